This design comes from an exercise in tuning for small area on the open sky130 flow, not from production work.
At most, simulation tests tie the RTL to the original design; equivalence was not proved.
The runs stand in the order in which they began. Some may have run side by side, so a run need not build on the results above it, and the first need not be the original design.
Not every run is shown, and edits may drop behaviour that the tests do not exercise.
For run 2, only the layout was checked, not whether the RTL still works.
Power is estimated from default activity; no workload was simulated.

**design/flow/config.mk**
```make
export PLATFORM = sky130hd
export DESIGN_NAME = ocx_dlx_rxdf
export DESIGN_NICKNAME = ocx_dlx_rxdf
export VERILOG_FILES = /design/flow/design.v
export SDC_FILE = /design/flow/constraint.sdc
export NUM_CORES = 8
export LEC_CHECK = 0
export CAP_MARGIN = 20
export CORE_MARGIN = 2
export CORE_UTILIZATION = 40
export SLEW_MARGIN = 20
```
**design/flow/constraint.sdc**
```tcl
create_clock -name core_clock -period 10.0 [get_ports {opt_gckn}]
set_input_delay 2.0000 -clock core_clock [delete_from_list [all_inputs] [get_ports {opt_gckn}]]
set_output_delay 2.0000 -clock core_clock [all_outputs]
set_load 0.01 [all_outputs]
```
**design/flow/design.v**
```verilog
module ocx_dlx_crc (
    init                      
  , checkbits_in              
  , data                      
  , checkbits0_out             
  , checkbits1_out
);
input           init;
input  [35:0]   checkbits_in;
input  [511:0]  data;
output [35:0]   checkbits0_out;
output [35:0]   checkbits1_out;
wire [35:0]  checkbits,temp_checkbits0, temp_checkbits1;
assign  checkbits = init ? 36'b0 : checkbits_in;
assign temp_checkbits0[35] = checkbits[1] ^ checkbits[3] ^ checkbits[4] ^ checkbits[5] ^ checkbits[7] ^ checkbits[8] ^ checkbits[10] ^ checkbits[11] ^ checkbits[12] ^ checkbits[14] ^ checkbits[15] ^ checkbits[17] ^ checkbits[19] ^ checkbits[22] ^ checkbits[25] ^ checkbits[26] ^ checkbits[27] ^ checkbits[28] ^ checkbits[29] ^ checkbits[30] ^ checkbits[31] ^ checkbits[32] ^ data[2] ^ data[3] ^ data[5] ^ data[8] ^ data[10] ^ data[12] ^ data[13] ^ data[15] ^ data[17] ^ data[18] ^ data[19] ^ data[21] ^ data[22] ^ data[23] ^ data[25] ^ data[31] ^ data[33] ^ data[35] ^ data[37] ^ data[38] ^ data[41] ^ data[43] ^ data[46] ^ data[49] ^ data[50] ^ data[52] ^ data[55] ^ data[57] ^ data[59] ^ data[61] ^ data[62] ^ data[63] ^ data[64] ^ data[66] ^ data[68] ^ data[69] ^ data[77] ^ data[81] ^ data[85] ^ data[86] ^ data[93] ^ data[95] ^ data[97] ^ data[98] ^ data[99] ^ data[100] ^ data[102] ^ data[103] ^ data[104] ^ data[105] ^ data[107] ^ data[108] ^ data[111] ^ data[112] ^ data[119] ^ data[120] ^ data[122] ^ data[123] ^ data[124] ^ data[127] ^ data[130] ^ data[132] ^ data[134] ^ data[135] ^ data[136] ^ data[137] ^ data[138] ^ data[139] ^ data[141] ^ data[142] ^ data[143] ^ data[146] ^ data[148] ^ data[151] ^ data[153] ^ data[154] ^ data[155] ^ data[156] ^ data[157] ^ data[158] ^ data[166] ^ data[167] ^ data[168] ^ data[170] ^ data[171] ^ data[172] ^ data[176] ^ data[177] ^ data[178] ^ data[182] ^ data[183] ^ data[188] ^ data[192] ^ data[194] ^ data[195] ^ data[196] ^ data[197] ^ data[199] ^ data[204] ^ data[207] ^ data[210] ^ data[211] ^ data[218] ^ data[219] ^ data[220] ^ data[222] ^ data[223] ^ data[225] ^ data[226] ^ data[232] ^ data[233] ^ data[235] ^ data[239] ^ data[241] ^ data[242] ^ data[244] ^ data[245] ^ data[246] ^ data[247] ^ data[251] ^ data[252] ^ data[253] ;
assign temp_checkbits0[34] = checkbits[0] ^ checkbits[2] ^ checkbits[3] ^ checkbits[4] ^ checkbits[6] ^ checkbits[7] ^ checkbits[9] ^ checkbits[10] ^ checkbits[11] ^ checkbits[13] ^ checkbits[14] ^ checkbits[16] ^ checkbits[18] ^ checkbits[21] ^ checkbits[24] ^ checkbits[25] ^ checkbits[26] ^ checkbits[27] ^ checkbits[28] ^ checkbits[29] ^ checkbits[30] ^ checkbits[31] ^ data[3] ^ data[4] ^ data[6] ^ data[9] ^ data[11] ^ data[13] ^ data[14] ^ data[16] ^ data[18] ^ data[19] ^ data[20] ^ data[22] ^ data[23] ^ data[24] ^ data[26] ^ data[32] ^ data[34] ^ data[36] ^ data[38] ^ data[39] ^ data[42] ^ data[44] ^ data[47] ^ data[50] ^ data[51] ^ data[53] ^ data[56] ^ data[58] ^ data[60] ^ data[62] ^ data[63] ^ data[64] ^ data[65] ^ data[67] ^ data[69] ^ data[70] ^ data[78] ^ data[82] ^ data[86] ^ data[87] ^ data[94] ^ data[96] ^ data[98] ^ data[99] ^ data[100] ^ data[101] ^ data[103] ^ data[104] ^ data[105] ^ data[106] ^ data[108] ^ data[109] ^ data[112] ^ data[113] ^ data[120] ^ data[121] ^ data[123] ^ data[124] ^ data[125] ^ data[128] ^ data[131] ^ data[133] ^ data[135] ^ data[136] ^ data[137] ^ data[138] ^ data[139] ^ data[140] ^ data[142] ^ data[143] ^ data[144] ^ data[147] ^ data[149] ^ data[152] ^ data[154] ^ data[155] ^ data[156] ^ data[157] ^ data[158] ^ data[159] ^ data[167] ^ data[168] ^ data[169] ^ data[171] ^ data[172] ^ data[173] ^ data[177] ^ data[178] ^ data[179] ^ data[183] ^ data[184] ^ data[189] ^ data[193] ^ data[195] ^ data[196] ^ data[197] ^ data[198] ^ data[200] ^ data[205] ^ data[208] ^ data[211] ^ data[212] ^ data[219] ^ data[220] ^ data[221] ^ data[223] ^ data[224] ^ data[226] ^ data[227] ^ data[233] ^ data[234] ^ data[236] ^ data[240] ^ data[242] ^ data[243] ^ data[245] ^ data[246] ^ data[247] ^ data[248] ^ data[252] ^ data[253] ^ data[254] ;
assign temp_checkbits0[33] = checkbits[2] ^ checkbits[4] ^ checkbits[6] ^ checkbits[7] ^ checkbits[9] ^ checkbits[11] ^ checkbits[13] ^ checkbits[14] ^ checkbits[19] ^ checkbits[20] ^ checkbits[22] ^ checkbits[23] ^ checkbits[24] ^ checkbits[31] ^ checkbits[32] ^ data[0] ^ data[2] ^ data[3] ^ data[4] ^ data[7] ^ data[8] ^ data[13] ^ data[14] ^ data[18] ^ data[20] ^ data[22] ^ data[24] ^ data[27] ^ data[31] ^ data[38] ^ data[39] ^ data[40] ^ data[41] ^ data[45] ^ data[46] ^ data[48] ^ data[49] ^ data[50] ^ data[51] ^ data[54] ^ data[55] ^ data[62] ^ data[65] ^ data[69] ^ data[70] ^ data[71] ^ data[77] ^ data[79] ^ data[81] ^ data[83] ^ data[85] ^ data[86] ^ data[87] ^ data[88] ^ data[93] ^ data[98] ^ data[101] ^ data[103] ^ data[106] ^ data[108] ^ data[109] ^ data[110] ^ data[111] ^ data[112] ^ data[113] ^ data[114] ^ data[119] ^ data[120] ^ data[121] ^ data[123] ^ data[125] ^ data[126] ^ data[127] ^ data[129] ^ data[130] ^ data[135] ^ data[140] ^ data[142] ^ data[144] ^ data[145] ^ data[146] ^ data[150] ^ data[151] ^ data[154] ^ data[159] ^ data[160] ^ data[166] ^ data[167] ^ data[169] ^ data[171] ^ data[173] ^ data[174] ^ data[176] ^ data[177] ^ data[179] ^ data[180] ^ data[182] ^ data[183] ^ data[184] ^ data[185] ^ data[188] ^ data[190] ^ data[192] ^ data[195] ^ data[198] ^ data[201] ^ data[204] ^ data[206] ^ data[207] ^ data[209] ^ data[210] ^ data[211] ^ data[212] ^ data[213] ^ data[218] ^ data[219] ^ data[221] ^ data[223] ^ data[224] ^ data[226] ^ data[227] ^ data[228] ^ data[232] ^ data[233] ^ data[234] ^ data[237] ^ data[239] ^ data[242] ^ data[243] ^ data[245] ^ data[248] ^ data[249] ^ data[251] ^ data[252] ^ data[254] ^ data[255] ;
assign temp_checkbits0[32] = checkbits[1] ^ checkbits[3] ^ checkbits[5] ^ checkbits[6] ^ checkbits[8] ^ checkbits[10] ^ checkbits[12] ^ checkbits[13] ^ checkbits[18] ^ checkbits[19] ^ checkbits[21] ^ checkbits[22] ^ checkbits[23] ^ checkbits[30] ^ checkbits[31] ^ checkbits[35] ^ data[1] ^ data[3] ^ data[4] ^ data[5] ^ data[8] ^ data[9] ^ data[14] ^ data[15] ^ data[19] ^ data[21] ^ data[23] ^ data[25] ^ data[28] ^ data[32] ^ data[39] ^ data[40] ^ data[41] ^ data[42] ^ data[46] ^ data[47] ^ data[49] ^ data[50] ^ data[51] ^ data[52] ^ data[55] ^ data[56] ^ data[63] ^ data[66] ^ data[70] ^ data[71] ^ data[72] ^ data[78] ^ data[80] ^ data[82] ^ data[84] ^ data[86] ^ data[87] ^ data[88] ^ data[89] ^ data[94] ^ data[99] ^ data[102] ^ data[104] ^ data[107] ^ data[109] ^ data[110] ^ data[111] ^ data[112] ^ data[113] ^ data[114] ^ data[115] ^ data[120] ^ data[121] ^ data[122] ^ data[124] ^ data[126] ^ data[127] ^ data[128] ^ data[130] ^ data[131] ^ data[136] ^ data[141] ^ data[143] ^ data[145] ^ data[146] ^ data[147] ^ data[151] ^ data[152] ^ data[155] ^ data[160] ^ data[161] ^ data[167] ^ data[168] ^ data[170] ^ data[172] ^ data[174] ^ data[175] ^ data[177] ^ data[178] ^ data[180] ^ data[181] ^ data[183] ^ data[184] ^ data[185] ^ data[186] ^ data[189] ^ data[191] ^ data[193] ^ data[196] ^ data[199] ^ data[202] ^ data[205] ^ data[207] ^ data[208] ^ data[210] ^ data[211] ^ data[212] ^ data[213] ^ data[214] ^ data[219] ^ data[220] ^ data[222] ^ data[224] ^ data[225] ^ data[227] ^ data[228] ^ data[229] ^ data[233] ^ data[234] ^ data[235] ^ data[238] ^ data[240] ^ data[243] ^ data[244] ^ data[246] ^ data[249] ^ data[250] ^ data[252] ^ data[253] ^ data[255] ;
assign temp_checkbits0[31] = checkbits[0] ^ checkbits[2] ^ checkbits[4] ^ checkbits[5] ^ checkbits[7] ^ checkbits[9] ^ checkbits[11] ^ checkbits[12] ^ checkbits[17] ^ checkbits[18] ^ checkbits[20] ^ checkbits[21] ^ checkbits[22] ^ checkbits[29] ^ checkbits[30] ^ checkbits[34] ^ checkbits[35] ^ data[2] ^ data[4] ^ data[5] ^ data[6] ^ data[9] ^ data[10] ^ data[15] ^ data[16] ^ data[20] ^ data[22] ^ data[24] ^ data[26] ^ data[29] ^ data[33] ^ data[40] ^ data[41] ^ data[42] ^ data[43] ^ data[47] ^ data[48] ^ data[50] ^ data[51] ^ data[52] ^ data[53] ^ data[56] ^ data[57] ^ data[64] ^ data[67] ^ data[71] ^ data[72] ^ data[73] ^ data[79] ^ data[81] ^ data[83] ^ data[85] ^ data[87] ^ data[88] ^ data[89] ^ data[90] ^ data[95] ^ data[100] ^ data[103] ^ data[105] ^ data[108] ^ data[110] ^ data[111] ^ data[112] ^ data[113] ^ data[114] ^ data[115] ^ data[116] ^ data[121] ^ data[122] ^ data[123] ^ data[125] ^ data[127] ^ data[128] ^ data[129] ^ data[131] ^ data[132] ^ data[137] ^ data[142] ^ data[144] ^ data[146] ^ data[147] ^ data[148] ^ data[152] ^ data[153] ^ data[156] ^ data[161] ^ data[162] ^ data[168] ^ data[169] ^ data[171] ^ data[173] ^ data[175] ^ data[176] ^ data[178] ^ data[179] ^ data[181] ^ data[182] ^ data[184] ^ data[185] ^ data[186] ^ data[187] ^ data[190] ^ data[192] ^ data[194] ^ data[197] ^ data[200] ^ data[203] ^ data[206] ^ data[208] ^ data[209] ^ data[211] ^ data[212] ^ data[213] ^ data[214] ^ data[215] ^ data[220] ^ data[221] ^ data[223] ^ data[225] ^ data[226] ^ data[228] ^ data[229] ^ data[230] ^ data[234] ^ data[235] ^ data[236] ^ data[239] ^ data[241] ^ data[244] ^ data[245] ^ data[247] ^ data[250] ^ data[251] ^ data[253] ^ data[254] ;
assign temp_checkbits0[30] = checkbits[5] ^ checkbits[6] ^ checkbits[7] ^ checkbits[12] ^ checkbits[14] ^ checkbits[15] ^ checkbits[16] ^ checkbits[20] ^ checkbits[21] ^ checkbits[22] ^ checkbits[25] ^ checkbits[26] ^ checkbits[27] ^ checkbits[30] ^ checkbits[31] ^ checkbits[32] ^ checkbits[33] ^ checkbits[34] ^ data[0] ^ data[2] ^ data[6] ^ data[7] ^ data[8] ^ data[11] ^ data[12] ^ data[13] ^ data[15] ^ data[16] ^ data[18] ^ data[19] ^ data[22] ^ data[27] ^ data[30] ^ data[31] ^ data[33] ^ data[34] ^ data[35] ^ data[37] ^ data[38] ^ data[42] ^ data[44] ^ data[46] ^ data[48] ^ data[50] ^ data[51] ^ data[53] ^ data[54] ^ data[55] ^ data[58] ^ data[59] ^ data[61] ^ data[62] ^ data[63] ^ data[64] ^ data[65] ^ data[66] ^ data[69] ^ data[72] ^ data[73] ^ data[74] ^ data[77] ^ data[80] ^ data[81] ^ data[82] ^ data[84] ^ data[85] ^ data[88] ^ data[89] ^ data[90] ^ data[91] ^ data[93] ^ data[95] ^ data[96] ^ data[97] ^ data[98] ^ data[99] ^ data[100] ^ data[101] ^ data[102] ^ data[103] ^ data[105] ^ data[106] ^ data[107] ^ data[108] ^ data[109] ^ data[113] ^ data[114] ^ data[115] ^ data[116] ^ data[117] ^ data[119] ^ data[120] ^ data[126] ^ data[127] ^ data[128] ^ data[129] ^ data[133] ^ data[134] ^ data[135] ^ data[136] ^ data[137] ^ data[139] ^ data[141] ^ data[142] ^ data[145] ^ data[146] ^ data[147] ^ data[149] ^ data[151] ^ data[155] ^ data[156] ^ data[158] ^ data[162] ^ data[163] ^ data[166] ^ data[167] ^ data[168] ^ data[169] ^ data[171] ^ data[174] ^ data[178] ^ data[179] ^ data[180] ^ data[185] ^ data[186] ^ data[187] ^ data[191] ^ data[192] ^ data[193] ^ data[194] ^ data[196] ^ data[197] ^ data[198] ^ data[199] ^ data[201] ^ data[209] ^ data[211] ^ data[212] ^ data[213] ^ data[214] ^ data[215] ^ data[216] ^ data[218] ^ data[219] ^ data[220] ^ data[221] ^ data[223] ^ data[224] ^ data[225] ^ data[227] ^ data[229] ^ data[230] ^ data[231] ^ data[232] ^ data[233] ^ data[236] ^ data[237] ^ data[239] ^ data[240] ^ data[241] ^ data[244] ^ data[247] ^ data[248] ^ data[253] ^ data[254] ^ data[255] ;
assign temp_checkbits0[29] = checkbits[1] ^ checkbits[3] ^ checkbits[6] ^ checkbits[7] ^ checkbits[8] ^ checkbits[10] ^ checkbits[12] ^ checkbits[13] ^ checkbits[17] ^ checkbits[20] ^ checkbits[21] ^ checkbits[22] ^ checkbits[24] ^ checkbits[27] ^ checkbits[28] ^ checkbits[33] ^ data[1] ^ data[2] ^ data[5] ^ data[7] ^ data[9] ^ data[10] ^ data[14] ^ data[15] ^ data[16] ^ data[18] ^ data[20] ^ data[21] ^ data[22] ^ data[25] ^ data[28] ^ data[32] ^ data[33] ^ data[34] ^ data[36] ^ data[37] ^ data[39] ^ data[41] ^ data[45] ^ data[46] ^ data[47] ^ data[50] ^ data[51] ^ data[54] ^ data[56] ^ data[57] ^ data[60] ^ data[61] ^ data[65] ^ data[67] ^ data[68] ^ data[69] ^ data[70] ^ data[73] ^ data[74] ^ data[75] ^ data[77] ^ data[78] ^ data[82] ^ data[83] ^ data[89] ^ data[90] ^ data[91] ^ data[92] ^ data[93] ^ data[94] ^ data[95] ^ data[96] ^ data[101] ^ data[105] ^ data[106] ^ data[109] ^ data[110] ^ data[111] ^ data[112] ^ data[114] ^ data[115] ^ data[116] ^ data[117] ^ data[118] ^ data[119] ^ data[121] ^ data[122] ^ data[123] ^ data[124] ^ data[128] ^ data[129] ^ data[132] ^ data[139] ^ data[140] ^ data[141] ^ data[147] ^ data[150] ^ data[151] ^ data[152] ^ data[153] ^ data[154] ^ data[155] ^ data[158] ^ data[159] ^ data[163] ^ data[164] ^ data[166] ^ data[169] ^ data[171] ^ data[175] ^ data[176] ^ data[177] ^ data[178] ^ data[179] ^ data[180] ^ data[181] ^ data[182] ^ data[183] ^ data[186] ^ data[187] ^ data[193] ^ data[196] ^ data[198] ^ data[200] ^ data[202] ^ data[204] ^ data[207] ^ data[211] ^ data[212] ^ data[213] ^ data[214] ^ data[215] ^ data[216] ^ data[217] ^ data[218] ^ data[221] ^ data[223] ^ data[224] ^ data[228] ^ data[230] ^ data[231] ^ data[234] ^ data[235] ^ data[237] ^ data[238] ^ data[239] ^ data[240] ^ data[244] ^ data[246] ^ data[247] ^ data[248] ^ data[249] ^ data[251] ^ data[252] ^ data[253] ^ data[254] ^ data[255] ;
assign temp_checkbits0[28] = checkbits[0] ^ checkbits[2] ^ checkbits[5] ^ checkbits[6] ^ checkbits[7] ^ checkbits[9] ^ checkbits[11] ^ checkbits[12] ^ checkbits[16] ^ checkbits[19] ^ checkbits[20] ^ checkbits[21] ^ checkbits[23] ^ checkbits[26] ^ checkbits[27] ^ checkbits[32] ^ checkbits[35] ^ data[2] ^ data[3] ^ data[6] ^ data[8] ^ data[10] ^ data[11] ^ data[15] ^ data[16] ^ data[17] ^ data[19] ^ data[21] ^ data[22] ^ data[23] ^ data[26] ^ data[29] ^ data[33] ^ data[34] ^ data[35] ^ data[37] ^ data[38] ^ data[40] ^ data[42] ^ data[46] ^ data[47] ^ data[48] ^ data[51] ^ data[52] ^ data[55] ^ data[57] ^ data[58] ^ data[61] ^ data[62] ^ data[66] ^ data[68] ^ data[69] ^ data[70] ^ data[71] ^ data[74] ^ data[75] ^ data[76] ^ data[78] ^ data[79] ^ data[83] ^ data[84] ^ data[90] ^ data[91] ^ data[92] ^ data[93] ^ data[94] ^ data[95] ^ data[96] ^ data[97] ^ data[102] ^ data[106] ^ data[107] ^ data[110] ^ data[111] ^ data[112] ^ data[113] ^ data[115] ^ data[116] ^ data[117] ^ data[118] ^ data[119] ^ data[120] ^ data[122] ^ data[123] ^ data[124] ^ data[125] ^ data[129] ^ data[130] ^ data[133] ^ data[140] ^ data[141] ^ data[142] ^ data[148] ^ data[151] ^ data[152] ^ data[153] ^ data[154] ^ data[155] ^ data[156] ^ data[159] ^ data[160] ^ data[164] ^ data[165] ^ data[167] ^ data[170] ^ data[172] ^ data[176] ^ data[177] ^ data[178] ^ data[179] ^ data[180] ^ data[181] ^ data[182] ^ data[183] ^ data[184] ^ data[187] ^ data[188] ^ data[194] ^ data[197] ^ data[199] ^ data[201] ^ data[203] ^ data[205] ^ data[208] ^ data[212] ^ data[213] ^ data[214] ^ data[215] ^ data[216] ^ data[217] ^ data[218] ^ data[219] ^ data[222] ^ data[224] ^ data[225] ^ data[229] ^ data[231] ^ data[232] ^ data[235] ^ data[236] ^ data[238] ^ data[239] ^ data[240] ^ data[241] ^ data[245] ^ data[247] ^ data[248] ^ data[249] ^ data[250] ^ data[252] ^ data[253] ^ data[254] ^ data[255] ;
assign temp_checkbits0[27] = checkbits[1] ^ checkbits[4] ^ checkbits[5] ^ checkbits[6] ^ checkbits[8] ^ checkbits[10] ^ checkbits[11] ^ checkbits[15] ^ checkbits[18] ^ checkbits[19] ^ checkbits[20] ^ checkbits[22] ^ checkbits[25] ^ checkbits[26] ^ checkbits[31] ^ checkbits[34] ^ data[0] ^ data[3] ^ data[4] ^ data[7] ^ data[9] ^ data[11] ^ data[12] ^ data[16] ^ data[17] ^ data[18] ^ data[20] ^ data[22] ^ data[23] ^ data[24] ^ data[27] ^ data[30] ^ data[34] ^ data[35] ^ data[36] ^ data[38] ^ data[39] ^ data[41] ^ data[43] ^ data[47] ^ data[48] ^ data[49] ^ data[52] ^ data[53] ^ data[56] ^ data[58] ^ data[59] ^ data[62] ^ data[63] ^ data[67] ^ data[69] ^ data[70] ^ data[71] ^ data[72] ^ data[75] ^ data[76] ^ data[77] ^ data[79] ^ data[80] ^ data[84] ^ data[85] ^ data[91] ^ data[92] ^ data[93] ^ data[94] ^ data[95] ^ data[96] ^ data[97] ^ data[98] ^ data[103] ^ data[107] ^ data[108] ^ data[111] ^ data[112] ^ data[113] ^ data[114] ^ data[116] ^ data[117] ^ data[118] ^ data[119] ^ data[120] ^ data[121] ^ data[123] ^ data[124] ^ data[125] ^ data[126] ^ data[130] ^ data[131] ^ data[134] ^ data[141] ^ data[142] ^ data[143] ^ data[149] ^ data[152] ^ data[153] ^ data[154] ^ data[155] ^ data[156] ^ data[157] ^ data[160] ^ data[161] ^ data[165] ^ data[166] ^ data[168] ^ data[171] ^ data[173] ^ data[177] ^ data[178] ^ data[179] ^ data[180] ^ data[181] ^ data[182] ^ data[183] ^ data[184] ^ data[185] ^ data[188] ^ data[189] ^ data[195] ^ data[198] ^ data[200] ^ data[202] ^ data[204] ^ data[206] ^ data[209] ^ data[213] ^ data[214] ^ data[215] ^ data[216] ^ data[217] ^ data[218] ^ data[219] ^ data[220] ^ data[223] ^ data[225] ^ data[226] ^ data[230] ^ data[232] ^ data[233] ^ data[236] ^ data[237] ^ data[239] ^ data[240] ^ data[241] ^ data[242] ^ data[246] ^ data[248] ^ data[249] ^ data[250] ^ data[251] ^ data[253] ^ data[254] ^ data[255] ;
assign temp_checkbits0[26] = checkbits[0] ^ checkbits[1] ^ checkbits[8] ^ checkbits[9] ^ checkbits[11] ^ checkbits[12] ^ checkbits[15] ^ checkbits[18] ^ checkbits[21] ^ checkbits[22] ^ checkbits[24] ^ checkbits[26] ^ checkbits[27] ^ checkbits[28] ^ checkbits[29] ^ checkbits[31] ^ checkbits[32] ^ checkbits[33] ^ checkbits[35] ^ data[1] ^ data[2] ^ data[3] ^ data[4] ^ data[15] ^ data[22] ^ data[24] ^ data[28] ^ data[33] ^ data[36] ^ data[38] ^ data[39] ^ data[40] ^ data[41] ^ data[42] ^ data[43] ^ data[44] ^ data[46] ^ data[48] ^ data[52] ^ data[53] ^ data[54] ^ data[55] ^ data[60] ^ data[61] ^ data[62] ^ data[66] ^ data[69] ^ data[70] ^ data[71] ^ data[72] ^ data[73] ^ data[76] ^ data[78] ^ data[80] ^ data[92] ^ data[94] ^ data[96] ^ data[100] ^ data[102] ^ data[103] ^ data[105] ^ data[107] ^ data[109] ^ data[111] ^ data[113] ^ data[114] ^ data[115] ^ data[117] ^ data[118] ^ data[121] ^ data[123] ^ data[125] ^ data[126] ^ data[130] ^ data[131] ^ data[134] ^ data[136] ^ data[137] ^ data[138] ^ data[139] ^ data[141] ^ data[144] ^ data[146] ^ data[148] ^ data[150] ^ data[151] ^ data[161] ^ data[162] ^ data[168] ^ data[169] ^ data[170] ^ data[171] ^ data[174] ^ data[176] ^ data[177] ^ data[179] ^ data[180] ^ data[181] ^ data[184] ^ data[185] ^ data[186] ^ data[188] ^ data[189] ^ data[190] ^ data[192] ^ data[194] ^ data[195] ^ data[197] ^ data[201] ^ data[203] ^ data[204] ^ data[205] ^ data[211] ^ data[214] ^ data[215] ^ data[216] ^ data[217] ^ data[221] ^ data[222] ^ data[223] ^ data[224] ^ data[225] ^ data[227] ^ data[231] ^ data[232] ^ data[234] ^ data[235] ^ data[237] ^ data[238] ^ data[239] ^ data[240] ^ data[243] ^ data[244] ^ data[245] ^ data[246] ^ data[249] ^ data[250] ^ data[253] ^ data[254] ^ data[255] ;
assign temp_checkbits0[25] = checkbits[0] ^ checkbits[7] ^ checkbits[8] ^ checkbits[10] ^ checkbits[11] ^ checkbits[14] ^ checkbits[17] ^ checkbits[20] ^ checkbits[21] ^ checkbits[23] ^ checkbits[25] ^ checkbits[26] ^ checkbits[27] ^ checkbits[28] ^ checkbits[30] ^ checkbits[31] ^ checkbits[32] ^ checkbits[34] ^ data[0] ^ data[2] ^ data[3] ^ data[4] ^ data[5] ^ data[16] ^ data[23] ^ data[25] ^ data[29] ^ data[34] ^ data[37] ^ data[39] ^ data[40] ^ data[41] ^ data[42] ^ data[43] ^ data[44] ^ data[45] ^ data[47] ^ data[49] ^ data[53] ^ data[54] ^ data[55] ^ data[56] ^ data[61] ^ data[62] ^ data[63] ^ data[67] ^ data[70] ^ data[71] ^ data[72] ^ data[73] ^ data[74] ^ data[77] ^ data[79] ^ data[81] ^ data[93] ^ data[95] ^ data[97] ^ data[101] ^ data[103] ^ data[104] ^ data[106] ^ data[108] ^ data[110] ^ data[112] ^ data[114] ^ data[115] ^ data[116] ^ data[118] ^ data[119] ^ data[122] ^ data[124] ^ data[126] ^ data[127] ^ data[131] ^ data[132] ^ data[135] ^ data[137] ^ data[138] ^ data[139] ^ data[140] ^ data[142] ^ data[145] ^ data[147] ^ data[149] ^ data[151] ^ data[152] ^ data[162] ^ data[163] ^ data[169] ^ data[170] ^ data[171] ^ data[172] ^ data[175] ^ data[177] ^ data[178] ^ data[180] ^ data[181] ^ data[182] ^ data[185] ^ data[186] ^ data[187] ^ data[189] ^ data[190] ^ data[191] ^ data[193] ^ data[195] ^ data[196] ^ data[198] ^ data[202] ^ data[204] ^ data[205] ^ data[206] ^ data[212] ^ data[215] ^ data[216] ^ data[217] ^ data[218] ^ data[222] ^ data[223] ^ data[224] ^ data[225] ^ data[226] ^ data[228] ^ data[232] ^ data[233] ^ data[235] ^ data[236] ^ data[238] ^ data[239] ^ data[240] ^ data[241] ^ data[244] ^ data[245] ^ data[246] ^ data[247] ^ data[250] ^ data[251] ^ data[254] ^ data[255] ;
assign temp_checkbits0[24] = checkbits[6] ^ checkbits[7] ^ checkbits[9] ^ checkbits[10] ^ checkbits[13] ^ checkbits[16] ^ checkbits[19] ^ checkbits[20] ^ checkbits[22] ^ checkbits[24] ^ checkbits[25] ^ checkbits[26] ^ checkbits[27] ^ checkbits[29] ^ checkbits[30] ^ checkbits[31] ^ checkbits[33] ^ checkbits[35] ^ data[0] ^ data[1] ^ data[3] ^ data[4] ^ data[5] ^ data[6] ^ data[17] ^ data[24] ^ data[26] ^ data[30] ^ data[35] ^ data[38] ^ data[40] ^ data[41] ^ data[42] ^ data[43] ^ data[44] ^ data[45] ^ data[46] ^ data[48] ^ data[50] ^ data[54] ^ data[55] ^ data[56] ^ data[57] ^ data[62] ^ data[63] ^ data[64] ^ data[68] ^ data[71] ^ data[72] ^ data[73] ^ data[74] ^ data[75] ^ data[78] ^ data[80] ^ data[82] ^ data[94] ^ data[96] ^ data[98] ^ data[102] ^ data[104] ^ data[105] ^ data[107] ^ data[109] ^ data[111] ^ data[113] ^ data[115] ^ data[116] ^ data[117] ^ data[119] ^ data[120] ^ data[123] ^ data[125] ^ data[127] ^ data[128] ^ data[132] ^ data[133] ^ data[136] ^ data[138] ^ data[139] ^ data[140] ^ data[141] ^ data[143] ^ data[146] ^ data[148] ^ data[150] ^ data[152] ^ data[153] ^ data[163] ^ data[164] ^ data[170] ^ data[171] ^ data[172] ^ data[173] ^ data[176] ^ data[178] ^ data[179] ^ data[181] ^ data[182] ^ data[183] ^ data[186] ^ data[187] ^ data[188] ^ data[190] ^ data[191] ^ data[192] ^ data[194] ^ data[196] ^ data[197] ^ data[199] ^ data[203] ^ data[205] ^ data[206] ^ data[207] ^ data[213] ^ data[216] ^ data[217] ^ data[218] ^ data[219] ^ data[223] ^ data[224] ^ data[225] ^ data[226] ^ data[227] ^ data[229] ^ data[233] ^ data[234] ^ data[236] ^ data[237] ^ data[239] ^ data[240] ^ data[241] ^ data[242] ^ data[245] ^ data[246] ^ data[247] ^ data[248] ^ data[251] ^ data[252] ^ data[255] ;
assign temp_checkbits0[23] = checkbits[1] ^ checkbits[3] ^ checkbits[4] ^ checkbits[6] ^ checkbits[7] ^ checkbits[9] ^ checkbits[10] ^ checkbits[11] ^ checkbits[14] ^ checkbits[17] ^ checkbits[18] ^ checkbits[21] ^ checkbits[22] ^ checkbits[23] ^ checkbits[24] ^ checkbits[27] ^ checkbits[31] ^ checkbits[34] ^ checkbits[35] ^ data[1] ^ data[3] ^ data[4] ^ data[6] ^ data[7] ^ data[8] ^ data[10] ^ data[12] ^ data[13] ^ data[15] ^ data[17] ^ data[19] ^ data[21] ^ data[22] ^ data[23] ^ data[27] ^ data[33] ^ data[35] ^ data[36] ^ data[37] ^ data[38] ^ data[39] ^ data[42] ^ data[44] ^ data[45] ^ data[47] ^ data[50] ^ data[51] ^ data[52] ^ data[56] ^ data[58] ^ data[59] ^ data[61] ^ data[62] ^ data[65] ^ data[66] ^ data[68] ^ data[72] ^ data[73] ^ data[74] ^ data[75] ^ data[76] ^ data[77] ^ data[79] ^ data[83] ^ data[85] ^ data[86] ^ data[93] ^ data[98] ^ data[100] ^ data[102] ^ data[104] ^ data[106] ^ data[107] ^ data[110] ^ data[111] ^ data[114] ^ data[116] ^ data[117] ^ data[118] ^ data[119] ^ data[121] ^ data[122] ^ data[123] ^ data[126] ^ data[127] ^ data[128] ^ data[129] ^ data[130] ^ data[132] ^ data[133] ^ data[135] ^ data[136] ^ data[138] ^ data[140] ^ data[143] ^ data[144] ^ data[146] ^ data[147] ^ data[148] ^ data[149] ^ data[155] ^ data[156] ^ data[157] ^ data[158] ^ data[164] ^ data[165] ^ data[166] ^ data[167] ^ data[168] ^ data[170] ^ data[173] ^ data[174] ^ data[176] ^ data[178] ^ data[179] ^ data[180] ^ data[184] ^ data[187] ^ data[189] ^ data[191] ^ data[193] ^ data[194] ^ data[196] ^ data[198] ^ data[199] ^ data[200] ^ data[206] ^ data[208] ^ data[210] ^ data[211] ^ data[214] ^ data[217] ^ data[222] ^ data[223] ^ data[224] ^ data[227] ^ data[228] ^ data[230] ^ data[232] ^ data[233] ^ data[234] ^ data[237] ^ data[238] ^ data[239] ^ data[240] ^ data[243] ^ data[244] ^ data[245] ^ data[248] ^ data[249] ^ data[251] ;
assign temp_checkbits0[22] = checkbits[0] ^ checkbits[2] ^ checkbits[3] ^ checkbits[5] ^ checkbits[6] ^ checkbits[8] ^ checkbits[9] ^ checkbits[10] ^ checkbits[13] ^ checkbits[16] ^ checkbits[17] ^ checkbits[20] ^ checkbits[21] ^ checkbits[22] ^ checkbits[23] ^ checkbits[26] ^ checkbits[30] ^ checkbits[33] ^ checkbits[34] ^ data[2] ^ data[4] ^ data[5] ^ data[7] ^ data[8] ^ data[9] ^ data[11] ^ data[13] ^ data[14] ^ data[16] ^ data[18] ^ data[20] ^ data[22] ^ data[23] ^ data[24] ^ data[28] ^ data[34] ^ data[36] ^ data[37] ^ data[38] ^ data[39] ^ data[40] ^ data[43] ^ data[45] ^ data[46] ^ data[48] ^ data[51] ^ data[52] ^ data[53] ^ data[57] ^ data[59] ^ data[60] ^ data[62] ^ data[63] ^ data[66] ^ data[67] ^ data[69] ^ data[73] ^ data[74] ^ data[75] ^ data[76] ^ data[77] ^ data[78] ^ data[80] ^ data[84] ^ data[86] ^ data[87] ^ data[94] ^ data[99] ^ data[101] ^ data[103] ^ data[105] ^ data[107] ^ data[108] ^ data[111] ^ data[112] ^ data[115] ^ data[117] ^ data[118] ^ data[119] ^ data[120] ^ data[122] ^ data[123] ^ data[124] ^ data[127] ^ data[128] ^ data[129] ^ data[130] ^ data[131] ^ data[133] ^ data[134] ^ data[136] ^ data[137] ^ data[139] ^ data[141] ^ data[144] ^ data[145] ^ data[147] ^ data[148] ^ data[149] ^ data[150] ^ data[156] ^ data[157] ^ data[158] ^ data[159] ^ data[165] ^ data[166] ^ data[167] ^ data[168] ^ data[169] ^ data[171] ^ data[174] ^ data[175] ^ data[177] ^ data[179] ^ data[180] ^ data[181] ^ data[185] ^ data[188] ^ data[190] ^ data[192] ^ data[194] ^ data[195] ^ data[197] ^ data[199] ^ data[200] ^ data[201] ^ data[207] ^ data[209] ^ data[211] ^ data[212] ^ data[215] ^ data[218] ^ data[223] ^ data[224] ^ data[225] ^ data[228] ^ data[229] ^ data[231] ^ data[233] ^ data[234] ^ data[235] ^ data[238] ^ data[239] ^ data[240] ^ data[241] ^ data[244] ^ data[245] ^ data[246] ^ data[249] ^ data[250] ^ data[252] ;
assign temp_checkbits0[21] = checkbits[1] ^ checkbits[2] ^ checkbits[4] ^ checkbits[5] ^ checkbits[7] ^ checkbits[8] ^ checkbits[9] ^ checkbits[12] ^ checkbits[15] ^ checkbits[16] ^ checkbits[19] ^ checkbits[20] ^ checkbits[21] ^ checkbits[22] ^ checkbits[25] ^ checkbits[29] ^ checkbits[32] ^ checkbits[33] ^ data[0] ^ data[3] ^ data[5] ^ data[6] ^ data[8] ^ data[9] ^ data[10] ^ data[12] ^ data[14] ^ data[15] ^ data[17] ^ data[19] ^ data[21] ^ data[23] ^ data[24] ^ data[25] ^ data[29] ^ data[35] ^ data[37] ^ data[38] ^ data[39] ^ data[40] ^ data[41] ^ data[44] ^ data[46] ^ data[47] ^ data[49] ^ data[52] ^ data[53] ^ data[54] ^ data[58] ^ data[60] ^ data[61] ^ data[63] ^ data[64] ^ data[67] ^ data[68] ^ data[70] ^ data[74] ^ data[75] ^ data[76] ^ data[77] ^ data[78] ^ data[79] ^ data[81] ^ data[85] ^ data[87] ^ data[88] ^ data[95] ^ data[100] ^ data[102] ^ data[104] ^ data[106] ^ data[108] ^ data[109] ^ data[112] ^ data[113] ^ data[116] ^ data[118] ^ data[119] ^ data[120] ^ data[121] ^ data[123] ^ data[124] ^ data[125] ^ data[128] ^ data[129] ^ data[130] ^ data[131] ^ data[132] ^ data[134] ^ data[135] ^ data[137] ^ data[138] ^ data[140] ^ data[142] ^ data[145] ^ data[146] ^ data[148] ^ data[149] ^ data[150] ^ data[151] ^ data[157] ^ data[158] ^ data[159] ^ data[160] ^ data[166] ^ data[167] ^ data[168] ^ data[169] ^ data[170] ^ data[172] ^ data[175] ^ data[176] ^ data[178] ^ data[180] ^ data[181] ^ data[182] ^ data[186] ^ data[189] ^ data[191] ^ data[193] ^ data[195] ^ data[196] ^ data[198] ^ data[200] ^ data[201] ^ data[202] ^ data[208] ^ data[210] ^ data[212] ^ data[213] ^ data[216] ^ data[219] ^ data[224] ^ data[225] ^ data[226] ^ data[229] ^ data[230] ^ data[232] ^ data[234] ^ data[235] ^ data[236] ^ data[239] ^ data[240] ^ data[241] ^ data[242] ^ data[245] ^ data[246] ^ data[247] ^ data[250] ^ data[251] ^ data[253] ;
assign temp_checkbits0[20] = checkbits[0] ^ checkbits[1] ^ checkbits[3] ^ checkbits[4] ^ checkbits[6] ^ checkbits[7] ^ checkbits[8] ^ checkbits[11] ^ checkbits[14] ^ checkbits[15] ^ checkbits[18] ^ checkbits[19] ^ checkbits[20] ^ checkbits[21] ^ checkbits[24] ^ checkbits[28] ^ checkbits[31] ^ checkbits[32] ^ data[1] ^ data[4] ^ data[6] ^ data[7] ^ data[9] ^ data[10] ^ data[11] ^ data[13] ^ data[15] ^ data[16] ^ data[18] ^ data[20] ^ data[22] ^ data[24] ^ data[25] ^ data[26] ^ data[30] ^ data[36] ^ data[38] ^ data[39] ^ data[40] ^ data[41] ^ data[42] ^ data[45] ^ data[47] ^ data[48] ^ data[50] ^ data[53] ^ data[54] ^ data[55] ^ data[59] ^ data[61] ^ data[62] ^ data[64] ^ data[65] ^ data[68] ^ data[69] ^ data[71] ^ data[75] ^ data[76] ^ data[77] ^ data[78] ^ data[79] ^ data[80] ^ data[82] ^ data[86] ^ data[88] ^ data[89] ^ data[96] ^ data[101] ^ data[103] ^ data[105] ^ data[107] ^ data[109] ^ data[110] ^ data[113] ^ data[114] ^ data[117] ^ data[119] ^ data[120] ^ data[121] ^ data[122] ^ data[124] ^ data[125] ^ data[126] ^ data[129] ^ data[130] ^ data[131] ^ data[132] ^ data[133] ^ data[135] ^ data[136] ^ data[138] ^ data[139] ^ data[141] ^ data[143] ^ data[146] ^ data[147] ^ data[149] ^ data[150] ^ data[151] ^ data[152] ^ data[158] ^ data[159] ^ data[160] ^ data[161] ^ data[167] ^ data[168] ^ data[169] ^ data[170] ^ data[171] ^ data[173] ^ data[176] ^ data[177] ^ data[179] ^ data[181] ^ data[182] ^ data[183] ^ data[187] ^ data[190] ^ data[192] ^ data[194] ^ data[196] ^ data[197] ^ data[199] ^ data[201] ^ data[202] ^ data[203] ^ data[209] ^ data[211] ^ data[213] ^ data[214] ^ data[217] ^ data[220] ^ data[225] ^ data[226] ^ data[227] ^ data[230] ^ data[231] ^ data[233] ^ data[235] ^ data[236] ^ data[237] ^ data[240] ^ data[241] ^ data[242] ^ data[243] ^ data[246] ^ data[247] ^ data[248] ^ data[251] ^ data[252] ^ data[254] ;
assign temp_checkbits0[19] = checkbits[0] ^ checkbits[2] ^ checkbits[3] ^ checkbits[5] ^ checkbits[6] ^ checkbits[7] ^ checkbits[10] ^ checkbits[13] ^ checkbits[14] ^ checkbits[17] ^ checkbits[18] ^ checkbits[19] ^ checkbits[20] ^ checkbits[23] ^ checkbits[27] ^ checkbits[30] ^ checkbits[31] ^ data[0] ^ data[2] ^ data[5] ^ data[7] ^ data[8] ^ data[10] ^ data[11] ^ data[12] ^ data[14] ^ data[16] ^ data[17] ^ data[19] ^ data[21] ^ data[23] ^ data[25] ^ data[26] ^ data[27] ^ data[31] ^ data[37] ^ data[39] ^ data[40] ^ data[41] ^ data[42] ^ data[43] ^ data[46] ^ data[48] ^ data[49] ^ data[51] ^ data[54] ^ data[55] ^ data[56] ^ data[60] ^ data[62] ^ data[63] ^ data[65] ^ data[66] ^ data[69] ^ data[70] ^ data[72] ^ data[76] ^ data[77] ^ data[78] ^ data[79] ^ data[80] ^ data[81] ^ data[83] ^ data[87] ^ data[89] ^ data[90] ^ data[97] ^ data[102] ^ data[104] ^ data[106] ^ data[108] ^ data[110] ^ data[111] ^ data[114] ^ data[115] ^ data[118] ^ data[120] ^ data[121] ^ data[122] ^ data[123] ^ data[125] ^ data[126] ^ data[127] ^ data[130] ^ data[131] ^ data[132] ^ data[133] ^ data[134] ^ data[136] ^ data[137] ^ data[139] ^ data[140] ^ data[142] ^ data[144] ^ data[147] ^ data[148] ^ data[150] ^ data[151] ^ data[152] ^ data[153] ^ data[159] ^ data[160] ^ data[161] ^ data[162] ^ data[168] ^ data[169] ^ data[170] ^ data[171] ^ data[172] ^ data[174] ^ data[177] ^ data[178] ^ data[180] ^ data[182] ^ data[183] ^ data[184] ^ data[188] ^ data[191] ^ data[193] ^ data[195] ^ data[197] ^ data[198] ^ data[200] ^ data[202] ^ data[203] ^ data[204] ^ data[210] ^ data[212] ^ data[214] ^ data[215] ^ data[218] ^ data[221] ^ data[226] ^ data[227] ^ data[228] ^ data[231] ^ data[232] ^ data[234] ^ data[236] ^ data[237] ^ data[238] ^ data[241] ^ data[242] ^ data[243] ^ data[244] ^ data[247] ^ data[248] ^ data[249] ^ data[252] ^ data[253] ^ data[255] ;
assign temp_checkbits0[18] = checkbits[2] ^ checkbits[3] ^ checkbits[6] ^ checkbits[7] ^ checkbits[8] ^ checkbits[9] ^ checkbits[10] ^ checkbits[11] ^ checkbits[13] ^ checkbits[14] ^ checkbits[15] ^ checkbits[16] ^ checkbits[18] ^ checkbits[25] ^ checkbits[27] ^ checkbits[28] ^ checkbits[31] ^ checkbits[32] ^ data[0] ^ data[1] ^ data[2] ^ data[5] ^ data[6] ^ data[9] ^ data[10] ^ data[11] ^ data[19] ^ data[20] ^ data[21] ^ data[23] ^ data[24] ^ data[25] ^ data[26] ^ data[27] ^ data[28] ^ data[31] ^ data[32] ^ data[33] ^ data[35] ^ data[37] ^ data[40] ^ data[42] ^ data[44] ^ data[46] ^ data[47] ^ data[56] ^ data[59] ^ data[62] ^ data[67] ^ data[68] ^ data[69] ^ data[70] ^ data[71] ^ data[73] ^ data[78] ^ data[79] ^ data[80] ^ data[82] ^ data[84] ^ data[85] ^ data[86] ^ data[88] ^ data[90] ^ data[91] ^ data[93] ^ data[95] ^ data[97] ^ data[99] ^ data[100] ^ data[102] ^ data[104] ^ data[108] ^ data[109] ^ data[115] ^ data[116] ^ data[120] ^ data[121] ^ data[126] ^ data[128] ^ data[130] ^ data[131] ^ data[133] ^ data[136] ^ data[139] ^ data[140] ^ data[142] ^ data[145] ^ data[146] ^ data[149] ^ data[152] ^ data[155] ^ data[156] ^ data[157] ^ data[158] ^ data[160] ^ data[161] ^ data[162] ^ data[163] ^ data[166] ^ data[167] ^ data[168] ^ data[169] ^ data[173] ^ data[175] ^ data[176] ^ data[177] ^ data[179] ^ data[181] ^ data[182] ^ data[184] ^ data[185] ^ data[188] ^ data[189] ^ data[195] ^ data[197] ^ data[198] ^ data[201] ^ data[203] ^ data[205] ^ data[207] ^ data[210] ^ data[213] ^ data[215] ^ data[216] ^ data[218] ^ data[220] ^ data[223] ^ data[225] ^ data[226] ^ data[227] ^ data[228] ^ data[229] ^ data[237] ^ data[238] ^ data[241] ^ data[243] ^ data[246] ^ data[247] ^ data[248] ^ data[249] ^ data[250] ^ data[251] ^ data[252] ^ data[254] ;
assign temp_checkbits0[17] = checkbits[2] ^ checkbits[3] ^ checkbits[4] ^ checkbits[6] ^ checkbits[9] ^ checkbits[11] ^ checkbits[13] ^ checkbits[19] ^ checkbits[22] ^ checkbits[24] ^ checkbits[25] ^ checkbits[28] ^ checkbits[29] ^ checkbits[32] ^ data[1] ^ data[5] ^ data[6] ^ data[7] ^ data[8] ^ data[11] ^ data[13] ^ data[15] ^ data[17] ^ data[18] ^ data[19] ^ data[20] ^ data[23] ^ data[24] ^ data[26] ^ data[27] ^ data[28] ^ data[29] ^ data[31] ^ data[32] ^ data[34] ^ data[35] ^ data[36] ^ data[37] ^ data[45] ^ data[46] ^ data[47] ^ data[48] ^ data[49] ^ data[50] ^ data[52] ^ data[55] ^ data[59] ^ data[60] ^ data[61] ^ data[62] ^ data[64] ^ data[66] ^ data[70] ^ data[71] ^ data[72] ^ data[74] ^ data[77] ^ data[79] ^ data[80] ^ data[83] ^ data[87] ^ data[89] ^ data[91] ^ data[92] ^ data[93] ^ data[94] ^ data[95] ^ data[96] ^ data[97] ^ data[99] ^ data[101] ^ data[102] ^ data[104] ^ data[107] ^ data[108] ^ data[109] ^ data[110] ^ data[111] ^ data[112] ^ data[116] ^ data[117] ^ data[119] ^ data[120] ^ data[121] ^ data[123] ^ data[124] ^ data[129] ^ data[130] ^ data[131] ^ data[135] ^ data[136] ^ data[138] ^ data[139] ^ data[140] ^ data[142] ^ data[147] ^ data[148] ^ data[150] ^ data[151] ^ data[154] ^ data[155] ^ data[159] ^ data[161] ^ data[162] ^ data[163] ^ data[164] ^ data[166] ^ data[169] ^ data[171] ^ data[172] ^ data[174] ^ data[180] ^ data[185] ^ data[186] ^ data[188] ^ data[189] ^ data[190] ^ data[192] ^ data[194] ^ data[195] ^ data[197] ^ data[198] ^ data[202] ^ data[206] ^ data[207] ^ data[208] ^ data[210] ^ data[214] ^ data[216] ^ data[217] ^ data[218] ^ data[220] ^ data[221] ^ data[222] ^ data[223] ^ data[224] ^ data[225] ^ data[227] ^ data[228] ^ data[229] ^ data[230] ^ data[232] ^ data[233] ^ data[235] ^ data[238] ^ data[241] ^ data[245] ^ data[246] ^ data[248] ^ data[249] ^ data[250] ^ data[255] ;
assign temp_checkbits0[16] = checkbits[2] ^ checkbits[4] ^ checkbits[7] ^ checkbits[11] ^ checkbits[14] ^ checkbits[15] ^ checkbits[17] ^ checkbits[18] ^ checkbits[19] ^ checkbits[21] ^ checkbits[22] ^ checkbits[23] ^ checkbits[24] ^ checkbits[25] ^ checkbits[26] ^ checkbits[29] ^ checkbits[30] ^ checkbits[32] ^ checkbits[35] ^ data[3] ^ data[5] ^ data[6] ^ data[7] ^ data[9] ^ data[10] ^ data[13] ^ data[14] ^ data[15] ^ data[16] ^ data[17] ^ data[20] ^ data[22] ^ data[23] ^ data[24] ^ data[27] ^ data[28] ^ data[29] ^ data[30] ^ data[31] ^ data[32] ^ data[36] ^ data[41] ^ data[43] ^ data[47] ^ data[48] ^ data[51] ^ data[52] ^ data[53] ^ data[55] ^ data[56] ^ data[57] ^ data[59] ^ data[60] ^ data[64] ^ data[65] ^ data[66] ^ data[67] ^ data[68] ^ data[69] ^ data[71] ^ data[72] ^ data[73] ^ data[75] ^ data[77] ^ data[78] ^ data[80] ^ data[84] ^ data[85] ^ data[86] ^ data[88] ^ data[90] ^ data[92] ^ data[94] ^ data[96] ^ data[99] ^ data[104] ^ data[107] ^ data[109] ^ data[110] ^ data[113] ^ data[117] ^ data[118] ^ data[119] ^ data[121] ^ data[123] ^ data[125] ^ data[127] ^ data[131] ^ data[134] ^ data[135] ^ data[138] ^ data[140] ^ data[142] ^ data[146] ^ data[149] ^ data[152] ^ data[153] ^ data[154] ^ data[157] ^ data[158] ^ data[160] ^ data[162] ^ data[163] ^ data[164] ^ data[165] ^ data[166] ^ data[168] ^ data[171] ^ data[173] ^ data[175] ^ data[176] ^ data[177] ^ data[178] ^ data[181] ^ data[182] ^ data[183] ^ data[186] ^ data[187] ^ data[188] ^ data[189] ^ data[190] ^ data[191] ^ data[192] ^ data[193] ^ data[194] ^ data[197] ^ data[198] ^ data[203] ^ data[204] ^ data[208] ^ data[209] ^ data[210] ^ data[215] ^ data[217] ^ data[220] ^ data[221] ^ data[224] ^ data[228] ^ data[229] ^ data[230] ^ data[231] ^ data[232] ^ data[234] ^ data[235] ^ data[236] ^ data[241] ^ data[244] ^ data[245] ^ data[249] ^ data[250] ^ data[252] ^ data[253] ;
assign temp_checkbits0[15] = checkbits[1] ^ checkbits[3] ^ checkbits[6] ^ checkbits[10] ^ checkbits[13] ^ checkbits[14] ^ checkbits[16] ^ checkbits[17] ^ checkbits[18] ^ checkbits[20] ^ checkbits[21] ^ checkbits[22] ^ checkbits[23] ^ checkbits[24] ^ checkbits[25] ^ checkbits[28] ^ checkbits[29] ^ checkbits[31] ^ checkbits[34] ^ data[4] ^ data[6] ^ data[7] ^ data[8] ^ data[10] ^ data[11] ^ data[14] ^ data[15] ^ data[16] ^ data[17] ^ data[18] ^ data[21] ^ data[23] ^ data[24] ^ data[25] ^ data[28] ^ data[29] ^ data[30] ^ data[31] ^ data[32] ^ data[33] ^ data[37] ^ data[42] ^ data[44] ^ data[48] ^ data[49] ^ data[52] ^ data[53] ^ data[54] ^ data[56] ^ data[57] ^ data[58] ^ data[60] ^ data[61] ^ data[65] ^ data[66] ^ data[67] ^ data[68] ^ data[69] ^ data[70] ^ data[72] ^ data[73] ^ data[74] ^ data[76] ^ data[78] ^ data[79] ^ data[81] ^ data[85] ^ data[86] ^ data[87] ^ data[89] ^ data[91] ^ data[93] ^ data[95] ^ data[97] ^ data[100] ^ data[105] ^ data[108] ^ data[110] ^ data[111] ^ data[114] ^ data[118] ^ data[119] ^ data[120] ^ data[122] ^ data[124] ^ data[126] ^ data[128] ^ data[132] ^ data[135] ^ data[136] ^ data[139] ^ data[141] ^ data[143] ^ data[147] ^ data[150] ^ data[153] ^ data[154] ^ data[155] ^ data[158] ^ data[159] ^ data[161] ^ data[163] ^ data[164] ^ data[165] ^ data[166] ^ data[167] ^ data[169] ^ data[172] ^ data[174] ^ data[176] ^ data[177] ^ data[178] ^ data[179] ^ data[182] ^ data[183] ^ data[184] ^ data[187] ^ data[188] ^ data[189] ^ data[190] ^ data[191] ^ data[192] ^ data[193] ^ data[194] ^ data[195] ^ data[198] ^ data[199] ^ data[204] ^ data[205] ^ data[209] ^ data[210] ^ data[211] ^ data[216] ^ data[218] ^ data[221] ^ data[222] ^ data[225] ^ data[229] ^ data[230] ^ data[231] ^ data[232] ^ data[233] ^ data[235] ^ data[236] ^ data[237] ^ data[242] ^ data[245] ^ data[246] ^ data[250] ^ data[251] ^ data[253] ^ data[254] ;
assign temp_checkbits0[14] = checkbits[0] ^ checkbits[1] ^ checkbits[2] ^ checkbits[3] ^ checkbits[4] ^ checkbits[7] ^ checkbits[8] ^ checkbits[9] ^ checkbits[10] ^ checkbits[11] ^ checkbits[13] ^ checkbits[14] ^ checkbits[16] ^ checkbits[20] ^ checkbits[21] ^ checkbits[23] ^ checkbits[24] ^ checkbits[25] ^ checkbits[26] ^ checkbits[29] ^ checkbits[31] ^ checkbits[32] ^ checkbits[33] ^ checkbits[35] ^ data[2] ^ data[3] ^ data[7] ^ data[9] ^ data[10] ^ data[11] ^ data[13] ^ data[16] ^ data[21] ^ data[23] ^ data[24] ^ data[26] ^ data[29] ^ data[30] ^ data[32] ^ data[34] ^ data[35] ^ data[37] ^ data[41] ^ data[45] ^ data[46] ^ data[52] ^ data[53] ^ data[54] ^ data[58] ^ data[63] ^ data[64] ^ data[67] ^ data[70] ^ data[71] ^ data[73] ^ data[74] ^ data[75] ^ data[79] ^ data[80] ^ data[81] ^ data[82] ^ data[85] ^ data[87] ^ data[88] ^ data[90] ^ data[92] ^ data[93] ^ data[94] ^ data[95] ^ data[96] ^ data[97] ^ data[99] ^ data[100] ^ data[101] ^ data[102] ^ data[103] ^ data[104] ^ data[105] ^ data[106] ^ data[107] ^ data[108] ^ data[109] ^ data[115] ^ data[121] ^ data[122] ^ data[124] ^ data[125] ^ data[129] ^ data[130] ^ data[132] ^ data[133] ^ data[134] ^ data[135] ^ data[138] ^ data[139] ^ data[140] ^ data[141] ^ data[143] ^ data[144] ^ data[146] ^ data[153] ^ data[157] ^ data[158] ^ data[159] ^ data[160] ^ data[162] ^ data[164] ^ data[165] ^ data[171] ^ data[172] ^ data[173] ^ data[175] ^ data[176] ^ data[179] ^ data[180] ^ data[182] ^ data[184] ^ data[185] ^ data[189] ^ data[190] ^ data[191] ^ data[193] ^ data[197] ^ data[200] ^ data[204] ^ data[205] ^ data[206] ^ data[207] ^ data[212] ^ data[217] ^ data[218] ^ data[220] ^ data[225] ^ data[230] ^ data[231] ^ data[234] ^ data[235] ^ data[236] ^ data[237] ^ data[238] ^ data[239] ^ data[241] ^ data[242] ^ data[243] ^ data[244] ^ data[245] ^ data[253] ^ data[254] ^ data[255] ;
assign temp_checkbits0[13] = checkbits[0] ^ checkbits[2] ^ checkbits[4] ^ checkbits[5] ^ checkbits[6] ^ checkbits[9] ^ checkbits[11] ^ checkbits[13] ^ checkbits[14] ^ checkbits[17] ^ checkbits[20] ^ checkbits[23] ^ checkbits[24] ^ checkbits[26] ^ checkbits[27] ^ checkbits[29] ^ checkbits[34] ^ data[0] ^ data[2] ^ data[4] ^ data[5] ^ data[11] ^ data[13] ^ data[14] ^ data[15] ^ data[18] ^ data[19] ^ data[21] ^ data[23] ^ data[24] ^ data[27] ^ data[30] ^ data[36] ^ data[37] ^ data[41] ^ data[42] ^ data[43] ^ data[47] ^ data[49] ^ data[50] ^ data[52] ^ data[53] ^ data[54] ^ data[57] ^ data[61] ^ data[62] ^ data[63] ^ data[65] ^ data[66] ^ data[69] ^ data[71] ^ data[72] ^ data[74] ^ data[75] ^ data[76] ^ data[77] ^ data[80] ^ data[82] ^ data[83] ^ data[85] ^ data[88] ^ data[89] ^ data[91] ^ data[94] ^ data[96] ^ data[99] ^ data[101] ^ data[106] ^ data[109] ^ data[110] ^ data[111] ^ data[112] ^ data[116] ^ data[119] ^ data[120] ^ data[124] ^ data[125] ^ data[126] ^ data[127] ^ data[131] ^ data[132] ^ data[133] ^ data[137] ^ data[138] ^ data[140] ^ data[143] ^ data[144] ^ data[145] ^ data[146] ^ data[147] ^ data[148] ^ data[151] ^ data[153] ^ data[155] ^ data[156] ^ data[157] ^ data[159] ^ data[160] ^ data[161] ^ data[163] ^ data[165] ^ data[167] ^ data[168] ^ data[170] ^ data[171] ^ data[173] ^ data[174] ^ data[178] ^ data[180] ^ data[181] ^ data[182] ^ data[185] ^ data[186] ^ data[188] ^ data[190] ^ data[191] ^ data[195] ^ data[196] ^ data[197] ^ data[198] ^ data[199] ^ data[201] ^ data[204] ^ data[205] ^ data[206] ^ data[208] ^ data[210] ^ data[211] ^ data[213] ^ data[220] ^ data[221] ^ data[222] ^ data[223] ^ data[225] ^ data[231] ^ data[233] ^ data[236] ^ data[237] ^ data[238] ^ data[240] ^ data[241] ^ data[243] ^ data[247] ^ data[251] ^ data[252] ^ data[253] ^ data[254] ^ data[255] ;
assign temp_checkbits0[12] = checkbits[1] ^ checkbits[3] ^ checkbits[4] ^ checkbits[5] ^ checkbits[8] ^ checkbits[10] ^ checkbits[12] ^ checkbits[13] ^ checkbits[16] ^ checkbits[19] ^ checkbits[22] ^ checkbits[23] ^ checkbits[25] ^ checkbits[26] ^ checkbits[28] ^ checkbits[33] ^ data[0] ^ data[1] ^ data[3] ^ data[5] ^ data[6] ^ data[12] ^ data[14] ^ data[15] ^ data[16] ^ data[19] ^ data[20] ^ data[22] ^ data[24] ^ data[25] ^ data[28] ^ data[31] ^ data[37] ^ data[38] ^ data[42] ^ data[43] ^ data[44] ^ data[48] ^ data[50] ^ data[51] ^ data[53] ^ data[54] ^ data[55] ^ data[58] ^ data[62] ^ data[63] ^ data[64] ^ data[66] ^ data[67] ^ data[70] ^ data[72] ^ data[73] ^ data[75] ^ data[76] ^ data[77] ^ data[78] ^ data[81] ^ data[83] ^ data[84] ^ data[86] ^ data[89] ^ data[90] ^ data[92] ^ data[95] ^ data[97] ^ data[100] ^ data[102] ^ data[107] ^ data[110] ^ data[111] ^ data[112] ^ data[113] ^ data[117] ^ data[120] ^ data[121] ^ data[125] ^ data[126] ^ data[127] ^ data[128] ^ data[132] ^ data[133] ^ data[134] ^ data[138] ^ data[139] ^ data[141] ^ data[144] ^ data[145] ^ data[146] ^ data[147] ^ data[148] ^ data[149] ^ data[152] ^ data[154] ^ data[156] ^ data[157] ^ data[158] ^ data[160] ^ data[161] ^ data[162] ^ data[164] ^ data[166] ^ data[168] ^ data[169] ^ data[171] ^ data[172] ^ data[174] ^ data[175] ^ data[179] ^ data[181] ^ data[182] ^ data[183] ^ data[186] ^ data[187] ^ data[189] ^ data[191] ^ data[192] ^ data[196] ^ data[197] ^ data[198] ^ data[199] ^ data[200] ^ data[202] ^ data[205] ^ data[206] ^ data[207] ^ data[209] ^ data[211] ^ data[212] ^ data[214] ^ data[221] ^ data[222] ^ data[223] ^ data[224] ^ data[226] ^ data[232] ^ data[234] ^ data[237] ^ data[238] ^ data[239] ^ data[241] ^ data[242] ^ data[244] ^ data[248] ^ data[252] ^ data[253] ^ data[254] ^ data[255] ;
assign temp_checkbits0[11] = checkbits[0] ^ checkbits[1] ^ checkbits[2] ^ checkbits[5] ^ checkbits[8] ^ checkbits[9] ^ checkbits[10] ^ checkbits[14] ^ checkbits[17] ^ checkbits[18] ^ checkbits[19] ^ checkbits[21] ^ checkbits[24] ^ checkbits[26] ^ checkbits[28] ^ checkbits[29] ^ checkbits[30] ^ checkbits[31] ^ data[1] ^ data[3] ^ data[4] ^ data[5] ^ data[6] ^ data[7] ^ data[8] ^ data[10] ^ data[12] ^ data[16] ^ data[18] ^ data[19] ^ data[20] ^ data[22] ^ data[26] ^ data[29] ^ data[31] ^ data[32] ^ data[33] ^ data[35] ^ data[37] ^ data[39] ^ data[41] ^ data[44] ^ data[45] ^ data[46] ^ data[50] ^ data[51] ^ data[54] ^ data[56] ^ data[57] ^ data[61] ^ data[62] ^ data[65] ^ data[66] ^ data[67] ^ data[69] ^ data[71] ^ data[73] ^ data[74] ^ data[76] ^ data[78] ^ data[79] ^ data[81] ^ data[82] ^ data[84] ^ data[86] ^ data[87] ^ data[90] ^ data[91] ^ data[95] ^ data[96] ^ data[97] ^ data[99] ^ data[100] ^ data[101] ^ data[102] ^ data[104] ^ data[105] ^ data[107] ^ data[113] ^ data[114] ^ data[118] ^ data[119] ^ data[120] ^ data[121] ^ data[123] ^ data[124] ^ data[126] ^ data[128] ^ data[129] ^ data[130] ^ data[132] ^ data[133] ^ data[136] ^ data[137] ^ data[138] ^ data[140] ^ data[141] ^ data[143] ^ data[145] ^ data[147] ^ data[149] ^ data[150] ^ data[151] ^ data[154] ^ data[156] ^ data[159] ^ data[161] ^ data[162] ^ data[163] ^ data[165] ^ data[166] ^ data[168] ^ data[169] ^ data[171] ^ data[173] ^ data[175] ^ data[177] ^ data[178] ^ data[180] ^ data[184] ^ data[187] ^ data[190] ^ data[193] ^ data[194] ^ data[195] ^ data[196] ^ data[198] ^ data[200] ^ data[201] ^ data[203] ^ data[204] ^ data[206] ^ data[208] ^ data[211] ^ data[212] ^ data[213] ^ data[215] ^ data[218] ^ data[219] ^ data[220] ^ data[224] ^ data[226] ^ data[227] ^ data[232] ^ data[238] ^ data[240] ^ data[241] ^ data[243] ^ data[244] ^ data[246] ^ data[247] ^ data[249] ^ data[251] ^ data[252] ^ data[254] ^ data[255] ;
assign temp_checkbits0[10] = checkbits[0] ^ checkbits[1] ^ checkbits[4] ^ checkbits[7] ^ checkbits[8] ^ checkbits[9] ^ checkbits[13] ^ checkbits[16] ^ checkbits[17] ^ checkbits[18] ^ checkbits[20] ^ checkbits[23] ^ checkbits[25] ^ checkbits[27] ^ checkbits[28] ^ checkbits[29] ^ checkbits[30] ^ checkbits[35] ^ data[0] ^ data[2] ^ data[4] ^ data[5] ^ data[6] ^ data[7] ^ data[8] ^ data[9] ^ data[11] ^ data[13] ^ data[17] ^ data[19] ^ data[20] ^ data[21] ^ data[23] ^ data[27] ^ data[30] ^ data[32] ^ data[33] ^ data[34] ^ data[36] ^ data[38] ^ data[40] ^ data[42] ^ data[45] ^ data[46] ^ data[47] ^ data[51] ^ data[52] ^ data[55] ^ data[57] ^ data[58] ^ data[62] ^ data[63] ^ data[66] ^ data[67] ^ data[68] ^ data[70] ^ data[72] ^ data[74] ^ data[75] ^ data[77] ^ data[79] ^ data[80] ^ data[82] ^ data[83] ^ data[85] ^ data[87] ^ data[88] ^ data[91] ^ data[92] ^ data[96] ^ data[97] ^ data[98] ^ data[100] ^ data[101] ^ data[102] ^ data[103] ^ data[105] ^ data[106] ^ data[108] ^ data[114] ^ data[115] ^ data[119] ^ data[120] ^ data[121] ^ data[122] ^ data[124] ^ data[125] ^ data[127] ^ data[129] ^ data[130] ^ data[131] ^ data[133] ^ data[134] ^ data[137] ^ data[138] ^ data[139] ^ data[141] ^ data[142] ^ data[144] ^ data[146] ^ data[148] ^ data[150] ^ data[151] ^ data[152] ^ data[155] ^ data[157] ^ data[160] ^ data[162] ^ data[163] ^ data[164] ^ data[166] ^ data[167] ^ data[169] ^ data[170] ^ data[172] ^ data[174] ^ data[176] ^ data[178] ^ data[179] ^ data[181] ^ data[185] ^ data[188] ^ data[191] ^ data[194] ^ data[195] ^ data[196] ^ data[197] ^ data[199] ^ data[201] ^ data[202] ^ data[204] ^ data[205] ^ data[207] ^ data[209] ^ data[212] ^ data[213] ^ data[214] ^ data[216] ^ data[219] ^ data[220] ^ data[221] ^ data[225] ^ data[227] ^ data[228] ^ data[233] ^ data[239] ^ data[241] ^ data[242] ^ data[244] ^ data[245] ^ data[247] ^ data[248] ^ data[250] ^ data[252] ^ data[253] ^ data[255] ;
assign temp_checkbits0[9] = checkbits[0] ^ checkbits[3] ^ checkbits[6] ^ checkbits[7] ^ checkbits[8] ^ checkbits[12] ^ checkbits[15] ^ checkbits[16] ^ checkbits[17] ^ checkbits[19] ^ checkbits[22] ^ checkbits[24] ^ checkbits[26] ^ checkbits[27] ^ checkbits[28] ^ checkbits[29] ^ checkbits[34] ^ data[0] ^ data[1] ^ data[3] ^ data[5] ^ data[6] ^ data[7] ^ data[8] ^ data[9] ^ data[10] ^ data[12] ^ data[14] ^ data[18] ^ data[20] ^ data[21] ^ data[22] ^ data[24] ^ data[28] ^ data[31] ^ data[33] ^ data[34] ^ data[35] ^ data[37] ^ data[39] ^ data[41] ^ data[43] ^ data[46] ^ data[47] ^ data[48] ^ data[52] ^ data[53] ^ data[56] ^ data[58] ^ data[59] ^ data[63] ^ data[64] ^ data[67] ^ data[68] ^ data[69] ^ data[71] ^ data[73] ^ data[75] ^ data[76] ^ data[78] ^ data[80] ^ data[81] ^ data[83] ^ data[84] ^ data[86] ^ data[88] ^ data[89] ^ data[92] ^ data[93] ^ data[97] ^ data[98] ^ data[99] ^ data[101] ^ data[102] ^ data[103] ^ data[104] ^ data[106] ^ data[107] ^ data[109] ^ data[115] ^ data[116] ^ data[120] ^ data[121] ^ data[122] ^ data[123] ^ data[125] ^ data[126] ^ data[128] ^ data[130] ^ data[131] ^ data[132] ^ data[134] ^ data[135] ^ data[138] ^ data[139] ^ data[140] ^ data[142] ^ data[143] ^ data[145] ^ data[147] ^ data[149] ^ data[151] ^ data[152] ^ data[153] ^ data[156] ^ data[158] ^ data[161] ^ data[163] ^ data[164] ^ data[165] ^ data[167] ^ data[168] ^ data[170] ^ data[171] ^ data[173] ^ data[175] ^ data[177] ^ data[179] ^ data[180] ^ data[182] ^ data[186] ^ data[189] ^ data[192] ^ data[195] ^ data[196] ^ data[197] ^ data[198] ^ data[200] ^ data[202] ^ data[203] ^ data[205] ^ data[206] ^ data[208] ^ data[210] ^ data[213] ^ data[214] ^ data[215] ^ data[217] ^ data[220] ^ data[221] ^ data[222] ^ data[226] ^ data[228] ^ data[229] ^ data[234] ^ data[240] ^ data[242] ^ data[243] ^ data[245] ^ data[246] ^ data[248] ^ data[249] ^ data[251] ^ data[253] ^ data[254] ;
assign temp_checkbits0[8] = checkbits[2] ^ checkbits[5] ^ checkbits[6] ^ checkbits[7] ^ checkbits[11] ^ checkbits[14] ^ checkbits[15] ^ checkbits[16] ^ checkbits[18] ^ checkbits[21] ^ checkbits[23] ^ checkbits[25] ^ checkbits[26] ^ checkbits[27] ^ checkbits[28] ^ checkbits[33] ^ data[0] ^ data[1] ^ data[2] ^ data[4] ^ data[6] ^ data[7] ^ data[8] ^ data[9] ^ data[10] ^ data[11] ^ data[13] ^ data[15] ^ data[19] ^ data[21] ^ data[22] ^ data[23] ^ data[25] ^ data[29] ^ data[32] ^ data[34] ^ data[35] ^ data[36] ^ data[38] ^ data[40] ^ data[42] ^ data[44] ^ data[47] ^ data[48] ^ data[49] ^ data[53] ^ data[54] ^ data[57] ^ data[59] ^ data[60] ^ data[64] ^ data[65] ^ data[68] ^ data[69] ^ data[70] ^ data[72] ^ data[74] ^ data[76] ^ data[77] ^ data[79] ^ data[81] ^ data[82] ^ data[84] ^ data[85] ^ data[87] ^ data[89] ^ data[90] ^ data[93] ^ data[94] ^ data[98] ^ data[99] ^ data[100] ^ data[102] ^ data[103] ^ data[104] ^ data[105] ^ data[107] ^ data[108] ^ data[110] ^ data[116] ^ data[117] ^ data[121] ^ data[122] ^ data[123] ^ data[124] ^ data[126] ^ data[127] ^ data[129] ^ data[131] ^ data[132] ^ data[133] ^ data[135] ^ data[136] ^ data[139] ^ data[140] ^ data[141] ^ data[143] ^ data[144] ^ data[146] ^ data[148] ^ data[150] ^ data[152] ^ data[153] ^ data[154] ^ data[157] ^ data[159] ^ data[162] ^ data[164] ^ data[165] ^ data[166] ^ data[168] ^ data[169] ^ data[171] ^ data[172] ^ data[174] ^ data[176] ^ data[178] ^ data[180] ^ data[181] ^ data[183] ^ data[187] ^ data[190] ^ data[193] ^ data[196] ^ data[197] ^ data[198] ^ data[199] ^ data[201] ^ data[203] ^ data[204] ^ data[206] ^ data[207] ^ data[209] ^ data[211] ^ data[214] ^ data[215] ^ data[216] ^ data[218] ^ data[221] ^ data[222] ^ data[223] ^ data[227] ^ data[229] ^ data[230] ^ data[235] ^ data[241] ^ data[243] ^ data[244] ^ data[246] ^ data[247] ^ data[249] ^ data[250] ^ data[252] ^ data[254] ^ data[255] ;
assign temp_checkbits0[7] = checkbits[1] ^ checkbits[4] ^ checkbits[5] ^ checkbits[6] ^ checkbits[10] ^ checkbits[13] ^ checkbits[14] ^ checkbits[15] ^ checkbits[17] ^ checkbits[20] ^ checkbits[22] ^ checkbits[24] ^ checkbits[25] ^ checkbits[26] ^ checkbits[27] ^ checkbits[32] ^ data[1] ^ data[2] ^ data[3] ^ data[5] ^ data[7] ^ data[8] ^ data[9] ^ data[10] ^ data[11] ^ data[12] ^ data[14] ^ data[16] ^ data[20] ^ data[22] ^ data[23] ^ data[24] ^ data[26] ^ data[30] ^ data[33] ^ data[35] ^ data[36] ^ data[37] ^ data[39] ^ data[41] ^ data[43] ^ data[45] ^ data[48] ^ data[49] ^ data[50] ^ data[54] ^ data[55] ^ data[58] ^ data[60] ^ data[61] ^ data[65] ^ data[66] ^ data[69] ^ data[70] ^ data[71] ^ data[73] ^ data[75] ^ data[77] ^ data[78] ^ data[80] ^ data[82] ^ data[83] ^ data[85] ^ data[86] ^ data[88] ^ data[90] ^ data[91] ^ data[94] ^ data[95] ^ data[99] ^ data[100] ^ data[101] ^ data[103] ^ data[104] ^ data[105] ^ data[106] ^ data[108] ^ data[109] ^ data[111] ^ data[117] ^ data[118] ^ data[122] ^ data[123] ^ data[124] ^ data[125] ^ data[127] ^ data[128] ^ data[130] ^ data[132] ^ data[133] ^ data[134] ^ data[136] ^ data[137] ^ data[140] ^ data[141] ^ data[142] ^ data[144] ^ data[145] ^ data[147] ^ data[149] ^ data[151] ^ data[153] ^ data[154] ^ data[155] ^ data[158] ^ data[160] ^ data[163] ^ data[165] ^ data[166] ^ data[167] ^ data[169] ^ data[170] ^ data[172] ^ data[173] ^ data[175] ^ data[177] ^ data[179] ^ data[181] ^ data[182] ^ data[184] ^ data[188] ^ data[191] ^ data[194] ^ data[197] ^ data[198] ^ data[199] ^ data[200] ^ data[202] ^ data[204] ^ data[205] ^ data[207] ^ data[208] ^ data[210] ^ data[212] ^ data[215] ^ data[216] ^ data[217] ^ data[219] ^ data[222] ^ data[223] ^ data[224] ^ data[228] ^ data[230] ^ data[231] ^ data[236] ^ data[242] ^ data[244] ^ data[245] ^ data[247] ^ data[248] ^ data[250] ^ data[251] ^ data[253] ^ data[255] ;
assign temp_checkbits0[6] = checkbits[0] ^ checkbits[3] ^ checkbits[4] ^ checkbits[5] ^ checkbits[9] ^ checkbits[12] ^ checkbits[13] ^ checkbits[14] ^ checkbits[16] ^ checkbits[19] ^ checkbits[21] ^ checkbits[23] ^ checkbits[24] ^ checkbits[25] ^ checkbits[26] ^ checkbits[31] ^ checkbits[35] ^ data[2] ^ data[3] ^ data[4] ^ data[6] ^ data[8] ^ data[9] ^ data[10] ^ data[11] ^ data[12] ^ data[13] ^ data[15] ^ data[17] ^ data[21] ^ data[23] ^ data[24] ^ data[25] ^ data[27] ^ data[31] ^ data[34] ^ data[36] ^ data[37] ^ data[38] ^ data[40] ^ data[42] ^ data[44] ^ data[46] ^ data[49] ^ data[50] ^ data[51] ^ data[55] ^ data[56] ^ data[59] ^ data[61] ^ data[62] ^ data[66] ^ data[67] ^ data[70] ^ data[71] ^ data[72] ^ data[74] ^ data[76] ^ data[78] ^ data[79] ^ data[81] ^ data[83] ^ data[84] ^ data[86] ^ data[87] ^ data[89] ^ data[91] ^ data[92] ^ data[95] ^ data[96] ^ data[100] ^ data[101] ^ data[102] ^ data[104] ^ data[105] ^ data[106] ^ data[107] ^ data[109] ^ data[110] ^ data[112] ^ data[118] ^ data[119] ^ data[123] ^ data[124] ^ data[125] ^ data[126] ^ data[128] ^ data[129] ^ data[131] ^ data[133] ^ data[134] ^ data[135] ^ data[137] ^ data[138] ^ data[141] ^ data[142] ^ data[143] ^ data[145] ^ data[146] ^ data[148] ^ data[150] ^ data[152] ^ data[154] ^ data[155] ^ data[156] ^ data[159] ^ data[161] ^ data[164] ^ data[166] ^ data[167] ^ data[168] ^ data[170] ^ data[171] ^ data[173] ^ data[174] ^ data[176] ^ data[178] ^ data[180] ^ data[182] ^ data[183] ^ data[185] ^ data[189] ^ data[192] ^ data[195] ^ data[198] ^ data[199] ^ data[200] ^ data[201] ^ data[203] ^ data[205] ^ data[206] ^ data[208] ^ data[209] ^ data[211] ^ data[213] ^ data[216] ^ data[217] ^ data[218] ^ data[220] ^ data[223] ^ data[224] ^ data[225] ^ data[229] ^ data[231] ^ data[232] ^ data[237] ^ data[243] ^ data[245] ^ data[246] ^ data[248] ^ data[249] ^ data[251] ^ data[252] ^ data[254] ;
assign temp_checkbits0[5] = checkbits[2] ^ checkbits[3] ^ checkbits[4] ^ checkbits[8] ^ checkbits[11] ^ checkbits[12] ^ checkbits[13] ^ checkbits[15] ^ checkbits[18] ^ checkbits[20] ^ checkbits[22] ^ checkbits[23] ^ checkbits[24] ^ checkbits[25] ^ checkbits[30] ^ checkbits[34] ^ checkbits[35] ^ data[0] ^ data[3] ^ data[4] ^ data[5] ^ data[7] ^ data[9] ^ data[10] ^ data[11] ^ data[12] ^ data[13] ^ data[14] ^ data[16] ^ data[18] ^ data[22] ^ data[24] ^ data[25] ^ data[26] ^ data[28] ^ data[32] ^ data[35] ^ data[37] ^ data[38] ^ data[39] ^ data[41] ^ data[43] ^ data[45] ^ data[47] ^ data[50] ^ data[51] ^ data[52] ^ data[56] ^ data[57] ^ data[60] ^ data[62] ^ data[63] ^ data[67] ^ data[68] ^ data[71] ^ data[72] ^ data[73] ^ data[75] ^ data[77] ^ data[79] ^ data[80] ^ data[82] ^ data[84] ^ data[85] ^ data[87] ^ data[88] ^ data[90] ^ data[92] ^ data[93] ^ data[96] ^ data[97] ^ data[101] ^ data[102] ^ data[103] ^ data[105] ^ data[106] ^ data[107] ^ data[108] ^ data[110] ^ data[111] ^ data[113] ^ data[119] ^ data[120] ^ data[124] ^ data[125] ^ data[126] ^ data[127] ^ data[129] ^ data[130] ^ data[132] ^ data[134] ^ data[135] ^ data[136] ^ data[138] ^ data[139] ^ data[142] ^ data[143] ^ data[144] ^ data[146] ^ data[147] ^ data[149] ^ data[151] ^ data[153] ^ data[155] ^ data[156] ^ data[157] ^ data[160] ^ data[162] ^ data[165] ^ data[167] ^ data[168] ^ data[169] ^ data[171] ^ data[172] ^ data[174] ^ data[175] ^ data[177] ^ data[179] ^ data[181] ^ data[183] ^ data[184] ^ data[186] ^ data[190] ^ data[193] ^ data[196] ^ data[199] ^ data[200] ^ data[201] ^ data[202] ^ data[204] ^ data[206] ^ data[207] ^ data[209] ^ data[210] ^ data[212] ^ data[214] ^ data[217] ^ data[218] ^ data[219] ^ data[221] ^ data[224] ^ data[225] ^ data[226] ^ data[230] ^ data[232] ^ data[233] ^ data[238] ^ data[244] ^ data[246] ^ data[247] ^ data[249] ^ data[250] ^ data[252] ^ data[253] ^ data[255] ;
assign temp_checkbits0[4] = checkbits[2] ^ checkbits[4] ^ checkbits[5] ^ checkbits[8] ^ checkbits[15] ^ checkbits[21] ^ checkbits[23] ^ checkbits[24] ^ checkbits[25] ^ checkbits[26] ^ checkbits[27] ^ checkbits[28] ^ checkbits[30] ^ checkbits[31] ^ checkbits[32] ^ checkbits[33] ^ checkbits[34] ^ checkbits[35] ^ data[1] ^ data[2] ^ data[3] ^ data[4] ^ data[6] ^ data[11] ^ data[14] ^ data[18] ^ data[21] ^ data[22] ^ data[26] ^ data[27] ^ data[29] ^ data[31] ^ data[35] ^ data[36] ^ data[37] ^ data[39] ^ data[40] ^ data[41] ^ data[42] ^ data[43] ^ data[44] ^ data[48] ^ data[49] ^ data[50] ^ data[51] ^ data[53] ^ data[55] ^ data[58] ^ data[59] ^ data[62] ^ data[66] ^ data[72] ^ data[73] ^ data[74] ^ data[76] ^ data[77] ^ data[78] ^ data[80] ^ data[83] ^ data[88] ^ data[89] ^ data[91] ^ data[94] ^ data[95] ^ data[99] ^ data[100] ^ data[105] ^ data[106] ^ data[109] ^ data[114] ^ data[119] ^ data[121] ^ data[122] ^ data[123] ^ data[124] ^ data[125] ^ data[126] ^ data[128] ^ data[131] ^ data[132] ^ data[133] ^ data[134] ^ data[138] ^ data[140] ^ data[141] ^ data[142] ^ data[144] ^ data[145] ^ data[146] ^ data[147] ^ data[150] ^ data[151] ^ data[152] ^ data[153] ^ data[155] ^ data[161] ^ data[163] ^ data[167] ^ data[169] ^ data[171] ^ data[173] ^ data[175] ^ data[177] ^ data[180] ^ data[183] ^ data[184] ^ data[185] ^ data[187] ^ data[188] ^ data[191] ^ data[192] ^ data[195] ^ data[196] ^ data[199] ^ data[200] ^ data[201] ^ data[202] ^ data[203] ^ data[204] ^ data[205] ^ data[208] ^ data[213] ^ data[215] ^ data[223] ^ data[227] ^ data[231] ^ data[232] ^ data[234] ^ data[235] ^ data[241] ^ data[242] ^ data[244] ^ data[246] ^ data[248] ^ data[250] ^ data[252] ^ data[254] ;
assign temp_checkbits0[3] = checkbits[1] ^ checkbits[3] ^ checkbits[4] ^ checkbits[7] ^ checkbits[14] ^ checkbits[20] ^ checkbits[22] ^ checkbits[23] ^ checkbits[24] ^ checkbits[25] ^ checkbits[26] ^ checkbits[27] ^ checkbits[29] ^ checkbits[30] ^ checkbits[31] ^ checkbits[32] ^ checkbits[33] ^ checkbits[34] ^ data[2] ^ data[3] ^ data[4] ^ data[5] ^ data[7] ^ data[12] ^ data[15] ^ data[19] ^ data[22] ^ data[23] ^ data[27] ^ data[28] ^ data[30] ^ data[32] ^ data[36] ^ data[37] ^ data[38] ^ data[40] ^ data[41] ^ data[42] ^ data[43] ^ data[44] ^ data[45] ^ data[49] ^ data[50] ^ data[51] ^ data[52] ^ data[54] ^ data[56] ^ data[59] ^ data[60] ^ data[63] ^ data[67] ^ data[73] ^ data[74] ^ data[75] ^ data[77] ^ data[78] ^ data[79] ^ data[81] ^ data[84] ^ data[89] ^ data[90] ^ data[92] ^ data[95] ^ data[96] ^ data[100] ^ data[101] ^ data[106] ^ data[107] ^ data[110] ^ data[115] ^ data[120] ^ data[122] ^ data[123] ^ data[124] ^ data[125] ^ data[126] ^ data[127] ^ data[129] ^ data[132] ^ data[133] ^ data[134] ^ data[135] ^ data[139] ^ data[141] ^ data[142] ^ data[143] ^ data[145] ^ data[146] ^ data[147] ^ data[148] ^ data[151] ^ data[152] ^ data[153] ^ data[154] ^ data[156] ^ data[162] ^ data[164] ^ data[168] ^ data[170] ^ data[172] ^ data[174] ^ data[176] ^ data[178] ^ data[181] ^ data[184] ^ data[185] ^ data[186] ^ data[188] ^ data[189] ^ data[192] ^ data[193] ^ data[196] ^ data[197] ^ data[200] ^ data[201] ^ data[202] ^ data[203] ^ data[204] ^ data[205] ^ data[206] ^ data[209] ^ data[214] ^ data[216] ^ data[224] ^ data[228] ^ data[232] ^ data[233] ^ data[235] ^ data[236] ^ data[242] ^ data[243] ^ data[245] ^ data[247] ^ data[249] ^ data[251] ^ data[253] ^ data[255] ;
assign temp_checkbits0[2] = checkbits[0] ^ checkbits[2] ^ checkbits[3] ^ checkbits[6] ^ checkbits[13] ^ checkbits[19] ^ checkbits[21] ^ checkbits[22] ^ checkbits[23] ^ checkbits[24] ^ checkbits[25] ^ checkbits[26] ^ checkbits[28] ^ checkbits[29] ^ checkbits[30] ^ checkbits[31] ^ checkbits[32] ^ checkbits[33] ^ checkbits[35] ^ data[3] ^ data[4] ^ data[5] ^ data[6] ^ data[8] ^ data[13] ^ data[16] ^ data[20] ^ data[23] ^ data[24] ^ data[28] ^ data[29] ^ data[31] ^ data[33] ^ data[37] ^ data[38] ^ data[39] ^ data[41] ^ data[42] ^ data[43] ^ data[44] ^ data[45] ^ data[46] ^ data[50] ^ data[51] ^ data[52] ^ data[53] ^ data[55] ^ data[57] ^ data[60] ^ data[61] ^ data[64] ^ data[68] ^ data[74] ^ data[75] ^ data[76] ^ data[78] ^ data[79] ^ data[80] ^ data[82] ^ data[85] ^ data[90] ^ data[91] ^ data[93] ^ data[96] ^ data[97] ^ data[101] ^ data[102] ^ data[107] ^ data[108] ^ data[111] ^ data[116] ^ data[121] ^ data[123] ^ data[124] ^ data[125] ^ data[126] ^ data[127] ^ data[128] ^ data[130] ^ data[133] ^ data[134] ^ data[135] ^ data[136] ^ data[140] ^ data[142] ^ data[143] ^ data[144] ^ data[146] ^ data[147] ^ data[148] ^ data[149] ^ data[152] ^ data[153] ^ data[154] ^ data[155] ^ data[157] ^ data[163] ^ data[165] ^ data[169] ^ data[171] ^ data[173] ^ data[175] ^ data[177] ^ data[179] ^ data[182] ^ data[185] ^ data[186] ^ data[187] ^ data[189] ^ data[190] ^ data[193] ^ data[194] ^ data[197] ^ data[198] ^ data[201] ^ data[202] ^ data[203] ^ data[204] ^ data[205] ^ data[206] ^ data[207] ^ data[210] ^ data[215] ^ data[217] ^ data[225] ^ data[229] ^ data[233] ^ data[234] ^ data[236] ^ data[237] ^ data[243] ^ data[244] ^ data[246] ^ data[248] ^ data[250] ^ data[252] ^ data[254] ;
assign temp_checkbits0[1] = checkbits[2] ^ checkbits[3] ^ checkbits[4] ^ checkbits[7] ^ checkbits[8] ^ checkbits[10] ^ checkbits[11] ^ checkbits[14] ^ checkbits[15] ^ checkbits[17] ^ checkbits[18] ^ checkbits[19] ^ checkbits[20] ^ checkbits[21] ^ checkbits[23] ^ checkbits[24] ^ checkbits[26] ^ checkbits[34] ^ data[0] ^ data[2] ^ data[3] ^ data[4] ^ data[6] ^ data[7] ^ data[8] ^ data[9] ^ data[10] ^ data[12] ^ data[13] ^ data[14] ^ data[15] ^ data[18] ^ data[19] ^ data[22] ^ data[23] ^ data[24] ^ data[29] ^ data[30] ^ data[31] ^ data[32] ^ data[33] ^ data[34] ^ data[35] ^ data[37] ^ data[39] ^ data[40] ^ data[41] ^ data[42] ^ data[44] ^ data[45] ^ data[47] ^ data[49] ^ data[50] ^ data[51] ^ data[53] ^ data[54] ^ data[55] ^ data[56] ^ data[57] ^ data[58] ^ data[59] ^ data[63] ^ data[64] ^ data[65] ^ data[66] ^ data[68] ^ data[75] ^ data[76] ^ data[79] ^ data[80] ^ data[83] ^ data[85] ^ data[91] ^ data[92] ^ data[93] ^ data[94] ^ data[95] ^ data[99] ^ data[100] ^ data[104] ^ data[105] ^ data[107] ^ data[109] ^ data[111] ^ data[117] ^ data[119] ^ data[120] ^ data[123] ^ data[125] ^ data[126] ^ data[128] ^ data[129] ^ data[130] ^ data[131] ^ data[132] ^ data[138] ^ data[139] ^ data[142] ^ data[144] ^ data[145] ^ data[146] ^ data[147] ^ data[149] ^ data[150] ^ data[151] ^ data[157] ^ data[164] ^ data[167] ^ data[168] ^ data[171] ^ data[174] ^ data[177] ^ data[180] ^ data[182] ^ data[186] ^ data[187] ^ data[190] ^ data[191] ^ data[192] ^ data[196] ^ data[197] ^ data[198] ^ data[202] ^ data[203] ^ data[205] ^ data[206] ^ data[208] ^ data[210] ^ data[216] ^ data[219] ^ data[220] ^ data[222] ^ data[223] ^ data[225] ^ data[230] ^ data[232] ^ data[233] ^ data[234] ^ data[237] ^ data[238] ^ data[239] ^ data[241] ^ data[242] ^ data[246] ^ data[249] ^ data[252] ^ data[255] ;
assign temp_checkbits0[0] = checkbits[2] ^ checkbits[4] ^ checkbits[5] ^ checkbits[6] ^ checkbits[8] ^ checkbits[9] ^ checkbits[11] ^ checkbits[12] ^ checkbits[13] ^ checkbits[15] ^ checkbits[16] ^ checkbits[18] ^ checkbits[20] ^ checkbits[23] ^ checkbits[26] ^ checkbits[27] ^ checkbits[28] ^ checkbits[29] ^ checkbits[30] ^ checkbits[31] ^ checkbits[32] ^ checkbits[33] ^ data[1] ^ data[2] ^ data[4] ^ data[7] ^ data[9] ^ data[11] ^ data[12] ^ data[14] ^ data[16] ^ data[17] ^ data[18] ^ data[20] ^ data[21] ^ data[22] ^ data[24] ^ data[30] ^ data[32] ^ data[34] ^ data[36] ^ data[37] ^ data[40] ^ data[42] ^ data[45] ^ data[48] ^ data[49] ^ data[51] ^ data[54] ^ data[56] ^ data[58] ^ data[60] ^ data[61] ^ data[62] ^ data[63] ^ data[65] ^ data[67] ^ data[68] ^ data[76] ^ data[80] ^ data[84] ^ data[85] ^ data[92] ^ data[94] ^ data[96] ^ data[97] ^ data[98] ^ data[99] ^ data[101] ^ data[102] ^ data[103] ^ data[104] ^ data[106] ^ data[107] ^ data[110] ^ data[111] ^ data[118] ^ data[119] ^ data[121] ^ data[122] ^ data[123] ^ data[126] ^ data[129] ^ data[131] ^ data[133] ^ data[134] ^ data[135] ^ data[136] ^ data[137] ^ data[138] ^ data[140] ^ data[141] ^ data[142] ^ data[145] ^ data[147] ^ data[150] ^ data[152] ^ data[153] ^ data[154] ^ data[155] ^ data[156] ^ data[157] ^ data[165] ^ data[166] ^ data[167] ^ data[169] ^ data[170] ^ data[171] ^ data[175] ^ data[176] ^ data[177] ^ data[181] ^ data[182] ^ data[187] ^ data[191] ^ data[193] ^ data[194] ^ data[195] ^ data[196] ^ data[198] ^ data[203] ^ data[206] ^ data[209] ^ data[210] ^ data[217] ^ data[218] ^ data[219] ^ data[221] ^ data[222] ^ data[224] ^ data[225] ^ data[231] ^ data[232] ^ data[234] ^ data[238] ^ data[240] ^ data[241] ^ data[243] ^ data[244] ^ data[245] ^ data[246] ^ data[250] ^ data[251] ^ data[252] ;
assign temp_checkbits1[35] =   data[257] ^ data[258] ^ data[259] ^ data[262] ^ data[263] ^ data[265] ^ data[267] ^ data[268] ^ data[272] ^ data[273] ^ data[274] ^ data[276] ^ data[277] ^ data[278] ^ data[282] ^ data[285] ^ data[287] ^ data[288] ^ data[291] ^ data[293] ^ data[294] ^ data[298] ^ data[299] ^ data[300] ^ data[302] ^ data[303] ^ data[304] ^ data[305] ^ data[306] ^ data[308] ^ data[310] ^ data[311] ^ data[312] ^ data[315] ^ data[320] ^ data[321] ^ data[323] ^ data[324] ^ data[326] ^ data[327] ^ data[329] ^ data[330] ^ data[335] ^ data[338] ^ data[342] ^ data[346] ^ data[349] ^ data[351] ^ data[355] ^ data[356] ^ data[357] ^ data[358] ^ data[364] ^ data[369] ^ data[372] ^ data[373] ^ data[374] ^ data[376] ^ data[378] ^ data[379] ^ data[380] ^ data[381] ^ data[382] ^ data[383] ^ data[385] ^ data[386] ^ data[387] ^ data[389] ^ data[390] ^ data[391] ^ data[392] ^ data[393] ^ data[394] ^ data[395] ^ data[396] ^ data[398] ^ data[399] ^ data[405] ^ data[410] ^ data[411] ^ data[412] ^ data[414] ^ data[418] ^ data[420] ^ data[423] ^ data[424] ^ data[426] ^ data[433] ^ data[435] ^ data[436] ^ data[442] ^ data[444] ^ data[446] ^ data[447] ^ data[450] ^ data[452] ^ data[453] ^ data[454] ^ data[455] ^ data[460] ^ data[461] ^ data[462] ^ data[466] ^ data[468] ^ data[471] ^ data[472] ^ data[474] ^ data[476];
assign temp_checkbits1[34] =   data[258] ^ data[259] ^ data[260] ^ data[263] ^ data[264] ^ data[266] ^ data[268] ^ data[269] ^ data[273] ^ data[274] ^ data[275] ^ data[277] ^ data[278] ^ data[279] ^ data[283] ^ data[286] ^ data[288] ^ data[289] ^ data[292] ^ data[294] ^ data[295] ^ data[299] ^ data[300] ^ data[301] ^ data[303] ^ data[304] ^ data[305] ^ data[306] ^ data[307] ^ data[309] ^ data[311] ^ data[312] ^ data[313] ^ data[316] ^ data[321] ^ data[322] ^ data[324] ^ data[325] ^ data[327] ^ data[328] ^ data[330] ^ data[331] ^ data[336] ^ data[339] ^ data[343] ^ data[347] ^ data[350] ^ data[352] ^ data[356] ^ data[357] ^ data[358] ^ data[359] ^ data[365] ^ data[370] ^ data[373] ^ data[374] ^ data[375] ^ data[377] ^ data[379] ^ data[380] ^ data[381] ^ data[382] ^ data[383] ^ data[384] ^ data[386] ^ data[387] ^ data[388] ^ data[390] ^ data[391] ^ data[392] ^ data[393] ^ data[394] ^ data[395] ^ data[396] ^ data[397] ^ data[399] ^ data[400] ^ data[406] ^ data[411] ^ data[412] ^ data[413] ^ data[415] ^ data[419] ^ data[421] ^ data[424] ^ data[425] ^ data[427] ^ data[434] ^ data[436] ^ data[437] ^ data[443] ^ data[445] ^ data[447] ^ data[448] ^ data[451] ^ data[453] ^ data[454] ^ data[455] ^ data[456] ^ data[461] ^ data[462] ^ data[463] ^ data[467] ^ data[469] ^ data[472] ^ data[473] ^ data[475] ^ data[477];
assign temp_checkbits1[33] =   data[257] ^ data[258] ^ data[260] ^ data[261] ^ data[262] ^ data[263] ^ data[264] ^ data[268] ^ data[269] ^ data[270] ^ data[272] ^ data[273] ^ data[275] ^ data[277] ^ data[279] ^ data[280] ^ data[282] ^ data[284] ^ data[285] ^ data[288] ^ data[289] ^ data[290] ^ data[291] ^ data[294] ^ data[295] ^ data[296] ^ data[298] ^ data[299] ^ data[301] ^ data[303] ^ data[307] ^ data[311] ^ data[313] ^ data[314] ^ data[315] ^ data[317] ^ data[320] ^ data[321] ^ data[322] ^ data[324] ^ data[325] ^ data[327] ^ data[328] ^ data[330] ^ data[331] ^ data[332] ^ data[335] ^ data[337] ^ data[338] ^ data[340] ^ data[342] ^ data[344] ^ data[346] ^ data[348] ^ data[349] ^ data[353] ^ data[355] ^ data[356] ^ data[359] ^ data[360] ^ data[364] ^ data[366] ^ data[369] ^ data[371] ^ data[372] ^ data[373] ^ data[375] ^ data[379] ^ data[384] ^ data[386] ^ data[388] ^ data[390] ^ data[397] ^ data[399] ^ data[400] ^ data[401] ^ data[405] ^ data[407] ^ data[410] ^ data[411] ^ data[413] ^ data[416] ^ data[418] ^ data[422] ^ data[423] ^ data[424] ^ data[425] ^ data[428] ^ data[433] ^ data[436] ^ data[437] ^ data[438] ^ data[442] ^ data[447] ^ data[448] ^ data[449] ^ data[450] ^ data[453] ^ data[456] ^ data[457] ^ data[460] ^ data[461] ^ data[463] ^ data[464] ^ data[466] ^ data[470] ^ data[471] ^ data[472] ^ data[473] ^ data[478];
assign temp_checkbits1[32] =   data[256] ^ data[258] ^ data[259] ^ data[261] ^ data[262] ^ data[263] ^ data[264] ^ data[265] ^ data[269] ^ data[270] ^ data[271] ^ data[273] ^ data[274] ^ data[276] ^ data[278] ^ data[280] ^ data[281] ^ data[283] ^ data[285] ^ data[286] ^ data[289] ^ data[290] ^ data[291] ^ data[292] ^ data[295] ^ data[296] ^ data[297] ^ data[299] ^ data[300] ^ data[302] ^ data[304] ^ data[308] ^ data[312] ^ data[314] ^ data[315] ^ data[316] ^ data[318] ^ data[321] ^ data[322] ^ data[323] ^ data[325] ^ data[326] ^ data[328] ^ data[329] ^ data[331] ^ data[332] ^ data[333] ^ data[336] ^ data[338] ^ data[339] ^ data[341] ^ data[343] ^ data[345] ^ data[347] ^ data[349] ^ data[350] ^ data[354] ^ data[356] ^ data[357] ^ data[360] ^ data[361] ^ data[365] ^ data[367] ^ data[370] ^ data[372] ^ data[373] ^ data[374] ^ data[376] ^ data[380] ^ data[385] ^ data[387] ^ data[389] ^ data[391] ^ data[398] ^ data[400] ^ data[401] ^ data[402] ^ data[406] ^ data[408] ^ data[411] ^ data[412] ^ data[414] ^ data[417] ^ data[419] ^ data[423] ^ data[424] ^ data[425] ^ data[426] ^ data[429] ^ data[434] ^ data[437] ^ data[438] ^ data[439] ^ data[443] ^ data[448] ^ data[449] ^ data[450] ^ data[451] ^ data[454] ^ data[457] ^ data[458] ^ data[461] ^ data[462] ^ data[464] ^ data[465] ^ data[467] ^ data[471] ^ data[472] ^ data[473] ^ data[474] ^ data[479];
assign temp_checkbits1[31] =   data[256] ^ data[257] ^ data[259] ^ data[260] ^ data[262] ^ data[263] ^ data[264] ^ data[265] ^ data[266] ^ data[270] ^ data[271] ^ data[272] ^ data[274] ^ data[275] ^ data[277] ^ data[279] ^ data[281] ^ data[282] ^ data[284] ^ data[286] ^ data[287] ^ data[290] ^ data[291] ^ data[292] ^ data[293] ^ data[296] ^ data[297] ^ data[298] ^ data[300] ^ data[301] ^ data[303] ^ data[305] ^ data[309] ^ data[313] ^ data[315] ^ data[316] ^ data[317] ^ data[319] ^ data[322] ^ data[323] ^ data[324] ^ data[326] ^ data[327] ^ data[329] ^ data[330] ^ data[332] ^ data[333] ^ data[334] ^ data[337] ^ data[339] ^ data[340] ^ data[342] ^ data[344] ^ data[346] ^ data[348] ^ data[350] ^ data[351] ^ data[355] ^ data[357] ^ data[358] ^ data[361] ^ data[362] ^ data[366] ^ data[368] ^ data[371] ^ data[373] ^ data[374] ^ data[375] ^ data[377] ^ data[381] ^ data[386] ^ data[388] ^ data[390] ^ data[392] ^ data[399] ^ data[401] ^ data[402] ^ data[403] ^ data[407] ^ data[409] ^ data[412] ^ data[413] ^ data[415] ^ data[418] ^ data[420] ^ data[424] ^ data[425] ^ data[426] ^ data[427] ^ data[430] ^ data[435] ^ data[438] ^ data[439] ^ data[440] ^ data[444] ^ data[449] ^ data[450] ^ data[451] ^ data[452] ^ data[455] ^ data[458] ^ data[459] ^ data[462] ^ data[463] ^ data[465] ^ data[466] ^ data[468] ^ data[472] ^ data[473] ^ data[474] ^ data[475] ^ data[480];
assign temp_checkbits1[30] =   data[259] ^ data[260] ^ data[261] ^ data[262] ^ data[264] ^ data[266] ^ data[268] ^ data[271] ^ data[274] ^ data[275] ^ data[277] ^ data[280] ^ data[283] ^ data[292] ^ data[297] ^ data[300] ^ data[301] ^ data[303] ^ data[305] ^ data[308] ^ data[311] ^ data[312] ^ data[314] ^ data[315] ^ data[316] ^ data[317] ^ data[318] ^ data[321] ^ data[325] ^ data[326] ^ data[328] ^ data[329] ^ data[331] ^ data[333] ^ data[334] ^ data[340] ^ data[341] ^ data[342] ^ data[343] ^ data[345] ^ data[346] ^ data[347] ^ data[352] ^ data[355] ^ data[357] ^ data[359] ^ data[362] ^ data[363] ^ data[364] ^ data[367] ^ data[373] ^ data[375] ^ data[379] ^ data[380] ^ data[381] ^ data[383] ^ data[385] ^ data[386] ^ data[390] ^ data[392] ^ data[394] ^ data[395] ^ data[396] ^ data[398] ^ data[399] ^ data[400] ^ data[402] ^ data[403] ^ data[404] ^ data[405] ^ data[408] ^ data[411] ^ data[412] ^ data[413] ^ data[416] ^ data[418] ^ data[419] ^ data[420] ^ data[421] ^ data[423] ^ data[424] ^ data[425] ^ data[427] ^ data[428] ^ data[431] ^ data[433] ^ data[435] ^ data[439] ^ data[440] ^ data[441] ^ data[442] ^ data[444] ^ data[445] ^ data[446] ^ data[447] ^ data[451] ^ data[454] ^ data[455] ^ data[456] ^ data[459] ^ data[461] ^ data[462] ^ data[463] ^ data[464] ^ data[467] ^ data[468] ^ data[469] ^ data[471] ^ data[472] ^ data[473] ^ data[475] ^ data[481];
assign temp_checkbits1[29] =   data[256] ^ data[257] ^ data[258] ^ data[259] ^ data[260] ^ data[261] ^ data[268] ^ data[269] ^ data[273] ^ data[274] ^ data[275] ^ data[277] ^ data[281] ^ data[282] ^ data[284] ^ data[285] ^ data[287] ^ data[288] ^ data[291] ^ data[294] ^ data[299] ^ data[300] ^ data[301] ^ data[303] ^ data[305] ^ data[308] ^ data[309] ^ data[310] ^ data[311] ^ data[313] ^ data[316] ^ data[317] ^ data[318] ^ data[319] ^ data[320] ^ data[321] ^ data[322] ^ data[323] ^ data[324] ^ data[332] ^ data[334] ^ data[338] ^ data[341] ^ data[343] ^ data[344] ^ data[347] ^ data[348] ^ data[349] ^ data[351] ^ data[353] ^ data[355] ^ data[357] ^ data[360] ^ data[363] ^ data[365] ^ data[368] ^ data[369] ^ data[372] ^ data[373] ^ data[378] ^ data[379] ^ data[383] ^ data[384] ^ data[385] ^ data[389] ^ data[390] ^ data[392] ^ data[394] ^ data[397] ^ data[398] ^ data[400] ^ data[401] ^ data[403] ^ data[404] ^ data[406] ^ data[409] ^ data[410] ^ data[411] ^ data[413] ^ data[417] ^ data[418] ^ data[419] ^ data[421] ^ data[422] ^ data[423] ^ data[425] ^ data[428] ^ data[429] ^ data[432] ^ data[433] ^ data[434] ^ data[435] ^ data[440] ^ data[441] ^ data[443] ^ data[444] ^ data[445] ^ data[448] ^ data[450] ^ data[453] ^ data[454] ^ data[456] ^ data[457] ^ data[461] ^ data[463] ^ data[464] ^ data[465] ^ data[466] ^ data[469] ^ data[470] ^ data[471] ^ data[473] ^ data[482];
assign temp_checkbits1[28] =   data[256] ^ data[257] ^ data[258] ^ data[259] ^ data[260] ^ data[261] ^ data[262] ^ data[269] ^ data[270] ^ data[274] ^ data[275] ^ data[276] ^ data[278] ^ data[282] ^ data[283] ^ data[285] ^ data[286] ^ data[288] ^ data[289] ^ data[292] ^ data[295] ^ data[300] ^ data[301] ^ data[302] ^ data[304] ^ data[306] ^ data[309] ^ data[310] ^ data[311] ^ data[312] ^ data[314] ^ data[317] ^ data[318] ^ data[319] ^ data[320] ^ data[321] ^ data[322] ^ data[323] ^ data[324] ^ data[325] ^ data[333] ^ data[335] ^ data[339] ^ data[342] ^ data[344] ^ data[345] ^ data[348] ^ data[349] ^ data[350] ^ data[352] ^ data[354] ^ data[356] ^ data[358] ^ data[361] ^ data[364] ^ data[366] ^ data[369] ^ data[370] ^ data[373] ^ data[374] ^ data[379] ^ data[380] ^ data[384] ^ data[385] ^ data[386] ^ data[390] ^ data[391] ^ data[393] ^ data[395] ^ data[398] ^ data[399] ^ data[401] ^ data[402] ^ data[404] ^ data[405] ^ data[407] ^ data[410] ^ data[411] ^ data[412] ^ data[414] ^ data[418] ^ data[419] ^ data[420] ^ data[422] ^ data[423] ^ data[424] ^ data[426] ^ data[429] ^ data[430] ^ data[433] ^ data[434] ^ data[435] ^ data[436] ^ data[441] ^ data[442] ^ data[444] ^ data[445] ^ data[446] ^ data[449] ^ data[451] ^ data[454] ^ data[455] ^ data[457] ^ data[458] ^ data[462] ^ data[464] ^ data[465] ^ data[466] ^ data[467] ^ data[470] ^ data[471] ^ data[472] ^ data[474] ^ data[483];
assign temp_checkbits1[27] =   data[256] ^ data[257] ^ data[258] ^ data[259] ^ data[260] ^ data[261] ^ data[262] ^ data[263] ^ data[270] ^ data[271] ^ data[275] ^ data[276] ^ data[277] ^ data[279] ^ data[283] ^ data[284] ^ data[286] ^ data[287] ^ data[289] ^ data[290] ^ data[293] ^ data[296] ^ data[301] ^ data[302] ^ data[303] ^ data[305] ^ data[307] ^ data[310] ^ data[311] ^ data[312] ^ data[313] ^ data[315] ^ data[318] ^ data[319] ^ data[320] ^ data[321] ^ data[322] ^ data[323] ^ data[324] ^ data[325] ^ data[326] ^ data[334] ^ data[336] ^ data[340] ^ data[343] ^ data[345] ^ data[346] ^ data[349] ^ data[350] ^ data[351] ^ data[353] ^ data[355] ^ data[357] ^ data[359] ^ data[362] ^ data[365] ^ data[367] ^ data[370] ^ data[371] ^ data[374] ^ data[375] ^ data[380] ^ data[381] ^ data[385] ^ data[386] ^ data[387] ^ data[391] ^ data[392] ^ data[394] ^ data[396] ^ data[399] ^ data[400] ^ data[402] ^ data[403] ^ data[405] ^ data[406] ^ data[408] ^ data[411] ^ data[412] ^ data[413] ^ data[415] ^ data[419] ^ data[420] ^ data[421] ^ data[423] ^ data[424] ^ data[425] ^ data[427] ^ data[430] ^ data[431] ^ data[434] ^ data[435] ^ data[436] ^ data[437] ^ data[442] ^ data[443] ^ data[445] ^ data[446] ^ data[447] ^ data[450] ^ data[452] ^ data[455] ^ data[456] ^ data[458] ^ data[459] ^ data[463] ^ data[465] ^ data[466] ^ data[467] ^ data[468] ^ data[471] ^ data[472] ^ data[473] ^ data[475] ^ data[484];
assign temp_checkbits1[26] =   data[256] ^ data[260] ^ data[261] ^ data[264] ^ data[265] ^ data[267] ^ data[268] ^ data[271] ^ data[273] ^ data[274] ^ data[280] ^ data[282] ^ data[284] ^ data[290] ^ data[293] ^ data[297] ^ data[298] ^ data[299] ^ data[300] ^ data[305] ^ data[310] ^ data[313] ^ data[314] ^ data[315] ^ data[316] ^ data[319] ^ data[322] ^ data[325] ^ data[329] ^ data[330] ^ data[337] ^ data[338] ^ data[341] ^ data[342] ^ data[344] ^ data[347] ^ data[349] ^ data[350] ^ data[352] ^ data[354] ^ data[355] ^ data[357] ^ data[360] ^ data[363] ^ data[364] ^ data[366] ^ data[368] ^ data[369] ^ data[371] ^ data[373] ^ data[374] ^ data[375] ^ data[378] ^ data[379] ^ data[380] ^ data[383] ^ data[385] ^ data[388] ^ data[389] ^ data[390] ^ data[391] ^ data[394] ^ data[396] ^ data[397] ^ data[398] ^ data[399] ^ data[400] ^ data[401] ^ data[403] ^ data[404] ^ data[405] ^ data[406] ^ data[407] ^ data[409] ^ data[410] ^ data[411] ^ data[413] ^ data[416] ^ data[418] ^ data[421] ^ data[422] ^ data[423] ^ data[425] ^ data[428] ^ data[431] ^ data[432] ^ data[433] ^ data[437] ^ data[438] ^ data[442] ^ data[443] ^ data[448] ^ data[450] ^ data[451] ^ data[452] ^ data[454] ^ data[455] ^ data[456] ^ data[457] ^ data[459] ^ data[461] ^ data[462] ^ data[464] ^ data[467] ^ data[469] ^ data[471] ^ data[473] ^ data[485];
assign temp_checkbits1[25] =   data[256] ^ data[257] ^ data[261] ^ data[262] ^ data[265] ^ data[266] ^ data[268] ^ data[269] ^ data[272] ^ data[274] ^ data[275] ^ data[281] ^ data[283] ^ data[285] ^ data[291] ^ data[294] ^ data[298] ^ data[299] ^ data[300] ^ data[301] ^ data[306] ^ data[311] ^ data[314] ^ data[315] ^ data[316] ^ data[317] ^ data[320] ^ data[323] ^ data[326] ^ data[330] ^ data[331] ^ data[338] ^ data[339] ^ data[342] ^ data[343] ^ data[345] ^ data[348] ^ data[350] ^ data[351] ^ data[353] ^ data[355] ^ data[356] ^ data[358] ^ data[361] ^ data[364] ^ data[365] ^ data[367] ^ data[369] ^ data[370] ^ data[372] ^ data[374] ^ data[375] ^ data[376] ^ data[379] ^ data[380] ^ data[381] ^ data[384] ^ data[386] ^ data[389] ^ data[390] ^ data[391] ^ data[392] ^ data[395] ^ data[397] ^ data[398] ^ data[399] ^ data[400] ^ data[401] ^ data[402] ^ data[404] ^ data[405] ^ data[406] ^ data[407] ^ data[408] ^ data[410] ^ data[411] ^ data[412] ^ data[414] ^ data[417] ^ data[419] ^ data[422] ^ data[423] ^ data[424] ^ data[426] ^ data[429] ^ data[432] ^ data[433] ^ data[434] ^ data[438] ^ data[439] ^ data[443] ^ data[444] ^ data[449] ^ data[451] ^ data[452] ^ data[453] ^ data[455] ^ data[456] ^ data[457] ^ data[458] ^ data[460] ^ data[462] ^ data[463] ^ data[465] ^ data[468] ^ data[470] ^ data[472] ^ data[474] ^ data[486];
assign temp_checkbits1[24] =   data[256] ^ data[257] ^ data[258] ^ data[262] ^ data[263] ^ data[266] ^ data[267] ^ data[269] ^ data[270] ^ data[273] ^ data[275] ^ data[276] ^ data[282] ^ data[284] ^ data[286] ^ data[292] ^ data[295] ^ data[299] ^ data[300] ^ data[301] ^ data[302] ^ data[307] ^ data[312] ^ data[315] ^ data[316] ^ data[317] ^ data[318] ^ data[321] ^ data[324] ^ data[327] ^ data[331] ^ data[332] ^ data[339] ^ data[340] ^ data[343] ^ data[344] ^ data[346] ^ data[349] ^ data[351] ^ data[352] ^ data[354] ^ data[356] ^ data[357] ^ data[359] ^ data[362] ^ data[365] ^ data[366] ^ data[368] ^ data[370] ^ data[371] ^ data[373] ^ data[375] ^ data[376] ^ data[377] ^ data[380] ^ data[381] ^ data[382] ^ data[385] ^ data[387] ^ data[390] ^ data[391] ^ data[392] ^ data[393] ^ data[396] ^ data[398] ^ data[399] ^ data[400] ^ data[401] ^ data[402] ^ data[403] ^ data[405] ^ data[406] ^ data[407] ^ data[408] ^ data[409] ^ data[411] ^ data[412] ^ data[413] ^ data[415] ^ data[418] ^ data[420] ^ data[423] ^ data[424] ^ data[425] ^ data[427] ^ data[430] ^ data[433] ^ data[434] ^ data[435] ^ data[439] ^ data[440] ^ data[444] ^ data[445] ^ data[450] ^ data[452] ^ data[453] ^ data[454] ^ data[456] ^ data[457] ^ data[458] ^ data[459] ^ data[461] ^ data[463] ^ data[464] ^ data[466] ^ data[469] ^ data[471] ^ data[473] ^ data[475] ^ data[487];
assign temp_checkbits1[23] =   data[256] ^ data[262] ^ data[264] ^ data[265] ^ data[270] ^ data[271] ^ data[272] ^ data[273] ^ data[278] ^ data[282] ^ data[283] ^ data[288] ^ data[291] ^ data[294] ^ data[296] ^ data[298] ^ data[299] ^ data[301] ^ data[304] ^ data[305] ^ data[306] ^ data[310] ^ data[311] ^ data[312] ^ data[313] ^ data[315] ^ data[316] ^ data[317] ^ data[318] ^ data[319] ^ data[320] ^ data[321] ^ data[322] ^ data[323] ^ data[324] ^ data[325] ^ data[326] ^ data[327] ^ data[328] ^ data[329] ^ data[330] ^ data[332] ^ data[333] ^ data[335] ^ data[338] ^ data[340] ^ data[341] ^ data[342] ^ data[344] ^ data[345] ^ data[346] ^ data[347] ^ data[349] ^ data[350] ^ data[351] ^ data[352] ^ data[353] ^ data[356] ^ data[360] ^ data[363] ^ data[364] ^ data[366] ^ data[367] ^ data[371] ^ data[373] ^ data[377] ^ data[379] ^ data[380] ^ data[385] ^ data[387] ^ data[388] ^ data[389] ^ data[390] ^ data[395] ^ data[396] ^ data[397] ^ data[398] ^ data[400] ^ data[401] ^ data[402] ^ data[403] ^ data[404] ^ data[405] ^ data[406] ^ data[407] ^ data[408] ^ data[409] ^ data[411] ^ data[413] ^ data[416] ^ data[418] ^ data[419] ^ data[420] ^ data[421] ^ data[423] ^ data[425] ^ data[428] ^ data[431] ^ data[433] ^ data[434] ^ data[440] ^ data[441] ^ data[442] ^ data[444] ^ data[445] ^ data[447] ^ data[450] ^ data[451] ^ data[452] ^ data[457] ^ data[458] ^ data[459] ^ data[461] ^ data[464] ^ data[465] ^ data[466] ^ data[467] ^ data[468] ^ data[470] ^ data[471] ^ data[488];
assign temp_checkbits1[22] =   data[257] ^ data[263] ^ data[265] ^ data[266] ^ data[271] ^ data[272] ^ data[273] ^ data[274] ^ data[279] ^ data[283] ^ data[284] ^ data[289] ^ data[292] ^ data[295] ^ data[297] ^ data[299] ^ data[300] ^ data[302] ^ data[305] ^ data[306] ^ data[307] ^ data[311] ^ data[312] ^ data[313] ^ data[314] ^ data[316] ^ data[317] ^ data[318] ^ data[319] ^ data[320] ^ data[321] ^ data[322] ^ data[323] ^ data[324] ^ data[325] ^ data[326] ^ data[327] ^ data[328] ^ data[329] ^ data[330] ^ data[331] ^ data[333] ^ data[334] ^ data[336] ^ data[339] ^ data[341] ^ data[342] ^ data[343] ^ data[345] ^ data[346] ^ data[347] ^ data[348] ^ data[350] ^ data[351] ^ data[352] ^ data[353] ^ data[354] ^ data[357] ^ data[361] ^ data[364] ^ data[365] ^ data[367] ^ data[368] ^ data[372] ^ data[374] ^ data[378] ^ data[380] ^ data[381] ^ data[386] ^ data[388] ^ data[389] ^ data[390] ^ data[391] ^ data[396] ^ data[397] ^ data[398] ^ data[399] ^ data[401] ^ data[402] ^ data[403] ^ data[404] ^ data[405] ^ data[406] ^ data[407] ^ data[408] ^ data[409] ^ data[410] ^ data[412] ^ data[414] ^ data[417] ^ data[419] ^ data[420] ^ data[421] ^ data[422] ^ data[424] ^ data[426] ^ data[429] ^ data[432] ^ data[434] ^ data[435] ^ data[441] ^ data[442] ^ data[443] ^ data[445] ^ data[446] ^ data[448] ^ data[451] ^ data[452] ^ data[453] ^ data[458] ^ data[459] ^ data[460] ^ data[462] ^ data[465] ^ data[466] ^ data[467] ^ data[468] ^ data[469] ^ data[471] ^ data[472] ^ data[489];
assign temp_checkbits1[21] =   data[258] ^ data[264] ^ data[266] ^ data[267] ^ data[272] ^ data[273] ^ data[274] ^ data[275] ^ data[280] ^ data[284] ^ data[285] ^ data[290] ^ data[293] ^ data[296] ^ data[298] ^ data[300] ^ data[301] ^ data[303] ^ data[306] ^ data[307] ^ data[308] ^ data[312] ^ data[313] ^ data[314] ^ data[315] ^ data[317] ^ data[318] ^ data[319] ^ data[320] ^ data[321] ^ data[322] ^ data[323] ^ data[324] ^ data[325] ^ data[326] ^ data[327] ^ data[328] ^ data[329] ^ data[330] ^ data[331] ^ data[332] ^ data[334] ^ data[335] ^ data[337] ^ data[340] ^ data[342] ^ data[343] ^ data[344] ^ data[346] ^ data[347] ^ data[348] ^ data[349] ^ data[351] ^ data[352] ^ data[353] ^ data[354] ^ data[355] ^ data[358] ^ data[362] ^ data[365] ^ data[366] ^ data[368] ^ data[369] ^ data[373] ^ data[375] ^ data[379] ^ data[381] ^ data[382] ^ data[387] ^ data[389] ^ data[390] ^ data[391] ^ data[392] ^ data[397] ^ data[398] ^ data[399] ^ data[400] ^ data[402] ^ data[403] ^ data[404] ^ data[405] ^ data[406] ^ data[407] ^ data[408] ^ data[409] ^ data[410] ^ data[411] ^ data[413] ^ data[415] ^ data[418] ^ data[420] ^ data[421] ^ data[422] ^ data[423] ^ data[425] ^ data[427] ^ data[430] ^ data[433] ^ data[435] ^ data[436] ^ data[442] ^ data[443] ^ data[444] ^ data[446] ^ data[447] ^ data[449] ^ data[452] ^ data[453] ^ data[454] ^ data[459] ^ data[460] ^ data[461] ^ data[463] ^ data[466] ^ data[467] ^ data[468] ^ data[469] ^ data[470] ^ data[472] ^ data[473] ^ data[490];
assign temp_checkbits1[20] =   data[259] ^ data[265] ^ data[267] ^ data[268] ^ data[273] ^ data[274] ^ data[275] ^ data[276] ^ data[281] ^ data[285] ^ data[286] ^ data[291] ^ data[294] ^ data[297] ^ data[299] ^ data[301] ^ data[302] ^ data[304] ^ data[307] ^ data[308] ^ data[309] ^ data[313] ^ data[314] ^ data[315] ^ data[316] ^ data[318] ^ data[319] ^ data[320] ^ data[321] ^ data[322] ^ data[323] ^ data[324] ^ data[325] ^ data[326] ^ data[327] ^ data[328] ^ data[329] ^ data[330] ^ data[331] ^ data[332] ^ data[333] ^ data[335] ^ data[336] ^ data[338] ^ data[341] ^ data[343] ^ data[344] ^ data[345] ^ data[347] ^ data[348] ^ data[349] ^ data[350] ^ data[352] ^ data[353] ^ data[354] ^ data[355] ^ data[356] ^ data[359] ^ data[363] ^ data[366] ^ data[367] ^ data[369] ^ data[370] ^ data[374] ^ data[376] ^ data[380] ^ data[382] ^ data[383] ^ data[388] ^ data[390] ^ data[391] ^ data[392] ^ data[393] ^ data[398] ^ data[399] ^ data[400] ^ data[401] ^ data[403] ^ data[404] ^ data[405] ^ data[406] ^ data[407] ^ data[408] ^ data[409] ^ data[410] ^ data[411] ^ data[412] ^ data[414] ^ data[416] ^ data[419] ^ data[421] ^ data[422] ^ data[423] ^ data[424] ^ data[426] ^ data[428] ^ data[431] ^ data[434] ^ data[436] ^ data[437] ^ data[443] ^ data[444] ^ data[445] ^ data[447] ^ data[448] ^ data[450] ^ data[453] ^ data[454] ^ data[455] ^ data[460] ^ data[461] ^ data[462] ^ data[464] ^ data[467] ^ data[468] ^ data[469] ^ data[470] ^ data[471] ^ data[473] ^ data[474] ^ data[491];
assign temp_checkbits1[19] =   data[260] ^ data[266] ^ data[268] ^ data[269] ^ data[274] ^ data[275] ^ data[276] ^ data[277] ^ data[282] ^ data[286] ^ data[287] ^ data[292] ^ data[295] ^ data[298] ^ data[300] ^ data[302] ^ data[303] ^ data[305] ^ data[308] ^ data[309] ^ data[310] ^ data[314] ^ data[315] ^ data[316] ^ data[317] ^ data[319] ^ data[320] ^ data[321] ^ data[322] ^ data[323] ^ data[324] ^ data[325] ^ data[326] ^ data[327] ^ data[328] ^ data[329] ^ data[330] ^ data[331] ^ data[332] ^ data[333] ^ data[334] ^ data[336] ^ data[337] ^ data[339] ^ data[342] ^ data[344] ^ data[345] ^ data[346] ^ data[348] ^ data[349] ^ data[350] ^ data[351] ^ data[353] ^ data[354] ^ data[355] ^ data[356] ^ data[357] ^ data[360] ^ data[364] ^ data[367] ^ data[368] ^ data[370] ^ data[371] ^ data[375] ^ data[377] ^ data[381] ^ data[383] ^ data[384] ^ data[389] ^ data[391] ^ data[392] ^ data[393] ^ data[394] ^ data[399] ^ data[400] ^ data[401] ^ data[402] ^ data[404] ^ data[405] ^ data[406] ^ data[407] ^ data[408] ^ data[409] ^ data[410] ^ data[411] ^ data[412] ^ data[413] ^ data[415] ^ data[417] ^ data[420] ^ data[422] ^ data[423] ^ data[424] ^ data[425] ^ data[427] ^ data[429] ^ data[432] ^ data[435] ^ data[437] ^ data[438] ^ data[444] ^ data[445] ^ data[446] ^ data[448] ^ data[449] ^ data[451] ^ data[454] ^ data[455] ^ data[456] ^ data[461] ^ data[462] ^ data[463] ^ data[465] ^ data[468] ^ data[469] ^ data[470] ^ data[471] ^ data[472] ^ data[474] ^ data[475] ^ data[492];
assign temp_checkbits1[18] =   data[256] ^ data[257] ^ data[258] ^ data[259] ^ data[261] ^ data[262] ^ data[263] ^ data[265] ^ data[268] ^ data[269] ^ data[270] ^ data[272] ^ data[273] ^ data[274] ^ data[275] ^ data[282] ^ data[283] ^ data[285] ^ data[291] ^ data[294] ^ data[296] ^ data[298] ^ data[300] ^ data[301] ^ data[302] ^ data[305] ^ data[308] ^ data[309] ^ data[312] ^ data[316] ^ data[317] ^ data[318] ^ data[322] ^ data[325] ^ data[328] ^ data[331] ^ data[332] ^ data[333] ^ data[334] ^ data[337] ^ data[340] ^ data[342] ^ data[343] ^ data[345] ^ data[347] ^ data[350] ^ data[352] ^ data[354] ^ data[361] ^ data[364] ^ data[365] ^ data[368] ^ data[371] ^ data[373] ^ data[374] ^ data[379] ^ data[380] ^ data[381] ^ data[383] ^ data[384] ^ data[386] ^ data[387] ^ data[389] ^ data[391] ^ data[396] ^ data[398] ^ data[399] ^ data[400] ^ data[401] ^ data[402] ^ data[403] ^ data[406] ^ data[407] ^ data[408] ^ data[409] ^ data[413] ^ data[416] ^ data[420] ^ data[421] ^ data[425] ^ data[428] ^ data[430] ^ data[435] ^ data[438] ^ data[439] ^ data[442] ^ data[444] ^ data[445] ^ data[449] ^ data[453] ^ data[454] ^ data[456] ^ data[457] ^ data[460] ^ data[461] ^ data[463] ^ data[464] ^ data[468] ^ data[469] ^ data[470] ^ data[473] ^ data[474] ^ data[475] ^ data[493];
assign temp_checkbits1[17] =   data[260] ^ data[264] ^ data[265] ^ data[266] ^ data[267] ^ data[268] ^ data[269] ^ data[270] ^ data[271] ^ data[272] ^ data[275] ^ data[277] ^ data[278] ^ data[282] ^ data[283] ^ data[284] ^ data[285] ^ data[286] ^ data[287] ^ data[288] ^ data[291] ^ data[292] ^ data[293] ^ data[294] ^ data[295] ^ data[297] ^ data[298] ^ data[300] ^ data[301] ^ data[304] ^ data[305] ^ data[308] ^ data[309] ^ data[311] ^ data[312] ^ data[313] ^ data[315] ^ data[317] ^ data[318] ^ data[319] ^ data[320] ^ data[321] ^ data[324] ^ data[327] ^ data[330] ^ data[332] ^ data[333] ^ data[334] ^ data[341] ^ data[342] ^ data[343] ^ data[344] ^ data[348] ^ data[349] ^ data[353] ^ data[356] ^ data[357] ^ data[358] ^ data[362] ^ data[364] ^ data[365] ^ data[366] ^ data[373] ^ data[375] ^ data[376] ^ data[378] ^ data[379] ^ data[383] ^ data[384] ^ data[386] ^ data[388] ^ data[389] ^ data[391] ^ data[393] ^ data[394] ^ data[395] ^ data[396] ^ data[397] ^ data[398] ^ data[400] ^ data[401] ^ data[402] ^ data[403] ^ data[404] ^ data[405] ^ data[407] ^ data[408] ^ data[409] ^ data[411] ^ data[412] ^ data[417] ^ data[418] ^ data[420] ^ data[421] ^ data[422] ^ data[423] ^ data[424] ^ data[429] ^ data[431] ^ data[433] ^ data[435] ^ data[439] ^ data[440] ^ data[442] ^ data[443] ^ data[444] ^ data[445] ^ data[447] ^ data[452] ^ data[453] ^ data[457] ^ data[458] ^ data[460] ^ data[464] ^ data[465] ^ data[466] ^ data[468] ^ data[469] ^ data[470] ^ data[472] ^ data[475] ^ data[494];
assign temp_checkbits1[16] =   data[256] ^ data[257] ^ data[258] ^ data[259] ^ data[261] ^ data[262] ^ data[263] ^ data[266] ^ data[269] ^ data[270] ^ data[271] ^ data[274] ^ data[277] ^ data[279] ^ data[282] ^ data[283] ^ data[284] ^ data[286] ^ data[289] ^ data[291] ^ data[292] ^ data[295] ^ data[296] ^ data[300] ^ data[301] ^ data[303] ^ data[304] ^ data[308] ^ data[309] ^ data[311] ^ data[313] ^ data[314] ^ data[315] ^ data[316] ^ data[318] ^ data[319] ^ data[322] ^ data[323] ^ data[324] ^ data[325] ^ data[326] ^ data[327] ^ data[328] ^ data[329] ^ data[330] ^ data[331] ^ data[333] ^ data[334] ^ data[338] ^ data[343] ^ data[344] ^ data[345] ^ data[346] ^ data[350] ^ data[351] ^ data[354] ^ data[355] ^ data[356] ^ data[359] ^ data[363] ^ data[364] ^ data[365] ^ data[366] ^ data[367] ^ data[369] ^ data[372] ^ data[373] ^ data[377] ^ data[378] ^ data[381] ^ data[382] ^ data[383] ^ data[384] ^ data[386] ^ data[391] ^ data[393] ^ data[397] ^ data[401] ^ data[402] ^ data[403] ^ data[404] ^ data[406] ^ data[408] ^ data[409] ^ data[411] ^ data[413] ^ data[414] ^ data[419] ^ data[420] ^ data[421] ^ data[422] ^ data[425] ^ data[426] ^ data[430] ^ data[432] ^ data[433] ^ data[434] ^ data[435] ^ data[440] ^ data[441] ^ data[442] ^ data[443] ^ data[445] ^ data[447] ^ data[448] ^ data[450] ^ data[452] ^ data[455] ^ data[458] ^ data[459] ^ data[460] ^ data[462] ^ data[465] ^ data[467] ^ data[468] ^ data[469] ^ data[470] ^ data[472] ^ data[473] ^ data[474] ^ data[495];
assign temp_checkbits1[15] =   data[257] ^ data[258] ^ data[259] ^ data[260] ^ data[262] ^ data[263] ^ data[264] ^ data[267] ^ data[270] ^ data[271] ^ data[272] ^ data[275] ^ data[278] ^ data[280] ^ data[283] ^ data[284] ^ data[285] ^ data[287] ^ data[290] ^ data[292] ^ data[293] ^ data[296] ^ data[297] ^ data[301] ^ data[302] ^ data[304] ^ data[305] ^ data[309] ^ data[310] ^ data[312] ^ data[314] ^ data[315] ^ data[316] ^ data[317] ^ data[319] ^ data[320] ^ data[323] ^ data[324] ^ data[325] ^ data[326] ^ data[327] ^ data[328] ^ data[329] ^ data[330] ^ data[331] ^ data[332] ^ data[334] ^ data[335] ^ data[339] ^ data[344] ^ data[345] ^ data[346] ^ data[347] ^ data[351] ^ data[352] ^ data[355] ^ data[356] ^ data[357] ^ data[360] ^ data[364] ^ data[365] ^ data[366] ^ data[367] ^ data[368] ^ data[370] ^ data[373] ^ data[374] ^ data[378] ^ data[379] ^ data[382] ^ data[383] ^ data[384] ^ data[385] ^ data[387] ^ data[392] ^ data[394] ^ data[398] ^ data[402] ^ data[403] ^ data[404] ^ data[405] ^ data[407] ^ data[409] ^ data[410] ^ data[412] ^ data[414] ^ data[415] ^ data[420] ^ data[421] ^ data[422] ^ data[423] ^ data[426] ^ data[427] ^ data[431] ^ data[433] ^ data[434] ^ data[435] ^ data[436] ^ data[441] ^ data[442] ^ data[443] ^ data[444] ^ data[446] ^ data[448] ^ data[449] ^ data[451] ^ data[453] ^ data[456] ^ data[459] ^ data[460] ^ data[461] ^ data[463] ^ data[466] ^ data[468] ^ data[469] ^ data[470] ^ data[471] ^ data[473] ^ data[474] ^ data[475] ^ data[496];
assign temp_checkbits1[14] =   data[257] ^ data[260] ^ data[261] ^ data[262] ^ data[264] ^ data[267] ^ data[271] ^ data[274] ^ data[277] ^ data[278] ^ data[279] ^ data[281] ^ data[282] ^ data[284] ^ data[286] ^ data[287] ^ data[297] ^ data[299] ^ data[300] ^ data[304] ^ data[308] ^ data[312] ^ data[313] ^ data[316] ^ data[317] ^ data[318] ^ data[323] ^ data[325] ^ data[328] ^ data[331] ^ data[332] ^ data[333] ^ data[336] ^ data[338] ^ data[340] ^ data[342] ^ data[345] ^ data[347] ^ data[348] ^ data[349] ^ data[351] ^ data[352] ^ data[353] ^ data[355] ^ data[361] ^ data[364] ^ data[365] ^ data[366] ^ data[367] ^ data[368] ^ data[371] ^ data[372] ^ data[373] ^ data[375] ^ data[376] ^ data[378] ^ data[381] ^ data[382] ^ data[384] ^ data[387] ^ data[388] ^ data[389] ^ data[390] ^ data[391] ^ data[392] ^ data[394] ^ data[396] ^ data[398] ^ data[403] ^ data[404] ^ data[406] ^ data[408] ^ data[412] ^ data[413] ^ data[414] ^ data[415] ^ data[416] ^ data[418] ^ data[420] ^ data[421] ^ data[422] ^ data[426] ^ data[427] ^ data[428] ^ data[432] ^ data[433] ^ data[434] ^ data[437] ^ data[443] ^ data[445] ^ data[446] ^ data[449] ^ data[453] ^ data[455] ^ data[457] ^ data[464] ^ data[466] ^ data[467] ^ data[468] ^ data[469] ^ data[470] ^ data[475] ^ data[497];
assign temp_checkbits1[13] =   data[256] ^ data[257] ^ data[259] ^ data[261] ^ data[267] ^ data[273] ^ data[274] ^ data[275] ^ data[276] ^ data[277] ^ data[279] ^ data[280] ^ data[283] ^ data[291] ^ data[293] ^ data[294] ^ data[299] ^ data[301] ^ data[302] ^ data[303] ^ data[304] ^ data[306] ^ data[308] ^ data[309] ^ data[310] ^ data[311] ^ data[312] ^ data[313] ^ data[314] ^ data[315] ^ data[317] ^ data[318] ^ data[319] ^ data[320] ^ data[321] ^ data[323] ^ data[327] ^ data[330] ^ data[332] ^ data[333] ^ data[334] ^ data[335] ^ data[337] ^ data[338] ^ data[339] ^ data[341] ^ data[342] ^ data[343] ^ data[348] ^ data[350] ^ data[351] ^ data[352] ^ data[353] ^ data[354] ^ data[355] ^ data[357] ^ data[358] ^ data[362] ^ data[364] ^ data[365] ^ data[366] ^ data[367] ^ data[368] ^ data[377] ^ data[378] ^ data[380] ^ data[381] ^ data[386] ^ data[387] ^ data[388] ^ data[394] ^ data[396] ^ data[397] ^ data[398] ^ data[404] ^ data[407] ^ data[409] ^ data[410] ^ data[411] ^ data[412] ^ data[413] ^ data[415] ^ data[416] ^ data[417] ^ data[418] ^ data[419] ^ data[420] ^ data[421] ^ data[422] ^ data[424] ^ data[426] ^ data[427] ^ data[428] ^ data[429] ^ data[434] ^ data[436] ^ data[438] ^ data[442] ^ data[452] ^ data[453] ^ data[455] ^ data[456] ^ data[458] ^ data[460] ^ data[461] ^ data[462] ^ data[465] ^ data[466] ^ data[467] ^ data[469] ^ data[470] ^ data[472] ^ data[474] ^ data[498];
assign temp_checkbits1[12] =   data[256] ^ data[257] ^ data[258] ^ data[260] ^ data[262] ^ data[268] ^ data[274] ^ data[275] ^ data[276] ^ data[277] ^ data[278] ^ data[280] ^ data[281] ^ data[284] ^ data[292] ^ data[294] ^ data[295] ^ data[300] ^ data[302] ^ data[303] ^ data[304] ^ data[305] ^ data[307] ^ data[309] ^ data[310] ^ data[311] ^ data[312] ^ data[313] ^ data[314] ^ data[315] ^ data[316] ^ data[318] ^ data[319] ^ data[320] ^ data[321] ^ data[322] ^ data[324] ^ data[328] ^ data[331] ^ data[333] ^ data[334] ^ data[335] ^ data[336] ^ data[338] ^ data[339] ^ data[340] ^ data[342] ^ data[343] ^ data[344] ^ data[349] ^ data[351] ^ data[352] ^ data[353] ^ data[354] ^ data[355] ^ data[356] ^ data[358] ^ data[359] ^ data[363] ^ data[365] ^ data[366] ^ data[367] ^ data[368] ^ data[369] ^ data[378] ^ data[379] ^ data[381] ^ data[382] ^ data[387] ^ data[388] ^ data[389] ^ data[395] ^ data[397] ^ data[398] ^ data[399] ^ data[405] ^ data[408] ^ data[410] ^ data[411] ^ data[412] ^ data[413] ^ data[414] ^ data[416] ^ data[417] ^ data[418] ^ data[419] ^ data[420] ^ data[421] ^ data[422] ^ data[423] ^ data[425] ^ data[427] ^ data[428] ^ data[429] ^ data[430] ^ data[435] ^ data[437] ^ data[439] ^ data[443] ^ data[453] ^ data[454] ^ data[456] ^ data[457] ^ data[459] ^ data[461] ^ data[462] ^ data[463] ^ data[466] ^ data[467] ^ data[468] ^ data[470] ^ data[471] ^ data[473] ^ data[475] ^ data[499];
assign temp_checkbits1[11] =   data[256] ^ data[261] ^ data[262] ^ data[265] ^ data[267] ^ data[268] ^ data[269] ^ data[272] ^ data[273] ^ data[274] ^ data[275] ^ data[279] ^ data[281] ^ data[287] ^ data[288] ^ data[291] ^ data[294] ^ data[295] ^ data[296] ^ data[298] ^ data[299] ^ data[300] ^ data[301] ^ data[302] ^ data[313] ^ data[314] ^ data[316] ^ data[317] ^ data[319] ^ data[322] ^ data[324] ^ data[325] ^ data[326] ^ data[327] ^ data[330] ^ data[332] ^ data[334] ^ data[336] ^ data[337] ^ data[338] ^ data[339] ^ data[340] ^ data[341] ^ data[342] ^ data[343] ^ data[344] ^ data[345] ^ data[346] ^ data[349] ^ data[350] ^ data[351] ^ data[352] ^ data[353] ^ data[354] ^ data[358] ^ data[359] ^ data[360] ^ data[366] ^ data[367] ^ data[368] ^ data[370] ^ data[372] ^ data[373] ^ data[374] ^ data[376] ^ data[378] ^ data[381] ^ data[385] ^ data[386] ^ data[387] ^ data[388] ^ data[391] ^ data[392] ^ data[393] ^ data[394] ^ data[395] ^ data[400] ^ data[405] ^ data[406] ^ data[409] ^ data[410] ^ data[413] ^ data[415] ^ data[417] ^ data[419] ^ data[421] ^ data[422] ^ data[428] ^ data[429] ^ data[430] ^ data[431] ^ data[433] ^ data[435] ^ data[438] ^ data[440] ^ data[442] ^ data[446] ^ data[447] ^ data[450] ^ data[452] ^ data[453] ^ data[457] ^ data[458] ^ data[461] ^ data[463] ^ data[464] ^ data[466] ^ data[467] ^ data[469] ^ data[500];
assign temp_checkbits1[10] =   data[256] ^ data[257] ^ data[262] ^ data[263] ^ data[266] ^ data[268] ^ data[269] ^ data[270] ^ data[273] ^ data[274] ^ data[275] ^ data[276] ^ data[280] ^ data[282] ^ data[288] ^ data[289] ^ data[292] ^ data[295] ^ data[296] ^ data[297] ^ data[299] ^ data[300] ^ data[301] ^ data[302] ^ data[303] ^ data[314] ^ data[315] ^ data[317] ^ data[318] ^ data[320] ^ data[323] ^ data[325] ^ data[326] ^ data[327] ^ data[328] ^ data[331] ^ data[333] ^ data[335] ^ data[337] ^ data[338] ^ data[339] ^ data[340] ^ data[341] ^ data[342] ^ data[343] ^ data[344] ^ data[345] ^ data[346] ^ data[347] ^ data[350] ^ data[351] ^ data[352] ^ data[353] ^ data[354] ^ data[355] ^ data[359] ^ data[360] ^ data[361] ^ data[367] ^ data[368] ^ data[369] ^ data[371] ^ data[373] ^ data[374] ^ data[375] ^ data[377] ^ data[379] ^ data[382] ^ data[386] ^ data[387] ^ data[388] ^ data[389] ^ data[392] ^ data[393] ^ data[394] ^ data[395] ^ data[396] ^ data[401] ^ data[406] ^ data[407] ^ data[410] ^ data[411] ^ data[414] ^ data[416] ^ data[418] ^ data[420] ^ data[422] ^ data[423] ^ data[429] ^ data[430] ^ data[431] ^ data[432] ^ data[434] ^ data[436] ^ data[439] ^ data[441] ^ data[443] ^ data[447] ^ data[448] ^ data[451] ^ data[453] ^ data[454] ^ data[458] ^ data[459] ^ data[462] ^ data[464] ^ data[465] ^ data[467] ^ data[468] ^ data[470] ^ data[501];
assign temp_checkbits1[9] =   data[256] ^ data[257] ^ data[258] ^ data[263] ^ data[264] ^ data[267] ^ data[269] ^ data[270] ^ data[271] ^ data[274] ^ data[275] ^ data[276] ^ data[277] ^ data[281] ^ data[283] ^ data[289] ^ data[290] ^ data[293] ^ data[296] ^ data[297] ^ data[298] ^ data[300] ^ data[301] ^ data[302] ^ data[303] ^ data[304] ^ data[315] ^ data[316] ^ data[318] ^ data[319] ^ data[321] ^ data[324] ^ data[326] ^ data[327] ^ data[328] ^ data[329] ^ data[332] ^ data[334] ^ data[336] ^ data[338] ^ data[339] ^ data[340] ^ data[341] ^ data[342] ^ data[343] ^ data[344] ^ data[345] ^ data[346] ^ data[347] ^ data[348] ^ data[351] ^ data[352] ^ data[353] ^ data[354] ^ data[355] ^ data[356] ^ data[360] ^ data[361] ^ data[362] ^ data[368] ^ data[369] ^ data[370] ^ data[372] ^ data[374] ^ data[375] ^ data[376] ^ data[378] ^ data[380] ^ data[383] ^ data[387] ^ data[388] ^ data[389] ^ data[390] ^ data[393] ^ data[394] ^ data[395] ^ data[396] ^ data[397] ^ data[402] ^ data[407] ^ data[408] ^ data[411] ^ data[412] ^ data[415] ^ data[417] ^ data[419] ^ data[421] ^ data[423] ^ data[424] ^ data[430] ^ data[431] ^ data[432] ^ data[433] ^ data[435] ^ data[437] ^ data[440] ^ data[442] ^ data[444] ^ data[448] ^ data[449] ^ data[452] ^ data[454] ^ data[455] ^ data[459] ^ data[460] ^ data[463] ^ data[465] ^ data[466] ^ data[468] ^ data[469] ^ data[471] ^ data[502];
assign temp_checkbits1[8] =   data[257] ^ data[258] ^ data[259] ^ data[264] ^ data[265] ^ data[268] ^ data[270] ^ data[271] ^ data[272] ^ data[275] ^ data[276] ^ data[277] ^ data[278] ^ data[282] ^ data[284] ^ data[290] ^ data[291] ^ data[294] ^ data[297] ^ data[298] ^ data[299] ^ data[301] ^ data[302] ^ data[303] ^ data[304] ^ data[305] ^ data[316] ^ data[317] ^ data[319] ^ data[320] ^ data[322] ^ data[325] ^ data[327] ^ data[328] ^ data[329] ^ data[330] ^ data[333] ^ data[335] ^ data[337] ^ data[339] ^ data[340] ^ data[341] ^ data[342] ^ data[343] ^ data[344] ^ data[345] ^ data[346] ^ data[347] ^ data[348] ^ data[349] ^ data[352] ^ data[353] ^ data[354] ^ data[355] ^ data[356] ^ data[357] ^ data[361] ^ data[362] ^ data[363] ^ data[369] ^ data[370] ^ data[371] ^ data[373] ^ data[375] ^ data[376] ^ data[377] ^ data[379] ^ data[381] ^ data[384] ^ data[388] ^ data[389] ^ data[390] ^ data[391] ^ data[394] ^ data[395] ^ data[396] ^ data[397] ^ data[398] ^ data[403] ^ data[408] ^ data[409] ^ data[412] ^ data[413] ^ data[416] ^ data[418] ^ data[420] ^ data[422] ^ data[424] ^ data[425] ^ data[431] ^ data[432] ^ data[433] ^ data[434] ^ data[436] ^ data[438] ^ data[441] ^ data[443] ^ data[445] ^ data[449] ^ data[450] ^ data[453] ^ data[455] ^ data[456] ^ data[460] ^ data[461] ^ data[464] ^ data[466] ^ data[467] ^ data[469] ^ data[470] ^ data[472] ^ data[503];
assign temp_checkbits1[7] =   data[256] ^ data[258] ^ data[259] ^ data[260] ^ data[265] ^ data[266] ^ data[269] ^ data[271] ^ data[272] ^ data[273] ^ data[276] ^ data[277] ^ data[278] ^ data[279] ^ data[283] ^ data[285] ^ data[291] ^ data[292] ^ data[295] ^ data[298] ^ data[299] ^ data[300] ^ data[302] ^ data[303] ^ data[304] ^ data[305] ^ data[306] ^ data[317] ^ data[318] ^ data[320] ^ data[321] ^ data[323] ^ data[326] ^ data[328] ^ data[329] ^ data[330] ^ data[331] ^ data[334] ^ data[336] ^ data[338] ^ data[340] ^ data[341] ^ data[342] ^ data[343] ^ data[344] ^ data[345] ^ data[346] ^ data[347] ^ data[348] ^ data[349] ^ data[350] ^ data[353] ^ data[354] ^ data[355] ^ data[356] ^ data[357] ^ data[358] ^ data[362] ^ data[363] ^ data[364] ^ data[370] ^ data[371] ^ data[372] ^ data[374] ^ data[376] ^ data[377] ^ data[378] ^ data[380] ^ data[382] ^ data[385] ^ data[389] ^ data[390] ^ data[391] ^ data[392] ^ data[395] ^ data[396] ^ data[397] ^ data[398] ^ data[399] ^ data[404] ^ data[409] ^ data[410] ^ data[413] ^ data[414] ^ data[417] ^ data[419] ^ data[421] ^ data[423] ^ data[425] ^ data[426] ^ data[432] ^ data[433] ^ data[434] ^ data[435] ^ data[437] ^ data[439] ^ data[442] ^ data[444] ^ data[446] ^ data[450] ^ data[451] ^ data[454] ^ data[456] ^ data[457] ^ data[461] ^ data[462] ^ data[465] ^ data[467] ^ data[468] ^ data[470] ^ data[471] ^ data[473] ^ data[504];
assign temp_checkbits1[6] =   data[256] ^ data[257] ^ data[259] ^ data[260] ^ data[261] ^ data[266] ^ data[267] ^ data[270] ^ data[272] ^ data[273] ^ data[274] ^ data[277] ^ data[278] ^ data[279] ^ data[280] ^ data[284] ^ data[286] ^ data[292] ^ data[293] ^ data[296] ^ data[299] ^ data[300] ^ data[301] ^ data[303] ^ data[304] ^ data[305] ^ data[306] ^ data[307] ^ data[318] ^ data[319] ^ data[321] ^ data[322] ^ data[324] ^ data[327] ^ data[329] ^ data[330] ^ data[331] ^ data[332] ^ data[335] ^ data[337] ^ data[339] ^ data[341] ^ data[342] ^ data[343] ^ data[344] ^ data[345] ^ data[346] ^ data[347] ^ data[348] ^ data[349] ^ data[350] ^ data[351] ^ data[354] ^ data[355] ^ data[356] ^ data[357] ^ data[358] ^ data[359] ^ data[363] ^ data[364] ^ data[365] ^ data[371] ^ data[372] ^ data[373] ^ data[375] ^ data[377] ^ data[378] ^ data[379] ^ data[381] ^ data[383] ^ data[386] ^ data[390] ^ data[391] ^ data[392] ^ data[393] ^ data[396] ^ data[397] ^ data[398] ^ data[399] ^ data[400] ^ data[405] ^ data[410] ^ data[411] ^ data[414] ^ data[415] ^ data[418] ^ data[420] ^ data[422] ^ data[424] ^ data[426] ^ data[427] ^ data[433] ^ data[434] ^ data[435] ^ data[436] ^ data[438] ^ data[440] ^ data[443] ^ data[445] ^ data[447] ^ data[451] ^ data[452] ^ data[455] ^ data[457] ^ data[458] ^ data[462] ^ data[463] ^ data[466] ^ data[468] ^ data[469] ^ data[471] ^ data[472] ^ data[474] ^ data[505];
assign temp_checkbits1[5] =   data[257] ^ data[258] ^ data[260] ^ data[261] ^ data[262] ^ data[267] ^ data[268] ^ data[271] ^ data[273] ^ data[274] ^ data[275] ^ data[278] ^ data[279] ^ data[280] ^ data[281] ^ data[285] ^ data[287] ^ data[293] ^ data[294] ^ data[297] ^ data[300] ^ data[301] ^ data[302] ^ data[304] ^ data[305] ^ data[306] ^ data[307] ^ data[308] ^ data[319] ^ data[320] ^ data[322] ^ data[323] ^ data[325] ^ data[328] ^ data[330] ^ data[331] ^ data[332] ^ data[333] ^ data[336] ^ data[338] ^ data[340] ^ data[342] ^ data[343] ^ data[344] ^ data[345] ^ data[346] ^ data[347] ^ data[348] ^ data[349] ^ data[350] ^ data[351] ^ data[352] ^ data[355] ^ data[356] ^ data[357] ^ data[358] ^ data[359] ^ data[360] ^ data[364] ^ data[365] ^ data[366] ^ data[372] ^ data[373] ^ data[374] ^ data[376] ^ data[378] ^ data[379] ^ data[380] ^ data[382] ^ data[384] ^ data[387] ^ data[391] ^ data[392] ^ data[393] ^ data[394] ^ data[397] ^ data[398] ^ data[399] ^ data[400] ^ data[401] ^ data[406] ^ data[411] ^ data[412] ^ data[415] ^ data[416] ^ data[419] ^ data[421] ^ data[423] ^ data[425] ^ data[427] ^ data[428] ^ data[434] ^ data[435] ^ data[436] ^ data[437] ^ data[439] ^ data[441] ^ data[444] ^ data[446] ^ data[448] ^ data[452] ^ data[453] ^ data[456] ^ data[458] ^ data[459] ^ data[463] ^ data[464] ^ data[467] ^ data[469] ^ data[470] ^ data[472] ^ data[473] ^ data[475] ^ data[506];
assign temp_checkbits1[4] =   data[256] ^ data[257] ^ data[261] ^ data[265] ^ data[267] ^ data[269] ^ data[273] ^ data[275] ^ data[277] ^ data[278] ^ data[279] ^ data[280] ^ data[281] ^ data[285] ^ data[286] ^ data[287] ^ data[291] ^ data[293] ^ data[295] ^ data[299] ^ data[300] ^ data[301] ^ data[304] ^ data[307] ^ data[309] ^ data[310] ^ data[311] ^ data[312] ^ data[315] ^ data[327] ^ data[330] ^ data[331] ^ data[332] ^ data[333] ^ data[334] ^ data[335] ^ data[337] ^ data[338] ^ data[339] ^ data[341] ^ data[342] ^ data[343] ^ data[344] ^ data[345] ^ data[347] ^ data[348] ^ data[350] ^ data[352] ^ data[353] ^ data[355] ^ data[359] ^ data[360] ^ data[361] ^ data[364] ^ data[365] ^ data[366] ^ data[367] ^ data[369] ^ data[372] ^ data[375] ^ data[376] ^ data[377] ^ data[378] ^ data[382] ^ data[386] ^ data[387] ^ data[388] ^ data[389] ^ data[390] ^ data[391] ^ data[396] ^ data[400] ^ data[401] ^ data[402] ^ data[405] ^ data[407] ^ data[410] ^ data[411] ^ data[413] ^ data[414] ^ data[416] ^ data[417] ^ data[418] ^ data[422] ^ data[423] ^ data[428] ^ data[429] ^ data[433] ^ data[437] ^ data[438] ^ data[440] ^ data[444] ^ data[445] ^ data[446] ^ data[449] ^ data[450] ^ data[452] ^ data[455] ^ data[457] ^ data[459] ^ data[461] ^ data[462] ^ data[464] ^ data[465] ^ data[466] ^ data[470] ^ data[472] ^ data[473] ^ data[507];
assign temp_checkbits1[3] =   data[257] ^ data[258] ^ data[262] ^ data[266] ^ data[268] ^ data[270] ^ data[274] ^ data[276] ^ data[278] ^ data[279] ^ data[280] ^ data[281] ^ data[282] ^ data[286] ^ data[287] ^ data[288] ^ data[292] ^ data[294] ^ data[296] ^ data[300] ^ data[301] ^ data[302] ^ data[305] ^ data[308] ^ data[310] ^ data[311] ^ data[312] ^ data[313] ^ data[316] ^ data[328] ^ data[331] ^ data[332] ^ data[333] ^ data[334] ^ data[335] ^ data[336] ^ data[338] ^ data[339] ^ data[340] ^ data[342] ^ data[343] ^ data[344] ^ data[345] ^ data[346] ^ data[348] ^ data[349] ^ data[351] ^ data[353] ^ data[354] ^ data[356] ^ data[360] ^ data[361] ^ data[362] ^ data[365] ^ data[366] ^ data[367] ^ data[368] ^ data[370] ^ data[373] ^ data[376] ^ data[377] ^ data[378] ^ data[379] ^ data[383] ^ data[387] ^ data[388] ^ data[389] ^ data[390] ^ data[391] ^ data[392] ^ data[397] ^ data[401] ^ data[402] ^ data[403] ^ data[406] ^ data[408] ^ data[411] ^ data[412] ^ data[414] ^ data[415] ^ data[417] ^ data[418] ^ data[419] ^ data[423] ^ data[424] ^ data[429] ^ data[430] ^ data[434] ^ data[438] ^ data[439] ^ data[441] ^ data[445] ^ data[446] ^ data[447] ^ data[450] ^ data[451] ^ data[453] ^ data[456] ^ data[458] ^ data[460] ^ data[462] ^ data[463] ^ data[465] ^ data[466] ^ data[467] ^ data[471] ^ data[473] ^ data[474] ^ data[508];
assign temp_checkbits1[2] =   data[256] ^ data[258] ^ data[259] ^ data[263] ^ data[267] ^ data[269] ^ data[271] ^ data[275] ^ data[277] ^ data[279] ^ data[280] ^ data[281] ^ data[282] ^ data[283] ^ data[287] ^ data[288] ^ data[289] ^ data[293] ^ data[295] ^ data[297] ^ data[301] ^ data[302] ^ data[303] ^ data[306] ^ data[309] ^ data[311] ^ data[312] ^ data[313] ^ data[314] ^ data[317] ^ data[329] ^ data[332] ^ data[333] ^ data[334] ^ data[335] ^ data[336] ^ data[337] ^ data[339] ^ data[340] ^ data[341] ^ data[343] ^ data[344] ^ data[345] ^ data[346] ^ data[347] ^ data[349] ^ data[350] ^ data[352] ^ data[354] ^ data[355] ^ data[357] ^ data[361] ^ data[362] ^ data[363] ^ data[366] ^ data[367] ^ data[368] ^ data[369] ^ data[371] ^ data[374] ^ data[377] ^ data[378] ^ data[379] ^ data[380] ^ data[384] ^ data[388] ^ data[389] ^ data[390] ^ data[391] ^ data[392] ^ data[393] ^ data[398] ^ data[402] ^ data[403] ^ data[404] ^ data[407] ^ data[409] ^ data[412] ^ data[413] ^ data[415] ^ data[416] ^ data[418] ^ data[419] ^ data[420] ^ data[424] ^ data[425] ^ data[430] ^ data[431] ^ data[435] ^ data[439] ^ data[440] ^ data[442] ^ data[446] ^ data[447] ^ data[448] ^ data[451] ^ data[452] ^ data[454] ^ data[457] ^ data[459] ^ data[461] ^ data[463] ^ data[464] ^ data[466] ^ data[467] ^ data[468] ^ data[472] ^ data[474] ^ data[475] ^ data[509];
assign temp_checkbits1[1] =   data[258] ^ data[260] ^ data[262] ^ data[263] ^ data[264] ^ data[265] ^ data[267] ^ data[270] ^ data[273] ^ data[274] ^ data[277] ^ data[280] ^ data[281] ^ data[283] ^ data[284] ^ data[285] ^ data[287] ^ data[289] ^ data[290] ^ data[291] ^ data[293] ^ data[296] ^ data[299] ^ data[300] ^ data[305] ^ data[306] ^ data[307] ^ data[308] ^ data[311] ^ data[313] ^ data[314] ^ data[318] ^ data[320] ^ data[321] ^ data[323] ^ data[324] ^ data[326] ^ data[327] ^ data[329] ^ data[333] ^ data[334] ^ data[336] ^ data[337] ^ data[340] ^ data[341] ^ data[344] ^ data[345] ^ data[347] ^ data[348] ^ data[349] ^ data[350] ^ data[353] ^ data[357] ^ data[362] ^ data[363] ^ data[367] ^ data[368] ^ data[370] ^ data[373] ^ data[374] ^ data[375] ^ data[376] ^ data[382] ^ data[383] ^ data[386] ^ data[387] ^ data[395] ^ data[396] ^ data[398] ^ data[403] ^ data[404] ^ data[408] ^ data[411] ^ data[412] ^ data[413] ^ data[416] ^ data[417] ^ data[418] ^ data[419] ^ data[421] ^ data[423] ^ data[424] ^ data[425] ^ data[431] ^ data[432] ^ data[433] ^ data[435] ^ data[440] ^ data[441] ^ data[442] ^ data[443] ^ data[444] ^ data[446] ^ data[448] ^ data[449] ^ data[450] ^ data[454] ^ data[458] ^ data[461] ^ data[464] ^ data[465] ^ data[466] ^ data[467] ^ data[469] ^ data[471] ^ data[472] ^ data[473] ^ data[474] ^ data[475] ^ data[510];
assign temp_checkbits1[0] =   data[256] ^ data[257] ^ data[258] ^ data[261] ^ data[262] ^ data[264] ^ data[266] ^ data[267] ^ data[271] ^ data[272] ^ data[273] ^ data[275] ^ data[276] ^ data[277] ^ data[281] ^ data[284] ^ data[286] ^ data[287] ^ data[290] ^ data[292] ^ data[293] ^ data[297] ^ data[298] ^ data[299] ^ data[301] ^ data[302] ^ data[303] ^ data[304] ^ data[305] ^ data[307] ^ data[309] ^ data[310] ^ data[311] ^ data[314] ^ data[319] ^ data[320] ^ data[322] ^ data[323] ^ data[325] ^ data[326] ^ data[328] ^ data[329] ^ data[334] ^ data[337] ^ data[341] ^ data[345] ^ data[348] ^ data[350] ^ data[354] ^ data[355] ^ data[356] ^ data[357] ^ data[363] ^ data[368] ^ data[371] ^ data[372] ^ data[373] ^ data[375] ^ data[377] ^ data[378] ^ data[379] ^ data[380] ^ data[381] ^ data[382] ^ data[384] ^ data[385] ^ data[386] ^ data[388] ^ data[389] ^ data[390] ^ data[391] ^ data[392] ^ data[393] ^ data[394] ^ data[395] ^ data[397] ^ data[398] ^ data[404] ^ data[409] ^ data[410] ^ data[411] ^ data[413] ^ data[417] ^ data[419] ^ data[422] ^ data[423] ^ data[425] ^ data[432] ^ data[434] ^ data[435] ^ data[441] ^ data[443] ^ data[445] ^ data[446] ^ data[449] ^ data[451] ^ data[452] ^ data[453] ^ data[454] ^ data[459] ^ data[460] ^ data[461] ^ data[465] ^ data[467] ^ data[470] ^ data[471] ^ data[473] ^ data[475] ^ data[511];
assign    checkbits0_out = temp_checkbits0;
assign    checkbits1_out = temp_checkbits1;
endmodule  
module ocx_dlx_rx_lane_66 (
  ln_valid_in            
 ,ln_header_in           
 ,ln_data_in             
 ,ln_slip_out            
 ,slip_in                
 ,ln_data_out            
 ,ln_header_out          
 ,ln_valid_out           
 ,lane_inverted          
 ,found_pattern_a        
 ,found_pattern_b        
 ,found_sync_pattern     
 ,find_a                 
 ,find_b                 
 ,find_first_b           
 ,rx_clk_in              
 ,rx_reset               
);
input           ln_valid_in;             
input  [1:0]    ln_header_in;            
input  [63:0]   ln_data_in;              
output [63:0]   ln_data_out;             
output          ln_slip_out;             
input           slip_in;                 
output [1:0]    ln_header_out;           
output          ln_valid_out;            
output          lane_inverted;           
output          found_pattern_a;         
output          found_pattern_b;         
output          found_sync_pattern;      
input           find_a;                  
input           find_b;                  
input           find_first_b;            
input           rx_clk_in;               
input           rx_reset;                
reg             ln_valid_q     ;          
reg  [63:0]     ln_data_q      ;         
reg  [1:0]      ln_header_q    ;          
reg             ln_slip_q      ;          
reg             need_slip_d1_q ;          
reg             need_slip_d2_q ;          
reg             need_slip_d3_q ;          
reg             need_slip_d4_q ;          
reg             need_slip_d5_q ;          
reg             need_slip_d6_q ;          
reg             found_pattern_a_dly1_q ;
reg             found_pattern_a_dly2_q ;
reg             found_pattern_a_dly3_q ;
reg [2:0]       post_slip_cnt_q        ;
wire            ln_valid_din;
wire [63:0]     ln_data_din;
wire [1:0]      ln_header_din;
wire            ln_slip_din;
wire            need_slip_d1_din;
wire            need_slip_d2_din;
wire            need_slip_d3_din;
wire            need_slip_d4_din;
wire            need_slip_d5_din;
wire            need_slip_d6_din;
wire            found_pattern_a_dly1_din;
wire            found_pattern_a_dly2_din;
wire            found_pattern_a_dly3_din;
wire [2:0]      post_slip_cnt_din;
wire            valid_in;                
wire [1:0]      header;                  
wire            ab_slip;               
wire            need_slip;
wire [63:0]     data_beat;               
reg  [2:0]      cycle_cntr_q                   ;          
reg             found_partial_pattern_b1_q     ;          
reg             found_partial_pattern_b2_q     ;          
reg             found_partial_inv_pattern_b1_q ;          
reg             found_partial_inv_pattern_b2_q ;          
reg             found_partial_sync1_q          ;          
reg             found_partial_sync2_q          ;          
reg             lane_inverted_q                ;          
wire [2:0]      cycle_cntr_din;
wire            found_partial_pattern_b1_din;
wire            found_partial_pattern_b2_din;
wire            found_partial_inv_pattern_b1_din;
wire            found_partial_inv_pattern_b2_din;
wire            found_partial_sync1_din;
wire            found_partial_sync2_din;
wire            lane_inverted_din;
wire [3:0]      found_a;                 
wire            found_pattern_a;         
wire            found_pattern_b_internal;         
wire            found_pattern_a_int;         
wire            found_std_pattern_b;     
wire            found_inv_pattern_b;     
wire            found_sync_pattern;      
assign ln_valid_din             = ln_valid_in;
assign ln_header_din[1:0]       = {2{lane_inverted_q}}  ^ ln_header_in[1:0];
assign ln_data_din[63:0]        = {64{lane_inverted_q}} ^ ln_data_in[63:0];
assign valid_in                 = ln_valid_q;
assign ln_slip_out              = ln_slip_q;
assign data_beat[63:0] = ln_data_q[63:0];                                  
assign header[1:0]     = ln_header_q[1:0];                                 
assign post_slip_cnt_din[2:0] =  rx_reset               ? 3'b000:
                                 ln_slip_q              ? 3'b110:
                                |(post_slip_cnt_q[2:0]) ? post_slip_cnt_q[2:0] - 3'b001:
                                                          3'b000;
assign ln_slip_din              = (need_slip & ~(need_slip_d1_q | need_slip_d2_q | need_slip_d3_q | need_slip_d4_q | need_slip_d5_q | need_slip_d6_q)) & ~rx_reset;
assign need_slip = valid_in & (ab_slip | slip_in) & ~(need_slip_d1_q | need_slip_d2_q | need_slip_d3_q | need_slip_d4_q | need_slip_d5_q | need_slip_d6_q);
assign need_slip_d1_din = ((valid_in & need_slip)      | (~valid_in & need_slip_d1_q)) & ~rx_reset;
assign need_slip_d2_din = ((valid_in & need_slip_d1_q) | (~valid_in & need_slip_d2_q)) & ~rx_reset;
assign need_slip_d3_din = ((valid_in & need_slip_d2_q) | (~valid_in & need_slip_d3_q)) & ~rx_reset;
assign need_slip_d4_din = ((valid_in & need_slip_d3_q) | (~valid_in & need_slip_d4_q)) & ~rx_reset;
assign need_slip_d5_din = ((valid_in & need_slip_d4_q) | (~valid_in & need_slip_d5_q)) & ~rx_reset;
assign need_slip_d6_din = ((valid_in & need_slip_d5_q) | (~valid_in & need_slip_d6_q)) & ~rx_reset;
assign ln_valid_out     = valid_in;
assign ln_data_out      = data_beat[63:0];
assign ln_header_out    = header[1:0];
assign cycle_cntr_din[2:0] =  (~find_a & ~find_b)              ?  3'b000                   :
                              ( valid_in & (find_a | find_b) ) ? (cycle_cntr_q[2:0] + 3'b001) :                       
                                                                 (cycle_cntr_q[2:0] );                                
assign found_pattern_a_int = &(found_a[3:0]) ;        
assign found_pattern_a = found_pattern_a_int;
assign found_a[0] = ( (cycle_cntr_q[2:0] == 3'd0) & (&(  data_beat[63:57]                   )) & (&(~data_beat[55:49])) ) |        
                    ( (cycle_cntr_q[2:0] == 3'd1) & (&( {data_beat[63:59], data_beat[49:48]})) & (&(~data_beat[57:51])) ) |        
                    ( (cycle_cntr_q[2:0] == 3'd2) & (&( {data_beat[63:61], data_beat[51:48]})) & (&(~data_beat[59:53])) ) |        
                    ( (cycle_cntr_q[2:0] == 3'd3) & (&( {data_beat[63],    data_beat[53:48]})) & (&(~data_beat[61:55])) ) |        
                    ( (cycle_cntr_q[2:0] == 3'd4) & (&( ~data_beat[63:57]                   )) & (&( data_beat[55:49])) ) |        
                    ( (cycle_cntr_q[2:0] == 3'd5) & (&(~{data_beat[63:59], data_beat[49:48]})) & (&( data_beat[57:51])) ) |        
                    ( (cycle_cntr_q[2:0] == 3'd6) & (&(~{data_beat[63:61], data_beat[51:48]})) & (&( data_beat[59:53])) ) |        
                    ( (cycle_cntr_q[2:0] == 3'd7) & (&(~{data_beat[63],    data_beat[53:48]})) & (&( data_beat[61:55])) );         
assign found_a[1] = ( (cycle_cntr_q[2:0] == 3'd0) & (&(  data_beat[47:41]                   )) & (&(~data_beat[39:33])) ) |        
                    ( (cycle_cntr_q[2:0] == 3'd1) & (&( {data_beat[47:43], data_beat[33:32]})) & (&(~data_beat[41:35])) ) |        
                    ( (cycle_cntr_q[2:0] == 3'd2) & (&( {data_beat[47:45], data_beat[35:32]})) & (&(~data_beat[43:37])) ) |        
                    ( (cycle_cntr_q[2:0] == 3'd3) & (&( {data_beat[47],    data_beat[37:32]})) & (&(~data_beat[45:39])) ) |        
                    ( (cycle_cntr_q[2:0] == 3'd4) & (&( ~data_beat[47:41]                   )) & (&( data_beat[39:33])) ) |        
                    ( (cycle_cntr_q[2:0] == 3'd5) & (&(~{data_beat[47:43], data_beat[33:32]})) & (&( data_beat[41:35])) ) |        
                    ( (cycle_cntr_q[2:0] == 3'd6) & (&(~{data_beat[47:45], data_beat[35:32]})) & (&( data_beat[43:37])) ) |        
                    ( (cycle_cntr_q[2:0] == 3'd7) & (&(~{data_beat[47],    data_beat[37:32]})) & (&( data_beat[45:39])) );         
assign found_a[2] = ( (cycle_cntr_q[2:0] == 3'd0) & (&(  data_beat[31:25]                   )) & (&(~data_beat[23:17])) ) |        
                    ( (cycle_cntr_q[2:0] == 3'd1) & (&( {data_beat[31:27], data_beat[17:16]})) & (&(~data_beat[25:19])) ) |        
                    ( (cycle_cntr_q[2:0] == 3'd2) & (&( {data_beat[31:29], data_beat[19:16]})) & (&(~data_beat[27:21])) ) |        
                    ( (cycle_cntr_q[2:0] == 3'd3) & (&( {data_beat[31],    data_beat[21:16]})) & (&(~data_beat[29:23])) ) |        
                    ( (cycle_cntr_q[2:0] == 3'd4) & (&( ~data_beat[31:25]                   )) & (&( data_beat[23:17])) ) |        
                    ( (cycle_cntr_q[2:0] == 3'd5) & (&(~{data_beat[31:27], data_beat[17:16]})) & (&( data_beat[25:19])) ) |        
                    ( (cycle_cntr_q[2:0] == 3'd6) & (&(~{data_beat[31:29], data_beat[19:16]})) & (&( data_beat[27:21])) ) |        
                    ( (cycle_cntr_q[2:0] == 3'd7) & (&(~{data_beat[31],    data_beat[21:16]})) & (&( data_beat[29:23])) );         
assign found_a[3] = ( (cycle_cntr_q[2:0] == 3'd0) & (&(  data_beat[15: 9]                 ))   & (&(~data_beat[ 7:1])) ) |         
                    ( (cycle_cntr_q[2:0] == 3'd1) & (&( {data_beat[15:11], data_beat[1:0]}))   & (&(~data_beat[ 9:3])) ) |         
                    ( (cycle_cntr_q[2:0] == 3'd2) & (&( {data_beat[15:13], data_beat[3:0]}))   & (&(~data_beat[11:5])) ) |         
                    ( (cycle_cntr_q[2:0] == 3'd3) & (&( {data_beat[15],    data_beat[5:0]}))   & (&(~data_beat[13:7])) ) |         
                    ( (cycle_cntr_q[2:0] == 3'd4) & (&( ~data_beat[15: 9]                 ))   & (&( data_beat[ 7:1])) ) |         
                    ( (cycle_cntr_q[2:0] == 3'd5) & (&(~{data_beat[15:11], data_beat[1:0]}))   & (&( data_beat[ 9:3])) ) |         
                    ( (cycle_cntr_q[2:0] == 3'd6) & (&(~{data_beat[15:13], data_beat[3:0]}))   & (&( data_beat[11:5])) ) |         
                    ( (cycle_cntr_q[2:0] == 3'd7) & (&(~{data_beat[15],    data_beat[5:0]}))   & (&( data_beat[13:7])) );          
assign found_partial_pattern_b1_din = rx_reset ? 1'b0 : ( ~valid_in ) ? found_partial_pattern_b1_q :       
                                      (( (cycle_cntr_q[2:0] == 3'd0) & (&(data_beat[15:1 ]))                         ) |           
                                       ( (cycle_cntr_q[2:0] == 3'd1) & (&(data_beat[17:3 ])) & (  ~data_beat[0   ]  )) |           
                                       ( (cycle_cntr_q[2:0] == 3'd2) & (&(data_beat[19:5 ])) & (&(~data_beat[2:0 ]) )) |           
                                       ( (cycle_cntr_q[2:0] == 3'd3) & (&(data_beat[21:7 ])) & (&(~data_beat[4:0 ]) )) |           
                                       ( (cycle_cntr_q[2:0] == 3'd4) & (&(data_beat[23:9 ])) & (&(~data_beat[6:0 ]) )) |           
                                       ( (cycle_cntr_q[2:0] == 3'd5) & (&(data_beat[25:11])) & (&(~data_beat[8:0 ]) )) |           
                                       ( (cycle_cntr_q[2:0] == 3'd6) & (&(data_beat[27:13])) & (&(~data_beat[10:0]) )) |           
                                       ( (cycle_cntr_q[2:0] == 3'd7) & (&(data_beat[29:15])) & (&(~data_beat[12:0]) )));           
assign found_partial_pattern_b2_din = rx_reset ? 1'b0 : ( ~valid_in ) ? found_partial_pattern_b2_q :                               
                                      (( (cycle_cntr_q[2:0] == 3'd1) & data_beat[1] & data_beat[0] ) |           
                                       ( (cycle_cntr_q[2:0] == 3'd2) & (&(data_beat[3:0 ])) ) |                  
                                       ( (cycle_cntr_q[2:0] == 3'd3) & (&(data_beat[5:0 ])) ) |                  
                                       ( (cycle_cntr_q[2:0] == 3'd4) & (&(data_beat[7:0 ])) ) |                  
                                       ( (cycle_cntr_q[2:0] == 3'd5) & (&(data_beat[9:0 ])) ) |                  
                                       ( (cycle_cntr_q[2:0] == 3'd6) & (&(data_beat[11:0])) ) |                  
                                       ( (cycle_cntr_q[2:0] == 3'd7) & (&(data_beat[13:0])) ));                  
assign found_std_pattern_b = (((cycle_cntr_q[2:0] == 3'd0) & (&(data_beat[63:49])) & (&(~data_beat[47:33]))   ) |                                                      
                             ( (cycle_cntr_q[2:0] == 3'd0) & (&(data_beat[47:33])) & (&(~data_beat[31:17]))   ) |                                                      
                             ( (cycle_cntr_q[2:0] == 3'd0) & (&(data_beat[31:17])) & (&(~data_beat[15:1 ]))   ) |                                                      
                             ( (cycle_cntr_q[2:0] == 3'd0) & found_partial_pattern_b1_q & (&(~header[1]))   )   |                                                      
                             ( (cycle_cntr_q[2:0] == 3'd0) & found_partial_pattern_b2_q & (&( header[1])) & (&(~data_beat[63:49])) ) |                               
                             ( (cycle_cntr_q[2:0] == 3'd1) & (&(data_beat[49:35])) & (&(~data_beat[33:19])) ) |                                                        
                             ( (cycle_cntr_q[2:0] == 3'd1) & (&(data_beat[33:19])) & (&(~data_beat[17:3 ])) ) |                                                        
                             ( (cycle_cntr_q[2:0] == 3'd1) & found_partial_pattern_b1_q & (&(~header[1:0])) & (&(~data_beat[63:51]))   ) |                             
                             ( (cycle_cntr_q[2:0] == 3'd1) & (&(header[1:0]))         & (&(data_beat[63:51])) & (&(~data_beat[49:35])) ) |                             
                             ( (cycle_cntr_q[2:0] == 3'd2) & (&(data_beat[51:37])) & (&(~data_beat[35:21])) ) |                                                        
                             ( (cycle_cntr_q[2:0] == 3'd2) & (&(data_beat[35:21])) & (&(~data_beat[19:5 ])) ) |                                                        
                             ( (cycle_cntr_q[2:0] == 3'd2) & found_partial_pattern_b1_q & (&(~header[1:0])) & (&(~data_beat[63:53])) ) |                               
                             ( (cycle_cntr_q[2:0] == 3'd2) & found_partial_pattern_b2_q & (&( header[1:0])) & (&( data_beat[63:53])) & (&(~data_beat[51:37])) ) |      
                             ( (cycle_cntr_q[2:0] == 3'd3) & (&(data_beat[53:39])) & (&(~data_beat[37:23])) ) |                                                        
                             ( (cycle_cntr_q[2:0] == 3'd3) & (&(data_beat[37:23])) & (&(~data_beat[21:7 ])) ) |                                                        
                             ( (cycle_cntr_q[2:0] == 3'd3) & found_partial_pattern_b1_q & (&(~header[1:0])) & (&(~data_beat[63:55])) ) |                               
                             ( (cycle_cntr_q[2:0] == 3'd3) & found_partial_pattern_b2_q & (&( header[1:0])) & (&( data_beat[63:55])) & (&(~data_beat[53:39])) ) |      
                             ( (cycle_cntr_q[2:0] == 3'd4) & (&(data_beat[55:41])) & (&(~data_beat[39:25])) ) |                                                        
                             ( (cycle_cntr_q[2:0] == 3'd4) & (&(data_beat[39:25])) & (&(~data_beat[23:9 ])) ) |                                                        
                             ( (cycle_cntr_q[2:0] == 3'd4) & found_partial_pattern_b1_q & (&(~header[1:0])) & (&(~data_beat[63:57])) ) |                               
                             ( (cycle_cntr_q[2:0] == 3'd4) & found_partial_pattern_b2_q & (&( header[1:0])) & (&( data_beat[63:57])) & (&(~data_beat[55:41])) ) |      
                             ( (cycle_cntr_q[2:0] == 3'd5) & (&(data_beat[57:43])) & (&(~data_beat[41:27])) ) |                                                        
                             ( (cycle_cntr_q[2:0] == 3'd5) & (&(data_beat[41:27])) & (&(~data_beat[25:11])) ) |                                                        
                             ( (cycle_cntr_q[2:0] == 3'd5) & found_partial_pattern_b1_q & (&(~header[1:0])) & (&(~data_beat[63:59])) ) |                               
                             ( (cycle_cntr_q[2:0] == 3'd5) & found_partial_pattern_b2_q & (&( header[1:0])) & (&( data_beat[63:59])) & (&(~data_beat[57:43])) ) |      
                             ( (cycle_cntr_q[2:0] == 3'd6) & (&(data_beat[59:45])) & (&(~data_beat[43:29])) ) |                                                        
                             ( (cycle_cntr_q[2:0] == 3'd6) & (&(data_beat[43:29])) & (&(~data_beat[27:13])) ) |                                                        
                             ( (cycle_cntr_q[2:0] == 3'd6) & found_partial_pattern_b1_q & (&(~header[1:0])) & (&(~data_beat[63:61])) ) |                               
                             ( (cycle_cntr_q[2:0] == 3'd6) & found_partial_pattern_b2_q & (&( header[1:0])) & (&( data_beat[63:61])) & (&(~data_beat[59:45])) ) |      
                             ( (cycle_cntr_q[2:0] == 3'd7) & (&(data_beat[61:47])) & (&(~data_beat[45:31])) ) |                                                        
                             ( (cycle_cntr_q[2:0] == 3'd7) & (&(data_beat[45:31])) & (&(~data_beat[29:15])) ) |                                                        
                             ( (cycle_cntr_q[2:0] == 3'd7) & found_partial_pattern_b1_q & (&(~header[1:0])) & (~data_beat[63]) ) |                                     
                             ( (cycle_cntr_q[2:0] == 3'd7) & found_partial_pattern_b2_q & (&( header[1:0])) &  data_beat[63] & (&(~data_beat[61:47])) ));              
assign found_partial_inv_pattern_b1_din = rx_reset ? 1'b0 : ( ~valid_in ) ? found_partial_inv_pattern_b1_q :                                            
                                         (( (cycle_cntr_q[2:0] == 3'd4) & (&(~data_beat[15:1 ]))                         ) |          
                                          ( (cycle_cntr_q[2:0] == 3'd5) & (&(~data_beat[17:3 ])) & (  data_beat[0   ]  )) |           
                                          ( (cycle_cntr_q[2:0] == 3'd6) & (&(~data_beat[19:5 ])) & (&(data_beat[2:0 ]) )) |           
                                          ( (cycle_cntr_q[2:0] == 3'd7) & (&(~data_beat[21:7 ])) & (&(data_beat[4:0 ]) )) |           
                                          ( (cycle_cntr_q[2:0] == 3'd0) & (&(~data_beat[23:9 ])) & (&(data_beat[6:0 ]) )) |           
                                          ( (cycle_cntr_q[2:0] == 3'd1) & (&(~data_beat[25:11])) & (&(data_beat[8:0 ]) )) |           
                                          ( (cycle_cntr_q[2:0] == 3'd2) & (&(~data_beat[27:13])) & (&(data_beat[10:0]) )) |           
                                          ( (cycle_cntr_q[2:0] == 3'd3) & (&(~data_beat[29:15])) & (&(data_beat[12:0]) )));           
assign found_partial_inv_pattern_b2_din = rx_reset ? 1'b0 : ( ~valid_in ) ? found_partial_inv_pattern_b2_q :                           
                                         (( (cycle_cntr_q[2:0] == 3'd5) & ~data_beat[1] & ~data_beat[0] ) |          
                                          ( (cycle_cntr_q[2:0] == 3'd6) & (&(~data_beat[3:0 ])) ) |                  
                                          ( (cycle_cntr_q[2:0] == 3'd7) & (&(~data_beat[5:0 ])) ) |                  
                                          ( (cycle_cntr_q[2:0] == 3'd0) & (&(~data_beat[7:0 ])) ) |                  
                                          ( (cycle_cntr_q[2:0] == 3'd1) & (&(~data_beat[9:0 ])) ) |                  
                                          ( (cycle_cntr_q[2:0] == 3'd2) & (&(~data_beat[11:0])) ) |                  
                                          ( (cycle_cntr_q[2:0] == 3'd3) & (&(~data_beat[13:0])) ));                  
assign found_inv_pattern_b = (((cycle_cntr_q[2:0] == 3'd4) & (&(~data_beat[63:49])) & (&(data_beat[47:33]))   ) |                                                      
                             ( (cycle_cntr_q[2:0] == 3'd4) & (&(~data_beat[47:33])) & (&(data_beat[31:17]))   ) |                                                      
                             ( (cycle_cntr_q[2:0] == 3'd4) & (&(~data_beat[31:17])) & (&(data_beat[15:1 ]))   ) |                                                      
                             ( (cycle_cntr_q[2:0] == 3'd4) & found_partial_inv_pattern_b1_q & (&(header[1]))  ) |                                                     
                             ( (cycle_cntr_q[2:0] == 3'd4) & found_partial_inv_pattern_b2_q & (&( ~header[1])) & (&(data_beat[63:49])) ) |                            
                             ( (cycle_cntr_q[2:0] == 3'd5) & (&(~data_beat[49:35])) & (&(data_beat[33:19])) ) |                                                        
                             ( (cycle_cntr_q[2:0] == 3'd5) & (&(~data_beat[33:19])) & (&(data_beat[17:3 ])) ) |                                                        
                             ( (cycle_cntr_q[2:0] == 3'd5) & found_partial_inv_pattern_b1_q & (&(header[1:0])) & (&(data_beat[63:51]))   ) |                          
                             ( (cycle_cntr_q[2:0] == 3'd5) & (&(~header[1:0]))         & (&(~data_beat[63:51])) & (&(data_beat[49:35])) ) |                             
                             ( (cycle_cntr_q[2:0] == 3'd6) & (&(~data_beat[51:37])) & (&(data_beat[35:21])) ) |                                                           
                             ( (cycle_cntr_q[2:0] == 3'd6) & (&(~data_beat[35:21])) & (&(data_beat[19:5 ])) ) |                                                           
                             ( (cycle_cntr_q[2:0] == 3'd6) & found_partial_inv_pattern_b1_q & (&(header[1:0])) & (&(data_beat[63:53])) ) |                               
                             ( (cycle_cntr_q[2:0] == 3'd6) & found_partial_inv_pattern_b2_q & (&( ~header[1:0])) & (&( ~data_beat[63:53])) & (&(data_beat[51:37])) ) |     
                             ( (cycle_cntr_q[2:0] == 3'd7) & (&(~data_beat[53:39])) & (&(data_beat[37:23])) ) |                                                            
                             ( (cycle_cntr_q[2:0] == 3'd7) & (&(~data_beat[37:23])) & (&(data_beat[21:7 ])) ) |                                                           
                             ( (cycle_cntr_q[2:0] == 3'd7) & found_partial_inv_pattern_b1_q & (&(header[1:0])) & (&(data_beat[63:55])) ) |                               
                             ( (cycle_cntr_q[2:0] == 3'd7) & found_partial_inv_pattern_b2_q & (&( ~header[1:0])) & (&( ~data_beat[63:55])) & (&(data_beat[53:39])) ) |     
                             ( (cycle_cntr_q[2:0] == 3'd0) & (&(~data_beat[55:41])) & (&(data_beat[39:25])) ) |                                                             
                             ( (cycle_cntr_q[2:0] == 3'd0) & (&(~data_beat[39:25])) & (&(data_beat[23:9 ])) ) |                                                           
                             ( (cycle_cntr_q[2:0] == 3'd0) & found_partial_inv_pattern_b1_q & (&(header[1:0])) & (&(data_beat[63:57])) ) |                               
                             ( (cycle_cntr_q[2:0] == 3'd0) & found_partial_inv_pattern_b2_q & (&( ~header[1:0])) & (&( ~data_beat[63:57])) & (&(data_beat[55:41])) ) |     
                             ( (cycle_cntr_q[2:0] == 3'd1) & (&(~data_beat[57:43])) & (&(data_beat[41:27])) ) |                                                           
                             ( (cycle_cntr_q[2:0] == 3'd1) & (&(~data_beat[41:27])) & (&(data_beat[25:11])) ) |                                                           
                             ( (cycle_cntr_q[2:0] == 3'd1) & found_partial_inv_pattern_b1_q & (&(header[1:0])) & (&(data_beat[63:59])) ) |                               
                             ( (cycle_cntr_q[2:0] == 3'd1) & found_partial_inv_pattern_b2_q & (&( ~header[1:0])) & (&( ~data_beat[63:59])) & (&(data_beat[57:43])) ) |     
                             ( (cycle_cntr_q[2:0] == 3'd2) & (&(~data_beat[59:45])) & (&(data_beat[43:29])) ) |                                                           
                             ( (cycle_cntr_q[2:0] == 3'd2) & (&(~data_beat[43:29])) & (&(data_beat[27:13])) ) |                                                           
                             ( (cycle_cntr_q[2:0] == 3'd2) & found_partial_inv_pattern_b1_q & (&(header[1:0])) & (&(data_beat[63:61])) ) |                               
                             ( (cycle_cntr_q[2:0] == 3'd2) & found_partial_inv_pattern_b2_q & (&( ~header[1:0])) & (&( ~data_beat[63:61])) & (&(data_beat[59:45])) ) |     
                             ( (cycle_cntr_q[2:0] == 3'd3) & (&(~data_beat[61:47])) & (&(data_beat[45:31])) ) |                                                           
                             ( (cycle_cntr_q[2:0] == 3'd3) & (&(~data_beat[45:31])) & (&(data_beat[29:15])) ) |                                                           
                             ( (cycle_cntr_q[2:0] == 3'd3) & found_partial_inv_pattern_b1_q & (&(header[1:0])) & (data_beat[63]) ) |                                     
                             ( (cycle_cntr_q[2:0] == 3'd3) & found_partial_inv_pattern_b2_q & (&( ~header[1:0])) &  ~data_beat[63] & (&(data_beat[61:47])) ));             
assign found_pattern_b_internal = (found_std_pattern_b | found_inv_pattern_b) & ~(|(post_slip_cnt_q[2:0]));      
assign found_pattern_b          = found_pattern_b_internal;
assign found_partial_sync1_din = rx_reset ? 1'b0 : ( ~valid_in ) ? found_partial_sync1_q :                                                                                               
                                 (( (cycle_cntr_q[2:0] == 3'd0) & (&(data_beat[15: 9])) & (&(~data_beat[ 7:0])) ) |                                                    
                                  ( (cycle_cntr_q[2:0] == 3'd1) & (&(data_beat[17:11])) & (&(~data_beat[ 9:0])) ) |                                                    
                                  ( (cycle_cntr_q[2:0] == 3'd2) & (&(data_beat[19:13])) & (&(~data_beat[11:0])) ) |                                                    
                                  ( (cycle_cntr_q[2:0] == 3'd3) & (&(data_beat[21:15])) & (&(~data_beat[13:0])) ) |                                                    
                                  ( (cycle_cntr_q[2:0] == 3'd4) & (&(data_beat[23:17])) & (&(~data_beat[15:1])) ) |                                                    
                                  ( (cycle_cntr_q[2:0] == 3'd5) & (&(data_beat[25:19])) & (&(~data_beat[17:3])) & (&(data_beat[1:0])) ) |                              
                                  ( (cycle_cntr_q[2:0] == 3'd6) & (&(data_beat[27:21])) & (&(~data_beat[19:5])) & (&(data_beat[3:0])) ) |                              
                                  ( (cycle_cntr_q[2:0] == 3'd7) & (&(data_beat[29:23])) & (&(~data_beat[21:7])) & (&(data_beat[5:0])) ));                              
assign found_partial_sync2_din = rx_reset ? 1'b0 : ( ~valid_in ) ? found_partial_sync2_q :                                                                                               
                                 (( (cycle_cntr_q[2:0] == 3'd1) & (&(data_beat[ 1:0])) ) |                                                                             
                                  ( (cycle_cntr_q[2:0] == 3'd2) & (&(data_beat[ 3:0])) ) |                                                                             
                                  ( (cycle_cntr_q[2:0] == 3'd3) & (&(data_beat[ 5:0])) ) |                                                                             
                                  ( (cycle_cntr_q[2:0] == 3'd4) & (&(data_beat[ 7:1])) ) |                                                                             
                                  ( (cycle_cntr_q[2:0] == 3'd5) & (&(data_beat[ 9:3])) & (&(~data_beat[1:0])) ) |                                                      
                                  ( (cycle_cntr_q[2:0] == 3'd6) & (&(data_beat[11:5])) & (&(~data_beat[3:0])) ) |                                                      
                                  ( (cycle_cntr_q[2:0] == 3'd7) & (&(data_beat[13:7])) & (&(~data_beat[5:0])) ));                                                      
assign found_sync_pattern = ~(|(post_slip_cnt_q[2:0])) &                                                                                                                                 
                           (( (cycle_cntr_q[2:0] == 3'd0) & (&(data_beat[63:57])) & (&(~data_beat[55:41])) & (&(data_beat[39:33])) ) |                                                 
                            ( (cycle_cntr_q[2:0] == 3'd0) & (&(data_beat[47:41])) & (&(~data_beat[39:25])) & (&(data_beat[23:17])) ) |                                                 
                            ( (cycle_cntr_q[2:0] == 3'd0) & (&(data_beat[31:25])) & (&(~data_beat[23: 9])) & (&(data_beat[ 7: 1])) ) |                                                 
                            ( (cycle_cntr_q[2:0] == 3'd0) & found_partial_sync1_q & (&( header[1:0])) ) |                                                                              
                            ( (cycle_cntr_q[2:0] == 3'd0) & found_partial_sync2_q & (&(~header[1:0])) & (&(~data_beat[63:57])) & (&(data_beat[55:49])) ) |                             
                            ( (cycle_cntr_q[2:0] == 3'd1) & (&(data_beat[49:43])) & (&(~data_beat[41:27])) & (&(data_beat[25:19])) ) |                                                 
                            ( (cycle_cntr_q[2:0] == 3'd1) & (&(data_beat[33:27])) & (&(~data_beat[25:11])) & (&(data_beat[ 9: 3])) ) |                                                 
                            ( (cycle_cntr_q[2:0] == 3'd1) & found_partial_sync1_q & (&(~header[1:0])) & (&(~data_beat[63:59])) & (&( data_beat[57:51])) ) |                            
                            ( (cycle_cntr_q[2:0] == 3'd1) & (&( header[1:0])) & (&( data_beat[63:59])) & (&(~data_beat[57:43])) & (&(data_beat[41:35])) ) |    
                            ( (cycle_cntr_q[2:0] == 3'd2) & (&(data_beat[51:45])) & (&(~data_beat[43:29])) & (&(data_beat[27:21])) ) |                                                 
                            ( (cycle_cntr_q[2:0] == 3'd2) & (&(data_beat[35:29])) & (&(~data_beat[27:13])) & (&(data_beat[11: 5])) ) |                                                 
                            ( (cycle_cntr_q[2:0] == 3'd2) & found_partial_sync1_q & (&(~header[1:0])) & (&(~data_beat[63:61])) & (&( data_beat[59:53])) ) |                            
                            ( (cycle_cntr_q[2:0] == 3'd2) & found_partial_sync2_q & (&( header[1:0])) & (&( data_beat[63:61])) & (&(~data_beat[59:45])) & (&(data_beat[43:37])) ) |    
                            ( (cycle_cntr_q[2:0] == 3'd3) & (&(data_beat[53:47])) & (&(~data_beat[45:31])) & (&(data_beat[29:23])) ) |                                                 
                            ( (cycle_cntr_q[2:0] == 3'd3) & (&(data_beat[37:31])) & (&(~data_beat[29:15])) & (&(data_beat[13: 7])) ) |                                                 
                            ( (cycle_cntr_q[2:0] == 3'd3) & found_partial_sync1_q & (&(~header[1:0])) & (~data_beat[63]) & (&( data_beat[61:55])) ) |                                  
                            ( (cycle_cntr_q[2:0] == 3'd3) & found_partial_sync2_q & (&( header[1:0])) &   data_beat[63]  & (&(~data_beat[61:47])) & (&(data_beat[45:39])) ) |          
                            ( (cycle_cntr_q[2:0] == 3'd4) & (&(data_beat[55:49])) & (&(~data_beat[47:33])) & (&(data_beat[31:25])) ) |                                                 
                            ( (cycle_cntr_q[2:0] == 3'd4) & (&(data_beat[39:33])) & (&(~data_beat[31:17])) & (&(data_beat[15: 9])) ) |                                                 
                            ( (cycle_cntr_q[2:0] == 3'd4) & found_partial_sync1_q & (&(~header[1])) & (&( data_beat[63:57])) ) |                                                       
                            ( (cycle_cntr_q[2:0] == 3'd4) & found_partial_sync2_q & (&( header[1])) & (&(~data_beat[63:49])) & (&(data_beat[47:41])) ) |                               
                            ( (cycle_cntr_q[2:0] == 3'd5) & (&(data_beat[57:51])) & (&(~data_beat[49:35])) & (&(data_beat[33:27])) ) |                                                 
                            ( (cycle_cntr_q[2:0] == 3'd5) & (&(data_beat[41:35])) & (&(~data_beat[33:19])) & (&(data_beat[17:11])) ) |                                                 
                            ( (cycle_cntr_q[2:0] == 3'd5) & found_partial_sync1_q & (&( header[1:0])) & (&( data_beat[63:59])) ) |                                                     
                            ( (cycle_cntr_q[2:0] == 3'd5) & found_partial_sync2_q & (&(~header[1:0])) & (&(~data_beat[63:51])) & (&(data_beat[49:43])) ) |                             
                            ( (cycle_cntr_q[2:0] == 3'd6) & (&(data_beat[59:53])) & (&(~data_beat[51:37])) & (&(data_beat[35:29])) ) |                                                 
                            ( (cycle_cntr_q[2:0] == 3'd6) & (&(data_beat[43:37])) & (&(~data_beat[35:21])) & (&(data_beat[19:13])) ) |                                                 
                            ( (cycle_cntr_q[2:0] == 3'd6) & found_partial_sync1_q & (&( header[1:0])) & (&( data_beat[63:61])) ) |                                                     
                            ( (cycle_cntr_q[2:0] == 3'd6) & found_partial_sync2_q & (&(~header[1:0])) & (&(~data_beat[63:53])) & (&(data_beat[51:45])) ) |                             
                            ( (cycle_cntr_q[2:0] == 3'd7) & (&(data_beat[61:55]))   & (&(~data_beat[53:39])) & (&(data_beat[37:31])) ) |                                               
                            ( (cycle_cntr_q[2:0] == 3'd7) & (&(data_beat[45:39]))   & (&(~data_beat[37:23])) & (&(data_beat[21:15])) ) |                                               
                            ( (cycle_cntr_q[2:0] == 3'd7) & found_partial_sync1_q & (&( header[1:0])) & data_beat[63] ) |                                                              
                            ( (cycle_cntr_q[2:0] == 3'd7) & found_partial_sync2_q & (&(~header[1:0])) & (&(~data_beat[63:55])) & (&(data_beat[53:47])) ));                             
assign found_pattern_a_dly1_din = found_pattern_a_int;
assign found_pattern_a_dly2_din = found_pattern_a_dly1_q;
assign found_pattern_a_dly3_din = found_pattern_a_dly2_q;
assign ab_slip = ((find_a | find_b) & ~found_pattern_a_int & ~found_pattern_a_dly1_q & ~found_pattern_a_dly2_q & ~found_pattern_a_dly3_q & ~found_pattern_b_internal & ~(|(post_slip_cnt_q[2:0])));       
assign lane_inverted_din = (lane_inverted_q | (find_first_b & found_inv_pattern_b) & ~(|(post_slip_cnt_q[2:0]))) & ~rx_reset;       
assign lane_inverted = lane_inverted_q;
always @(posedge rx_clk_in) begin
  ln_valid_q              <= ln_valid_din;
  ln_data_q[63:0]         <= ln_data_din[63:0];
  ln_header_q[1:0]        <= ln_header_din[1:0];
  ln_slip_q               <= ln_slip_din;
  need_slip_d1_q          <= need_slip_d1_din;
  need_slip_d2_q          <= need_slip_d2_din;
  need_slip_d3_q          <= need_slip_d3_din;
  need_slip_d4_q          <= need_slip_d4_din;
  need_slip_d5_q          <= need_slip_d5_din;
  need_slip_d6_q          <= need_slip_d6_din;
  found_pattern_a_dly1_q  <= found_pattern_a_dly1_din;
  found_pattern_a_dly2_q  <= found_pattern_a_dly2_din;
  found_pattern_a_dly3_q  <= found_pattern_a_dly3_din;
  post_slip_cnt_q[2:0]    <= post_slip_cnt_din[2:0];
  cycle_cntr_q[2:0]               <= cycle_cntr_din[2:0];
  lane_inverted_q                 <= lane_inverted_din;
  found_partial_pattern_b1_q      <= found_partial_pattern_b1_din;         
  found_partial_pattern_b2_q      <= found_partial_pattern_b2_din;         
  found_partial_inv_pattern_b1_q  <= found_partial_inv_pattern_b1_din;
  found_partial_inv_pattern_b2_q  <= found_partial_inv_pattern_b2_din;
  found_partial_sync1_q           <= found_partial_sync1_din;
  found_partial_sync2_q           <= found_partial_sync2_din;
end
endmodule  
module ocx_dlx_rx_lane (
  valid_in               
 ,header_in              
 ,data_in                
 ,slip_out               
 ,found_pattern_a        
 ,found_pattern_b        
 ,found_sync_pattern     
 ,ctl_header             
 ,find_a                 
 ,find_b                 
 ,find_first_b           
 ,nghbr_data_in          
 ,nghbr_data_out         
 ,rx_clk_in              
 ,rx_reset               
 ,rx_data_out            
 ,rx_tx_last_byte_ts3    
 ,training_enable        
 ,phy_training           
 ,deskew_enable          
 ,deskew_all_valid       
 ,deskew_reset           
 ,deskew_valid           
 ,deskew_overflow        
 ,x4_hold_data           
 ,pattern_a              
 ,pattern_b              
 ,pattern_sync           
 ,pattern_TS1            
 ,pattern_TS2            
 ,pattern_TS3            
 ,block_lock             
 ,data_flit              
);
input           valid_in;        
input [1:0]     header_in;       
input [63:0]    data_in;         
output          slip_out;        
input           found_pattern_a;
input           found_pattern_b;
input           found_sync_pattern;
output          ctl_header;
output          find_a;
output          find_b;
output          find_first_b;
input           rx_clk_in;               
input           rx_reset;                
output [63:0]   rx_data_out;             
input  [63:0]   nghbr_data_in;           
output [63:0]   nghbr_data_out;          
output [7:0]    rx_tx_last_byte_ts3;     
input           training_enable;         
input           phy_training;            
input           deskew_enable;           
input           deskew_all_valid;        
input           deskew_reset;            
output          deskew_valid;            
output          deskew_overflow;         
input           x4_hold_data;            
output          pattern_a;       
output          pattern_b;       
output          pattern_sync;    
output          pattern_TS1;     
output          pattern_TS2;     
output          pattern_TS3;     
output          block_lock;      
output          data_flit;       
reg             count_pattern_a_q;       
reg             count_pattern_b_q;       
reg  [6:0]      a_cntr_q;                
reg  [6:0]      b_cntr_q;                
reg  [3:0]      pattern_b_cntr_q;        
reg             pattern_a_q    ;             
reg             pattern_b_q    ;             
reg             pattern_sync_q ;          
wire            count_pattern_a_din;
wire            count_pattern_b_din;
wire [6:0]      a_cntr_din;
wire [6:0]      b_cntr_din;
wire [3:0]      pattern_b_cntr_din;
wire            pattern_a_din;
wire            pattern_b_din;
wire            pattern_sync_din;
wire            count_pattern_a;         
wire            count_pattern_b;         
wire            rcv_pattern_b;           
wire            phy_training_done;       
wire            reset;                   
reg             phy_training_d1_q;       
reg             find_ts_q;               
reg  [3:0]      ts1_cntr_q;              
reg  [3:0]      ts2_cntr_q;              
reg  [3:0]      ts3_cntr_q;              
reg             pattern_TS1_q;           
reg             pattern_TS2_q;           
reg             pattern_TS3_q;           
wire            phy_training_d1_din;
wire            find_ts_din;
wire [3:0]      ts1_cntr_din;
wire [3:0]      ts2_cntr_din;
wire [3:0]      ts3_cntr_din;
wire            pattern_TS1_din;
wire            pattern_TS2_din;
wire            pattern_TS3_din;
wire            find_ts;                 
wire [1:0]      ts_type;                 
wire            found_data_flit;         
reg             find_header_q;           
reg             block_locked_q;          
reg  [6:0]      header_cntr_q;           
wire            find_header_din;
wire            block_locked_din;
wire [6:0]      header_cntr_din;
wire            find_header;             
wire            found_header;            
wire            block_locked;            
reg  [0:22]     lfsr_q;                  
reg             lfsr_locked_q ;           
reg             lfsr_running_q;          
reg  [0:2]      lfsr_cntr_q;             
reg  [1:0]      ts_type_d1_q;            
reg  [1:0]      ts_type_d1c_q;            
reg             bad_ts_d1_q;             
reg             bad_ts_d2_q;             
wire [0:22]     lfsr_din;
wire            lfsr_locked_din;
wire            lfsr_running_din;
wire [0:2]      lfsr_cntr_din;
wire [1:0]      ts_type_d1_din;
wire [1:0]      ts_type_d1c_din;
wire            bad_ts_d1_din;
wire            bad_ts_d2_din;
wire [0:47]     init_data_in;
wire [0:47]     raw_sequence1x;          
wire [0:47]     raw_sequence2x;
wire [0:47]     raw_sequence1;           
wire [0:47]     raw_sequence2;
wire [0:22]     initial_lfsr1;
wire [0:22]     initial_lfsr2;
wire [0:22]     final_lfsr1;
wire [0:22]     final_lfsr2;
wire [23:47]    prbs_pattern1;
wire [23:47]    prbs_pattern2;
wire [0:4]      match_pat1;
wire [0:4]      match_pat2;
wire            match_pattern1;
wire            match_pattern2;
wire [0:63]     descramble;              
wire [0:63]     descrambled_data_raw;    
wire [0:63] 	descrambled_data;        
wire [63:0]     pre_deskew_data;         
wire [63:0]     deskewed_data;           
wire            lfsr_advance;
wire		lfsr_init_check;
wire            load_pattern1;
wire            load_pattern2;
wire            lfsr_lock;
wire            lfsr_unlock;             
wire            data_aligned;            
wire            is_any_TS;               
wire            is_same_TS;              
wire            bad_ts;                  
reg  [63:0]     deskew_buffer0_q;        
reg  [63:0]     deskew_buffer1_q;
reg  [63:0]     deskew_buffer2_q;
reg  [63:0]     deskew_buffer3_q;
reg  [2:0]      deskew_write_ptr_q;      
reg  [2:0]      deskew_read_ptr_q ;       
reg             data_flit0_q   ;            
reg             data_flit1_q   ;
reg             data_flit2_q   ;
reg             data_flit3_q   ;
reg             deskew_found_q ;          
reg             deskew_locked_q;         
reg             valid_q        ;
wire            valid_din;
wire [63:0]     deskew_buffer0_din;
wire [63:0]     deskew_buffer1_din;
wire [63:0]     deskew_buffer2_din;
wire [63:0]     deskew_buffer3_din;
wire [2:0]      deskew_write_ptr_din;
wire [2:0]      deskew_read_ptr_din;
wire            data_flit0_din;
wire            data_flit1_din;
wire            data_flit2_din;
wire            data_flit3_din;
wire            deskew_found_din;
wire            deskew_locked_din;
wire            is_deskew_din;               
reg             is_deskew_q;
wire            found_pattern_a_din;
reg             found_pattern_a_q;
wire [7:0]      rx_tx_last_byte_ts3_din;
reg  [7:0]      rx_tx_last_byte_ts3_q;
wire            found_pattern_b_din;
reg             found_pattern_b_q;
wire            deskew_found;            
wire            deskew_write;            
wire            deskew_read;             
wire [2:0]      deskew_diff;             
wire            deskew_lock;             
wire            slip;
wire            found_header_din;
reg              found_header_q;
function [63:0] reverse64 (input [63:0] forward);
  integer i;
  for (i=0; i<=63; i=i+1)
    reverse64[63-i] = forward[i];
endfunction
function [22:0] reverse23 (input [22:0] forward);
  integer i;
  for (i=0; i<=22; i=i+1)
    reverse23[22-i] = forward[i];
endfunction
function [15:0] reverse16 (input [15:0] forward);
  integer i;
  for (i=0; i<=15; i=i+1)
    reverse16[15-i] = forward[i];
endfunction
function [7:0] reverse8 (input [7:0] forward);
  integer i;
  for (i=0; i<=7; i=i+1)
    reverse8[7-i] = forward[i];
endfunction
function [0:22] advance64;       
input [0:22] lfsr;
begin 
advance64[22] =    lfsr[2]  ^ lfsr[4]  ^ lfsr[6]  ^ lfsr[13] ^ lfsr[15] ^ lfsr[18] ^
                   lfsr[19] ^ lfsr[20] ^ lfsr[22];
advance64[21] =    lfsr[1]  ^ lfsr[3]  ^ lfsr[5]  ^ lfsr[12] ^ lfsr[14] ^ lfsr[17] ^
                   lfsr[18] ^ lfsr[19] ^ lfsr[21];
advance64[20] =    lfsr[0]  ^ lfsr[2]  ^ lfsr[4]  ^ lfsr[11] ^ lfsr[13] ^ lfsr[16] ^
                   lfsr[17] ^ lfsr[18] ^ lfsr[20];
advance64[19] =    lfsr[3]  ^ lfsr[6]  ^ lfsr[10] ^ lfsr[12] ^ lfsr[14] ^ lfsr[15] ^
                   lfsr[16] ^ lfsr[19] ^ lfsr[20] ^ lfsr[22];
advance64[18] =    lfsr[2]  ^ lfsr[5]  ^ lfsr[9]  ^ lfsr[11] ^ lfsr[13] ^ lfsr[14] ^
                   lfsr[15] ^ lfsr[18] ^ lfsr[19] ^ lfsr[21];
advance64[17] =    lfsr[1]  ^ lfsr[4]  ^ lfsr[8]  ^ lfsr[10] ^ lfsr[12] ^ lfsr[13] ^
                   lfsr[14] ^ lfsr[17] ^ lfsr[18] ^ lfsr[20];
advance64[16] =    lfsr[0]  ^ lfsr[3]  ^ lfsr[7]  ^ lfsr[9]  ^ lfsr[11] ^ lfsr[12] ^
                   lfsr[13] ^ lfsr[16] ^ lfsr[17] ^ lfsr[19];
advance64[15] =    lfsr[1]  ^ lfsr[2]  ^ lfsr[8]  ^ lfsr[10] ^ lfsr[11] ^ lfsr[12] ^
                   lfsr[14] ^ lfsr[15] ^ lfsr[16] ^ lfsr[17] ^ lfsr[18] ^ lfsr[20] ^ lfsr[22];
advance64[14] =    lfsr[0]  ^ lfsr[1]  ^ lfsr[7]  ^ lfsr[9]  ^ lfsr[10] ^ lfsr[11] ^
                   lfsr[13] ^ lfsr[14] ^ lfsr[15] ^ lfsr[16] ^ lfsr[17] ^ lfsr[19] ^ lfsr[21];
advance64[13] =    lfsr[0]  ^ lfsr[1]  ^ lfsr[8]  ^ lfsr[9]  ^ lfsr[10] ^ lfsr[12] ^
                   lfsr[13] ^ lfsr[15] ^ lfsr[16] ^ lfsr[17] ^ lfsr[18] ^ lfsr[22];
advance64[12] =    lfsr[0]  ^ lfsr[1]  ^ lfsr[6]  ^ lfsr[7]  ^ lfsr[8]  ^ lfsr[9]  ^
                   lfsr[11] ^ lfsr[12] ^ lfsr[15] ^ lfsr[16] ^ lfsr[20] ^ lfsr[21] ^ lfsr[22];
advance64[11] =    lfsr[0]  ^ lfsr[1]  ^ lfsr[5]  ^ lfsr[7]  ^ lfsr[8]  ^ lfsr[10] ^
                   lfsr[11] ^ lfsr[15] ^ lfsr[17] ^ lfsr[19] ^ lfsr[21] ^ lfsr[22];
advance64[10] =    lfsr[0]  ^ lfsr[1]  ^ lfsr[4]  ^ lfsr[7]  ^ lfsr[9]  ^ lfsr[10] ^
                   lfsr[16] ^ lfsr[17] ^ lfsr[18] ^ lfsr[21] ^ lfsr[22];
advance64[9]  =    lfsr[0]  ^ lfsr[1]  ^ lfsr[3]  ^ lfsr[8]  ^ lfsr[9]  ^ lfsr[14] ^
                   lfsr[15] ^ lfsr[16] ^ lfsr[21] ^ lfsr[22];
advance64[8]  =    lfsr[0]  ^ lfsr[1]  ^ lfsr[2]  ^ lfsr[6]  ^ lfsr[7]  ^ lfsr[8]  ^
                   lfsr[13] ^ lfsr[15] ^ lfsr[17] ^ lfsr[21] ^ lfsr[22];
advance64[7]  =    lfsr[0]  ^ lfsr[5]  ^ lfsr[7]  ^ lfsr[12] ^ lfsr[16] ^ lfsr[17] ^
                   lfsr[21] ^ lfsr[22];
advance64[6]  =    lfsr[1]  ^ lfsr[4]  ^ lfsr[11] ^ lfsr[14] ^ lfsr[15] ^ lfsr[16] ^
                   lfsr[17] ^ lfsr[21] ^ lfsr[22];
advance64[5]  =    lfsr[0]  ^ lfsr[3]  ^ lfsr[10] ^ lfsr[13] ^ lfsr[14] ^ lfsr[15] ^
                   lfsr[16] ^ lfsr[20] ^ lfsr[21];
advance64[4]  =    lfsr[1]  ^ lfsr[2]  ^ lfsr[6]  ^ lfsr[9]  ^ lfsr[12] ^ lfsr[13] ^
                   lfsr[15] ^ lfsr[17] ^ lfsr[19] ^ lfsr[22];
advance64[3]  =    lfsr[0]  ^ lfsr[1]  ^ lfsr[5]  ^ lfsr[8]  ^ lfsr[11] ^ lfsr[12] ^
                   lfsr[14] ^ lfsr[16] ^ lfsr[18] ^ lfsr[21];
advance64[2]  =    lfsr[0]  ^ lfsr[1]  ^ lfsr[4]  ^ lfsr[6]  ^ lfsr[7]  ^ lfsr[10] ^
                   lfsr[11] ^ lfsr[13] ^ lfsr[14] ^ lfsr[15] ^ lfsr[22];
advance64[1]  =    lfsr[0]  ^ lfsr[1]  ^ lfsr[3]  ^ lfsr[5]  ^ lfsr[9]  ^ lfsr[10] ^
                   lfsr[12] ^ lfsr[13] ^ lfsr[17] ^ lfsr[20] ^ lfsr[21] ^ lfsr[22];
advance64[0]  =    lfsr[0]  ^ lfsr[1]  ^ lfsr[2]  ^ lfsr[4]  ^ lfsr[6]  ^ lfsr[8]  ^
                   lfsr[9]  ^ lfsr[11] ^ lfsr[12] ^ lfsr[14] ^ lfsr[16] ^ lfsr[17] ^
                   lfsr[19] ^ lfsr[21] ^ lfsr[22];
end 
endfunction
function [0:63] next64;          
input [0:22] lfsr_q;
begin
  next64[0]    = lfsr_q[22];
  next64[1]    = lfsr_q[21];
  next64[2]    = lfsr_q[20];
  next64[3]    = lfsr_q[19];
  next64[4]    = lfsr_q[18];
  next64[5]    = lfsr_q[17];
  next64[6]    = lfsr_q[16];
  next64[7]    = lfsr_q[15];
  next64[8]    = lfsr_q[14];
  next64[9]    = lfsr_q[13];
  next64[10]   = lfsr_q[12];
  next64[11]   = lfsr_q[11];
  next64[12]   = lfsr_q[10];
  next64[13]   = lfsr_q[9];
  next64[14]   = lfsr_q[8];
  next64[15]   = lfsr_q[7];
  next64[16]   = lfsr_q[6];
  next64[17]   = lfsr_q[5];
  next64[18]   = lfsr_q[4];
  next64[19]   = lfsr_q[3];
  next64[20]   = lfsr_q[2];
  next64[21]   = lfsr_q[1];
  next64[22]   = lfsr_q[0];
  next64[23]   = lfsr_q[1]  ^ lfsr_q[6]  ^ lfsr_q[14] ^ lfsr_q[17] ^ lfsr_q[20] ^ lfsr_q[22];
  next64[24]   = lfsr_q[0]  ^ lfsr_q[5]  ^ lfsr_q[13] ^ lfsr_q[16] ^ lfsr_q[19] ^ lfsr_q[21];
  next64[25]   = lfsr_q[1]  ^ lfsr_q[4]  ^ lfsr_q[6]  ^ lfsr_q[12] ^ lfsr_q[14] ^ lfsr_q[15] ^ lfsr_q[17] ^ lfsr_q[18] ^ lfsr_q[22];
  next64[26]   = lfsr_q[0]  ^ lfsr_q[3]  ^ lfsr_q[5]  ^ lfsr_q[11] ^ lfsr_q[13] ^ lfsr_q[14] ^ lfsr_q[16] ^ lfsr_q[17] ^ lfsr_q[21];
  next64[27]   = lfsr_q[1]  ^ lfsr_q[2]  ^ lfsr_q[4]  ^ lfsr_q[6]  ^ lfsr_q[10] ^ lfsr_q[12] ^ lfsr_q[13] ^ lfsr_q[14] ^ lfsr_q[15] ^ lfsr_q[16] ^ lfsr_q[17] ^ lfsr_q[22];
  next64[28]   = lfsr_q[0]  ^ lfsr_q[1]  ^ lfsr_q[3]  ^ lfsr_q[5]  ^ lfsr_q[9]  ^ lfsr_q[11] ^ lfsr_q[12] ^ lfsr_q[13] ^ lfsr_q[14] ^ lfsr_q[15] ^ lfsr_q[16] ^ lfsr_q[21];
  next64[29]   = lfsr_q[0]  ^ lfsr_q[1]  ^ lfsr_q[2]  ^ lfsr_q[4]  ^ lfsr_q[6]  ^ lfsr_q[8]  ^ lfsr_q[10] ^ lfsr_q[11] ^ lfsr_q[12] ^ lfsr_q[13] ^ lfsr_q[15] ^ lfsr_q[17] ^ lfsr_q[22];
  next64[30]   = lfsr_q[0]  ^ lfsr_q[3]  ^ lfsr_q[5]  ^ lfsr_q[6]  ^ lfsr_q[7]  ^ lfsr_q[9]  ^ lfsr_q[10] ^ lfsr_q[11] ^ lfsr_q[12] ^ lfsr_q[16] ^ lfsr_q[17] ^ lfsr_q[20] ^ lfsr_q[21] ^ lfsr_q[22];
  next64[31]   = lfsr_q[1]  ^ lfsr_q[2]  ^ lfsr_q[4]  ^ lfsr_q[5]  ^ lfsr_q[8]  ^ lfsr_q[9]  ^ lfsr_q[10] ^ lfsr_q[11] ^ lfsr_q[14] ^ lfsr_q[15] ^ lfsr_q[16] ^ lfsr_q[17] ^ lfsr_q[19] ^ lfsr_q[21] ^ lfsr_q[22];
  next64[32]   = lfsr_q[0]  ^ lfsr_q[1]  ^ lfsr_q[3]  ^ lfsr_q[4]  ^ lfsr_q[7]  ^ lfsr_q[8]  ^ lfsr_q[9]  ^ lfsr_q[10] ^ lfsr_q[13] ^ lfsr_q[14] ^ lfsr_q[15] ^ lfsr_q[16] ^ lfsr_q[18] ^ lfsr_q[20] ^ lfsr_q[21];
  next64[33]   = lfsr_q[0]  ^ lfsr_q[1]  ^ lfsr_q[2]  ^ lfsr_q[3]  ^ lfsr_q[7]  ^ lfsr_q[8]  ^ lfsr_q[9]  ^ lfsr_q[12] ^ lfsr_q[13] ^ lfsr_q[15] ^ lfsr_q[19] ^ lfsr_q[22];
  next64[34]   = lfsr_q[0]  ^ lfsr_q[2]  ^ lfsr_q[7]  ^ lfsr_q[8]  ^ lfsr_q[11] ^ lfsr_q[12] ^ lfsr_q[17] ^ lfsr_q[18] ^ lfsr_q[20] ^ lfsr_q[21] ^ lfsr_q[22];
  next64[35]   = lfsr_q[7]  ^ lfsr_q[10] ^ lfsr_q[11] ^ lfsr_q[14] ^ lfsr_q[16] ^ lfsr_q[19] ^ lfsr_q[21] ^ lfsr_q[22];
  next64[36]   = lfsr_q[6]  ^ lfsr_q[9]  ^ lfsr_q[10] ^ lfsr_q[13] ^ lfsr_q[15] ^ lfsr_q[18] ^ lfsr_q[20] ^ lfsr_q[21];
  next64[37]   = lfsr_q[5]  ^ lfsr_q[8]  ^ lfsr_q[9]  ^ lfsr_q[12] ^ lfsr_q[14] ^ lfsr_q[17] ^ lfsr_q[19] ^ lfsr_q[20];
  next64[38]   = lfsr_q[4]  ^ lfsr_q[7]  ^ lfsr_q[8]  ^ lfsr_q[11] ^ lfsr_q[13] ^ lfsr_q[16] ^ lfsr_q[18] ^ lfsr_q[19];
  next64[39]   = lfsr_q[3]  ^ lfsr_q[6]  ^ lfsr_q[7]  ^ lfsr_q[10] ^ lfsr_q[12] ^ lfsr_q[15] ^ lfsr_q[17] ^ lfsr_q[18];
  next64[40]   = lfsr_q[2]  ^ lfsr_q[5]  ^ lfsr_q[6]  ^ lfsr_q[9]  ^ lfsr_q[11] ^ lfsr_q[14] ^ lfsr_q[16] ^ lfsr_q[17];
  next64[41]   = lfsr_q[1]  ^ lfsr_q[4]  ^ lfsr_q[5]  ^ lfsr_q[8]  ^ lfsr_q[10] ^ lfsr_q[13] ^ lfsr_q[15] ^ lfsr_q[16];
  next64[42]   = lfsr_q[0]  ^ lfsr_q[3]  ^ lfsr_q[4]  ^ lfsr_q[7]  ^ lfsr_q[9]  ^ lfsr_q[12] ^ lfsr_q[14] ^ lfsr_q[15];
  next64[43]   = lfsr_q[1]  ^ lfsr_q[2]  ^ lfsr_q[3]  ^ lfsr_q[8]  ^ lfsr_q[11] ^ lfsr_q[13] ^ lfsr_q[17] ^ lfsr_q[20] ^ lfsr_q[22];
  next64[44]   = lfsr_q[0]  ^ lfsr_q[1]  ^ lfsr_q[2]  ^ lfsr_q[7]  ^ lfsr_q[10] ^ lfsr_q[12] ^ lfsr_q[16] ^ lfsr_q[19] ^ lfsr_q[21];
  next64[45]   = lfsr_q[0]  ^ lfsr_q[9]  ^ lfsr_q[11] ^ lfsr_q[14] ^ lfsr_q[15] ^ lfsr_q[17] ^ lfsr_q[18] ^ lfsr_q[22];
  next64[46]   = lfsr_q[1]  ^ lfsr_q[6]  ^ lfsr_q[8]  ^ lfsr_q[10] ^ lfsr_q[13] ^ lfsr_q[16] ^ lfsr_q[20] ^ lfsr_q[21] ^ lfsr_q[22];
  next64[47]   = lfsr_q[0]  ^ lfsr_q[5]  ^ lfsr_q[7]  ^ lfsr_q[9]  ^ lfsr_q[12] ^ lfsr_q[15] ^ lfsr_q[19] ^ lfsr_q[20] ^ lfsr_q[21];
  next64[48]   = lfsr_q[1]  ^ lfsr_q[4]  ^ lfsr_q[8]  ^ lfsr_q[11] ^ lfsr_q[17] ^ lfsr_q[18] ^ lfsr_q[19] ^ lfsr_q[22];
  next64[49]   = lfsr_q[0]  ^ lfsr_q[3]  ^ lfsr_q[7]  ^ lfsr_q[10] ^ lfsr_q[16] ^ lfsr_q[17] ^ lfsr_q[18] ^ lfsr_q[21];
  next64[50]   = lfsr_q[1]  ^ lfsr_q[2]  ^ lfsr_q[9]  ^ lfsr_q[14] ^ lfsr_q[15] ^ lfsr_q[16] ^ lfsr_q[22];
  next64[51]   = lfsr_q[0]  ^ lfsr_q[1]  ^ lfsr_q[8]  ^ lfsr_q[13] ^ lfsr_q[14] ^ lfsr_q[15] ^ lfsr_q[21];
  next64[52]   = lfsr_q[0]  ^ lfsr_q[1]  ^ lfsr_q[6]  ^ lfsr_q[7]  ^ lfsr_q[12] ^ lfsr_q[13] ^ lfsr_q[17] ^ lfsr_q[22];
  next64[53]   = lfsr_q[0]  ^ lfsr_q[1]  ^ lfsr_q[5]  ^ lfsr_q[11] ^ lfsr_q[12] ^ lfsr_q[14] ^ lfsr_q[16] ^ lfsr_q[17] ^ lfsr_q[20] ^ lfsr_q[21] ^ lfsr_q[22];
  next64[54]   = lfsr_q[0]  ^ lfsr_q[1]  ^ lfsr_q[4]  ^ lfsr_q[6]  ^ lfsr_q[10] ^ lfsr_q[11] ^ lfsr_q[13] ^ lfsr_q[14] ^ lfsr_q[15] ^ lfsr_q[16] ^ lfsr_q[17] ^ lfsr_q[19] ^ lfsr_q[21] ^ lfsr_q[22];
  next64[55]   = lfsr_q[0]  ^ lfsr_q[1]  ^ lfsr_q[3]  ^ lfsr_q[5]  ^ lfsr_q[6]  ^ lfsr_q[9]  ^ lfsr_q[10] ^ lfsr_q[12] ^ lfsr_q[13] ^ lfsr_q[15] ^ lfsr_q[16] ^ lfsr_q[17] ^ lfsr_q[18] ^ lfsr_q[21] ^ lfsr_q[22];
  next64[56]   = lfsr_q[0]  ^ lfsr_q[1]  ^ lfsr_q[2]  ^ lfsr_q[4]  ^ lfsr_q[5]  ^ lfsr_q[6]  ^ lfsr_q[8]  ^ lfsr_q[9]  ^ lfsr_q[11] ^ lfsr_q[12] ^ lfsr_q[15] ^ lfsr_q[16] ^ lfsr_q[21] ^ lfsr_q[22];
  next64[57]   = lfsr_q[0]  ^ lfsr_q[3]  ^ lfsr_q[4]  ^ lfsr_q[5]  ^ lfsr_q[6]  ^ lfsr_q[7]  ^ lfsr_q[8]  ^ lfsr_q[10] ^ lfsr_q[11] ^ lfsr_q[15] ^ lfsr_q[17] ^ lfsr_q[21] ^ lfsr_q[22];
  next64[58]   = lfsr_q[1]  ^ lfsr_q[2]  ^ lfsr_q[3]  ^ lfsr_q[4]  ^ lfsr_q[5]  ^ lfsr_q[7]  ^ lfsr_q[9]  ^ lfsr_q[10] ^ lfsr_q[16] ^ lfsr_q[17] ^ lfsr_q[21] ^ lfsr_q[22];
  next64[59]   = lfsr_q[0]  ^ lfsr_q[1]  ^ lfsr_q[2]  ^ lfsr_q[3]  ^ lfsr_q[4]  ^ lfsr_q[6]  ^ lfsr_q[8]  ^ lfsr_q[9]  ^ lfsr_q[15] ^ lfsr_q[16] ^ lfsr_q[20] ^ lfsr_q[21];
  next64[60]   = lfsr_q[0]  ^ lfsr_q[2]  ^ lfsr_q[3]  ^ lfsr_q[5]  ^ lfsr_q[6]  ^ lfsr_q[7]  ^ lfsr_q[8]  ^ lfsr_q[15] ^ lfsr_q[17] ^ lfsr_q[19] ^ lfsr_q[22];
  next64[61]   = lfsr_q[2]  ^ lfsr_q[4]  ^ lfsr_q[5]  ^ lfsr_q[7]  ^ lfsr_q[16] ^ lfsr_q[17] ^ lfsr_q[18] ^ lfsr_q[20] ^ lfsr_q[21] ^ lfsr_q[22];
  next64[62]   = lfsr_q[1]  ^ lfsr_q[3]  ^ lfsr_q[4]  ^ lfsr_q[6]  ^ lfsr_q[15] ^ lfsr_q[16] ^ lfsr_q[17] ^ lfsr_q[19] ^ lfsr_q[20] ^ lfsr_q[21];
  next64[63]   = lfsr_q[0]  ^ lfsr_q[2]  ^ lfsr_q[3]  ^ lfsr_q[5]  ^ lfsr_q[14] ^ lfsr_q[15] ^ lfsr_q[16] ^ lfsr_q[18] ^ lfsr_q[19] ^ lfsr_q[20];
end
endfunction
assign valid_din = valid_in;
assign reset = rx_reset;
assign phy_training_d1_din = phy_training;
assign phy_training_done = (~phy_training & phy_training_d1_q);                  
assign count_pattern_a = phy_training & ~reset;     
assign found_pattern_a_din = found_pattern_a;   
assign found_pattern_b_din = found_pattern_b & a_cntr_q[6];   
assign count_pattern_b = ( (count_pattern_a_q & found_pattern_b_q) | count_pattern_b_q ) & phy_training & ~reset;       
assign find_ts =  training_enable;                                     
assign count_pattern_a_din = count_pattern_a;
assign count_pattern_b_din = count_pattern_b;
assign find_ts_din = find_ts;
assign find_a = count_pattern_a & ~count_pattern_b;      
assign find_b = count_pattern_b & ~find_ts;              
assign find_first_b = a_cntr_q[6] & ~count_pattern_b & ~find_ts;          
assign a_cntr_din[6:0] = ( (count_pattern_a_din & ~count_pattern_a_q) | reset )                 ? 7'b0000000 :                      
                         ( valid_q & count_pattern_a &  found_pattern_a_q & ~a_cntr_q[6] )     ? (a_cntr_q[6:0] + 7'b0000001) :    
                         ( valid_q & count_pattern_a & ~found_pattern_a_q & |(a_cntr_q[6:0]) ) ? (a_cntr_q[6:0] - 7'b0000001) :    
                                                                                                   a_cntr_q[6:0];                   
assign b_cntr_din[6:0] = reset                                                                                             ? 7'b0000001 :                     
                         (valid_in & count_pattern_b &  rcv_pattern_b & ~(b_cntr_q[3] & b_cntr_q[2]))                      ? (b_cntr_q[6:0] + 7'b0000001) :   
                         (valid_in & count_pattern_b & (pattern_b_cntr_q[3:0] == 4'b0000) & (b_cntr_q[6:0]) != 7'b0000000) ? (b_cntr_q[6:0] - 7'b0000001) :   
                                                                                                                              b_cntr_q[6:0];                  
assign rcv_pattern_b = count_pattern_b & ( found_pattern_b_q & (pattern_b_cntr_q[3:0] != 4'b0000) );                                     
assign pattern_b_cntr_din[3:0] = reset                                                    ? 4'b0000 :                            
                                 ( valid_q & count_pattern_b & found_pattern_b_q )        ? 4'b1000 :                            
                                 ( valid_q & count_pattern_b )                            ? (pattern_b_cntr_q[3:0] - 4'b0001) :  
                                                                                              pattern_b_cntr_q[3:0];             
assign pattern_a_din = ( (count_pattern_a & a_cntr_q[4]) | found_pattern_b_q | (pattern_a_q & |(a_cntr_q[6:0])) ) & ~reset & phy_training;      
assign pattern_b_din = ( (count_pattern_b & b_cntr_q[3]) | (pattern_b_q & |(b_cntr_q[6:0])) ) & ~reset & phy_training;                        
assign pattern_sync_din = ( (count_pattern_b_q & found_sync_pattern & b_cntr_q[3]) | pattern_sync_q ) & ~reset & phy_training;                              
assign pattern_a        = pattern_a_q;
assign pattern_b        = pattern_b_q;
assign pattern_sync     = pattern_sync_q;
assign ts1_cntr_din[3:0] = ( reset | ~training_enable )                                              ? 4'b0000 :                       
                           ( valid_in & find_ts &   ~ts_type_d1c_q[1] & ts_type_d1c_q[0]  & ~ts1_cntr_q[3] )     ? (ts1_cntr_q[3:0] + 4'b0001) :   
                           ( valid_in & find_ts & ~(~ts_type_d1c_q[1] & ts_type_d1c_q[0]) & |(ts1_cntr_q[3:0]) ) ? (ts1_cntr_q[3:0] - 4'b0001) :   
                                                                                                        ts1_cntr_q[3:0];               
assign ts2_cntr_din[3:0] = ( reset | ~training_enable )                                       ? 4'b0000 :                      
                           ( valid_in & find_ts & ts_type_d1c_q[1] & ~ts_type_d1c_q[0] & ~ts2_cntr_q[3] ) ? (ts2_cntr_q[3:0] + 4'b0001) :  
                                                                                                 ts2_cntr_q[3:0];              
assign ts3_cntr_din[3:0] = ( reset | ~training_enable )                                       ? 4'b0000 :                      
                           ( valid_in & find_ts & ((ts_type_d1c_q[1] &  ts_type_d1c_q[0]) | (found_data_flit & ts2_cntr_q[3])) & ~ts3_cntr_q[3] ) ? (ts3_cntr_q[3:0] + 4'b0001) :  
                                                                                                 ts3_cntr_q[3:0];              
assign pattern_TS1_din          = |(ts1_cntr_q[3:0]) & training_enable;        
assign pattern_TS2_din          = ts2_cntr_din[3] & training_enable;           
assign pattern_TS3_din          = ts3_cntr_din[3] & training_enable;           
assign block_locked_din         = (block_locked | block_locked_q) & ~reset;              
assign pattern_TS1      = pattern_TS1_q;
assign pattern_TS2      = pattern_TS2_q;
assign pattern_TS3      = pattern_TS3_q;
assign block_lock       = block_locked_q;
assign ts_type[1:0] = (descrambled_data[0:63] == 64'h4B4A4A4A4A4A4A4A) ? 2'b01 :         
                      (descrambled_data[0:47] == 48'h4B4545454545)     ? 2'b10 :         
                      (descrambled_data[0:47] == 48'h4B4141414141)     ? 2'b11 :         
                      2'b00;                                                             
assign rx_tx_last_byte_ts3_din[7:0] = ts_type[1] ? descrambled_data[56:63] : 8'h00;
assign rx_tx_last_byte_ts3[7:0]     = rx_tx_last_byte_ts3_q[7:0];
assign is_any_TS = valid_in & (ts_type[1] | ts_type[0]);                                                 
assign is_same_TS = (ts_type[1:0] == ts_type_d1_q[1:0]);                                                 
assign ts_type_d1_din[1:0] = ({2{valid_in}} & ts_type[1:0]) | ({2{~valid_in}} & ts_type_d1_q[1:0]);      
assign ts_type_d1c_din[1:0] = ts_type[1:0];   
assign is_deskew_din = data_aligned & (descrambled_data[0:39] == 40'h4B1E1E1E1E);            
assign bad_ts = valid_in & ~is_any_TS & ~is_deskew_q;                                      
assign bad_ts_d1_din = (~valid_in & bad_ts_d1_q) | (valid_in & bad_ts);                  
assign bad_ts_d2_din = (~valid_in & bad_ts_d2_q) | (valid_in & bad_ts_d1_q);                  
assign header_cntr_din[6:0] = ( reset )                        ? 7'b0000000 :                             
                              ( ~valid_in )                    ? ( header_cntr_q[6:0] ) :                 
                              ( find_header_q & found_header ) ? (header_cntr_q[6:0] + 7'b0000001) :      
                                                                 7'b0000000;                              
assign find_header     = ~reset & ( (phy_training_done | find_header_q) & ~block_locked );    
assign find_header_din = find_header;
assign found_header_din = ~valid_in ? found_header_q:
                                      found_header;
assign ctl_header      = found_header_q;
assign found_header    = header_in[1] & ~header_in[0];              
assign slip            = valid_in & find_header & ~found_header;        
assign slip_out        = slip;          
assign block_locked    = find_header_q & header_cntr_q[6];          
assign deskew_found_din = deskew_found;
assign deskew_found = deskew_enable & (is_deskew_q | deskew_found_q) & ~deskew_reset;      
assign deskew_valid = ( ~deskew_locked_q & deskew_found ) |                              
                      (  deskew_locked_q & ~( ((deskew_diff[2:0] == 3'b001) & ~valid_in) |    
                                              &(~deskew_diff[2:0]) ) );                  
assign deskew_locked_din = (deskew_locked_q | deskew_lock) & ~reset & ~deskew_reset;     
assign deskew_lock = deskew_enable & deskew_found;                       
assign deskew_write = valid_in & (deskew_locked_q | deskew_found);       
assign deskew_read = deskew_all_valid;                                   
assign deskew_write_ptr_din[2:0] = ( deskew_reset | reset ) ? 3'b000 :                     
                                   ( deskew_write )         ? (deskew_write_ptr_q[2:0] + 3'b001) :    
                                                              deskew_write_ptr_q[2:0];                              
assign deskew_read_ptr_din[2:0] = ( deskew_reset | reset ) ? 3'b000 :                      
                                  ( deskew_read )          ? (deskew_read_ptr_q[2:0] + 3'b001) :       
                                                              deskew_read_ptr_q[2:0];                                
assign deskew_diff = deskew_write_ptr_q[2:0] - deskew_read_ptr_q[2:0];
assign deskew_overflow = ( deskew_diff[2] & (~deskew_read | deskew_diff[1] | deskew_diff[0]) );          
assign pre_deskew_data[63:0] = (~header_in[1] & header_in[0]) ? {descrambled_data[56:63], descrambled_data[48:55], descrambled_data[40:47], descrambled_data[32:39],
                                                                 descrambled_data[24:31], descrambled_data[16:23], descrambled_data[ 8:15], descrambled_data[ 0: 7]} :    
                               descrambled_data[0:63];
assign deskew_buffer0_din[63:0] =  x4_hold_data & deskew_all_valid                    ? nghbr_data_in[63:0]:
                                   x4_hold_data                                       ? deskew_buffer0_q[63:0]:
                                  (deskew_write & (deskew_write_ptr_q[1:0] == 2'b00)) ? pre_deskew_data[63:0] :
                                                                                        deskew_buffer0_q[63:0];      
assign deskew_buffer1_din[63:0] =  x4_hold_data & deskew_all_valid                    ? nghbr_data_in[63:0]:
                                   x4_hold_data                                       ? deskew_buffer1_q[63:0]:
                                  (deskew_write & (deskew_write_ptr_q[1:0] == 2'b01)) ? pre_deskew_data[63:0] :
                                                                                        deskew_buffer1_q[63:0];      
assign deskew_buffer2_din[63:0] =  x4_hold_data & deskew_all_valid                    ? nghbr_data_in[63:0]:
                                   x4_hold_data                                       ? deskew_buffer2_q[63:0]:
                                  (deskew_write & (deskew_write_ptr_q[1:0] == 2'b10)) ? pre_deskew_data[63:0] :
                                                                                        deskew_buffer2_q[63:0];      
assign deskew_buffer3_din[63:0] =  x4_hold_data & deskew_all_valid                    ? nghbr_data_in[63:0]:
                                   x4_hold_data                                       ? deskew_buffer3_q[63:0]:
                                  (deskew_write & (deskew_write_ptr_q[1:0] == 2'b11)) ? pre_deskew_data[63:0] :
                                                                                        deskew_buffer3_q[63:0];      
assign nghbr_data_out[63:0] = deskewed_data[63:0];
assign deskewed_data[63:0] = 
                             ( {64{deskew_read_ptr_q[1:0] == 2'b00}} & (deskew_buffer0_q[63:0]) ) |      
                             ( {64{deskew_read_ptr_q[1:0] == 2'b01}} & (deskew_buffer1_q[63:0]) ) |
                             ( {64{deskew_read_ptr_q[1:0] == 2'b10}} & (deskew_buffer2_q[63:0]) ) |
                             ( {64{deskew_read_ptr_q[1:0] == 2'b11}} & (deskew_buffer3_q[63:0]) );
assign rx_data_out[63:0] =  deskewed_data[63:0];          
assign found_data_flit = ~header_in[1] & header_in[0];   
assign data_flit0_din = reset                                                 ? 1'b0:
                        ( deskew_write & (deskew_write_ptr_q[1:0] == 2'b00) ) ? found_data_flit:
                                                                                data_flit0_q;
assign data_flit1_din = reset                                                 ? 1'b0:
                        ( deskew_write & (deskew_write_ptr_q[1:0] == 2'b01) ) ? found_data_flit :
                                                                                data_flit1_q;
assign data_flit2_din = reset                                                 ? 1'b0:
                        ( deskew_write & (deskew_write_ptr_q[1:0] == 2'b10) ) ? found_data_flit :
                                                                                data_flit2_q;
assign data_flit3_din = reset                                                 ? 1'b0:
                        ( deskew_write & (deskew_write_ptr_q[1:0] == 2'b11) ) ? found_data_flit :
                                                                                data_flit3_q;
assign data_flit = 
                  ((deskew_read_ptr_q[1:0] == 2'b00) &  deskew_read & data_flit0_q) |   
                  ((deskew_read_ptr_q[1:0] == 2'b01) & ~deskew_read & data_flit0_q) |   
                  ((deskew_read_ptr_q[1:0] == 2'b01) &  deskew_read & data_flit1_q) |
                  ((deskew_read_ptr_q[1:0] == 2'b10) & ~deskew_read & data_flit1_q) |
                  ((deskew_read_ptr_q[1:0] == 2'b10) &  deskew_read & data_flit2_q) |
                  ((deskew_read_ptr_q[1:0] == 2'b11) & ~deskew_read & data_flit2_q) |
                  ((deskew_read_ptr_q[1:0] == 2'b11) &  deskew_read & data_flit3_q) |
                  ((deskew_read_ptr_q[1:0] == 2'b00) & ~deskew_read & data_flit3_q);
assign data_aligned = valid_in & (block_locked_q | (find_ts & found_header));
assign lfsr_din[0:22] = ~valid_in     ? lfsr_q[0:22]:                 
                        load_pattern1 ? final_lfsr1[0:22]:            
                        load_pattern2 ? final_lfsr2[0:22]:            
                        lfsr_advance  ? advance64(lfsr_q[0:22]):      
                        ~lfsr_unlock  ? lfsr_q[0:22]:                 
                                        23'b0;  
assign lfsr_cntr_din[0:2] = ( ~valid_in )                                                               ? lfsr_cntr_q[0:2] :               
                            ( data_aligned & lfsr_running_q & ~lfsr_locked_q & is_any_TS & is_same_TS ) ? (lfsr_cntr_q[0:2] + 3'b001) :    
                                                                                                           3'b000;                        
assign descramble[0:63] = next64(lfsr_q[0:22]);                          
assign descrambled_data_raw[0:63] = data_in[63:0] ^ descramble[0:63];    
assign descrambled_data[0:63] = { reverse8(descrambled_data_raw[ 0: 7]), reverse8(descrambled_data_raw[ 8:15]), reverse8(descrambled_data_raw[16:23]), reverse8(descrambled_data_raw[24:31]),   
                                  reverse8(descrambled_data_raw[32:39]), reverse8(descrambled_data_raw[40:47]), reverse8(descrambled_data_raw[48:55]), reverse8(descrambled_data_raw[56:63]) };
assign init_data_in[0:47] = { reverse8(data_in[63:56]), reverse8(data_in[55:48]), reverse8(data_in[47:40]), reverse8(data_in[39:32]),   
                                  reverse8(data_in[31:24]), reverse8(data_in[23:16])};
assign lfsr_running_din = (valid_in & (load_pattern1 | load_pattern2 | lfsr_running_q) & ~lfsr_unlock) | (~valid_in & lfsr_running_q);       
assign lfsr_advance = data_aligned & lfsr_running_q;                                             
assign lfsr_locked_din  = (lfsr_lock | lfsr_locked_q) & ~lfsr_unlock;                            
assign lfsr_lock = lfsr_running_q & (&(lfsr_cntr_din[0:2]));       
assign lfsr_unlock = ( lfsr_running_q & ~lfsr_locked_q & bad_ts_d2_q & bad_ts_d1_q )                  
                     | slip | reset;                                                         
assign lfsr_init_check = ~lfsr_running_q & data_aligned;         
assign load_pattern1 = match_pattern1 & lfsr_init_check;         
assign load_pattern2 = match_pattern2 & lfsr_init_check;         
assign raw_sequence1x[0:47] = init_data_in[0:47] ^ 48'h4B4A4A4A4A4A;
assign raw_sequence2x[0:47] = init_data_in[0:47] ^ 48'h4B4545454545;
assign raw_sequence1[0:47] = { reverse8(raw_sequence1x[ 0: 7]), reverse8(raw_sequence1x[ 8:15]), reverse8(raw_sequence1x[16:23]),        
                               reverse8(raw_sequence1x[24:31]), reverse8(raw_sequence1x[32:39]), reverse8(raw_sequence1x[40:47]) };
assign raw_sequence2[0:47] = { reverse8(raw_sequence2x[ 0: 7]), reverse8(raw_sequence2x[ 8:15]), reverse8(raw_sequence2x[16:23]),
                               reverse8(raw_sequence2x[24:31]), reverse8(raw_sequence2x[32:39]), reverse8(raw_sequence2x[40:47]) };
assign initial_lfsr1[0:22] = reverse23(raw_sequence1[0:22]);
assign final_lfsr1[0:22] = advance64(initial_lfsr1[0:22]);
assign prbs_pattern1[23]   = initial_lfsr1[1]  ^ initial_lfsr1[6]  ^ initial_lfsr1[14] ^ initial_lfsr1[17] ^ initial_lfsr1[20] ^ initial_lfsr1[22];
assign prbs_pattern1[24]   = initial_lfsr1[0]  ^ initial_lfsr1[5]  ^ initial_lfsr1[13] ^ initial_lfsr1[16] ^ initial_lfsr1[19] ^ initial_lfsr1[21];
assign prbs_pattern1[25]   = initial_lfsr1[1]  ^ initial_lfsr1[4]  ^ initial_lfsr1[6]  ^ initial_lfsr1[12] ^ initial_lfsr1[14] ^ initial_lfsr1[15] ^ initial_lfsr1[17] ^ initial_lfsr1[18] ^ initial_lfsr1[22];
assign prbs_pattern1[26]   = initial_lfsr1[0]  ^ initial_lfsr1[3]  ^ initial_lfsr1[5]  ^ initial_lfsr1[11] ^ initial_lfsr1[13] ^ initial_lfsr1[14] ^ initial_lfsr1[16] ^ initial_lfsr1[17] ^ initial_lfsr1[21];
assign prbs_pattern1[27]   = initial_lfsr1[1]  ^ initial_lfsr1[2]  ^ initial_lfsr1[4]  ^ initial_lfsr1[6]  ^ initial_lfsr1[10] ^ initial_lfsr1[12] ^ initial_lfsr1[13] ^ initial_lfsr1[14] ^ initial_lfsr1[15] ^ initial_lfsr1[16] ^ initial_lfsr1[17] ^ initial_lfsr1[22];
assign prbs_pattern1[28]   = initial_lfsr1[0]  ^ initial_lfsr1[1]  ^ initial_lfsr1[3]  ^ initial_lfsr1[5]  ^ initial_lfsr1[9]  ^ initial_lfsr1[11] ^ initial_lfsr1[12] ^ initial_lfsr1[13] ^ initial_lfsr1[14] ^ initial_lfsr1[15] ^ initial_lfsr1[16] ^ initial_lfsr1[21];
assign prbs_pattern1[29]   = initial_lfsr1[0]  ^ initial_lfsr1[1]  ^ initial_lfsr1[2]  ^ initial_lfsr1[4]  ^ initial_lfsr1[6]  ^ initial_lfsr1[8]  ^ initial_lfsr1[10] ^ initial_lfsr1[11] ^ initial_lfsr1[12] ^ initial_lfsr1[13] ^ initial_lfsr1[15] ^ initial_lfsr1[17] ^ initial_lfsr1[22];
assign prbs_pattern1[30]   = initial_lfsr1[0]  ^ initial_lfsr1[3]  ^ initial_lfsr1[5]  ^ initial_lfsr1[6]  ^ initial_lfsr1[7]  ^ initial_lfsr1[9]  ^ initial_lfsr1[10] ^ initial_lfsr1[11] ^ initial_lfsr1[12] ^ initial_lfsr1[16] ^ initial_lfsr1[17] ^ initial_lfsr1[20] ^ initial_lfsr1[21] ^ initial_lfsr1[22];
assign prbs_pattern1[31]   = initial_lfsr1[1]  ^ initial_lfsr1[2]  ^ initial_lfsr1[4]  ^ initial_lfsr1[5]  ^ initial_lfsr1[8]  ^ initial_lfsr1[9]  ^ initial_lfsr1[10] ^ initial_lfsr1[11] ^ initial_lfsr1[14] ^ initial_lfsr1[15] ^ initial_lfsr1[16] ^ initial_lfsr1[17] ^ initial_lfsr1[19] ^ initial_lfsr1[21] ^ initial_lfsr1[22];
assign prbs_pattern1[32]   = initial_lfsr1[0]  ^ initial_lfsr1[1]  ^ initial_lfsr1[3]  ^ initial_lfsr1[4]  ^ initial_lfsr1[7]  ^ initial_lfsr1[8]  ^ initial_lfsr1[9]  ^ initial_lfsr1[10] ^ initial_lfsr1[13] ^ initial_lfsr1[14] ^ initial_lfsr1[15] ^ initial_lfsr1[16] ^ initial_lfsr1[18] ^ initial_lfsr1[20] ^ initial_lfsr1[21];
assign prbs_pattern1[33]   = initial_lfsr1[0]  ^ initial_lfsr1[1]  ^ initial_lfsr1[2]  ^ initial_lfsr1[3]  ^ initial_lfsr1[7]  ^ initial_lfsr1[8]  ^ initial_lfsr1[9]  ^ initial_lfsr1[12] ^ initial_lfsr1[13] ^ initial_lfsr1[15] ^ initial_lfsr1[19] ^ initial_lfsr1[22];
assign prbs_pattern1[34]   = initial_lfsr1[0]  ^ initial_lfsr1[2]  ^ initial_lfsr1[7]  ^ initial_lfsr1[8]  ^ initial_lfsr1[11] ^ initial_lfsr1[12] ^ initial_lfsr1[17] ^ initial_lfsr1[18] ^ initial_lfsr1[20] ^ initial_lfsr1[21] ^ initial_lfsr1[22];
assign prbs_pattern1[35]   = initial_lfsr1[7]  ^ initial_lfsr1[10] ^ initial_lfsr1[11] ^ initial_lfsr1[14] ^ initial_lfsr1[16] ^ initial_lfsr1[19] ^ initial_lfsr1[21] ^ initial_lfsr1[22];
assign prbs_pattern1[36]   = initial_lfsr1[6]  ^ initial_lfsr1[9]  ^ initial_lfsr1[10] ^ initial_lfsr1[13] ^ initial_lfsr1[15] ^ initial_lfsr1[18] ^ initial_lfsr1[20] ^ initial_lfsr1[21];
assign prbs_pattern1[37]   = initial_lfsr1[5]  ^ initial_lfsr1[8]  ^ initial_lfsr1[9]  ^ initial_lfsr1[12] ^ initial_lfsr1[14] ^ initial_lfsr1[17] ^ initial_lfsr1[19] ^ initial_lfsr1[20];
assign prbs_pattern1[38]   = initial_lfsr1[4]  ^ initial_lfsr1[7]  ^ initial_lfsr1[8]  ^ initial_lfsr1[11] ^ initial_lfsr1[13] ^ initial_lfsr1[16] ^ initial_lfsr1[18] ^ initial_lfsr1[19];
assign prbs_pattern1[39]   = initial_lfsr1[3]  ^ initial_lfsr1[6]  ^ initial_lfsr1[7]  ^ initial_lfsr1[10] ^ initial_lfsr1[12] ^ initial_lfsr1[15] ^ initial_lfsr1[17] ^ initial_lfsr1[18];
assign prbs_pattern1[40]   = initial_lfsr1[2]  ^ initial_lfsr1[5]  ^ initial_lfsr1[6]  ^ initial_lfsr1[9]  ^ initial_lfsr1[11] ^ initial_lfsr1[14] ^ initial_lfsr1[16] ^ initial_lfsr1[17];
assign prbs_pattern1[41]   = initial_lfsr1[1]  ^ initial_lfsr1[4]  ^ initial_lfsr1[5]  ^ initial_lfsr1[8]  ^ initial_lfsr1[10] ^ initial_lfsr1[13] ^ initial_lfsr1[15] ^ initial_lfsr1[16];
assign prbs_pattern1[42]   = initial_lfsr1[0]  ^ initial_lfsr1[3]  ^ initial_lfsr1[4]  ^ initial_lfsr1[7]  ^ initial_lfsr1[9]  ^ initial_lfsr1[12] ^ initial_lfsr1[14] ^ initial_lfsr1[15];
assign prbs_pattern1[43]   = initial_lfsr1[1]  ^ initial_lfsr1[2]  ^ initial_lfsr1[3]  ^ initial_lfsr1[8]  ^ initial_lfsr1[11] ^ initial_lfsr1[13] ^ initial_lfsr1[17] ^ initial_lfsr1[20] ^ initial_lfsr1[22];
assign prbs_pattern1[44]   = initial_lfsr1[0]  ^ initial_lfsr1[1]  ^ initial_lfsr1[2]  ^ initial_lfsr1[7]  ^ initial_lfsr1[10] ^ initial_lfsr1[12] ^ initial_lfsr1[16] ^ initial_lfsr1[19] ^ initial_lfsr1[21];
assign prbs_pattern1[45]   = initial_lfsr1[0]  ^ initial_lfsr1[9]  ^ initial_lfsr1[11] ^ initial_lfsr1[14] ^ initial_lfsr1[15] ^ initial_lfsr1[17] ^ initial_lfsr1[18] ^ initial_lfsr1[22];
assign prbs_pattern1[46]   = initial_lfsr1[1]  ^ initial_lfsr1[6]  ^ initial_lfsr1[8]  ^ initial_lfsr1[10] ^ initial_lfsr1[13] ^ initial_lfsr1[16] ^ initial_lfsr1[20] ^ initial_lfsr1[21] ^ initial_lfsr1[22];
assign prbs_pattern1[47]   = initial_lfsr1[0]  ^ initial_lfsr1[5]  ^ initial_lfsr1[7]  ^ initial_lfsr1[9]  ^ initial_lfsr1[12] ^ initial_lfsr1[15] ^ initial_lfsr1[19] ^ initial_lfsr1[20] ^ initial_lfsr1[21];
assign match_pat1[0] = 1'b1;
assign match_pat1[1] = 1'b1;
assign match_pat1[2] = 1'b1;
assign match_pat1[3] = 1'b1;
assign match_pat1[4] = (prbs_pattern1[35:42] == raw_sequence1[35:42]);
assign match_pattern1 = match_pat1[0] & match_pat1[1] & match_pat1[2] & match_pat1[3] & match_pat1[4];
assign initial_lfsr2[0:22] = reverse23(raw_sequence2[0:22]);
assign final_lfsr2[0:22] = advance64(initial_lfsr2[0:22]);
assign prbs_pattern2[23]   = initial_lfsr2[1]  ^ initial_lfsr2[6]  ^ initial_lfsr2[14] ^ initial_lfsr2[17] ^ initial_lfsr2[20] ^ initial_lfsr2[22];
assign prbs_pattern2[24]   = initial_lfsr2[0]  ^ initial_lfsr2[5]  ^ initial_lfsr2[13] ^ initial_lfsr2[16] ^ initial_lfsr2[19] ^ initial_lfsr2[21];
assign prbs_pattern2[25]   = initial_lfsr2[1]  ^ initial_lfsr2[4]  ^ initial_lfsr2[6]  ^ initial_lfsr2[12] ^ initial_lfsr2[14] ^ initial_lfsr2[15] ^ initial_lfsr2[17] ^ initial_lfsr2[18] ^ initial_lfsr2[22];
assign prbs_pattern2[26]   = initial_lfsr2[0]  ^ initial_lfsr2[3]  ^ initial_lfsr2[5]  ^ initial_lfsr2[11] ^ initial_lfsr2[13] ^ initial_lfsr2[14] ^ initial_lfsr2[16] ^ initial_lfsr2[17] ^ initial_lfsr2[21];
assign prbs_pattern2[27]   = initial_lfsr2[1]  ^ initial_lfsr2[2]  ^ initial_lfsr2[4]  ^ initial_lfsr2[6]  ^ initial_lfsr2[10] ^ initial_lfsr2[12] ^ initial_lfsr2[13] ^ initial_lfsr2[14] ^ initial_lfsr2[15] ^ initial_lfsr2[16] ^ initial_lfsr2[17] ^ initial_lfsr2[22];
assign prbs_pattern2[28]   = initial_lfsr2[0]  ^ initial_lfsr2[1]  ^ initial_lfsr2[3]  ^ initial_lfsr2[5]  ^ initial_lfsr2[9]  ^ initial_lfsr2[11] ^ initial_lfsr2[12] ^ initial_lfsr2[13] ^ initial_lfsr2[14] ^ initial_lfsr2[15] ^ initial_lfsr2[16] ^ initial_lfsr2[21];
assign prbs_pattern2[29]   = initial_lfsr2[0]  ^ initial_lfsr2[1]  ^ initial_lfsr2[2]  ^ initial_lfsr2[4]  ^ initial_lfsr2[6]  ^ initial_lfsr2[8]  ^ initial_lfsr2[10] ^ initial_lfsr2[11] ^ initial_lfsr2[12] ^ initial_lfsr2[13] ^ initial_lfsr2[15] ^ initial_lfsr2[17] ^ initial_lfsr2[22];
assign prbs_pattern2[30]   = initial_lfsr2[0]  ^ initial_lfsr2[3]  ^ initial_lfsr2[5]  ^ initial_lfsr2[6]  ^ initial_lfsr2[7]  ^ initial_lfsr2[9]  ^ initial_lfsr2[10] ^ initial_lfsr2[11] ^ initial_lfsr2[12] ^ initial_lfsr2[16] ^ initial_lfsr2[17] ^ initial_lfsr2[20] ^ initial_lfsr2[21] ^ initial_lfsr2[22];
assign prbs_pattern2[31]   = initial_lfsr2[1]  ^ initial_lfsr2[2]  ^ initial_lfsr2[4]  ^ initial_lfsr2[5]  ^ initial_lfsr2[8]  ^ initial_lfsr2[9]  ^ initial_lfsr2[10] ^ initial_lfsr2[11] ^ initial_lfsr2[14] ^ initial_lfsr2[15] ^ initial_lfsr2[16] ^ initial_lfsr2[17] ^ initial_lfsr2[19] ^ initial_lfsr2[21] ^ initial_lfsr2[22];
assign prbs_pattern2[32]   = initial_lfsr2[0]  ^ initial_lfsr2[1]  ^ initial_lfsr2[3]  ^ initial_lfsr2[4]  ^ initial_lfsr2[7]  ^ initial_lfsr2[8]  ^ initial_lfsr2[9]  ^ initial_lfsr2[10] ^ initial_lfsr2[13] ^ initial_lfsr2[14] ^ initial_lfsr2[15] ^ initial_lfsr2[16] ^ initial_lfsr2[18] ^ initial_lfsr2[20] ^ initial_lfsr2[21];
assign prbs_pattern2[33]   = initial_lfsr2[0]  ^ initial_lfsr2[1]  ^ initial_lfsr2[2]  ^ initial_lfsr2[3]  ^ initial_lfsr2[7]  ^ initial_lfsr2[8]  ^ initial_lfsr2[9]  ^ initial_lfsr2[12] ^ initial_lfsr2[13] ^ initial_lfsr2[15] ^ initial_lfsr2[19] ^ initial_lfsr2[22];
assign prbs_pattern2[34]   = initial_lfsr2[0]  ^ initial_lfsr2[2]  ^ initial_lfsr2[7]  ^ initial_lfsr2[8]  ^ initial_lfsr2[11] ^ initial_lfsr2[12] ^ initial_lfsr2[17] ^ initial_lfsr2[18] ^ initial_lfsr2[20] ^ initial_lfsr2[21] ^ initial_lfsr2[22];
assign prbs_pattern2[35]   = initial_lfsr2[7]  ^ initial_lfsr2[10] ^ initial_lfsr2[11] ^ initial_lfsr2[14] ^ initial_lfsr2[16] ^ initial_lfsr2[19] ^ initial_lfsr2[21] ^ initial_lfsr2[22];
assign prbs_pattern2[36]   = initial_lfsr2[6]  ^ initial_lfsr2[9]  ^ initial_lfsr2[10] ^ initial_lfsr2[13] ^ initial_lfsr2[15] ^ initial_lfsr2[18] ^ initial_lfsr2[20] ^ initial_lfsr2[21];
assign prbs_pattern2[37]   = initial_lfsr2[5]  ^ initial_lfsr2[8]  ^ initial_lfsr2[9]  ^ initial_lfsr2[12] ^ initial_lfsr2[14] ^ initial_lfsr2[17] ^ initial_lfsr2[19] ^ initial_lfsr2[20];
assign prbs_pattern2[38]   = initial_lfsr2[4]  ^ initial_lfsr2[7]  ^ initial_lfsr2[8]  ^ initial_lfsr2[11] ^ initial_lfsr2[13] ^ initial_lfsr2[16] ^ initial_lfsr2[18] ^ initial_lfsr2[19];
assign prbs_pattern2[39]   = initial_lfsr2[3]  ^ initial_lfsr2[6]  ^ initial_lfsr2[7]  ^ initial_lfsr2[10] ^ initial_lfsr2[12] ^ initial_lfsr2[15] ^ initial_lfsr2[17] ^ initial_lfsr2[18];
assign prbs_pattern2[40]   = initial_lfsr2[2]  ^ initial_lfsr2[5]  ^ initial_lfsr2[6]  ^ initial_lfsr2[9]  ^ initial_lfsr2[11] ^ initial_lfsr2[14] ^ initial_lfsr2[16] ^ initial_lfsr2[17];
assign prbs_pattern2[41]   = initial_lfsr2[1]  ^ initial_lfsr2[4]  ^ initial_lfsr2[5]  ^ initial_lfsr2[8]  ^ initial_lfsr2[10] ^ initial_lfsr2[13] ^ initial_lfsr2[15] ^ initial_lfsr2[16];
assign prbs_pattern2[42]   = initial_lfsr2[0]  ^ initial_lfsr2[3]  ^ initial_lfsr2[4]  ^ initial_lfsr2[7]  ^ initial_lfsr2[9]  ^ initial_lfsr2[12] ^ initial_lfsr2[14] ^ initial_lfsr2[15];
assign prbs_pattern2[43]   = initial_lfsr2[1]  ^ initial_lfsr2[2]  ^ initial_lfsr2[3]  ^ initial_lfsr2[8]  ^ initial_lfsr2[11] ^ initial_lfsr2[13] ^ initial_lfsr2[17] ^ initial_lfsr2[20] ^ initial_lfsr2[22];
assign prbs_pattern2[44]   = initial_lfsr2[0]  ^ initial_lfsr2[1]  ^ initial_lfsr2[2]  ^ initial_lfsr2[7]  ^ initial_lfsr2[10] ^ initial_lfsr2[12] ^ initial_lfsr2[16] ^ initial_lfsr2[19] ^ initial_lfsr2[21];
assign prbs_pattern2[45]   = initial_lfsr2[0]  ^ initial_lfsr2[9]  ^ initial_lfsr2[11] ^ initial_lfsr2[14] ^ initial_lfsr2[15] ^ initial_lfsr2[17] ^ initial_lfsr2[18] ^ initial_lfsr2[22];
assign prbs_pattern2[46]   = initial_lfsr2[1]  ^ initial_lfsr2[6]  ^ initial_lfsr2[8]  ^ initial_lfsr2[10] ^ initial_lfsr2[13] ^ initial_lfsr2[16] ^ initial_lfsr2[20] ^ initial_lfsr2[21] ^ initial_lfsr2[22];
assign prbs_pattern2[47]   = initial_lfsr2[0]  ^ initial_lfsr2[5]  ^ initial_lfsr2[7]  ^ initial_lfsr2[9]  ^ initial_lfsr2[12] ^ initial_lfsr2[15] ^ initial_lfsr2[19] ^ initial_lfsr2[20] ^ initial_lfsr2[21];
assign match_pat2[0] = 1'b1;
assign match_pat2[1] = 1'b1;
assign match_pat2[2] = 1'b1;
assign match_pat2[3] = 1'b1;
assign match_pat2[4] = (prbs_pattern2[35:42] == raw_sequence2[35:42]);
assign match_pattern2 = match_pat2[0] & match_pat2[1] & match_pat2[2] & match_pat2[3] & match_pat2[4];
always @(posedge rx_clk_in) begin
count_pattern_a_q       <= count_pattern_a_din;
count_pattern_b_q       <= count_pattern_b_din;
find_ts_q               <= find_ts_din;
phy_training_d1_q       <= phy_training_d1_din;
lfsr_q[0:22]            <= lfsr_din[0:22];
lfsr_locked_q           <= lfsr_locked_din;
lfsr_running_q          <= lfsr_running_din;
lfsr_cntr_q[0:2]        <= lfsr_cntr_din[0:2];
deskew_buffer0_q[63:0]  <= deskew_buffer0_din[63:0];
deskew_buffer1_q[63:0]  <= deskew_buffer1_din[63:0];
deskew_buffer2_q[63:0]  <= deskew_buffer2_din[63:0];
deskew_buffer3_q[63:0]  <= deskew_buffer3_din[63:0];
deskew_write_ptr_q[2:0] <= deskew_write_ptr_din[2:0];
deskew_read_ptr_q[2:0]  <= deskew_read_ptr_din[2:0];
data_flit0_q            <= data_flit0_din;
data_flit1_q            <= data_flit1_din;
data_flit2_q            <= data_flit2_din;
data_flit3_q            <= data_flit3_din;
deskew_found_q          <= deskew_found_din;
deskew_locked_q         <= deskew_locked_din;
find_header_q           <= find_header_din;
header_cntr_q[6:0]      <= header_cntr_din[6:0];
ts_type_d1_q[1:0]       <= ts_type_d1_din[1:0];
ts_type_d1c_q[1:0]      <= ts_type_d1c_din[1:0];
bad_ts_d1_q             <= bad_ts_d1_din;
bad_ts_d2_q             <= bad_ts_d2_din;
pattern_a_q             <= pattern_a_din;
pattern_b_q             <= pattern_b_din;
a_cntr_q[6:0]           <= a_cntr_din[6:0];
b_cntr_q[6:0]           <= b_cntr_din[6:0];
pattern_b_cntr_q[3:0]   <= pattern_b_cntr_din[3:0];
pattern_sync_q          <= pattern_sync_din;
pattern_TS1_q           <= pattern_TS1_din;
pattern_TS2_q           <= pattern_TS2_din;
pattern_TS3_q           <= pattern_TS3_din;
ts1_cntr_q[3:0]         <= ts1_cntr_din[3:0];
ts2_cntr_q[3:0]         <= ts2_cntr_din[3:0];
ts3_cntr_q[3:0]         <= ts3_cntr_din[3:0];
block_locked_q          <= block_locked_din;
is_deskew_q             <= is_deskew_din; 
found_pattern_a_q       <= found_pattern_a_din;
found_pattern_b_q       <= found_pattern_b_din;
rx_tx_last_byte_ts3_q   <= rx_tx_last_byte_ts3_din;
valid_q                 <= valid_din;
found_header_q          <= found_header_din;
end
endmodule  
module ocx_dlx_rx_main (
  reset                          
 ,training_enable                
 ,train_ts2                      
 ,train_ts67                     
 ,ln0_data                       
 ,ln1_data                       
 ,ln2_data                       
 ,ln3_data                       
 ,ln4_data                       
 ,ln5_data                       
 ,ln6_data                       
 ,ln7_data                       
 ,data_flit                      
 ,disabled_lanes                 
 ,ctl_header                     
 ,deskew_valid                   
 ,deskew_overflow                
 ,deskew_all_valid_l0            
 ,deskew_all_valid_l1            
 ,deskew_all_valid_l2            
 ,deskew_all_valid_l3            
 ,deskew_all_valid_l4            
 ,deskew_all_valid_l5            
 ,deskew_all_valid_l6            
 ,deskew_all_valid_l7            
 ,deskew_reset                   
 ,flit_out                       
 ,valid_out                      
 ,tlx_crc_error                  
 ,tx_crc_error                   
 ,rx_TS1                         
 ,rx_tx_retrain                  
 ,x4_rx_good_evens               
 ,x4_rx_good_odds                
 ,nack_out                       
 ,ack_ptr_vld_out                
 ,ack_ptr_out                    
 ,ack_rtn_out                    
 ,ack_inc_out                    
 ,deskew_done_out                
 ,lane_swap_out                  
 ,linkup_out                     
 ,tl_linkup_out                  
 ,dlx_config_info                
 ,cfg_transmit_order             
 ,rx_clk_in                      
);
input           reset;                   
input           training_enable;         
input           train_ts2;               
input           train_ts67;              
input [63:0]    ln0_data;                
input [63:0]    ln1_data;
input [63:0]    ln2_data;
input [63:0]    ln3_data;
input [63:0]    ln4_data;
input [63:0]    ln5_data;
input [63:0]    ln6_data;
input [63:0]    ln7_data;
input [7:0]     data_flit;               
input [7:0]     disabled_lanes;          
input [7:0]     ctl_header;              
input [7:0]     deskew_valid;            
input [7:0]     deskew_overflow;         
output          deskew_all_valid_l0;        
output          deskew_all_valid_l1;        
output          deskew_all_valid_l2;        
output          deskew_all_valid_l3;        
output          deskew_all_valid_l4;        
output          deskew_all_valid_l5;        
output          deskew_all_valid_l6;        
output          deskew_all_valid_l7;        
output          deskew_reset;            
output [511:0]  flit_out;                
output          valid_out;               
output          tlx_crc_error;           
output          tx_crc_error;            
input  [7:0]    rx_TS1;                  
output          rx_tx_retrain;           
output          x4_rx_good_evens;        
output          x4_rx_good_odds;         
output          nack_out;                
output          ack_ptr_vld_out;         
output [6:0]    ack_ptr_out;             
output [4:0]    ack_rtn_out;             
output [3:0]    ack_inc_out;             
output          deskew_done_out;         
output          lane_swap_out;           
output          linkup_out;              
output          tl_linkup_out;           
output [31:0]   dlx_config_info;   
input           cfg_transmit_order;
input           rx_clk_in;               
reg  [511:0]    flit_q ;                  
reg  [35:0]     crc_bits0_q;             
reg  [35:0]     crc_bits1_q;             
reg             crc_init_q;              
reg  [3:0]      run_length_q;            
reg             flit_vld_q;              
reg             tlx_crc_error_q;         
reg             tx_crc_error_q;          
reg             replay_pending_q;        
reg             replay_ip_q;             
reg  [6:0]      rx_ack_ptr_q;            
reg  [6:0]      rx_curr_ptr_q;           
reg             nack_q;                  
reg             tx_ack_ptr_vld_q;        
reg  [6:0]      tx_ack_ptr_q;            
reg  [4:0]      tx_ack_rtn_q;            
reg  [3:0]      ack_cnt_q;               
reg  [3:0]      tx_ack_inc_q;            
reg             deskew_reset_q;          
reg  [63:0]     ln0_data_d1_q; 
reg  [63:0]     ln1_data_d1_q;
reg  [4:0]      ln2_data_d1_q;
reg  [4:0]      ln3_data_d1_q;
reg             deskew_all_valid_d1_q; 
reg             deskew_all_valid_q;      
reg             deskew_all_valid_l0_q;      
reg             deskew_all_valid_l1_q;      
reg             deskew_all_valid_l2_q;      
reg             deskew_all_valid_l3_q;      
reg             deskew_all_valid_l4_q;      
reg             deskew_all_valid_l5_q;      
reg             deskew_all_valid_l6_q;      
reg             deskew_all_valid_l7_q;      
reg  [7:0]      replay_deskew_cntr_q ;    
reg  [23:5]     prev_deskew_q;           
reg             deskew_done_q;           
reg             lane_swap_q;             
reg             linkup_q;                
reg             tl_linkup_q;                
reg             link_is_tl_q;                
reg             link_is_tl_d1_q;             
reg             link_is_tl_d2_q;             
reg             link_is_tl_d3_q;             
wire [511:0]    flit_din;
wire [511:0]    flit_to_tl_din;
reg  [511:0]    flit_to_tl_q;
wire [35:0]     crc_bits, crc_bits0_din, crc_bits1_din;
wire [35:0]     crc_bits0_out, crc_bits1_out;
wire            crc_init_din;
wire [3:0]      run_length_din;
wire            flit_vld_din;
wire            tlx_crc_error_din;
wire            tx_crc_error_din;
wire            replay_pending_din;
wire            replay_ip_din;
wire [31:0]     dlx_config_din;
reg  [31:0]     dlx_config_q;
wire [7:0]      dlx_link_error_din;
reg  [7:0]      dlx_link_error_q;
wire [7:0]      disabled_lanes_din;
reg  [7:0]      disabled_lanes_q;
wire            good_evens_only_din;
reg             good_evens_only_q;
wire            good_odds_only_din;
reg             good_odds_only_q;
wire            x4_not_x8_rx_mode_din;
reg             x4_not_x8_rx_mode_q;
wire            flit_cycle_odd_din;
reg             flit_cycle_odd_q;
wire            is_crc_data_flit_din;
reg             is_crc_data_flit_q;
wire [6:0]      rx_ack_ptr_din;
wire [6:0]      rx_curr_ptr_din;
wire            nack_din;
wire            tx_ack_ptr_vld_din;
wire [6:0]      tx_ack_ptr_din;
wire [4:0]      tx_ack_rtn_din;
wire [3:0]      ack_cnt_din;
wire [3:0]      tx_ack_inc_din;
wire            deskew_reset_din;
wire [63:0]     ln0_data_d1_din; 
wire [63:0]     ln1_data_d1_din;
wire [4:0]      ln2_data_d1_din;
wire [4:0]      ln3_data_d1_din;
wire            deskew_all_valid_d1_din; 
wire            deskew_all_valid_din;
wire            deskew_all_valid_l0_din;
wire            deskew_all_valid_l1_din;
wire            deskew_all_valid_l2_din;
wire            deskew_all_valid_l3_din;
wire            deskew_all_valid_l4_din;
wire            deskew_all_valid_l5_din;
wire            deskew_all_valid_l6_din;
wire            deskew_all_valid_l7_din;
wire [7:0]      replay_deskew_cntr_din;
wire [23:5]     prev_deskew_din;
wire            deskew_done_din;
wire            lane_swap_din;
wire            linkup_din;
wire            tl_linkup_din;
wire            link_is_tl_din;
wire            link_is_tl_d1_din;
wire            link_is_tl_d2_din;
wire            link_is_tl_d3_din;
wire            retrain_din;
reg             retrain_q;
wire            retrain_d1_din;
reg             retrain_d1_q;
wire            retrain_d2_din;
reg             retrain_d2_q;
wire            retrain_d3_din;
reg             retrain_d3_q;
wire [511:0]    flit;                    
wire            master_valid;            
wire            master_valid_din;
reg             master_valid_q;
wire            master_valid_dly_din;
reg             master_valid_dly_q;
wire [3:0]      num_good_flits_rcvd;     
wire            replay_pending;          
wire            replay_ip;               
wire            crc_nonzero;             
wire            nack_dly_din;
reg             nack_dly_q;
wire            crc_error;
wire            is_data_flit;            
wire            is_ctrl_flit;            
wire            is_dl2dl_flit;           
wire            is_replay_flit;          
wire            is_idle_flit;
wire            are_deskew;              
wire            matching_deskew;         
wire            good_odds;
wire            good_evens;
wire            valid_crc_din;
wire            is_crc_data_flit;
wire  [3:0]     sum_ctl_headers;
wire  [15:0]    crc_error_cntr_din;
wire            start_cycle;
reg [15:0] crc_error_cntr_q; 
assign flit[511:0] =  {ln7_data[63:0] , ln6_data[63:0] , ln5_data[63:0] , ln4_data[63:0] , ln3_data[63:0] , ln2_data[63:0] , ln1_data[63:0] , ln0_data[63:0] } ;
assign deskew_all_valid_d1_din = deskew_all_valid_q;
assign ln0_data_d1_din[63:0]   = ln0_data[63:0];
assign ln1_data_d1_din[63:0]   = ln1_data[63:0];
assign ln2_data_d1_din[4:0]    = ln2_data[4:0];
assign ln3_data_d1_din[4:0]    = ln3_data[4:0];
assign flit_din[511:0] = flit[511:0];
assign flit_to_tl_din[511:0] = is_data_flit ? flit_q[511:0]:
                                              {46'b0, flit_q[465:0]};
assign flit_out[511:0] = flit_to_tl_q[511:0];
assign start_cycle =  (({data_flit[7], data_flit[5], data_flit[3], data_flit[1]} == 4'b1000) |                
                       ({data_flit[7], data_flit[5], data_flit[3], data_flit[1]} == 4'b0100) |
                       ({data_flit[7], data_flit[5], data_flit[3], data_flit[1]} == 4'b0010) |
                       ({data_flit[7], data_flit[5], data_flit[3], data_flit[1]} == 4'b0001) |
                       ({data_flit[7], data_flit[5], data_flit[3], data_flit[1]} == 4'b0000) |
                       ({data_flit[6], data_flit[4], data_flit[2], data_flit[0]} == 4'b1000) |
                       ({data_flit[6], data_flit[4], data_flit[2], data_flit[0]} == 4'b0100) |
                       ({data_flit[6], data_flit[4], data_flit[2], data_flit[0]} == 4'b0010) |
                       ({data_flit[6], data_flit[4], data_flit[2], data_flit[0]} == 4'b0001) |
                       ({data_flit[6], data_flit[4], data_flit[2], data_flit[0]} == 4'b0000)) &                
                     ~(({data_flit[7], data_flit[5], data_flit[3], data_flit[1]} == 4'b1110) |
                       ({data_flit[7], data_flit[5], data_flit[3], data_flit[1]} == 4'b0111) |
                       ({data_flit[7], data_flit[5], data_flit[3], data_flit[1]} == 4'b1011) |
                       ({data_flit[7], data_flit[5], data_flit[3], data_flit[1]} == 4'b1101) |
                       ({data_flit[7], data_flit[5], data_flit[3], data_flit[1]} == 4'b1111) |
                       ({data_flit[6], data_flit[4], data_flit[2], data_flit[0]} == 4'b1110) |
                       ({data_flit[6], data_flit[4], data_flit[2], data_flit[0]} == 4'b0111) |
                       ({data_flit[6], data_flit[4], data_flit[2], data_flit[0]} == 4'b1011) |
                       ({data_flit[6], data_flit[4], data_flit[2], data_flit[0]} == 4'b1101) |
                       ({data_flit[6], data_flit[4], data_flit[2], data_flit[0]} == 4'b1111));
assign flit_cycle_odd_din = start_cycle                     ? 1'b0:                         
                             master_valid                   ? ~flit_cycle_odd_q:
                                                               flit_cycle_odd_q;
assign x4_rx_good_evens =  good_evens_only_q ; 
assign x4_rx_good_odds  =  good_odds_only_q ; 
assign valid_crc_din = (flit_cycle_odd_q & master_valid) | ~x4_not_x8_rx_mode_q;
ocx_dlx_crc crc_mod (
  .init                 (crc_init_q)
 ,.checkbits_in         (crc_bits)
 ,.data                 (flit[511:0])
 ,.checkbits0_out        (crc_bits0_out[35:0])
 ,.checkbits1_out        (crc_bits1_out[35:0])
);
assign crc_bits = crc_bits0_q ^ crc_bits1_q;
assign crc_bits0_din[35:0] =                                                                    reset ? 36'h000000000:
                             master_valid & valid_crc_din & (flit_cycle_odd_q | ~x4_not_x8_rx_mode_q) ? crc_bits0_out[35:0]:
                                                                                                        crc_bits0_q[35:0];        
assign crc_bits1_din[35:0] =                                                                    reset ? 36'h000000000:
                             master_valid & valid_crc_din & (flit_cycle_odd_q | ~x4_not_x8_rx_mode_q) ? crc_bits1_out[35:0]:
                                                                                                        crc_bits1_q[35:0];        
assign is_crc_data_flit   = ~x4_not_x8_rx_mode_q ?                     (run_length_din[3:0] != 4'b0000):                                                  
                                                   flit_cycle_odd_q  & (run_length_q[3:0]   != 4'b0000);                                           
assign is_crc_data_flit_din = master_valid ? is_crc_data_flit:
                                             is_crc_data_flit_q;
assign crc_init_din = (master_valid & ~is_crc_data_flit & ~(is_crc_data_flit_q & x4_not_x8_rx_mode_q)) | reset | ~link_is_tl_d3_q;         
assign crc_nonzero = (|crc_bits) & linkup_q;
assign crc_error          =  ~x4_not_x8_rx_mode_q ?                      master_valid_q & ~is_crc_data_flit_q & crc_nonzero:      
                                                    ~flit_cycle_odd_q & (master_valid_q & ~is_crc_data_flit_q & crc_nonzero);     
assign replay_pending     = ~is_replay_flit & (crc_error | replay_pending_q) & ~reset;                       
assign replay_ip          = is_replay_flit | (replay_ip_q & (rx_curr_ptr_q[6:0] != rx_ack_ptr_q[6:0]));      
assign replay_pending_din = replay_pending;
assign replay_ip_din      = replay_ip;
assign flit_vld_din       = (is_data_flit | is_ctrl_flit) & ~(replay_pending | replay_ip) & linkup_q ;       
assign crc_error_cntr_din[15:0] = reset     ? 16'h0000 :
                                  crc_error ? crc_error_cntr_q[15:0] + 16'h0001 :
                                              crc_error_cntr_q[15:0];
assign tlx_crc_error_din  = is_replay_flit | crc_error;                                          
assign tx_crc_error_din   = crc_error | (replay_pending_q & (&(replay_deskew_cntr_q[7:0])));     
assign valid_out        = flit_vld_q;
assign tlx_crc_error    = tlx_crc_error_q;
assign tx_crc_error     = tx_crc_error_q;
assign nack_din            = (is_replay_flit & flit_q[468]);            
assign tx_ack_ptr_vld_din  = is_replay_flit;                             
assign tx_ack_ptr_din[6:0] = {7{is_replay_flit}} & flit_q[422:416];      
assign tx_ack_rtn_din[4:0] = ((is_ctrl_flit | is_dl2dl_flit) & ~replay_pending_q & train_ts67)  ? flit_q[475:471]:
                                                                                                  5'b0;            
assign ack_cnt_din[3:0] = (~reset & is_data_flit)                  ? (ack_cnt_q[3:0] + 4'b0001) :   
                          (x4_not_x8_rx_mode_q & flit_cycle_odd_q) ? ack_cnt_q[3:0]:                
                          (~reset & ~master_valid_q)               ? ack_cnt_q[3:0] :               
                                                                     4'b0;                                                  
assign num_good_flits_rcvd[3:0] = (~reset & is_ctrl_flit & linkup_q) ? (ack_cnt_q[3:0] + 4'b0001) :                     
                                                                        4'b0;                                            
assign tx_ack_inc_din[3:0] = ( ~(replay_pending | replay_ip) & master_valid_q ) ? num_good_flits_rcvd[3:0] :
                                                                                4'b0;                        
assign rx_ack_ptr_din[6:0] = {7{~reset}} & (rx_ack_ptr_q[6:0] + {3'b0, tx_ack_inc_din[3:0]});               
assign rx_curr_ptr_din[6:0] = reset            ? 7'b0 :                                                     
                              (is_replay_flit) ? flit_q[438:432] :                                          
                                                 (rx_curr_ptr_q[6:0] + {3'b0, num_good_flits_rcvd[3:0]});   
assign nack_out   =  master_valid_dly_q ? nack_q:       
                                          nack_dly_q;
assign nack_dly_din = reset              ? 1'b0:
                      master_valid_dly_q ? nack_q:
                                           nack_dly_q; 
assign ack_ptr_vld_out          = tx_ack_ptr_vld_q & train_ts67;
assign ack_ptr_out[6:0]         = tx_ack_ptr_q[6:0];
assign ack_rtn_out[4:0]         = tx_ack_rtn_q[4:0];
assign ack_inc_out[3:0]         = tx_ack_inc_q[3:0];
assign deskew_reset_din = |(deskew_overflow[7:0] & ~disabled_lanes_q[7:0]) | reset;               
assign deskew_all_valid_l0_din = &(deskew_valid[7:0] | disabled_lanes_q[7:0]) & ~deskew_reset_din;  
assign deskew_all_valid_l1_din = &(deskew_valid[7:0] | disabled_lanes_q[7:0]) & ~deskew_reset_din;  
assign deskew_all_valid_l2_din = &(deskew_valid[7:0] | disabled_lanes_q[7:0]) & ~deskew_reset_din;  
assign deskew_all_valid_l3_din = &(deskew_valid[7:0] | disabled_lanes_q[7:0]) & ~deskew_reset_din;  
assign deskew_all_valid_l4_din = &(deskew_valid[7:0] | disabled_lanes_q[7:0]) & ~deskew_reset_din;  
assign deskew_all_valid_l5_din = &(deskew_valid[7:0] | disabled_lanes_q[7:0]) & ~deskew_reset_din;  
assign deskew_all_valid_l6_din = &(deskew_valid[7:0] | disabled_lanes_q[7:0]) & ~deskew_reset_din;  
assign deskew_all_valid_l7_din = &(deskew_valid[7:0] | disabled_lanes_q[7:0]) & ~deskew_reset_din;  
assign deskew_all_valid_din = &(deskew_valid[7:0] | disabled_lanes_q[7:0]) & ~deskew_reset_din;  
assign are_deskew = good_evens ? deskew_all_valid_d1_q & (ln0_data_d1_q[63:24] == 40'h4B1E1E1E1E):            
                                 deskew_all_valid_d1_q & (ln1_data_d1_q[63:24] == 40'h4B1E1E1E1E);
assign matching_deskew = good_evens ? are_deskew & (ln0_data_d1_q[23:5] == prev_deskew_q[23:5]):           
                                      are_deskew & (ln1_data_d1_q[23:5] == prev_deskew_q[23:5]);
assign prev_deskew_din[23:5] = (good_evens & are_deskew) ? ln0_data_d1_q[23:5] :        
                                              are_deskew ? ln1_data_d1_q[23:5] :
                                                           (prev_deskew_q[23:5] & {19{~reset}});
assign replay_deskew_cntr_din[7:0] = (reset | (replay_pending_din & ~replay_pending_q))       ? 8'b0 :                                        
                                     ((training_enable & matching_deskew) | (replay_pending)) ? (replay_deskew_cntr_q[7:0] + 8'b00000001) :   
                                                                                                 replay_deskew_cntr_q[7:0];                   
assign deskew_done_din = ((deskew_all_valid_q & (&(replay_deskew_cntr_q[2:0]))) | deskew_done_q) & ~reset;    
assign lane_swap_din = ~reset & ( lane_swap_q | (matching_deskew &                                                       
                                ((good_evens & (ln0_data_d1_q[4:0] == 5'b00111)  & (ln2_data_d1_q[4:0] == 5'b00101)) | (good_odds & (ln1_data_d1_q[4:0] == 5'b00110) & (ln3_data_d1_q[4:0] == 5'b00100))) ));
assign linkup_din     = ~(reset | (retrain_q & retrain_d1_q & retrain_d2_q)) & (linkup_q | ((&(data_flit[7:0] | disabled_lanes_q[7:0])) & train_ts67));                         
assign tl_linkup_din  = ~reset & (tl_linkup_q | ( (&(data_flit[7:0] | disabled_lanes_q[7:0]))  & train_ts67) );                                   
assign link_is_tl_din    = ~reset & ~train_ts2 & (link_is_tl_q | (train_ts67 & ~start_cycle));        
assign link_is_tl_d1_din = reset ? 1'b0 : deskew_all_valid_q ? link_is_tl_q    : link_is_tl_d1_q;
assign link_is_tl_d2_din = reset ? 1'b0 : deskew_all_valid_q ? link_is_tl_d1_q : link_is_tl_d2_q;
assign link_is_tl_d3_din = reset ? 1'b0 : deskew_all_valid_q ? link_is_tl_d2_q : link_is_tl_d3_q;
assign sum_ctl_headers[3:0] = {3'b000, (ctl_header[7] & ~disabled_lanes_q[7])} +
                              {3'b000, (ctl_header[6] & ~disabled_lanes_q[6])} +
                              {3'b000, (ctl_header[5] & ~disabled_lanes_q[5])} +
                              {3'b000, (ctl_header[4] & ~disabled_lanes_q[4])} +
                              {3'b000, (ctl_header[3] & ~disabled_lanes_q[3])} +
                              {3'b000, (ctl_header[2] & ~disabled_lanes_q[2])} +
                              {3'b000, (ctl_header[1] & ~disabled_lanes_q[1])} +
                              {3'b000, (ctl_header[0] & ~disabled_lanes_q[0])};
assign retrain_din    = (link_is_tl_q     & (|sum_ctl_headers[3:1]) & ~training_enable) | (train_ts67 & ~link_is_tl_q & (|(ctl_header[7:0] & rx_TS1[7:0] & ~disabled_lanes_q[7:0])));
assign retrain_d1_din = retrain_q;   
assign retrain_d2_din = retrain_d1_q;
assign retrain_d3_din = retrain_d2_q;
assign rx_tx_retrain = retrain_q & retrain_d1_q & retrain_d2_q;
assign disabled_lanes_din = disabled_lanes;
assign good_odds                   = ~(disabled_lanes_q[7] | disabled_lanes_q[5] | disabled_lanes_q[3] | disabled_lanes_q[1]); 
assign good_evens                  = ~(disabled_lanes_q[6] | disabled_lanes_q[4] | disabled_lanes_q[2] | disabled_lanes_q[0]); 
assign good_odds_only_din          = reset ? 1'b0 :
                                             good_odds & ~good_evens;
assign good_evens_only_din         = reset ? 1'b0 :
                                             good_evens & ~good_odds;
assign x4_not_x8_rx_mode_din       = good_odds_only_q || good_evens_only_q;
assign deskew_all_valid_l0 = deskew_all_valid_l0_q;
assign deskew_all_valid_l1 = deskew_all_valid_l1_q;
assign deskew_all_valid_l2 = deskew_all_valid_l2_q;
assign deskew_all_valid_l3 = deskew_all_valid_l3_q;
assign deskew_all_valid_l4 = deskew_all_valid_l4_q;
assign deskew_all_valid_l5 = deskew_all_valid_l5_q;
assign deskew_all_valid_l6 = deskew_all_valid_l6_q;
assign deskew_all_valid_l7 = deskew_all_valid_l7_q;
assign deskew_reset        = deskew_reset_q;
assign deskew_done_out     = deskew_done_q;
assign lane_swap_out       = lane_swap_q;
assign linkup_out          = linkup_q;
assign tl_linkup_out       = tl_linkup_q;
assign master_valid         = deskew_all_valid_q & link_is_tl_d3_q & ~reset;
assign master_valid_din     = master_valid;
assign master_valid_dly_din = master_valid_q;
assign is_data_flit   = ~x4_not_x8_rx_mode_q ?                     master_valid_q & linkup_q & (run_length_q[3:0] != 4'b0000):                                                  
                                               ~flit_cycle_odd_q & master_valid_q & linkup_q & (run_length_q[3:0] != 4'b0000);                                           
assign is_ctrl_flit   = ~x4_not_x8_rx_mode_q ?                     master_valid_q & linkup_q & ~crc_error & (run_length_q[3:0] == 4'b0000) & (flit_q[451:448] <= 4'b1000):      
                                               ~flit_cycle_odd_q & master_valid_q & linkup_q & ~crc_error & (run_length_q[3:0] == 4'b0000) & (flit_q[451:448] <= 4'b1000);  
assign is_dl2dl_flit  = ~x4_not_x8_rx_mode_q ?                     master_valid_q & linkup_q & ~crc_error & (run_length_q[3:0] == 4'b0000) & (flit_q[451:448] > 4'b1000):       
                                               ~flit_cycle_odd_q & master_valid_q & linkup_q & ~crc_error & (run_length_q[3:0] == 4'b0000) & (flit_q[451:448] > 4'b1000);   
assign is_replay_flit = ~x4_not_x8_rx_mode_q ?                     master_valid_q & linkup_q & ~crc_error & (run_length_q[3:0] == 4'b0000) & (flit_q[451:448] == 4'hA):         
                                               ~flit_cycle_odd_q & master_valid_q & linkup_q & ~crc_error & (run_length_q[3:0] == 4'b0000) & (flit_q[451:448] == 4'hA);  
assign is_idle_flit   = ~x4_not_x8_rx_mode_q ?                     master_valid_q & linkup_q & ~crc_error & (run_length_q[3:0] == 4'b0000) & (flit_q[451:448] == 4'hF):         
                                               ~flit_cycle_odd_q & master_valid_q & linkup_q & ~crc_error & (run_length_q[3:0] == 4'b0000) & (flit_q[451:448] == 4'hF);  
assign run_length_din[3:0] = ~train_ts67                                  ? 4'b0000:                         
                             is_data_flit                                 ? (run_length_q[3:0] - 4'b0001):   
                             is_ctrl_flit & ~flit_q[467]                  ? flit_q[451:448]:                 
                             is_replay_flit & ~flit_q[467]                ? flit_q[455:452]:                 
                             is_idle_flit & ~(flit_q[455:452] == 4'b0000) ? flit_q[455:452]:                 
                             ~master_valid_q & ~reset                     ? run_length_q[3:0]:               
                             flit_cycle_odd_q                             ? run_length_q[3:0]:               
                                                                            4'b0000;                         
assign dlx_link_error_din[7:0] = reset          ? 8'b0:
                                 is_replay_flit ? flit_q[463:456]:
                                                  dlx_link_error_q[7:0];
assign dlx_config_din[31:0] = reset          ? 32'b0:
                              is_replay_flit ? flit_q[415:384]:
                                               dlx_config_q[31:0];
assign dlx_config_info[31:0] = dlx_config_q[31:0];
always @(posedge rx_clk_in) begin
flit_q[511:0]              <= flit_din[511:0];
flit_to_tl_q[511:0]        <= flit_to_tl_din[511:0];
flit_cycle_odd_q           <= flit_cycle_odd_din;
crc_bits0_q[35:0]          <= crc_bits0_din[35:0];
crc_bits1_q[35:0]          <= crc_bits1_din[35:0];
crc_init_q                 <= crc_init_din;
replay_pending_q           <= replay_pending_din;
replay_ip_q                <= replay_ip_din;
flit_vld_q                 <= flit_vld_din;
tlx_crc_error_q            <= tlx_crc_error_din;
tx_crc_error_q             <= tx_crc_error_din;
deskew_reset_q             <= deskew_reset_din;
deskew_all_valid_d1_q      <= deskew_all_valid_d1_din;
ln0_data_d1_q[63:0]        <= ln0_data_d1_din[63:0];
ln1_data_d1_q[63:0]        <= ln1_data_d1_din[63:0];
ln2_data_d1_q[4:0]         <= ln2_data_d1_din[4:0];
ln3_data_d1_q[4:0]         <= ln3_data_d1_din[4:0];
deskew_all_valid_q         <= deskew_all_valid_din;
deskew_all_valid_l0_q      <= deskew_all_valid_l0_din;
deskew_all_valid_l1_q      <= deskew_all_valid_l1_din;
deskew_all_valid_l2_q      <= deskew_all_valid_l2_din;
deskew_all_valid_l3_q      <= deskew_all_valid_l3_din;
deskew_all_valid_l4_q      <= deskew_all_valid_l4_din;
deskew_all_valid_l5_q      <= deskew_all_valid_l5_din;
deskew_all_valid_l6_q      <= deskew_all_valid_l6_din;
deskew_all_valid_l7_q      <= deskew_all_valid_l7_din;
prev_deskew_q[23:5]        <= prev_deskew_din[23:5];
replay_deskew_cntr_q[7:0]  <= replay_deskew_cntr_din[7:0];
deskew_done_q              <= deskew_done_din;
lane_swap_q                <= lane_swap_din;
linkup_q                   <= linkup_din;
tl_linkup_q                <= tl_linkup_din;
link_is_tl_q               <= link_is_tl_din;
link_is_tl_d1_q            <= link_is_tl_d1_din;
link_is_tl_d2_q            <= link_is_tl_d2_din;
link_is_tl_d3_q            <= link_is_tl_d3_din;
retrain_q                  <= retrain_din;
retrain_d1_q               <= retrain_d1_din;
retrain_d2_q               <= retrain_d2_din;
retrain_d3_q               <= retrain_d3_din;
disabled_lanes_q           <= disabled_lanes_din;
good_evens_only_q          <= good_evens_only_din;
good_odds_only_q           <= good_odds_only_din;
x4_not_x8_rx_mode_q        <= x4_not_x8_rx_mode_din;
nack_q                     <= nack_din;
tx_ack_ptr_vld_q           <= tx_ack_ptr_vld_din;
tx_ack_ptr_q[6:0]          <= tx_ack_ptr_din[6:0];
tx_ack_rtn_q[4:0]          <= tx_ack_rtn_din[4:0];
ack_cnt_q[3:0]             <= ack_cnt_din[3:0];
tx_ack_inc_q[3:0]          <= tx_ack_inc_din[3:0];
rx_ack_ptr_q[6:0]          <= rx_ack_ptr_din[6:0];
rx_curr_ptr_q[6:0]         <= rx_curr_ptr_din[6:0];
run_length_q[3:0]          <= run_length_din[3:0];
dlx_config_q[31:0]         <= dlx_config_din[31:0];
dlx_link_error_q[7:0]      <= dlx_link_error_din[7:0];
is_crc_data_flit_q         <= is_crc_data_flit_din;
master_valid_q             <= master_valid_din;
master_valid_dly_q         <= master_valid_dly_din;
nack_dly_q                 <= nack_dly_din;
crc_error_cntr_q[15:0]     <= crc_error_cntr_din[15:0];
end
endmodule  
module ocx_dlx_rxdf (
  ln0_rx_valid                    
 ,ln0_rx_data                     
 ,ln0_rx_header                   
 ,ln0_rx_slip                     
 ,ln1_rx_valid                    
 ,ln1_rx_data                     
 ,ln1_rx_header                   
 ,ln1_rx_slip                     
 ,ln2_rx_valid                    
 ,ln2_rx_data                     
 ,ln2_rx_header                   
 ,ln2_rx_slip                     
 ,ln3_rx_valid                    
 ,ln3_rx_data                     
 ,ln3_rx_header                   
 ,ln3_rx_slip                     
 ,ln4_rx_valid                    
 ,ln4_rx_data                     
 ,ln4_rx_header                   
 ,ln4_rx_slip                     
 ,ln5_rx_valid                    
 ,ln5_rx_data                     
 ,ln5_rx_header                   
 ,ln5_rx_slip                     
 ,ln6_rx_valid                    
 ,ln6_rx_data                     
 ,ln6_rx_header                   
 ,ln6_rx_slip                     
 ,ln7_rx_valid                    
 ,ln7_rx_data                     
 ,ln7_rx_header                   
 ,ln7_rx_slip                     
 ,dlx_tlx_flit_valid              
 ,dlx_tlx_flit                    
 ,dlx_tlx_flit_crc_err            
 ,dlx_tlx_link_up                 
 ,dlx_config_info                 
 ,tx_rx_reset                     
 ,train_ts2                       
 ,train_ts67                      
 ,rx_tx_retrain                   
 ,rx_tx_crc_error                 
 ,rx_tx_nack                      
 ,rx_tx_tx_ack_rtn                
 ,rx_tx_rx_ack_inc                
 ,rx_tx_tx_ack_ptr_vld            
 ,rx_tx_tx_ack_ptr                
 ,ln0_rx_tx_last_byte_ts3         
 ,ln1_rx_tx_last_byte_ts3         
 ,ln2_rx_tx_last_byte_ts3         
 ,ln3_rx_tx_last_byte_ts3         
 ,cfg_transmit_order             
 ,rx_tx_tx_lane_swap              
 ,rx_tx_deskew_done               
 ,tx_rx_training                  
 ,tx_rx_phy_training              
 ,tx_rx_disabled_rx_lanes            
 ,rx_tx_pattern_a                 
 ,rx_tx_pattern_b                 
 ,rx_tx_lane_inverted             
 ,rx_tx_sync                      
 ,rx_tx_TS1                       
 ,rx_tx_TS2                       
 ,rx_tx_TS3                       
 ,rx_tx_block_lock                
 ,rx_tx_linkup                    
 ,opt_gckn                        
);
input             ln0_rx_valid;                  
input  [63:0]     ln0_rx_data;
input  [1:0]      ln0_rx_header;
output            ln0_rx_slip;                   
output [7:0]      ln0_rx_tx_last_byte_ts3;
input             ln1_rx_valid;
input  [63:0]     ln1_rx_data;
input  [1:0]      ln1_rx_header;
output            ln1_rx_slip;
output [7:0]      ln1_rx_tx_last_byte_ts3;
input             ln2_rx_valid;
input  [63:0]     ln2_rx_data;
input  [1:0]      ln2_rx_header;
output            ln2_rx_slip;
output [7:0]      ln2_rx_tx_last_byte_ts3;
input             ln3_rx_valid;
input  [63:0]     ln3_rx_data;
input  [1:0]      ln3_rx_header;
output            ln3_rx_slip;
output [7:0]      ln3_rx_tx_last_byte_ts3;
input             ln4_rx_valid;
input  [63:0]     ln4_rx_data;
input  [1:0]      ln4_rx_header;
output            ln4_rx_slip;
input             ln5_rx_valid;
input  [63:0]     ln5_rx_data;
input  [1:0]      ln5_rx_header;
output            ln5_rx_slip;
input             ln6_rx_valid;
input  [63:0]     ln6_rx_data;
input  [1:0]      ln6_rx_header;
output            ln6_rx_slip;
input             ln7_rx_valid;
input  [63:0]     ln7_rx_data;
input  [1:0]      ln7_rx_header;
output            ln7_rx_slip;
output            dlx_tlx_flit_valid;            
output [511:0]    dlx_tlx_flit;                  
output            dlx_tlx_flit_crc_err;          
output            dlx_tlx_link_up;               
output [31:0]     dlx_config_info;
input             tx_rx_reset;                   
input             train_ts2;                     
input             train_ts67;                    
output            rx_tx_retrain;                 
output            rx_tx_crc_error;               
output            rx_tx_nack;                    
output [4:0]      rx_tx_tx_ack_rtn;              
output [3:0]      rx_tx_rx_ack_inc;              
output            rx_tx_tx_ack_ptr_vld;          
output [6:0]      rx_tx_tx_ack_ptr;              
input             tx_rx_training;                
input             tx_rx_phy_training;            
input  [7:0]      tx_rx_disabled_rx_lanes;          
input             cfg_transmit_order;
output [7:0]      rx_tx_pattern_a;               
output [7:0]      rx_tx_pattern_b;               
output [7:0]      rx_tx_lane_inverted;           
output [7:0]      rx_tx_sync;                    
output [7:0]      rx_tx_TS1;                     
output [7:0]      rx_tx_TS2;                     
output [7:0]      rx_tx_TS3;                     
output [7:0]      rx_tx_block_lock;              
output            rx_tx_deskew_done;             
output            rx_tx_tx_lane_swap;            
output            rx_tx_linkup;                  
input             opt_gckn;                      
reg     training_q     ;
reg     phy_training_q ;
reg     reset_q        ;
wire    training_din;
wire    phy_training_din;
wire    reset_din;
wire    any_training;
wire    phy_training;
wire    reset;
wire    deskew_enable;
wire [7:0]  block_lock_int;
wire    training_enable;
wire    x4_rx_good_evens;
wire    x4_rx_good_odds;
always @(posedge opt_gckn) begin
training_q              <= training_din;
phy_training_q          <= phy_training_din;
reset_q                 <= reset_din;
end
assign training_din             = tx_rx_training;        
assign phy_training_din         = tx_rx_phy_training;
assign reset_din                = tx_rx_reset;
assign any_training     = training_q | phy_training_q; 
assign training_enable  = training_q;                    
assign phy_training     = phy_training_q;
assign reset            = reset_q;
assign deskew_enable         = &(block_lock_int[7:0] | tx_rx_disabled_rx_lanes[7:0]);      
assign rx_tx_block_lock[7:0] =  block_lock_int[7:0];
wire [63:0]     ln0_data;
wire [63:0]     ln1_data;
wire [63:0]     ln2_data;
wire [63:0]     ln3_data;
wire [63:0]     ln4_data;
wire [63:0]     ln5_data;
wire [63:0]     ln6_data;
wire [63:0]     ln7_data;
wire [7:0]      data_flit;
wire [7:0]      deskew_valid;
wire [7:0]      deskew_overflow;
wire            deskew_all_valid_l0;
wire            deskew_all_valid_l1;
wire            deskew_all_valid_l2;
wire            deskew_all_valid_l3;
wire            deskew_all_valid_l4;
wire            deskew_all_valid_l5;
wire            deskew_all_valid_l6;
wire            deskew_all_valid_l7;
wire            deskew_reset;
wire [63:0]     nghbr_data_0to1;
wire [63:0]     nghbr_data_1to0;
wire [63:0]     nghbr_data_2to3;
wire [63:0]     nghbr_data_3to2;
wire [63:0]     nghbr_data_4to5;
wire [63:0]     nghbr_data_5to4;
wire [63:0]     nghbr_data_6to7;
wire [63:0]     nghbr_data_7to6;
wire [7:0]      unused4;
wire [7:0]      unused5;
wire [7:0]      unused6;
wire [7:0]      unused7;
wire [7:0]      ctl_header;
wire linkup;
wire tl_linkup;
assign rx_tx_linkup = linkup;
assign dlx_tlx_link_up = tl_linkup;
ocx_dlx_rx_main main (
    .reset              ( reset )
   ,.training_enable    ( any_training )
   ,.train_ts2          ( train_ts2 )
   ,.train_ts67         ( train_ts67 )
   ,.rx_tx_retrain      ( rx_tx_retrain )
   ,.ln0_data           ( ln0_data )
   ,.ln1_data           ( ln1_data )
   ,.ln2_data           ( ln2_data )
   ,.ln3_data           ( ln3_data )
   ,.ln4_data           ( ln4_data )
   ,.ln5_data           ( ln5_data )
   ,.ln6_data           ( ln6_data )
   ,.ln7_data           ( ln7_data )
   ,.ctl_header         ( ctl_header[7:0] )
   ,.data_flit          ( data_flit[7:0] )
   ,.disabled_lanes     ( tx_rx_disabled_rx_lanes )
   ,.cfg_transmit_order ( cfg_transmit_order )
   ,.deskew_valid       ( deskew_valid[7:0] )
   ,.deskew_overflow    ( deskew_overflow[7:0] )
   ,.deskew_all_valid_l0   ( deskew_all_valid_l0 )
   ,.deskew_all_valid_l1   ( deskew_all_valid_l1 )
   ,.deskew_all_valid_l2   ( deskew_all_valid_l2 )
   ,.deskew_all_valid_l3   ( deskew_all_valid_l3 )
   ,.deskew_all_valid_l4   ( deskew_all_valid_l4 )
   ,.deskew_all_valid_l5   ( deskew_all_valid_l5 )
   ,.deskew_all_valid_l6   ( deskew_all_valid_l6 )
   ,.deskew_all_valid_l7   ( deskew_all_valid_l7 )
   ,.deskew_reset       ( deskew_reset )
   ,.flit_out           ( dlx_tlx_flit[511:0] )
   ,.valid_out          ( dlx_tlx_flit_valid )
   ,.tlx_crc_error      ( dlx_tlx_flit_crc_err )
   ,.tx_crc_error       ( rx_tx_crc_error )
   ,.rx_TS1             ( rx_tx_TS1[7:0])
   ,.x4_rx_good_evens   ( x4_rx_good_evens)
   ,.x4_rx_good_odds    ( x4_rx_good_odds)
   ,.nack_out           ( rx_tx_nack )
   ,.ack_ptr_vld_out    ( rx_tx_tx_ack_ptr_vld )
   ,.ack_ptr_out        ( rx_tx_tx_ack_ptr[6:0] )
   ,.ack_rtn_out        ( rx_tx_tx_ack_rtn )
   ,.ack_inc_out        ( rx_tx_rx_ack_inc )
   ,.deskew_done_out    ( rx_tx_deskew_done )
   ,.lane_swap_out      ( rx_tx_tx_lane_swap )
   ,.linkup_out         ( linkup )
   ,.tl_linkup_out      ( tl_linkup )
   ,.dlx_config_info    ( dlx_config_info )
   ,.rx_clk_in          ( opt_gckn )
);
wire [7:0] found_a;
wire [7:0] found_b;
wire [7:0] found_sync;
wire [7:0] find_a;
wire [7:0] find_b;
wire [7:0] find_first_b;
wire [7:0] valid_ln;
wire [7:0] slip_ln;
wire [63:0] data_ln0;
wire [1:0] header_ln0;
ocx_dlx_rx_lane lane0 (
    .valid_in           ( valid_ln[0] )
   ,.data_in            ( data_ln0[63:0] )
   ,.header_in          ( header_ln0[1:0] )
   ,.slip_out           ( slip_ln[0] )
   ,.found_pattern_a    ( found_a[0] )
   ,.found_pattern_b    ( found_b[0] )
   ,.found_sync_pattern ( found_sync[0] )
   ,.ctl_header         ( ctl_header[0] )
   ,.find_a             ( find_a[0] )
   ,.find_b             ( find_b[0] )
   ,.find_first_b       ( find_first_b[0] )
   ,.nghbr_data_in      ( nghbr_data_1to0[63:0] )
   ,.nghbr_data_out     ( nghbr_data_0to1[63:0] )
   ,.rx_clk_in           ( opt_gckn )
   ,.rx_reset            ( reset )
   ,.rx_data_out         ( ln0_data[63:0] )
   ,.rx_tx_last_byte_ts3 ( ln0_rx_tx_last_byte_ts3[7:0] )
   ,.data_flit           ( data_flit[0] )
   ,.training_enable    ( training_enable )
   ,.phy_training       ( phy_training )
   ,.deskew_enable      ( deskew_enable )
   ,.deskew_all_valid   ( deskew_all_valid_l0 )
   ,.deskew_reset       ( deskew_reset )
   ,.deskew_valid       ( deskew_valid[0] )
   ,.deskew_overflow    ( deskew_overflow[0] )
   ,.x4_hold_data       ( x4_rx_good_odds)
   ,.pattern_a          ( rx_tx_pattern_a[0] )
   ,.pattern_b          ( rx_tx_pattern_b[0] )
   ,.pattern_sync       ( rx_tx_sync[0] )
   ,.pattern_TS1        ( rx_tx_TS1[0] )
   ,.pattern_TS2        ( rx_tx_TS2[0] )
   ,.pattern_TS3        ( rx_tx_TS3[0] )
   ,.block_lock         ( block_lock_int[0] )
);
ocx_dlx_rx_lane_66 phy0 (
    .slip_in            ( slip_ln[0] )
   ,.ln_data_out        ( data_ln0[63:0] )
   ,.ln_header_out      ( header_ln0[1:0] )
   ,.ln_valid_out       ( valid_ln[0] )
   ,.found_pattern_a    ( found_a[0] )
   ,.found_pattern_b    ( found_b[0] )
   ,.found_sync_pattern ( found_sync[0] )
   ,.find_a             ( find_a[0] )
   ,.find_b             ( find_b[0] )
   ,.find_first_b       ( find_first_b[0] )
   ,.lane_inverted      ( rx_tx_lane_inverted[0] )
   ,.ln_valid_in        ( ln0_rx_valid )
   ,.ln_data_in         ( ln0_rx_data[63:0] )
   ,.ln_header_in       ( ln0_rx_header[1:0] )
   ,.ln_slip_out        ( ln0_rx_slip )
   ,.rx_clk_in          ( opt_gckn )
   ,.rx_reset           ( reset )
);
wire [63:0] data_ln1;
wire [1:0] header_ln1;
ocx_dlx_rx_lane lane1 (
    .valid_in           ( valid_ln[1] )
   ,.data_in            ( data_ln1[63:0] )
   ,.header_in          ( header_ln1[1:0] )
   ,.slip_out           ( slip_ln[1] )
   ,.found_pattern_a    ( found_a[1] )
   ,.found_pattern_b    ( found_b[1] )
   ,.found_sync_pattern ( found_sync[1] )
   ,.ctl_header         ( ctl_header[1] )
   ,.find_a             ( find_a[1] )
   ,.find_b             ( find_b[1] )
   ,.find_first_b       ( find_first_b[1] )
   ,.nghbr_data_in      ( nghbr_data_0to1[63:0] )
   ,.nghbr_data_out     ( nghbr_data_1to0[63:0] )
   ,.rx_clk_in           ( opt_gckn )
   ,.rx_reset            ( reset )
   ,.rx_data_out         ( ln1_data[63:0] )
   ,.rx_tx_last_byte_ts3 ( ln1_rx_tx_last_byte_ts3[7:0] )
   ,.data_flit           ( data_flit[1] )
   ,.training_enable    ( training_enable )
   ,.phy_training       ( phy_training )
   ,.deskew_enable      ( deskew_enable )
   ,.deskew_all_valid   ( deskew_all_valid_l1 )
   ,.deskew_reset       ( deskew_reset )
   ,.deskew_valid       ( deskew_valid[1] )
   ,.deskew_overflow    ( deskew_overflow[1] )
   ,.x4_hold_data       ( x4_rx_good_evens)
   ,.pattern_a          ( rx_tx_pattern_a[1] )
   ,.pattern_b          ( rx_tx_pattern_b[1] )
   ,.pattern_sync       ( rx_tx_sync[1] )
   ,.pattern_TS1        ( rx_tx_TS1[1] )
   ,.pattern_TS2        ( rx_tx_TS2[1] )
   ,.pattern_TS3        ( rx_tx_TS3[1] )
   ,.block_lock         ( block_lock_int[1] )
);
ocx_dlx_rx_lane_66 phy1 (
    .slip_in            ( slip_ln[1] )
   ,.ln_data_out        ( data_ln1[63:0] )
   ,.ln_header_out      ( header_ln1[1:0] )
   ,.ln_valid_out       ( valid_ln[1] )
   ,.found_pattern_a    ( found_a[1] )
   ,.found_pattern_b    ( found_b[1] )
   ,.found_sync_pattern ( found_sync[1] )
   ,.find_a             ( find_a[1] )
   ,.find_b             ( find_b[1] )
   ,.find_first_b       ( find_first_b[1] )
   ,.lane_inverted      ( rx_tx_lane_inverted[1] )
   ,.ln_valid_in        ( ln1_rx_valid )
   ,.ln_data_in         ( ln1_rx_data[63:0] )
   ,.ln_header_in       ( ln1_rx_header[1:0] )
   ,.ln_slip_out        ( ln1_rx_slip )
   ,.rx_clk_in          ( opt_gckn )
   ,.rx_reset           ( reset )
); 
wire [63:0] data_ln2;
wire [1:0] header_ln2;
ocx_dlx_rx_lane lane2 (
    .valid_in           ( valid_ln[2] )
   ,.data_in            ( data_ln2[63:0] )
   ,.header_in          ( header_ln2[1:0] )
   ,.slip_out           ( slip_ln[2] )
   ,.found_pattern_a    ( found_a[2] )
   ,.found_pattern_b    ( found_b[2] )
   ,.found_sync_pattern ( found_sync[2] )
   ,.ctl_header         ( ctl_header[2] )
   ,.find_a             ( find_a[2] )
   ,.find_b             ( find_b[2] )
   ,.find_first_b       ( find_first_b[2] )
   ,.nghbr_data_in      ( nghbr_data_3to2[63:0] )
   ,.nghbr_data_out     ( nghbr_data_2to3[63:0] )
   ,.rx_clk_in           ( opt_gckn )
   ,.rx_reset            ( reset )
   ,.rx_data_out         ( ln2_data[63:0] )
   ,.rx_tx_last_byte_ts3 ( ln2_rx_tx_last_byte_ts3[7:0] )
   ,.data_flit           ( data_flit[2] )
   ,.training_enable    ( training_enable )
   ,.phy_training       ( phy_training )
   ,.deskew_enable      ( deskew_enable )
   ,.deskew_all_valid   ( deskew_all_valid_l2 )
   ,.deskew_reset       ( deskew_reset )
   ,.deskew_valid       ( deskew_valid[2] )
   ,.deskew_overflow    ( deskew_overflow[2] )
   ,.x4_hold_data       ( x4_rx_good_odds)
   ,.pattern_a          ( rx_tx_pattern_a[2] )
   ,.pattern_b          ( rx_tx_pattern_b[2] )
   ,.pattern_sync       ( rx_tx_sync[2] )
   ,.pattern_TS1        ( rx_tx_TS1[2] )
   ,.pattern_TS2        ( rx_tx_TS2[2] )
   ,.pattern_TS3        ( rx_tx_TS3[2] )
   ,.block_lock         ( block_lock_int[2] )
);
ocx_dlx_rx_lane_66 phy2 (
    .slip_in            ( slip_ln[2] )
   ,.ln_data_out        ( data_ln2[63:0] )
   ,.ln_header_out      ( header_ln2[1:0] )
   ,.ln_valid_out       ( valid_ln[2] )
   ,.found_pattern_a    ( found_a[2] )
   ,.found_pattern_b    ( found_b[2] )
   ,.found_sync_pattern ( found_sync[2] )
   ,.find_a             ( find_a[2] )
   ,.find_b             ( find_b[2] )
   ,.find_first_b       ( find_first_b[2] )
   ,.lane_inverted      ( rx_tx_lane_inverted[2] )
   ,.ln_valid_in        ( ln2_rx_valid )
   ,.ln_data_in         ( ln2_rx_data[63:0] )
   ,.ln_header_in       ( ln2_rx_header[1:0] )
   ,.ln_slip_out        ( ln2_rx_slip )
   ,.rx_clk_in          ( opt_gckn )
   ,.rx_reset           ( reset )
); 
wire [63:0] data_ln3;
wire [1:0] header_ln3;
ocx_dlx_rx_lane lane3 (
    .valid_in           ( valid_ln[3] )
   ,.data_in            ( data_ln3[63:0] )
   ,.header_in          ( header_ln3[1:0] )
   ,.slip_out           ( slip_ln[3] )
   ,.found_pattern_a    ( found_a[3] )
   ,.found_pattern_b    ( found_b[3] )
   ,.found_sync_pattern ( found_sync[3] )
   ,.ctl_header         ( ctl_header[3] )
   ,.find_a             ( find_a[3] )
   ,.find_b             ( find_b[3] )
   ,.find_first_b       ( find_first_b[3] )
   ,.nghbr_data_in      ( nghbr_data_2to3[63:0] )
   ,.nghbr_data_out     ( nghbr_data_3to2[63:0] )
   ,.rx_clk_in          ( opt_gckn )
   ,.rx_reset           ( reset )
   ,.rx_data_out        ( ln3_data[63:0] )
   ,.rx_tx_last_byte_ts3 ( ln3_rx_tx_last_byte_ts3[7:0]  )
   ,.data_flit          ( data_flit[3] )
   ,.training_enable    ( training_enable )
   ,.phy_training       ( phy_training )
   ,.deskew_enable      ( deskew_enable )
   ,.deskew_all_valid   ( deskew_all_valid_l3 )
   ,.deskew_reset       ( deskew_reset )
   ,.deskew_valid       ( deskew_valid[3] )
   ,.deskew_overflow    ( deskew_overflow[3] )
   ,.x4_hold_data       ( x4_rx_good_evens)
   ,.pattern_a          ( rx_tx_pattern_a[3] )
   ,.pattern_b          ( rx_tx_pattern_b[3] )
   ,.pattern_sync       ( rx_tx_sync[3] )
   ,.pattern_TS1        ( rx_tx_TS1[3] )
   ,.pattern_TS2        ( rx_tx_TS2[3] )
   ,.pattern_TS3        ( rx_tx_TS3[3] )
   ,.block_lock         ( block_lock_int[3] )
);
ocx_dlx_rx_lane_66 phy3 (
    .slip_in            ( slip_ln[3] )
   ,.ln_data_out        ( data_ln3[63:0] )
   ,.ln_header_out      ( header_ln3[1:0] )
   ,.ln_valid_out       ( valid_ln[3] )
   ,.found_pattern_a    ( found_a[3] )
   ,.found_pattern_b    ( found_b[3] )
   ,.found_sync_pattern ( found_sync[3] )
   ,.find_a             ( find_a[3] )
   ,.find_b             ( find_b[3] )
   ,.find_first_b       ( find_first_b[3] )
   ,.lane_inverted      ( rx_tx_lane_inverted[3] )
   ,.ln_valid_in        ( ln3_rx_valid )
   ,.ln_data_in         ( ln3_rx_data[63:0] )
   ,.ln_header_in       ( ln3_rx_header[1:0] )
   ,.ln_slip_out        ( ln3_rx_slip )
   ,.rx_clk_in          ( opt_gckn )
   ,.rx_reset           ( reset )
); 
wire [63:0] data_ln4;
wire [1:0] header_ln4;
ocx_dlx_rx_lane lane4 (
    .valid_in           ( valid_ln[4] )
   ,.data_in            ( data_ln4[63:0] )
   ,.header_in          ( header_ln4[1:0] )
   ,.slip_out           ( slip_ln[4] )
   ,.found_pattern_a    ( found_a[4] )
   ,.found_pattern_b    ( found_b[4] )
   ,.found_sync_pattern ( found_sync[4] )
   ,.ctl_header         ( ctl_header[4] )
   ,.find_a             ( find_a[4] )
   ,.find_b             ( find_b[4] )
   ,.find_first_b       ( find_first_b[4] )
   ,.nghbr_data_in      ( nghbr_data_5to4[63:0] )
   ,.nghbr_data_out     ( nghbr_data_4to5[63:0] )
   ,.rx_clk_in          ( opt_gckn )
   ,.rx_reset           ( reset )
   ,.rx_data_out        ( ln4_data[63:0] )
   ,.rx_tx_last_byte_ts3 ( unused4[7:0] )
   ,.data_flit          ( data_flit[4] )
   ,.training_enable    ( training_enable )
   ,.phy_training       ( phy_training )
   ,.deskew_enable      ( deskew_enable )
   ,.deskew_all_valid   ( deskew_all_valid_l4 )
   ,.deskew_reset       ( deskew_reset )
   ,.deskew_valid       ( deskew_valid[4] )
   ,.deskew_overflow    ( deskew_overflow[4] )
   ,.x4_hold_data       ( x4_rx_good_odds)
   ,.pattern_a          ( rx_tx_pattern_a[4] )
   ,.pattern_b          ( rx_tx_pattern_b[4] )
   ,.pattern_sync       ( rx_tx_sync[4] )
   ,.pattern_TS1        ( rx_tx_TS1[4] )
   ,.pattern_TS2        ( rx_tx_TS2[4] )
   ,.pattern_TS3        ( rx_tx_TS3[4] )
   ,.block_lock         ( block_lock_int[4] )
);
ocx_dlx_rx_lane_66 phy4 (
    .slip_in            ( slip_ln[4] )
   ,.ln_data_out        ( data_ln4[63:0] )
   ,.ln_header_out      ( header_ln4[1:0] )
   ,.ln_valid_out       ( valid_ln[4] )
   ,.found_pattern_a    ( found_a[4] )
   ,.found_pattern_b    ( found_b[4] )
   ,.found_sync_pattern ( found_sync[4] )
   ,.find_a             ( find_a[4] )
   ,.find_b             ( find_b[4] )
   ,.find_first_b       ( find_first_b[4] )
   ,.lane_inverted      ( rx_tx_lane_inverted[4] )
   ,.ln_valid_in        ( ln4_rx_valid )
   ,.ln_data_in         ( ln4_rx_data[63:0] )
   ,.ln_header_in       ( ln4_rx_header[1:0] )
   ,.ln_slip_out        ( ln4_rx_slip )
   ,.rx_clk_in          ( opt_gckn )
   ,.rx_reset           ( reset )
); 
wire [63:0] data_ln5;
wire [1:0] header_ln5;
ocx_dlx_rx_lane lane5 (
    .valid_in           ( valid_ln[5] )
   ,.data_in            ( data_ln5[63:0] )
   ,.header_in          ( header_ln5[1:0] )
   ,.slip_out           ( slip_ln[5] )
   ,.found_pattern_a    ( found_a[5] )
   ,.found_pattern_b    ( found_b[5] )
   ,.found_sync_pattern ( found_sync[5] )
   ,.ctl_header         ( ctl_header[5] )
   ,.find_a             ( find_a[5] )
   ,.find_b             ( find_b[5] )
   ,.find_first_b       ( find_first_b[5] )
   ,.nghbr_data_in      ( nghbr_data_4to5[63:0] )
   ,.nghbr_data_out     ( nghbr_data_5to4[63:0] )
   ,.rx_clk_in          ( opt_gckn )
   ,.rx_reset           ( reset )
   ,.rx_data_out        ( ln5_data[63:0] )
   ,.rx_tx_last_byte_ts3 ( unused5[7:0]  )
   ,.data_flit          ( data_flit[5] )
   ,.training_enable    ( training_enable )
   ,.phy_training       ( phy_training )
   ,.deskew_enable      ( deskew_enable )
   ,.deskew_all_valid   ( deskew_all_valid_l5 )
   ,.deskew_reset       ( deskew_reset )
   ,.deskew_valid       ( deskew_valid[5] )
   ,.deskew_overflow    ( deskew_overflow[5] )
   ,.x4_hold_data       ( x4_rx_good_evens)
   ,.pattern_a          ( rx_tx_pattern_a[5] )
   ,.pattern_b          ( rx_tx_pattern_b[5] )
   ,.pattern_sync       ( rx_tx_sync[5] )
   ,.pattern_TS1        ( rx_tx_TS1[5] )
   ,.pattern_TS2        ( rx_tx_TS2[5] )
   ,.pattern_TS3        ( rx_tx_TS3[5] )
   ,.block_lock         ( block_lock_int[5] )
);
ocx_dlx_rx_lane_66 phy5 (
    .slip_in            ( slip_ln[5] )
   ,.ln_data_out        ( data_ln5[63:0] )
   ,.ln_header_out      ( header_ln5[1:0] )
   ,.ln_valid_out       ( valid_ln[5] )
   ,.found_pattern_a    ( found_a[5] )
   ,.found_pattern_b    ( found_b[5] )
   ,.found_sync_pattern ( found_sync[5] )
   ,.find_a             ( find_a[5] )
   ,.find_b             ( find_b[5] )
   ,.find_first_b       ( find_first_b[5] )
   ,.lane_inverted      ( rx_tx_lane_inverted[5] )
   ,.ln_valid_in        ( ln5_rx_valid )
   ,.ln_data_in         ( ln5_rx_data[63:0] )
   ,.ln_header_in       ( ln5_rx_header[1:0] )
   ,.ln_slip_out        ( ln5_rx_slip )
   ,.rx_clk_in          ( opt_gckn )
   ,.rx_reset           ( reset )
); 
wire [63:0] data_ln6;
wire [1:0] header_ln6;
ocx_dlx_rx_lane lane6 (
    .valid_in           ( valid_ln[6] )
   ,.data_in            ( data_ln6[63:0] )
   ,.header_in          ( header_ln6[1:0] )
   ,.slip_out           ( slip_ln[6] )
   ,.found_pattern_a    ( found_a[6] )
   ,.found_pattern_b    ( found_b[6] )
   ,.found_sync_pattern ( found_sync[6] )
   ,.ctl_header         ( ctl_header[6] )
   ,.find_a             ( find_a[6] )
   ,.find_b             ( find_b[6] )
   ,.find_first_b       ( find_first_b[6] )
   ,.nghbr_data_in      ( nghbr_data_7to6[63:0] )
   ,.nghbr_data_out     ( nghbr_data_6to7[63:0] )
   ,.rx_clk_in          ( opt_gckn )
   ,.rx_reset           ( reset )
   ,.rx_data_out        ( ln6_data[63:0] )
   ,.rx_tx_last_byte_ts3 ( unused6[7:0] )
   ,.data_flit          ( data_flit[6] )
   ,.training_enable    ( training_enable )
   ,.phy_training       ( phy_training )
   ,.deskew_enable      ( deskew_enable )
   ,.deskew_all_valid   ( deskew_all_valid_l6 )
   ,.deskew_reset       ( deskew_reset )
   ,.deskew_valid       ( deskew_valid[6] )
   ,.deskew_overflow    ( deskew_overflow[6] )
   ,.x4_hold_data       ( x4_rx_good_odds)
   ,.pattern_a          ( rx_tx_pattern_a[6] )
   ,.pattern_b          ( rx_tx_pattern_b[6] )
   ,.pattern_sync       ( rx_tx_sync[6] )
   ,.pattern_TS1        ( rx_tx_TS1[6] )
   ,.pattern_TS2        ( rx_tx_TS2[6] )
   ,.pattern_TS3        ( rx_tx_TS3[6] )
   ,.block_lock         ( block_lock_int[6] )
);
ocx_dlx_rx_lane_66 phy6 (
    .slip_in            ( slip_ln[6] )
   ,.ln_data_out        ( data_ln6[63:0] )
   ,.ln_header_out      ( header_ln6[1:0] )
   ,.ln_valid_out       ( valid_ln[6] )
   ,.found_pattern_a    ( found_a[6] )
   ,.found_pattern_b    ( found_b[6] )
   ,.found_sync_pattern ( found_sync[6] )
   ,.find_a             ( find_a[6] )
   ,.find_b             ( find_b[6] )
   ,.find_first_b       ( find_first_b[6] )
   ,.lane_inverted      ( rx_tx_lane_inverted[6] )
   ,.ln_valid_in        ( ln6_rx_valid )
   ,.ln_data_in         ( ln6_rx_data[63:0] )
   ,.ln_header_in       ( ln6_rx_header[1:0] )
   ,.ln_slip_out        ( ln6_rx_slip )
   ,.rx_clk_in          ( opt_gckn )
   ,.rx_reset           ( reset )
); 
wire [63:0] data_ln7;
wire [1:0] header_ln7;
ocx_dlx_rx_lane lane7 (
    .valid_in           ( valid_ln[7] )
   ,.data_in            ( data_ln7[63:0] )
   ,.header_in          ( header_ln7[1:0] )
   ,.slip_out           ( slip_ln[7] )
   ,.found_pattern_a    ( found_a[7] )
   ,.found_pattern_b    ( found_b[7] )
   ,.found_sync_pattern ( found_sync[7] )
   ,.ctl_header         ( ctl_header[7] )
   ,.find_a             ( find_a[7] )
   ,.find_b             ( find_b[7] )
   ,.find_first_b       ( find_first_b[7] )
   ,.nghbr_data_in      ( nghbr_data_6to7[63:0] )
   ,.nghbr_data_out     ( nghbr_data_7to6[63:0] )
   ,.rx_clk_in          ( opt_gckn )
   ,.rx_reset           ( reset )
   ,.rx_data_out        ( ln7_data[63:0] )
   ,.rx_tx_last_byte_ts3 ( unused7[7:0]  )
   ,.data_flit          ( data_flit[7] )
   ,.training_enable    ( training_enable )
   ,.phy_training       ( phy_training )
   ,.deskew_enable      ( deskew_enable )
   ,.deskew_all_valid   ( deskew_all_valid_l7 )
   ,.deskew_reset       ( deskew_reset )
   ,.deskew_valid       ( deskew_valid[7] )
   ,.deskew_overflow    ( deskew_overflow[7] )
   ,.x4_hold_data       ( x4_rx_good_evens)
   ,.pattern_a          ( rx_tx_pattern_a[7] )
   ,.pattern_b          ( rx_tx_pattern_b[7] )
   ,.pattern_sync       ( rx_tx_sync[7] )
   ,.pattern_TS1        ( rx_tx_TS1[7] )
   ,.pattern_TS2        ( rx_tx_TS2[7] )
   ,.pattern_TS3        ( rx_tx_TS3[7] )
   ,.block_lock         ( block_lock_int[7] )
);
ocx_dlx_rx_lane_66 phy7 (
    .slip_in            ( slip_ln[7] )
   ,.ln_data_out        ( data_ln7[63:0] )
   ,.ln_header_out      ( header_ln7[1:0] )
   ,.ln_valid_out       ( valid_ln[7] )
   ,.found_pattern_a    ( found_a[7] )
   ,.found_pattern_b    ( found_b[7] )
   ,.found_sync_pattern ( found_sync[7] )
   ,.find_a             ( find_a[7] )
   ,.find_b             ( find_b[7] )
   ,.find_first_b       ( find_first_b[7] )
   ,.lane_inverted      ( rx_tx_lane_inverted[7] )
   ,.ln_valid_in        ( ln7_rx_valid )
   ,.ln_data_in         ( ln7_rx_data[63:0] )
   ,.ln_header_in       ( ln7_rx_header[1:0] )
   ,.ln_slip_out        ( ln7_rx_slip )
   ,.rx_clk_in          ( opt_gckn )
   ,.rx_reset           ( reset )
);
endmodule  
```
**design/flow/run.sh**
```bash
#!/bin/bash
# synth_recipe.tcl (not shown) runs the flow's synth.tcl, then flattens the netlist and writes it again
# the make line also repeats each setting of config.mk as NAME=value (left out here)
make -C /OpenROAD-flow-scripts/flow DESIGN_CONFIG=/design/flow/config.mk WORK_HOME=/design/flow/orfs CLKGATE_MAP_FILE= SYNTH_SCRIPT=/design/flow/synth_recipe.tcl finish
```
==> out/results.ini, run 1 <==
[synth]
synth_commonest_cells=xnor2_1 (6,187), xor2_1 (2,553), dfxtp_1 (2,527), edfxtp_1 (2,277), nand2_1 (2,133)
netlist_instances=27600
ys.warnings.count=4
ys_ff_latch=4804
synth-seq-area-share_pct=42.3
yosysTopAreaCell=edfxtp_1
synth_area_leaders=edfxtp_1 (24%), xnor2_1 (19%), dfxtp_1 (18%)
synth_edf_count=2277
synth_fp_nets=28500
synth_area_per_cell_um2=10.2
synth_top_area_share_pct=24.3
syn_area_um2=281000
synth-async-reset-ratio_pct=0
synth_flop_cell=dfxtp_1
synth.distinct_cells=95
synth_most_common_cell=xnor2_1

[hold_path]
holdPathEnd=main.flit_to_tl_q[304]
min_path_cells=0
hp-start=main.flit_q[304]
hp-class=reg2reg

[floorplanning]
ios=1225
die-area_um2=710000
std_cell_rows=308
initial_core_util_pct=40.1
die_h_um=843
core_um2=702000
die_w_um=843

[timing]
rsz0062_at_grt=false
maxSlewViolCount=0
fin_crit_sh_pct=69.6
hold_viol=0
setup_viol=0
relSlewSlack_pct=6.73
timing.final.ws_setup_ps=3040
fin_worst_skew_ps=88.2
worst_slew_pin_slew_ps=1390
fin_hold_ws_ps=312
fmax_mhz=144
period_minus_slack_ps=6960
tns_ps=0

[drt]
vias=235000
vias_per_cell=6.08
dr.first_iter.drc_count=35600
drc=0
totalWireLength_mm=1570
drtPass1Iterations=9
post_drt_wl_per_cell_um=40.5
ant_nets=0

[clock_tree]
cts_hold_buf=0
clkTransAtPathRegs_ps=60
cts_tree=done
cts_buffers=529
cts.sinks=4804
cts_max_level=6
clock_latency_ps=1190
clock_path_buffers=4
post-cts-setup-buffer-count=0
ctsResizeCount=0
root_buffer=clkbuf_16

[critical_path]
r2r-end=main.crc_bits0_q[9]
path_max_fanout=25
r2r-start=lane3.deskew_read_ptr_q[1]
cpMaxStageDelayCell=xnor2_1
crit_chain=ha_2, buf_4, a22oi_1, nand2_1, xor2_1, xnor2_1, xnor2_1, xnor2_1, xnor2_1, xnor2_1, xnor2_1, a211oi_1
path_buf_inv=1
path_common_cell=xnor2_1
end_kind=register
r2r_slack_ps=3040
slowest_delay_ps=1030
path_class=reg2reg
path_delay_family=XOR/XNOR gates
rr_worst_depth=12
crit_required_ps=10970
worst_setup_path_start_kind=register
worstPathArrival_ps=7920

[grt]
antenna_found_initial=191
grtUsageTotal_pct=42.2
grt_overflow=0
grt_pass1_wl_mm=2040
grt_max_degree=149
grt_pass1_vias=219000

[outcome]
status=complete, no violations

[power]
vdd_drop_max_mv=0.187
power.density_nw_per_um2=160
p_leak_nw=115

[placement]
portBuffers=1223
dp_hpwl_mm=1180
dp.cells=37600
dp_slack_ps=3060
placed_area_um2=308000
place_congestion=1.10

[layout]
drive_above_1_share_pct=8.42
layoutNonFillerInstCount=38700
nNetsFinal=29700
area.growth.synth_to_final_pct=16.2
nFillCells=65900
multi_input_area_um2=157000
seq_area_um2=119000
stdcell_area_um2=327000
reg_top3=main.flit_q x512, main.flit_to_tl_q x512

[run]
cap_violations=0

==> logic make-up after synthesis <==
family          share of synthesized area [%]
flops                                    42.3
mux                                     0.793
fa+ha+maj                                1.62
compound gates                           9.08
simple gates                             12.4
buf+inv                                  2.62
xor+xnor                                 31.2
==> final cells by class <==
type / instances / area share (%)
tap: 9300 / 3.56
sequential: 4804 / 36.4
multi-input combinational: 21000 / 47.9
antenna: 102 / 0.0781
clock inverter: 243 / 0.931
inverter: 252 / 0.291
clock buffer: 723 / 4.58
timing repair buffer: 2306 / 6.26
==> per-stage QoR <==
stage	util (%)	total power, W
final	46.6	0.0522
after global routing	46.5	0.0535
after CTS	46.5	0.0521
after detailed placement	43.9	0.0320
after global placement	43.9	0.0319
after floorplan	-	0.0284
==> how the worst max path moves through the flow <==
stage                                           from                         end  slack, ps  depth (start not counted)
final                     lane3.deskew_read_ptr_q[1]         main.crc_bits0_q[9]       3040                         12
after global routing      lane3.deskew_read_ptr_q[1]         main.crc_bits0_q[9]       3360                         12
after CTS                 lane2.deskew_read_ptr_q[1]        main.crc_bits0_q[25]       3600                         14
after detailed placement  tx_rx_disabled_rx_lanes[0]  lane5.deskew_buffer3_q[29]       3060                         14
after global placement    tx_rx_disabled_rx_lanes[0]  lane5.deskew_buffer0_q[62]       3110                         14
after floorplan           tx_rx_disabled_rx_lanes[5]   lane3.deskew_buffer0_q[0]       5040                          9
==> cell usage in the layout (no fill, tap or decap), drive strengths merged, types with 569 or more instances in the layout <==
cell type and count:
edfxtp 2277, xor2 2558, o21ai 756, xnor2 6198
nand3 569, clkbuf 723, dfxtp 2527, nand2 2133
clkdlybuf4s50 1223, buf 1083, a21oi 941, a22oi 1041
nor2 2002
==> layer usage <==
metal / track usage (%) / vias up / part of all wire (%) / routed length (um)
met4: 30.3 / 89 / 8.9 / 139000
met3: 9.94 / 3946 / 10 / 162000
met1: 53.5 / 117000 / 38 / 598000
met5: 0 / - / 0.048 / 757
met2: 63.3 / 16300 / 43 / 669000
li1: - / 98300 / - / -
==> where the power goes <==
part	leakage [nW]	internal (W)	switching, W
Clock	8.76	0.0116	0.00868
Sequential	41.6	0.0215	0.000658
Combinational	64.5	0.00365	0.00612
==> worst register-to-register path, cell delays in order (launching register included) <==
cell and delay, ps:
dfxtp_1 430, ha_2 550, buf_4 450, a22oi_1 190, nand2_1 780, xor2_1 1020
xnor2_1 390, xnor2_1 1030, xnor2_1 190, xnor2_1 1000, xnor2_1 210, xnor2_1 380
a211oi_1 130
--- run 2: outline of the changes from run 1 ---
design/flow/design.v: 2250 -> 3875 lines; modules unchanged: 2
  ocx_dlx_crc: edited, 89 -> 1583 lines, shown in part
  ocx_dlx_rx_lane: edited, 635 -> 772 lines, not shown
  ocx_dlx_rx_main: edited, 485 -> 479 lines
==> module ocx_dlx_crc, changes in run 2, first 19 of 1667 lines <==
@@ -1,89 +1,1583 @@
 module ocx_dlx_crc (
-    init                      
-  , checkbits_in              
-  , data                      
-  , checkbits0_out             
-  , checkbits1_out
+    init
+  , checkbits_in
+  , data
+  , checkbits_out
 );
 input           init;
 input  [35:0]   checkbits_in;
 input  [511:0]  data;
-output [35:0]   checkbits0_out;
-output [35:0]   checkbits1_out;
-wire [35:0]  checkbits,temp_checkbits0, temp_checkbits1;
-assign  checkbits = init ? 36'b0 : checkbits_in;
==> module ocx_dlx_rx_main, changes in run 2 <==
@@ -94,6 +94,5 @@
 input           rx_clk_in;               
 reg  [511:0]    flit_q ;                  
-reg  [35:0]     crc_bits0_q;             
-reg  [35:0]     crc_bits1_q;             
+reg  [35:0]     crc_bits_q;              
 reg             crc_init_q;              
 reg  [3:0]      run_length_q;            
@@ -139,6 +138,6 @@
 wire [511:0]    flit_to_tl_din;
 reg  [511:0]    flit_to_tl_q;
-wire [35:0]     crc_bits, crc_bits0_din, crc_bits1_din;
-wire [35:0]     crc_bits0_out, crc_bits1_out;
+wire [35:0]     crc_bits, crc_bits_din;
+wire [35:0]     crc_bits_out;
 wire            crc_init_din;
 wire [3:0]      run_length_din;
@@ -273,14 +272,10 @@
  ,.checkbits_in         (crc_bits)
  ,.data                 (flit[511:0])
- ,.checkbits0_out        (crc_bits0_out[35:0])
- ,.checkbits1_out        (crc_bits1_out[35:0])
+ ,.checkbits_out         (crc_bits_out[35:0])
 );
-assign crc_bits = crc_bits0_q ^ crc_bits1_q;
-assign crc_bits0_din[35:0] =                                                                    reset ? 36'h000000000:
-                             master_valid & valid_crc_din & (flit_cycle_odd_q | ~x4_not_x8_rx_mode_q) ? crc_bits0_out[35:0]:
-                                                                                                        crc_bits0_q[35:0];        
-assign crc_bits1_din[35:0] =                                                                    reset ? 36'h000000000:
-                             master_valid & valid_crc_din & (flit_cycle_odd_q | ~x4_not_x8_rx_mode_q) ? crc_bits1_out[35:0]:
-                                                                                                        crc_bits1_q[35:0];        
+assign crc_bits = crc_bits_q;
+assign crc_bits_din[35:0] =  reset ? 36'h000000000:
+                             master_valid & valid_crc_din & (flit_cycle_odd_q | ~x4_not_x8_rx_mode_q) ? crc_bits_out[35:0]:
+                             crc_bits_q[35:0];        
 assign is_crc_data_flit   = ~x4_not_x8_rx_mode_q ?                     (run_length_din[3:0] != 4'b0000):                                                  
                                                    flit_cycle_odd_q  & (run_length_q[3:0]   != 4'b0000);                                           
@@ -425,6 +420,5 @@
 flit_to_tl_q[511:0]        <= flit_to_tl_din[511:0];
 flit_cycle_odd_q           <= flit_cycle_odd_din;
-crc_bits0_q[35:0]          <= crc_bits0_din[35:0];
-crc_bits1_q[35:0]          <= crc_bits1_din[35:0];
+crc_bits_q[35:0]           <= crc_bits_din[35:0];
 crc_init_q                 <= crc_init_din;
 replay_pending_q           <= replay_pending_din;
removed: design/flow/run.sh
==> design/flow/flow/run.sh (new file) <==
#!/bin/bash
# Own layout flow: the standard ORFS flow (standard.sh) with
#  - synthesis through flow/synth_area.tcl (synth_recipe.tcl with an area-oriented ABC script
#    without the final buffering/resizing),
#  - port buffers made with the smallest buffer cell,
#  - a clock tree without dummy loads, built from clkbuf_8 with larger sink clusters.
set -euo pipefail
here=$(pwd)
bash standard.sh \
  "SYNTH_SCRIPT=$here/flow/synth_area.tcl" \
  "BUFFER_PORTS_ARGS=-buffer_cell sky130_fd_sc_hd__buf_1" \
  "CTS_ARGS=-sink_clustering_enable -repair_clock_nets -dont_use_dummy_load -buf_list sky130_fd_sc_hd__clkbuf_8 -sink_clustering_size 12 -sink_clustering_max_diameter 60" \
  finish > flow_make.log 2>&1
==> design/flow/flow/abc_area.script (new file) <==
&get -n
&st
&dch
&nf -R 1000
&st
&syn2
&dch
&nf -R 1000
&st
&syn2
&dch
&nf -R 1000
&st
&syn2
&dch
&nf -R 1000
&st
&syn2
&dch
&nf -R 1000
&st
&syn2
&dch
&nf -R 1000
&put
==> design/flow/flow/synth_area.tcl (new file) <==
# The standard synthesis (synth_recipe.tcl), with ABC's mapping script replaced by
# flow/abc_area.script: AIG optimisation (&dch, &syn2) and area-oriented mapping (&nf -R 1000)
# and without its final buffering and resizing.
set ::own_abc_script [file normalize [file join [file dirname [info script]] abc_area.script]]
proc abc {args} {
  set i [lsearch -exact $args -script]
  if {$i >= 0} { set args [lreplace $args [expr {$i + 1}] [expr {$i + 1}] $::own_abc_script] }
  yosys abc {*}$args
}
source [file normalize [file join [file dirname [info script]] .. synth_recipe.tcl]]
==> design/flow/standard.sh (new file) <==
#!/bin/bash
# synth_recipe.tcl (not shown) runs the flow's synth.tcl, then flattens the netlist and writes it again
# the make line also repeats each setting of config.mk as NAME=value (left out here)
make -C /OpenROAD-flow-scripts/flow DESIGN_CONFIG=/design/flow/config.mk WORK_HOME=/design/flow/orfs CLKGATE_MAP_FILE= SYNTH_SCRIPT=/design/flow/synth_recipe.tcl "${@:-finish}"
--- a/design/flow/config.mk
+++ b/design/flow/config.mk
@@ -6,6 +6,6 @@
 export NUM_CORES = 8
 export LEC_CHECK = 0
-export CAP_MARGIN = 20
+export CAP_MARGIN = 5
 export CORE_MARGIN = 2
 export CORE_UTILIZATION = 40
-export SLEW_MARGIN = 20
+export SLEW_MARGIN = 5
==> run 2 against run 1 <==
Compared with the run above: now fails the layout checks on capacitance limit, slew limit; fmax shrank 9.4%; combinational power decreased by 14%; non-clock buffer count decreased by 37; register-to-register slack lost 720 ps; clock power is 44% lower; via count fell by 7.0%; area after synthesis is 12% lower; sequential power about the same; worst hold slack lost 80 ps; wire length down 2.4%; critical endpoint is now main.crc_bits_q[0].
==> out/results.ini, run 2 <==
[outcome]
status=finished with violations
check-failures=capacitance limit, slew limit

[synth]
synth_edf_count=2277  ; unchanged
synth-seq-area-share_pct=47.7  ; +5.4 points
synth_area_per_cell_um2=10.4  ; +2.4%
synth_most_common_cell=xnor2_1
synth_area_leaders=edfxtp_1 (28%), dfxtp_1 (20%), xnor2_1 (16%)
netlist_instances=23700  ; -14%
synth-async-reset-ratio_pct=0  ; unchanged
syn_area_um2=248000  ; -12%
ys.warnings.count=4  ; unchanged
yosysTopAreaCell=edfxtp_1
synth_fp_nets=24600  ; -14%
synth.distinct_cells=77  ; -19%
synth_top_area_share_pct=27.6  ; +3.3 points
synth_flop_cell=dfxtp_1
synth_commonest_cells=xnor2_1 (4,661), dfxtp_1 (2,491), xor2_1 (2,470), edfxtp_1 (2,277), nand2_1 (2,182)
ys_ff_latch=4768  ; -0.75%

[power]
p_leak_nw=95.1  ; -17%
swShare_pct=31.0  ; +1.4 points
power.density_nw_per_um2=149  ; -6.4%
vdd_drop_max_mv=0.159  ; -15%
clockPowerShare_pct=27.2  ; -12 points
power_frac_seq_pct=52.6  ; +10 points
comb_power_share_pct=20.2  ; +1.5 points
p_sw_w=0.0130  ; -16%
intPower_w=0.0289  ; -21%

[clock_tree]
cts_hold_buf=0  ; unchanged
clkTransAtPathRegs_ps=80  ; +20 ps
ctsResizeCount=0  ; unchanged
cts_max_level=6  ; unchanged
cts.sinks=4768  ; -0.75%
cts_tree=done
clock_path_buffers=4  ; unchanged
cts_buffers=532  ; +0.57%
clock_latency_ps=1430  ; +240 ps
post-cts-setup-buffer-count=0  ; unchanged
root_buffer=clkbuf_8

[critical_path]
path_class=reg2reg
worstPathArrival_ps=8920  ; +1000 ps
path_max_fanout=40  ; +60%
path_buf_inv=3  ; +2
r2r_slack_ps=2330  ; -720 ps
path_common_cell=xnor2_1
r2r-start=lane2.deskew_read_ptr_q[0]
end_kind=register
path_delay_family=XOR/XNOR gates
crit_chain=ha_2, buf_4, buf_4, a22oi_1, nand2_1, buf_4, xor2_1, xnor2_1, xnor2_1, xnor2_1, xnor2_1, xnor2_1, xor2_1, xnor2_1, xnor2_1, a211oi_1
cpMaxStageDelayCell=xor2_1
crit_required_ps=11250  ; +280 ps
slowest_delay_ps=1020  ; about the same
rr_worst_depth=16  ; +4
r2r-end=main.crc_bits_q[0]
worst_setup_path_start_kind=register

[floorplanning]
std_cell_rows=289  ; -6.2%
initial_core_util_pct=40.1  ; about the same
die_w_um=791  ; -6.1%
die_h_um=791  ; -6.1%
die-area_um2=626000  ; -12%
core_um2=618000  ; -12%
ios=1225  ; unchanged

[hold_path]
hp-start=main.flit_q[252]
holdPathEnd=main.flit_to_tl_q[252]
min_path_cells=0  ; unchanged
hp-class=reg2reg

[drt]
ant_nets=0  ; unchanged
post_drt_wl_per_cell_um=43.9  ; +8.4%
drtPass1Iterations=10  ; +1
vias_per_cell=6.28  ; +3.3%
drc=0  ; unchanged
totalWireLength_mm=1530  ; -2.4%
dr.first_iter.drc_count=36900  ; +3.6%
vias=219000  ; -7.0%

[layout]
area.growth.synth_to_final_pct=12.9
reg_top3=main.flit_q x512, main.flit_to_tl_q x512
drive_above_1_share_pct=7.27  ; -1.2 points
final_core_util_pct=45.3  ; -1.3 points
nFillCells=58900  ; -11%
nNetsFinal=27300  ; -8.1%
stdcell_area_um2=280000  ; -14%
mostFrequentLayoutCell=xnor2_1
layout_common_cells=xnor2_1 (4,579), dfxtp_1 (2,470), xor2_1 (2,417)

[placement]
dp_hpwl_mm=1210  ; +1.9%
portBuffers=1223  ; unchanged
place_congestion=1.19  ; +7.5%
placed_area_um2=272000  ; -12%

[timing]
fin_crit_sh_pct=76.7  ; +7.2 points
relSlewSlack_pct=-8.11  ; -15 points
period_minus_slack_ps=7670  ; +719 ps
worst_slew_pin_slew_ps=1610  ; +221 ps
maxSlewViolCount=10  ; +10
fmax_mhz=130  ; -9.4%
hold_viol=0  ; unchanged
rsz0062_at_grt=false
tns_ps=0  ; unchanged
fin_hold_ws_ps=232  ; -79.9 ps
fin_worst_skew_ps=190  ; +102 ps
setup_viol=0  ; unchanged

[run]
cap_violations=5  ; +5

[grt]
grtUsageTotal_pct=46.9  ; +4.7 points
grt_max_degree=149  ; unchanged
grt_use_met2_pct=65.4  ; +2.2 points
antenna_found_initial=223  ; +17%
grt_pass1_wl_mm=1950  ; -4.7%
grt_overflow=0  ; unchanged
busiest_layer=met2
met3_usage_pct=15.3  ; +5.3 points
met1_usage_pct=60.6  ; +7.1 points
grt_pass1_vias=197000  ; -10%

==> run 2: cell count changes after synthesis, sizes merged, moves of 146 or more <==
cell / change
a22oi: -210
buf: -413
clkbuf: -1104
clkinv: +305
inv: -252
mux2i: +213
nor3: +146
xnor2: -1537
xnor3: -429
==> run 2: power groups by stage <==
| stage | Clock (W) | Combinational, W | Sequential (W) |
|---|---|---|---|
| after global routing | 0.0121 | 0.00875 | 0.0220 |
| after CTS | 0.0115 | 0.00814 | 0.0219 |
| final | 0.0114 | 0.00845 | 0.0220 |
| after detailed placement | 0 | 0.00810 | 0.0224 |
| after floorplan | 0 | 0.00524 | 0.0221 |
| after global placement | 0 | 0.00801 | 0.0224 |
==> run 2: through the flow <==
stage                     total power, W  worst slack [ps]  cells
final                             0.0418              2330  34800
after global routing              0.0428              2540  34700
after CTS                         0.0415              2980  34600
after detailed placement          0.0305              3070  34100
after global placement            0.0304              3050  34100
after floorplan                   0.0273               109  23700
==> run 2: final cells by class <==
cell class | count | area, um^2 | area share, %
Multi-Input combinational cell | 18600 | 130000 | 46.4
Tap cell | 8148 | 10200 | 3.64
Sequential cell | 4768 | 118000 | 42.3
Antenna cell | 219 | 548 | 0.196
Inverter | 305 | 1150 | 0.411
Timing Repair Buffer | 2269 | 12600 | 4.49
Clock buffer | 532 | 7320 | 2.62
==> run 2: logic make-up (layout without fill, tap and decap cells) <==
kind of cell,count (synthesis),after routing,synth area share [%]
AOI/OAI and AO/OA,3742,3742,9.76
xor gates and xnor gates,7135,7135,25.2
adders and majority gates,325,325,1.75
buffers and inverters,369,3106,0.656
DFF,4768,4768,47.7
muxes,428,428,1.73
other,0,219,0
and+or+nand+nor,6957,6957,13.2
==> run 2: worst max-delay path by stage <==
stage / startpoint / to / cells past startpoint
final: lane2.deskew_read_ptr_q[0] / main.crc_bits_q[0] / 16
after global routing: lane5.deskew_read_ptr_q[0] / main.crc_bits_q[23] / 18
after CTS: lane2.deskew_read_ptr_q[0] / main.crc_bits_q[0] / 16
after detailed placement: lane2.deskew_read_ptr_q[0] / main.crc_bits_q[0] / 16
after global placement: lane2.deskew_read_ptr_q[0] / main.crc_bits_q[0] / 16
after floorplan: main.deskew_all_valid_q / lane0.deskew_buffer0_q[23] / 2
==> run 2: metal layers <==
layer  up-vias  wire [um]  part of all wire [%]
li1      89700          -                     -
met1    108000     592000                    39
met2     16900     618000                    40
met3      3824     187000                    12
met4       105     132000                   8.6
met5         -       1040                 0.068
==> run 3: too many edits to list; what changed since run 2 <==
design/flow/design.v: 3875 -> 3843 lines; modules unchanged: 3
  ocx_dlx_crc: edited, 1583 -> 1554 lines, shown in part
  ocx_dlx_rx_lane: edited, 772 -> 769 lines
==> module ocx_dlx_crc as of run 3, first 54 of 1554 lines <==
module ocx_dlx_crc (
    init
  , checkbits_in
  , data
  , checkbits_out
);
input           init;
input  [35:0]   checkbits_in;
input  [511:0]  data;
output [35:0]   checkbits_out;
wire   [35:0]   checkbits = init ? 36'b0 : checkbits_in;
wire x548 = data[239] ^ data[241];
wire x549 = data[58] ^ data[277];
wire x550 = checkbits[13] ^ data[87];
wire x551 = data[100] ^ data[161];
wire x552 = checkbits[0] ^ data[70];
wire x553 = data[224] ^ data[343];
wire x554 = checkbits[30] ^ data[237];
wire x555 = data[13] ^ data[105];
wire x556 = data[57] ^ data[248];
wire x557 = checkbits[25] ^ data[238];
wire x558 = data[284] ^ x548;
wire x559 = checkbits[7] ^ data[256];
wire x560 = checkbits[34] ^ data[59];
wire x561 = data[216] ^ data[403];
wire x562 = data[95] ^ data[285];
wire x563 = data[111] ^ data[397];
wire x564 = data[89] ^ data[374];
wire x565 = data[29] ^ data[190];
wire x566 = data[156] ^ data[313];
wire x567 = data[159] ^ data[235];
wire x568 = data[381] ^ data[401];
wire x569 = checkbits[4] ^ data[152];
wire x570 = checkbits[23] ^ data[23];
wire x571 = data[441] ^ data[443];
wire x572 = checkbits[22] ^ data[367];
wire x573 = data[173] ^ data[208];
wire x574 = data[231] ^ data[411];
wire x575 = checkbits[27] ^ data[6];
wire x576 = data[43] ^ data[463];
wire x577 = data[128] ^ data[198];
wire x578 = checkbits[20] ^ data[314];
wire x579 = data[316] ^ data[349];
wire x580 = checkbits[3] ^ data[390];
wire x581 = data[278] ^ data[382];
wire x582 = data[136] ^ data[379];
wire x583 = data[91] ^ data[157];
wire x584 = data[311] ^ data[386];
wire x585 = checkbits[31] ^ data[201];
wire x586 = data[74] ^ data[322];
wire x587 = data[163] ^ data[189];
wire x588 = data[99] ^ data[442];
wire x589 = data[191] ^ data[376];
wire x590 = data[142] ^ x549;
==> module ocx_dlx_rx_lane, changes in run 3 <==
@@ -407,10 +407,10 @@
 assign is_any_TS = valid_in & (ts_type[1] | ts_type[0]);                                                 
 assign is_same_TS = (ts_type[1:0] == ts_type_d1_q[1:0]);                                                 
-assign ts_type_d1_din[1:0] = ({2{valid_in}} & ts_type[1:0]) | ({2{~valid_in}} & ts_type_d1_q[1:0]);      
+assign ts_type_d1_din[1:0] = valid_in ? ts_type[1:0] : ts_type_d1_q[1:0];      
 assign ts_type_d1c_din[1:0] = ts_type[1:0];   
 assign is_deskew_din = data_aligned & (descrambled_data[0:39] == 40'h4B1E1E1E1E);            
 assign bad_ts = valid_in & ~is_any_TS & ~is_deskew_q;                                      
-assign bad_ts_d1_din = (~valid_in & bad_ts_d1_q) | (valid_in & bad_ts);                  
-assign bad_ts_d2_din = (~valid_in & bad_ts_d2_q) | (valid_in & bad_ts_d1_q);                  
+assign bad_ts_d1_din = valid_in ? bad_ts : bad_ts_d1_q;                  
+assign bad_ts_d2_din = valid_in ? bad_ts_d1_q : bad_ts_d2_q;                  
 assign header_cntr_din[6:0] = ( reset )                        ? 7'b0000000 :                             
                               ( ~valid_in )                    ? ( header_cntr_q[6:0] ) :                 
@@ -446,20 +446,17 @@
                                                                  descrambled_data[24:31], descrambled_data[16:23], descrambled_data[ 8:15], descrambled_data[ 0: 7]} :    
                                descrambled_data[0:63];
-assign deskew_buffer0_din[63:0] =  x4_hold_data & deskew_all_valid                    ? nghbr_data_in[63:0]:
-                                   x4_hold_data                                       ? deskew_buffer0_q[63:0]:
-                                  (deskew_write & (deskew_write_ptr_q[1:0] == 2'b00)) ? pre_deskew_data[63:0] :
-                                                                                        deskew_buffer0_q[63:0];      
-assign deskew_buffer1_din[63:0] =  x4_hold_data & deskew_all_valid                    ? nghbr_data_in[63:0]:
-                                   x4_hold_data                                       ? deskew_buffer1_q[63:0]:
-                                  (deskew_write & (deskew_write_ptr_q[1:0] == 2'b01)) ? pre_deskew_data[63:0] :
-                                                                                        deskew_buffer1_q[63:0];      
-assign deskew_buffer2_din[63:0] =  x4_hold_data & deskew_all_valid                    ? nghbr_data_in[63:0]:
-                                   x4_hold_data                                       ? deskew_buffer2_q[63:0]:
-                                  (deskew_write & (deskew_write_ptr_q[1:0] == 2'b10)) ? pre_deskew_data[63:0] :
-                                                                                        deskew_buffer2_q[63:0];      
-assign deskew_buffer3_din[63:0] =  x4_hold_data & deskew_all_valid                    ? nghbr_data_in[63:0]:
-                                   x4_hold_data                                       ? deskew_buffer3_q[63:0]:
-                                  (deskew_write & (deskew_write_ptr_q[1:0] == 2'b11)) ? pre_deskew_data[63:0] :
-                                                                                        deskew_buffer3_q[63:0];      
+wire            sel_nghbr    = x4_hold_data & deskew_all_valid;
+wire            hdr_data     = ~header_in[1] & header_in[0];
+wire            sel_rev      = ~x4_hold_data & hdr_data;
+wire            sel_fwd      = ~x4_hold_data & ~hdr_data;
+wire [63:0]     rev_data     = {descrambled_data[56:63], descrambled_data[48:55], descrambled_data[40:47], descrambled_data[32:39],
+                                descrambled_data[24:31], descrambled_data[16:23], descrambled_data[ 8:15], descrambled_data[ 0: 7]};
+wire [63:0]     fwd_data     = descrambled_data[0:63];
+wire [63:0]     buffer_src   = ({64{sel_nghbr}} & nghbr_data_in[63:0]) | ({64{sel_rev}} & rev_data) | ({64{sel_fwd}} & fwd_data);
+wire            buffer_ld_own = ~x4_hold_data & deskew_write;
+assign deskew_buffer0_din[63:0] = (sel_nghbr | (buffer_ld_own & (deskew_write_ptr_q[1:0] == 2'b00))) ? buffer_src : deskew_buffer0_q[63:0];
+assign deskew_buffer1_din[63:0] = (sel_nghbr | (buffer_ld_own & (deskew_write_ptr_q[1:0] == 2'b01))) ? buffer_src : deskew_buffer1_q[63:0];
+assign deskew_buffer2_din[63:0] = (sel_nghbr | (buffer_ld_own & (deskew_write_ptr_q[1:0] == 2'b10))) ? buffer_src : deskew_buffer2_q[63:0];
+assign deskew_buffer3_din[63:0] = (sel_nghbr | (buffer_ld_own & (deskew_write_ptr_q[1:0] == 2'b11))) ? buffer_src : deskew_buffer3_q[63:0];
 assign nghbr_data_out[63:0] = deskewed_data[63:0];
 assign deskewed_data[63:0] = 
==> design/flow/flow/run.sh (replaced) <==
#!/bin/bash
# Own layout flow: the standard ORFS flow (standard.sh) with
#  - synthesis through flow/synth_area.tcl (synth_recipe.tcl with the standard ABC script, its
#    last mapping area-oriented and without its final buffering/resizing),
#  - port buffers made with the smallest buffer cell,
#  - a clock tree without dummy loads, built from clkbuf_4 with small sink clusters,
#  - larger slew/capacitance margins for the repair after global routing (flow/grt_margins.tcl).
# ORFS writes each step's full log under orfs/logs/; make's own output goes to flow_make.log.
set -euo pipefail
here=$(pwd)
bash standard.sh \
  "SYNTH_SCRIPT=$here/flow/synth_area.tcl" \
  "BUFFER_PORTS_ARGS=-buffer_cell sky130_fd_sc_hd__buf_1" \
  "CTS_ARGS=-sink_clustering_enable -repair_clock_nets -dont_use_dummy_load -buf_list sky130_fd_sc_hd__clkbuf_4 -sink_clustering_size 8 -sink_clustering_max_diameter 40" \
  "PRE_GLOBAL_ROUTE_TCL=$here/flow/grt_margins.tcl" \
  finish > flow_make.log 2>&1
==> design/flow/flow/abc_area.script (replaced) <==
&get -n
&st
&dch
&nf
&st
&syn2
&if -g -K 6
&synch2
&nf
&st
&syn2
&if -g -K 6
&synch2
&nf
&st
&syn2
&if -g -K 6
&synch2
&nf
&st
&syn2
&if -g -K 6
&synch2
&nf
&st
&syn2
&if -g -K 6
&synch2
&nf -R 1000
&put
==> design/flow/flow/grt_margins.tcl (new file) <==
# Hook run before global routing (PRE_GLOBAL_ROUTE_TCL): the repair after global routing fixes
# slew and capacitance with larger margins, since its wire estimates can still grow in detailed
# routing.
set ::env(SLEW_MARGIN) 30
set ::env(CAP_MARGIN) 30
==> design/flow/flow/synth_area.tcl (replaced) <==
# The standard synthesis (synth_recipe.tcl), with ABC's mapping script replaced by
# flow/abc_area.script: the standard speed script (abc_speed.script) with its last mapping made
# area-oriented (&nf -R 1000) and without its last steps, which insert buffers and resize gates for
# ABC's own delay model (the layout buffers and resizes later).
set ::own_abc_script [file normalize [file join [file dirname [info script]] abc_area.script]]
proc abc {args} {
  set i [lsearch -exact $args -script]
  if {$i >= 0} { set args [lreplace $args [expr {$i + 1}] [expr {$i + 1}] $::own_abc_script] }
  yosys abc {*}$args
}
source [file normalize [file join [file dirname [info script]] .. synth_recipe.tcl]]
--- a/design/flow/config.mk
+++ b/design/flow/config.mk
@@ -6,6 +6,6 @@
 export NUM_CORES = 8
 export LEC_CHECK = 0
-export CAP_MARGIN = 5
+export CAP_MARGIN = 20
 export CORE_MARGIN = 2
 export CORE_UTILIZATION = 40
-export SLEW_MARGIN = 5
+export SLEW_MARGIN = 20
==> run 3 against run 2 <==
Compared with the run above: the run now finishes clean; fmax increased by 3.0%; flip-flop and latch count unchanged; combinational power decreased by 2.7%; worst setup slack improved by 220 ps; power decreased by 3.4%; critical path depth decreased by 1; sequential share of layout area decreased by 0.46 points; non-clock buffer count increased by 26; area after synthesis increased by 1.1%; worst hold slack got worse by 120 ps; final cell count increased by 2.6%; wire length decreased by 1.4%; critical endpoint is now main.crc_bits_q[17]; largest cell class unchanged; largest power group unchanged.
==> out/results.ini, run 3 <==
[outcome]
status=complete, no violations

[clock_tree]
root_buffer=clkbuf_4
clock_latency_ps=2040  ; +610 ps
cts.sinks=4768  ; unchanged
clkTransAtPathRegs_ps=90  ; about the same
post-cts-setup-buffer-count=0  ; unchanged
cts_tree=done
cts_max_level=6  ; unchanged
clock_path_buffers=4  ; unchanged
ctsResizeCount=0  ; unchanged
cts_hold_buf=1  ; +1
cts_buffers=788  ; +48%

[layout]
final_core_util_pct=45.4  ; +0.084 points
stdcell_area_um2=283000  ; +1.1%
area.growth.synth_to_final_pct=13.0  ; about the same
mostFrequentLayoutCell=xnor2_1
drive_above_1_share_pct=8.55  ; +1.3 points
reg_top3=main.flit_q x512, main.flit_to_tl_q x512
nNetsFinal=28100  ; +2.8%
layout_common_cells=xnor2_1 (4,793), dfxtp_1 (2,463), edfxtp_1 (2,277)

[drt]
drtPass1Iterations=10  ; unchanged
dr.first_iter.drc_count=38600  ; +4.6%
ant_nets=0  ; unchanged
vias=223000  ; +1.7%
post_drt_wl_per_cell_um=42.2  ; -3.9%
vias_per_cell=6.23  ; -0.89%
drc=0  ; unchanged
totalWireLength_mm=1510  ; -1.4%

[timing]
setup_viol=0  ; unchanged
fmax_mhz=134  ; +3.0%
hold_viol=0  ; unchanged
fin_worst_skew_ps=265  ; +74.7 ps
fin_hold_ws_ps=114  ; -117 ps
period_minus_slack_ps=7450  ; -223 ps
worst_slew_pin_slew_ps=1320  ; -287 ps
fin_crit_sh_pct=74.5  ; -2.2 points
maxSlewViolCount=0  ; -10
rsz0062_at_grt=false
tns_ps=0  ; unchanged
relSlewSlack_pct=11.1  ; +19 points

[synth]
ys.warnings.count=4  ; unchanged
synth_top_area_share_pct=27.3  ; -0.30 points
yosysTopAreaCell=edfxtp_1
ys_ff_latch=4768  ; unchanged
synth_fp_nets=25100  ; +2.0%
synth_edf_count=2277  ; unchanged
synth_area_leaders=edfxtp_1 (27%), dfxtp_1 (20%), xnor2_1 (17%)
synth-seq-area-share_pct=47.2  ; -0.52 points
netlist_instances=24200  ; +2.1%
synth_flop_cell=dfxtp_1
synth.distinct_cells=80  ; +3.9%
synth-async-reset-ratio_pct=0  ; unchanged
syn_area_um2=251000  ; +1.1%
synth_area_per_cell_um2=10.3  ; -0.95%
synth_most_common_cell=xnor2_1
synth_commonest_cells=xnor2_1 (4,928), dfxtp_1 (2,491), edfxtp_1 (2,277), xor2_1 (2,237), nand2_1 (2,208)

[placement]
dp_hpwl_mm=1180  ; -2.1%
place_congestion=1.13  ; -4.4%
portBuffers=1223  ; unchanged
placed_area_um2=276000  ; +1.4%

[floorplanning]
initial_core_util_pct=40.2  ; +0.071 points
ios=1225  ; unchanged
die_h_um=796  ; +0.55%
die_w_um=796  ; +0.55%
die-area_um2=633000  ; +1.1%
core_um2=624000  ; +0.93%
std_cell_rows=290  ; +0.35%

[run]
cap_violations=0  ; -5

[grt]
grt_overflow=0  ; unchanged
grt_pass1_wl_mm=1930  ; -0.71%
grt_pass1_vias=201000  ; +2.4%
antenna_found_initial=236  ; +5.8%
grt_max_degree=129  ; -13%
grtUsageTotal_pct=45.6  ; -1.2 points

[critical_path]
r2r-start=lane5.deskew_read_ptr_q[0]
crit_required_ps=11750  ; +500 ps
rr_worst_depth=15  ; -1
r2r-end=main.crc_bits_q[17]
path_class=reg2reg
path_max_fanout=22  ; -45%
worst_setup_path_start_kind=register
end_kind=register
worstPathArrival_ps=9200  ; +280 ps
r2r_slack_ps=2550  ; +220 ps

[power]
power.density_nw_per_um2=143  ; -4.5%
p_leak_nw=95.1  ; about the same
vdd_drop_max_mv=0.145  ; -8.7%
total_power_w=0.0404  ; -3.4%

[hold_path]
min_path_cells=1  ; +1
hp-start=ln5_rx_valid
hp-class=in2reg
holdPathEnd=phy5.ln_valid_q

[run 3: cell count changes in the layout (fill, tap and decap cells not counted), moves of 51 or more]
cell | before | now
xor2_1 | 2417 | 2152
clkbuf_8 | 532 | 0
nor2_1 | 1898 | 2130
a22oi_1 | 830 | 1077
nor4_1 | 306 | 358
xnor2_1 | 4579 | 4793
a222oi_1 | 131 | 1
and3_1 | 210 | 130
nand4_1 | 341 | 392
clkbuf_4 | 0 | 788
a21o_1 | 50 | 107
nor3_1 | 608 | 505
clkinv_1 | 300 | 249
[run 3: cell type report]
class	instances	area [um^2]
repair buffers	2295	13000
inverters	251	945
fillers	59700	341000
clock buffers	788	5920
well taps	8322	10400
flip-flops and latches	4768	118000
diodes	182	455
multi-input cells	19100	134000
[run 3: cells by family (layout without fill, tap and decap cells)]
kind of cell	Yosys count	count (layout)	synth area share (%)
adders and majority gates	326	326	1.74
buffers and inverters	315	3334	0.568
muxes	461	461	1.85
other	0	182	0
xor gates and xnor gates	7172	7172	25.1
DFF	4768	4768	47.2
and+or+nand+nor	7330	7330	13.8
AOI/OAI and AO/OA	3847	3847	9.80
[run 3: worst max-delay path by stage]
stage / depth (start not counted) / startpoint / slack, ps / to
3_3_place_gp: 17 / lane2.deskew_read_ptr_q[0] / 3060 / main.crc_bits_q[8]
4_1_cts: 16 / lane1.deskew_read_ptr_q[0] / 2970 / main.crc_bits_q[17]
6_report: 15 / lane5.deskew_read_ptr_q[0] / 2550 / main.crc_bits_q[17]
2_1_floorplan: 1 / main.good_evens_only_q / 670 / lane7.deskew_buffer0_q[0]
3_5_place_dp: 17 / lane2.deskew_read_ptr_q[0] / 3130 / main.crc_bits_q[8]
5_1_grt: 17 / lane5.deskew_read_ptr_q[1] / 2890 / main.crc_bits_q[17]
[run 3: power breakdown]
group / internal [W] / switching [W] / total [W]
logic: 0.00285 / 0.00536 / 0.00822
registers: 0.0213 / 0.000652 / 0.0219
clock network: 0.00357 / 0.00668 / 0.0102
total: 0.0277 / 0.0127 / 0.0404
[run 3: critical path: stages, from the launching register on]
cell	delay, ps
dfxtp_1	450
clkinv_1	140
ha_2	400
a22oi_1	310
nand2_2	610
xor2_2	1120
xor2_1	870
xor2_2	840
xnor2_1	160
xnor2_1	660
xnor2_1	330
xnor2_1	590
xnor2_1	250
xnor2_1	150
nor2_1	50
nor3_1	150
[run 3: layer usage]
layer | wire length, um | GRT usage, % | up-vias
met5 | 587 | 0 | -
met4 | 107000 | 26.9 | 92
met3 | 193000 | 15.1 | 3314
met2 | 607000 | 63.6 | 17400
met1 | 601000 | 61.3 | 110000
li1 | - | - | 92100
[run 3: metrics by stage]
step	cells	setup WS, ps
floorplan	24200	674
global placement	34800	3060
detailed placement	34800	3130
CTS	35500	2970
global route	35600	2890
finish	35700	2550
==> run 4: changes to the inputs <==
==> design/flow/flow/grt_margins.tcl (replaced) <==
# Hook run before global routing (PRE_GLOBAL_ROUTE_TCL): the repair after global routing fixes
# slew and capacitance with larger margins, since its wire estimates can still grow in detailed
# routing.
set ::env(SLEW_MARGIN) 25
set ::env(CAP_MARGIN) 25
==> run 4 against run 3 <==
Compared with the run above: clock power barely moved; wire length barely moved; critical endpoint unchanged; clock skew fell by 1.3 ps; combinational power barely moved; sequential power barely moved; via count barely moved; worst hold slack got worse by 1.1 ps; power barely moved; sequential share of layout area rose by 0.067 points; global-route usage did not move; flip-flop and latch count did not move.
==> out/results.ini, run 4 <==
[outcome]
status=complete, no violations

[critical_path]
r2r-start=lane5.deskew_read_ptr_q[0]
path_class=reg2reg
end_kind=register
worstSetupStartpoint=lane5.deskew_read_ptr_q[0]
path_common_cell=xnor2_1
slowest_delay_ps=860  ; -260 ps
path_delay_family=XOR/XNOR gates
path_buf_inv=2  ; +1
crit_chain=ha_2, buf_4, a22oi_1, nand2_1, xor2_2, buf_4, xor2_1, xor2_2, xnor2_1, xnor2_1, xnor2_1, xnor2_1, xnor2_1, xnor2_1, nor2_1, nor3_1
worstPathArrival_ps=9180  ; -20 ps
crit_required_ps=11750  ; about the same
worst_setup_path_start_kind=register
path_max_fanout=54  ; +150%
cpMaxStageDelayCell=xor2_1

[layout]
reg_top3=main.flit_q x512, main.flit_to_tl_q x512
layout_common_cells=xnor2_1 (4,808), dfxtp_1 (2,464), edfxtp_1 (2,277)
mostFrequentLayoutCell=xnor2_1
nFillCells=59800  ; +0.092%
drive_above_1_share_pct=8.41  ; -0.13 points
nNetsFinal=28100  ; -0.011%
area.growth.synth_to_final_pct=12.8
layoutNonFillerInstCount=35800  ; +0.039%

[grt]
met3_usage_pct=15.1  ; unchanged
busiest_layer=met2
grtUsageTotal_pct=45.6  ; unchanged
antenna_found_initial=233  ; -1.3%
grt_pass1_wl_mm=1930  ; unchanged
grt_overflow=0  ; unchanged
met1_usage_pct=61.3  ; unchanged
grt_pass1_vias=201000  ; unchanged
grt_max_degree=129  ; unchanged
grt_use_met2_pct=63.6  ; unchanged

[clock_tree]
cts.sinks=4768  ; unchanged
ctsResizeCount=0  ; unchanged
cts_max_level=6  ; unchanged
root_buffer=clkbuf_4
clock_latency_ps=2030  ; about the same
post-cts-setup-buffer-count=0  ; unchanged
clkTransAtPathRegs_ps=90  ; about the same
cts_hold_buf=1  ; unchanged
cts_tree=done
cts_buffers=788  ; unchanged
clock_path_buffers=4  ; unchanged

[hold_path]
hp-class=in2reg
hp-start=ln5_rx_valid

[drt]
drtPass1Iterations=9  ; -1
vias_per_cell=6.23  ; about the same
drc=0  ; unchanged
post_drt_wl_per_cell_um=42.2  ; about the same
vias=223000  ; -0.016%
dr.first_iter.drc_count=38700  ; +0.31%
ant_nets=0  ; unchanged
totalWireLength_mm=1510  ; about the same

[timing]
fmax_mhz=135  ; +0.35%
tns_ps=0  ; unchanged
fin_crit_sh_pct=74.2  ; -0.26 points
maxSlewViolCount=0  ; unchanged
worst_slew_pin_slew_ps=1390  ; +62.4 ps
fin_worst_skew_ps=263  ; -1.35 ps
rsz0062_at_grt=false
setup_viol=0  ; unchanged
period_minus_slack_ps=7420  ; -26.2 ps
hold_viol=0  ; unchanged
relSlewSlack_pct=6.94  ; -4.2 points

[synth]
synth_fp_nets=25100  ; unchanged
ys.warnings.count=4  ; unchanged
ys_ff_latch=4768  ; unchanged
synth_area_per_cell_um2=10.3  ; unchanged
syn_area_um2=251000  ; unchanged
synth_flop_cell=dfxtp_1
synth_most_common_cell=xnor2_1
synth_area_leaders=edfxtp_1 (27%), dfxtp_1 (20%), xnor2_1 (17%)
netlist_instances=24200  ; unchanged
synth_commonest_cells=xnor2_1 (4,928), dfxtp_1 (2,491), edfxtp_1 (2,277), xor2_1 (2,237), nand2_1 (2,208)
synth_top_area_share_pct=27.3  ; unchanged
synth-async-reset-ratio_pct=0  ; unchanged
yosysTopAreaCell=edfxtp_1
synth.distinct_cells=80  ; unchanged
synth_edf_count=2277  ; unchanged
synth-seq-area-share_pct=47.2  ; unchanged

[placement]
place_congestion=1.13  ; unchanged
dp.cells=34800  ; unchanged
portBuffers=1223  ; unchanged
dp_hpwl_mm=1180  ; unchanged

[floorplanning]
die-area_um2=633000  ; unchanged
core_um2=624000  ; unchanged
ios=1225  ; unchanged
die_h_um=796  ; unchanged
initial_core_util_pct=40.2  ; unchanged
die_w_um=796  ; unchanged
std_cell_rows=290  ; unchanged

[power]
vdd_drop_max_mv=0.143  ; -1.1%
p_leak_nw=94.9  ; -0.16%
power.density_nw_per_um2=143  ; +0.13%

[run]
cap_violations=0  ; unchanged

[run 4: cell counts after synthesis]
No cell type changed its count.
[run 4: cell families (layout without fill, tap and decap cells)]
logic type / count (synthesis) / after routing / share of synthesized area [%]
buffers and inverters: 315 / 3331 / 0.568
other: 0 / 199 / 0
AO/OA/AOI/OAI: 3847 / 3847 / 9.80
multiplexers: 461 / 461 / 1.85
adder cells (fa/ha/maj): 326 / 326 / 1.74
flip-flops: 4768 / 4768 / 47.2
XOR/XNOR: 7172 / 7172 / 25.1
AND/OR/NAND/NOR: 7330 / 7330 / 13.8
[run 4: layout make-up]
cell class | instances | area, um^2 | area share (%)
diodes | 199 | 498 | 0.176
repair buffers | 2292 | 12900 | 4.58
multi-input cells | 19100 | 134000 | 47.3
inverters | 251 | 945 | 0.334
clock buffers | 788 | 5920 | 2.09
well taps | 8322 | 10400 | 3.68
flip-flops and latches | 4768 | 118000 | 41.9
[run 4: per-layer routing]
layer  wire [um]  up-vias
li1            -    92100
met4      104000       94
met1      602000   110000
met2      609000    17500
met3      193000     3191
met5         615        -
[run 4: through the flow]
stage               total power (W)  worst slack [ps]  utilization [%]  cell area, um^2  hold WS (ps)
floorplan                    0.0274               674                -           251000           310
global placement             0.0302              3060             44.1           275000           311
detailed placement           0.0303              3130             44.2           276000           312
CTS                          0.0402              2970             45.1           282000          1.94
global route                 0.0416              2880             45.2           282000          41.4
finish                       0.0404              2580             45.3           283000           113
[run 4: worst paths after layout]
path	endpoint	slack (ps)	cells after the start
worst min register to register	main.flit_to_tl_q[221]	200	0
worst min-delay path	phy5.ln_valid_q	110	1
worst max register to register	main.crc_bits_q[17]	2580	16
worst max-delay path	main.crc_bits_q[17]	2580	16
[run 4: where the power goes]
| part | internal (W) | switching, W |
|---|---|---|
| Combinational | 0.00285 | 0.00537 |
| Clock | 0.00357 | 0.00666 |
| Sequential | 0.0213 | 0.000652 |
| Total | 0.0277 | 0.0127 |
[run 4: worst reg2reg max path, stage by stage (launching register included)]
cell and delay, ps:
dfxtp_1 450, ha_2 430, buf_4 680, a22oi_1 210
nand2_1 840, xor2_2 210, buf_4 220, xor2_1 870
xor2_2 870, xnor2_1 190, xnor2_1 650, xnor2_1 330
xnor2_1 620, xnor2_1 250, xnor2_1 160, nor2_1 50
nor3_1 150

[re-timing with driven ports]
No port has a modelled driver above. Below, the same layouts with a new extraction and two added sets of constraints. Step 1: set_driving_cell puts a clkbuf_16 on opt_gckn and a buf_2 on each other input, an assumption about the parent block. Step 2 also shifts input and output timing later by t, the mid clock arrival at the registers, as if the neighbouring blocks saw the same clock. Three values: no drivers, after step 1, after step 2; two values: the first two.
| run | t, ns | setup WS [ns] | hold slack, ns | worst setup path at the end | worst slew at a driven data input, ns |
|---|---|---|---|---|---|
| run 1 | 1.307 | 3.044 / 3.044 / 2.709 | 0.312 / 0.312 / 0.312 | input to register | 0.21 |
| run 2 | 1.490 | 2.326 / 2.326 / 2.326 | 0.232 / 0.232 / 0.232 | register to register | 0.21 |
| run 3 | 2.064 | 2.549 / 2.549 / 2.549 | 0.114 / -0.014 / 0.190 | register to register | 0.24 |
| run 4 | 2.054 | 2.576 / 2.576 / 2.576 | 0.113 / -0.013 / 0.201 | register to register | 0.24 |
The setup slack of run 1, which loses most, moves by 0.000 ns with the drivers and by -0.335 ns with both steps.
